Background: an optimization exercise with open tools, aiming at small area. Do not read the settings as production practice. Function was checked by simulation only, so behaviour that the tests miss may differ from the original. Order is by start time. A run may have started before the one above it ended, and the first run may already hold edits. Not every run is shown, and edits may drop behaviour that the tests do not exercise. Power is estimated from default activity; no workload was simulated.

==> design/flow/design.v <==
`timescale 1ns / 1ns
module mc6809is
#(
    parameter ILLEGAL_INSTRUCTIONS="GHOST"
) 
(
    input   CLK,
    input   fallE_en,
    input   fallQ_en,
    input   [7:0]  D,
    output  [7:0]  DOut,
    output  [15:0] ADDR,
    output  RnW,
    output  BS,
    output  BA,
    input   nIRQ,
    input   nFIRQ,
    input   nNMI,
    output  AVMA,
    output  BUSY,
    output  LIC,
    input   nHALT,
    input   nRESET,
    input   nDMABREQ,
    output  [111:0] RegData
);
reg     [7:0]  DOutput;
assign DOut = DOutput;
reg     RnWOut;          
reg     rLIC;
assign LIC = rLIC;
reg     rAVMA;
assign AVMA = rAVMA;
reg     rBUSY;
assign BUSY = rBUSY;
assign RnW = RnWOut;
reg     [7:0]           a;
reg     [7:0]           b;
reg     [15:0]          x;
reg     [15:0]          y;
reg     [15:0]          u;
reg     [15:0]          s;
reg     [15:0]          pc;
reg     [7:0]           dp;
reg     [7:0]           cc;
reg     [15:0]          tmp;
reg     [15:0]          addr;
reg     [15:0]          ea;
assign  RegData[7:0] = a;
assign  RegData[15:8] = b;
assign  RegData[31:16] = x;
assign  RegData[47:32] = y;
assign  RegData[63:48] = s;
assign  RegData[79:64] = u;
assign  RegData[87:80] = cc;
assign  RegData[95:88] = dp;
assign  RegData[111:96] = pc;
reg     [7:0]           a_nxt;
reg     [7:0]           b_nxt;
reg     [15:0]          x_nxt;
reg     [15:0]          y_nxt;
reg     [15:0]          u_nxt;
reg     [15:0]          s_nxt;
reg     [15:0]          pc_nxt;
reg     [7:0]           dp_nxt;
reg     [7:0]           cc_nxt;
reg     [15:0]          addr_nxt;
reg     [15:0]          ea_nxt;
reg     [15:0]          tmp_nxt;
reg                     BS_nxt;
reg                     BA_nxt;
assign BS = BS_nxt;
assign BA = BA_nxt;
assign ADDR=addr_nxt;
localparam CC_E=  8'H80;
localparam CC_F=  8'H40;
localparam CC_H=  8'H20;
localparam CC_I=  8'H10;
localparam CC_N=  8'H08;
localparam CC_Z=  8'H04;
localparam CC_V=  8'H02;
localparam CC_C=  8'H01;
localparam CC_E_BIT=  3'd7;
localparam CC_F_BIT=  3'd6;
localparam CC_H_BIT=  3'd5;
localparam CC_I_BIT=  3'd4;
localparam CC_N_BIT=  3'd3;
localparam CC_Z_BIT=  3'd2;
localparam CC_V_BIT=  3'd1;
localparam CC_C_BIT=  3'd0;
reg     [15:0] pc_p1;
reg     [15:0] pc_p2;
reg     [15:0] pc_p3;
reg     [15:0] s_p1;
reg     [15:0] s_m1;
reg     [15:0] u_p1;
reg     [15:0] u_m1;
reg     [15:0] addr_p1;
reg     [15:0] ea_p1;
reg     NMIMask;
reg     NMILatched;
reg     rnRESET;  
reg     NMISample;
reg     NMISample2;
reg     NMIClear;
reg     NMIClear_nxt;
wire    wNMIClear = NMIClear;
reg     IRQLatched;
reg     IRQSample;
reg     IRQSample2;
reg     FIRQLatched;
reg     FIRQSample;
reg     FIRQSample2;
reg     HALTLatched;
reg     HALTSample;
reg     HALTSample2;
reg     DMABREQLatched;
reg     DMABREQSample;
reg     DMABREQSample2;
localparam INTTYPE_NMI      = 3'H0 ;
localparam INTTYPE_IRQ      = 3'H1 ;
localparam INTTYPE_FIRQ     = 3'H2 ;
localparam INTTYPE_SWI      = 3'H3 ;
localparam INTTYPE_SWI2     = 3'H4 ;
localparam INTTYPE_SWI3     = 3'H5 ;
reg [2:0] IntType;
reg [2:0] IntType_nxt;
reg     InstPage2;
reg     InstPage3;
reg     InstPage2_nxt;
reg     InstPage3_nxt;
reg     [7:0]        Inst1;
reg     [7:0]        Inst2;
reg     [7:0]        Inst3;
reg     [7:0]        Inst1_nxt;
reg     [7:0]        Inst2_nxt;
reg     [7:0]        Inst3_nxt;
localparam CPUSTATE_RESET      =  7'd0;
localparam CPUSTATE_RESET0     =  7'd1;
localparam CPUSTATE_RESET2     =  7'd3;
localparam CPUSTATE_FETCH_I1   =  7'd4;
localparam CPUSTATE_FETCH_I1V2 =  7'd5;     
localparam CPUSTATE_FETCH_I2   =  7'd8;
localparam CPUSTATE_LBRA_OFFSETLOW =  7'd17;
localparam CPUSTATE_LBRA_DONTCARE  =  7'd18;
localparam CPUSTATE_LBRA_DONTCARE2 =  7'd19;
localparam CPUSTATE_BRA_DONTCARE   =  7'd20;
localparam CPUSTATE_BSR_DONTCARE1  =  7'd21;
localparam CPUSTATE_BSR_DONTCARE2  =  7'd22;
localparam CPUSTATE_BSR_RETURNLOW  =  7'd23;
localparam CPUSTATE_BSR_RETURNHIGH =  7'd24;
localparam CPUSTATE_TFR_DONTCARE1  =  7'd26;
localparam CPUSTATE_TFR_DONTCARE2  =  7'd27;
localparam CPUSTATE_TFR_DONTCARE3  =  7'd28;
localparam CPUSTATE_TFR_DONTCARE4  =  7'd29;
localparam CPUSTATE_EXG_DONTCARE1      =    7'd30;
localparam CPUSTATE_EXG_DONTCARE2      =    7'd31;
localparam CPUSTATE_EXG_DONTCARE3      =    7'd32;
localparam CPUSTATE_EXG_DONTCARE4      =    7'd33;
localparam CPUSTATE_EXG_DONTCARE5      =    7'd34;
localparam CPUSTATE_EXG_DONTCARE6      =    7'd35;
localparam CPUSTATE_ABX_DONTCARE       =    7'd36;
localparam  CPUSTATE_RTS_HI            =    7'd38;
localparam  CPUSTATE_RTS_LO            =    7'd39;     
localparam  CPUSTATE_RTS_DONTCARE2     =    7'd40;          
localparam  CPUSTATE_16IMM_LO          =    7'd41;
localparam CPUSTATE_ALU16_DONTCARE     =    7'd42;
localparam CPUSTATE_DIRECT_DONTCARE    =    7'd43;
localparam CPUSTATE_ALU_EA             =    7'd44;
localparam CPUSTATE_ALU_DONTCARE       =    7'd46;
localparam CPUSTATE_ALU_WRITEBACK      =    7'd47;
localparam CPUSTATE_LD16_LO            =    7'd48;
localparam CPUSTATE_ST16_LO            =    7'd49;
localparam CPUSTATE_ALU16_LO           =    7'd50;
localparam CPUSTATE_JSR_DONTCARE       =    7'd53;
localparam CPUSTATE_JSR_RETLO          =    7'd54;
localparam CPUSTATE_JSR_RETHI          =    7'd55;      
localparam CPUSTATE_EXTENDED_ADDRLO    =    7'd56;
localparam CPUSTATE_EXTENDED_DONTCARE  =    7'd57;      
localparam CPUSTATE_INDEXED_BASE       =    7'd58;                
localparam CPUSTATE_IDX_DONTCARE3      =    7'd60;
localparam CPUSTATE_IDX_OFFSET_LO      =    7'd61;
localparam CPUSTATE_IDX_16OFFSET_LO    =    7'd62;
localparam CPUSTATE_IDX_16OFF_DONTCARE0=    7'd63;
localparam CPUSTATE_IDX_16OFF_DONTCARE1=    7'd64;
localparam CPUSTATE_IDX_16OFF_DONTCARE2=    7'd65;
localparam CPUSTATE_IDX_16OFF_DONTCARE3=    7'd66;
localparam CPUSTATE_IDX_DOFF_DONTCARE1 =    7'd68;
localparam CPUSTATE_IDX_DOFF_DONTCARE2 =    7'd69;
localparam CPUSTATE_IDX_DOFF_DONTCARE3 =    7'd70;
localparam CPUSTATE_IDX_PC16OFF_DONTCARE =  7'd71;
localparam CPUSTATE_IDX_EXTIND_LO =         7'd72;
localparam CPUSTATE_IDX_EXTIND_DONTCARE =   7'd73;
localparam CPUSTATE_INDIRECT_HI         =   7'd74;
localparam CPUSTATE_INDIRECT_LO         =   7'd75;
localparam CPUSTATE_INDIRECT_DONTCARE   =   7'd76;
localparam CPUSTATE_MUL_ACTION          =   7'd77;
localparam CPUSTATE_PSH_DONTCARE1       =   7'd80;
localparam CPUSTATE_PSH_DONTCARE2       =   7'd81;
localparam CPUSTATE_PSH_DONTCARE3       =   7'd82;
localparam CPUSTATE_PSH_ACTION          =   7'd83;
localparam CPUSTATE_PUL_DONTCARE1       =   7'd84;
localparam CPUSTATE_PUL_DONTCARE2       =   7'd85;
localparam CPUSTATE_PUL_ACTION          =   7'd86;
localparam CPUSTATE_NMI_START           =   7'd87;
localparam CPUSTATE_IRQ_DONTCARE        =   7'd88;
localparam CPUSTATE_IRQ_START           =   7'd89;
localparam CPUSTATE_IRQ_DONTCARE2       =   7'd90;
localparam CPUSTATE_IRQ_VECTOR_HI       =   7'd91;
localparam CPUSTATE_IRQ_VECTOR_LO       =   7'd92;
localparam CPUSTATE_FIRQ_START          =   7'd93;
localparam CPUSTATE_CC_DONTCARE         =   7'd94;
localparam CPUSTATE_SWI_START           =   7'd95;
localparam CPUSTATE_TST_DONTCARE1       =   7'd96;
localparam CPUSTATE_TST_DONTCARE2       =   7'd97;
localparam CPUSTATE_DEBUG               =   7'd98;
localparam CPUSTATE_16IMM_DONTCARE      =   7'd99;
localparam CPUSTATE_HALTED              =  7'd100;
localparam CPUSTATE_HALT_EXIT2          =  7'd102;
localparam CPUSTATE_STOP                =  7'd105;
localparam CPUSTATE_STOP2               =  7'd106;
localparam CPUSTATE_STOP3               =  7'd107;
localparam CPUSTATE_CWAI                =  7'd108;
localparam CPUSTATE_CWAI_DONTCARE1      =  7'd109;
localparam CPUSTATE_CWAI_POST           =  7'd110;
localparam CPUSTATE_DMABREQ             =  7'd111;
localparam CPUSTATE_DMABREQ_EXIT        =  7'd112;
localparam CPUSTATE_SYNC                =  7'd113;
localparam CPUSTATE_SYNC_EXIT           =  7'd114;
localparam CPUSTATE_INT_DONTCARE        =  7'd115;
reg     [6:0]    CpuState;
reg     [6:0]    CpuState_nxt;
reg     [6:0]    NextState;
reg     [6:0]    NextState_nxt;
wire    [6:0]    PostIllegalState;
generate
if (ILLEGAL_INSTRUCTIONS=="STOP")
begin : postillegal
    assign PostIllegalState = CPUSTATE_STOP; 
end
else
begin
    assign PostIllegalState = CPUSTATE_FETCH_I1;
end
endgenerate
function [7:0] MapInstruction(input [7:0] i);
reg [3:0] topnyb;
reg [3:0] btmnyb;
reg [7:0] newinst;
begin
    newinst = i;
    topnyb = i[7:4];
    btmnyb = i[3:0];
    if ( (topnyb == 4'H0) || 
         (topnyb == 4'H4) || 
         (topnyb == 4'H5) || 
         (topnyb == 4'H6) ||
         (topnyb == 4'H7) 
        )
    begin
        if (btmnyb == 4'H1)
            newinst = {topnyb, 4'H0};
        if (btmnyb == 4'H2)
            newinst = {topnyb, 4'H3};
        if (btmnyb == 4'H5)
            newinst = {topnyb, 4'H4};
        if (btmnyb == 4'HB)
            newinst = {topnyb, 4'HA};
    end
    MapInstruction = newinst;
end
endfunction
wire [7:0] MappedInstruction;
generate
if (ILLEGAL_INSTRUCTIONS=="GHOST")
begin : ghost
    assign MappedInstruction = MapInstruction(D);  
end
else
begin
    assign MappedInstruction = D;
end
endgenerate
function IllegalInstruction(input [7:0] i);
reg [3:0] hi;
reg [3:0] lo;
reg       illegal;
begin
    illegal = 1'b0;
    hi = i[7:4];
    lo = i[3:0];
    if ( (hi == 4'H0) || (hi == 4'H4) || (hi == 4'H5) || (hi == 4'H6) || (hi == 4'H7) )
    begin
        if ( (lo == 4'H1) || (lo == 4'H2) || (lo == 4'H5) || (lo == 4'HB) )
            illegal = 1'b1;
        if (lo == 4'HE)
            if ( (hi == 4'H4) || (hi == 4'H5) )
                illegal = 1'b1;
    end
    if (hi == 4'H3)
    begin
        if ( (lo == 4'H8) || (lo == 4'HE) )
            illegal = 1'b1;
    end
    if (hi == 4'H1)
    begin
        if ( (lo == 4'H4) || (lo == 4'H5) || (lo == 4'H8) || (lo == 4'HB) )
            illegal = 1'b1;
    end
    if ( (hi == 4'H8) || (hi == 4'HC) )
    begin
        if ( (lo == 4'H7) || (lo == 4'HF) )
            illegal = 1'b1;
        if ( lo == 4'HD )
            if (hi == 4'HC)
                illegal = 1'b1;
    end
    IllegalInstruction = illegal;
end
endfunction
wire IsIllegalInstruction;
generate
if (ILLEGAL_INSTRUCTIONS=="GHOST")
begin : never_illegal
    assign IsIllegalInstruction = 1'b0; 
end
else
begin
    assign IsIllegalInstruction = IllegalInstruction(Inst1);
end
endgenerate
wire [6:0] IllegalInstructionState;
generate
if (ILLEGAL_INSTRUCTIONS=="IGNORE")
begin : illegal_state
    assign IllegalInstructionState = CPUSTATE_FETCH_I1;
end
else if (ILLEGAL_INSTRUCTIONS=="STOP")
begin
    assign IllegalInstructionState = CPUSTATE_STOP;
end
else
begin
    assign IllegalInstructionState = 7'd0;
end
endgenerate
always @(posedge CLK)
begin
	reg old_sample;
	old_sample <= NMISample2;
    if (rnRESET == 0) NMILatched <= 1;
    else if (wNMIClear == 1) NMILatched <= 1;
    else if(old_sample & ~NMISample2) NMILatched <= NMIMask;
end
always @(posedge CLK)
begin
	if(fallQ_en) begin
		NMISample <= nNMI;
		IRQSample <= nIRQ;
		FIRQSample <= nFIRQ;
		HALTSample <= nHALT;
		DMABREQSample <= nDMABREQ;
	end
end
always @(posedge CLK)
begin
	if(fallE_en) begin
		rnRESET <= nRESET;
		NMISample2 <= NMISample;
		IRQSample2 <= IRQSample;
		IRQLatched <= IRQSample2;
		FIRQSample2 <= FIRQSample;
		FIRQLatched <= FIRQSample2;
		HALTSample2 <= HALTSample;
		HALTLatched <= HALTSample2;
		DMABREQSample2 <= DMABREQSample;
		DMABREQLatched <= DMABREQSample2;
		if (rnRESET == 1)
		begin
			CpuState <= CpuState_nxt;
			NextState <= NextState_nxt;
			a <= a_nxt;
			b <= b_nxt;
			x <= x_nxt;
			y <= y_nxt;
			s <= s_nxt;
			u <= u_nxt;
			cc <= cc_nxt;
			dp <= dp_nxt;
			pc <= pc_nxt;
			tmp <= tmp_nxt;
			addr <= addr_nxt;
			ea <= ea_nxt;
			InstPage2 <= InstPage2_nxt;
			InstPage3 <= InstPage3_nxt;
			Inst1 <= Inst1_nxt;
			Inst2 <= Inst2_nxt;
			Inst3 <= Inst3_nxt;
			NMIClear <= NMIClear_nxt;
			IntType <= IntType_nxt;
			if ((s != s_nxt) && (CpuState != CPUSTATE_RESET)) NMIMask <= 1'b0;
		end
		else
		begin
			CpuState <= CPUSTATE_RESET;
			NMIMask <= 1'b1;  
			NMIClear <= 1'b0;  
		end
	end
end
localparam IDX_REG_X   =  3'd0;
localparam IDX_REG_Y   =  3'd1;
localparam IDX_REG_U   =  3'd2;
localparam IDX_REG_S   =  3'd3;
localparam IDX_REG_PC  =  3'd4;
localparam IDX_MODE_POSTINC1   =  4'd0;
localparam IDX_MODE_POSTINC2   =  4'd1;
localparam IDX_MODE_PREDEC1    =  4'd2;
localparam IDX_MODE_PREDEC2    =  4'd3;
localparam IDX_MODE_NOOFFSET   =  4'd4;
localparam IDX_MODE_B_OFFSET   =  4'd5;
localparam IDX_MODE_A_OFFSET   =  4'd6;
localparam IDX_MODE_5BIT_OFFSET=  4'd7;     
localparam IDX_MODE_8BIT_OFFSET=  4'd8;
localparam IDX_MODE_16BIT_OFFSET   =  4'd9;
localparam IDX_MODE_D_OFFSET       =  4'd11;
localparam IDX_MODE_8BIT_OFFSET_PC =  4'd12;
localparam IDX_MODE_16BIT_OFFSET_PC=  4'd13;
localparam IDX_MODE_EXTENDED_INDIRECT  =  4'd15;
function [7:0] IndexDecode(input   [7:0] postbyte);
reg     [2:0]  regnum;
reg     indirect;
reg     [3:0]  mode;
begin
    indirect   =  0;
    mode       =  0;
    if (postbyte[7] == 0)            
    begin
        mode   =  IDX_MODE_5BIT_OFFSET;
    end
    else
    begin
        mode   =  postbyte[3:0];
        indirect   =  postbyte[4];
    end            
    if ((mode != IDX_MODE_8BIT_OFFSET_PC) && (mode != IDX_MODE_16BIT_OFFSET_PC))
        regnum[2:0]    =  postbyte[6:5];
    else
        regnum[2:0]    =  IDX_REG_PC;
    IndexDecode    =  {indirect, mode, regnum};
end
endfunction
wire    [3:0]  IndexedMode;
wire    IndexedIndirect;
wire    [2:0]  IndexedRegister;
assign  {IndexedIndirect, IndexedMode, IndexedRegister}    =  IndexDecode(Inst2);
function IsJMP(input   [7:0] inst);
reg     [3:0] hi;
reg     [3:0] lo;
begin
    hi =  inst[7:4];
    lo =  inst[3:0];
    IsJMP  =  0;
    if ((hi == 4'H0) || (hi == 4'H6) || (hi == 4'H7))
        if (lo == 4'HE)
            IsJMP  =  1;
end
endfunction
localparam ST8_REG_A   =  1'b0;
localparam ST8_REG_B   =  1'b1;
function [1:0] IsST8(input   [7:0] inst);
reg     regnum;
reg     IsStore;
begin
    IsStore        =  1'b0;
    regnum =  1'b1;
    if ( (Inst1 == 8'H97) || (Inst1 == 8'HA7) || (Inst1 == 8'HB7) )
    begin
        IsStore    =  1'b1;
        regnum     =  1'b0;
    end
    else if ( (Inst1 == 8'HD7) || (Inst1 == 8'HE7) || (Inst1 == 8'HF7) )
    begin
        IsStore    =  1'b1;
        regnum     =  1'b1;
    end
    IsST8  =  {IsStore, regnum};
end
endfunction
wire    IsStore8;
wire    Store8RegisterNum;
assign  {IsStore8, Store8RegisterNum}  =  IsST8(Inst1);        
localparam ST16_REG_X  =  3'd0;
localparam ST16_REG_Y  =  3'd1;
localparam ST16_REG_U  =  3'd2;
localparam ST16_REG_S  =  3'd3;
localparam ST16_REG_D  =  3'd4;
function [3:0] IsST16(input   [7:0] inst);
reg     [3:0] hi;
reg     [3:0] lo;
reg     [2:0] regnum;
reg     IsStore;
begin
    hi =  inst[7:4];
    lo =  inst[3:0];
    IsStore    =  1'b0;
    regnum     =  3'b111;
    if ((inst == 8'H9F) || (inst == 8'HAF) || (inst == 8'HBF))
    begin
        IsStore    =  1;
        if (~InstPage2)
            regnum =  ST16_REG_X;
        else
            regnum =  ST16_REG_Y;
    end
    else if ((inst == 8'HDF) || (inst == 8'HEF) || (inst == 8'HFF))
    begin
        IsStore        =  1;
        if (~InstPage2)
            regnum =  ST16_REG_U;
        else
            regnum =  ST16_REG_S;
    end
    else if ((inst == 8'HDD) || (inst == 8'HED) || (inst == 8'HFD))
    begin
        IsStore        =  1;
        regnum =  ST16_REG_D;
    end
    IsST16 =  {IsStore, regnum};
end
endfunction
wire    IsStore16;
wire    [2:0] StoreRegisterNum;
assign  {IsStore16, StoreRegisterNum}  =  IsST16(Inst1);
function IsSpecialImm(input   [7:0] inst);
reg     is;
reg     [3:0] hi;
reg     [3:0] lo;
begin
    hi =  inst[7:4];
    lo =  inst[3:0];
    is =  0;
    if (hi == 4'H1)
    begin
        if ( (lo == 4'HA) || (lo == 4'HC) || (lo == 4'HE) || (lo == 4'HF) )      
            is =  1;
    end
    else if (hi == 4'H3)
    begin
        if ( (lo >= 4'H3) && (lo <= 4'H7) )      
            is =  1;
    end
    else
        is =  0;
    IsSpecialImm   =  is;
end
endfunction
wire    IsSpecialImmediate =  IsSpecialImm(Inst1);
function IsOneByteInstruction(input   [7:0] inst);
reg     is;
reg     [3:0] hi;
reg     [3:0] lo;
begin
    hi =  inst[7:4];
    lo =  inst[3:0];
    is = 1'b0;
    if ( (hi == 4'H4) || (hi == 4'H5) )
        is =  1'b1;
    else if ( hi == 4'H1)
    begin
        if ( (lo == 4'H2) || (lo == 4'H3) || (lo == 4'H9) || (lo == 4'HD) )
            is =  1'b1;
    end
    else if (hi == 4'H3)
    begin
        if ( (lo >= 4'H9) && (lo != 4'HC) )
            is =  1'b1;
    end
    else
        is =  1'b0;
    IsOneByteInstruction   =  is;           
end
endfunction 
localparam ALU16_REG_X =  3'd0;
localparam ALU16_REG_Y =  3'd1;
localparam ALU16_REG_U =  3'd2;
localparam ALU16_REG_S =  3'd3;
localparam ALU16_REG_D =  3'd4;
function [2:0] ALU16RegFromInst(input   Page2, input   Page3, input   [7:0] inst);
reg     [2:0] srcreg;
begin
    srcreg =  3'b111;        
    casex ({Page2, Page3, inst})  
        10'b1010xx0011:          
            srcreg =  ALU16_REG_D;
        10'b1010xx1100:          
            srcreg =  ALU16_REG_Y;
        10'b0110xx0011:          
            srcreg =  ALU16_REG_U;
        10'b0110xx1100:          
            srcreg =  ALU16_REG_S;
        10'b0010xx1100:          
            srcreg =  ALU16_REG_X;
        10'b0011xx0011:          
            srcreg =  ALU16_REG_D;
        10'b0011xx1100:          
            srcreg =  ALU16_REG_D;            
        10'b0010xx1110:          
            srcreg =  ALU16_REG_X;
        10'b0011xx1110:          
            srcreg =  ALU16_REG_U;        
        10'b1010xx1110:          
            srcreg =  ALU16_REG_Y;
        10'b1011xx1110:          
            srcreg =  ALU16_REG_S;               
        10'b0010xx0011:          
            srcreg =  ALU16_REG_D;
        10'H03A:                 
            srcreg =  ALU16_REG_X;
        10'H030:                 
            srcreg =  ALU16_REG_X;
        10'H031:                 
            srcreg =  ALU16_REG_Y;
        10'H032:                 
            srcreg =  ALU16_REG_S;
        10'H033:                 
            srcreg =  ALU16_REG_U;
        default:
            srcreg =  3'b111;
    endcase
    ALU16RegFromInst   =  srcreg;
end
endfunction
wire    [2:0] ALU16Reg     =  ALU16RegFromInst(InstPage2, InstPage3, Inst1);
localparam  ALUOP16_SUB        =  3'H0;
localparam  ALUOP16_ADD        =  3'H1;
localparam  ALUOP16_LD         =  3'H2;
localparam  ALUOP16_CMP        =  3'H3;
localparam  ALUOP16_LEA        =  3'H4;
localparam  ALUOP16_INVALID    =  3'H7;
function [3:0] ALU16OpFromInst(input   Page2, input   Page3, input   [7:0] inst);
reg     [2:0] aluop;
reg     writeback;
begin
    aluop  =  3'b111;
    writeback  =  1'b1;
    casex ({Page2, Page3, inst})
        10'b1010xx0011:          
        begin 
            aluop  =  ALUOP16_CMP;
            writeback  =  1'b0;
        end                
        10'b1010xx1100:          
        begin 
            aluop      =  ALUOP16_CMP;
            writeback  =  1'b0;
        end                
        10'b0110xx0011:          
        begin 
            aluop      =  ALUOP16_CMP;
            writeback  =  1'b0;
        end                
        10'b0110xx1100:          
        begin 
            aluop      =  ALUOP16_CMP;
            writeback  =  1'b0;
        end                
        10'b0010xx1100:          
        begin 
            aluop      =  ALUOP16_CMP;
            writeback  =  1'b0;
        end                
        10'b0011xx0011:          
            aluop  =  ALUOP16_ADD;
        10'b0011xx1100:          
            aluop  =  ALUOP16_LD;                
        10'b001xxx1110:          
            aluop  =  ALUOP16_LD;
        10'b101xxx1110:          
            aluop  =  ALUOP16_LD;
        10'b0010xx0011:          
            aluop  =  ALUOP16_SUB;
        10'H03A:                 
            aluop  =  ALUOP16_ADD;
        10'b00001100xx:          
            aluop  =  ALUOP16_LEA;
        default:
            aluop  =  ALUOP16_INVALID;
    endcase
    ALU16OpFromInst    =  {writeback, aluop};
end
endfunction
wire    ALU16OpWriteback;
wire    [2:0]  ALU16Opcode;
assign  {ALU16OpWriteback, ALU16Opcode}    =  ALU16OpFromInst(InstPage2, InstPage3, Inst1);  
wire    IsALU16Opcode  =  (ALU16Opcode != 3'b111);          
function [23:0] ALU16Inst(input   [2:0] operation16, input   [15:0] a_arg, input   [15:0] b_arg, input   [7:0] cc_arg);
reg     [7:0]    cc_out;
reg     [15:0]   ALUFn;
reg     carry;
reg     borrow;
begin
    cc_out =  cc_arg;
    case (operation16)
        ALUOP16_ADD:
        begin
            {cc_out[CC_C_BIT], ALUFn} =  {1'b0, a_arg} + b_arg;
            cc_out[CC_V_BIT]   =  (a_arg[15] & b_arg[15] & ~ALUFn[15]) | (~a_arg[15] & ~b_arg[15] & ALUFn[15]);
        end
        ALUOP16_SUB:
        begin
            {cc_out[CC_C_BIT], ALUFn} =  {1'b0, a_arg} - {1'b0, b_arg};
            cc_out[CC_V_BIT]   =  (a_arg[15] & ~b_arg[15] & ~ALUFn[15]) | (~a_arg[15] & b_arg[15] & ALUFn[15]);
        end
        ALUOP16_LD:
        begin
            ALUFn  =  b_arg;
            cc_out[CC_V_BIT]   =  1'b0;
        end
        ALUOP16_CMP:
        begin
            {cc_out[CC_C_BIT], ALUFn} =  {1'b0, a_arg} - {1'b0, b_arg};
            cc_out[CC_V_BIT]   =  (a_arg[15] & ~b_arg[15] & ~ALUFn[15]) | (~a_arg[15] & b_arg[15] & ALUFn[15]);
        end
        ALUOP16_LEA:
        begin
            ALUFn  =  a_arg;
        end
        default:
            ALUFn = 16'H0000;
    endcase
    cc_out[CC_Z_BIT]   =  (ALUFn[15:0] == 16'H0000);
    if (operation16 != ALUOP16_LEA)
        cc_out[CC_N_BIT]   =  ALUFn[15];
    ALU16Inst  =  {cc_out, ALUFn};
end
endfunction
reg     [2:0]   ALU16_OP;
reg     [15:0]  ALU16_A;
reg     [15:0]  ALU16_B;
reg     [7:0]   ALU16_CC;     
wire    [23:0] ALU16   =  ALU16Inst(ALU16_OP, ALU16_A, ALU16_B, ALU16_CC);
localparam        ALUOP_NEG  =  5'd0;
localparam        ALUOP_COM  =  5'd3;
localparam        ALUOP_LSR  =  5'd4;
localparam        ALUOP_ROR  =  5'd6;
localparam        ALUOP_ASR  =  5'd7;
localparam        ALUOP_ASL  =  5'd8;
localparam        ALUOP_LSL  =  5'd8;
localparam        ALUOP_ROL  =  5'd9;
localparam        ALUOP_DEC  =  5'd10;
localparam        ALUOP_INC  =  5'd12;
localparam        ALUOP_TST  =  5'd13;
localparam        ALUOP_CLR  =  5'd15;
localparam        ALUOP_SUB  =  5'd16;
localparam        ALUOP_CMP  =  5'd17;
localparam        ALUOP_SBC  =  5'd18;
localparam        ALUOP_AND  =  5'd20;
localparam        ALUOP_BIT  =  5'd21;
localparam        ALUOP_LD   =  5'd22;
localparam        ALUOP_EOR  =  5'd24;
localparam        ALUOP_ADC  =  5'd25;
localparam        ALUOP_OR   =  5'd26;
localparam        ALUOP_ADD  =  5'd27;
function [5:0] ALUOpFromInst(input   [7:0] inst);
reg     [4:0] op;
reg     writeback;
begin
    op =  {inst[7], inst[3:0]};
    case (op)
        ALUOP_CMP:
            writeback  =  0;
        ALUOP_TST:
            writeback  =  0;
        ALUOP_BIT:
            writeback  =  0;
        default:
            writeback  =  1;
    endcase
    ALUOpFromInst  =  {writeback, op};                        
end
endfunction
wire    [4:0] ALU8Op;
wire    ALU8Writeback;
assign  {ALU8Writeback, ALU8Op}    =  ALUOpFromInst(Inst1);
reg     [7:0] ALU_A;
reg     [7:0] ALU_B;
reg     [7:0] ALU_CC;
reg     [4:0] ALU_OP;
function [15:0] ALUInst(input   [4:0] operation, input   [7:0] a_arg, input   [7:0] b_arg, input   [7:0] cc_arg);
reg     [7:0]    cc_out;
reg     [7:0]    ALUFn;
reg     borrow;
begin
    cc_out =  cc_arg;
    case (operation)
        ALUOP_NEG:
        begin
            ALUFn            = ~a_arg + 1'b1;
            cc_out[CC_C_BIT] = (ALUFn != 8'H00);
            cc_out[CC_V_BIT] = (a_arg == 8'H80);
        end
        ALUOP_LSL:
        begin
            {cc_out[CC_C_BIT], ALUFn}  =  {a_arg, 1'b0};
            cc_out[CC_V_BIT] = a_arg[7] ^ a_arg[6];
        end
        ALUOP_LSR:
        begin
            {ALUFn, cc_out[CC_C_BIT]}  =  {1'b0, a_arg}; 
        end
        ALUOP_ASR:
        begin
            {ALUFn, cc_out[CC_C_BIT]}  =  {a_arg[7], a_arg}; 
        end    
        ALUOP_ROL:
        begin
            {cc_out[CC_C_BIT], ALUFn}  =  {a_arg, cc_arg[CC_C_BIT]};
            cc_out[CC_V_BIT] = a_arg[7] ^ a_arg[6];
        end
        ALUOP_ROR:
        begin
            {ALUFn, cc_out[CC_C_BIT]}  =  {cc_arg[CC_C_BIT], a_arg}; 
        end
        ALUOP_OR:
        begin
            ALUFn =  (a_arg | b_arg);
            cc_out[CC_V_BIT] = 0;
        end
        ALUOP_ADD:
        begin
            {cc_out[CC_C_BIT], ALUFn} =  {1'b0, a_arg} + {1'b0, b_arg};
            cc_out[CC_V_BIT] = (a_arg[7] & b_arg[7] & ~ALUFn[7]) | (~a_arg[7] & ~b_arg[7] & ALUFn[7]);
            cc_out[CC_H_BIT] = a_arg[4] ^ b_arg[4] ^ ALUFn[4];
        end
        ALUOP_SUB:
        begin
            {cc_out[CC_C_BIT], ALUFn} = {1'b0, a_arg} - {1'b0, b_arg};
            cc_out[CC_V_BIT] = (a_arg[7] & ~b_arg[7] & ~ALUFn[7]) | (~a_arg[7] & b_arg[7] & ALUFn[7]);
        end
        ALUOP_AND:
        begin
            ALUFn =  (a_arg & b_arg);
            cc_out[CC_V_BIT] = 0;
        end
        ALUOP_BIT:
        begin
            ALUFn =  (a_arg & b_arg);
            cc_out[CC_V_BIT] = 0;
        end
        ALUOP_EOR:
        begin
            ALUFn =  (a_arg ^ b_arg);
            cc_out[CC_V_BIT] = 0;                
        end
        ALUOP_CMP:
        begin
            {cc_out[CC_C_BIT], ALUFn} = {1'b0, a_arg} - {1'b0, b_arg};
            cc_out[CC_V_BIT] =   (a_arg[7] & ~b_arg[7] & ~ALUFn[7]) | (~a_arg[7] & b_arg[7] & ALUFn[7]);
        end
        ALUOP_COM:
        begin
            ALUFn =  ~a_arg;
            cc_out[CC_V_BIT] = 0;
            cc_out[CC_C_BIT] = 1;
        end
        ALUOP_ADC:
        begin
            {cc_out[CC_C_BIT], ALUFn} =  {1'b0, a_arg} + {1'b0, b_arg} + cc_arg[CC_C_BIT];
            cc_out[CC_V_BIT] = (a_arg[7] & b_arg[7] & ~ALUFn[7]) | (~a_arg[7] & ~b_arg[7] & ALUFn[7]);
            cc_out[CC_H_BIT] = a_arg[4] ^ b_arg[4] ^ ALUFn[4];
        end
        ALUOP_LD:
        begin
            ALUFn =  b_arg;
            cc_out[CC_V_BIT] = 0;
        end
        ALUOP_INC:
        begin
            ALUFn            = a_arg + 1'b1;
            cc_out[CC_V_BIT] = (~a_arg[7] & ALUFn[7]);             
        end
        ALUOP_DEC:
        begin
            ALUFn            = a_arg - 1'b1;
            cc_out[CC_V_BIT] = (a_arg[7] & ~ALUFn[7]);
        end
        ALUOP_CLR:
        begin
            ALUFn = 0;
            cc_out[CC_V_BIT] = 0;
            cc_out[CC_C_BIT] = 0;
        end
        ALUOP_TST:
        begin
            ALUFn =  a_arg;
            cc_out[CC_V_BIT] = 0;
        end
        ALUOP_SBC:
        begin
            {cc_out[CC_C_BIT], ALUFn} = {1'b0, a_arg} - {1'b0, b_arg} - cc_arg[CC_C_BIT];
            cc_out[CC_V_BIT] = (a_arg[7] & ~b_arg[7] & ~ALUFn[7]) | (~a_arg[7] & b_arg[7] & ALUFn[7]);
        end
        default:
            ALUFn = 0;
    endcase
    cc_out[CC_N_BIT] = ALUFn[7];
    cc_out[CC_Z_BIT] = !ALUFn;
    ALUInst          = {cc_out[7:0], ALUFn};
end
endfunction
wire    [15:0] ALU =  ALUInst(ALU_OP, ALU_A, ALU_B, ALU_CC);
localparam TYPE_INHERENT   =  3'd0;
localparam TYPE_IMMEDIATE  =  3'd1;
localparam TYPE_DIRECT     =  3'd2;
localparam TYPE_RELATIVE   =  3'd3;
localparam TYPE_INDEXED    =  3'd4;
localparam TYPE_EXTENDED   =  3'd5;
localparam TYPE_INVALID    =  3'd7;
function [2:0] addressing_mode_type(input   [7:0] inst);
begin
    casex (inst)
    8'b0000???? :                 addressing_mode_type   =  TYPE_DIRECT;
    8'b0001???? :
    begin
        casex (inst[3:0])
        4'b0010:
            addressing_mode_type   =  TYPE_INHERENT;
        4'b0011:
            addressing_mode_type   =  TYPE_INHERENT;
        4'b1001:
            addressing_mode_type   =  TYPE_INHERENT;
        4'b1101:
            addressing_mode_type   =  TYPE_INHERENT;
        4'b0110:
            addressing_mode_type   =  TYPE_RELATIVE;
        4'b0111:
            addressing_mode_type   =  TYPE_RELATIVE;
        4'b1010:
            addressing_mode_type   =  TYPE_IMMEDIATE;
        4'b1100:
            addressing_mode_type   =  TYPE_IMMEDIATE;
        4'b1110:
            addressing_mode_type   =  TYPE_IMMEDIATE;
        4'b1111:
            addressing_mode_type   =  TYPE_IMMEDIATE;
        default:
            addressing_mode_type   =  TYPE_INVALID;
        endcase
    end
    8'b0010????:                     addressing_mode_type   =  TYPE_RELATIVE;
    8'b0011????:
    begin
        casex(inst[3:0])
        4'b00??:
            addressing_mode_type   =  TYPE_INDEXED;
        4'b01??:
            addressing_mode_type   =  TYPE_IMMEDIATE;
        4'b1001:
            addressing_mode_type   =  TYPE_INHERENT;
        4'b101?:
            addressing_mode_type   =  TYPE_INHERENT;
        4'b1100:
            addressing_mode_type   =  TYPE_INHERENT;
        4'b1101:
            addressing_mode_type   =  TYPE_INHERENT;
        4'b1111:
            addressing_mode_type   =  TYPE_INHERENT;
        default:
            addressing_mode_type   =  TYPE_INVALID;
        endcase
    end
    8'b010?????:                addressing_mode_type   =  TYPE_INHERENT;
    8'b0110????:                addressing_mode_type   =  TYPE_INDEXED;
    8'b0111????:                addressing_mode_type   =  TYPE_EXTENDED;
    8'b1000????:
    begin
        casex (inst[3:0])
        4'b0111:                addressing_mode_type   =  TYPE_INVALID;
        4'b1111:                addressing_mode_type   =  TYPE_INVALID;
        4'b1101:                addressing_mode_type   =  TYPE_RELATIVE;
        default:                addressing_mode_type   =  TYPE_IMMEDIATE;
        endcase
    end
    8'b1001????:                addressing_mode_type   =  TYPE_DIRECT;
    8'b1010????:                addressing_mode_type   =  TYPE_INDEXED;
    8'b1011????:                addressing_mode_type   =  TYPE_EXTENDED;
    8'b1100????:                addressing_mode_type   =  TYPE_IMMEDIATE;
    8'b1101????:                addressing_mode_type   =  TYPE_DIRECT;
    8'b1110????:                addressing_mode_type   =  TYPE_INDEXED;
    8'b1111????:                addressing_mode_type   =  TYPE_EXTENDED;
    endcase
end
endfunction
wire    [2:0]    AddrModeType   =  addressing_mode_type(Inst1);
localparam OPCODE_INH_ABX           =  8'H3A;
localparam OPCODE_INH_RTS           =  8'H39;
localparam OPCODE_INH_RTI           =  8'H3B;
localparam OPCODE_INH_CWAI          =  8'H3C;
localparam OPCODE_INH_MUL           =  8'H3D;
localparam OPCODE_INH_SWI           =  8'H3F;
localparam OPCODE_INH_SEX           =  8'H1D;
localparam OPCODE_INH_NOP           =  8'H12;
localparam OPCODE_INH_SYNC          =  8'H13;
localparam OPCODE_INH_DAA           =  8'H19;
localparam OPCODE_IMM_ORCC          =  8'H1A;
localparam OPCODE_IMM_ANDCC         =  8'H1C;
localparam OPCODE_IMM_EXG           =  8'H1E;
localparam OPCODE_IMM_TFR           =  8'H1F;
localparam OPCODE_IMM_PSHS          =  8'H34;
localparam OPCODE_IMM_PULS          =  8'H35;
localparam OPCODE_IMM_PSHU          =  8'H36;
localparam OPCODE_IMM_PULU          =  8'H37;
localparam OPCODE_IMM_SUBD          =  8'H83;
localparam OPCODE_IMM_CMPX          =  8'H8C;
localparam OPCODE_IMM_LDX           =  8'H8E;
localparam OPCODE_IMM_ADDD          =  8'HC3;
localparam OPCODE_IMM_LDD           =  8'HCC;
localparam OPCODE_IMM_LDU           =  8'HCE;
localparam OPCODE_IMM_CMPD          =  8'H83;     
localparam OPCODE_IMM_CMPY          =  8'H8C;     
localparam OPCODE_IMM_LDY           =  8'H8E;     
localparam OPCODE_IMM_LDS           =  8'HCE;     
localparam OPCODE_IMM_CMPU          =  8'H83;     
localparam OPCODE_IMM_CMPS          =  8'H8C;     
localparam EXGTFR_REG_D             =  4'H0;
localparam EXGTFR_REG_X             =  4'H1;
localparam EXGTFR_REG_Y             =  4'H2;
localparam EXGTFR_REG_U             =  4'H3;
localparam EXGTFR_REG_S             =  4'H4;
localparam EXGTFR_REG_PC            =  4'H5;
localparam EXGTFR_REG_A             =  4'H8;
localparam EXGTFR_REG_B             =  4'H9;
localparam EXGTFR_REG_CC            =  4'HA;
localparam EXGTFR_REG_DP            =  4'HB;
function IsALU8Set0(input   [7:0] instr);
reg     result;
reg     [3:0] hi;
reg     [3:0] lo;
begin
    hi =  instr[7:4];
    lo =  instr[3:0];
    if ( (hi == 4'H0) || (hi == 4'H4) || (hi == 4'H5) || (hi == 4'H6) || (hi == 4'H7) )
    begin
        if ( (lo != 4'H1) && (lo != 4'H2) && (lo != 4'H5) && (lo != 4'HB) && (lo != 4'HE) )      
            result =  1;
        else
            result =  0;
    end
    else
        result =  0;
    IsALU8Set0     =  result;            
end
endfunction    
function IsALU8Set1(input   [7:0] instr);
reg     result;
reg     [3:0] hi;
reg     [3:0] lo;
begin
    hi =  instr[7:4];
    lo =  instr[3:0];
    if ( (hi >= 4'H8) )
    begin
        if ( (lo <= 4'HB) && (lo != 4'H3) && (lo != 4'H7) )      
            result =  1;
        else
            result =  0;
    end
    else
        result =  0;
    IsALU8Set1     =  result;                
end
endfunction
function ALU8BitOp(input   [7:0] instr);
begin
    ALU8BitOp      =  IsALU8Set0(instr) | IsALU8Set1(instr);
end
endfunction
wire    Is8BitInst     =  ALU8BitOp(Inst1);
function IsRegA(input   [7:0] instr);
reg     result;
reg     [3:0]    hi;
begin
    hi =  instr[7:4];
    if ((hi == 4'H4) || (hi == 4'H8) || (hi == 4'H9) || (hi == 4'HA) || (hi == 4'HB) )
        result =  1;
    else
        result =  0;
    IsRegA =  result;
end
endfunction
wire    IsTargetRegA   =  IsRegA(Inst1);
localparam INST_LBRA   =  8'H16;                 
localparam INST_LBSR   =  8'H17;                
localparam INST_BRA    =  8'H20;            
localparam INST_BRN    =  8'H21;            
localparam INST_BHI    =  8'H22;            
localparam INST_BLS    =  8'H23;            
localparam INST_BCC    =  8'H24;            
localparam INST_BHS    =  8'H24;            
localparam INST_BCS    =  8'H25;            
localparam INST_BLO    =  8'H25;            
localparam INST_BNE    =  8'H26;            
localparam INST_BEQ    =  8'H27;            
localparam INST_BVC    =  8'H28;            
localparam INST_BVS    =  8'H29;            
localparam INST_BPL    =  8'H2A;            
localparam INST_BMI    =  8'H2B;            
localparam INST_BGE    =  8'H2C;            
localparam INST_BLT    =  8'H2D;            
localparam INST_BGT    =  8'H2E;            
localparam INST_BLE    =  8'H2F;            
localparam INST_BSR    =  8'H8D;            
localparam NYB_BRA     =  4'H0;             
localparam NYB_BRN     =  4'H1;             
localparam NYB_BHI     =  4'H2;             
localparam NYB_BLS     =  4'H3;             
localparam NYB_BCC     =  4'H4;             
localparam NYB_BHS     =  4'H4;             
localparam NYB_BCS     =  4'H5;             
localparam NYB_BLO     =  4'H5;             
localparam NYB_BNE     =  4'H6;             
localparam NYB_BEQ     =  4'H7;             
localparam NYB_BVC     =  4'H8;             
localparam NYB_BVS     =  4'H9;             
localparam NYB_BPL     =  4'HA;             
localparam NYB_BMI     =  4'HB;             
localparam NYB_BGE     =  4'HC;             
localparam NYB_BLT     =  4'HD;             
localparam NYB_BGT     =  4'HE;             
localparam NYB_BLE     =  4'HF;             
function take_branch(input   [7:0] Inst1, input   [7:0] cc);
begin
    take_branch    =  0;     
    if ( (Inst1 == INST_BSR) || (Inst1 == INST_LBSR) || (Inst1 == INST_LBRA) )
        take_branch    =  1;
    else
        case (Inst1[3:0])
            NYB_BRA:
                take_branch    =  1;
            NYB_BRN:
                take_branch    =  0;
            NYB_BHI:
                if ( ( cc[CC_Z_BIT] | cc[CC_C_BIT] ) == 0)
                    take_branch    =  1;
            NYB_BLS:
                if ( cc[CC_Z_BIT] | cc[CC_C_BIT] )
                    take_branch    =  1;
            NYB_BCC:
                if ( cc[CC_C_BIT] == 0 )
                    take_branch    =  1;
            NYB_BCS:
                if ( cc[CC_C_BIT] == 1 )
                    take_branch    =  1;
            NYB_BNE:
                if ( cc[CC_Z_BIT] == 0 )
                    take_branch    =  1;
            NYB_BEQ:
                if ( cc[CC_Z_BIT] == 1 )
                    take_branch    =  1;
            NYB_BVC:
                if ( cc[CC_V_BIT] == 0)
                    take_branch    =  1;
            NYB_BVS:
                if ( cc[CC_V_BIT] == 1)
                    take_branch    =  1;
            NYB_BPL:
                if ( cc[CC_N_BIT] == 0 )
                    take_branch    =  1;
            NYB_BMI:
                if (cc[CC_N_BIT] == 1)
                    take_branch    =  1;
            NYB_BGE:
                if ((cc[CC_N_BIT] ^ cc[CC_V_BIT]) == 0)
                    take_branch    =  1;
            NYB_BLT:
                if ((cc[CC_N_BIT] ^ cc[CC_V_BIT]) == 1)
                    take_branch    =  1;
            NYB_BGT:
                if ( ((cc[CC_N_BIT] ^ cc[CC_V_BIT]) == 0) & (cc[CC_Z_BIT] == 0) )
                    take_branch    =  1;
            NYB_BLE:
                if ( ((cc[CC_N_BIT] ^ cc[CC_V_BIT]) == 1) | (cc[CC_Z_BIT] == 1) )
                    take_branch    =  1;
    endcase
end
endfunction
wire    TakeBranch =  take_branch(Inst1, cc);
function [15:0] EXGTFRRegister(input [3:0] regid);
begin
        case (regid)
            EXGTFR_REG_D:
                EXGTFRRegister   =  {a, b};
            EXGTFR_REG_X:
                EXGTFRRegister   =  x;
            EXGTFR_REG_Y:
                EXGTFRRegister   =  y;
            EXGTFR_REG_U:
                EXGTFRRegister   =  u;
            EXGTFR_REG_S:
                EXGTFRRegister   =  s;
            EXGTFR_REG_PC:
                EXGTFRRegister   =  pc_p1;  
            EXGTFR_REG_DP:
                EXGTFRRegister   =  {8'HFF, dp};
            EXGTFR_REG_A:
                EXGTFRRegister   =  {8'HFF, a};
            EXGTFR_REG_B:
                EXGTFRRegister   =  {8'HFF, b};
            EXGTFR_REG_CC:
                EXGTFRRegister   =  {8'HFF, cc};
            default:
                EXGTFRRegister   =  16'H0;                                       
        endcase
end
endfunction
wire [15:0] EXGTFRRegA = EXGTFRRegister(D[7:4]);
wire [15:0] EXGTFRRegB = EXGTFRRegister(D[3:0]);
always @(*)
begin
    rLIC       =  1'b0;
    rAVMA      =  1'b1;
    rBUSY      =  1'b0;
    addr_nxt   =  16'HFFFF;
    pc_p1      =  (pc+16'H1);
    pc_p2      =  (pc+16'H2);
    pc_p3      =  (pc+16'H3);
    s_p1       =  (s+16'H1);
    s_m1       =  (s-16'H1);
    u_p1       =  (u+16'H1);
    u_m1       =  (u-16'H1);
    addr_p1    =  (addr+16'H1);
    ea_p1      =  (ea+16'H1);
    BS_nxt     =  1'b0;
    BA_nxt     =  1'b0;
    IntType_nxt = IntType;
    NMIClear_nxt = NMIClear;
    NextState_nxt = NextState;
    a_nxt      =  a;
    b_nxt      =  b;
    x_nxt      =  x;
    y_nxt      =  y;
    s_nxt      =  s;
    u_nxt      =  u;
    cc_nxt     =  cc;
    dp_nxt     =  dp;
    pc_nxt     =  pc;
    tmp_nxt    =  tmp;
    ea_nxt     =  ea;
    ALU_A      =  8'H00;
    ALU_B      =  8'H00;
    ALU_CC     =  8'H00;
    ALU_OP     =  5'H00;
    ALU16_OP   =  3'H0;
    ALU16_A    =  16'H0000;
    ALU16_B    =  16'H0000;
    ALU16_CC   =  8'H00;
    DOutput       =  8'H00;
    RnWOut     =  1'b1;      
    Inst1_nxt  =  Inst1;
    Inst2_nxt  =  Inst2;
    Inst3_nxt  =  Inst3;
    InstPage2_nxt  =  InstPage2;
    InstPage3_nxt  =  InstPage3;
    CpuState_nxt   =  CpuState;
    case (CpuState)
    CPUSTATE_RESET:
    begin
        addr_nxt   =  16'HFFFF;
        a_nxt      =  0;
        b_nxt      =  0;
        x_nxt      =  0;
        y_nxt      =  0;
        s_nxt      =  16'HFFFD;     
        u_nxt      =  0;
        cc_nxt     =  CC_F | CC_I;  
        dp_nxt     =  0;
        ea_nxt     =  16'HFFFF;
        RnWOut     =  1;         
        rLIC       =  1'b0;      
        NMIClear_nxt= 1'b0;
        IntType_nxt = 3'b111;
        rAVMA = 1'b1;
        CpuState_nxt   =  CPUSTATE_RESET0;
    end
    CPUSTATE_RESET0:
    begin
        addr_nxt       =  16'HFFFE;
        rBUSY          =  1'b1;
        pc_nxt[15:8]   =  D[7:0];
        BS_nxt         =  1'b1;  
        rAVMA = 1'b1;
        rLIC = 1'b1;
        CpuState_nxt   =  CPUSTATE_RESET2;
    end
    CPUSTATE_RESET2:
    begin
        addr_nxt       =  addr_p1;
        BS_nxt         =  1'b1;  
        pc_nxt[7:0]    =  D[7:0];
        rAVMA = 1'b1;
        rLIC = 1'b1;
        CpuState_nxt   =  CPUSTATE_FETCH_I1;
    end
    CPUSTATE_FETCH_I1:
    begin
        if (~DMABREQLatched)
        begin
            addr_nxt      = pc;
            RnWOut        = 1'b1;
            rAVMA         = 1'b0;
            tmp_nxt       = {tmp[15:4], 4'b1111};
            BS_nxt         = 1'b1;
            BA_nxt         = 1'b1;
            rLIC           = 1'b1;
            CpuState_nxt  = CPUSTATE_DMABREQ;
        end
        else if (~HALTLatched)
        begin
            addr_nxt       = pc;
            RnWOut         = 1'b1;
            rAVMA          = 1'b0;
            BS_nxt         = 1'b1;
            BA_nxt         = 1'b1;
            rLIC           = 1'b1;            
            CpuState_nxt = CPUSTATE_HALTED;
        end
        else  
        begin
            addr_nxt       =  pc;    
            pc_nxt =  pc_p1;
            RnWOut =  1;             
            Inst1_nxt  =  MappedInstruction;
            InstPage2_nxt  =  0;
            InstPage3_nxt  =  0;
            if (NMILatched == 0)
            begin
                pc_nxt = pc;        
                rAVMA = 1'b1;
                CpuState_nxt = CPUSTATE_NMI_START;
            end
            else if ((FIRQLatched == 0) && (cc[CC_F_BIT] == 0))
            begin
                pc_nxt = pc;
                rAVMA = 1'b1;
                CpuState_nxt = CPUSTATE_FIRQ_START;
            end
            else if ((IRQLatched == 0) && (cc[CC_I_BIT] == 0))
            begin
                pc_nxt = pc; 
                rAVMA = 1'b1;                
                CpuState_nxt = CPUSTATE_IRQ_START;
            end
            else if (Inst1_nxt == 8'H10)  
            begin
                InstPage2_nxt  =  1;
                rAVMA = 1'b1;
                CpuState_nxt   =  CPUSTATE_FETCH_I1V2;
            end
            else if (Inst1_nxt == 8'H11)     
            begin
                InstPage3_nxt  =  1;
                rAVMA = 1'b1;
                CpuState_nxt   =  CPUSTATE_FETCH_I1V2;
            end
            else
            begin
                rAVMA = 1'b1;
                CpuState_nxt   =  CPUSTATE_FETCH_I2;
            end
        end  
    end
    CPUSTATE_FETCH_I1V2:
    begin
        addr_nxt   =  pc;             
        pc_nxt     =  pc_p1;
        RnWOut     =  1;             
        Inst1_nxt  =  MappedInstruction;
        if (Inst1_nxt == 8'H10)          
        begin
            if (InstPage3 == 0)              
                InstPage2_nxt  =  1;
            rAVMA = 1'b1;
            CpuState_nxt   =  CPUSTATE_FETCH_I1V2;
        end
        else if (Inst1_nxt == 8'H11)     
        begin
            if (InstPage2 == 0)              
                InstPage3_nxt  =  1;
            rAVMA = 1'b1;
            CpuState_nxt   =  CPUSTATE_FETCH_I1V2;
        end
        else
        begin
            rAVMA = 1'b1;
            CpuState_nxt   =  CPUSTATE_FETCH_I2;
        end
    end
    CPUSTATE_FETCH_I2:       
    begin
        addr_nxt   =  addr_p1;     
        pc_nxt     =  pc_p1;
        Inst2_nxt  =  D[7:0];
        rAVMA = 1'b1;
        CpuState_nxt   =  CPUSTATE_FETCH_I1;
        if (IsIllegalInstruction)            
        begin
            rAVMA = 1'b1;
            CpuState_nxt = IllegalInstructionState;
            rLIC = 1'b1;
        end
        else
        begin
            case (AddrModeType)
                TYPE_INDEXED:
                begin
                    rAVMA = 1'b1;
                    CpuState_nxt   =  CPUSTATE_INDEXED_BASE;
                end
                TYPE_EXTENDED:
                begin
                    ea_nxt[15:8]   =  Inst2_nxt;
                    rAVMA = 1'b1;
                    CpuState_nxt   =  CPUSTATE_EXTENDED_ADDRLO;
                end
                TYPE_DIRECT:
                begin
                    ea_nxt =  {dp, Inst2_nxt};
                    rAVMA = 1'b0;
                    CpuState_nxt   =  CPUSTATE_DIRECT_DONTCARE;
                end
                TYPE_INHERENT:
                begin
                    if (Inst1 == OPCODE_INH_NOP)
                    begin
                        rLIC = 1'b1;  
                        rAVMA = 1'b1;
                        CpuState_nxt = CPUSTATE_FETCH_I1;    
                    end
                    else if (Inst1 == OPCODE_INH_DAA)        
                    begin
                        if ( ((cc[CC_C_BIT]) || (a[7:4] > 4'H9)) ||
                             ((a[7:4] > 4'H8) && (a[3:0] > 4'H9)) )
                            tmp_nxt[7:4] = 4'H6;
                        else
                            tmp_nxt[7:4] = 4'H0;
                        if ((cc[CC_H_BIT]) || (a[3:0] > 4'H9))
                            tmp_nxt[3:0] = 4'H6;
                        else
                            tmp_nxt[3:0] = 4'H0;
                        {tmp_nxt[8], a_nxt} = {1'b0, a} + tmp_nxt[7:0];
                        cc_nxt[CC_C_BIT] = cc_nxt[CC_C_BIT] | tmp_nxt[8];
                        cc_nxt[CC_N_BIT] = a_nxt[7];
                        cc_nxt[CC_Z_BIT] = (a_nxt == 8'H00);
                        rLIC = 1'b1;  
                        rAVMA = 1'b1;
                        CpuState_nxt = CPUSTATE_FETCH_I1;    
                    end
                    else if (Inst1 == OPCODE_INH_SYNC)
                    begin
                        CpuState_nxt = CPUSTATE_SYNC;
                        rLIC = 1'b1;
                        rAVMA = 1'b0;
                    end
                    else if (Inst1 == OPCODE_INH_MUL)
                    begin
                        tmp_nxt = 16'H0000;
                        ea_nxt[15:8] = 8'H00;
                        ea_nxt[7:0] = a;
                        a_nxt = 8;
                        rAVMA = 1'b0;
                        CpuState_nxt = CPUSTATE_MUL_ACTION;
                    end
                    else if (Inst1 == OPCODE_INH_RTS)
                    begin
                        rAVMA = 1'b1;
                        CpuState_nxt   =  CPUSTATE_RTS_HI;
                    end
                    else if (Inst1 == OPCODE_INH_RTI)
                    begin
                        rAVMA = 1'b1;
                        tmp_nxt = 16'H1001;  
                        CpuState_nxt = CPUSTATE_PUL_ACTION;
                        NextState_nxt = CPUSTATE_FETCH_I1;
                    end
                    else if (Inst1 == OPCODE_INH_SWI)
                    begin
                        rAVMA = 1'b1;
                        CpuState_nxt = CPUSTATE_SWI_START;
                    end
                    else if (Inst1 == OPCODE_INH_CWAI)
                    begin
                        rAVMA = 1'b1;
                        CpuState_nxt = CPUSTATE_CWAI;
                    end
                    else if (Inst1 == OPCODE_INH_SEX)
                    begin
                        a_nxt = {8{b[7]}};
                        cc_nxt[CC_N_BIT] = b[7];
                        cc_nxt[CC_Z_BIT] = {b == 8'H00};
                        rLIC = 1'b1;  
                        rAVMA = 1'b1;
                        CpuState_nxt = CPUSTATE_FETCH_I1;
                        end
                    else if (Inst1 == OPCODE_INH_ABX)
                    begin
                        x_nxt  =  x + b;
                        rAVMA = 1'b0;
                        CpuState_nxt   =  CPUSTATE_ABX_DONTCARE;
                    end                                                                        
                    else
                    begin
                        ALU_OP =  ALU8Op; 
                        if (IsTargetRegA)
                            ALU_A  =  a;
                        else
                            ALU_A  =  b;
                        ALU_B  =  0;
                        ALU_CC =  cc;
                        cc_nxt =  ALU[15:8];
                        if (ALU8Writeback)
                        begin
                            if (IsTargetRegA)
                                a_nxt  =  ALU[7:0];
                            else
                                b_nxt  =  ALU[7:0];
                        end
                        rLIC = 1'b1;  
                        rAVMA = 1'b1;
                        CpuState_nxt = CPUSTATE_FETCH_I1;  
                    end
                    if (IsOneByteInstruction(Inst1))         
                        pc_nxt =  pc;                        
                 end
                TYPE_IMMEDIATE:
                begin
                    if (IsSpecialImmediate)
                    begin
                        if (Inst1 == OPCODE_IMM_ANDCC)
                        begin
                            pc_nxt = pc_p1;
                            cc_nxt = cc & D;  
                            rAVMA = 1'b1;
                            CpuState_nxt = CPUSTATE_CC_DONTCARE;
                        end
                        else if (Inst1 == OPCODE_IMM_ORCC)
                        begin
                            pc_nxt = pc_p1;
                            cc_nxt = cc | D;  
                            rAVMA = 1'b1;
                            CpuState_nxt = CPUSTATE_CC_DONTCARE;
                        end
                        else if ( (Inst1 == OPCODE_IMM_PSHS) | (Inst1 == OPCODE_IMM_PSHU) )
                        begin
                            pc_nxt = pc_p1;
                            tmp_nxt[15] = 1'b0;
                            tmp_nxt[14] = Inst1[1];  
                            tmp_nxt[13] = 1'b0;  
                            tmp_nxt[13:8] = 6'H00;
                            tmp_nxt[7:0] = Inst2_nxt;
                            rAVMA = 1'b0;
                            CpuState_nxt = CPUSTATE_PSH_DONTCARE1;
                            NextState_nxt = CPUSTATE_FETCH_I1;
                        end
                        else if ( (Inst1 == OPCODE_IMM_PULS) | (Inst1 == OPCODE_IMM_PULU) )
                        begin
                            pc_nxt = pc_p1;
                            tmp_nxt[15] = 1'b0;
                            tmp_nxt[14] = Inst1[1];  
                            tmp_nxt[13:8] = 6'H00;
                            tmp_nxt[7:0] = Inst2_nxt;
                            rAVMA = 1'b0;
                            CpuState_nxt = CPUSTATE_PUL_DONTCARE1;
                            NextState_nxt = CPUSTATE_FETCH_I1;
                        end
                        else if (Inst1 == OPCODE_IMM_TFR)
                        begin
                            case (Inst2_nxt[3:0])
                                EXGTFR_REG_D:
                                    {a_nxt,b_nxt}  =  EXGTFRRegA;
                                EXGTFR_REG_X:
                                    x_nxt  =  EXGTFRRegA;
                                EXGTFR_REG_Y:
                                    y_nxt  =  EXGTFRRegA;
                                EXGTFR_REG_U:
                                    u_nxt  =  EXGTFRRegA;
                                EXGTFR_REG_S:
                                    s_nxt  =  EXGTFRRegA;
                                EXGTFR_REG_PC:
                                    pc_nxt =  EXGTFRRegA;
                                EXGTFR_REG_DP:
                                    dp_nxt =  EXGTFRRegA[7:0];
                                EXGTFR_REG_A:
                                    a_nxt  =  EXGTFRRegA[7:0];
                                EXGTFR_REG_B:
                                    b_nxt  =  EXGTFRRegA[7:0];
                                EXGTFR_REG_CC:
                                    cc_nxt =  EXGTFRRegA[7:0];
                                default:
                                begin
                                end
                            endcase                          
                            rAVMA = 1'b0;
                            CpuState_nxt   =  CPUSTATE_TFR_DONTCARE1;
                        end
                        else if (Inst1 == OPCODE_IMM_EXG)
                        begin
                            case (Inst2_nxt[7:4])
                                EXGTFR_REG_D:
                                    {a_nxt,b_nxt}  =  EXGTFRRegB;
                                EXGTFR_REG_X:
                                    x_nxt  =  EXGTFRRegB;
                                EXGTFR_REG_Y:
                                    y_nxt  =  EXGTFRRegB;
                                EXGTFR_REG_U:
                                    u_nxt  =  EXGTFRRegB;
                                EXGTFR_REG_S:
                                    s_nxt  =  EXGTFRRegB;
                                EXGTFR_REG_PC:
                                    pc_nxt =  EXGTFRRegB;
                                EXGTFR_REG_DP:
                                    dp_nxt =  EXGTFRRegB[7:0];
                                EXGTFR_REG_A:
                                    a_nxt  =  EXGTFRRegB[7:0];
                                EXGTFR_REG_B:
                                    b_nxt  =  EXGTFRRegB[7:0];
                                EXGTFR_REG_CC:
                                    cc_nxt =  EXGTFRRegB[7:0];
                                default:
                                begin
                                end
                            endcase
                            case (Inst2_nxt[3:0])
                                EXGTFR_REG_D:
                                    {a_nxt,b_nxt}  =  EXGTFRRegA;
                                EXGTFR_REG_X:
                                    x_nxt  =  EXGTFRRegA;
                                EXGTFR_REG_Y:
                                    y_nxt  =  EXGTFRRegA;
                                EXGTFR_REG_U:
                                    u_nxt  =  EXGTFRRegA;
                                EXGTFR_REG_S:
                                    s_nxt  =  EXGTFRRegA;
                                EXGTFR_REG_PC:
                                    pc_nxt =  EXGTFRRegA;
                                EXGTFR_REG_DP:
                                    dp_nxt =  EXGTFRRegA[7:0];
                                EXGTFR_REG_A:
                                    a_nxt  =  EXGTFRRegA[7:0];
                                EXGTFR_REG_B:
                                    b_nxt  =  EXGTFRRegA[7:0];
                                EXGTFR_REG_CC:
                                    cc_nxt =  EXGTFRRegA[7:0];
                                default:
                                begin
                                end
                            endcase                               
                            rAVMA = 1'b0;
                            CpuState_nxt   =  CPUSTATE_EXG_DONTCARE1;  
                        end
                    end
                    else if (Is8BitInst)
                    begin
                        ALU_OP =  ALU8Op;     
                        if (IsTargetRegA)
                            ALU_A  =  a;
                        else
                            ALU_A  =  b;
                        ALU_B  =  Inst2_nxt;
                        ALU_CC =  cc;
                        cc_nxt =  ALU[15:8];
                        if (ALU8Writeback)
                        begin
                            if (IsTargetRegA)
                                a_nxt  =  ALU[7:0];
                            else
                                b_nxt  =  ALU[7:0];
                        end
                        rLIC = 1'b1;  
                        rAVMA = 1'b1;
                        CpuState_nxt   =  CPUSTATE_FETCH_I1;
                    end
                    else             
                    begin
                        if (IsALU16Opcode)
                        begin
                            rAVMA = 1'b1;
                            CpuState_nxt   =  CPUSTATE_16IMM_LO;
                        end
                    end
                end
                TYPE_RELATIVE:
                begin
                    if ( (InstPage2) || (Inst1 == INST_LBRA) || (Inst1 == INST_LBSR) )
                    begin
                        rAVMA = 1'b1;
                        CpuState_nxt   =  CPUSTATE_LBRA_OFFSETLOW;
                    end
                    else
                    begin
                        rAVMA = 1'b0;
                        CpuState_nxt   =  CPUSTATE_BRA_DONTCARE;
                    end
                end
                default:
                begin
                    CpuState_nxt = CPUSTATE_FETCH_I1;
                end
            endcase
        end
    end
    CPUSTATE_LBRA_OFFSETLOW:
    begin
        addr_nxt   =  pc;
        pc_nxt     =  pc_p1;
        Inst3_nxt  =  D[7:0];
        rAVMA = 1'b0;
        CpuState_nxt   =  CPUSTATE_LBRA_DONTCARE;
    end
    CPUSTATE_LBRA_DONTCARE:
    begin
        addr_nxt       =  16'HFFFF;
        if ( TakeBranch )
        begin
            rAVMA = 1'b0;
            CpuState_nxt   =  CPUSTATE_LBRA_DONTCARE2;
        end
        else
        begin
            rLIC = 1'b1;  
            rAVMA = 1'b1;            
            CpuState_nxt   =  CPUSTATE_FETCH_I1;
        end            
    end
    CPUSTATE_BRA_DONTCARE:
    begin
        addr_nxt   =  16'HFFFF;
        tmp_nxt    =  pc;
        if (TakeBranch)
        begin
            pc_nxt =  pc + { {8{Inst2[7]}}, Inst2[7:0]};  
            if (Inst1 == INST_BSR)
            begin
                rAVMA = 1'b1;
                CpuState_nxt   =  CPUSTATE_BSR_DONTCARE1;
            end
            else
            begin
                rLIC = 1'b1;  
                rAVMA = 1'b1;                
                CpuState_nxt   =  CPUSTATE_FETCH_I1;
            end
        end
        else
        begin
            rLIC = 1'b1;
            rAVMA = 1'b1;
            CpuState_nxt   =  CPUSTATE_FETCH_I1;
        end
    end
    CPUSTATE_LBRA_DONTCARE2:
    begin
        tmp_nxt=  pc;
        addr_nxt   =  16'HFFFF;
        pc_nxt     =  pc + {Inst2[7:0], Inst3[7:0]};
        if (Inst1 == INST_LBSR)
        begin
            rAVMA = 1'b1;
            CpuState_nxt   =  CPUSTATE_BSR_DONTCARE1;
        end
        else
        begin
            rLIC = 1'b1;  
            rAVMA = 1'b1;
            CpuState_nxt   =  CPUSTATE_FETCH_I1;
        end
    end
    CPUSTATE_BSR_DONTCARE1:
    begin
        addr_nxt   =  pc;
        rAVMA = 1'b0;
        CpuState_nxt   =  CPUSTATE_BSR_DONTCARE2;
    end
    CPUSTATE_BSR_DONTCARE2:
    begin
        addr_nxt       =  16'HFFFF;
        rAVMA = 1'b1;
        CpuState_nxt   =  CPUSTATE_BSR_RETURNLOW;
    end
    CPUSTATE_BSR_RETURNLOW:
    begin
        addr_nxt       =  s_m1;
        s_nxt  =  s_m1;
        DOutput[7:0]  =  tmp[7:0];
        RnWOut     =  0;
        rAVMA = 1'b1;
        CpuState_nxt   =  CPUSTATE_BSR_RETURNHIGH;
    end
    CPUSTATE_BSR_RETURNHIGH:
    begin
        addr_nxt       =  s_m1;
        s_nxt  =  s_m1;
        DOutput[7:0]  =  tmp[15:8];
        RnWOut     =  0;
        rLIC = 1'b1;  
        rAVMA = 1'b1;
        CpuState_nxt   =  CPUSTATE_FETCH_I1;     
    end
    CPUSTATE_TFR_DONTCARE1:
    begin
        addr_nxt       =  16'HFFFF;
        rAVMA = 1'b0;
        CpuState_nxt   =  CPUSTATE_TFR_DONTCARE2;
    end            
    CPUSTATE_TFR_DONTCARE2:
    begin
        addr_nxt       =  16'HFFFF;
        rAVMA = 1'b0;
        CpuState_nxt   =  CPUSTATE_TFR_DONTCARE3;
    end            
    CPUSTATE_TFR_DONTCARE3:
    begin
        addr_nxt       =  16'HFFFF;
        rAVMA = 1'b0;
        CpuState_nxt   =  CPUSTATE_TFR_DONTCARE4;
    end            
    CPUSTATE_TFR_DONTCARE4:
    begin
        addr_nxt       =  16'HFFFF;
        rAVMA = 1'b1;
        rLIC = 1'b1;  
        CpuState_nxt   =  CPUSTATE_FETCH_I1;
    end            
    CPUSTATE_EXG_DONTCARE1:
    begin
        addr_nxt       =  16'HFFFF;
        rAVMA = 1'b0;
        CpuState_nxt   =  CPUSTATE_EXG_DONTCARE2;
    end            
    CPUSTATE_EXG_DONTCARE2:
    begin
        addr_nxt       =  16'HFFFF;
        rAVMA = 1'b0;
        CpuState_nxt   =  CPUSTATE_EXG_DONTCARE3;
    end            
    CPUSTATE_EXG_DONTCARE3:
    begin
        addr_nxt       =  16'HFFFF;
        rAVMA = 1'b0;
        CpuState_nxt   =  CPUSTATE_EXG_DONTCARE4;
    end            
    CPUSTATE_EXG_DONTCARE4:
    begin
        addr_nxt       =  16'HFFFF;
        rAVMA = 1'b0;
        CpuState_nxt   =  CPUSTATE_EXG_DONTCARE5;
    end    
    CPUSTATE_EXG_DONTCARE5:
    begin
        rAVMA = 1'b0;
        addr_nxt       =  16'HFFFF;
        CpuState_nxt   =  CPUSTATE_EXG_DONTCARE6;
    end    
    CPUSTATE_EXG_DONTCARE6:
    begin
        addr_nxt       =  16'HFFFF;
        rAVMA = 1'b1;
        rLIC = 1'b1;  
        CpuState_nxt   =  CPUSTATE_FETCH_I1;
    end            
    CPUSTATE_ABX_DONTCARE:
    begin
        addr_nxt       =  16'HFFFF;
        rAVMA = 1'b1;
        rLIC = 1'b1;  
        CpuState_nxt   =  CPUSTATE_FETCH_I1;
    end            
    CPUSTATE_RTS_HI:
    begin
        addr_nxt       =  s;
        s_nxt  =  s_p1;
        pc_nxt[15:8]   =  D[7:0];
        rAVMA = 1'b1;
        CpuState_nxt   =  CPUSTATE_RTS_LO;
    end
    CPUSTATE_RTS_LO:
    begin
        addr_nxt       =  s;
        s_nxt  =  s_p1;
        pc_nxt[7:0]    =  D[7:0];
        rAVMA = 1'b0;
        CpuState_nxt   =  CPUSTATE_RTS_DONTCARE2;
    end
    CPUSTATE_RTS_DONTCARE2:
    begin
        addr_nxt       =  16'HFFFF;
        rLIC = 1'b1;  
        rAVMA = 1'b1;
        CpuState_nxt   =  CPUSTATE_FETCH_I1;
    end
    CPUSTATE_16IMM_LO:
    begin
        addr_nxt       =  pc;
        pc_nxt =  pc_p1;
        ALU16_OP   =  ALU16Opcode;
        ALU16_CC   =  cc;
        ALU16_B    =  {Inst2, D[7:0]};
        case (ALU16Reg)
            ALU16_REG_X:
                ALU16_A    =  x;
            ALU16_REG_D:
                ALU16_A    =  {a, b};
            ALU16_REG_Y:
                ALU16_A    =  y;
            ALU16_REG_U:
                ALU16_A    =  u;
            ALU16_REG_S:
                ALU16_A    =  s;
            default:
                ALU16_A    =  16'H0;
        endcase
        if (ALU16OpWriteback)
        begin
            case (ALU16Reg)
                ALU16_REG_X:
                    {cc_nxt, x_nxt}        =  ALU16; 
                ALU16_REG_D:
                    {cc_nxt, a_nxt, b_nxt} =  ALU16;
                ALU16_REG_Y:
                    {cc_nxt, y_nxt}        =  ALU16;
                ALU16_REG_U:
                    {cc_nxt, u_nxt}        =  ALU16;
                ALU16_REG_S:
                    {cc_nxt, s_nxt}        =  ALU16;
                default:
                begin
                end
            endcase
        end
        else
            cc_nxt = ALU16[23:16];
        if (ALU16_OP == ALUOP16_LD)
        begin
            rLIC = 1'b1;  
            rAVMA = 1'b1;
            CpuState_nxt   =  CPUSTATE_FETCH_I1;
        end
        else
        begin
            rAVMA = 1'b0;
            CpuState_nxt   =  CPUSTATE_16IMM_DONTCARE;
        end
    end   
    CPUSTATE_DIRECT_DONTCARE:
    begin
        addr_nxt       =  16'HFFFF;
        if (IsJMP(Inst1))
        begin
            pc_nxt =  ea;
            rLIC = 1'b1;  
            rAVMA = 1'b1;
            CpuState_nxt   =  CPUSTATE_FETCH_I1;
        end
        else
        begin
            rAVMA = 1'b1;
            CpuState_nxt   =  CPUSTATE_ALU_EA;
        end
    end
    CPUSTATE_ALU_EA:
    begin
        if (IsALU8Set1(Inst1))
        begin
            addr_nxt   =  ea;
            ALU_OP     =  ALU8Op;
            ALU_B      =  D[7:0];
            ALU_CC     =  cc;
            if (IsTargetRegA)
                ALU_A  =  a;
            else
                ALU_A  =  b;
            cc_nxt =  ALU[15:8];
            if ( (ALU8Writeback) )
            begin
                if (IsTargetRegA)
                    a_nxt  =  ALU[7:0];
                else
                    b_nxt  =  ALU[7:0];
            end
            rLIC = 1'b1;  
            rAVMA = 1'b1;
            CpuState_nxt   =  CPUSTATE_FETCH_I1;
        end
        else if (IsStore8)
        begin
            addr_nxt       =  ea;
            RnWOut =  0;     
            ALU_OP     =  ALUOP_LD;   
            ALU_A      =  8'H00;
            ALU_CC     =  cc;
            case (Store8RegisterNum)
                ST8_REG_A:
                begin
                    DOutput   =  a;
                    ALU_B  =  a;
                end
                ST8_REG_B:
                begin
                    DOutput   =  b;                                                
                    ALU_B  =  b;
                end
            endcase
            cc_nxt =  ALU[15:8];
            rLIC = 1'b1;  
            rAVMA = 1'b1;
            CpuState_nxt   =  CPUSTATE_FETCH_I1;
        end
        else if (IsALU16Opcode & (ALU16Opcode == ALUOP16_LD))
        begin
            addr_nxt   =  ea;
            ea_nxt     =  ea_p1;
            case (ALU16Reg)
                ALU16_REG_X:
                    x_nxt[15:8]    =  D[7:0];
                ALU16_REG_D:
                    a_nxt          =  D[7:0];
                ALU16_REG_Y:
                    y_nxt[15:8]    =  D[7:0];
                ALU16_REG_S:
                    s_nxt[15:8]    =  D[7:0];                                
                ALU16_REG_U:
                    u_nxt[15:8]    =  D[7:0];
                default:
                begin
                end
            endcase
            rAVMA = 1'b1;
            rBUSY = 1'b1;
            CpuState_nxt   =  CPUSTATE_LD16_LO;
        end
        else if (IsStore16)
        begin
            addr_nxt       =  ea;
            ea_nxt         =  ea_p1;
            ALU16_OP       =  ALUOP16_LD;    
            ALU16_CC       =  cc;
            ALU16_A        =  8'H00;
            case (StoreRegisterNum)
                ST16_REG_X:
                begin
                    DOutput[7:0]  =  x[15:8];
                    ALU16_B    =  x;
                end
                ST16_REG_Y:
                begin
                    DOutput[7:0]  =  y[15:8];
                    ALU16_B    =  y;
                end
                ST16_REG_U:
                begin
                    DOutput[7:0]  =  u[15:8];
                    ALU16_B    =  u;                    
                end
                ST16_REG_S:
                begin
                    DOutput[7:0]  =  s[15:8];
                    ALU16_B    =  s;                    
                end
                ST16_REG_D:
                begin
                    DOutput[7:0]  =  a[7:0];
                    ALU16_B    =  {a,b};
                end
                default:
                begin
                end
            endcase
            cc_nxt = ALU16[23:16];
            RnWOut         =  0;         
            rAVMA          =  1'b1;
            rBUSY          =  1'b1;
            CpuState_nxt   =  CPUSTATE_ST16_LO;
        end
        else if (IsALU8Set0(Inst1))
        begin
            addr_nxt       =  ea;
            ALU_OP =  ALU8Op;       
            ALU_A  =  D[7:0];
            ALU_CC =  cc;
            tmp_nxt[15:8] = cc;   
            tmp_nxt[7:0]   =  ALU[7:0];
            cc_nxt =  ALU[15:8];
            if (ALU8Op == ALUOP_TST)
            begin
                rAVMA = 1'b0;
                CpuState_nxt = CPUSTATE_TST_DONTCARE1;
            end
            else
            begin
                rAVMA = 1'b0;
                rBUSY = 1'b1;
                CpuState_nxt   =  CPUSTATE_ALU_DONTCARE;
            end
        end
        else if (IsALU16Opcode && (ALU16Opcode != ALUOP16_LD) && ((Inst1 < 8'H30) || (Inst1 > 8'H33)) )  
        begin
            addr_nxt       =  ea;
            ea_nxt =  ea_p1;
            tmp_nxt[15:8]  =  D[7:0];
            rAVMA = 1'b1;
            rBUSY = 1'b1;
            CpuState_nxt   =  CPUSTATE_ALU16_LO;
        end
        else if ((Inst1 == 8'H9D) || (Inst1 == 8'HAD) || (Inst1 == 8'HBD))       
        begin
            pc_nxt =  ea;
            addr_nxt   =  ea;
            tmp_nxt    =  pc;
            rAVMA = 1'b0;
            CpuState_nxt   =  CPUSTATE_JSR_DONTCARE;
        end
        else if ((Inst1 >= 8'H30) && (Inst1<= 8'H33))
        begin
            addr_nxt = 16'HFFFF;  
            ALU16_OP       =  ALU16Opcode;
            ALU16_CC       =  cc;
            ALU16_A        =  ea;
            case (ALU16Reg)
                ALU16_REG_X:
                    {cc_nxt, x_nxt}    =  ALU16; 
                ALU16_REG_Y:
                    {cc_nxt, y_nxt}    =  ALU16;
                ALU16_REG_U:
                    u_nxt = ALU16[15:0];
                ALU16_REG_S:
                    s_nxt = ALU16[15:0];
                default:
                begin
                end
            endcase
            rLIC = 1'b1;  
            rAVMA = 1'b1;
            CpuState_nxt   =  CPUSTATE_FETCH_I1;
        end
    end         
    CPUSTATE_ALU_DONTCARE:
    begin
        addr_nxt       =  16'HFFFF;
        rAVMA = 1'b1;
        rBUSY = 1'b1;  
        CpuState_nxt   =  CPUSTATE_ALU_WRITEBACK;
    end
    CPUSTATE_ALU_WRITEBACK:
    begin
        addr_nxt       =  ea;
        RnWOut =  0;     
        DOutput   =  tmp[7:0];
        rLIC = 1'b1;  
        rAVMA = 1'b1;
        CpuState_nxt   =  CPUSTATE_FETCH_I1;
    end
    CPUSTATE_LD16_LO:
    begin
        addr_nxt       =  ea;
        case (ALU16Reg)
            ALU16_REG_X:
            begin
                x_nxt[7:0] =  D[7:0];
                ALU16_B[15:8] = x[15:8];
            end
            ALU16_REG_D:
            begin
                b_nxt      =  D[7:0];
                ALU16_B[15:8] = a;
            end
            ALU16_REG_Y:
            begin
                y_nxt[7:0] =  D[7:0];
                ALU16_B[15:8] = y[15:8];                
            end
            ALU16_REG_S:
            begin
                s_nxt[7:0] =  D[7:0];                                
                ALU16_B[15:8] = s[15:8];                
            end
            ALU16_REG_U:
            begin
                u_nxt[7:0] =  D[7:0];                                
                ALU16_B[15:8] = u[15:8];                
            end
            default:
            begin
            end
        endcase
        ALU16_OP       =    ALU16Opcode;
        ALU16_CC       =    cc;
        ALU16_A        =    8'H00;        
        ALU16_B[7:0]   =    D[7:0];
        cc_nxt         =    ALU16[23:16];
        rLIC = 1'b1;  
        rAVMA = 1'b1;
        CpuState_nxt   =  CPUSTATE_FETCH_I1;
    end
    CPUSTATE_ST16_LO:
    begin
        addr_nxt       =  ea;
        ea_nxt =  ea_p1;
        case (StoreRegisterNum)
            ST16_REG_X:
                DOutput[7:0]  =  x[7:0];
            ST16_REG_Y:
                DOutput[7:0]  =  y[7:0];
            ST16_REG_U:
                DOutput[7:0]  =  u[7:0];
            ST16_REG_S:
                DOutput[7:0]  =  s[7:0];
            ST16_REG_D:
                DOutput[7:0]  =  b[7:0];
            default:
            begin
            end
        endcase
        RnWOut     =  0;         
        rLIC = 1'b1;  
        rAVMA = 1'b1;
        CpuState_nxt   =  CPUSTATE_FETCH_I1;                
    end
    CPUSTATE_ALU16_LO:
    begin
        addr_nxt       =  ea;
        ALU16_OP       =  ALU16Opcode;
        ALU16_CC       =  cc;
        ALU16_B        =  {tmp[15:8], D[7:0]};
        case (ALU16Reg)
            ALU16_REG_X:
                ALU16_A        =  x;
            ALU16_REG_D:
                ALU16_A        =  {a, b};
            ALU16_REG_Y:
                ALU16_A        =  y;
            ALU16_REG_S:
                ALU16_A        =  s;                                
            ALU16_REG_U:
                ALU16_A        =  u;      
            default:
                ALU16_A        =  16'H0;
        endcase
        if (ALU16OpWriteback)
        begin
            case (ALU16Reg)
                ALU16_REG_X:
                    {cc_nxt, x_nxt}        =  ALU16; 
                ALU16_REG_D:
                    {cc_nxt, a_nxt, b_nxt} =  ALU16;
                ALU16_REG_Y:
                    {cc_nxt, y_nxt}        =  ALU16;
                ALU16_REG_U:
                    {cc_nxt, u_nxt}        =  ALU16;
                ALU16_REG_S:
                    {cc_nxt, s_nxt}        =  ALU16;
                default:
                begin
                end
            endcase
        end
        else
            cc_nxt = ALU16[23:16];
        rAVMA = 1'b0;
        CpuState_nxt   =  CPUSTATE_ALU16_DONTCARE;
    end
    CPUSTATE_ALU16_DONTCARE:
    begin
        addr_nxt = 16'HFFFF;
        rLIC = 1'b1;  
        rAVMA = 1'b1;
        CpuState_nxt   =  CPUSTATE_FETCH_I1;
    end
    CPUSTATE_JSR_DONTCARE:
    begin
        addr_nxt       =  16'HFFFF;
        rAVMA = 1'b1;
        CpuState_nxt   =  CPUSTATE_JSR_RETLO;
    end
    CPUSTATE_JSR_RETLO:
    begin
        addr_nxt       =  s_m1;
        s_nxt  =  s_m1;
        RnWOut =  0;
        DOutput   =  tmp[7:0];
        rAVMA = 1'b1;
        CpuState_nxt   =  CPUSTATE_JSR_RETHI;
    end
    CPUSTATE_JSR_RETHI:
    begin
        addr_nxt       =  s_m1;
        s_nxt  =  s_m1;
        RnWOut =  0;
        DOutput   =  tmp[15:8];
        rLIC = 1'b1;  
        rAVMA = 1'b1;
        CpuState_nxt   =  CPUSTATE_FETCH_I1;
    end
    CPUSTATE_EXTENDED_ADDRLO:
    begin
        addr_nxt       =  pc;
        pc_nxt =  pc_p1;
        ea_nxt[7:0]    =  D[7:0];
        rAVMA = 1'b0;
        CpuState_nxt   =  CPUSTATE_EXTENDED_DONTCARE;
    end
    CPUSTATE_EXTENDED_DONTCARE:
    begin
        addr_nxt       =  16'HFFFF;
        if (IsJMP(Inst1))
        begin
            pc_nxt =  ea;
            rLIC = 1'b1;  
            rAVMA = 1'b1;
            CpuState_nxt   =  CPUSTATE_FETCH_I1;
        end
        else
        begin
            rAVMA = 1'b1;
            CpuState_nxt   =  CPUSTATE_ALU_EA;
        end
    end
    CPUSTATE_INDEXED_BASE:
    begin
        addr_nxt       =  pc;
        Inst3_nxt      =  D[7:0];
        case (IndexedRegister)
            IDX_REG_X:
                ALU16_A        =  x;
            IDX_REG_Y:
                ALU16_A        =  y;
            IDX_REG_U:
                ALU16_A        =  u;
            IDX_REG_S:
                ALU16_A        =  s;
            IDX_REG_PC:
                ALU16_A        =  pc_p1;
            default:
                ALU16_A        =  16'H0;
        endcase
        ALU16_OP       =  ALUOP16_ADD;                    
        case (IndexedMode)
            IDX_MODE_NOOFFSET:
            begin
                case (IndexedRegister)
                    IDX_REG_X:
                        ea_nxt =  x;
                    IDX_REG_Y:
                        ea_nxt =  y;
                    IDX_REG_U:
                        ea_nxt =  u;
                    IDX_REG_S:
                        ea_nxt =  s;
                    default:
                        ea_nxt =  16'H0;
                endcase
                if (IndexedIndirect)
                begin
                    rAVMA = 1'b1;
                    CpuState_nxt   =  CPUSTATE_INDIRECT_HI;
                end
                else
                begin
                    if (IsJMP(Inst1))
                    begin
                        pc_nxt =  ea_nxt;
                        rLIC = 1'b1;  
                        rAVMA = 1'b1;
                        CpuState_nxt   =  CPUSTATE_FETCH_I1;
                    end
                    else
                    begin
                        rAVMA = 1'b1;
                        CpuState_nxt   =  CPUSTATE_ALU_EA;
                    end
                end
            end
            IDX_MODE_5BIT_OFFSET:
            begin
                ALU16_B    =  { {11{Inst2[4]}}, Inst2[4:0] };
                ea_nxt     =  ALU16[15:0]; 
                rAVMA = 1'b0;
                CpuState_nxt   =  CPUSTATE_IDX_DONTCARE3;
            end
            IDX_MODE_8BIT_OFFSET_PC:
            begin
                ALU16_B        =  { {8{D[7]}}, D[7:0] };
                pc_nxt =  pc_p1;
                ea_nxt =  ALU16[15:0];
                rAVMA = 1'b0;
                CpuState_nxt   =  CPUSTATE_IDX_DONTCARE3;
            end
            IDX_MODE_8BIT_OFFSET:
            begin
                ALU16_B        =  { {8{D[7]}}, D[7:0] };
                pc_nxt =  pc_p1;
                ea_nxt =  ALU16[15:0];
                rAVMA = 1'b0;
                CpuState_nxt   =  CPUSTATE_IDX_DONTCARE3;
            end
            IDX_MODE_A_OFFSET:
            begin
                ALU16_B        =  { {8{a[7]}}, a[7:0] };
                rAVMA = 1'b0;
                CpuState_nxt   =  CPUSTATE_IDX_DONTCARE3;
                ea_nxt =  ALU16[15:0];
            end
            IDX_MODE_B_OFFSET:
            begin
                ALU16_B    =  { {8{b[7]}}, b[7:0] };
                rAVMA = 1'b0;
                CpuState_nxt   =  CPUSTATE_IDX_DONTCARE3;
                ea_nxt =  ALU16[15:0];
            end
            IDX_MODE_D_OFFSET:
            begin
                ALU16_B    =  {a, b};
                ea_nxt     =  ALU16[15:0];
                rAVMA = 1'b1;
                CpuState_nxt = CPUSTATE_IDX_DOFF_DONTCARE1;
            end
            IDX_MODE_POSTINC1:
            begin
                ALU16_B    =  16'H1;
                ea_nxt     =  ALU16_A;
                case (IndexedRegister)
                IDX_REG_X:
                    x_nxt      =  ALU16[15:0];
                IDX_REG_Y:
                    y_nxt      =  ALU16[15:0];
                IDX_REG_U:
                    u_nxt      =  ALU16[15:0];
                IDX_REG_S:
                    s_nxt      =  ALU16[15:0];
                default:
                begin
                end
                endcase
                rAVMA = 1'b0;
                CpuState_nxt   =  CPUSTATE_IDX_16OFF_DONTCARE2;  
            end
            IDX_MODE_POSTINC2:
            begin
                ALU16_B        =  16'H2;
                ea_nxt =  ALU16_A;
                case (IndexedRegister)
                    IDX_REG_X:
                        x_nxt  =  ALU16[15:0];
                    IDX_REG_Y:
                        y_nxt  =  ALU16[15:0];
                    IDX_REG_U:
                        u_nxt  =  ALU16[15:0];
                    IDX_REG_S:
                        s_nxt  =  ALU16[15:0];
                    default:
                    begin
                    end
                endcase
                rAVMA = 1'b0;
                CpuState_nxt   =  CPUSTATE_IDX_16OFF_DONTCARE0;
            end
            IDX_MODE_PREDEC1:
            begin
                ALU16_B        =  16'HFFFF;      
                case (IndexedRegister)
                    IDX_REG_X:
                        x_nxt  =  ALU16[15:0];
                    IDX_REG_Y:
                        y_nxt  =  ALU16[15:0];
                    IDX_REG_U:
                        u_nxt  =  ALU16[15:0];
                    IDX_REG_S:
                        s_nxt  =  ALU16[15:0];
                    default:
                    begin
                    end
                endcase
                ea_nxt =  ALU16[15:0];
                rAVMA = 1'b0;
                CpuState_nxt   =  CPUSTATE_IDX_16OFF_DONTCARE2;                              
            end
            IDX_MODE_PREDEC2:
            begin
                ALU16_B        =  16'HFFFE;      
                case (IndexedRegister)
                    IDX_REG_X:
                        x_nxt  =  ALU16[15:0];
                    IDX_REG_Y:
                        y_nxt  =  ALU16[15:0];
                    IDX_REG_U:
                        u_nxt  =  ALU16[15:0];
                    IDX_REG_S:
                        s_nxt  =  ALU16[15:0];
                    default:
                    begin
                    end
                endcase
                ea_nxt =  ALU16[15:0];
                rAVMA = 1'b1;
                CpuState_nxt   =  CPUSTATE_IDX_16OFF_DONTCARE0;                            
            end
            IDX_MODE_16BIT_OFFSET_PC:            
            begin
                tmp_nxt[15:8]  =  D[7:0];
                pc_nxt =  pc_p1;
                rAVMA = 1'b1;
                CpuState_nxt   =  CPUSTATE_IDX_16OFFSET_LO;
            end
            IDX_MODE_16BIT_OFFSET:
            begin
                tmp_nxt[15:8]  =  D[7:0];
                pc_nxt =  pc_p1;
                rAVMA = 1'b1;
                CpuState_nxt   =  CPUSTATE_IDX_16OFFSET_LO;
            end
            IDX_MODE_EXTENDED_INDIRECT:
            begin
                ea_nxt[15:8] = D[7:0];
                pc_nxt =  pc_p1;
                rAVMA = 1'b1;
                CpuState_nxt   =  CPUSTATE_IDX_EXTIND_LO;
            end
            default:
            begin
                rLIC = 1'b1;
                CpuState_nxt = PostIllegalState;
            end
        endcase
    end
    CPUSTATE_IDX_OFFSET_LO:
    begin
        tmp_nxt[7:0]   =  D[7:0];
        addr_nxt       =  pc;
        pc_nxt =  pc_p1;
        ALU16_B    =  tmp_nxt;
        case (IndexedRegister)
            IDX_REG_X:
                ALU16_A    =  x;
            IDX_REG_Y:
                ALU16_A    =  y;
            IDX_REG_U:
                ALU16_A    =  u;
            IDX_REG_S:
                ALU16_A    =  s;
            IDX_REG_PC:
                ALU16_A    =  pc;
            default:
                ALU16_A    =  16'H0;
        endcase
        ALU16_OP   =  ALUOP16_ADD;                    
        ea_nxt     =  ALU16[15:0];
        rAVMA = 1'b1;
        CpuState_nxt   =  CPUSTATE_IDX_16OFF_DONTCARE1;
    end
    CPUSTATE_IDX_DONTCARE3:
    begin
        addr_nxt   =  16'HFFFF;
        if (IndexedIndirect)
        begin
            rAVMA = 1'b1;
            CpuState_nxt = CPUSTATE_INDIRECT_HI;
        end
        else
        begin
            if (IsJMP(Inst1))
            begin
                pc_nxt =  ea;
                rLIC = 1'b1;  
                rAVMA = 1'b1;
                CpuState_nxt   =  CPUSTATE_FETCH_I1;
            end
            else
            begin
                rAVMA = 1'b1;
                CpuState_nxt   =  CPUSTATE_ALU_EA;
            end
        end
    end                
    CPUSTATE_IDX_16OFFSET_LO:
    begin
        addr_nxt       =  pc;
        pc_nxt =  pc_p1;
        case (IndexedRegister)
            IDX_REG_X:
                ALU16_A    =  x;
            IDX_REG_Y:
                ALU16_A    =  y;
            IDX_REG_U:
                ALU16_A    =  u;
            IDX_REG_S:
                ALU16_A    =  s;
            IDX_REG_PC:
                ALU16_A    =  pc_nxt;   
            default:
                ALU16_A    =  x;  
        endcase
        ALU16_OP   =  ALUOP16_ADD;                    
        ALU16_B    =  {tmp[15:8], D[7:0]};
        ea_nxt     =  ALU16[15:0];
        rAVMA = 1'b1;
        CpuState_nxt   =  CPUSTATE_IDX_16OFF_DONTCARE1;
    end
    CPUSTATE_IDX_16OFF_DONTCARE1:
    begin
        addr_nxt       =  pc;
        rAVMA = 1'b0;
        CpuState_nxt   =  CPUSTATE_IDX_16OFF_DONTCARE2;
    end
    CPUSTATE_IDX_16OFF_DONTCARE0:
    begin
        addr_nxt       =  16'HFFFF;
        rAVMA = 1'b0;
        CpuState_nxt   =  CPUSTATE_IDX_16OFF_DONTCARE2;
    end
    CPUSTATE_IDX_16OFF_DONTCARE2:
    begin
        addr_nxt       =  16'HFFFF;
        if (IndexedRegister == IDX_REG_PC)
        begin
            rAVMA = 1'b0;
            CpuState_nxt = CPUSTATE_IDX_PC16OFF_DONTCARE;
        end
        else        
        begin
            rAVMA = 1'b0;
            CpuState_nxt   =  CPUSTATE_IDX_16OFF_DONTCARE3;
        end
    end
    CPUSTATE_IDX_PC16OFF_DONTCARE:
    begin
        addr_nxt       =  16'HFFFF;
        rAVMA = 1'b0;
        CpuState_nxt   =  CPUSTATE_IDX_16OFF_DONTCARE3;
    end
    CPUSTATE_IDX_16OFF_DONTCARE3:
    begin
        addr_nxt       =  16'HFFFF;
        if (IndexedIndirect)
        begin
            rAVMA = 1'b1;
            CpuState_nxt = CPUSTATE_INDIRECT_HI;
        end
        else
        begin
            if (IsJMP(Inst1))
            begin
                pc_nxt =  ea;
                rLIC = 1'b1;  
                rAVMA = 1'b1;
                CpuState_nxt   =  CPUSTATE_FETCH_I1;
            end
            else
            begin
                rAVMA = 1'b1;
                CpuState_nxt   =  CPUSTATE_ALU_EA;        
            end
        end
    end
    CPUSTATE_IDX_DOFF_DONTCARE1:
    begin
        addr_nxt = pc_p1;
        rAVMA = 1'b1;
        CpuState_nxt = CPUSTATE_IDX_DOFF_DONTCARE2;
    end
    CPUSTATE_IDX_DOFF_DONTCARE2:
    begin
        addr_nxt = pc_p2;
        rAVMA = 1'b0;
        CpuState_nxt = CPUSTATE_IDX_16OFF_DONTCARE2;
    end
    CPUSTATE_IDX_DOFF_DONTCARE3:
    begin
        addr_nxt = pc_p3;
        rAVMA = 1'b1;
        CpuState_nxt = CPUSTATE_IDX_DOFF_DONTCARE2;
    end
    CPUSTATE_IDX_EXTIND_LO:
    begin
        ea_nxt[7:0]   =  D[7:0];
        addr_nxt       =  pc;
        pc_nxt =  pc_p1;
        rAVMA = 1'b1;
        CpuState_nxt = CPUSTATE_IDX_EXTIND_DONTCARE;        
    end
    CPUSTATE_IDX_EXTIND_DONTCARE:
    begin
        addr_nxt = pc;
        if (IndexedIndirect)
        begin
            rAVMA = 1'b1;
            CpuState_nxt = CPUSTATE_INDIRECT_HI;
        end
        else
        begin
            if (IsJMP(Inst1))
            begin
                pc_nxt =  ea;
                rLIC = 1'b1;  
                rAVMA = 1'b1;
                CpuState_nxt   =  CPUSTATE_FETCH_I1;
            end
            else
            begin
                rAVMA = 1'b1;
                CpuState_nxt   =  CPUSTATE_ALU_EA;        
            end
        end
    end
    CPUSTATE_INDIRECT_HI:
    begin
        addr_nxt = ea;
        tmp_nxt[15:8] = D[7:0];
        rAVMA = 1'b1;
        rBUSY = 1'b1;
        CpuState_nxt = CPUSTATE_INDIRECT_LO;
    end                        
    CPUSTATE_INDIRECT_LO:
    begin
        addr_nxt = ea_p1;
        ea_nxt[15:8] = tmp_nxt[15:8];
        ea_nxt[7:0] = D[7:0];
        rAVMA = 1'b0;
        CpuState_nxt = CPUSTATE_INDIRECT_DONTCARE;
    end
    CPUSTATE_INDIRECT_DONTCARE:
    begin
        addr_nxt = 16'HFFFF;
        if (IsJMP(Inst1))
        begin
            pc_nxt =  ea;
            rLIC = 1'b1;  
            rAVMA = 1'b1;
            CpuState_nxt   =  CPUSTATE_FETCH_I1;
        end
        else
        begin
            rAVMA = 1'b1;
            CpuState_nxt   =  CPUSTATE_ALU_EA;
        end
    end
    CPUSTATE_MUL_ACTION:
    begin
        addr_nxt = 16'HFFFF;
        rAVMA = 1'b0;
        if (a != 8'H00)
        begin
            if (b[0])
            begin
                tmp_nxt = tmp + ea;
            end
            ea_nxt = {ea[14:0], 1'b0};
            b_nxt = {1'b0, b[7:1]};
            a_nxt = a - 8'H1;
        end
        else
        begin
            {a_nxt, b_nxt} = tmp;
            cc_nxt[CC_Z_BIT] = (tmp == 0);
            cc_nxt[CC_C_BIT] = tmp[7];
            rLIC = 1'b1;  
            rAVMA = 1'b1;
            CpuState_nxt = CPUSTATE_FETCH_I1;
        end
    end
    CPUSTATE_PSH_DONTCARE1:
    begin
        addr_nxt = 16'HFFFF;
        rAVMA = 1'b0;
        CpuState_nxt = CPUSTATE_PSH_DONTCARE2;
    end
    CPUSTATE_PSH_DONTCARE2:
    begin
        addr_nxt = 16'HFFFF;
        rAVMA = 1'b1;
        CpuState_nxt = CPUSTATE_PSH_DONTCARE3;
    end
    CPUSTATE_PSH_DONTCARE3:
    begin
        addr_nxt = (Inst1[1]) ? u : s;
        CpuState_nxt = CPUSTATE_PSH_ACTION;
    end    
    CPUSTATE_PSH_ACTION:
    begin
        rAVMA = 1'b1;
        if (tmp[7] & ~(tmp[15]))                     
        begin
            addr_nxt = (tmp[14]) ? u_m1 : s_m1;
            if (tmp[14])
                u_nxt = u_m1;
            else
                s_nxt = s_m1;
            DOutput = pc[7:0];
            RnWOut = 1'b0;  
            tmp_nxt[15] = 1'b1;            
        end
        else if (tmp[7] & (tmp[15]))                     
        begin
            addr_nxt = (tmp[14]) ? u_m1 : s_m1;
            if (tmp[14])
                u_nxt = u_m1;
            else
                s_nxt = s_m1;
            DOutput = pc[15:8];
            RnWOut = 1'b0;  
            tmp_nxt[7] = 1'b0;
            tmp_nxt[15] = 1'b0;            
        end
        else if (tmp[6] & ~(tmp[15]))                     
        begin
            addr_nxt = (tmp[14]) ? u_m1 : s_m1;
            if (tmp[14])
                u_nxt = u_m1;
            else
                s_nxt = s_m1;
            DOutput = (tmp[14]) ? s[7:0] : u[7:0]; 
            RnWOut = 1'b0;  
            tmp_nxt[15] = 1'b1;            
        end
        else if (tmp[6] & (tmp[15]))                     
        begin
            addr_nxt = (tmp[14]) ? u_m1 : s_m1;
            if (tmp[14])
                u_nxt = u_m1;
            else
                s_nxt = s_m1;
            DOutput = (tmp[14]) ? s[15:8] : u[15:8]; 
            RnWOut = 1'b0;  
            tmp_nxt[6] = 1'b0;
            tmp_nxt[15] = 1'b0;            
        end
        else if (tmp[5] & ~(tmp[15]))                     
        begin
            addr_nxt = (tmp[14]) ? u_m1 : s_m1;
            if (tmp[14])
                u_nxt = u_m1;
            else
                s_nxt = s_m1;
            DOutput = y[7:0];
            RnWOut = 1'b0;  
            tmp_nxt[15] = 1'b1;            
        end
        else if (tmp[5] & (tmp[15]))                     
        begin
            addr_nxt = (tmp[14]) ? u_m1 : s_m1;
            if (tmp[14])
                u_nxt = u_m1;
            else
                s_nxt = s_m1;
            DOutput = y[15:8];
            RnWOut = 1'b0;  
            tmp_nxt[5] = 1'b0;
            tmp_nxt[15] = 1'b0;            
        end        
        else if (tmp[4] & ~(tmp[15]))                     
        begin
            addr_nxt = (tmp[14]) ? u_m1 : s_m1;
            if (tmp[14])
                u_nxt = u_m1;
            else
                s_nxt = s_m1;
            DOutput = x[7:0];
            RnWOut = 1'b0;  
            tmp_nxt[15] = 1'b1;            
        end
        else if (tmp[4] & (tmp[15]))                     
        begin
            addr_nxt = (tmp[14]) ? u_m1 : s_m1;
            if (tmp[14])
                u_nxt = u_m1;
            else
                s_nxt = s_m1;
            DOutput = x[15:8];
            RnWOut = 1'b0;  
            tmp_nxt[4] = 1'b0;
            tmp_nxt[15] = 1'b0;            
        end
        else if (tmp[3])                     
        begin
            addr_nxt = (tmp[14]) ? u_m1 : s_m1;
            if (tmp[14])
                u_nxt = u_m1;
            else
                s_nxt = s_m1;
            DOutput = dp;
            RnWOut = 1'b0;  
            tmp_nxt[3] = 1'b0;        
        end
        else if (tmp[2])                     
        begin
            addr_nxt = (tmp[14]) ? u_m1 : s_m1;
            if (tmp[14])
                u_nxt = u_m1;
            else
                s_nxt = s_m1;
            DOutput = b;
            RnWOut = 1'b0;  
            tmp_nxt[2] = 1'b0;        
        end
        else if (tmp[1])                     
        begin
            addr_nxt = (tmp[14]) ? u_m1 : s_m1;
            if (tmp[14])
                u_nxt = u_m1;
            else
                s_nxt = s_m1;
            DOutput = a;
            RnWOut = 1'b0;  
            tmp_nxt[1] = 1'b0;        
        end
        else if (tmp[0])                     
        begin
            addr_nxt = (tmp[14]) ? u_m1 : s_m1;
            if (tmp[14])
                u_nxt = u_m1;
            else
                s_nxt = s_m1;
            DOutput = cc;
            RnWOut = 1'b0;  
            tmp_nxt[0] = 1'b0;        
        end
        if (tmp[13])  
            rLIC = 1'b1;
        if (tmp_nxt[7:0] == 8'H00)
        begin
            if (NextState == CPUSTATE_FETCH_I1)
            begin
                rAVMA = 1'b1;
                rLIC = 1'b1;
            end
            else
                rAVMA = 1'b0;
            CpuState_nxt  = NextState;
        end                                           
    end
    CPUSTATE_PUL_DONTCARE1:
    begin
        addr_nxt = 16'HFFFF;
        rAVMA = 1'b0;
        CpuState_nxt = CPUSTATE_PUL_DONTCARE2;
    end
    CPUSTATE_PUL_DONTCARE2:
    begin
        addr_nxt = 16'HFFFF;
        rAVMA = 1'b1;
        CpuState_nxt = CPUSTATE_PUL_ACTION;
    end    
    CPUSTATE_PUL_ACTION:
    begin
        rAVMA = 1'b1;
        if (tmp[0])                     
        begin
            addr_nxt = (tmp[14]) ? u : s;
            if (tmp[14])
                u_nxt = u_p1;
            else
                s_nxt = s_p1;
            cc_nxt = D[7:0];
            if (tmp[12] == 1'b1)  
            begin
                if (D[CC_E_BIT])
                    tmp_nxt[7:0] = 8'HFE;      
                else
                    tmp_nxt[7:0] = 8'H80;      
            end
            else
                tmp_nxt[0] = 1'b0;
        end 
        else if (tmp[1])                     
        begin
            addr_nxt = (tmp[14]) ? u : s;
            if (tmp[14])
                u_nxt = u_p1;
            else
                s_nxt = s_p1;
            a_nxt = D[7:0];
            tmp_nxt[1] = 1'b0;
        end         
        else if (tmp[2])                     
        begin
            addr_nxt = (tmp[14]) ? u : s;
            if (tmp[14])
                u_nxt = u_p1;
            else
                s_nxt = s_p1;
            b_nxt = D[7:0];
            tmp_nxt[2] = 1'b0;
        end 
        else if (tmp[3])                     
        begin
            addr_nxt = (tmp[14]) ? u : s;
            if (tmp[14])
                u_nxt = u_p1;
            else
                s_nxt = s_p1;
            dp_nxt = D[7:0];
            tmp_nxt[3] = 1'b0;
        end        
        else if (tmp[4] & (~tmp[15]))                     
        begin
            addr_nxt = (tmp[14]) ? u : s;
            if (tmp[14])
                u_nxt = u_p1;
            else
                s_nxt = s_p1;
            x_nxt[15:8] = D[7:0];
            tmp_nxt[15] = 1'b1;            
        end
        else if (tmp[4] & tmp[15])                     
        begin
            addr_nxt = (tmp[14]) ? u : s;
            if (tmp[14])
                u_nxt = u_p1;
            else
                s_nxt = s_p1;
            x_nxt[7:0] = D[7:0];
            tmp_nxt[4] = 1'b0;
            tmp_nxt[15] = 1'b0;            
        end
        else if (tmp[5] & (~tmp[15]))                     
        begin
            addr_nxt = (tmp[14]) ? u : s;
            if (tmp[14])
                u_nxt = u_p1;
            else
                s_nxt = s_p1;
            y_nxt[15:8] = D[7:0];
            tmp_nxt[15] = 1'b1;            
        end
        else if (tmp[5] & tmp[15])                     
        begin
            addr_nxt = (tmp[14]) ? u : s;
            if (tmp[14])
                u_nxt = u_p1;
            else
                s_nxt = s_p1;
            y_nxt[7:0] = D[7:0];
            tmp_nxt[5] = 1'b0;
            tmp_nxt[15] = 1'b0;            
        end
        else if (tmp[6] & (~tmp[15]))                     
        begin
            addr_nxt = (tmp[14]) ? u : s;
            if (tmp[14])
                u_nxt = u_p1;
            else
                s_nxt = s_p1;
            if (tmp[14])
                s_nxt[15:8] = D[7:0];
            else
                u_nxt[15:8] = D[7:0];
            tmp_nxt[15] = 1'b1;            
        end
        else if (tmp[6] & tmp[15])                     
        begin
            addr_nxt = (tmp[14]) ? u : s;
            if (tmp[14])
                u_nxt = u_p1;
            else
                s_nxt = s_p1;
            if (tmp[14])
                s_nxt[7:0] = D[7:0];
            else
                u_nxt[7:0] = D[7:0];
            tmp_nxt[6] = 1'b0;
            tmp_nxt[15] = 1'b0;            
        end
        else if (tmp[7] & (~tmp[15]))                     
        begin
            addr_nxt = (tmp[14]) ? u : s;
            if (tmp[14])
                u_nxt = u_p1;
            else
                s_nxt = s_p1;
            pc_nxt[15:8] = D[7:0];
            tmp_nxt[15] = 1'b1;            
        end
        else if (tmp[7] & tmp[15])                     
        begin
            addr_nxt = (tmp[14]) ? u : s;
            if (tmp[14])
                u_nxt = u_p1;
            else
                s_nxt = s_p1;
            pc_nxt[7:0] = D[7:0];
            tmp_nxt[7] = 1'b0;
            tmp_nxt[15] = 1'b0;            
        end
        else
        begin
            addr_nxt = (tmp[14]) ? u : s;
            if (NextState == CPUSTATE_FETCH_I1)
            begin
                rAVMA = 1'b1;
                rLIC = 1'b1;
            end
            else
                rAVMA = 1'b0;
            CpuState_nxt  = NextState;
        end  
    end
    CPUSTATE_NMI_START:
    begin
        NMIClear_nxt = 1'b1;
        addr_nxt = pc;
        tmp_nxt = 16'H20FF;  
        NextState_nxt = CPUSTATE_IRQ_DONTCARE2;
        rAVMA = 1'b0;
        CpuState_nxt = CPUSTATE_IRQ_DONTCARE;
        IntType_nxt = INTTYPE_NMI;
        cc_nxt[CC_E_BIT] = 1'b1;
    end
    CPUSTATE_IRQ_START:
    begin
        addr_nxt = pc;
        tmp_nxt = 16'H20FF;  
        NextState_nxt = CPUSTATE_IRQ_DONTCARE2;
        rAVMA = 1'b1;
        CpuState_nxt = CPUSTATE_IRQ_DONTCARE;
        IntType_nxt = INTTYPE_IRQ;        
        cc_nxt[CC_E_BIT] = 1'b1;
    end
    CPUSTATE_FIRQ_START:
    begin
        addr_nxt = pc;
        tmp_nxt = 16'H2081;  
        NextState_nxt = CPUSTATE_IRQ_DONTCARE2;
        rAVMA = 1'b1;
        CpuState_nxt = CPUSTATE_IRQ_DONTCARE;
        IntType_nxt = INTTYPE_FIRQ;        
        cc_nxt[CC_E_BIT] = 1'b0;
    end
    CPUSTATE_SWI_START:
    begin
        addr_nxt = pc;
        tmp_nxt = 16'H00FF;  
        NextState_nxt = CPUSTATE_IRQ_DONTCARE2;
        rAVMA = 1'b1;
        CpuState_nxt = CPUSTATE_IRQ_DONTCARE;
        if (InstPage3)
            IntType_nxt = INTTYPE_SWI3;
        if (InstPage2)
            IntType_nxt = INTTYPE_SWI2;
        else
            IntType_nxt = INTTYPE_SWI;        
        cc_nxt[CC_E_BIT] = 1'b1;
    end
    CPUSTATE_IRQ_DONTCARE:
    begin
        NMIClear_nxt = 1'b0;    
        addr_nxt = 16'HFFFF;
        rAVMA = 1'b1;
        CpuState_nxt = CPUSTATE_PSH_ACTION;
    end
    CPUSTATE_IRQ_DONTCARE2:
    begin
        addr_nxt = 16'HFFFF;
        rAVMA = 1'b1;
        CpuState_nxt = CPUSTATE_IRQ_VECTOR_HI;
        rLIC = 1'b1;
    end
    CPUSTATE_IRQ_VECTOR_HI:
    begin
        case (IntType)
            INTTYPE_NMI:
            begin
                addr_nxt = 16'HFFFC;
                BS_nxt         =  1'b1;  
            end
            INTTYPE_IRQ:
            begin
                addr_nxt = 16'HFFF8;
                BS_nxt         =  1'b1;  
            end
            INTTYPE_SWI:
            begin
                addr_nxt = 16'HFFFA;
            end
            INTTYPE_FIRQ:
            begin
                addr_nxt = 16'HFFF6;
                BS_nxt         =  1'b1;  
            end
            INTTYPE_SWI2:
            begin
                addr_nxt = 16'HFFF4;
            end
            INTTYPE_SWI3:
            begin
                addr_nxt = 16'HFFF2;
            end
            default:  
            begin
                addr_nxt = 16'HFFF8;
                BS_nxt         =  1'b1;  
            end
        endcase
        pc_nxt[15:8] = D[7:0];
        rAVMA = 1'b1;
        rBUSY = 1'b1;
        rLIC = 1'b1;
        CpuState_nxt = CPUSTATE_IRQ_VECTOR_LO;
    end
    CPUSTATE_IRQ_VECTOR_LO:
    begin
        case (IntType)
            INTTYPE_NMI:
            begin
                addr_nxt = 16'HFFFC+16'H1;
                cc_nxt[CC_I_BIT] = 1'b1;
                cc_nxt[CC_F_BIT] = 1'b1;
                BS_nxt         =  1'b1;  
            end                
            INTTYPE_IRQ:
            begin
                addr_nxt = 16'HFFF8+16'H1;
                cc_nxt[CC_I_BIT] = 1'b1;                
                BS_nxt         =  1'b1;  
            end  
            INTTYPE_SWI:
            begin
                addr_nxt = 16'HFFFA+16'H1;
                cc_nxt[CC_F_BIT] = 1'b1;
                cc_nxt[CC_I_BIT] = 1'b1;
                rLIC = 1'b1;
            end                  
            INTTYPE_FIRQ:
            begin
                addr_nxt = 16'HFFF6+16'H1;
                cc_nxt[CC_F_BIT] = 1'b1;                                
                cc_nxt[CC_I_BIT] = 1'b1;
                BS_nxt         =  1'b1;  
            end                  
            INTTYPE_SWI2:
            begin
                addr_nxt = 16'HFFF4+16'H1;
                rLIC = 1'b1;                
            end                  
            INTTYPE_SWI3:
            begin
                addr_nxt = 16'HFFF2+16'H1;
                rLIC = 1'b1;
            end                
            default:
            begin
            end
        endcase
        pc_nxt[7:0] = D[7:0];
        rAVMA = 1'b1;
        rLIC = 1'b1;
        CpuState_nxt = CPUSTATE_INT_DONTCARE;
    end
    CPUSTATE_INT_DONTCARE:
    begin
        addr_nxt = 16'HFFFF;
        rAVMA = 1'b1;
        rLIC = 1'b1;
        CpuState_nxt = CPUSTATE_FETCH_I1;
    end
    CPUSTATE_CC_DONTCARE:
    begin
        addr_nxt = pc;
        rLIC = 1'b1;
        rAVMA = 1'b1;
        CpuState_nxt = CPUSTATE_FETCH_I1;
    end
    CPUSTATE_TST_DONTCARE1:
    begin
        addr_nxt = 16'HFFFF;
        rAVMA = 1'b0;
        CpuState_nxt = CPUSTATE_TST_DONTCARE2;
    end
    CPUSTATE_TST_DONTCARE2:
    begin
        addr_nxt = 16'HFFFF;
        rLIC = 1'b1;
        rAVMA = 1'b1;
        CpuState_nxt = CPUSTATE_FETCH_I1;
    end
    CPUSTATE_DEBUG:
    begin
        addr_nxt = tmp;
        rLIC = 1'b1;
        rAVMA = 1'b1;
        CpuState_nxt = CPUSTATE_FETCH_I1;
    end
    CPUSTATE_16IMM_DONTCARE:
    begin
        addr_nxt = 16'HFFFF;
        rLIC = 1'b1;
        rAVMA = 1'b1;
        CpuState_nxt = CPUSTATE_FETCH_I1;
    end
    CPUSTATE_SYNC:
    begin
        addr_nxt = 16'HFFFF;
        BA_nxt = 1'b1;
        rLIC   = 1'b1;
        rAVMA  = 1'b0;
        if (~(NMILatched & FIRQLatched & IRQLatched))
        begin
            CpuState_nxt = CPUSTATE_SYNC_EXIT;
        end
    end
    CPUSTATE_SYNC_EXIT:
    begin
        addr_nxt = 16'HFFFF;
        BA_nxt = 1'b1;
        rLIC   = 1'b1;
        rAVMA = 1'b1;
        CpuState_nxt = CPUSTATE_FETCH_I1;
    end
    CPUSTATE_DMABREQ:
    begin
        rAVMA = 1'b0;
        addr_nxt = 16'HFFFF;
        BS_nxt = 1'b1;
        BA_nxt = 1'b1;
        rLIC   = 1'b1;
        tmp_nxt[3:0] = tmp[3:0] - 1'b1;
        if ( (tmp[3:0] == 4'H0) | (DMABREQSample2) )
        begin
            CpuState_nxt = CPUSTATE_DMABREQ_EXIT;
        end
    end
    CPUSTATE_DMABREQ_EXIT:
    begin
        addr_nxt = 16'HFFFF;
        rAVMA = 1'b1;
        CpuState_nxt = CPUSTATE_FETCH_I1;
    end
    CPUSTATE_HALTED:
    begin
        rAVMA = 1'b0;
        addr_nxt = 16'HFFFF;
        BS_nxt = 1'b1;
        BA_nxt = 1'b1;
        rLIC   = 1'b1;
        if (HALTSample2)
        begin
            CpuState_nxt = CPUSTATE_HALT_EXIT2;
        end
    end
    CPUSTATE_HALT_EXIT2:
    begin
        addr_nxt = 16'HFFFF;
        rAVMA = 1'b1;
        CpuState_nxt = CPUSTATE_FETCH_I1;
    end
    CPUSTATE_STOP:
    begin
        addr_nxt = 16'HDEAD;
        rAVMA = 1'b1;
        CpuState_nxt = CPUSTATE_STOP2;
    end
    CPUSTATE_STOP2:
    begin
        addr_nxt = pc;
        rAVMA = 1'b1;
        CpuState_nxt = CPUSTATE_STOP3;
    end
    CPUSTATE_STOP3:
    begin
        addr_nxt = 16'H0000;  
        rAVMA = 1'b1;
        CpuState_nxt = CPUSTATE_STOP;
    end
    CPUSTATE_CWAI:
    begin
        addr_nxt = pc;
        cc_nxt = {1'b1, (cc[6:0] & Inst2[6:0])};  
        tmp_nxt = 16'H00FF;  
        NextState_nxt = CPUSTATE_CWAI_POST;
        rAVMA = 1'b0;
        CpuState_nxt = CPUSTATE_CWAI_DONTCARE1;
    end
    CPUSTATE_CWAI_DONTCARE1:
    begin
        addr_nxt = 16'HFFFF;
        rAVMA = 1'b1;
        CpuState_nxt = CPUSTATE_PSH_ACTION;
    end
    CPUSTATE_CWAI_POST:
    begin
        addr_nxt = 16'HFFFF;
        rAVMA = 1'b0;
        CpuState_nxt = CPUSTATE_CWAI_POST;
        if (NMILatched == 0)
        begin
            rAVMA = 1'b1;
            IntType_nxt = INTTYPE_NMI;
            cc_nxt[CC_F_BIT] = 1'b1;
            cc_nxt[CC_I_BIT] = 1'b1;
            CpuState_nxt = CPUSTATE_IRQ_VECTOR_HI;
        end
        else if ((FIRQLatched == 0) && (cc[CC_F_BIT] == 0))
        begin
            rAVMA = 1'b1;
            cc_nxt[CC_F_BIT] = 1'b1;
            cc_nxt[CC_I_BIT] = 1'b1;
            IntType_nxt = INTTYPE_FIRQ;
            CpuState_nxt = CPUSTATE_IRQ_VECTOR_HI;
        end
        else if ((IRQLatched == 0) && (cc[CC_I_BIT] == 0))
        begin
            rAVMA = 1'b1;
            cc_nxt[CC_I_BIT] = 1'b1;
            IntType_nxt = INTTYPE_IRQ;
            CpuState_nxt = CPUSTATE_IRQ_VECTOR_HI;
        end
    end
    default:  
    begin
        CpuState_nxt = PostIllegalState;
    end
    endcase
end
endmodule
==> design/flow/run.sh <==
#!/bin/bash
# synth_recipe.tcl (not shown) runs the flow's synth.tcl, then flattens the netlist and writes it again
# the make line also repeats each setting of config.mk as NAME=value (left out here)
make -C /OpenROAD-flow-scripts/flow DESIGN_CONFIG=/design/flow/config.mk WORK_HOME=/design/flow/orfs CLKGATE_MAP_FILE= SYNTH_SCRIPT=/design/flow/synth_recipe.tcl finish
==> design/flow/config.mk <==
export PLATFORM = sky130hd
export DESIGN_NAME = mc6809is
export DESIGN_NICKNAME = mc6809is
export VERILOG_FILES = /design/flow/design.v
export SDC_FILE = /design/flow/constraint.sdc
export NUM_CORES = 4
export LEC_CHECK = 0
export CAP_MARGIN = 40
export CORE_MARGIN = 2
export CORE_UTILIZATION = 30
export PLACE_DENSITY = 0.45
export SLEW_MARGIN = 40
==> design/flow/constraint.sdc <==
create_clock -name core_clock -period 10.0 [get_ports {CLK}]
set_input_delay 2.0000 -clock core_clock [delete_from_list [all_inputs] [get_ports {CLK}]]
set_output_delay 2.0000 -clock core_clock [all_outputs]
set_load 0.01 [all_outputs]
==> results of run 1 <==
state kept, by name, summed over array words and instances (netlist names), 3 cells and up, named ones only:
register / cells
addr: 16
ea: 16
pc: 16
s: 16
tmp: 16
u: 16
x: 16
y: 16
Inst1: 8
Inst2: 8
Inst3: 8
a: 8
b: 8
cc: 8
dp: 8
CpuState: 7
NextState: 4
IntType: 3
final cells by class:
class	count	area, um2
Clock buffer	42	933
Sequential cell	222	6620
Tap cell	1876	2350
Antenna cell	75	188
Fill cell	15300	89800
Timing Repair Buffer	657	5330
Clock inverter	24	248
Inverter	145	546
Multi-Input combinational cell	5164	33700
cells in the final DEF (no fill, tap or decap), types with 61 or more instances in the layout:
master / netlist / layout
nand2_1: 657 / 651
nor2_1: 647 / 621
a21oi_1: 536 / 522
o21ai_0: 527 / 513
buf_4: 9 / 474
edfxtp_1: 217 / 217
nand3_1: 200 / 200
nor3_1: 187 / 166
clkdlybuf4s50_1: 0 / 150
ha_1: 142 / 142
inv_1: 138 / 134
xnor2_1: 137 / 132
a221oi_1: 137 / 132
mux2i_1: 129 / 127
o211ai_1: 112 / 112
a22oi_1: 93 / 92
o221ai_1: 91 / 91
a31oi_1: 86 / 85
a211oi_1: 83 / 78
xor2_1: 78 / 77
o22ai_1: 80 / 77
diode_2: 0 / 75
nand4_1: 70 / 70
nor2b_1: 67 / 65
and3_1: 61 / 61
cells in the mapped netlist, drive strengths merged (70+ instances only):
master,count,area [um2]
a211oi,84,636
a21oi,540,2720
a221oi,138,1210
a22oi,94,711
a31oi,87,559
buf,106,488
clkbuf,481,1810
edfxtp,217,6520
ha,142,1780
inv,141,529
mux2i,129,1290
nand2,658,2470
nand3,200,1000
nand4,70,438
nor2,649,2450
nor3,190,966
nor4,70,472
o211ai,115,878
o21ai,544,2730
o221ai,92,812
o22ai,80,500
xnor2,137,1200
xor2,78,683
cells by family after synthesis:
kind of cell	synth area share [%]
AND/OR/NAND/NOR	25.3
flip-flops	15.7
XOR/XNOR	4.46
multiplexers	5.08
AO/OA/AOI/OAI	38.2
buffers and inverters	6.72
adder cells (fa/ha/maj)	4.63
metrics by stage:
stage               power, W  hold WS (ns)
global route         0.00465         0.397
finish               0.00469         0.373
detailed placement   0.00309         0.363
floorplan            0.00203         0.349
global placement     0.00308         0.353
CTS                  0.00446         0.376
worst max-delay path: stages (launching register included):
cell             delay (ns)
edfxtp_1               0.61
buf_4                  0.49
nand2b_1               0.44
nor2_1                 0.70
nand2_1                0.67
nand2_1                0.65
nor4_1                 0.15
o21ai_0                0.38
nor2_1                 0.19
nor2_1                 0.30
o21ai_0                0.25
a2111oi_0              0.50
nand2_1                0.21
clkdlybuf4s50_1        0.56
worst paths after layout:
path              slack (ns)  endpoint
setup / recovery        1.18   ADDR[3]
hold / removal          0.37      flop
setup reg to reg        1.63     cc[2]
hold reg to reg         0.37      flop
power breakdown:
group / switching, W / internal (W) / total [W]
combinational: 0.00158 / 0.000558 / 0.00213
sequential: 0.0000742 / 0.00108 / 0.00116
clock: 0.000646 / 0.000756 / 0.00140
total: 0.00230 / 0.00240 / 0.00469
per-layer routing:
| layer | GRT usage [%] | vias to the layer above | routed length (um) |
|---|---|---|---|
| met1 | 67.3 | 31200 | 154000 |
| li1 | - | 23900 | - |
| met4 | 46.3 | 64 | 44200 |
| met3 | 32.1 | 2049 | 71000 |
| met2 | 74.2 | 7000 | 157000 |
| met5 | 4.43 | - | 1600 |
==> impl_results.md, run 1 <==
- Status: finished clean
- Worst slew margin: ~25%
- Hold Buf Count CTS: 0
- Pre-CTS setup slack: 1.86 ns
- Critical Path RT: ~8 ns
- Pwr/cell area: 94.0 nW/um2
- CTS Buf Count: 36
- # H-tree levels: 2
- CP Max Fanout: 41
- Final Hold Violating Endpoints: 0
- Placed Cells: between 8k and 9k
- Initial core utilization: ~30%
- Core Box Area: between 100000 and 150000 um2
- Post-Synthesis Cells: roughly 6k
- Global-route wire length before repair: 552 mm
- Row cnt: around 140
- Min-Delay Startpoint: NMISample2
- Die W: roughly 380 um
- Post-DP Area: 48300 um2
- Dpl hpwl: 324 mm
- Final Max Tran Viols: 0
- Reg clk slew, reported paths: 0.07 ns
- Global route total overflow: 0
- RSZ-0062 raised after global routing: false
- DIE HEIGHT: 379 um
- Main synth FF type: edfxtp_1
- Via count: 64.2k
- Critical path class: flop to output port
- Post-layout util: about 36%
- Fmax: 0.113 GHz
- # setup viols final: 0
- Reg2Reg Depth: 24
- IO Count: about 160
- Tot GR Track Use: between 50% and 60%
- Post-CTS Resized: 0
- Worst Hold Class: flop to flop
- CTS tree: done
- Maximum vdd drop: between 100 and 150 uV
- LEAKAGE: roughly 18 nW
- Setup ws final: between 1 and 1.5 ns
- Share of cells above drive strength 1: about 14%
- R2r startpoint: Inst1[1]
- Postcts setup bufs: 0
- Placer Congestion: between 1 and 1.5
- Starting DRT DRC Count: around 15k
- Final ANT Viol Nets: 0
- Detailed Routing Iterations Pass 1: 12
- Initial antenna violation count: 86
- Critical Path Source: CpuState[1]
- Clk sink count: around 220
- Yosys cell types: around 120
- Area grow syn2layout: 18.2%
- Async set-reset flop share out of synthesis: 0%
- Design area: 49900 um2
- Measured slew at the worst slew-check pin: around 1.1 ns
- Clock latency on the worst-skew pair: 0.69 ns
- Total Die Area: between 100000 and 150000 um2
- Max cap viols: 0
- Number of port buffers: 158
- Crit path time final: between 8 and 9 ns
- CTS root buf: clkbuf_16
- Mean Syn Cell Area: 6.91 um2
- Wire per inst: 52.2 um
- Nets@finish: approximately 6.4k
- Setup TNS: 0 ns
- Non-filler cells, final: between 8k and 9k
- Final Skew: between 0.03 and 0.04 ns
- Startpoint Class: flop
- Synth Register Bits: 222
- Synth warnings: 1
- Via density: 7.83
- Mapped Area: approximately 42000 um2
- Arrival @ worst endpoint: ~6.8 ns
- EDFF count, synth: around 220
- DR DRC count: 0
- Routed Wire Length: 428 mm
- CP Capture Type: output port
- Min-Delay Path Depth: 0
- Pin count of the biggest net entering global routing: between 60 and 70
- Tcrit/Tclk final: roughly nine tenths
- Vias in the first global route: 56.3k
- Sequential fraction of the synthesis area: between 15 and 20%
- CTS Buffer Depth: 3
==> run 2: changes to the inputs <==
==> design/flow/design.v (replaced) <==
`timescale 1ns / 1ns
module mc6809is
#(
    parameter ILLEGAL_INSTRUCTIONS="GHOST"
) 
(
    input   CLK,
    input   fallE_en,
    input   fallQ_en,
    input   [7:0]  D,
    output  [7:0]  DOut,
    output  [15:0] ADDR,
    output  RnW,
    output  BS,
    output  BA,
    input   nIRQ,
    input   nFIRQ,
    input   nNMI,
    output  AVMA,
    output  BUSY,
    output  LIC,
    input   nHALT,
    input   nRESET,
    input   nDMABREQ,
    output  [111:0] RegData
);
reg     [7:0]  DOutput;
assign DOut = DOutput;
reg     RnWOut;          
reg     rLIC;
assign LIC = rLIC;
reg     rAVMA;
assign AVMA = rAVMA;
reg     rBUSY;
assign BUSY = rBUSY;
assign RnW = RnWOut;
reg     [7:0]           a;
reg     [7:0]           b;
reg     [15:0]          x;
reg     [15:0]          y;
reg     [15:0]          u;
reg     [15:0]          s;
reg     [15:0]          pc;
reg     [7:0]           dp;
reg     [7:0]           cc;
reg     [15:0]          tmp;
reg     [15:0]          ea;
assign  RegData[7:0] = a;
assign  RegData[15:8] = b;
assign  RegData[31:16] = x;
assign  RegData[47:32] = y;
assign  RegData[63:48] = s;
assign  RegData[79:64] = u;
assign  RegData[87:80] = cc;
assign  RegData[95:88] = dp;
assign  RegData[111:96] = pc;
reg     [7:0]           a_nxt;
reg     [7:0]           b_nxt;
reg     [15:0]          x_nxt;
reg     [15:0]          y_nxt;
reg     [15:0]          u_nxt;
reg     [15:0]          s_nxt;
reg     [15:0]          pc_nxt;
reg     [7:0]           dp_nxt;
reg     [7:0]           cc_nxt;
reg     [15:0]          addr_nxt;
reg     [15:0]          ea_nxt;
reg                     s_chg;           
reg     [15:0]          tmp_nxt;
reg                     BS_nxt;
reg                     BA_nxt;
assign BS = BS_nxt;
assign BA = BA_nxt;
assign ADDR=addr_nxt;
localparam CC_E=  8'H80;
localparam CC_F=  8'H40;
localparam CC_H=  8'H20;
localparam CC_I=  8'H10;
localparam CC_N=  8'H08;
localparam CC_Z=  8'H04;
localparam CC_V=  8'H02;
localparam CC_C=  8'H01;
localparam CC_E_BIT=  3'd7;
localparam CC_F_BIT=  3'd6;
localparam CC_H_BIT=  3'd5;
localparam CC_I_BIT=  3'd4;
localparam CC_N_BIT=  3'd3;
localparam CC_Z_BIT=  3'd2;
localparam CC_V_BIT=  3'd1;
localparam CC_C_BIT=  3'd0;
wire    [15:0] pc_p1;
reg     NMIMask;
reg     NMILatched;
reg     rnRESET;  
reg     NMISample;
reg     NMISample2;
reg     NMIClear;
reg     NMIClear_nxt;
wire    wNMIClear = NMIClear;
reg     IRQLatched;
reg     IRQSample;
reg     IRQSample2;
reg     FIRQLatched;
reg     FIRQSample;
reg     FIRQSample2;
reg     HALTLatched;
reg     HALTSample;
reg     HALTSample2;
reg     DMABREQLatched;
reg     DMABREQSample;
reg     DMABREQSample2;
localparam INTTYPE_NMI      = 3'H0 ;
localparam INTTYPE_IRQ      = 3'H1 ;
localparam INTTYPE_FIRQ     = 3'H2 ;
localparam INTTYPE_SWI      = 3'H3 ;
localparam INTTYPE_SWI2     = 3'H4 ;
localparam INTTYPE_SWI3     = 3'H5 ;
reg [2:0] IntType;
reg [2:0] IntType_nxt;
reg     InstPage2;
reg     InstPage3;
reg     InstPage2_nxt;
reg     InstPage3_nxt;
reg     [7:0]        Inst1;
reg     [7:0]        Inst2;
reg     [7:0]        Inst1_nxt;
reg     [7:0]        Inst2_nxt;
localparam CPUSTATE_RESET      =  7'd0;
localparam CPUSTATE_RESET0     =  7'd1;
localparam CPUSTATE_RESET2     =  7'd3;
localparam CPUSTATE_FETCH_I1   =  7'd4;
localparam CPUSTATE_FETCH_I1V2 =  7'd5;     
localparam CPUSTATE_FETCH_I2   =  7'd8;
localparam CPUSTATE_LBRA_OFFSETLOW =  7'd17;
localparam CPUSTATE_LBRA_DONTCARE  =  7'd18;
localparam CPUSTATE_LBRA_DONTCARE2 =  7'd19;
localparam CPUSTATE_BRA_DONTCARE   =  7'd20;
localparam CPUSTATE_BSR_DONTCARE1  =  7'd21;
localparam CPUSTATE_BSR_DONTCARE2  =  7'd22;
localparam CPUSTATE_BSR_RETURNLOW  =  7'd23;
localparam CPUSTATE_BSR_RETURNHIGH =  7'd24;
localparam CPUSTATE_TFR_DONTCARE1  =  7'd26;
localparam CPUSTATE_TFR_DONTCARE2  =  7'd27;
localparam CPUSTATE_TFR_DONTCARE3  =  7'd28;
localparam CPUSTATE_TFR_DONTCARE4  =  7'd29;
localparam CPUSTATE_EXG_DONTCARE1      =    7'd30;
localparam CPUSTATE_EXG_DONTCARE2      =    7'd31;
localparam CPUSTATE_EXG_DONTCARE3      =    7'd32;
localparam CPUSTATE_EXG_DONTCARE4      =    7'd33;
localparam CPUSTATE_EXG_DONTCARE5      =    7'd34;
localparam CPUSTATE_EXG_DONTCARE6      =    7'd35;
localparam CPUSTATE_ABX_DONTCARE       =    7'd36;
localparam  CPUSTATE_RTS_HI            =    7'd38;
localparam  CPUSTATE_RTS_LO            =    7'd39;     
localparam  CPUSTATE_RTS_DONTCARE2     =    7'd40;          
localparam  CPUSTATE_16IMM_LO          =    7'd41;
localparam CPUSTATE_ALU16_DONTCARE     =    7'd42;
localparam CPUSTATE_DIRECT_DONTCARE    =    7'd43;
localparam CPUSTATE_ALU_EA             =    7'd44;
localparam CPUSTATE_ALU_DONTCARE       =    7'd46;
localparam CPUSTATE_ALU_WRITEBACK      =    7'd47;
localparam CPUSTATE_LD16_LO            =    7'd48;
localparam CPUSTATE_ST16_LO            =    7'd49;
localparam CPUSTATE_ALU16_LO           =    7'd50;
localparam CPUSTATE_JSR_DONTCARE       =    7'd53;
localparam CPUSTATE_JSR_RETLO          =    7'd54;
localparam CPUSTATE_JSR_RETHI          =    7'd55;      
localparam CPUSTATE_EXTENDED_ADDRLO    =    7'd56;
localparam CPUSTATE_EXTENDED_DONTCARE  =    7'd57;      
localparam CPUSTATE_INDEXED_BASE       =    7'd58;                
localparam CPUSTATE_IDX_DONTCARE3      =    7'd60;
localparam CPUSTATE_IDX_OFFSET_LO      =    7'd61;
localparam CPUSTATE_IDX_16OFFSET_LO    =    7'd62;
localparam CPUSTATE_IDX_16OFF_DONTCARE0=    7'd63;
localparam CPUSTATE_IDX_16OFF_DONTCARE1=    7'd64;
localparam CPUSTATE_IDX_16OFF_DONTCARE2=    7'd65;
localparam CPUSTATE_IDX_16OFF_DONTCARE3=    7'd66;
localparam CPUSTATE_IDX_DOFF_DONTCARE1 =    7'd68;
localparam CPUSTATE_IDX_DOFF_DONTCARE2 =    7'd69;
localparam CPUSTATE_IDX_DOFF_DONTCARE3 =    7'd70;
localparam CPUSTATE_IDX_PC16OFF_DONTCARE =  7'd71;
localparam CPUSTATE_IDX_EXTIND_LO =         7'd72;
localparam CPUSTATE_IDX_EXTIND_DONTCARE =   7'd73;
localparam CPUSTATE_INDIRECT_HI         =   7'd74;
localparam CPUSTATE_INDIRECT_LO         =   7'd75;
localparam CPUSTATE_INDIRECT_DONTCARE   =   7'd76;
localparam CPUSTATE_MUL_ACTION          =   7'd77;
localparam CPUSTATE_PSH_DONTCARE1       =   7'd80;
localparam CPUSTATE_PSH_DONTCARE2       =   7'd81;
localparam CPUSTATE_PSH_DONTCARE3       =   7'd82;
localparam CPUSTATE_PSH_ACTION          =   7'd83;
localparam CPUSTATE_PUL_DONTCARE1       =   7'd84;
localparam CPUSTATE_PUL_DONTCARE2       =   7'd85;
localparam CPUSTATE_PUL_ACTION          =   7'd86;
localparam CPUSTATE_NMI_START           =   7'd87;
localparam CPUSTATE_IRQ_DONTCARE        =   7'd88;
localparam CPUSTATE_IRQ_START           =   7'd89;
localparam CPUSTATE_IRQ_DONTCARE2       =   7'd90;
localparam CPUSTATE_IRQ_VECTOR_HI       =   7'd91;
localparam CPUSTATE_IRQ_VECTOR_LO       =   7'd92;
localparam CPUSTATE_FIRQ_START          =   7'd93;
localparam CPUSTATE_CC_DONTCARE         =   7'd94;
localparam CPUSTATE_SWI_START           =   7'd95;
localparam CPUSTATE_TST_DONTCARE1       =   7'd96;
localparam CPUSTATE_TST_DONTCARE2       =   7'd97;
localparam CPUSTATE_DEBUG               =   7'd98;
localparam CPUSTATE_16IMM_DONTCARE      =   7'd99;
localparam CPUSTATE_HALTED              =  7'd100;
localparam CPUSTATE_HALT_EXIT2          =  7'd102;
localparam CPUSTATE_STOP                =  7'd105;
localparam CPUSTATE_STOP2               =  7'd106;
localparam CPUSTATE_STOP3               =  7'd107;
localparam CPUSTATE_CWAI                =  7'd108;
localparam CPUSTATE_CWAI_DONTCARE1      =  7'd109;
localparam CPUSTATE_CWAI_POST           =  7'd110;
localparam CPUSTATE_DMABREQ             =  7'd111;
localparam CPUSTATE_DMABREQ_EXIT        =  7'd112;
localparam CPUSTATE_SYNC                =  7'd113;
localparam CPUSTATE_SYNC_EXIT           =  7'd114;
localparam CPUSTATE_INT_DONTCARE        =  7'd115;
reg     [6:0]    CpuState;
reg     [6:0]    CpuState_nxt;
reg     [1:0]    NextState;       
reg     [1:0]    NextState_nxt;
wire    [6:0]    PostIllegalState;
generate
if (ILLEGAL_INSTRUCTIONS=="STOP")
begin : postillegal
    assign PostIllegalState = CPUSTATE_STOP; 
end
else
begin
    assign PostIllegalState = CPUSTATE_FETCH_I1;
end
endgenerate
function [7:0] MapInstruction(input [7:0] i);
reg [3:0] topnyb;
reg [3:0] btmnyb;
reg [7:0] newinst;
begin
    newinst = i;
    topnyb = i[7:4];
    btmnyb = i[3:0];
    if ( (topnyb == 4'H0) || 
         (topnyb == 4'H4) || 
         (topnyb == 4'H5) || 
         (topnyb == 4'H6) ||
         (topnyb == 4'H7) 
        )
    begin
        if (btmnyb == 4'H1)
            newinst = {topnyb, 4'H0};
        if (btmnyb == 4'H2)
            newinst = {topnyb, 4'H3};
        if (btmnyb == 4'H5)
            newinst = {topnyb, 4'H4};
        if (btmnyb == 4'HB)
            newinst = {topnyb, 4'HA};
    end
    MapInstruction = newinst;
end
endfunction
wire [7:0] MappedInstruction = MapInstruction(D);
wire    [15:0]  inc_out = pc + 16'H1;
assign  pc_p1 = inc_out;
always @(posedge CLK)
begin
	reg old_sample;
	old_sample <= NMISample2;
    if (rnRESET == 0) NMILatched <= 1;
    else if (wNMIClear == 1) NMILatched <= 1;
    else if(old_sample & ~NMISample2) NMILatched <= NMIMask;
end
always @(posedge CLK)
begin
	if(fallQ_en) begin
		NMISample <= nNMI;
		IRQSample <= nIRQ;
		FIRQSample <= nFIRQ;
		HALTSample <= nHALT;
		DMABREQSample <= nDMABREQ;
	end
end
always @(posedge CLK)
begin
	if(fallE_en) begin
		rnRESET <= nRESET;
		NMISample2 <= NMISample;
		IRQSample2 <= IRQSample;
		IRQLatched <= IRQSample2;
		FIRQSample2 <= FIRQSample;
		FIRQLatched <= FIRQSample2;
		HALTSample2 <= HALTSample;
		HALTLatched <= HALTSample2;
		DMABREQSample2 <= DMABREQSample;
		DMABREQLatched <= DMABREQSample2;
		if (rnRESET == 1)
		begin
			CpuState <= CpuState_nxt;
			NextState <= NextState_nxt;
			a <= a_nxt;
			b <= b_nxt;
			x <= x_nxt;
			y <= y_nxt;
			s <= s_nxt;
			u <= u_nxt;
			cc <= cc_nxt;
			dp <= dp_nxt;
			pc <= pc_nxt;
			tmp <= tmp_nxt;
			ea <= ea_nxt;
			InstPage2 <= InstPage2_nxt;
			InstPage3 <= InstPage3_nxt;
			Inst1 <= Inst1_nxt;
			Inst2 <= Inst2_nxt;
			NMIClear <= NMIClear_nxt;
			IntType <= IntType_nxt;
			if (s_chg && (CpuState != CPUSTATE_RESET)) NMIMask <= 1'b0;
		end
		else
		begin
			CpuState <= CPUSTATE_RESET;
			NMIMask <= 1'b1;  
			NMIClear <= 1'b0;  
		end
	end
end
localparam IDX_REG_X   =  3'd0;
localparam IDX_REG_Y   =  3'd1;
localparam IDX_REG_U   =  3'd2;
localparam IDX_REG_S   =  3'd3;
localparam IDX_REG_PC  =  3'd4;
localparam IDX_MODE_POSTINC1   =  4'd0;
localparam IDX_MODE_POSTINC2   =  4'd1;
localparam IDX_MODE_PREDEC1    =  4'd2;
localparam IDX_MODE_PREDEC2    =  4'd3;
localparam IDX_MODE_NOOFFSET   =  4'd4;
localparam IDX_MODE_B_OFFSET   =  4'd5;
localparam IDX_MODE_A_OFFSET   =  4'd6;
localparam IDX_MODE_5BIT_OFFSET=  4'd7;     
localparam IDX_MODE_8BIT_OFFSET=  4'd8;
localparam IDX_MODE_16BIT_OFFSET   =  4'd9;
localparam IDX_MODE_D_OFFSET       =  4'd11;
localparam IDX_MODE_8BIT_OFFSET_PC =  4'd12;
localparam IDX_MODE_16BIT_OFFSET_PC=  4'd13;
localparam IDX_MODE_EXTENDED_INDIRECT  =  4'd15;
function [7:0] IndexDecode(input   [7:0] postbyte);
reg     [2:0]  regnum;
reg     indirect;
reg     [3:0]  mode;
begin
    indirect   =  0;
    mode       =  0;
    if (postbyte[7] == 0)            
    begin
        mode   =  IDX_MODE_5BIT_OFFSET;
    end
    else
    begin
        mode   =  postbyte[3:0];
        indirect   =  postbyte[4];
    end            
    if ((mode != IDX_MODE_8BIT_OFFSET_PC) && (mode != IDX_MODE_16BIT_OFFSET_PC))
        regnum[2:0]    =  postbyte[6:5];
    else
        regnum[2:0]    =  IDX_REG_PC;
    IndexDecode    =  {indirect, mode, regnum};
end
endfunction
wire    [3:0]  IndexedMode;
wire    IndexedIndirect;
wire    [2:0]  IndexedRegister;
assign  {IndexedIndirect, IndexedMode, IndexedRegister}    =  IndexDecode(Inst2);
function IsJMP(input   [7:0] inst);
reg     [3:0] hi;
reg     [3:0] lo;
begin
    hi =  inst[7:4];
    lo =  inst[3:0];
    IsJMP  =  0;
    if ((hi == 4'H0) || (hi == 4'H6) || (hi == 4'H7))
        if (lo == 4'HE)
            IsJMP  =  1;
end
endfunction
localparam ST8_REG_A   =  1'b0;
localparam ST8_REG_B   =  1'b1;
function [1:0] IsST8(input   [7:0] inst);
reg     regnum;
reg     IsStore;
begin
    IsStore        =  1'b0;
    regnum =  1'b1;
    if ( (Inst1 == 8'H97) || (Inst1 == 8'HA7) || (Inst1 == 8'HB7) )
    begin
        IsStore    =  1'b1;
        regnum     =  1'b0;
    end
    else if ( (Inst1 == 8'HD7) || (Inst1 == 8'HE7) || (Inst1 == 8'HF7) )
    begin
        IsStore    =  1'b1;
        regnum     =  1'b1;
    end
    IsST8  =  {IsStore, regnum};
end
endfunction
wire    IsStore8;
wire    Store8RegisterNum;
assign  {IsStore8, Store8RegisterNum}  =  IsST8(Inst1);        
localparam ST16_REG_X  =  3'd0;
localparam ST16_REG_Y  =  3'd1;
localparam ST16_REG_U  =  3'd2;
localparam ST16_REG_S  =  3'd3;
localparam ST16_REG_D  =  3'd4;
function [3:0] IsST16(input   [7:0] inst);
reg     [3:0] hi;
reg     [3:0] lo;
reg     [2:0] regnum;
reg     IsStore;
begin
    hi =  inst[7:4];
    lo =  inst[3:0];
    IsStore    =  1'b0;
    regnum     =  3'b111;
    if ((inst == 8'H9F) || (inst == 8'HAF) || (inst == 8'HBF))
    begin
        IsStore    =  1;
        if (~InstPage2)
            regnum =  ST16_REG_X;
        else
            regnum =  ST16_REG_Y;
    end
    else if ((inst == 8'HDF) || (inst == 8'HEF) || (inst == 8'HFF))
    begin
        IsStore        =  1;
        if (~InstPage2)
            regnum =  ST16_REG_U;
        else
            regnum =  ST16_REG_S;
    end
    else if ((inst == 8'HDD) || (inst == 8'HED) || (inst == 8'HFD))
    begin
        IsStore        =  1;
        regnum =  ST16_REG_D;
    end
    IsST16 =  {IsStore, regnum};
end
endfunction
wire    IsStore16;
wire    [2:0] StoreRegisterNum;
assign  {IsStore16, StoreRegisterNum}  =  IsST16(Inst1);
function IsSpecialImm(input   [7:0] inst);
reg     is;
reg     [3:0] hi;
reg     [3:0] lo;
begin
    hi =  inst[7:4];
    lo =  inst[3:0];
    is =  0;
    if (hi == 4'H1)
    begin
        if ( (lo == 4'HA) || (lo == 4'HC) || (lo == 4'HE) || (lo == 4'HF) )      
            is =  1;
    end
    else if (hi == 4'H3)
    begin
        if ( (lo >= 4'H3) && (lo <= 4'H7) )      
            is =  1;
    end
    else
        is =  0;
    IsSpecialImm   =  is;
end
endfunction
wire    IsSpecialImmediate =  IsSpecialImm(Inst1);
function IsOneByteInstruction(input   [7:0] inst);
reg     is;
reg     [3:0] hi;
reg     [3:0] lo;
begin
    hi =  inst[7:4];
    lo =  inst[3:0];
    is = 1'b0;
    if ( (hi == 4'H4) || (hi == 4'H5) )
        is =  1'b1;
    else if ( hi == 4'H1)
    begin
        if ( (lo == 4'H2) || (lo == 4'H3) || (lo == 4'H9) || (lo == 4'HD) )
            is =  1'b1;
    end
    else if (hi == 4'H3)
    begin
        if ( (lo >= 4'H9) && (lo != 4'HC) )
            is =  1'b1;
    end
    else
        is =  1'b0;
    IsOneByteInstruction   =  is;           
end
endfunction 
localparam ALU16_REG_X =  3'd0;
localparam ALU16_REG_Y =  3'd1;
localparam ALU16_REG_U =  3'd2;
localparam ALU16_REG_S =  3'd3;
localparam ALU16_REG_D =  3'd4;
function [2:0] ALU16RegFromInst(input   Page2, input   Page3, input   [7:0] inst);
reg     [2:0] srcreg;
begin
    srcreg =  3'b111;        
    casex ({Page2, Page3, inst})  
        10'b1010xx0011:          
            srcreg =  ALU16_REG_D;
        10'b1010xx1100:          
            srcreg =  ALU16_REG_Y;
        10'b0110xx0011:          
            srcreg =  ALU16_REG_U;
        10'b0110xx1100:          
            srcreg =  ALU16_REG_S;
        10'b0010xx1100:          
            srcreg =  ALU16_REG_X;
        10'b0011xx0011:          
            srcreg =  ALU16_REG_D;
        10'b0011xx1100:          
            srcreg =  ALU16_REG_D;            
        10'b0010xx1110:          
            srcreg =  ALU16_REG_X;
        10'b0011xx1110:          
            srcreg =  ALU16_REG_U;        
        10'b1010xx1110:          
            srcreg =  ALU16_REG_Y;
        10'b1011xx1110:          
            srcreg =  ALU16_REG_S;               
        10'b0010xx0011:          
            srcreg =  ALU16_REG_D;
        10'H03A:                 
            srcreg =  ALU16_REG_X;
        10'H030:                 
            srcreg =  ALU16_REG_X;
        10'H031:                 
            srcreg =  ALU16_REG_Y;
        10'H032:                 
            srcreg =  ALU16_REG_S;
        10'H033:                 
            srcreg =  ALU16_REG_U;
        default:
            srcreg =  3'b111;
    endcase
    ALU16RegFromInst   =  srcreg;
end
endfunction
wire    [2:0] ALU16Reg     =  ALU16RegFromInst(InstPage2, InstPage3, Inst1);
localparam  ALUOP16_SUB        =  3'H0;
localparam  ALUOP16_ADD        =  3'H1;
localparam  ALUOP16_LD         =  3'H2;
localparam  ALUOP16_CMP        =  3'H3;
localparam  ALUOP16_LEA        =  3'H4;
localparam  ALUOP16_INVALID    =  3'H7;
function [3:0] ALU16OpFromInst(input   Page2, input   Page3, input   [7:0] inst);
reg     [2:0] aluop;
reg     writeback;
begin
    aluop  =  3'b111;
    writeback  =  1'b1;
    casex ({Page2, Page3, inst})
        10'b1010xx0011:          
        begin 
            aluop  =  ALUOP16_CMP;
            writeback  =  1'b0;
        end                
        10'b1010xx1100:          
        begin 
            aluop      =  ALUOP16_CMP;
            writeback  =  1'b0;
        end                
        10'b0110xx0011:          
        begin 
            aluop      =  ALUOP16_CMP;
            writeback  =  1'b0;
        end                
        10'b0110xx1100:          
        begin 
            aluop      =  ALUOP16_CMP;
            writeback  =  1'b0;
        end                
        10'b0010xx1100:          
        begin 
            aluop      =  ALUOP16_CMP;
            writeback  =  1'b0;
        end                
        10'b0011xx0011:          
            aluop  =  ALUOP16_ADD;
        10'b0011xx1100:          
            aluop  =  ALUOP16_LD;                
        10'b001xxx1110:          
            aluop  =  ALUOP16_LD;
        10'b101xxx1110:          
            aluop  =  ALUOP16_LD;
        10'b0010xx0011:          
            aluop  =  ALUOP16_SUB;
        10'H03A:                 
            aluop  =  ALUOP16_ADD;
        10'b00001100xx:          
            aluop  =  ALUOP16_LEA;
        default:
            aluop  =  ALUOP16_INVALID;
    endcase
    ALU16OpFromInst    =  {writeback, aluop};
end
endfunction
wire    ALU16OpWriteback;
wire    [2:0]  ALU16Opcode;
assign  {ALU16OpWriteback, ALU16Opcode}    =  ALU16OpFromInst(InstPage2, InstPage3, Inst1);  
wire    IsALU16Opcode  =  (ALU16Opcode != 3'b111);          
reg     [2:0]   a16_op;
reg     [15:0]  add_a;
reg     [15:0]  add_b;
reg             add_pc1;         
wire            add_sub = (a16_op == ALUOP16_SUB) | (a16_op == ALUOP16_CMP);
wire    [15:0]  add_bx = add_b ^ {16{add_sub}};
wire    [16:0]  add_full = {1'b0, add_a} + {1'b0, add_bx} + {16'h0, add_sub | add_pc1};
wire    [15:0]  sum16 = add_full[15:0];
wire            add_v = (add_a[15] & add_bx[15] & ~sum16[15]) | (~add_a[15] & ~add_bx[15] & sum16[15]);
reg     [7:0]   a16_cc;
always @(*)
begin
    a16_cc = cc;
    case (a16_op)
        ALUOP16_ADD:
        begin
            a16_cc[CC_C_BIT] = add_full[16];
            a16_cc[CC_V_BIT] = add_v;
        end
        ALUOP16_SUB, ALUOP16_CMP:
        begin
            a16_cc[CC_C_BIT] = ~add_full[16];
            a16_cc[CC_V_BIT] = add_v;
        end
        ALUOP16_LD:
            a16_cc[CC_V_BIT] = 1'b0;
        default:
        begin
        end
    endcase
    a16_cc[CC_Z_BIT] = (sum16 == 16'H0000);
    if (a16_op != ALUOP16_LEA)
        a16_cc[CC_N_BIT] = sum16[15];
end
localparam        ALUOP_NEG  =  5'd0;
localparam        ALUOP_COM  =  5'd3;
localparam        ALUOP_LSR  =  5'd4;
localparam        ALUOP_ROR  =  5'd6;
localparam        ALUOP_ASR  =  5'd7;
localparam        ALUOP_ASL  =  5'd8;
localparam        ALUOP_LSL  =  5'd8;
localparam        ALUOP_ROL  =  5'd9;
localparam        ALUOP_DEC  =  5'd10;
localparam        ALUOP_INC  =  5'd12;
localparam        ALUOP_TST  =  5'd13;
localparam        ALUOP_CLR  =  5'd15;
localparam        ALUOP_SUB  =  5'd16;
localparam        ALUOP_CMP  =  5'd17;
localparam        ALUOP_SBC  =  5'd18;
localparam        ALUOP_AND  =  5'd20;
localparam        ALUOP_BIT  =  5'd21;
localparam        ALUOP_LD   =  5'd22;
localparam        ALUOP_EOR  =  5'd24;
localparam        ALUOP_ADC  =  5'd25;
localparam        ALUOP_OR   =  5'd26;
localparam        ALUOP_ADD  =  5'd27;
function [5:0] ALUOpFromInst(input   [7:0] inst);
reg     [4:0] op;
reg     writeback;
begin
    op =  {inst[7], inst[3:0]};
    case (op)
        ALUOP_CMP:
            writeback  =  0;
        ALUOP_TST:
            writeback  =  0;
        ALUOP_BIT:
            writeback  =  0;
        default:
            writeback  =  1;
    endcase
    ALUOpFromInst  =  {writeback, op};                        
end
endfunction
wire    [4:0] ALU8Op;
wire    ALU8Writeback;
assign  {ALU8Writeback, ALU8Op}    =  ALUOpFromInst(Inst1);
reg     [4:0]   alu_op;
reg     [7:0]   alu_a;
reg             alu_daa;         
wire    [7:0]   daa_corr;
reg     [7:0]   alu_x;
reg     [7:0]   alu_y;
reg             alu_ci;
wire    [8:0]   alu_sum = {1'b0, alu_x} + {1'b0, alu_y} + {8'h00, alu_ci};
wire            alu_v = (alu_x[7] & alu_y[7] & ~alu_sum[7]) | (~alu_x[7] & ~alu_y[7] & alu_sum[7]);
reg     [7:0]   alu_r;
reg     [7:0]   alu_cc;
always @(*)
begin
    alu_x  = alu_a;
    alu_y  = alu_daa ? daa_corr : D;
    alu_ci = 1'b0;
    case (alu_op)
        ALUOP_NEG:
        begin
            alu_x  = ~alu_a;
            alu_y  = 8'H00;
            alu_ci = 1'b1;
        end
        ALUOP_INC:
        begin
            alu_y  = 8'H00;
            alu_ci = 1'b1;
        end
        ALUOP_DEC:
            alu_y  = 8'HFF;
        ALUOP_SUB, ALUOP_CMP:
        begin
            alu_y  = ~D;
            alu_ci = 1'b1;
        end
        ALUOP_SBC:
        begin
            alu_y  = ~D;
            alu_ci = ~cc[CC_C_BIT];
        end
        ALUOP_ADC:
            alu_ci = cc[CC_C_BIT];
        default:
        begin
        end
    endcase
    alu_cc = cc;
    case (alu_op)
        ALUOP_NEG, ALUOP_SUB, ALUOP_CMP, ALUOP_SBC:
        begin
            alu_r = alu_sum[7:0];
            alu_cc[CC_C_BIT] = ~alu_sum[8];
            alu_cc[CC_V_BIT] = alu_v;
        end
        ALUOP_ADD, ALUOP_ADC:
        begin
            alu_r = alu_sum[7:0];
            alu_cc[CC_C_BIT] = alu_sum[8];
            alu_cc[CC_V_BIT] = alu_v;
            alu_cc[CC_H_BIT] = alu_a[4] ^ D[4] ^ alu_sum[4];
        end
        ALUOP_INC, ALUOP_DEC:
        begin
            alu_r = alu_sum[7:0];
            alu_cc[CC_V_BIT] = alu_v;
        end
        ALUOP_LSL:
        begin
            {alu_cc[CC_C_BIT], alu_r} = {alu_a, 1'b0};
            alu_cc[CC_V_BIT] = alu_a[7] ^ alu_a[6];
        end
        ALUOP_ROL:
        begin
            {alu_cc[CC_C_BIT], alu_r} = {alu_a, cc[CC_C_BIT]};
            alu_cc[CC_V_BIT] = alu_a[7] ^ alu_a[6];
        end
        ALUOP_LSR:
            {alu_r, alu_cc[CC_C_BIT]} = {1'b0, alu_a};
        ALUOP_ASR:
            {alu_r, alu_cc[CC_C_BIT]} = {alu_a[7], alu_a};
        ALUOP_ROR:
            {alu_r, alu_cc[CC_C_BIT]} = {cc[CC_C_BIT], alu_a};
        ALUOP_OR:
        begin
            alu_r = alu_a | D;
            alu_cc[CC_V_BIT] = 1'b0;
        end
        ALUOP_AND, ALUOP_BIT:
        begin
            alu_r = alu_a & D;
            alu_cc[CC_V_BIT] = 1'b0;
        end
        ALUOP_EOR:
        begin
            alu_r = alu_a ^ D;
            alu_cc[CC_V_BIT] = 1'b0;
        end
        ALUOP_COM:
        begin
            alu_r = ~alu_a;
            alu_cc[CC_V_BIT] = 1'b0;
            alu_cc[CC_C_BIT] = 1'b1;
        end
        ALUOP_LD:
        begin
            alu_r = D;
            alu_cc[CC_V_BIT] = 1'b0;
        end
        ALUOP_TST:
        begin
            alu_r = alu_a;
            alu_cc[CC_V_BIT] = 1'b0;
        end
        ALUOP_CLR:
        begin
            alu_r = 8'H00;
            alu_cc[CC_V_BIT] = 1'b0;
            alu_cc[CC_C_BIT] = 1'b0;
        end
        default:
            alu_r = 8'H00;
    endcase
    alu_cc[CC_N_BIT] = alu_r[7];
    alu_cc[CC_Z_BIT] = (alu_r == 8'H00);
end
localparam TYPE_INHERENT   =  3'd0;
localparam TYPE_IMMEDIATE  =  3'd1;
localparam TYPE_DIRECT     =  3'd2;
localparam TYPE_RELATIVE   =  3'd3;
localparam TYPE_INDEXED    =  3'd4;
localparam TYPE_EXTENDED   =  3'd5;
localparam TYPE_INVALID    =  3'd7;
function [2:0] addressing_mode_type(input   [7:0] inst);
begin
    casex (inst)
    8'b0000???? :                 addressing_mode_type   =  TYPE_DIRECT;
    8'b0001???? :
    begin
        casex (inst[3:0])
        4'b0010:
            addressing_mode_type   =  TYPE_INHERENT;
        4'b0011:
            addressing_mode_type   =  TYPE_INHERENT;
        4'b1001:
            addressing_mode_type   =  TYPE_INHERENT;
        4'b1101:
            addressing_mode_type   =  TYPE_INHERENT;
        4'b0110:
            addressing_mode_type   =  TYPE_RELATIVE;
        4'b0111:
            addressing_mode_type   =  TYPE_RELATIVE;
        4'b1010:
            addressing_mode_type   =  TYPE_IMMEDIATE;
        4'b1100:
            addressing_mode_type   =  TYPE_IMMEDIATE;
        4'b1110:
            addressing_mode_type   =  TYPE_IMMEDIATE;
        4'b1111:
            addressing_mode_type   =  TYPE_IMMEDIATE;
        default:
            addressing_mode_type   =  TYPE_INVALID;
        endcase
    end
    8'b0010????:                     addressing_mode_type   =  TYPE_RELATIVE;
    8'b0011????:
    begin
        casex(inst[3:0])
        4'b00??:
            addressing_mode_type   =  TYPE_INDEXED;
        4'b01??:
            addressing_mode_type   =  TYPE_IMMEDIATE;
        4'b1001:
            addressing_mode_type   =  TYPE_INHERENT;
        4'b101?:
            addressing_mode_type   =  TYPE_INHERENT;
        4'b1100:
            addressing_mode_type   =  TYPE_INHERENT;
        4'b1101:
            addressing_mode_type   =  TYPE_INHERENT;
        4'b1111:
            addressing_mode_type   =  TYPE_INHERENT;
        default:
            addressing_mode_type   =  TYPE_INVALID;
        endcase
    end
    8'b010?????:                addressing_mode_type   =  TYPE_INHERENT;
    8'b0110????:                addressing_mode_type   =  TYPE_INDEXED;
    8'b0111????:                addressing_mode_type   =  TYPE_EXTENDED;
    8'b1000????:
    begin
        casex (inst[3:0])
        4'b0111:                addressing_mode_type   =  TYPE_INVALID;
        4'b1111:                addressing_mode_type   =  TYPE_INVALID;
        4'b1101:                addressing_mode_type   =  TYPE_RELATIVE;
        default:                addressing_mode_type   =  TYPE_IMMEDIATE;
        endcase
    end
    8'b1001????:                addressing_mode_type   =  TYPE_DIRECT;
    8'b1010????:                addressing_mode_type   =  TYPE_INDEXED;
    8'b1011????:                addressing_mode_type   =  TYPE_EXTENDED;
    8'b1100????:                addressing_mode_type   =  TYPE_IMMEDIATE;
    8'b1101????:                addressing_mode_type   =  TYPE_DIRECT;
    8'b1110????:                addressing_mode_type   =  TYPE_INDEXED;
    8'b1111????:                addressing_mode_type   =  TYPE_EXTENDED;
    endcase
end
endfunction
wire    [2:0]    AddrModeType   =  addressing_mode_type(Inst1);
localparam OPCODE_INH_ABX           =  8'H3A;
localparam OPCODE_INH_RTS           =  8'H39;
localparam OPCODE_INH_RTI           =  8'H3B;
localparam OPCODE_INH_CWAI          =  8'H3C;
localparam OPCODE_INH_MUL           =  8'H3D;
localparam OPCODE_INH_SWI           =  8'H3F;
localparam OPCODE_INH_SEX           =  8'H1D;
localparam OPCODE_INH_NOP           =  8'H12;
localparam OPCODE_INH_SYNC          =  8'H13;
localparam OPCODE_INH_DAA           =  8'H19;
localparam OPCODE_IMM_ORCC          =  8'H1A;
localparam OPCODE_IMM_ANDCC         =  8'H1C;
localparam OPCODE_IMM_EXG           =  8'H1E;
localparam OPCODE_IMM_TFR           =  8'H1F;
localparam OPCODE_IMM_PSHS          =  8'H34;
localparam OPCODE_IMM_PULS          =  8'H35;
localparam OPCODE_IMM_PSHU          =  8'H36;
localparam OPCODE_IMM_PULU          =  8'H37;
localparam OPCODE_IMM_SUBD          =  8'H83;
localparam OPCODE_IMM_CMPX          =  8'H8C;
localparam OPCODE_IMM_LDX           =  8'H8E;
localparam OPCODE_IMM_ADDD          =  8'HC3;
localparam OPCODE_IMM_LDD           =  8'HCC;
localparam OPCODE_IMM_LDU           =  8'HCE;
localparam OPCODE_IMM_CMPD          =  8'H83;     
localparam OPCODE_IMM_CMPY          =  8'H8C;     
localparam OPCODE_IMM_LDY           =  8'H8E;     
localparam OPCODE_IMM_LDS           =  8'HCE;     
localparam OPCODE_IMM_CMPU          =  8'H83;     
localparam OPCODE_IMM_CMPS          =  8'H8C;     
localparam EXGTFR_REG_D             =  4'H0;
localparam EXGTFR_REG_X             =  4'H1;
localparam EXGTFR_REG_Y             =  4'H2;
localparam EXGTFR_REG_U             =  4'H3;
localparam EXGTFR_REG_S             =  4'H4;
localparam EXGTFR_REG_PC            =  4'H5;
localparam EXGTFR_REG_A             =  4'H8;
localparam EXGTFR_REG_B             =  4'H9;
localparam EXGTFR_REG_CC            =  4'HA;
localparam EXGTFR_REG_DP            =  4'HB;
function IsALU8Set0(input   [7:0] instr);
reg     result;
reg     [3:0] hi;
reg     [3:0] lo;
begin
    hi =  instr[7:4];
    lo =  instr[3:0];
    if ( (hi == 4'H0) || (hi == 4'H4) || (hi == 4'H5) || (hi == 4'H6) || (hi == 4'H7) )
    begin
        if ( (lo != 4'H1) && (lo != 4'H2) && (lo != 4'H5) && (lo != 4'HB) && (lo != 4'HE) )      
            result =  1;
        else
            result =  0;
    end
    else
        result =  0;
    IsALU8Set0     =  result;            
end
endfunction    
function IsALU8Set1(input   [7:0] instr);
reg     result;
reg     [3:0] hi;
reg     [3:0] lo;
begin
    hi =  instr[7:4];
    lo =  instr[3:0];
    if ( (hi >= 4'H8) )
    begin
        if ( (lo <= 4'HB) && (lo != 4'H3) && (lo != 4'H7) )      
            result =  1;
        else
            result =  0;
    end
    else
        result =  0;
    IsALU8Set1     =  result;                
end
endfunction
function ALU8BitOp(input   [7:0] instr);
begin
    ALU8BitOp      =  IsALU8Set0(instr) | IsALU8Set1(instr);
end
endfunction
wire    Is8BitInst     =  ALU8BitOp(Inst1);
function IsRegA(input   [7:0] instr);
reg     result;
reg     [3:0]    hi;
begin
    hi =  instr[7:4];
    if ((hi == 4'H4) || (hi == 4'H8) || (hi == 4'H9) || (hi == 4'HA) || (hi == 4'HB) )
        result =  1;
    else
        result =  0;
    IsRegA =  result;
end
endfunction
wire    IsTargetRegA   =  IsRegA(Inst1);
localparam INST_LBRA   =  8'H16;                 
localparam INST_LBSR   =  8'H17;                
localparam INST_BRA    =  8'H20;            
localparam INST_BRN    =  8'H21;            
localparam INST_BHI    =  8'H22;            
localparam INST_BLS    =  8'H23;            
localparam INST_BCC    =  8'H24;            
localparam INST_BHS    =  8'H24;            
localparam INST_BCS    =  8'H25;            
localparam INST_BLO    =  8'H25;            
localparam INST_BNE    =  8'H26;            
localparam INST_BEQ    =  8'H27;            
localparam INST_BVC    =  8'H28;            
localparam INST_BVS    =  8'H29;            
localparam INST_BPL    =  8'H2A;            
localparam INST_BMI    =  8'H2B;            
localparam INST_BGE    =  8'H2C;            
localparam INST_BLT    =  8'H2D;            
localparam INST_BGT    =  8'H2E;            
localparam INST_BLE    =  8'H2F;            
localparam INST_BSR    =  8'H8D;            
localparam NYB_BRA     =  4'H0;             
localparam NYB_BRN     =  4'H1;             
localparam NYB_BHI     =  4'H2;             
localparam NYB_BLS     =  4'H3;             
localparam NYB_BCC     =  4'H4;             
localparam NYB_BHS     =  4'H4;             
localparam NYB_BCS     =  4'H5;             
localparam NYB_BLO     =  4'H5;             
localparam NYB_BNE     =  4'H6;             
localparam NYB_BEQ     =  4'H7;             
localparam NYB_BVC     =  4'H8;             
localparam NYB_BVS     =  4'H9;             
localparam NYB_BPL     =  4'HA;             
localparam NYB_BMI     =  4'HB;             
localparam NYB_BGE     =  4'HC;             
localparam NYB_BLT     =  4'HD;             
localparam NYB_BGT     =  4'HE;             
localparam NYB_BLE     =  4'HF;             
function take_branch(input   [7:0] Inst1, input   [7:0] cc);
begin
    take_branch    =  0;     
    if ( (Inst1 == INST_BSR) || (Inst1 == INST_LBSR) || (Inst1 == INST_LBRA) )
        take_branch    =  1;
    else
        case (Inst1[3:0])
            NYB_BRA:
                take_branch    =  1;
            NYB_BRN:
                take_branch    =  0;
            NYB_BHI:
                if ( ( cc[CC_Z_BIT] | cc[CC_C_BIT] ) == 0)
                    take_branch    =  1;
            NYB_BLS:
                if ( cc[CC_Z_BIT] | cc[CC_C_BIT] )
                    take_branch    =  1;
            NYB_BCC:
                if ( cc[CC_C_BIT] == 0 )
                    take_branch    =  1;
            NYB_BCS:
                if ( cc[CC_C_BIT] == 1 )
                    take_branch    =  1;
            NYB_BNE:
                if ( cc[CC_Z_BIT] == 0 )
                    take_branch    =  1;
            NYB_BEQ:
                if ( cc[CC_Z_BIT] == 1 )
                    take_branch    =  1;
            NYB_BVC:
                if ( cc[CC_V_BIT] == 0)
                    take_branch    =  1;
            NYB_BVS:
                if ( cc[CC_V_BIT] == 1)
                    take_branch    =  1;
            NYB_BPL:
                if ( cc[CC_N_BIT] == 0 )
                    take_branch    =  1;
            NYB_BMI:
                if (cc[CC_N_BIT] == 1)
                    take_branch    =  1;
            NYB_BGE:
                if ((cc[CC_N_BIT] ^ cc[CC_V_BIT]) == 0)
                    take_branch    =  1;
            NYB_BLT:
                if ((cc[CC_N_BIT] ^ cc[CC_V_BIT]) == 1)
                    take_branch    =  1;
            NYB_BGT:
                if ( ((cc[CC_N_BIT] ^ cc[CC_V_BIT]) == 0) & (cc[CC_Z_BIT] == 0) )
                    take_branch    =  1;
            NYB_BLE:
                if ( ((cc[CC_N_BIT] ^ cc[CC_V_BIT]) == 1) | (cc[CC_Z_BIT] == 1) )
                    take_branch    =  1;
    endcase
end
endfunction
wire    TakeBranch =  take_branch(Inst1, cc);
function [15:0] EXGTFRRegister(input [3:0] regid);
begin
        case (regid)
            EXGTFR_REG_D:
                EXGTFRRegister   =  {a, b};
            EXGTFR_REG_X:
                EXGTFRRegister   =  x;
            EXGTFR_REG_Y:
                EXGTFRRegister   =  y;
            EXGTFR_REG_U:
                EXGTFRRegister   =  u;
            EXGTFR_REG_S:
                EXGTFRRegister   =  s;
            EXGTFR_REG_PC:
                EXGTFRRegister   =  pc_p1;  
            EXGTFR_REG_DP:
                EXGTFRRegister   =  {8'HFF, dp};
            EXGTFR_REG_A:
                EXGTFRRegister   =  {8'HFF, a};
            EXGTFR_REG_B:
                EXGTFRRegister   =  {8'HFF, b};
            EXGTFR_REG_CC:
                EXGTFRRegister   =  {8'HFF, cc};
            default:
                EXGTFRRegister   =  16'H0;                                       
        endcase
end
endfunction
wire [15:0] EXGTFRRegB = EXGTFRRegister(D[3:0]);
reg     [3:0]   rsel_code;
reg     [15:0]  rsel;
function [3:0] RegNum(input [2:0] r);
begin
    case (r)
        3'd0:    RegNum = 4'H1;
        3'd1:    RegNum = 4'H2;
        3'd2:    RegNum = 4'H3;
        3'd3:    RegNum = 4'H4;
        3'd4:    RegNum = 4'H0;
        default: RegNum = 4'H7;
    endcase
end
endfunction
wire    [15:0]  stk = tmp[14] ? u : s;
always @(*)
begin
    case (CpuState)
        CPUSTATE_FETCH_I2:
            rsel_code = (D[7:6] == 2'b11) ? 4'H7 : D[7:4];
        CPUSTATE_INDEXED_BASE, CPUSTATE_IDX_16OFFSET_LO:
            rsel_code = (IndexedRegister == IDX_REG_PC) ? 4'H5 : RegNum({1'b0, IndexedRegister[1:0]});
        CPUSTATE_ALU_EA, CPUSTATE_ST16_LO:
            rsel_code = RegNum(StoreRegisterNum);
        CPUSTATE_RTS_HI, CPUSTATE_RTS_LO, CPUSTATE_BSR_RETURNLOW, CPUSTATE_BSR_RETURNHIGH, CPUSTATE_JSR_RETLO, CPUSTATE_JSR_RETHI:
            rsel_code = 4'H4;
        CPUSTATE_PUL_ACTION, CPUSTATE_PSH_DONTCARE3:
            rsel_code = tmp[14] ? 4'H3 : 4'H4;
        CPUSTATE_PSH_ACTION:
            if (tmp[7])       rsel_code = 4'HC;
            else if (tmp[6])  rsel_code = tmp[14] ? 4'H4 : 4'H3;
            else if (tmp[5])  rsel_code = 4'H2;
            else if (tmp[4])  rsel_code = 4'H1;
            else if (tmp[3])  rsel_code = 4'HB;
            else if (tmp[2])  rsel_code = 4'H9;
            else if (tmp[1])  rsel_code = 4'H8;
            else              rsel_code = 4'HA;
        default:
            rsel_code = RegNum(ALU16Reg);
    endcase
    case (rsel_code)
        4'H0:    rsel = {a, b};
        4'H1:    rsel = x;
        4'H2:    rsel = y;
        4'H3:    rsel = u;
        4'H4:    rsel = s;
        4'H5:    rsel = pc;          
        4'HC:    rsel = pc;
        4'H8:    rsel = {8'HFF, a};
        4'H9:    rsel = {8'HFF, b};
        4'HA:    rsel = {8'HFF, cc};
        4'HB:    rsel = {8'HFF, dp};
        default: rsel = 16'H0000;
    endcase
end
assign          daa_corr = { ( ((cc[CC_C_BIT]) || (a[7:4] > 4'H9)) || ((a[7:4] > 4'H8) && (a[3:0] > 4'H9)) ) ? 4'H6 : 4'H0,
                             ((cc[CC_H_BIT]) || (a[3:0] > 4'H9)) ? 4'H6 : 4'H0 };
localparam NS_FETCH_I1       = 2'd0;
localparam NS_IRQ_DONTCARE2  = 2'd1;
localparam NS_CWAI_POST      = 2'd2;
wire [6:0] NextStateDecoded = (NextState == NS_FETCH_I1)      ? CPUSTATE_FETCH_I1 :
                              (NextState == NS_IRQ_DONTCARE2) ? CPUSTATE_IRQ_DONTCARE2 :
                                                                CPUSTATE_CWAI_POST;
reg [15:0] psh_prog;
always @(*)
begin
    psh_prog = tmp;
    if (tmp[7] & ~(tmp[15]))       psh_prog[15] = 1'b1;
    else if (tmp[7] & (tmp[15]))   begin psh_prog[7] = 1'b0; psh_prog[15] = 1'b0; end
    else if (tmp[6] & ~(tmp[15]))  psh_prog[15] = 1'b1;
    else if (tmp[6] & (tmp[15]))   begin psh_prog[6] = 1'b0; psh_prog[15] = 1'b0; end
    else if (tmp[5] & ~(tmp[15]))  psh_prog[15] = 1'b1;
    else if (tmp[5] & (tmp[15]))   begin psh_prog[5] = 1'b0; psh_prog[15] = 1'b0; end
    else if (tmp[4] & ~(tmp[15]))  psh_prog[15] = 1'b1;
    else if (tmp[4] & (tmp[15]))   begin psh_prog[4] = 1'b0; psh_prog[15] = 1'b0; end
    else if (tmp[3])               psh_prog[3] = 1'b0;
    else if (tmp[2])               psh_prog[2] = 1'b0;
    else if (tmp[1])               psh_prog[1] = 1'b0;
    else if (tmp[0])               psh_prog[0] = 1'b0;
end
reg [15:0] pul_prog;
always @(*)
begin
    pul_prog = tmp;
    if (tmp[0])
    begin
        if (tmp[12] == 1'b1)
            pul_prog[7:0] = D[CC_E_BIT] ? 8'HFE : 8'H80;
        else
            pul_prog[0] = 1'b0;
    end
    else if (tmp[1])               pul_prog[1] = 1'b0;
    else if (tmp[2])               pul_prog[2] = 1'b0;
    else if (tmp[3])               pul_prog[3] = 1'b0;
    else if (tmp[4] & ~(tmp[15]))  pul_prog[15] = 1'b1;
    else if (tmp[4] & (tmp[15]))   begin pul_prog[4] = 1'b0; pul_prog[15] = 1'b0; end
    else if (tmp[5] & ~(tmp[15]))  pul_prog[15] = 1'b1;
    else if (tmp[5] & (tmp[15]))   begin pul_prog[5] = 1'b0; pul_prog[15] = 1'b0; end
    else if (tmp[6] & ~(tmp[15]))  pul_prog[15] = 1'b1;
    else if (tmp[6] & (tmp[15]))   begin pul_prog[6] = 1'b0; pul_prog[15] = 1'b0; end
    else if (tmp[7] & ~(tmp[15]))  pul_prog[15] = 1'b1;
    else if (tmp[7] & (tmp[15]))   begin pul_prog[7] = 1'b0; pul_prog[15] = 1'b0; end
end
wire pul_cc  = tmp[0];
wire pul_a   = ~tmp[0] & tmp[1];
wire pul_b   = ~tmp[0] & ~tmp[1] & tmp[2];
wire pul_dp  = ~tmp[0] & ~tmp[1] & ~tmp[2] & tmp[3];
wire pul_16  = ~tmp[0] & ~tmp[1] & ~tmp[2] & ~tmp[3];
wire pul_x   = pul_16 & tmp[4];
wire pul_y   = pul_16 & ~tmp[4] & tmp[5];
wire pul_us  = pul_16 & ~tmp[4] & ~tmp[5] & tmp[6];
wire pul_pc  = pul_16 & ~tmp[4] & ~tmp[5] & ~tmp[6] & tmp[7];
reg [3:0] vec_lo;
reg       vec_second;    
always @(*)
begin
    if (!vec_second)
        case (IntType)
            INTTYPE_NMI:  vec_lo = 4'HC;
            INTTYPE_SWI:  vec_lo = 4'HA;
            INTTYPE_FIRQ: vec_lo = 4'H6;
            INTTYPE_SWI2: vec_lo = 4'H4;
            INTTYPE_SWI3: vec_lo = 4'H2;
            default:      vec_lo = 4'H8;
        endcase
    else
        case (IntType)
            INTTYPE_NMI:  vec_lo = 4'HD;
            INTTYPE_IRQ:  vec_lo = 4'H9;
            INTTYPE_SWI:  vec_lo = 4'HB;
            INTTYPE_FIRQ: vec_lo = 4'H7;
            INTTYPE_SWI2: vec_lo = 4'H5;
            INTTYPE_SWI3: vec_lo = 4'H3;
            default:      vec_lo = 4'HF;
        endcase
end
localparam A_HOLD=4'd0, A_ZERO=4'd1, A_ALU=4'd2, A_SEX=4'd3, A_EIGHT=4'd4, A_D=4'd5, A_S16H=4'd6, A_S16L=4'd7, A_V2H=4'd8, A_V2L=4'd9;
localparam B_HOLD=3'd0, B_ZERO=3'd1, B_ALU=3'd2, B_D=3'd3, B_S16L=3'd4, B_V2L=3'd5, B_SHR=3'd6;
localparam R_HOLD=3'd0, R_RST=3'd1, R_SUM=3'd2, R_V2=3'd3, R_DHI=3'd4, R_DLO=3'd5, R_INC=3'd6;
localparam DP_HOLD=3'd0, DP_ZERO=3'd1, DP_S16L=3'd2, DP_V2L=3'd3, DP_D=3'd4;
localparam CC_HOLD=4'd0, CC_RST=4'd1, CC_ALU=4'd2, CC_A16=4'd3, CC_D=4'd4, CC_S16L=4'd5, CC_V2L=4'd6, CC_AND=4'd7, CC_OR=4'd8,
           CC_CWAI=4'd9, CC_DAA=4'd10, CC_SEX=4'd11, CC_ST16=4'd12, CC_MUL=4'd13;
localparam EA_HOLD=3'd0, EA_SUM=3'd1, EA_RSEL=3'd2, EA_DIRECT=3'd3, EA_MUL=3'd4, EA_SHL=3'd5, EA_INDIR=3'd6, EA_DHI=3'd7;
localparam T_HOLD=4'd0, T_DMA=4'd1, T_DMADEC=4'd2, T_ZERO=4'd3, T_SUM=4'd4, T_PC=4'd5, T_RTI=4'd6, T_NMI=4'd7, T_FIRQ=4'd8,
           T_SWI=4'd9, T_PSHPUL=4'd10, T_HID=4'd11, T_LOD=4'd12, T_LOALU=4'd13, T_PSH=4'd14, T_PUL=4'd15;
localparam AD_FFFF=3'd0, AD_FFFE=3'd1, AD_PC=3'd2, AD_INC=3'd3, AD_SUM=3'd4, AD_RSEL=3'd5, AD_EA=3'd6, AD_VEC=3'd7;
localparam DO_ZERO=3'd0, DO_TMPL=3'd1, DO_TMPH=3'd2, DO_ALUA=3'd3, DO_RSELH=3'd4, DO_RSELL=3'd5;
reg [3:0] a_sel;
reg [2:0] b_sel;
reg [2:0] x_sel, y_sel, u_sel, s_sel, pc_sel;
reg [2:0] dp_sel;
reg [3:0] cc_sel;
reg       cc_set_e, cc_clr_e, cc_set_i, cc_set_f;
reg [2:0] ea_sel;
reg       ea_dlo;
reg [3:0] tmp_sel;
reg [2:0] addr_sel;
reg [2:0] do_sel;
always @(*)
begin
    rLIC       =  1'b0;
    rAVMA      =  1'b1;
    rBUSY      =  1'b0;
    BS_nxt     =  1'b0;
    BA_nxt     =  1'b0;
    addr_sel   =  AD_FFFF;
    vec_second =  1'b0;
    do_sel     =  DO_ZERO;
    RnWOut     =  1'b1;      
    IntType_nxt = IntType;
    NMIClear_nxt = NMIClear;
    NextState_nxt = NextState;
    a_sel      =  A_HOLD;
    b_sel      =  B_HOLD;
    x_sel      =  R_HOLD;
    y_sel      =  R_HOLD;
    u_sel      =  R_HOLD;
    s_sel      =  R_HOLD;
    pc_sel     =  R_HOLD;
    dp_sel     =  DP_HOLD;
    cc_sel     =  CC_HOLD;
    cc_set_e   =  1'b0;
    cc_clr_e   =  1'b0;
    cc_set_i   =  1'b0;
    cc_set_f   =  1'b0;
    ea_sel     =  EA_HOLD;
    ea_dlo     =  1'b0;
    tmp_sel    =  T_HOLD;
    alu_op     =  ALU8Op;
    alu_a      =  IsTargetRegA ? a : b;
    alu_daa    =  1'b0;
    a16_op     =  ALUOP16_ADD;
    add_a      =  rsel;
    add_b      =  16'H0000;
    add_pc1    =  1'b0;
    Inst1_nxt  =  Inst1;
    Inst2_nxt  =  Inst2;
    InstPage2_nxt  =  InstPage2;
    InstPage3_nxt  =  InstPage3;
    CpuState_nxt   =  CpuState;
    case (CpuState)
    CPUSTATE_RESET:
    begin
        a_sel      =  A_ZERO;
        b_sel      =  B_ZERO;
        x_sel      =  R_RST;
        y_sel      =  R_RST;
        s_sel      =  R_RST;
        u_sel      =  R_RST;
        cc_sel     =  CC_RST;
        dp_sel     =  DP_ZERO;
        NMIClear_nxt= 1'b0;
        IntType_nxt = 3'b111;
        CpuState_nxt   =  CPUSTATE_RESET0;
    end
    CPUSTATE_RESET0:
    begin
        addr_sel       =  AD_FFFE;
        rBUSY          =  1'b1;
        pc_sel         =  R_DHI;
        BS_nxt         =  1'b1;
        rLIC = 1'b1;
        CpuState_nxt   =  CPUSTATE_RESET2;
    end
    CPUSTATE_RESET2:
    begin
        BS_nxt         =  1'b1;
        pc_sel         =  R_DLO;
        rLIC = 1'b1;
        CpuState_nxt   =  CPUSTATE_FETCH_I1;
    end
    CPUSTATE_FETCH_I1:
    begin
        addr_sel = AD_PC;
        if (~DMABREQLatched)
        begin
            rAVMA         = 1'b0;
            tmp_sel       = T_DMA;
            BS_nxt         = 1'b1;
            BA_nxt         = 1'b1;
            rLIC           = 1'b1;
            CpuState_nxt  = CPUSTATE_DMABREQ;
        end
        else if (~HALTLatched)
        begin
            rAVMA          = 1'b0;
            BS_nxt         = 1'b1;
            BA_nxt         = 1'b1;
            rLIC           = 1'b1;            
            CpuState_nxt = CPUSTATE_HALTED;
        end
        else
        begin
            Inst1_nxt  =  MappedInstruction;
            InstPage2_nxt  =  0;
            InstPage3_nxt  =  0;
            if (NMILatched == 0)
                CpuState_nxt = CPUSTATE_NMI_START;
            else if ((FIRQLatched == 0) && (cc[CC_F_BIT] == 0))
                CpuState_nxt = CPUSTATE_FIRQ_START;
            else if ((IRQLatched == 0) && (cc[CC_I_BIT] == 0))
                CpuState_nxt = CPUSTATE_IRQ_START;
            else
            begin
                pc_sel = R_INC;
                if (MappedInstruction == 8'H10)
                begin
                    InstPage2_nxt  =  1;
                    CpuState_nxt   =  CPUSTATE_FETCH_I1V2;
                end
                else if (MappedInstruction == 8'H11)
                begin
                    InstPage3_nxt  =  1;
                    CpuState_nxt   =  CPUSTATE_FETCH_I1V2;
                end
                else
                    CpuState_nxt   =  CPUSTATE_FETCH_I2;
            end
        end
    end
    CPUSTATE_FETCH_I1V2:
    begin
        addr_sel   =  AD_PC;
        pc_sel     =  R_INC;
        Inst1_nxt  =  MappedInstruction;
        if (MappedInstruction == 8'H10)
        begin
            if (InstPage3 == 0)
                InstPage2_nxt  =  1;
            CpuState_nxt   =  CPUSTATE_FETCH_I1V2;
        end
        else if (MappedInstruction == 8'H11)
        begin
            if (InstPage2 == 0)
                InstPage3_nxt  =  1;
            CpuState_nxt   =  CPUSTATE_FETCH_I1V2;
        end
        else
            CpuState_nxt   =  CPUSTATE_FETCH_I2;
    end
    CPUSTATE_FETCH_I2:
    begin
        addr_sel   =  AD_PC;
        pc_sel     =  R_INC;
        Inst2_nxt  =  D[7:0];
        CpuState_nxt   =  CPUSTATE_FETCH_I1;
        case (AddrModeType)
            TYPE_INDEXED:
                CpuState_nxt   =  CPUSTATE_INDEXED_BASE;
            TYPE_EXTENDED:
            begin
                ea_sel         =  EA_DHI;
                CpuState_nxt   =  CPUSTATE_EXTENDED_ADDRLO;
            end
            TYPE_DIRECT:
            begin
                ea_sel         =  EA_DIRECT;
                rAVMA = 1'b0;
                CpuState_nxt   =  CPUSTATE_DIRECT_DONTCARE;
            end
            TYPE_INHERENT:
            begin
                if (Inst1 == OPCODE_INH_NOP)
                begin
                    rLIC = 1'b1;
                end
                else if (Inst1 == OPCODE_INH_DAA)
                begin
                    alu_op  = ALUOP_ADD;
                    alu_a   = a;
                    alu_daa = 1'b1;
                    a_sel   = A_ALU;
                    cc_sel  = CC_DAA;
                    rLIC = 1'b1;
                end
                else if (Inst1 == OPCODE_INH_SYNC)
                begin
                    CpuState_nxt = CPUSTATE_SYNC;
                    rLIC = 1'b1;
                    rAVMA = 1'b0;
                end
                else if (Inst1 == OPCODE_INH_MUL)
                begin
                    tmp_sel = T_ZERO;
                    ea_sel  = EA_MUL;
                    a_sel   = A_EIGHT;
                    rAVMA = 1'b0;
                    CpuState_nxt = CPUSTATE_MUL_ACTION;
                end
                else if (Inst1 == OPCODE_INH_RTS)
                begin
                    CpuState_nxt   =  CPUSTATE_RTS_HI;
                end
                else if (Inst1 == OPCODE_INH_RTI)
                begin
                    tmp_sel = T_RTI;
                    CpuState_nxt = CPUSTATE_PUL_ACTION;
                    NextState_nxt = NS_FETCH_I1;
                end
                else if (Inst1 == OPCODE_INH_SWI)
                begin
                    CpuState_nxt = CPUSTATE_SWI_START;
                end
                else if (Inst1 == OPCODE_INH_CWAI)
                begin
                    CpuState_nxt = CPUSTATE_CWAI;
                end
                else if (Inst1 == OPCODE_INH_SEX)
                begin
                    a_sel  = A_SEX;
                    cc_sel = CC_SEX;
                    rLIC = 1'b1;
                end
                else if (Inst1 == OPCODE_INH_ABX)
                begin
                    add_a  =  x;
                    add_b  =  {8'H00, b};
                    x_sel  =  R_SUM;
                    rAVMA = 1'b0;
                    CpuState_nxt   =  CPUSTATE_ABX_DONTCARE;
                end                                                                        
                else
                begin
                    cc_sel =  CC_ALU;
                    if (ALU8Writeback)
                    begin
                        if (IsTargetRegA)
                            a_sel  =  A_ALU;
                        else
                            b_sel  =  B_ALU;
                    end
                    rLIC = 1'b1;
                end
                if (IsOneByteInstruction(Inst1))
                    pc_sel =  R_HOLD;
            end
            TYPE_IMMEDIATE:
            begin
                if (IsSpecialImmediate)
                begin
                    if (Inst1 == OPCODE_IMM_ANDCC)
                    begin
                        cc_sel = CC_AND;
                        CpuState_nxt = CPUSTATE_CC_DONTCARE;
                    end
                    else if (Inst1 == OPCODE_IMM_ORCC)
                    begin
                        cc_sel = CC_OR;
                        CpuState_nxt = CPUSTATE_CC_DONTCARE;
                    end
                    else if ( (Inst1 == OPCODE_IMM_PSHS) | (Inst1 == OPCODE_IMM_PSHU) )
                    begin
                        tmp_sel = T_PSHPUL;
                        rAVMA = 1'b0;
                        CpuState_nxt = CPUSTATE_PSH_DONTCARE1;
                        NextState_nxt = NS_FETCH_I1;
                    end
                    else if ( (Inst1 == OPCODE_IMM_PULS) | (Inst1 == OPCODE_IMM_PULU) )
                    begin
                        tmp_sel = T_PSHPUL;
                        rAVMA = 1'b0;
                        CpuState_nxt = CPUSTATE_PUL_DONTCARE1;
                        NextState_nxt = NS_FETCH_I1;
                    end
                    else if ((Inst1 == OPCODE_IMM_TFR) || (Inst1 == OPCODE_IMM_EXG))
                    begin
                        add_pc1 = (D[7:4] == EXGTFR_REG_PC);
                        if (Inst1 == OPCODE_IMM_EXG)
                        begin
                            case (D[7:4])
                                EXGTFR_REG_D:  begin a_sel = A_V2H; b_sel = B_V2L; end
                                EXGTFR_REG_X:  x_sel  = R_V2;
                                EXGTFR_REG_Y:  y_sel  = R_V2;
                                EXGTFR_REG_U:  u_sel  = R_V2;
                                EXGTFR_REG_S:  s_sel  = R_V2;
                                EXGTFR_REG_PC: pc_sel = R_V2;
                                EXGTFR_REG_DP: dp_sel = DP_V2L;
                                EXGTFR_REG_A:  a_sel  = A_V2L;
                                EXGTFR_REG_B:  b_sel  = B_V2L;
                                EXGTFR_REG_CC: cc_sel = CC_V2L;
                                default:
                                begin
                                end
                            endcase
                        end
                        case (D[3:0])
                            EXGTFR_REG_D:  begin a_sel = A_S16H; b_sel = B_S16L; end
                            EXGTFR_REG_X:  x_sel  = R_SUM;
                            EXGTFR_REG_Y:  y_sel  = R_SUM;
                            EXGTFR_REG_U:  u_sel  = R_SUM;
                            EXGTFR_REG_S:  s_sel  = R_SUM;
                            EXGTFR_REG_PC: pc_sel = R_SUM;
                            EXGTFR_REG_DP: dp_sel = DP_S16L;
                            EXGTFR_REG_A:  a_sel  = A_S16L;
                            EXGTFR_REG_B:  b_sel  = B_S16L;
                            EXGTFR_REG_CC: cc_sel = CC_S16L;
                            default:
                            begin
                            end
                        endcase
                        rAVMA = 1'b0;
                        CpuState_nxt   =  (Inst1 == OPCODE_IMM_EXG) ? CPUSTATE_EXG_DONTCARE1 : CPUSTATE_TFR_DONTCARE1;
                    end
                end
                else if (Is8BitInst)
                begin
                    cc_sel =  CC_ALU;
                    if (ALU8Writeback)
                    begin
                        if (IsTargetRegA)
                            a_sel  =  A_ALU;
                        else
                            b_sel  =  B_ALU;
                    end
                    rLIC = 1'b1;
                end
                else if (IsALU16Opcode)
                begin
                    CpuState_nxt   =  CPUSTATE_16IMM_LO;
                end
            end
            TYPE_RELATIVE:
            begin
                if ( (InstPage2) || (Inst1 == INST_LBRA) || (Inst1 == INST_LBSR) )
                    CpuState_nxt   =  CPUSTATE_LBRA_OFFSETLOW;
                else
                begin
                    rAVMA = 1'b0;
                    CpuState_nxt   =  CPUSTATE_BRA_DONTCARE;
                end
            end
            default:
            begin
            end
        endcase
    end
    CPUSTATE_LBRA_OFFSETLOW:
    begin
        addr_sel   =  AD_PC;
        pc_sel     =  R_INC;
        tmp_sel    =  T_LOD;      
        rAVMA = 1'b0;
        CpuState_nxt   =  CPUSTATE_LBRA_DONTCARE;
    end
    CPUSTATE_LBRA_DONTCARE:
    begin
        if ( TakeBranch )
        begin
            rAVMA = 1'b0;
            CpuState_nxt   =  CPUSTATE_LBRA_DONTCARE2;
        end
        else
        begin
            rLIC = 1'b1;
            CpuState_nxt   =  CPUSTATE_FETCH_I1;
        end            
    end
    CPUSTATE_BRA_DONTCARE:
    begin
        tmp_sel    =  T_PC;
        add_a      =  pc;
        add_b      =  { {8{Inst2[7]}}, Inst2[7:0]};
        if (TakeBranch)
        begin
            pc_sel =  R_SUM;
            if (Inst1 == INST_BSR)
                CpuState_nxt   =  CPUSTATE_BSR_DONTCARE1;
            else
            begin
                rLIC = 1'b1;
                CpuState_nxt   =  CPUSTATE_FETCH_I1;
            end
        end
        else
        begin
            rLIC = 1'b1;
            CpuState_nxt   =  CPUSTATE_FETCH_I1;
        end
    end
    CPUSTATE_LBRA_DONTCARE2:
    begin
        tmp_sel    =  T_PC;
        add_a      =  pc;
        add_b      =  {Inst2[7:0], tmp[7:0]};
        pc_sel     =  R_SUM;
        if (Inst1 == INST_LBSR)
            CpuState_nxt   =  CPUSTATE_BSR_DONTCARE1;
        else
        begin
            rLIC = 1'b1;
            CpuState_nxt   =  CPUSTATE_FETCH_I1;
        end
    end
    CPUSTATE_BSR_DONTCARE1:
    begin
        addr_sel   =  AD_PC;
        rAVMA = 1'b0;
        CpuState_nxt   =  CPUSTATE_BSR_DONTCARE2;
    end
    CPUSTATE_BSR_DONTCARE2:
    begin
        CpuState_nxt   =  CPUSTATE_BSR_RETURNLOW;
    end
    CPUSTATE_BSR_RETURNLOW, CPUSTATE_JSR_RETLO:
    begin
        add_b          =  16'HFFFF;
        addr_sel       =  AD_SUM;
        s_sel          =  R_SUM;
        do_sel         =  DO_TMPL;
        RnWOut         =  0;
        CpuState_nxt   =  (CpuState == CPUSTATE_JSR_RETLO) ? CPUSTATE_JSR_RETHI : CPUSTATE_BSR_RETURNHIGH;
    end
    CPUSTATE_BSR_RETURNHIGH, CPUSTATE_JSR_RETHI:
    begin
        add_b          =  16'HFFFF;
        addr_sel       =  AD_SUM;
        s_sel          =  R_SUM;
        do_sel         =  DO_TMPH;
        RnWOut         =  0;
        rLIC = 1'b1;
        CpuState_nxt   =  CPUSTATE_FETCH_I1;
    end
    CPUSTATE_TFR_DONTCARE1:
    begin
        rAVMA = 1'b0;
        CpuState_nxt   =  CPUSTATE_TFR_DONTCARE2;
    end            
    CPUSTATE_TFR_DONTCARE2:
    begin
        rAVMA = 1'b0;
        CpuState_nxt   =  CPUSTATE_TFR_DONTCARE3;
    end            
    CPUSTATE_TFR_DONTCARE3:
    begin
        rAVMA = 1'b0;
        CpuState_nxt   =  CPUSTATE_TFR_DONTCARE4;
    end            
    CPUSTATE_EXG_DONTCARE1:
    begin
        rAVMA = 1'b0;
        CpuState_nxt   =  CPUSTATE_EXG_DONTCARE2;
    end            
    CPUSTATE_EXG_DONTCARE2:
    begin
        rAVMA = 1'b0;
        CpuState_nxt   =  CPUSTATE_EXG_DONTCARE3;
    end            
    CPUSTATE_EXG_DONTCARE3:
    begin
        rAVMA = 1'b0;
        CpuState_nxt   =  CPUSTATE_EXG_DONTCARE4;
    end            
    CPUSTATE_EXG_DONTCARE4:
    begin
        rAVMA = 1'b0;
        CpuState_nxt   =  CPUSTATE_EXG_DONTCARE5;
    end    
    CPUSTATE_EXG_DONTCARE5:
    begin
        rAVMA = 1'b0;
        CpuState_nxt   =  CPUSTATE_EXG_DONTCARE6;
    end    
    CPUSTATE_TFR_DONTCARE4, CPUSTATE_EXG_DONTCARE6, CPUSTATE_ABX_DONTCARE, CPUSTATE_RTS_DONTCARE2,
    CPUSTATE_ALU16_DONTCARE, CPUSTATE_16IMM_DONTCARE, CPUSTATE_INT_DONTCARE, CPUSTATE_TST_DONTCARE2:
    begin
        rLIC = 1'b1;
        CpuState_nxt   =  CPUSTATE_FETCH_I1;
    end            
    CPUSTATE_RTS_HI:
    begin
        addr_sel       =  AD_RSEL;
        add_b          =  16'H0001;
        s_sel          =  R_SUM;
        pc_sel         =  R_DHI;
        CpuState_nxt   =  CPUSTATE_RTS_LO;
    end
    CPUSTATE_RTS_LO:
    begin
        addr_sel       =  AD_RSEL;
        add_b          =  16'H0001;
        s_sel          =  R_SUM;
        pc_sel         =  R_DLO;
        rAVMA = 1'b0;
        CpuState_nxt   =  CPUSTATE_RTS_DONTCARE2;
    end
    CPUSTATE_16IMM_LO, CPUSTATE_ALU16_LO:
    begin
        if (CpuState == CPUSTATE_16IMM_LO)
        begin
            addr_sel   =  AD_PC;
            pc_sel     =  R_INC;
            add_b      =  {Inst2, D[7:0]};
        end
        else
        begin
            addr_sel   =  AD_EA;
            add_b      =  {tmp[15:8], D[7:0]};
        end
        a16_op     =  ALU16Opcode;
        if (ALU16Opcode == ALUOP16_LD)
            add_a  =  16'H0000;
        cc_sel     =  CC_A16;
        if (ALU16OpWriteback)
        begin
            case (ALU16Reg)
                ALU16_REG_X:
                    x_sel  =  R_SUM;
                ALU16_REG_D:
                begin
                    a_sel  =  A_S16H;
                    b_sel  =  B_S16L;
                end
                ALU16_REG_Y:
                    y_sel  =  R_SUM;
                ALU16_REG_U:
                    u_sel  =  R_SUM;
                ALU16_REG_S:
                    s_sel  =  R_SUM;
                default:
                    cc_sel =  CC_HOLD;
            endcase
        end
        if ((CpuState == CPUSTATE_16IMM_LO) && (ALU16Opcode == ALUOP16_LD))
        begin
            rLIC = 1'b1;
            CpuState_nxt   =  CPUSTATE_FETCH_I1;
        end
        else
        begin
            rAVMA = 1'b0;
            CpuState_nxt   =  (CpuState == CPUSTATE_16IMM_LO) ? CPUSTATE_16IMM_DONTCARE : CPUSTATE_ALU16_DONTCARE;
        end
    end   
    CPUSTATE_DIRECT_DONTCARE, CPUSTATE_EXTENDED_DONTCARE, CPUSTATE_INDIRECT_DONTCARE,
    CPUSTATE_IDX_DONTCARE3, CPUSTATE_IDX_16OFF_DONTCARE3, CPUSTATE_IDX_EXTIND_DONTCARE:
    begin
        if (CpuState == CPUSTATE_IDX_EXTIND_DONTCARE)
            addr_sel   =  AD_PC;
        add_a          =  ea;
        if (IndexedIndirect && ((CpuState == CPUSTATE_IDX_DONTCARE3) || (CpuState == CPUSTATE_IDX_16OFF_DONTCARE3) ||
                                (CpuState == CPUSTATE_IDX_EXTIND_DONTCARE)))
        begin
            CpuState_nxt = CPUSTATE_INDIRECT_HI;
        end
        else if (IsJMP(Inst1))
        begin
            pc_sel =  R_SUM;
            rLIC = 1'b1;
            CpuState_nxt   =  CPUSTATE_FETCH_I1;
        end
        else
        begin
            CpuState_nxt   =  CPUSTATE_ALU_EA;
        end
    end
    CPUSTATE_ALU_EA:
    begin
        add_a = ea;
        if (IsALU8Set1(Inst1))
        begin
            addr_sel   =  AD_EA;
            cc_sel     =  CC_ALU;
            if ( (ALU8Writeback) )
            begin
                if (IsTargetRegA)
                    a_sel  =  A_ALU;
                else
                    b_sel  =  B_ALU;
            end
            rLIC = 1'b1;
            CpuState_nxt   =  CPUSTATE_FETCH_I1;
        end
        else if (IsStore8)
        begin
            addr_sel   =  AD_EA;
            RnWOut =  0;
            alu_op     =  ALUOP_TST;   
            do_sel     =  DO_ALUA;
            cc_sel     =  CC_ALU;
            rLIC = 1'b1;
            CpuState_nxt   =  CPUSTATE_FETCH_I1;
        end
        else if (IsALU16Opcode & (ALU16Opcode == ALUOP16_LD))
        begin
            addr_sel   =  AD_EA;
            add_b      =  16'H0001;
            ea_sel     =  EA_SUM;
            case (ALU16Reg)
                ALU16_REG_X:
                    x_sel  =  R_DHI;
                ALU16_REG_D:
                    a_sel  =  A_D;
                ALU16_REG_Y:
                    y_sel  =  R_DHI;
                ALU16_REG_S:
                    s_sel  =  R_DHI;
                ALU16_REG_U:
                    u_sel  =  R_DHI;
                default:
                begin
                end
            endcase
            rBUSY = 1'b1;
            CpuState_nxt   =  CPUSTATE_LD16_LO;
        end
        else if (IsStore16)
        begin
            addr_sel       =  AD_EA;
            add_b          =  16'H0001;
            ea_sel         =  EA_SUM;
            do_sel         =  DO_RSELH;
            cc_sel         =  CC_ST16;
            RnWOut         =  0;
            rBUSY          =  1'b1;
            CpuState_nxt   =  CPUSTATE_ST16_LO;
        end
        else if (IsALU8Set0(Inst1))
        begin
            addr_sel       =  AD_EA;
            alu_a          =  D[7:0];
            tmp_sel        =  T_LOALU;
            cc_sel         =  CC_ALU;
            rAVMA = 1'b0;
            if (ALU8Op == ALUOP_TST)
            begin
                CpuState_nxt = CPUSTATE_TST_DONTCARE1;
            end
            else
            begin
                rBUSY = 1'b1;
                CpuState_nxt   =  CPUSTATE_ALU_DONTCARE;
            end
        end
        else if (IsALU16Opcode && (ALU16Opcode != ALUOP16_LD) && ((Inst1 < 8'H30) || (Inst1 > 8'H33)) )
        begin
            addr_sel       =  AD_EA;
            add_b          =  16'H0001;
            ea_sel         =  EA_SUM;
            tmp_sel        =  T_HID;
            rBUSY = 1'b1;
            CpuState_nxt   =  CPUSTATE_ALU16_LO;
        end
        else if ((Inst1 == 8'H9D) || (Inst1 == 8'HAD) || (Inst1 == 8'HBD))       
        begin
            pc_sel     =  R_SUM;
            addr_sel   =  AD_EA;
            tmp_sel    =  T_PC;
            rAVMA = 1'b0;
            CpuState_nxt   =  CPUSTATE_JSR_DONTCARE;
        end
        else if ((Inst1 >= 8'H30) && (Inst1<= 8'H33))
        begin
            a16_op         =  ALUOP16_LEA;
            case (ALU16Reg)
                ALU16_REG_X:
                begin
                    cc_sel = CC_A16;
                    x_sel  = R_SUM;
                end
                ALU16_REG_Y:
                begin
                    cc_sel = CC_A16;
                    y_sel  = R_SUM;
                end
                ALU16_REG_U:
                    u_sel  = R_SUM;
                ALU16_REG_S:
                    s_sel  = R_SUM;
                default:
                begin
                end
            endcase
            rLIC = 1'b1;
            CpuState_nxt   =  CPUSTATE_FETCH_I1;
        end
    end         
    CPUSTATE_ALU_DONTCARE:
    begin
        rBUSY = 1'b1;
        CpuState_nxt   =  CPUSTATE_ALU_WRITEBACK;
    end
    CPUSTATE_ALU_WRITEBACK:
    begin
        addr_sel       =  AD_EA;
        RnWOut =  0;
        do_sel         =  DO_TMPL;
        rLIC = 1'b1;
        CpuState_nxt   =  CPUSTATE_FETCH_I1;
    end
    CPUSTATE_LD16_LO:
    begin
        addr_sel       =  AD_EA;
        case (ALU16Reg)
            ALU16_REG_X:
                x_sel  =  R_DLO;
            ALU16_REG_D:
                b_sel  =  B_D;
            ALU16_REG_Y:
                y_sel  =  R_DLO;
            ALU16_REG_S:
                s_sel  =  R_DLO;
            ALU16_REG_U:
                u_sel  =  R_DLO;
            default:
            begin
            end
        endcase
        a16_op         =    ALUOP16_LD;
        add_a          =    {rsel[15:8], 8'H00};
        add_b          =    {8'H00, D[7:0]};
        cc_sel         =    CC_A16;
        rLIC = 1'b1;
        CpuState_nxt   =  CPUSTATE_FETCH_I1;
    end
    CPUSTATE_ST16_LO:
    begin
        addr_sel       =  AD_EA;
        do_sel         =  DO_RSELL;
        RnWOut     =  0;
        rLIC = 1'b1;
        CpuState_nxt   =  CPUSTATE_FETCH_I1;                
    end
    CPUSTATE_JSR_DONTCARE:
    begin
        CpuState_nxt   =  CPUSTATE_JSR_RETLO;
    end
    CPUSTATE_EXTENDED_ADDRLO:
    begin
        addr_sel       =  AD_PC;
        pc_sel         =  R_INC;
        ea_sel         =  EA_HOLD;
        ea_dlo         =  1'b1;
        rAVMA = 1'b0;
        CpuState_nxt   =  CPUSTATE_EXTENDED_DONTCARE;
    end
    CPUSTATE_INDEXED_BASE:
    begin
        addr_sel       =  AD_PC;
        ea_sel         =  EA_SUM;
        add_pc1        =  (IndexedRegister == IDX_REG_PC);
        case (IndexedMode)
            IDX_MODE_NOOFFSET:
            begin
                if (IndexedIndirect)
                    CpuState_nxt   =  CPUSTATE_INDIRECT_HI;
                else if (IsJMP(Inst1))
                begin
                    pc_sel =  R_SUM;
                    rLIC = 1'b1;
                    CpuState_nxt   =  CPUSTATE_FETCH_I1;
                end
                else
                    CpuState_nxt   =  CPUSTATE_ALU_EA;
            end
            IDX_MODE_5BIT_OFFSET:
            begin
                add_b      =  { {11{Inst2[4]}}, Inst2[4:0] };
                rAVMA = 1'b0;
                CpuState_nxt   =  CPUSTATE_IDX_DONTCARE3;
            end
            IDX_MODE_8BIT_OFFSET_PC, IDX_MODE_8BIT_OFFSET:
            begin
                add_b          =  { {8{D[7]}}, D[7:0] };
                pc_sel         =  R_INC;
                rAVMA = 1'b0;
                CpuState_nxt   =  CPUSTATE_IDX_DONTCARE3;
            end
            IDX_MODE_A_OFFSET:
            begin
                add_b          =  { {8{a[7]}}, a[7:0] };
                rAVMA = 1'b0;
                CpuState_nxt   =  CPUSTATE_IDX_DONTCARE3;
            end
            IDX_MODE_B_OFFSET:
            begin
                add_b          =  { {8{b[7]}}, b[7:0] };
                rAVMA = 1'b0;
                CpuState_nxt   =  CPUSTATE_IDX_DONTCARE3;
            end
            IDX_MODE_D_OFFSET:
            begin
                add_b          =  {a, b};
                CpuState_nxt   =  CPUSTATE_IDX_DOFF_DONTCARE1;
            end
            IDX_MODE_POSTINC1, IDX_MODE_POSTINC2, IDX_MODE_PREDEC1, IDX_MODE_PREDEC2:
            begin
                case (IndexedMode)
                    IDX_MODE_POSTINC1: add_b = 16'H0001;
                    IDX_MODE_POSTINC2: add_b = 16'H0002;
                    IDX_MODE_PREDEC1:  add_b = 16'HFFFF;
                    default:           add_b = 16'HFFFE;
                endcase
                if ((IndexedMode == IDX_MODE_POSTINC1) || (IndexedMode == IDX_MODE_POSTINC2))
                    ea_sel     =  EA_RSEL;
                case (IndexedRegister)
                IDX_REG_X:
                    x_sel      =  R_SUM;
                IDX_REG_Y:
                    y_sel      =  R_SUM;
                IDX_REG_U:
                    u_sel      =  R_SUM;
                IDX_REG_S:
                    s_sel      =  R_SUM;
                default:
                begin
                end
                endcase
                rAVMA = (IndexedMode == IDX_MODE_PREDEC2);
                CpuState_nxt   =  ((IndexedMode == IDX_MODE_POSTINC1) || (IndexedMode == IDX_MODE_PREDEC1)) ?
                                   CPUSTATE_IDX_16OFF_DONTCARE2 : CPUSTATE_IDX_16OFF_DONTCARE0;
            end
            IDX_MODE_16BIT_OFFSET_PC, IDX_MODE_16BIT_OFFSET:
            begin
                tmp_sel        =  T_HID;
                pc_sel         =  R_INC;
                CpuState_nxt   =  CPUSTATE_IDX_16OFFSET_LO;
            end
            IDX_MODE_EXTENDED_INDIRECT:
            begin
                ea_sel         =  EA_DHI;
                pc_sel         =  R_INC;
                CpuState_nxt   =  CPUSTATE_IDX_EXTIND_LO;
            end
            default:
            begin
                rLIC = 1'b1;
                CpuState_nxt = CPUSTATE_FETCH_I1;
            end
        endcase
    end
    CPUSTATE_IDX_16OFFSET_LO:
    begin
        addr_sel       =  AD_PC;
        pc_sel         =  R_INC;
        add_pc1        =  (IndexedRegister == IDX_REG_PC);
        add_b          =  {tmp[15:8], D[7:0]};
        ea_sel         =  EA_SUM;
        CpuState_nxt   =  CPUSTATE_IDX_16OFF_DONTCARE1;
    end
    CPUSTATE_IDX_16OFF_DONTCARE1:
    begin
        addr_sel       =  AD_PC;
        rAVMA = 1'b0;
        CpuState_nxt   =  CPUSTATE_IDX_16OFF_DONTCARE2;
    end
    CPUSTATE_IDX_16OFF_DONTCARE0:
    begin
        rAVMA = 1'b0;
        CpuState_nxt   =  CPUSTATE_IDX_16OFF_DONTCARE2;
    end
    CPUSTATE_IDX_16OFF_DONTCARE2:
    begin
        rAVMA = 1'b0;
        if (IndexedRegister == IDX_REG_PC)
            CpuState_nxt = CPUSTATE_IDX_PC16OFF_DONTCARE;
        else        
            CpuState_nxt   =  CPUSTATE_IDX_16OFF_DONTCARE3;
    end
    CPUSTATE_IDX_PC16OFF_DONTCARE:
    begin
        rAVMA = 1'b0;
        CpuState_nxt   =  CPUSTATE_IDX_16OFF_DONTCARE3;
    end
    CPUSTATE_IDX_DOFF_DONTCARE1:
    begin
        addr_sel = AD_INC;            
        CpuState_nxt = CPUSTATE_IDX_DOFF_DONTCARE2;
    end
    CPUSTATE_IDX_DOFF_DONTCARE2:
    begin
        add_a    = pc;
        add_b    = 16'H0002;
        addr_sel = AD_SUM;            
        rAVMA = 1'b0;
        CpuState_nxt = CPUSTATE_IDX_16OFF_DONTCARE2;
    end
    CPUSTATE_IDX_EXTIND_LO:
    begin
        ea_dlo         =  1'b1;
        addr_sel       =  AD_PC;
        pc_sel         =  R_INC;
        CpuState_nxt = CPUSTATE_IDX_EXTIND_DONTCARE;        
    end
    CPUSTATE_INDIRECT_HI:
    begin
        addr_sel = AD_EA;
        tmp_sel  = T_HID;
        rBUSY = 1'b1;
        CpuState_nxt = CPUSTATE_INDIRECT_LO;
    end                        
    CPUSTATE_INDIRECT_LO:
    begin
        add_a    = ea;
        add_b    = 16'H0001;
        addr_sel = AD_SUM;            
        ea_sel   = EA_INDIR;
        rAVMA = 1'b0;
        CpuState_nxt = CPUSTATE_INDIRECT_DONTCARE;
    end
    CPUSTATE_MUL_ACTION:
    begin
        rAVMA = 1'b0;
        add_a = tmp;
        alu_op = ALUOP_DEC;
        alu_a  = a;
        if (a != 8'H00)
        begin
            add_b = ea;
            if (b[0])
                tmp_sel = T_SUM;
            ea_sel = EA_SHL;
            b_sel  = B_SHR;
            a_sel  = A_ALU;
        end
        else
        begin
            a_sel  = A_S16H;
            b_sel  = B_S16L;
            cc_sel = CC_MUL;
            rLIC = 1'b1;
            rAVMA = 1'b1;
            CpuState_nxt = CPUSTATE_FETCH_I1;
        end
    end
    CPUSTATE_PSH_DONTCARE1:
    begin
        rAVMA = 1'b0;
        CpuState_nxt = CPUSTATE_PSH_DONTCARE2;
    end
    CPUSTATE_PSH_DONTCARE2:
    begin
        CpuState_nxt = CPUSTATE_PSH_DONTCARE3;
    end
    CPUSTATE_PSH_DONTCARE3:
    begin
        addr_sel = AD_RSEL;
        CpuState_nxt = CPUSTATE_PSH_ACTION;
    end    
    CPUSTATE_PSH_ACTION:
    begin
        add_a = stk;
        add_b = 16'HFFFF;
        do_sel = tmp[15] ? DO_RSELH : DO_RSELL;
        tmp_sel = T_PSH;
        if (tmp[7:0] != 8'H00)
        begin
            addr_sel = AD_SUM;
            if (tmp[14])
                u_sel = R_SUM;
            else
                s_sel = R_SUM;
            RnWOut = 1'b0;  
        end
        if (tmp[13])
            rLIC = 1'b1;
        if (psh_prog[7:0] == 8'H00)
        begin
            if (NextState == NS_FETCH_I1)
                rLIC = 1'b1;
            else
                rAVMA = 1'b0;
            CpuState_nxt  = NextStateDecoded;
        end                                           
    end
    CPUSTATE_PUL_DONTCARE1:
    begin
        rAVMA = 1'b0;
        CpuState_nxt = CPUSTATE_PUL_DONTCARE2;
    end
    CPUSTATE_PUL_DONTCARE2:
    begin
        CpuState_nxt = CPUSTATE_PUL_ACTION;
    end    
    CPUSTATE_PUL_ACTION:
    begin
        addr_sel = AD_RSEL;
        add_b = 16'H0001;
        tmp_sel = T_PUL;
        if (tmp[7:0] != 8'H00)
        begin
            if (tmp[14])
                u_sel = R_SUM;
            else
                s_sel = R_SUM;
        end
        if (pul_cc)
            cc_sel = CC_D;
        if (pul_a)
            a_sel = A_D;
        if (pul_b)
            b_sel = B_D;
        if (pul_dp)
            dp_sel = DP_D;
        if (pul_x)
            x_sel = tmp[15] ? R_DLO : R_DHI;
        if (pul_y)
            y_sel = tmp[15] ? R_DLO : R_DHI;
        if (pul_us)
        begin
            if (tmp[14])
                s_sel = tmp[15] ? R_DLO : R_DHI;
            else
                u_sel = tmp[15] ? R_DLO : R_DHI;
        end
        if (pul_pc)
            pc_sel = tmp[15] ? R_DLO : R_DHI;
        if (tmp[7:0] == 8'H00)
        begin
            if (NextState == NS_FETCH_I1)
                rLIC = 1'b1;
            else
                rAVMA = 1'b0;
            CpuState_nxt  = NextStateDecoded;
        end  
    end
    CPUSTATE_NMI_START, CPUSTATE_IRQ_START, CPUSTATE_FIRQ_START, CPUSTATE_SWI_START:
    begin
        addr_sel = AD_PC;
        NextState_nxt = NS_IRQ_DONTCARE2;
        CpuState_nxt = CPUSTATE_IRQ_DONTCARE;
        case (CpuState)
            CPUSTATE_NMI_START:
            begin
                NMIClear_nxt = 1'b1;
                tmp_sel = T_NMI;
                rAVMA = 1'b0;
                IntType_nxt = INTTYPE_NMI;
                cc_set_e = 1'b1;
            end
            CPUSTATE_IRQ_START:
            begin
                tmp_sel = T_NMI;
                IntType_nxt = INTTYPE_IRQ;        
                cc_set_e = 1'b1;
            end
            CPUSTATE_FIRQ_START:
            begin
                tmp_sel = T_FIRQ;
                IntType_nxt = INTTYPE_FIRQ;        
                cc_clr_e = 1'b1;
            end
            default:
            begin
                tmp_sel = T_SWI;
                if (InstPage2)
                    IntType_nxt = INTTYPE_SWI2;
                else
                    IntType_nxt = INTTYPE_SWI;        
                cc_set_e = 1'b1;
            end
        endcase
    end
    CPUSTATE_IRQ_DONTCARE:
    begin
        NMIClear_nxt = 1'b0;    
        CpuState_nxt = CPUSTATE_PSH_ACTION;
    end
    CPUSTATE_IRQ_DONTCARE2:
    begin
        CpuState_nxt = CPUSTATE_IRQ_VECTOR_HI;
        rLIC = 1'b1;
    end
    CPUSTATE_IRQ_VECTOR_HI:
    begin
        addr_sel = AD_VEC;
        BS_nxt   = (IntType != INTTYPE_SWI) && (IntType != INTTYPE_SWI2) && (IntType != INTTYPE_SWI3);
        pc_sel   = R_DHI;
        rBUSY = 1'b1;
        rLIC = 1'b1;
        CpuState_nxt = CPUSTATE_IRQ_VECTOR_LO;
    end
    CPUSTATE_IRQ_VECTOR_LO:
    begin
        addr_sel   = AD_VEC;
        vec_second = 1'b1;
        case (IntType)
            INTTYPE_NMI, INTTYPE_SWI, INTTYPE_FIRQ:
            begin
                cc_set_i = 1'b1;
                cc_set_f = 1'b1;
            end
            INTTYPE_IRQ:
                cc_set_i = 1'b1;                
            default:
            begin
            end
        endcase
        BS_nxt   = (IntType == INTTYPE_NMI) || (IntType == INTTYPE_IRQ) || (IntType == INTTYPE_FIRQ);
        pc_sel   = R_DLO;
        rLIC = 1'b1;
        CpuState_nxt = CPUSTATE_INT_DONTCARE;
    end
    CPUSTATE_CC_DONTCARE:
    begin
        addr_sel = AD_PC;
        rLIC = 1'b1;
        CpuState_nxt = CPUSTATE_FETCH_I1;
    end
    CPUSTATE_TST_DONTCARE1:
    begin
        rAVMA = 1'b0;
        CpuState_nxt = CPUSTATE_TST_DONTCARE2;
    end
    CPUSTATE_SYNC:
    begin
        BA_nxt = 1'b1;
        rLIC   = 1'b1;
        rAVMA  = 1'b0;
        if (~(NMILatched & FIRQLatched & IRQLatched))
            CpuState_nxt = CPUSTATE_SYNC_EXIT;
    end
    CPUSTATE_SYNC_EXIT:
    begin
        BA_nxt = 1'b1;
        rLIC   = 1'b1;
        CpuState_nxt = CPUSTATE_FETCH_I1;
    end
    CPUSTATE_DMABREQ:
    begin
        rAVMA = 1'b0;
        BS_nxt = 1'b1;
        BA_nxt = 1'b1;
        rLIC   = 1'b1;
        tmp_sel = T_DMADEC;
        if ( (tmp[3:0] == 4'H0) | (DMABREQSample2) )
            CpuState_nxt = CPUSTATE_DMABREQ_EXIT;
    end
    CPUSTATE_DMABREQ_EXIT, CPUSTATE_HALT_EXIT2:
    begin
        CpuState_nxt = CPUSTATE_FETCH_I1;
    end
    CPUSTATE_HALTED:
    begin
        rAVMA = 1'b0;
        BS_nxt = 1'b1;
        BA_nxt = 1'b1;
        rLIC   = 1'b1;
        if (HALTSample2)
            CpuState_nxt = CPUSTATE_HALT_EXIT2;
    end
    CPUSTATE_CWAI:
    begin
        addr_sel = AD_PC;
        cc_sel   = CC_CWAI;
        tmp_sel  = T_SWI;
        NextState_nxt = NS_CWAI_POST;
        rAVMA = 1'b0;
        CpuState_nxt = CPUSTATE_CWAI_DONTCARE1;
    end
    CPUSTATE_CWAI_DONTCARE1:
    begin
        CpuState_nxt = CPUSTATE_PSH_ACTION;
    end
    CPUSTATE_CWAI_POST:
    begin
        rAVMA = 1'b0;
        if (NMILatched == 0)
        begin
            rAVMA = 1'b1;
            IntType_nxt = INTTYPE_NMI;
            cc_set_f = 1'b1;
            cc_set_i = 1'b1;
            CpuState_nxt = CPUSTATE_IRQ_VECTOR_HI;
        end
        else if ((FIRQLatched == 0) && (cc[CC_F_BIT] == 0))
        begin
            rAVMA = 1'b1;
            cc_set_f = 1'b1;
            cc_set_i = 1'b1;
            IntType_nxt = INTTYPE_FIRQ;
            CpuState_nxt = CPUSTATE_IRQ_VECTOR_HI;
        end
        else if ((IRQLatched == 0) && (cc[CC_I_BIT] == 0))
        begin
            rAVMA = 1'b1;
            cc_set_i = 1'b1;
            IntType_nxt = INTTYPE_IRQ;
            CpuState_nxt = CPUSTATE_IRQ_VECTOR_HI;
        end
    end
    default:
    begin
        CpuState_nxt = CPUSTATE_FETCH_I1;
    end
    endcase
end
wire [15:0] V2 = (CpuState == CPUSTATE_FETCH_I2) ? EXGTFRRegB : {D, D};
always @(*)
begin
    case (a_sel)
        A_ZERO:  a_nxt = 8'H00;
        A_ALU:   a_nxt = alu_r;
        A_SEX:   a_nxt = {8{b[7]}};
        A_EIGHT: a_nxt = 8'H08;
        A_S16H:  a_nxt = sum16[15:8];
        A_S16L:  a_nxt = sum16[7:0];
        A_V2H:   a_nxt = V2[15:8];
        A_V2L, A_D: a_nxt = V2[7:0];
        default: a_nxt = a;
    endcase
    case (b_sel)
        B_ZERO:  b_nxt = 8'H00;
        B_ALU:   b_nxt = alu_r;
        B_S16L:  b_nxt = sum16[7:0];
        B_V2L, B_D: b_nxt = V2[7:0];
        B_SHR:   b_nxt = {1'b0, b[7:1]};
        default: b_nxt = b;
    endcase
    case (x_sel)
        R_RST:        x_nxt[15:8] = 8'H00;
        R_SUM:        x_nxt[15:8] = sum16[15:8];
        R_V2, R_DHI:  x_nxt[15:8] = V2[15:8];
        default:      x_nxt[15:8] = x[15:8];
    endcase
    case (x_sel)
        R_RST:        x_nxt[7:0] = 8'H00;
        R_SUM:        x_nxt[7:0] = sum16[7:0];
        R_V2, R_DLO:  x_nxt[7:0] = V2[7:0];
        default:      x_nxt[7:0] = x[7:0];
    endcase
    case (y_sel)
        R_RST:        y_nxt[15:8] = 8'H00;
        R_SUM:        y_nxt[15:8] = sum16[15:8];
        R_V2, R_DHI:  y_nxt[15:8] = V2[15:8];
        default:      y_nxt[15:8] = y[15:8];
    endcase
    case (y_sel)
        R_RST:        y_nxt[7:0] = 8'H00;
        R_SUM:        y_nxt[7:0] = sum16[7:0];
        R_V2, R_DLO:  y_nxt[7:0] = V2[7:0];
        default:      y_nxt[7:0] = y[7:0];
    endcase
    case (u_sel)
        R_RST:        u_nxt[15:8] = 8'H00;
        R_SUM:        u_nxt[15:8] = sum16[15:8];
        R_V2, R_DHI:  u_nxt[15:8] = V2[15:8];
        default:      u_nxt[15:8] = u[15:8];
    endcase
    case (u_sel)
        R_RST:        u_nxt[7:0] = 8'H00;
        R_SUM:        u_nxt[7:0] = sum16[7:0];
        R_V2, R_DLO:  u_nxt[7:0] = V2[7:0];
        default:      u_nxt[7:0] = u[7:0];
    endcase
    case (s_sel)
        R_RST:        s_nxt[15:8] = 8'HFF;
        R_SUM:        s_nxt[15:8] = sum16[15:8];
        R_V2, R_DHI:  s_nxt[15:8] = V2[15:8];
        default:      s_nxt[15:8] = s[15:8];
    endcase
    case (s_sel)
        R_RST:        s_nxt[7:0] = 8'HFD;
        R_SUM:        s_nxt[7:0] = sum16[7:0];
        R_V2, R_DLO:  s_nxt[7:0] = V2[7:0];
        default:      s_nxt[7:0] = s[7:0];
    endcase
    case (pc_sel)
        R_INC:        pc_nxt[15:8] = inc_out[15:8];
        R_SUM:        pc_nxt[15:8] = sum16[15:8];
        R_V2, R_DHI:  pc_nxt[15:8] = V2[15:8];
        default:      pc_nxt[15:8] = pc[15:8];
    endcase
    case (pc_sel)
        R_INC:        pc_nxt[7:0] = inc_out[7:0];
        R_SUM:        pc_nxt[7:0] = sum16[7:0];
        R_V2, R_DLO:  pc_nxt[7:0] = V2[7:0];
        default:      pc_nxt[7:0] = pc[7:0];
    endcase
    case (dp_sel)
        DP_ZERO: dp_nxt = 8'H00;
        DP_S16L: dp_nxt = sum16[7:0];
        DP_V2L, DP_D: dp_nxt = V2[7:0];
        default: dp_nxt = dp;
    endcase
    case (cc_sel)
        CC_RST:  cc_nxt = CC_F | CC_I;
        CC_ALU:  cc_nxt = alu_cc;
        CC_A16:  cc_nxt = a16_cc;
        CC_S16L: cc_nxt = sum16[7:0];
        CC_V2L, CC_D: cc_nxt = V2[7:0];
        CC_AND:  cc_nxt = cc & D;
        CC_OR:   cc_nxt = cc | D;
        CC_CWAI: cc_nxt = {1'b1, (cc[6:0] & Inst2[6:0])};
        CC_DAA:  cc_nxt = {cc[7:4], alu_cc[CC_N_BIT], alu_cc[CC_Z_BIT], cc[CC_V_BIT], cc[CC_C_BIT] | alu_sum[8]};
        CC_SEX:  cc_nxt = {cc[7:4], b[7], (b == 8'H00), cc[1:0]};
        CC_ST16: cc_nxt = {cc[7:4], rsel[15], (rsel == 16'H0000), 1'b0, cc[0]};
        CC_MUL:  cc_nxt = {cc[7:3], (tmp == 16'H0000), cc[1], tmp[7]};
        default: cc_nxt = cc;
    endcase
    if (cc_set_e) cc_nxt[CC_E_BIT] = 1'b1;
    if (cc_clr_e) cc_nxt[CC_E_BIT] = 1'b0;
    if (cc_set_i) cc_nxt[CC_I_BIT] = 1'b1;
    if (cc_set_f) cc_nxt[CC_F_BIT] = 1'b1;
    case (ea_sel)
        EA_SUM:    ea_nxt = sum16;
        EA_RSEL:   ea_nxt = rsel;
        EA_DIRECT: ea_nxt = {dp, D};
        EA_MUL:    ea_nxt = {8'H00, a};
        EA_SHL:    ea_nxt = {ea[14:0], 1'b0};
        EA_INDIR:  ea_nxt = {tmp[15:8], D};
        EA_DHI:    ea_nxt = {D, ea[7:0]};
        default:   ea_nxt = ea;
    endcase
    if (ea_dlo) ea_nxt[7:0] = D;
    case (tmp_sel)
        T_DMA:    tmp_nxt = {tmp[15:4], 4'b1111};
        T_DMADEC: tmp_nxt = {tmp[15:4], tmp[3:0] - 4'H1};
        T_ZERO:   tmp_nxt = 16'H0000;
        T_SUM:    tmp_nxt = sum16;
        T_PC:     tmp_nxt = pc;
        T_RTI:    tmp_nxt = 16'H1001;
        T_NMI:    tmp_nxt = 16'H20FF;
        T_FIRQ:   tmp_nxt = 16'H2081;
        T_SWI:    tmp_nxt = 16'H00FF;
        T_PSHPUL: tmp_nxt = {1'b0, Inst1[1], 6'H00, D};
        T_HID:    tmp_nxt = {D, tmp[7:0]};
        T_LOD:    tmp_nxt = {tmp[15:8], D};
        T_LOALU:  tmp_nxt = {tmp[15:8], alu_r};
        T_PSH:    tmp_nxt = psh_prog;
        T_PUL:    tmp_nxt = pul_prog;
        default:  tmp_nxt = tmp;
    endcase
    case (addr_sel)
        AD_FFFE: addr_nxt = 16'HFFFE;
        AD_PC:   addr_nxt = pc;
        AD_INC:  addr_nxt = inc_out;
        AD_SUM:  addr_nxt = sum16;
        AD_RSEL: addr_nxt = rsel;
        AD_EA:   addr_nxt = ea;
        AD_VEC:  addr_nxt = {12'HFFF, vec_lo};
        default: addr_nxt = 16'HFFFF;
    endcase
    case (do_sel)
        DO_TMPL:  DOutput = tmp[7:0];
        DO_TMPH:  DOutput = tmp[15:8];
        DO_ALUA:  DOutput = alu_a;
        DO_RSELH: DOutput = rsel[15:8];
        DO_RSELL: DOutput = rsel[7:0];
        default:  DOutput = 8'H00;
    endcase
end
always @(*)
begin
    case (s_sel)
        R_SUM:
        begin
            if (a16_op == ALUOP16_LD)
                s_chg = (add_b != s);                
            else if (add_b != 16'H0000)
                s_chg = 1'b1;                        
            else if (add_pc1)
                s_chg = (inc_out != s);              
            else
                s_chg = (add_a != s);                
        end
        R_RST:   s_chg = (s != 16'HFFFD);
        R_V2:    s_chg = (V2 != s);
        R_DHI:   s_chg = (V2[15:8] != s[15:8]);
        R_DLO:   s_chg = (V2[7:0] != s[7:0]);
        default: s_chg = 1'b0;
    endcase
end
endmodule
--- a/design/flow/config.mk
+++ b/design/flow/config.mk
@@ -9,4 +9,5 @@
 export CORE_MARGIN = 2
 export CORE_UTILIZATION = 30
 export PLACE_DENSITY = 0.45
+export SETUP_SLACK_MARGIN = 0.3
 export SLEW_MARGIN = 40
==> run 2 against run 1 <==
Net effect:
- area after synthesis decreased by 39%
- register-to-register slack got worse by 0.32 ns
- via count decreased by 45%
- sequential cell count shrank 26
- largest cell class unchanged
- largest power group unchanged
==> impl_results.md, run 2 <==
- Status: finished clean
- # setup viols final: 0 (unchanged)
- Routed Wire Length: 208 mm (-51%)
- Synth Register Bits: 196 (-12%)
- Register-to-Register Setup Slack: 1.31 ns (-0.32 ns)
- Tcrit/Tclk final: 96.0% (+7.8 points)
- Reg clk slew, reported paths: 0.08 ns (about the same)
- DIE HEIGHT: 297 um (-22%)
- Cell count along the critical path: 27 (+14)
- RSZ-0062 raised after global routing: true
- LEAKAGE: 11.4 nW (-35%)
- Via density: 7.18 (-8.3%)
- Mapped Area: 25800 um2 (-39%)
- Die W: 297 um (-22%)
- Most common cell after layout, fill and taps aside: buf_4
- Area grow syn2layout: 22.4%
- Design area: 31600 um2 (-37%)
- Dpl hpwl: 160 mm (-51%)
- Clock latency on the worst-skew pair: 0.58 ns (-0.11 ns)
- Worst Path Buf+Inv: 6 (+4)
- CP Capture Type: output port
- Post-DP Area: 30500 um2 (-37%)
- CTS Buf Count: 17 (-53%)
- CP Max Fanout: 12 (-71%)
- Wire per inst: 42.2 um (-19%)
- Critical Path RT: 8.00 ns (about the same)
- DR DRC count: 0 (unchanged)
- Main synth FF type: edfxtp_1
- Crit path time final: 9.60 ns (+0.782 ns)
- Synth top area share: 22.3% (+6.8 points)
- Mean Syn Cell Area: 7.37 um2 (+6.7%)
- Pwr/cell area: 117 nW/um2 (+24%)
- Startpoint Class: input pin
- Async set-reset flop share out of synthesis: 0% (unchanged)
- Worst slew margin: 32.5% (+7.8 points)
- Maximum vdd drop: 159 uV (+29%)
- Number of port buffers: 158 (unchanged)
- Top post-synthesis cells by area: edfxtp_1 22%, nand2_1 5.4%, a21oi_1 5.2%
- Tot GR Track Use: 45.1% (-12 points)
- # H-tree levels: 4 (+2)
- Fmax: 0.104 GHz (-8.1%)
- Final Hold Violating Endpoints: 0 (unchanged)
- GRT met1 Usage: 58.5% (-8.8 points)
- CTS Buffer Depth: 2 (-1)
- Detailed Routing Iterations Pass 1: 13 (+1)
- Clk sink count: 196 (-12%)
- Starting DRT DRC Count: 7033 (-52%)
- Hold Slack: 0.380 ns (+0.00654 ns)
- Non-filler cells, final: 4929 (-40%)
- IO Count: 159 (unchanged)
- Met2 usage: 61.9% (-12 points)
- Critical path class: input pin to output port
- CP delay by family, top: compound AO/OA/AOI/OAI gates
- Reg2Reg Depth: 27 (+13%)
- Pre-CTS setup slack: -0.561 ns (-2.42 ns)
- Final ANT Viol Nets: 0 (unchanged)
- Core Box Area: 85100 um2 (-39%)
- Final Max Tran Viols: 0 (unchanged)
- Pin count of the biggest net entering global routing: 46 (-25%)
- CTS tree: done
- Final Skew: 0.0332 ns (+0.000105 ns)
- Cell taking the most area after synthesis: edfxtp_1
- Measured slew at the worst slew-check pin: 1.01 ns (-0.0892 ns)
- Arrival @ worst endpoint: 7.60 ns (+0.78 ns)
- Post-Synthesis Cells: 3499 (-43%)
- Placer Congestion: 1.09 (-6.7%)
- Nets@finish: 3824 (-40%)
- Worst Hold Class: flop to flop
- Initial antenna violation count: 29 (-66%)
- Min-Delay Startpoint: NMISample2
- Yosys cell types: 108 (-9.2%)
- Most common library cells after synthesis: 370 x nand2_1, 331 x nor2_1, 270 x a21oi_1, 243 x o21ai_0, 214 x clkbuf_1
- Most frequent cells in the layout: 383 x buf_4, 370 x nand2_1, 313 x nor2_1
- EDFF count, synth: 191 (-12%)
- Initial core utilization: 30.3% (about the same)
- Max cap viols: 0 (unchanged)
- Synth warnings: 1 (unchanged)
- Busiest grt layer: met2
- Top-count cell post-synth: nand2_1
- GR Util met3: 19.2% (-13 points)
- Crit-path max cell delay: 0.55 ns (-0.15 ns)
- Crit path max-delay cell type: or4_4
- Via count: 35.4k (-45%)
- Setup ws final: 0.398 ns (-0.782 ns)
- CTS root buf: clkbuf_16
- Placed Cells: 4862 (-40%)
- R2r startpoint: CpuState[5]
- Vias in the first global route: 32.2k (-43%)
- Worst R2R End: cc[2]
- Row cnt: 107 (-22%)
- Post-layout util: 37.1% (+1.3 points)
- Min-Delay Path Depth: 0 (unchanged)
- Share of cells above drive strength 1: 16.1% (+2.3 points)
- Sequential fraction of the synthesis area: 22.6% (+7.0 points)
- Total Die Area: 88300 um2 (-39%)
- Global-route wire length before repair: 279 mm (-49%)
- Global route total overflow: 0 (unchanged)
## run 2: power by group
part           total [W]  switching, W  internal, W
combinational    0.00188       0.00130     0.000585
clock           0.000818      0.000470     0.000347
sequential      0.000985     0.0000514     0.000934
total            0.00368       0.00182      0.00187
## run 2: how the worst max path moves through the flow
stage,startpoint,end,slack [ns]
after CTS,D[6],ADDR[12],0.31
after detailed placement,D[6],ADDR[14],-0.56
after global routing,D[6],ADDR[14],0.23
after global placement,D[6],ADDR[14],-0.45
after floorplan,D[6],ADDR[13],0.92
final,D[6],ADDR[14],0.40
## run 2: area by class of cell
type | count | area [um2]
diodes | 19 | 47.5
clock buffers | 18 | 429
clock inverters | 14 | 194
fillers | 9218 | 53600
inverters | 103 | 387
multi-input cells | 2890 | 18700
flip-flops and latches | 196 | 5840
well taps | 1144 | 1430
repair buffers | 545 | 4510
## run 2: timing repair
item,CTS,global route
gates resized for setup,26,27
hold buffers,0,0
buffers inserted,3,12
setup endpoints to repair,10,9
pin swaps,3,7
## run 2: cell families (layout without fill, tap and decap cells)
family	Yosys count	count (layout)	share of synthesized area, %
AOI/OAI and AO/OA	1340	1340	35.9
and+or+nand+nor	1300	1300	24.8
buffers and inverters	413	680	6.69
DFF	196	196	22.6
xor gates and xnor gates	100	100	3.40
muxes	96	96	3.91
adders and majority gates	54	54	2.74
other	0	19	0
## run 2: worst register-to-register path, stage by stage, from the launching register on
cell	delay, ns
edfxtp_1	0.61
buf_4	0.30
or3b_1	0.63
buf_4	0.27
nor3_2	0.36
buf_4	0.51
nor2_1	0.11
o21ai_1	0.56
nand2_1	0.55
nor2_1	0.33
nor3_1	0.07
o22ai_1	0.48
a21boi_0	0.26
o22ai_1	0.14
fa_1	0.46
a21o_1	0.18
a21oi_1	0.24
o21bai_1	0.11
a21oi_1	0.24
o21bai_1	0.09
a21oi_1	0.19
xor2_1	0.35
o2111ai_1	0.23
nor4_1	0.28
and4b_1	0.57
a211oi_1	0.15
o41ai_1	0.11
buf_4	0.22
## run 2: per-layer routing
metal  vias up  share of wire, %
met1     17100                39
li1      14100                 -
met3       786                15
met2      3337                39
met5         -             0.081
met4        26               7.0
## run 2: metrics by stage
step | total power (W) | setup TNS (ns)
finish | 0.00368 | 0
global placement | 0.00275 | -2.06
CTS | 0.00354 | 0
floorplan | 0.00181 | 0
detailed placement | 0.00273 | -1.97
global route | 0.00371 | 0
==> run 3: changes to the inputs <==
--- a/design/flow/design.v
+++ b/design/flow/design.v
@@ -142,7 +142,7 @@
 localparam CPUSTATE_TFR_DONTCARE1  =  7'd26;
 localparam CPUSTATE_TFR_DONTCARE2  =  7'd27;
 localparam CPUSTATE_TFR_DONTCARE3  =  7'd28;
-localparam CPUSTATE_TFR_DONTCARE4  =  7'd29;
+localparam CPUSTATE_END            =  7'd29;      
 localparam CPUSTATE_EXG_DONTCARE1      =    7'd30;
 localparam CPUSTATE_EXG_DONTCARE2      =    7'd31;
 localparam CPUSTATE_EXG_DONTCARE3      =    7'd32;
@@ -1132,7 +1132,6 @@
     endcase
 end
 endfunction
-wire    [15:0]  stk = tmp[14] ? u : s;
 always @(*)
 begin
     case (CpuState)
@@ -1142,7 +1141,7 @@
             rsel_code = (IndexedRegister == IDX_REG_PC) ? 4'H5 : RegNum({1'b0, IndexedRegister[1:0]});
         CPUSTATE_ALU_EA, CPUSTATE_ST16_LO:
             rsel_code = RegNum(StoreRegisterNum);
-        CPUSTATE_RTS_HI, CPUSTATE_RTS_LO, CPUSTATE_BSR_RETURNLOW, CPUSTATE_BSR_RETURNHIGH, CPUSTATE_JSR_RETLO, CPUSTATE_JSR_RETHI:
+        CPUSTATE_RTS_HI, CPUSTATE_RTS_LO, CPUSTATE_BSR_DONTCARE2, CPUSTATE_IRQ_DONTCARE:
             rsel_code = 4'H4;
         CPUSTATE_PUL_ACTION, CPUSTATE_PSH_DONTCARE3:
             rsel_code = tmp[14] ? 4'H3 : 4'H4;
@@ -1256,14 +1255,14 @@
 end
 localparam A_HOLD=4'd0, A_ZERO=4'd1, A_ALU=4'd2, A_SEX=4'd3, A_EIGHT=4'd4, A_D=4'd5, A_S16H=4'd6, A_S16L=4'd7, A_V2H=4'd8, A_V2L=4'd9;
 localparam B_HOLD=3'd0, B_ZERO=3'd1, B_ALU=3'd2, B_D=3'd3, B_S16L=3'd4, B_V2L=3'd5, B_SHR=3'd6;
-localparam R_HOLD=3'd0, R_RST=3'd1, R_SUM=3'd2, R_V2=3'd3, R_DHI=3'd4, R_DLO=3'd5, R_INC=3'd6;
+localparam R_HOLD=3'd0, R_RST=3'd1, R_SUM=3'd2, R_V2=3'd3, R_DHI=3'd4, R_DLO=3'd5, R_INC=3'd6, R_EA=3'd7;
 localparam DP_HOLD=3'd0, DP_ZERO=3'd1, DP_S16L=3'd2, DP_V2L=3'd3, DP_D=3'd4;
 localparam CC_HOLD=4'd0, CC_RST=4'd1, CC_ALU=4'd2, CC_A16=4'd3, CC_D=4'd4, CC_S16L=4'd5, CC_V2L=4'd6, CC_AND=4'd7, CC_OR=4'd8,
            CC_CWAI=4'd9, CC_DAA=4'd10, CC_SEX=4'd11, CC_ST16=4'd12, CC_MUL=4'd13;
 localparam EA_HOLD=3'd0, EA_SUM=3'd1, EA_RSEL=3'd2, EA_DIRECT=3'd3, EA_MUL=3'd4, EA_SHL=3'd5, EA_INDIR=3'd6, EA_DHI=3'd7;
 localparam T_HOLD=4'd0, T_DMA=4'd1, T_DMADEC=4'd2, T_ZERO=4'd3, T_SUM=4'd4, T_PC=4'd5, T_RTI=4'd6, T_NMI=4'd7, T_FIRQ=4'd8,
            T_SWI=4'd9, T_PSHPUL=4'd10, T_HID=4'd11, T_LOD=4'd12, T_LOALU=4'd13, T_PSH=4'd14, T_PUL=4'd15;
-localparam AD_FFFF=3'd0, AD_FFFE=3'd1, AD_PC=3'd2, AD_INC=3'd3, AD_SUM=3'd4, AD_RSEL=3'd5, AD_EA=3'd6, AD_VEC=3'd7;
+localparam AD_FFFF=3'd0, AD_FFFE=3'd1, AD_PC=3'd2, AD_INC=3'd3, AD_TMP=3'd4, AD_RSEL=3'd5, AD_EA=3'd6, AD_VEC=3'd7;
 localparam DO_ZERO=3'd0, DO_TMPL=3'd1, DO_TMPH=3'd2, DO_ALUA=3'd3, DO_RSELH=3'd4, DO_RSELL=3'd5;
 reg [3:0] a_sel;
 reg [2:0] b_sel;
@@ -1497,7 +1496,7 @@
                     add_b  =  {8'H00, b};
                     x_sel  =  R_SUM;
                     rAVMA = 1'b0;
-                    CpuState_nxt   =  CPUSTATE_ABX_DONTCARE;
+                    CpuState_nxt   =  CPUSTATE_END;
                 end                                                                        
                 else
                 begin
@@ -1679,22 +1678,25 @@
     end
     CPUSTATE_BSR_DONTCARE2:
     begin
+        add_b          =  16'HFFFF;
+        ea_sel         =  EA_SUM;          
         CpuState_nxt   =  CPUSTATE_BSR_RETURNLOW;
     end
-    CPUSTATE_BSR_RETURNLOW, CPUSTATE_JSR_RETLO:
+    CPUSTATE_BSR_RETURNLOW:
     begin
+        add_a          =  ea;
         add_b          =  16'HFFFF;
-        addr_sel       =  AD_SUM;
-        s_sel          =  R_SUM;
+        ea_sel         =  EA_SUM;
+        addr_sel       =  AD_EA;
+        s_sel          =  R_EA;
         do_sel         =  DO_TMPL;
         RnWOut         =  0;
-        CpuState_nxt   =  (CpuState == CPUSTATE_JSR_RETLO) ? CPUSTATE_JSR_RETHI : CPUSTATE_BSR_RETURNHIGH;
+        CpuState_nxt   =  CPUSTATE_BSR_RETURNHIGH;
     end
-    CPUSTATE_BSR_RETURNHIGH, CPUSTATE_JSR_RETHI:
+    CPUSTATE_BSR_RETURNHIGH:
     begin
-        add_b          =  16'HFFFF;
-        addr_sel       =  AD_SUM;
-        s_sel          =  R_SUM;
+        addr_sel       =  AD_EA;
+        s_sel          =  R_EA;
         do_sel         =  DO_TMPH;
         RnWOut         =  0;
         rLIC = 1'b1;
@@ -1713,7 +1715,7 @@
     CPUSTATE_TFR_DONTCARE3:
     begin
         rAVMA = 1'b0;
-        CpuState_nxt   =  CPUSTATE_TFR_DONTCARE4;
+        CpuState_nxt   =  CPUSTATE_END;
     end            
     CPUSTATE_EXG_DONTCARE1:
     begin
@@ -1723,25 +1725,9 @@
     CPUSTATE_EXG_DONTCARE2:
     begin
         rAVMA = 1'b0;
-        CpuState_nxt   =  CPUSTATE_EXG_DONTCARE3;
-    end            
-    CPUSTATE_EXG_DONTCARE3:
-    begin
-        rAVMA = 1'b0;
-        CpuState_nxt   =  CPUSTATE_EXG_DONTCARE4;
+        CpuState_nxt   =  CPUSTATE_TFR_DONTCARE1;
     end            
-    CPUSTATE_EXG_DONTCARE4:
-    begin
-        rAVMA = 1'b0;
-        CpuState_nxt   =  CPUSTATE_EXG_DONTCARE5;
-    end    
-    CPUSTATE_EXG_DONTCARE5:
-    begin
-        rAVMA = 1'b0;
-        CpuState_nxt   =  CPUSTATE_EXG_DONTCARE6;
-    end    
-    CPUSTATE_TFR_DONTCARE4, CPUSTATE_EXG_DONTCARE6, CPUSTATE_ABX_DONTCARE, CPUSTATE_RTS_DONTCARE2,
-    CPUSTATE_ALU16_DONTCARE, CPUSTATE_16IMM_DONTCARE, CPUSTATE_INT_DONTCARE, CPUSTATE_TST_DONTCARE2:
+    CPUSTATE_END:
     begin
         rLIC = 1'b1;
         CpuState_nxt   =  CPUSTATE_FETCH_I1;
@@ -1761,7 +1747,7 @@
         s_sel          =  R_SUM;
         pc_sel         =  R_DLO;
         rAVMA = 1'b0;
-        CpuState_nxt   =  CPUSTATE_RTS_DONTCARE2;
+        CpuState_nxt   =  CPUSTATE_END;
     end
     CPUSTATE_16IMM_LO, CPUSTATE_ALU16_LO:
     begin
@@ -1808,16 +1794,15 @@
         else
         begin
             rAVMA = 1'b0;
-            CpuState_nxt   =  (CpuState == CPUSTATE_16IMM_LO) ? CPUSTATE_16IMM_DONTCARE : CPUSTATE_ALU16_DONTCARE;
+            CpuState_nxt   =  (CpuState == CPUSTATE_16IMM_LO) ? CPUSTATE_END : CPUSTATE_END;
         end
     end   
-    CPUSTATE_DIRECT_DONTCARE, CPUSTATE_EXTENDED_DONTCARE, CPUSTATE_INDIRECT_DONTCARE,
-    CPUSTATE_IDX_DONTCARE3, CPUSTATE_IDX_16OFF_DONTCARE3, CPUSTATE_IDX_EXTIND_DONTCARE:
+    CPUSTATE_DIRECT_DONTCARE, CPUSTATE_IDX_DONTCARE3, CPUSTATE_IDX_EXTIND_DONTCARE:
     begin
         if (CpuState == CPUSTATE_IDX_EXTIND_DONTCARE)
             addr_sel   =  AD_PC;
         add_a          =  ea;
-        if (IndexedIndirect && ((CpuState == CPUSTATE_IDX_DONTCARE3) || (CpuState == CPUSTATE_IDX_16OFF_DONTCARE3) ||
+        if (IndexedIndirect && ((CpuState == CPUSTATE_IDX_DONTCARE3) || (CpuState == CPUSTATE_IDX_DONTCARE3) ||
                                 (CpuState == CPUSTATE_IDX_EXTIND_DONTCARE)))
         begin
             CpuState_nxt = CPUSTATE_INDIRECT_HI;
@@ -1903,7 +1888,7 @@
             rAVMA = 1'b0;
             if (ALU8Op == ALUOP_TST)
             begin
-                CpuState_nxt = CPUSTATE_TST_DONTCARE1;
+                CpuState_nxt = CPUSTATE_TFR_DONTCARE3;
             end
             else
             begin
@@ -1926,7 +1911,7 @@
             addr_sel   =  AD_EA;
             tmp_sel    =  T_PC;
             rAVMA = 1'b0;
-            CpuState_nxt   =  CPUSTATE_JSR_DONTCARE;
+            CpuState_nxt   =  CPUSTATE_BSR_DONTCARE2;
         end
         else if ((Inst1 >= 8'H30) && (Inst1<= 8'H33))
         begin
@@ -2000,10 +1985,6 @@
         rLIC = 1'b1;
         CpuState_nxt   =  CPUSTATE_FETCH_I1;                
     end
-    CPUSTATE_JSR_DONTCARE:
-    begin
-        CpuState_nxt   =  CPUSTATE_JSR_RETLO;
-    end
     CPUSTATE_EXTENDED_ADDRLO:
     begin
         addr_sel       =  AD_PC;
@@ -2011,7 +1992,7 @@
         ea_sel         =  EA_HOLD;
         ea_dlo         =  1'b1;
         rAVMA = 1'b0;
-        CpuState_nxt   =  CPUSTATE_EXTENDED_DONTCARE;
+        CpuState_nxt   =  CPUSTATE_DIRECT_DONTCARE;
     end
     CPUSTATE_INDEXED_BASE:
     begin
@@ -2134,23 +2115,24 @@
         if (IndexedRegister == IDX_REG_PC)
             CpuState_nxt = CPUSTATE_IDX_PC16OFF_DONTCARE;
         else        
-            CpuState_nxt   =  CPUSTATE_IDX_16OFF_DONTCARE3;
+            CpuState_nxt   =  CPUSTATE_IDX_DONTCARE3;
     end
     CPUSTATE_IDX_PC16OFF_DONTCARE:
     begin
         rAVMA = 1'b0;
-        CpuState_nxt   =  CPUSTATE_IDX_16OFF_DONTCARE3;
+        CpuState_nxt   =  CPUSTATE_IDX_DONTCARE3;
     end
     CPUSTATE_IDX_DOFF_DONTCARE1:
     begin
         addr_sel = AD_INC;            
+        add_a    = pc;
+        add_b    = 16'H0002;
+        tmp_sel  = T_SUM;             
         CpuState_nxt = CPUSTATE_IDX_DOFF_DONTCARE2;
     end
     CPUSTATE_IDX_DOFF_DONTCARE2:
     begin
-        add_a    = pc;
-        add_b    = 16'H0002;
-        addr_sel = AD_SUM;            
+        addr_sel = AD_TMP;            
         rAVMA = 1'b0;
         CpuState_nxt = CPUSTATE_IDX_16OFF_DONTCARE2;
     end
@@ -2164,18 +2146,19 @@
     CPUSTATE_INDIRECT_HI:
     begin
         addr_sel = AD_EA;
+        add_a    = ea;
+        add_b    = 16'H0001;
+        ea_sel   = EA_SUM;            
         tmp_sel  = T_HID;
         rBUSY = 1'b1;
         CpuState_nxt = CPUSTATE_INDIRECT_LO;
     end                        
     CPUSTATE_INDIRECT_LO:
     begin
-        add_a    = ea;
-        add_b    = 16'H0001;
-        addr_sel = AD_SUM;            
+        addr_sel = AD_EA;             
         ea_sel   = EA_INDIR;
         rAVMA = 1'b0;
-        CpuState_nxt = CPUSTATE_INDIRECT_DONTCARE;
+        CpuState_nxt = CPUSTATE_DIRECT_DONTCARE;
     end
     CPUSTATE_MUL_ACTION:
     begin
@@ -2214,21 +2197,24 @@
     CPUSTATE_PSH_DONTCARE3:
     begin
         addr_sel = AD_RSEL;
+        add_b    = 16'HFFFF;
+        ea_sel   = EA_SUM;            
         CpuState_nxt = CPUSTATE_PSH_ACTION;
     end    
     CPUSTATE_PSH_ACTION:
     begin
-        add_a = stk;
+        add_a = ea;
         add_b = 16'HFFFF;
+        ea_sel = EA_SUM;
         do_sel = tmp[15] ? DO_RSELH : DO_RSELL;
         tmp_sel = T_PSH;
         if (tmp[7:0] != 8'H00)
         begin
-            addr_sel = AD_SUM;
+            addr_sel = AD_EA;
             if (tmp[14])
-                u_sel = R_SUM;
+                u_sel = R_EA;
             else
-                s_sel = R_SUM;
+                s_sel = R_EA;
             RnWOut = 1'b0;  
         end
         if (tmp[13])
@@ -2333,6 +2319,8 @@
     CPUSTATE_IRQ_DONTCARE:
     begin
         NMIClear_nxt = 1'b0;    
+        add_b    = 16'HFFFF;
+        ea_sel   = EA_SUM;            
         CpuState_nxt = CPUSTATE_PSH_ACTION;
     end
     CPUSTATE_IRQ_DONTCARE2:
@@ -2368,7 +2356,7 @@
         BS_nxt   = (IntType == INTTYPE_NMI) || (IntType == INTTYPE_IRQ) || (IntType == INTTYPE_FIRQ);
         pc_sel   = R_DLO;
         rLIC = 1'b1;
-        CpuState_nxt = CPUSTATE_INT_DONTCARE;
+        CpuState_nxt = CPUSTATE_END;
     end
     CPUSTATE_CC_DONTCARE:
     begin
@@ -2376,11 +2364,6 @@
         rLIC = 1'b1;
         CpuState_nxt = CPUSTATE_FETCH_I1;
     end
-    CPUSTATE_TST_DONTCARE1:
-    begin
-        rAVMA = 1'b0;
-        CpuState_nxt = CPUSTATE_TST_DONTCARE2;
-    end
     CPUSTATE_SYNC:
     begin
         BA_nxt = 1'b1;
@@ -2405,7 +2388,7 @@
         if ( (tmp[3:0] == 4'H0) | (DMABREQSample2) )
             CpuState_nxt = CPUSTATE_DMABREQ_EXIT;
     end
-    CPUSTATE_DMABREQ_EXIT, CPUSTATE_HALT_EXIT2:
+    CPUSTATE_DMABREQ_EXIT:
     begin
         CpuState_nxt = CPUSTATE_FETCH_I1;
     end
@@ -2416,7 +2399,7 @@
         BA_nxt = 1'b1;
         rLIC   = 1'b1;
         if (HALTSample2)
-            CpuState_nxt = CPUSTATE_HALT_EXIT2;
+            CpuState_nxt = CPUSTATE_DMABREQ_EXIT;
     end
     CPUSTATE_CWAI:
     begin
@@ -2425,11 +2408,7 @@
         tmp_sel  = T_SWI;
         NextState_nxt = NS_CWAI_POST;
         rAVMA = 1'b0;
-        CpuState_nxt = CPUSTATE_CWAI_DONTCARE1;
-    end
-    CPUSTATE_CWAI_DONTCARE1:
-    begin
-        CpuState_nxt = CPUSTATE_PSH_ACTION;
+        CpuState_nxt = CPUSTATE_IRQ_DONTCARE;
     end
     CPUSTATE_CWAI_POST:
     begin
@@ -2513,24 +2492,28 @@
     case (u_sel)
         R_RST:        u_nxt[15:8] = 8'H00;
         R_SUM:        u_nxt[15:8] = sum16[15:8];
+        R_EA:         u_nxt[15:8] = ea[15:8];
         R_V2, R_DHI:  u_nxt[15:8] = V2[15:8];
         default:      u_nxt[15:8] = u[15:8];
     endcase
     case (u_sel)
         R_RST:        u_nxt[7:0] = 8'H00;
         R_SUM:        u_nxt[7:0] = sum16[7:0];
+        R_EA:         u_nxt[7:0] = ea[7:0];
         R_V2, R_DLO:  u_nxt[7:0] = V2[7:0];
         default:      u_nxt[7:0] = u[7:0];
     endcase
     case (s_sel)
         R_RST:        s_nxt[15:8] = 8'HFF;
         R_SUM:        s_nxt[15:8] = sum16[15:8];
+        R_EA:         s_nxt[15:8] = ea[15:8];
         R_V2, R_DHI:  s_nxt[15:8] = V2[15:8];
         default:      s_nxt[15:8] = s[15:8];
     endcase
     case (s_sel)
         R_RST:        s_nxt[7:0] = 8'HFD;
         R_SUM:        s_nxt[7:0] = sum16[7:0];
+        R_EA:         s_nxt[7:0] = ea[7:0];
         R_V2, R_DLO:  s_nxt[7:0] = V2[7:0];
         default:      s_nxt[7:0] = s[7:0];
     endcase
@@ -2604,7 +2587,7 @@
         AD_FFFE: addr_nxt = 16'HFFFE;
         AD_PC:   addr_nxt = pc;
         AD_INC:  addr_nxt = inc_out;
-        AD_SUM:  addr_nxt = sum16;
+        AD_TMP:  addr_nxt = tmp;
         AD_RSEL: addr_nxt = rsel;
         AD_EA:   addr_nxt = ea;
         AD_VEC:  addr_nxt = {12'HFFF, vec_lo};
@@ -2619,25 +2602,17 @@
         default:  DOutput = 8'H00;
     endcase
 end
+reg     [15:0]  s_cmp;
 always @(*)
 begin
-    case (s_sel)
-        R_SUM:
-        begin
-            if (a16_op == ALUOP16_LD)
-                s_chg = (add_b != s);                
-            else if (add_b != 16'H0000)
-                s_chg = 1'b1;                        
-            else if (add_pc1)
-                s_chg = (inc_out != s);              
-            else
-                s_chg = (add_a != s);                
-        end
-        R_RST:   s_chg = (s != 16'HFFFD);
-        R_V2:    s_chg = (V2 != s);
-        R_DHI:   s_chg = (V2[15:8] != s[15:8]);
-        R_DLO:   s_chg = (V2[7:0] != s[7:0]);
-        default: s_chg = 1'b0;
-    endcase
+    if (s_sel == R_SUM)
+        s_cmp = (a16_op == ALUOP16_LD) ? add_b : (add_pc1 ? inc_out : add_a);
+    else if (s_sel == R_EA)
+        s_cmp = ea;
+    else
+        s_cmp = {(s_sel == R_DLO) ? s[15:8] : V2[15:8], (s_sel == R_DHI) ? s[7:0] : V2[7:0]};
+    s_chg = (s_sel == R_SUM) & (a16_op != ALUOP16_LD) & (add_b != 16'H0000);
+    if ((s_sel == R_SUM) || (s_sel == R_V2) || (s_sel == R_DHI) || (s_sel == R_DLO) || (s_sel == R_EA))
+        s_chg = s_chg | (s_cmp != s);
 end
 endmodule
==> design/flow/config.mk (replaced) <==
export PLATFORM = sky130hd
export DESIGN_NAME = mc6809is
export DESIGN_NICKNAME = mc6809is
export VERILOG_FILES = /design/flow/design.v
export SDC_FILE = /design/flow/constraint.sdc
export NUM_CORES = 4
export LEC_CHECK = 0
export CAP_MARGIN = 20
export CORE_MARGIN = 2
export CORE_UTILIZATION = 30
export GPL_TIMING_DRIVEN = 0
export PLACE_DENSITY = 0.45
export SETUP_SLACK_MARGIN = 0.5
export SLEW_MARGIN = 20
==> run 3 against run 2 <==
Net effect:
- clock skew decreased by 0.0027 ns
- final area shrank 2.9%
- sequential cell count is the same
- largest cell class unchanged
- register-to-register slack got worse by 0.93 ns
- wire length grew 11%
- sequential share of layout area up 0.55 points
==> impl_results.md, run 3 <==
- Nets@finish: 3738 (-2.2%)
- CP Max Fanout: 10 (-2)
- Final Max Tran Viols: 0 (unchanged)
- Main synth FF type: edfxtp_1
- Mapped Area: 25600 um2 (-0.52%)
- Tcrit/Tclk final: 96.2% (+0.14 points)
- RSZ-0062 raised after global routing: true
- Pwr/cell area: 111 nW/um2 (-4.5%)
- LEAKAGE: 10.5 nW (-7.9%)
- Cell taking the most area after synthesis: edfxtp_1
- Register-to-Register Setup Slack: 0.38 ns (-0.93 ns)
- Placer Congestion: 1.09 (+0.66%)
- EDFF count, synth: 191 (unchanged)
- Synth Register Bits: 196 (unchanged)
- Most Frequent Cell on Critical Path: a21o_1
- Routed Wire Length: 230 mm (+11%)
- Post-Synthesis Cells: 3425 (-2.1%)
- Number of port buffers: 158 (unchanged)
- Fmax: 0.104 GHz (-0.15%)
- CTS Buffer Depth: 2 (unchanged)
- Post-layout util: 36.1% (-0.96 points)
- Critical path class: flop to flop
- Most common cell after layout, fill and taps aside: nand2_1
- Critical Path RT: 10.30 ns (+2.30 ns)
- Min-Delay Startpoint: NMISample2
- # setup viols final: 0 (unchanged)
- Core Box Area: 84900 um2 (-0.31%)
- DIE HEIGHT: 296 um (-0.26%)
- Global route total overflow: 0 (unchanged)
- Design area: 30600 um2 (-2.9%)
- Status: finished clean
- Tot GR Track Use: 50.7% (+5.6 points)
- Async set-reset flop share out of synthesis: 0% (unchanged)
- Area grow syn2layout: 19.5%
- Maximum vdd drop: 157 uV (-1.5%)
- Yosys cell types: 133 (+23%)
- Initial antenna violation count: 24 (-17%)
- Final ANT Viol Nets: 0 (unchanged)
- Measured slew at the worst slew-check pin: 1.43 ns (+0.419 ns)
- Startpoint Class: flop
- Final Hold Violating Endpoints: 0 (unchanged)
- Most frequent cells in the layout: 374 x nand2_1, 313 x nor2_1, 260 x a21oi_1
- Clock latency on the worst-skew pair: 0.55 ns (-0.03 ns)
- Starting DRT DRC Count: 7479 (+6.3%)
- DR DRC count: 0 (unchanged)
- Post-DP Area: 29600 um2 (-3.0%)
- CTS tree: done
- Sequential fraction of the synthesis area: 22.8% (+0.12 points)
- Synth warnings: 1 (unchanged)
- Crit path time final: 9.62 ns (+0.0143 ns)
- Synth top area share: 22.4% (+0.12 points)
- Mean Syn Cell Area: 7.49 um2 (+1.6%)
- Dpl hpwl: 181 mm (+13%)
- M1 WL: 87.4 mm (+8.7%)
- Most common library cells after synthesis: 375 x nand2_1, 317 x nor2_1, 263 x a21oi_1, 247 x o21ai_0, 191 x edfxtp_1
- Reg2Reg Depth: 26 (-3.7%)
- Crit path max-delay cell type: clkbuf_1
- Row cnt: 107 (unchanged)
- Clk sink count: 196 (unchanged)
- Vias in the first global route: 32.8k (+1.9%)
- Worst Path Buf+Inv: 7 (+1)
- Worst Hold Class: flop to flop
- CP Capture Type: flop
- Top post-synthesis cells by area: edfxtp_1 22%, nand2_1 5.5%, a21oi_1 5.1%
- Final Skew: 0.0305 ns (-0.00270 ns)
- Reg clk slew, reported paths: 0.10 ns (+0.02 ns)
- CTS Buf Count: 17 (unchanged)
- Arrival @ worst endpoint: 9.91 ns (+2.31 ns)
- Share of cells above drive strength 1: 10.7% (-5.4 points)
- Top-count cell post-synth: nand2_1
- # H-tree levels: 4 (unchanged)
- Via count: 36.5k (+3.2%)
- Crit-path max cell delay: 0.89 ns (+0.34 ns)
- Met3 WL post-DR: 37.4 mm (+18%)
- Global-route wire length before repair: 300 mm (+7.5%)
- Via density: 7.54 (+5.1%)
- Die W: 296 um (-0.26%)
- Worst slew margin: 4.21% (-28 points)
- CP delay by family, top: buffers and inverters
- Hold Buf Count CTS: 0 (unchanged)
- CTS root buf: clkbuf_16
- Total Die Area: 87800 um2 (-0.52%)
- Initial core utilization: 30.2% (-0.064 points)
- Setup TNS: 0 ns (unchanged)
- R2r startpoint: CpuState[0]
- Routed wl met2: 87.7 mm (+8.2%)
- IO Count: 159 (unchanged)
- Detailed Routing Iterations Pass 1: 14 (+1)
- Wire per inst: 47.5 um (+13%)
- Max cap viols: 0 (unchanged)
- Hold Slack: 0.411 ns (+0.0308 ns)
- Pin count of the biggest net entering global routing: 26 (-43%)
- Min-Delay Path Depth: 0 (unchanged)
- Worst R2R End: cc[0]
- Max Used Layer: met5
run 3: logic make-up (layout without fill, tap and decap cells):
kind of cell / after synthesis / count (layout) / share of synthesized area, %
compound gates: 1326 / 1326 / 36.3
simple gates: 1306 / 1306 / 25.8
buf+inv: 383 / 638 / 6.35
flops: 196 / 196 / 22.8
xor+xnor: 80 / 80 / 2.76
mux: 79 / 79 / 3.25
fa+ha+maj: 55 / 55 / 2.79
other cells: 0 / 16 / 0
run 3: layout make-up:
class,instances,area (um2)
sequential,196,5840
multi-input combinational,2846,18700
clock inverter,15,241
inverter,99,380
clock buffer,17,425
tap,1144,1430
fill,9228,54200
timing repair buffer,223,2270
buffer,284,1310
antenna,16,40.0
run 3: what timing repair did:
item                                    CTS  global route
gates resized for setup                  24            20
buffers inserted                          5            10
endpoints found under the setup margin  101            16
pin swaps                                 2             4
run 3: worst max-delay path by stage:
stage / end / slack, ns / cells after the start / start
final: cc[0] / 0.38 / 26 / CpuState[0]
after global routing: cc[0] / 0.46 / 26 / D[7]
after CTS: cc[0] / 0.51 / 28 / D[4]
after detailed placement: cc[0] / -1.86 / 27 / D[6]
after global placement: tmp[14] / -2.26 / 27 / D[6]
after floorplan: a[6] / 2.36 / 26 / D[7]
run 3: per-layer routing:
layer  global-route usage, %  vias up
met2                    68.4     3669
met3                    25.1      938
met5                   0.887        -
met4                    30.6       20
li1                        -    13900
met1                    63.9    18000
run 3: power breakdown:
group	internal, W	leakage, nW	total (W)	switching (W)
registers	0.000926	1.76	0.000962	0.0000355
logic	0.000445	8.46	0.00160	0.00115
clock network	0.000361	0.322	0.000857	0.000496
total	0.00173	10.5	0.00341	0.00168
run 3: metrics by stage:
stage | std cells | setup slack [ns] | total power (W)
global route | 4824 | 0.460 | 0.00339
CTS | 4810 | 0.507 | 0.00326
global placement | 4727 | -2.26 | 0.00230
detailed placement | 4773 | -1.86 | 0.00242
finish | 4840 | 0.384 | 0.00341
floorplan | 3425 | 2.36 | 0.00159
==> run 4: changes to the inputs <==
==> design/flow/flow/run.sh (new file) <==
#!/bin/bash
# The standard layout, with two changes: a small buffer (buf_1) on every input and output
# port instead of the default clkdlybuf4s50_1, and the buffers that synthesis (abc) put in
# are taken out at floorplan, so that the resizer buffers the netlist from scratch. All tool
# output goes to standard.log here and to ORFS's own logs under orfs/logs.
set -euo pipefail
export BUFFER_PORTS_ARGS="-buffer_cell sky130_fd_sc_hd__buf_1"
export REMOVE_ABC_BUFFERS=1
bash standard.sh finish > standard.log 2>&1
==> design/flow/standard.sh (new file) <==
#!/bin/bash
# synth_recipe.tcl (not shown) runs the flow's synth.tcl, then flattens the netlist and writes it again
# the make line also repeats each setting of config.mk as NAME=value (left out here)
make -C /OpenROAD-flow-scripts/flow DESIGN_CONFIG=/design/flow/config.mk WORK_HOME=/design/flow/orfs CLKGATE_MAP_FILE= SYNTH_SCRIPT=/design/flow/synth_recipe.tcl "${@:-finish}"
--- a/design/flow/config.mk
+++ b/design/flow/config.mk
@@ -5,10 +5,11 @@
 export SDC_FILE = /design/flow/constraint.sdc
 export NUM_CORES = 4
 export LEC_CHECK = 0
+export ABC_AREA = 1
 export CAP_MARGIN = 20
 export CORE_MARGIN = 2
 export CORE_UTILIZATION = 30
 export GPL_TIMING_DRIVEN = 0
 export PLACE_DENSITY = 0.45
-export SETUP_SLACK_MARGIN = 0.5
+export SETUP_SLACK_MARGIN = 0.8
 export SLEW_MARGIN = 20
removed: design/flow/run.sh
==> run 4 against run 3 <==
Net effect:
- still clean on timing, DRC and antenna
- highest routed layer unchanged
- sequential cell count unchanged
- via count decreased by 9.9%
- clock skew increased by 0.0015 ns
- final cell count increased by 3.0%
==> impl_results.md, run 4 <==
- Main synth FF type: edfxtp_1
- CTS Buffer Depth: 2 (unchanged)
- Sequential Area: 5840 um2 (unchanged)
- Sequential fraction of the synthesis area: 24.2% (+1.4 points)
- CP delay by family, top: simple AND/OR/NAND/NOR gates
- Detailed Routing Iterations Pass 1: 7 (-7)
- Pin count of the biggest net entering global routing: 51 (+96%)
- Maximum vdd drop: 156 uV (-0.63%)
- Crit path max-delay cell type: nor2_4
- Via density: 6.60 (-12%)
- LEAKAGE: 11.5 nW (+9.2%)
- Crit-path max cell delay: 0.84 ns (-0.05 ns)
- Dpl hpwl: 156 mm (-14%)
- Startpoint Class: flop
- Fmax: 0.109 GHz (+5.0%)
- Worst Path Buf+Inv: 4 (-3)
- Routed Wire Length: 195 mm (-15%)
- Clk sink count: 196 (unchanged)
- Tcrit/Tclk final: 91.6% (-4.6 points)
- Non-filler cells, final: 4983 (+3.0%)
- CTS root buf: clkbuf_16
- Mean Syn Cell Area: 6.33 um2 (-15%)
- Tot GR Track Use: 45.8% (-4.9 points)
- Initial antenna violation count: 17 (-29%)
- Row cnt: 103 (-3.7%)
- Global route total overflow: 0 (unchanged)
- # setup viols final: 0 (unchanged)
- CTS tree: done
- Most Frequent Cell on Critical Path: nand3_1
- Post-layout util: 33.9% (-2.2 points)
- IO Count: 159 (unchanged)
- Clock latency on the worst-skew pair: 0.56 ns (about the same)
- Post-Synthesis Cells: 3812 (+11%)
- # H-tree levels: 4 (unchanged)
- RSZ-0062 raised after global routing: false
- Final ANT Viol Nets: 0 (unchanged)
- Vias in the first global route: 29.8k (-8.9%)
- Worst slew margin: 14.3% (+10 points)
- Global-route wire length before repair: 259 mm (-14%)
- Area grow syn2layout: 11.4%
- Critical path class: flop to flop
- Max cap viols: 0 (unchanged)
- Most frequent cells in the layout: 795 x nand2_1, 514 x nor2_1, 507 x inv_1
- CTS Buf Count: 17 (unchanged)
- Placed Cells: 4931 (+3.3%)
- Placer Congestion: 1.07 (-2.0%)
- Cell taking the most area after synthesis: edfxtp_1
- Async set-reset flop share out of synthesis: 0% (unchanged)
- Fillers: 9113 (-1.2%)
- Synth top area share: 23.8% (+1.4 points)
- CP Capture Type: flop
- Core Box Area: 79300 um2 (-6.6%)
- Most common cell after layout, fill and taps aside: nand2_1
- Reg clk slew, reported paths: 0.10 ns (about the same)
- EDFF count, synth: 191 (unchanged)
- Yosys cell types: 72 (-46%)
- Synth Register Bits: 196 (unchanged)
- Die W: 288 um (-3.0%)
- Critical Path RT: 10.41 ns (+0.11 ns)
- Top post-synthesis cells by area: edfxtp_1 24%, nand2_1 12%, nor2_1 8.2%
- Status: finished clean
- Hold Buf Count CTS: 0 (unchanged)
- Setup TNS: 0 ns (unchanged)
- Total Die Area: 82700 um2 (-5.8%)
- Final Hold Violating Endpoints: 0 (unchanged)
- Top-count cell post-synth: nand2_1
- Number of port buffers: 158 (unchanged)
- Most common library cells after synthesis: 800 x nand2_1, 528 x nor2_1, 508 x inv_1, 231 x nand3_1, 209 x o21ai_0
- Mapped Area: 24100 um2 (-5.9%)
- Nets@finish: 3975 (+6.3%)
- Final Max Tran Viols: 0 (unchanged)
- DR DRC count: 0 (unchanged)
- Wire per inst: 39.1 um (-18%)
- Arrival @ worst endpoint: 9.57 ns (-0.34 ns)
- CP Max Fanout: 20 (+10)
- Final Skew: 0.0320 ns (+0.00150 ns)
- Measured slew at the worst slew-check pin: 1.27 ns (-0.163 ns)
- Initial core utilization: 30.4% (+0.23 points)
- DIE HEIGHT: 288 um (-3.0%)
- Multi-input gate area: 15800 um2 (-15%)
- Starting DRT DRC Count: 5854 (-22%)
- Synth warnings: 1 (unchanged)
- Crit path time final: 9.16 ns (-0.455 ns)
- Via count: 32.9k (-9.9%)
- Share of cells above drive strength 1: 7.17% (-3.5 points)
- Pwr/cell area: 138 nW/um2 (+24%)
- Worst Hold Class: flop to flop
==> run 4: cell types whose count changed in the layout (fill, tap and decap cells not counted), sizes merged, moves of 38 or more <==
cell	delta
a21oi	-83
o22ai	+38
nand2b	-38
nand3	+126
o2111ai	+41
nand2	+457
inv	+456
nor2	+240
clkdlybuf4s50	-156
a222oi	-67
mux2i	-65
clkbuf	-186
==> run 4: through the flow <==
stage / power [W] / worst slack (ns) / instance area [um2] / hold slack (ns)
floorplan: 0.00181 / 3.24 / 23600 / 0.348
global placement: 0.00268 / -2.78 / 25500 / 0.403
detailed placement: 0.00273 / -0.666 / 26100 / 0.413
CTS: 0.00357 / 0.821 / 26800 / 0.434
global route: 0.00375 / 0.800 / 26800 / 0.444
finish: 0.00372 / 0.839 / 26900 / 0.428
==> run 4: kinds of logic after synthesis <==
group | count (synthesis) | synth area share, %
XOR/XNOR | 57 | 2.07
flip-flops | 196 | 24.2
AO/OA/AOI/OAI | 950 | 25.7
multiplexers | 1 | 0.0467
adder cells (fa/ha/maj) | 54 | 2.93
AND/OR/NAND/NOR | 1865 | 33.8
buffers and inverters | 689 | 11.3
==> run 4: layout make-up <==
class / count / share of cell area, %
antenna: 16 / 0.149
clock buffer: 17 / 1.58
clock inverter: 15 / 0.773
inverter: 570 / 8.03
multi-input combinational: 2927 / 59.0
sequential: 196 / 21.7
tap: 1050 / 4.89
timing repair buffer: 192 / 3.89
==> run 4: final timing paths <==
path	start	endpoint	slack (ns)	cells after the start
max	CpuState[5]	cc[2]	0.84	25
min	NMISample2	flop	0.43	0
max reg2reg	CpuState[5]	cc[2]	0.84	25
min reg2reg	NMISample2	flop	0.43	0
==> run 4: per-layer routing <==
| layer | up-vias | wire, um | track usage (%) | part of all wire [%] |
|---|---|---|---|---|
| li1 | 13500 | - | - | - |
| met1 | 16100 | 79100 | 61.6 | 41 |
| met2 | 2734 | 77200 | 63.5 | 40 |
| met3 | 536 | 26900 | 16.7 | 14 |
| met4 | 6 | 11600 | 23.6 | 6.0 |
| met5 | - | 34 | 0 | 0.017 |
==> run 4: worst register-to-register path, delay by kind of cell (launching register included) <==
| family | cells | cell delay (ns) |
|---|---|---|
| and+or+nand+nor | 12 | 3.88 |
| AOI/OAI and AO/OA | 6 | 1.53 |
| buffers and inverters | 4 | 1.48 |
| adders and majority gates | 2 | 0.99 |
| xor gates and xnor gates | 1 | 0.63 |
| DFF | 1 | 0.52 |
==> run 4: report_power, final <==
group          switching [W]  internal, W  leakage (nW)
clock network       0.000438     0.000406         0.305
registers          0.0000473     0.000950          1.81
logic                0.00147     0.000405          9.39
==> run 4: timing repair <==
action / CTS / global route
setup buffers: 1 / 3
setup endpoints to repair: 15 / 10
pin swaps: 2 / 1
gates resized for setup: 7 / 14
==> run 5: changes to the inputs <==
--- a/design/flow/config.mk
+++ b/design/flow/config.mk
@@ -6,10 +6,10 @@
 export NUM_CORES = 4
 export LEC_CHECK = 0
 export ABC_AREA = 1
-export CAP_MARGIN = 20
+export CAP_MARGIN = 5
 export CORE_MARGIN = 2
 export CORE_UTILIZATION = 30
 export GPL_TIMING_DRIVEN = 0
 export PLACE_DENSITY = 0.45
-export SETUP_SLACK_MARGIN = 0.8
-export SLEW_MARGIN = 20
+export SETUP_SLACK_MARGIN = 0.6
+export SLEW_MARGIN = 5
==> run 5 against run 4 <==
Net effect:
- the layout now fails its checks (capacitance limit, slew limit)
- synthesized cell count is the same
- highest routed layer unchanged
- count of clock-buffer cells in the layout is the same
- fmax down 1.7%
- critical endpoint unchanged
- final cell count decreased by 0.14%
- utilization is 0.12 points lower
- final area down 0.34%
- setup slack worse by 0.16 ns
- hold slack is essentially flat
- via count up 0.35%
==> impl_results.md, run 5 <==
- Status: failed layout checks
- Layout check fault list: capacitance limit, slew limit
- Wire per inst: 39.4 um (+0.74%)
- IO Count: 159 (unchanged)
- CP Capture Type: flop
- Nets@finish: 3972 (-0.075%)
- Synth Register Bits: 196 (unchanged)
- CTS Buf Count: 17 (unchanged)
- Top post-synthesis cells by area: edfxtp_1 24%, nand2_1 12%, nor2_1 8.2%
- Number of port buffers: 158 (unchanged)
- Mean Syn Cell Area: 6.33 um2 (unchanged)
- Fmax: 0.107 GHz (-1.7%)
- Critical Path Source: D[0]
- Reg clk slew, reported paths: 0.08 ns (-0.02 ns)
- Adder-cell area share of the yosys netlist: 2.93% (unchanged)
- Yosys cell types: 72 (unchanged)
- Main synth FF type: edfxtp_1
- Final Skew: 0.0349 ns (+0.00294 ns)
- CP Max Fanout: 13 (-35%)
- Cell taking the most area after synthesis: edfxtp_1
- Synth warnings: 1 (unchanged)
- R2r startpoint: CpuState[5]
- Worst slew margin: -4.61% (-19 points)
- Row cnt: 103 (unchanged)
- Mux share of post-synthesis cell area: 0.0467% (unchanged)
- Placer Congestion: 1.07 (unchanged)
- Measured slew at the worst slew-check pin: 1.56 ns (+0.290 ns)
- CTS Buffer Depth: 2 (unchanged)
- Hold Slack: 0.428 ns (+0.000208 ns)
- Share of cells above drive strength 1: 6.85% (-0.33 points)
- Post-Synthesis Cells: 3812 (unchanged)
- Global-route wire length before repair: 260 mm (+0.72%)
- Maximum vdd drop: 158 uV (+1.8%)
- Crit path time final: 9.32 ns (+0.156 ns)
- Final ANT Viol Nets: 0 (unchanged)
- Routed Wire Length: 196 mm (+0.60%)
- Synthesized-area fraction occupied by xor and xnor cells: 2.07% (unchanged)
- CTS root buf: clkbuf_16
- Max cap viols: 4 (+4)
- Sequential fraction of the synthesis area: 24.2% (unchanged)
- Area grow syn2layout: 11.0%
- Core Box Area: 79300 um2 (unchanged)
- Most common cell after layout, fill and taps aside: nand2_1
- DR DRC count: 0 (unchanged)
- RSZ-0062 raised after global routing: true
- Synth Area in Simple Gates: 33.8% (unchanged)
- # setup viols final: 0 (unchanged)
- Total chip power: 0.00369 W (-0.84%)
- Critical Path RT: 10.42 ns (about the same)
- DIE HEIGHT: 288 um (unchanged)
- Top-count cell post-synth: nand2_1
- Dpl hpwl: 156 mm (-0.18%)
- Synth top area share: 23.8% (unchanged)
- Tot GR Track Use: 46.2% (+0.39 points)
- Detailed Routing Iterations Pass 1: 7 (unchanged)
- Reg2Reg Depth: 28 (+12%)
- Min-Delay Startpoint: NMISample
- Vias in the first global route: 29.8k (-0.050%)
- Starting DRT DRC Count: 6178 (+5.5%)
- Clk sink count: 196 (unchanged)
- Clock latency on the worst-skew pair: 0.58 ns (+0.02 ns)
- Min-Delay Path Depth: 0 (unchanged)
- Global route total overflow: 0 (unchanged)
- Initial core utilization: 30.4% (unchanged)
- Largest family of logic cells by synthesized area: simple AND/OR/NAND/NOR gates
- Pin count of the biggest net entering global routing: 51 (unchanged)
- EDFF count, synth: 191 (unchanged)
- Worst Hold Class: flop to flop
- Initial antenna violation count: 19 (+2)
- Final Max Tran Viols: 13 (+13)
- Mapped Area: 24100 um2 (unchanged)
- # H-tree levels: 4 (unchanged)
- Via density: 6.63 (+0.49%)
- Total Die Area: 82700 um2 (unchanged)
- Most frequent cells in the layout: 796 x nand2_1, 515 x nor2_1, 506 x inv_1
- Synth Area in Compound Gates: 25.7% (unchanged)
- Via count: 33.0k (+0.35%)
- Non-filler cells, final: 4976 (-0.14%)
- Final Hold Violating Endpoints: 0 (unchanged)
- Pwr/cell area: 138 nW/um2 (-0.50%)
- Placed Cells: 4925 (-0.12%)
- Fillers: 9071 (-0.46%)
- LEAKAGE: 11.4 nW (-0.57%)
- Critical path class: input pin to flop
- Tcrit/Tclk final: 93.2% (+1.6 points)
- Startpoint Class: input pin
- Async set-reset flop share out of synthesis: 0% (unchanged)
- CTS tree: done
- Most common library cells after synthesis: 800 x nand2_1, 528 x nor2_1, 508 x inv_1, 231 x nand3_1, 209 x o21ai_0
- Arrival @ worst endpoint: 9.74 ns (+0.17 ns)
- Die W: 288 um (unchanged)
[run 5: cell counts after synthesis]
No cell type changed its count.
[run 5: final timing paths]
check             slack, ns          to
setup reg to reg       0.71       cc[2]
hold reg to reg        0.43  NMISample2
hold / removal         0.43  NMISample2
setup / recovery       0.68       cc[2]
[run 5: through the flow]
| stage | setup TNS (ns) | util, % | cell area (um2) | worst slack [ns] |
|---|---|---|---|---|
| floorplan | 0 | - | 23600 | 3.24 |
| global placement | -60.84 | 32.1 | 25500 | -2.78 |
| detailed placement | -6.63 | 32.8 | 26000 | -1.23 |
| CTS | 0 | 33.6 | 26700 | 0.644 |
| global route | 0 | 33.8 | 26800 | 0.491 |
| finish | 0 | 33.8 | 26800 | 0.683 |
[run 5: cell families (layout without fill, tap and decap cells)]
| family | Yosys count | after routing |
|---|---|---|
| buffers and inverters | 689 | 790 |
| multiplexers | 1 | 1 |
| adder cells (fa/ha/maj) | 54 | 54 |
| AND/OR/NAND/NOR | 1865 | 1866 |
| flip-flops | 196 | 196 |
| other | 0 | 12 |
| XOR/XNOR | 57 | 57 |
| AO/OA/AOI/OAI | 950 | 950 |
[run 5: critical path, cell delays in order]
cell and delay, ns:
buf_1 1.05, clkinv_2 0.77, o221ai_1 0.40, a21oi_1 0.09, o2111ai_1 0.68, xnor2_1 0.18
fa_1 0.49, fa_1 0.44, o21ai_0 0.34, a21oi_1 0.16, o21bai_1 0.29, nand3_1 0.12
nand2_1 0.20, nand3_1 0.11, nand2_1 0.19, a21oi_1 0.12, o21bai_1 0.23, xor2_1 0.13
inv_1 0.64, nand3_1 0.25, nor3_4 0.57, nand3_1 0.14, nand3_1 0.11
[run 5: final cells by class]
| cell class | instances | area (um2) | area share, % |
|---|---|---|---|
| Clock buffer | 17 | 425 | 1.59 |
| Clock inverter | 15 | 186 | 0.696 |
| Multi-Input combinational cell | 2928 | 15800 | 59.0 |
| Timing Repair Buffer | 188 | 1030 | 3.84 |
| Sequential cell | 196 | 5840 | 21.8 |
| Tap cell | 1050 | 1310 | 4.91 |
| Antenna cell | 12 | 30.0 | 0.112 |
| Inverter | 570 | 2160 | 8.07 |
[run 5: report_power, final]
group	switching (W)	internal (W)	total (W)
clock network	0.000461	0.000341	0.000803
logic	0.00148	0.000405	0.00189
registers	0.0000470	0.000950	0.000997
total	0.00199	0.00170	0.00369
[run 5: timing repair]
item                       4_1_cts  5_1_grt
cloned                           1        0
hold buffers                     0        0
pin swaps                        3        1
gates resized for setup         10       10
setup endpoints to repair       62       13
buffers inserted                 3        3
[run 5: layer usage]
layer  share of wire, %  wire (um)  GRT usage, %
met5              0.057        112             0
met3                 14      28300          17.2
met1                 40      78600          62.3
met4                5.7      11200          23.1
met2                 40      77700          63.8
==> run 6: changes to the inputs <==
--- a/design/flow/design.v
+++ b/design/flow/design.v
@@ -263,9 +263,9 @@
 wire [7:0] MappedInstruction = MapInstruction(D);
 wire    [15:0]  inc_out = pc + 16'H1;
 assign  pc_p1 = inc_out;
+reg     old_sample;      
 always @(posedge CLK)
 begin
-	reg old_sample;
 	old_sample <= NMISample2;
     if (rnRESET == 0) NMILatched <= 1;
     else if (wNMIClear == 1) NMILatched <= 1;
@@ -826,30 +826,13 @@
     8'b0000???? :                 addressing_mode_type   =  TYPE_DIRECT;
     8'b0001???? :
     begin
-        casex (inst[3:0])
-        4'b0010:
+        addressing_mode_type   =  TYPE_INVALID;
+        if ((inst[3:0] == 4'b0010) || (inst[3:0] == 4'b0011) || (inst[3:0] == 4'b1001) || (inst[3:0] == 4'b1101))
             addressing_mode_type   =  TYPE_INHERENT;
-        4'b0011:
-            addressing_mode_type   =  TYPE_INHERENT;
-        4'b1001:
-            addressing_mode_type   =  TYPE_INHERENT;
-        4'b1101:
-            addressing_mode_type   =  TYPE_INHERENT;
-        4'b0110:
-            addressing_mode_type   =  TYPE_RELATIVE;
-        4'b0111:
+        if ((inst[3:0] == 4'b0110) || (inst[3:0] == 4'b0111))
             addressing_mode_type   =  TYPE_RELATIVE;
-        4'b1010:
+        if ((inst[3:0] == 4'b1010) || (inst[3:0] == 4'b1100) || (inst[3:0] == 4'b1110) || (inst[3:0] == 4'b1111))
             addressing_mode_type   =  TYPE_IMMEDIATE;
-        4'b1100:
-            addressing_mode_type   =  TYPE_IMMEDIATE;
-        4'b1110:
-            addressing_mode_type   =  TYPE_IMMEDIATE;
-        4'b1111:
-            addressing_mode_type   =  TYPE_IMMEDIATE;
-        default:
-            addressing_mode_type   =  TYPE_INVALID;
-        endcase
     end
     8'b0010????:                     addressing_mode_type   =  TYPE_RELATIVE;
     8'b0011????:
==> design/flow/flow/run.sh (replaced) <==
#!/bin/bash
# The standard layout (standard.sh) with three changes:
#  - synthesis maps the logic with flow/abc_area3.script (see flow/synth.tcl); the rest of the
#    synthesis is the standard flow's own (synth_recipe.tcl), so registers keep their names and cells;
#  - the buffers abc put in are removed at floorplan (REMOVE_ABC_BUFFERS), so the resizer
#    buffers the netlist itself;
#  - every input and output port gets a buf_1 instead of the default clkdlybuf4s50_1.
# All tool output goes to standard.log here and to ORFS's own logs under orfs/logs.
set -euo pipefail
export FLOW_WORK="$PWD"
export FLOW_ABC_SCRIPT="$PWD/flow/abc_area3.script"
export BUFFER_PORTS_ARGS="-buffer_cell sky130_fd_sc_hd__buf_1"
export REMOVE_ABC_BUFFERS=1
bash standard.sh "SYNTH_SCRIPT=$PWD/flow/synth.tcl" finish > standard.log 2>&1
==> design/flow/flow/abc_area3.script (new file) <==
strash
ifraig
dc2
dch -f
amap
strash
dc2
dch -f
amap
strash
dch -f
amap
topo
stime -c
buffer -c
dnsize -c
==> design/flow/flow/synth.tcl (new file) <==
# The standard flow's synthesis script (synth_recipe.tcl, in the work folder), with one change: abc maps the
# logic with flow/abc_area3.script, three rounds of AIG optimisation and area-oriented
# standard-cell mapping (amap), instead of ORFS's abc_area.script. Registers are mapped before
# abc and are untouched by it.
proc abc {args} {
  set i [lsearch -exact $args -script]
  if {$i >= 0} { lset args [expr {$i + 1}] $::env(FLOW_ABC_SCRIPT) }
  yosys abc {*}$args
}
source $::env(FLOW_WORK)/synth_recipe.tcl
--- a/design/flow/config.mk
+++ b/design/flow/config.mk
@@ -6,10 +6,10 @@
 export NUM_CORES = 4
 export LEC_CHECK = 0
 export ABC_AREA = 1
-export CAP_MARGIN = 5
+export CAP_MARGIN = 20
 export CORE_MARGIN = 2
 export CORE_UTILIZATION = 30
 export GPL_TIMING_DRIVEN = 0
 export PLACE_DENSITY = 0.45
-export SETUP_SLACK_MARGIN = 0.6
-export SLEW_MARGIN = 5
+export SETUP_SLACK_MARGIN = 0.8
+export SLEW_MARGIN = 20
==> run 6 against run 5 <==
Net effect:
- now clean on timing, DRC and antenna
- critical endpoint is now NMIMask
- sequential share of layout area rose by 0.88 points
- global-route usage rose by 2.0 points
- wire length fell by 8.3%
==> impl_results.md, run 6 <==
- Hold Path Sink: old_sample
- EDFF count, synth: 191 (unchanged)
- Area grow syn2layout: 21.9%
- Initial antenna violation count: 13 (-6)
- Via density: 7.30 (+10%)
- Critical Path RT: 10.31 ns (-0.11 ns)
- Pin count of the biggest net entering global routing: 41 (-20%)
- IO Count: 159 (unchanged)
- Measured slew at the worst slew-check pin: 1.39 ns (-0.166 ns)
- Die W: 268 um (-6.8%)
- Most common library cells after synthesis: 571 x nor2_1, 367 x inv_1, 197 x o21ai_0, 197 x o22ai_1, 191 x edfxtp_1
- Status: finished clean
- Gate power share: 50.3% (-0.9 points)
- Arrival @ worst endpoint: 9.84 ns (+0.10 ns)
- Synth warnings: 1 (unchanged)
- Sequential Area: 5780 um2 (-1.0%)
- Mean Syn Cell Area: 6.96 um2 (+9.9%)
- CTS Buf Count: 17 (unchanged)
- Wire per inst: 43.0 um (+9.2%)
- Mapped Area: 20900 um2 (-13%)
- # H-tree levels: 4 (unchanged)
- Initial core utilization: 30.4% (-0.072 points)
- Crit path max-delay cell type: clkdlybuf4s15_1
- Vias in the first global route: 26.8k (-10%)
- Global-route wire length before repair: 235 mm (-9.8%)
- Pwr/cell area: 139 nW/um2 (+0.93%)
- Reg2Reg Depth: 40 (+43%)
- Nets@finish: 3299 (-17%)
- Register-to-Register Setup Slack: 0.63 ns (-0.08 ns)
- Most frequent cells in the layout: 527 x nor2_1, 340 x inv_1, 192 x o22ai_1
- Main synth FF type: edfxtp_1
- Routed Wire Length: 180 mm (-8.3%)
- Final Skew: 0.0316 ns (-0.00327 ns)
- Maximum vdd drop: 86.2 uV (-46%)
- Sequential fraction of the synthesis area: 27.6% (+3.4 points)
- CP Max Fanout: 17 (+4)
- Total Die Area: 71800 um2 (-13%)
- CP delay by family, top: simple AND/OR/NAND/NOR gates
- Multi-input gate area: 14300 um2 (-9.5%)
- Max cap viols: 0 (-4)
- Min-Delay Path Depth: 0 (unchanged)
- Synthesized-area fraction occupied by xor and xnor cells: 0.0419% (-2.0 points)
- Synth Register Bits: 193 (-1.5%)
- Fillers: 7444 (-18%)
- Post-layout util: 37.0% (+3.2 points)
- Crit path time final: 9.52 ns (+0.205 ns)
- Reg power frac: 27.6% (+0.6 points)
- DIE HEIGHT: 268 um (-6.8%)
- Core Box Area: 68800 um2 (-13%)
- Reg clk slew, reported paths: 0.09 ns (about the same)
- CP Capture Type: flop
- Detailed Routing Iterations Pass 1: 10 (+3)
- Startpoint Class: input pin
- Dpl hpwl: 140 mm (-11%)
- Mux share of post-synthesis cell area: 0% (-0.047 points)
- CTS tree: done
- Top post-synthesis cells by area: edfxtp_1 27%, nor2_1 10%, inv_1 6.6%
- Post-Synthesis Cells: 3004 (-21%)
- # setup viols final: 0 (unchanged)
- Adder-cell area share of the yosys netlist: 3.32% (+0.39 points)
- Top-count cell post-synth: nor2_1
- Synth Area in Compound Gates: 34.3% (+8.5 points)
- Clk sink count: 193 (-1.5%)
- Worst Hold Class: flop to flop
- Number of port buffers: 158 (unchanged)
- Critical path class: input pin to flop
- Clock latency on the worst-skew pair: 0.55 ns (-0.03 ns)
- RSZ-0062 raised after global routing: true
- Yosys cell types: 67 (-6.9%)
- Tcrit/Tclk final: 95.2% (+2.1 points)
- Most Frequent Cell on Critical Path: nor2_1
- Sw Pwr: 0.00181 W (-9.3%)
- M1 WL: 69.4 mm (-12%)
- Async set-reset flop share out of synthesis: 0% (unchanged)
- Row cnt: 96 (-6.8%)
- CTS Buffer Depth: 2 (unchanged)
- Sw Ratio: 51.1% (-3.0 points)
- Routed wl met2: 67.8 mm (-13%)
- Share of cells above drive strength 1: 13.8% (+6.9 points)
- Setup TNS: 0 ns (unchanged)
- Worst Path Buf+Inv: 7 (+4)
- LEAKAGE: 9.32 nW (-19%)
- CTS root buf: clkbuf_16
- Final ANT Viol Nets: 0 (unchanged)
- Worst slew margin: 6.32% (+11 points)
- Max Used Layer: met5
- Min-Delay Startpoint: NMISample2
- Tot GR Track Use: 48.2% (+2.0 points)
- Cell taking the most area after synthesis: edfxtp_1
- Synth top area share: 27.4% (+3.7 points)
- Global route total overflow: 0 (unchanged)
- Most common cell after layout, fill and taps aside: nor2_1
- Cell Int Power: 0.00173 W (+2.2%)
- Clock power frac: 22.1% (+0.3 points)
- DR DRC count: 0 (unchanged)
- Fmax: 0.105 GHz (-2.2%)
- Synth Area in Simple Gates: 25.7% (-8.1 points)
- Largest family of logic cells by synthesized area: compound AO/OA/AOI/OAI gates
- Starting DRT DRC Count: 6755 (+9.3%)
- Hold Buf Count CTS: 0 (unchanged)
- Worst R2R End: cc[0]
- Hold Slack: 0.384 ns (-0.0442 ns)
- Placed Cells: 4030 (-18%)
- Final Max Tran Viols: 0 (-13)
- Met3 WL post-DR: 28.9 mm (+2.1%)
- Non-filler cells, final: 4181 (-16%)
- Crit-path max cell delay: 0.91 ns (-0.14 ns)
- Placer Congestion: 1.13 (+5.2%)
- R2r startpoint: CpuState[6]
- Via count: 30.5k (-7.5%)
- Final Hold Violating Endpoints: 0 (unchanged)
==> run 6: cell types whose count changed after synthesis, moves of 32 or more <==
cell       delta
o21a_1       +36
nand3_1     -159
inv_2        -39
inv_1       -141
a2111oi_0    +32
clkbuf_1     +35
nor2_1       +43
o221ai_1     +68
o211ai_1     -52
o22ai_1      +72
o2111ai_1    -49
nand2_1     -612
nor3_1       +51
xor2_1       -45
==> run 6: cell families after synthesis <==
| logic type | count (synthesis) |
|---|---|
| buf+inv | 504 |
| fa+ha+maj | 53 |
| xor+xnor | 1 |
| simple gates | 1200 |
| flops | 193 |
| compound gates | 1053 |
==> run 6: repair_timing <==
item,CTS,global route
setup endpoints to repair,129,35
buffers inserted,46,61
gates cloned,1,2
pin swaps,17,19
gates resized for setup,79,110
==> run 6: final cells by class <==
class	instances	share of cell area, %
inverter	384	6.02
timing repair buffer	323	8.15
antenna	8	0.0786
multi-input combinational	2308	56.1
clock buffer	18	1.68
tap	931	4.57
sequential	193	22.7
timing repair inverter	2	0.0393
clock inverter	14	0.653
==> run 6: worst max-delay path by stage <==
stage | slack, ns | cells past startpoint | startpoint | endpoint
floorplan | 1.61 | 39 | D[7] | cc[1]
global placement | -9.18 | 25 | CpuState[2] | cc[2]
detailed placement | -2.86 | 40 | D[6] | cc[1]
CTS | 0.69 | 44 | CpuState[2] | cc[1]
global route | 0.57 | 42 | CpuState[6] | cc[1]
finish | 0.48 | 25 | D[2] | NMIMask
==> run 6: through the flow <==
stage          total power (W)  instance area, um2  setup slack, ns
4_1_cts                0.00332               24500            0.692
2_1_floorplan          0.00163               20400             1.61
3_3_place_gp           0.00239               22200            -9.18
5_1_grt                0.00352               25500            0.566
3_5_place_dp           0.00250               23200            -2.86
6_report               0.00354               25500            0.478
==> run 6: power groups by stage <==
| stage | logic, W | registers, W | clock network [W] |
|---|---|---|---|
| finish | 0.00178 | 0.000976 | 0.000783 |
| global route | 0.00175 | 0.000975 | 0.000798 |
| CTS | 0.00157 | 0.000975 | 0.000777 |
| detailed placement | 0.00151 | 0.000993 | 0 |
| global placement | 0.00139 | 0.000994 | 0 |
| floorplan | 0.000659 | 0.000974 | 0 |
==> run 6: per-layer routing <==
layer	GRT usage, %	up-vias
met2	64.8	3129
met4	27.4	12
met3	20.3	687
met1	63.9	14800
li1	-	11900
met5	0	-
==> run 6: worst reg2reg max path: cells and delay by family (launching register included) <==
kind,cells,cell delay [ns]
compound gates,13,2.98
fa+ha+maj,2,0.55
buf+inv,8,1.31
flops,1,0.55
simple gates,17,3.70
==> run 7: changes to the inputs <==
--- a/design/flow/config.mk
+++ b/design/flow/config.mk
@@ -8,8 +8,9 @@
 export ABC_AREA = 1
 export CAP_MARGIN = 20
 export CORE_MARGIN = 2
-export CORE_UTILIZATION = 30
+export CORE_UTILIZATION = 35
+export CTS_BUF_LIST = sky130_fd_sc_hd__clkbuf_8 sky130_fd_sc_hd__clkbuf_16
 export GPL_TIMING_DRIVEN = 0
-export PLACE_DENSITY = 0.45
+export PLACE_DENSITY = 0.5
 export SETUP_SLACK_MARGIN = 0.8
 export SLEW_MARGIN = 20
==> run 7 against run 6 <==
Net effect:
- combinational power decreased by 3%
- synthesized cell count unchanged
- area after synthesis did not move
- final area decreased by 0.88%
==> impl_results.md, run 7 <==
- Status: finished clean
- Hold Buf Count CTS: 0 (unchanged)
- Share of cells above drive strength 1: 13.5% (-0.29 points)
- Fillers: 6179 (-17%)
- Multi-input gate area: 14300 um2 (-0.23%)
- CP Max Fanout: 15 (-2)
- Reg power frac: 28.5% (+0.9 points)
- Worst slew margin: 8.54% (+2.2 points)
- Clock latency on the worst-skew pair: 0.53 ns (-0.02 ns)
- Dpl hpwl: 135 mm (-3.3%)
- Critical Path RT: 10.29 ns (-0.02 ns)
- Nets@finish: 3303 (+0.12%)
- Cell Int Power: 0.00169 W (-2.7%)
- Post-layout util: 42.8% (+5.8 points)
- Non-filler cells, final: 4046 (-3.2%)
- CTS Buf Count: 17 (unchanged)
- CP delay by family, top: compound AO/OA/AOI/OAI gates
- Detailed Routing Iterations Pass 1: 13 (+3)
- CTS tree: done
- Via density: 7.92 (+8.5%)
- Placer Congestion: 1.13 (about the same)
- Placed Cells: 3867 (-4.0%)
- Global-route wire length before repair: 235 mm (about the same)
- Yosys cell types: 67 (unchanged)
- Number of port buffers: 158 (unchanged)
- Sw Ratio: 50.6% (-0.46 points)
- Critical path class: input pin to flop
- Top-count cell post-synth: nor2_1
- CTS Buffer Depth: 2 (unchanged)
- Register-to-Register Setup Slack: 0.57 ns (-0.06 ns)
- Sw Pwr: 0.00173 W (-4.4%)
- CTS root buf: clkbuf_16
- LEAKAGE: 9.30 nW (-0.23%)
- Measured slew at the worst slew-check pin: 1.37 ns (-0.0205 ns)
- Area grow syn2layout: 20.8%
- Gate power share: 50.2% (about the same)
- Cell taking the most area after synthesis: edfxtp_1
- Pwr/cell area: 135 nW/um2 (-2.7%)
- Wire per inst: 44.0 um (+2.4%)
- Final Max Tran Viols: 0 (unchanged)
- Final ANT Viol Nets: 0 (unchanged)
- Maximum vdd drop: 164 uV (+90%)
- Crit path time final: 9.50 ns (-0.0246 ns)
- # setup viols final: 0 (unchanged)
- IO Count: 159 (unchanged)
- Row cnt: 89 (-7.3%)
- Worst Hold Class: flop to flop
- EDFF count, synth: 191 (unchanged)
- Sequential Area: 5780 um2 (unchanged)
- Synth warnings: 1 (unchanged)
- DR DRC count: 0 (unchanged)
- Synth Register Bits: 193 (unchanged)
- Fmax: 0.105 GHz (+0.26%)
- RSZ-0062 raised after global routing: false
- CP Capture Type: flop
- Total Die Area: 61700 um2 (-14%)
- Core Box Area: 59000 um2 (-14%)
- Tot GR Track Use: 55.8% (+7.6 points)
- Most common cell after layout, fill and taps aside: nor2_1
- Worst Path Buf+Inv: 6 (-1)
- Startpoint Class: input pin
- Starting DRT DRC Count: 7126 (+5.5%)
- Crit-path max cell delay: 0.69 ns (-0.22 ns)
- Total chip power: 0.00342 W (-3.6%)
- Synth top area share: 27.4% (unchanged)
- Main synth FF type: edfxtp_1
- Global route total overflow: 0 (unchanged)
- Routed Wire Length: 178 mm (-0.95%)
- Final Skew: 0.0212 ns (-0.0105 ns)
- Sequential fraction of the synthesis area: 27.6% (unchanged)
- Post-Synthesis Cells: 3004 (unchanged)
- Pin count of the biggest net entering global routing: 28 (-32%)
- Most common library cells after synthesis: 571 x nor2_1, 367 x inv_1, 197 x o21ai_0, 197 x o22ai_1, 191 x edfxtp_1
- # H-tree levels: 4 (unchanged)
- Reg clk slew, reported paths: 0.08 ns (about the same)
- Mean Syn Cell Area: 6.96 um2 (unchanged)
- Mapped Area: 20900 um2 (unchanged)
- Die W: 248 um (-7.3%)
- Max cap viols: 0 (unchanged)
- Via count: 32.0k (+5.0%)
- Vias in the first global route: 27.9k (+3.9%)
- Tcrit/Tclk final: 95.0% (-0.25 points)
- Final Hold Violating Endpoints: 0 (unchanged)
- Most frequent cells in the layout: 529 x nor2_1, 345 x inv_1, 191 x edfxtp_1, 191 x o22ai_1, 189 x o21ai_0
- Async set-reset flop share out of synthesis: 0% (unchanged)
- Clock power frac: 21.3% (-0.8 points)
- Crit path max-delay cell type: inv_1
- Arrival @ worst endpoint: 9.79 ns (-0.05 ns)
- DIE HEIGHT: 248 um (-7.3%)
- Clk sink count: 193 (unchanged)
- Initial core utilization: 35.4% (+5.0 points)
- Top post-synthesis cells by area: edfxtp_1 27%, nor2_1 10%, inv_1 6.6%
- Initial antenna violation count: 34 (+21)
- Crit-path cells: buf_2 > inv_1 > nor2_1 > inv_1 > o21ai_1 > inv_1 > o221ai_1 > a22oi_2 > buf_6 > inv_1 > o221ai_1 > a32oi_1 > nor2_1 > a2111oi_1 > o21ai_0 > nor4_1 > a21boi_0 > and4_1 > nand2_1 > nand3b_1 > a21boi_1 > nor2_1 > nor2_1
run 7: cell families after synthesis:
family                     Yosys count  share of synthesized area, %
adders and majority gates           53                          3.32
buffers and inverters              504                          9.08
and+or+nand+nor                   1200                          25.7
AOI/OAI and AO/OA                 1053                          34.3
DFF                                193                          27.6
xor gates and xnor gates             1                        0.0419
run 7: worst paths after layout:
check             startpoint    endpoint  depth (start not counted)
setup / recovery        D[3]     NMIMask                         23
hold / removal    NMISample2  old_sample                          0
setup reg to reg      tmp[1]     NMIMask                         32
hold reg to reg   NMISample2  old_sample                          0
run 7: per-stage QoR:
stage | TNS (ns) | hold WS [ns] | instance area, um2 | worst slack (ns)
after CTS | 0 | 0.419 | 24200 | 0.808
after detailed placement | -136.72 | 0.406 | 22900 | -3.22
after global placement | -998.95 | 0.403 | 22000 | -9.01
after floorplan | 0 | 0.349 | 20400 | 1.61
final | 0 | 0.410 | 25200 | 0.503
after global routing | 0 | 0.429 | 25200 | 0.764
run 7: timing repair:
| action | 4_1_cts | 5_1_grt |
|---|---|---|
| setup endpoints to repair | 138 | 44 |
| resized for setup | 85 | 102 |
| gates cloned | 2 | 0 |
| pin swaps | 12 | 17 |
| setup buffers | 46 | 72 |
run 7: final cells by class:
cell class / count / share of cell area [%]
tap: 773 / 3.83
antenna: 28 / 0.278
multi-input combinational: 2307 / 56.5
timing repair buffer: 328 / 8.24
clock inverter: 14 / 0.496
timing repair inverter: 2 / 0.0396
clock buffer: 17 / 1.68
inverter: 384 / 6.06
sequential: 193 / 22.9
run 7: power by group through the flow:
stage / combinational (W) / clock (W) / sequential [W]
floorplan: 0.000659 / 0 / 0.000974
global placement: 0.00133 / 0 / 0.000989
detailed placement: 0.00142 / 0 / 0.000990
CTS: 0.00147 / 0.000714 / 0.000971
global route: 0.00166 / 0.000732 / 0.000971
finish: 0.00172 / 0.000728 / 0.000972
run 7: layer usage:
metal,global-route usage [%],up-vias,wire [um]
li1,-,11900,-
met1,67.3,15100,61900
met2,72.5,3909,64200
met3,35.5,1142,35300
met4,34.9,34,16300
met5,1.27,-,400
run 7: worst reg2reg max path: cells and delay by family, from the launching register on:
kind	cells	cell delay (ns)
flip-flops	1	0.64
AO/OA/AOI/OAI	8	2.43
adder cells (fa/ha/maj)	1	0.21
AND/OR/NAND/NOR	15	3.86
buffers and inverters	8	2.07
==> run 8: changes to the inputs <==
==> design/flow/flow/abc_area3.script (replaced) <==
strash
ifraig
dc2
dch -f
amap
strash
dc2
dch -f
amap
strash
dch -f
amap
topo
stime -c
buffer -c
upsize -c
dnsize -c
--- a/design/flow/config.mk
+++ b/design/flow/config.mk
@@ -8,9 +8,8 @@
 export ABC_AREA = 1
 export CAP_MARGIN = 20
 export CORE_MARGIN = 2
-export CORE_UTILIZATION = 35
-export CTS_BUF_LIST = sky130_fd_sc_hd__clkbuf_8 sky130_fd_sc_hd__clkbuf_16
+export CORE_UTILIZATION = 30
 export GPL_TIMING_DRIVEN = 0
-export PLACE_DENSITY = 0.5
+export PLACE_DENSITY = 0.45
 export SETUP_SLACK_MARGIN = 0.8
 export SLEW_MARGIN = 20
==> run 8 against run 7 <==
Net effect:
- power is 4.0% higher
- sequential cell count stayed put
- combinational power is 3% higher
- critical path depth is 16 higher
- via count is 4.9% lower
- fmax is 3.1% higher
- die area is 18% higher
- non-clock buffer count is 10 lower
- critical path type is now flop to flop
==> impl_results.md, run 8 <==
- Pin count of the biggest net entering global routing: 41 (+46%)
- DIE HEIGHT: 270 um (+8.6%)
- Core Box Area: 70000 um2 (+19%)
- Post-Synthesis Cells: 3004 (unchanged)
- Global route total overflow: 0 (unchanged)
- Tot GR Track Use: 47.7% (-8.1 points)
- Worst R2R End: cc[1]
- CTS root buf: clkbuf_16
- Via density: 7.28 (-8.0%)
- Worst slew margin: 8.11% (-0.43 points)
- Global-route wire length before repair: 239 mm (+1.7%)
- Sequential fraction of the synthesis area: 27.2% (-0.39 points)
- Synth warnings: 1 (unchanged)
- Row cnt: 97 (+9.0%)
- Measured slew at the worst slew-check pin: 1.38 ns (+0.00642 ns)
- Wire per inst: 43.4 um (-1.4%)
- Arrival @ worst endpoint: 9.48 ns (-0.31 ns)
- CP Max Fanout: 18 (+3)
- Placer Congestion: 1.11 (-1.6%)
- Critical path class: flop to flop
- Total Die Area: 72800 um2 (+18%)
- Share of cells above drive strength 1: 14.4% (+0.93 points)
- Final Hold Violating Endpoints: 0 (unchanged)
- Number of port buffers: 158 (unchanged)
- Maximum vdd drop: 100 uV (-39%)
- Reg clk slew, reported paths: 0.11 ns (+0.03 ns)
- CTS Buf Count: 17 (unchanged)
- Tcrit/Tclk final: 92.1% (-2.9 points)
- Pre-CTS setup slack: -2.74 ns (+0.477 ns)
- Setup ws final: 0.790 ns (+0.287 ns)
- LEAKAGE: 9.38 nW (+0.82%)
- DR DRC count: 0 (unchanged)
- Initial core utilization: 30.3% (-5.1 points)
- Clk sink count: 193 (unchanged)
- Synth Register Bits: 193 (unchanged)
- EDFF count, synth: 191 (unchanged)
- CP Capture Type: flop
- Status: finished clean
- Clock latency on the worst-skew pair: 0.55 ns (+0.02 ns)
- Crit path time final: 9.21 ns (-0.287 ns)
- RSZ-0062 raised after global routing: false
- Via count: 30.5k (-4.9%)
- Fillers: 7641 (+24%)
- Initial antenna violation count: 21 (-38%)
- Async set-reset flop share out of synthesis: 0% (unchanged)
- Final Max Tran Viols: 0 (unchanged)
- Most common library cells after synthesis: 559 x nor2_1, 355 x inv_1, 197 x o22ai_1, 191 x edfxtp_1, 189 x o21ai_0
- Detailed Routing Iterations Pass 1: 10 (-3)
- Top post-synthesis cells by area: edfxtp_1 27%, nor2_1 9.9%, inv_1 6.3%
- Dpl hpwl: 141 mm (+4.4%)
- Pwr/cell area: 139 nW/um2 (+2.5%)
- Min-Delay Startpoint: NMISample
- Startpoint Class: flop
- Mapped Area: 21200 um2 (+1.4%)
- Worst Hold Class: flop to flop
- Min-Delay Path Depth: 0 (unchanged)
- Most common cell after layout, fill and taps aside: nor2_1
- Cell taking the most area after synthesis: edfxtp_1
- Routed Wire Length: 181 mm (+1.9%)
- R2r startpoint: CpuState[3]
- Hold Buf Count CTS: 0 (unchanged)
- Post-layout util: 36.6% (-6.2 points)
- Register-to-Register Setup Slack: 0.79 ns (+0.22 ns)
- Vias in the first global route: 27.1k (-2.8%)
- Most Frequent Cell on Critical Path: nor2_1
- Area grow syn2layout: 20.9% (about the same)
- Final ANT Viol Nets: 0 (unchanged)
- Top-count cell post-synth: nor2_1
- Fmax: 0.109 GHz (+3.1%)
- Most frequent cells in the layout: 519 x nor2_1, 331 x inv_1, 192 x o22ai_1
- IO Count: 159 (unchanged)
- Mean Syn Cell Area: 7.06 um2 (+1.4%)
- CTS Buffer Depth: 2 (unchanged)
- Crit path max-delay cell type: a32oi_4
- Crit-path max cell delay: 0.64 ns (-0.05 ns)
- # H-tree levels: 4 (unchanged)
- Die W: 270 um (+8.6%)
- Synth top area share: 27.1% (-0.39 points)
- Hold Path Sink: NMISample2
- Yosys cell types: 87 (+30%)
- Starting DRT DRC Count: 6661 (-6.5%)
- CTS tree: done
- Critical Path RT: 10.27 ns (-0.02 ns)
- Nets@finish: 3293 (-0.30%)
- Final Skew: 0.0429 ns (+0.0217 ns)
- Main synth FF type: edfxtp_1
- # setup viols final: 0 (unchanged)
- Max cap viols: 0 (unchanged)
- Reg2Reg Depth: 39 (+22%)
run 8: cell types whose count changed after synthesis, moves of 5 or more:
cell,previous run,this run
o21ai_0,197,189
buf_2,1,13
clkbuf_1,110,96
a2111oi_0,50,43
inv_1,367,355
o21ai_1,12,20
nor2_4,0,5
inv_2,0,15
nor2_2,0,7
nor2_1,571,559
run 8: final cells by class:
type                       instances  area [um2]  area share [%]
antenna                            7        17.5          0.0683
clock buffer                      17         425            1.66
clock inverter                    15         178           0.693
inverter                         384        1520            5.94
multi-input combinational       2308       14500            56.5
sequential                       193        5780            22.5
tap                              940        1180            4.59
timing repair buffer             318        2050            8.00
timing repair inverter             1        5.00          0.0195
run 8: routing by layer:
layer,GRT usage (%),routed length [um]
met5,0,123
met4,25.5,13200
met3,19.7,29200
met2,65.1,69200
met1,63.2,69700
run 8: stage by stage:
step | hold slack [ns] | power (W) | cell area (um2) | TNS, ns | instances
after detailed placement | 0.404 | 0.00251 | 23400 | -82.42 | 4031
after floorplan | 0.349 | 0.00165 | 20700 | 0 | 2884
after global placement | 0.403 | 0.00241 | 22500 | -753.26 | 3982
after global routing | 0.423 | 0.00354 | 25600 | 0 | 4176
after CTS | 0.422 | 0.00334 | 24500 | 0 | 4099
final | 0.413 | 0.00355 | 25600 | 0 | 4183
run 8: repair_timing:
action,in CTS,in global routing
gates resized for setup,59,109
cloned,1,1
setup endpoints to repair,110,32
pin swaps,11,18
buffers inserted,35,74
run 8: how the worst max path moves through the flow:
stage | slack (ns) | end | from
floorplan | 1.85 | cc[1] | CpuState[2]
global placement | -8.27 | cc[2] | CpuState[2]
detailed placement | -2.74 | cc[1] | D[6]
CTS | 0.67 | cc[1] | Inst2[7]
global route | 0.73 | cc[1] | CpuState[2]
finish | 0.79 | cc[1] | CpuState[3]
run 8: cells by family after synthesis:
group / after synthesis / synth area share [%]
and+or+nand+nor: 1200 / 26.1
AOI/OAI and AO/OA: 1053 / 34.3
buffers and inverters: 504 / 9.04
DFF: 193 / 27.2
adders and majority gates: 53 / 3.27
xor gates and xnor gates: 1 / 0.0413
run 8: power by group:
part           switching [W]  total (W)  internal, W
clock network       0.000466   0.000808     0.000342
registers          0.0000460   0.000979     0.000933
logic                0.00131    0.00177     0.000454
total                0.00182    0.00355      0.00173
run 8: worst max-delay path, delay by kind of cell (launching register included):
family	cells	cell delay, ns
adder cells (fa/ha/maj)	1	0.38
AND/OR/NAND/NOR	21	3.78
AO/OA/AOI/OAI	11	2.86
buffers and inverters	6	1.40
flip-flops	1	0.48
==> run 9: changes to the inputs <==
==> design/flow/flow/abc_area3.script (replaced) <==
strash
ifraig
dc2
dch -f
amap
strash
dc2
dch -f
amap
strash
dch -f
amap
topo
stime -c
buffer -c
dnsize -c
==> design/flow/config.mk (replaced) <==
export PLATFORM = sky130hd
export DESIGN_NAME = mc6809is
export DESIGN_NICKNAME = mc6809is
export VERILOG_FILES = /design/flow/design.v
export SDC_FILE = /design/flow/constraint.sdc
export NUM_CORES = 4
export LEC_CHECK = 0
export ABC_AREA = 1
export CAP_MARGIN = 15
export CORE_MARGIN = 2
export CORE_UTILIZATION = 35
export CTS_BUF_LIST = sky130_fd_sc_hd__clkbuf_8 sky130_fd_sc_hd__clkbuf_16
export GPL_TIMING_DRIVEN = 0
export PLACE_DENSITY = 0.5
export SETUP_SLACK_MARGIN = 0.8
export SLEW_MARGIN = 15
==> run 9 against run 8 <==
Net effect:
- critical endpoint is now NMIMask
- hold slack worse by 0.0036 ns
- still clean on timing, DRC and antenna
- clock skew fell by 0.027 ns
- sequential cell count did not move
- sequential power is 0.7% lower
- via count is 4.9% higher
- synthesized cell count did not move
- largest cell class unchanged
- power down 3.1%
- final area fell by 2.4%
- first-iteration DRC count rose by 12%
- highest routed layer unchanged
- area after synthesis shrank 1.4%
- non-clock buffer count shrank 9
- setup slack worse by 0.43 ns
- critical path type is now input pin to flop
==> impl_results.md, run 9 <==
- Status: finished clean
- Gate power share: 49.5% (-0.2 points)
- CTS Buf Count: 17 (unchanged)
- Number of port buffers: 158 (unchanged)
- Top-count cell post-synth: nor2_1
- Crit-path cells: buf_1 > clkinvlp_4 > nand2_1 > nor2_1 > nand2_1 > o21ai_0 > inv_1 > o221ai_1 > a22oi_2 > buf_6 > inv_1 > o221ai_1 > a32oi_1 > nor2_1 > a2111oi_2 > o21ai_0 > nor4_1 > a21boi_0 > and4_1 > nand2_1 > nand3b_1 > a21boi_2 > nor2_1 > nor2_1
- Clock latency on the worst-skew pair: 0.55 ns (about the same)
- Reg clk slew, reported paths: 0.08 ns (-0.03 ns)
- Startpoint Class: input pin
- Crit-path max cell delay: 0.97 ns (+0.33 ns)
- Nets@finish: 3285 (-0.24%)
- Worst Hold Class: flop to flop
- Final Hold Violating Endpoints: 0 (unchanged)
- Sw Pwr: 0.00174 W (-4.7%)
- Top post-synthesis cells by area: edfxtp_1 27%, nor2_1 10%, inv_1 6.6%
- Crit path max-delay cell type: clkinvlp_4
- Max cap viols: 0 (unchanged)
- Crit path time final: 9.64 ns (+0.431 ns)
- Global-route wire length before repair: 234 mm (-2.1%)
- Clock power frac: 22.3% (-0.4 points)
- Arrival @ worst endpoint: 9.89 ns (+0.41 ns)
- CTS root buf: clkbuf_16
- # H-tree levels: 4 (unchanged)
- Tot GR Track Use: 55.6% (+8.0 points)
- Sequential Area: 5780 um2 (unchanged)
- Critical Path RT: 10.25 ns (-0.02 ns)
- Multi-input gate area: 14200 um2 (-2.0%)
- Synth Register Bits: 193 (unchanged)
- CP Capture Type: flop
- Via count: 32.0k (+4.9%)
- Synth top area share: 27.4% (+0.39 points)
- Main synth FF type: edfxtp_1
- Maximum vdd drop: 158 uV (+58%)
- Fmax: 0.104 GHz (-4.5%)
- Initial core utilization: 35.4% (+5.1 points)
- Tcrit/Tclk final: 96.4% (+4.3 points)
- Core Box Area: 59000 um2 (-16%)
- LEAKAGE: 9.20 nW (-1.9%)
- Post-layout util: 42.4% (+5.8 points)
- Measured slew at the worst slew-check pin: 1.40 ns (+0.0217 ns)
- Sequential fraction of the synthesis area: 27.6% (+0.39 points)
- Pre-CTS setup slack: -3.23 ns (-0.493 ns)
- Hold Buf Count CTS: 0 (unchanged)
- Reg power frac: 28.2% (+0.6 points)
- Row cnt: 89 (-8.2%)
- Most frequent cells in the layout: 534 x nor2_1, 343 x inv_1, 192 x o21ai_0, 192 x o22ai_1, 191 x edfxtp_1
- Async set-reset flop share out of synthesis: 0% (unchanged)
- Via density: 7.95 (+9.1%)
- DIE HEIGHT: 248 um (-8.0%)
- Non-filler cells, final: 4024 (-3.8%)
- Final Skew: 0.0157 ns (-0.0272 ns)
- CTS tree: done
- Fillers: 6218 (-19%)
- Pin count of the biggest net entering global routing: 28 (-32%)
- RSZ-0062 raised after global routing: true
- IO Count: 159 (unchanged)
- Placer Congestion: 1.13 (+1.6%)
- Most common cell after layout, fill and taps aside: nor2_1
- Placed Cells: 3861 (-4.2%)
- Synth warnings: 1 (unchanged)
- Initial antenna violation count: 38 (+81%)
- Final Max Tran Viols: 0 (unchanged)
- CP Max Fanout: 13 (-5)
- DR DRC count: 0 (unchanged)
- Setup ws final: 0.358 ns (-0.431 ns)
- Setup TNS: 0 ns (unchanged)
- Total Die Area: 61700 um2 (-15%)
- Share of cells above drive strength 1: 12.6% (-1.8 points)
- Die W: 248 um (-8.0%)
- Yosys cell types: 67 (-23%)
- Sw Ratio: 50.5% (-0.87 points)
- Pwr/cell area: 138 nW/um2 (-0.67%)
- Mean Syn Cell Area: 6.96 um2 (-1.4%)
- Area grow syn2layout: 19.7%
- # setup viols final: 0 (unchanged)
- Clk sink count: 193 (unchanged)
- Routed Wire Length: 177 mm (-2.2%)
- Most common library cells after synthesis: 571 x nor2_1, 367 x inv_1, 197 x o21ai_0, 197 x o22ai_1, 191 x edfxtp_1
- Detailed Routing Iterations Pass 1: 14 (+4)
- Starting DRT DRC Count: 7469 (+12%)
- Cell taking the most area after synthesis: edfxtp_1
- Wire per inst: 44.1 um (+1.6%)
- Vias in the first global route: 27.9k (+2.9%)
- Global route total overflow: 0 (unchanged)
- EDFF count, synth: 191 (unchanged)
- Dpl hpwl: 135 mm (-4.4%)
- Worst slew margin: 6.66% (-1.4 points)
- CTS Buffer Depth: 2 (unchanged)
- Critical path class: input pin to flop
- Mapped Area: 20900 um2 (-1.4%)
- Post-Synthesis Cells: 3004 (unchanged)
- Cell Int Power: 0.00171 W (-1.3%)
- Final ANT Viol Nets: 0 (unchanged)
- Most Frequent Cell on Critical Path: nor2_1
## run 9: power groups by stage
stage	combinational [W]	sequential [W]	clock [W]
floorplan	0.000659	0.000974	0
global placement	0.00133	0.000989	0
detailed placement	0.00141	0.000990	0
CTS	0.00147	0.000971	0.000757
global route	0.00165	0.000970	0.000780
finish	0.00170	0.000972	0.000768
## run 9: stage by stage
stage	power (W)	area, um2	hold slack, ns
global placement	0.00232	22000	0.403
global route	0.00340	25000	0.432
CTS	0.00319	24000	0.425
finish	0.00344	25000	0.410
detailed placement	0.00240	22800	0.407
floorplan	0.00163	20400	0.349
## run 9: critical path: cells and delay by family
kind / cells / cell delay (ns)
AOI/OAI and AO/OA: 9 / 2.79
buffers and inverters: 5 / 2.58
and+or+nand+nor: 10 / 2.48
## run 9: what timing repair did
action	4_1_cts	5_1_grt
setup buffers	40	64
resized for setup	82	89
gates cloned	2	1
pin swaps	8	15
setup endpoints to repair	143	42
## run 9: cell families (layout without fill, tap and decap cells)
logic type / count (synthesis) / count (layout) / share of synthesized area, %
AOI/OAI and AO/OA: 1053 / 1053 / 34.3
other: 0 / 23 / 0
buffers and inverters: 504 / 727 / 9.08
xor gates and xnor gates: 1 / 1 / 0.0419
DFF: 193 / 193 / 27.6
adders and majority gates: 53 / 53 / 3.32
and+or+nand+nor: 1200 / 1201 / 25.7
## run 9: path summary, 6_finish.rpt
check             slack [ns]  startpoint  depth (start not counted)         end
setup / recovery        0.36        D[0]                         24     NMIMask
hold / removal          0.41  NMISample2                          0  old_sample
setup reg to reg        0.50      tmp[1]                         31     NMIMask
hold reg to reg         0.41  NMISample2                          0  old_sample
## run 9: layout make-up
cell class,count,share of cell area [%]
clock buffer,17,1.70
timing repair buffer,309,7.54
tap,773,3.87
timing repair inverter,2,0.0400
antenna,23,0.230
sequential,193,23.1
clock inverter,15,0.685
multi-input combinational,2308,56.8
inverter,384,6.09
## run 9: per-layer routing
layer | track usage (%) | part of all wire (%)
met1 | 67.3 | 35
met2 | 71.9 | 36
met4 | 35.8 | 9.3
met3 | 34.7 | 20
met5 | 2.46 | 0.22
==> run 10: changes to the inputs <==
==> design/flow/flow/abc_area3.script (replaced) <==
strash
ifraig
dc2
dch -f
amap
strash
dc2
dch -f
amap
strash
dch -f
amap
topo
stime -c
buffer -c
upsize -c
dnsize -c
==> design/flow/config.mk (replaced) <==
export PLATFORM = sky130hd
export DESIGN_NAME = mc6809is
export DESIGN_NICKNAME = mc6809is
export VERILOG_FILES = /design/flow/design.v
export SDC_FILE = /design/flow/constraint.sdc
export NUM_CORES = 4
export LEC_CHECK = 0
export ABC_AREA = 1
export CAP_MARGIN = 20
export CORE_MARGIN = 2
export CORE_UTILIZATION = 30
export GPL_TIMING_DRIVEN = 0
export PLACE_DENSITY = 0.45
export SETUP_SLACK_MARGIN = 0.5
export SLEW_MARGIN = 20
==> run 10 against run 9 <==
Net effect:
- still clean
- sequential power grew 0.7%
- final area is essentially flat
- global-route usage shrank 8.0 points
- sequential share of layout area is essentially flat
- combinational power is essentially flat
- die area grew 18%
- utilization shrank 6.7 points
- critical path type unchanged
- highest routed layer unchanged
==> impl_results.md, run 10 <==
- Setup ws final: 0.504 ns (+0.146 ns)
- Clk sink count: 193 (unchanged)
- Crit path time final: 9.50 ns (-0.146 ns)
- Multi-input gate area: 14200 um2 (+0.19%)
- Most common library cells after synthesis: 559 x nor2_1, 355 x inv_1, 197 x o22ai_1, 191 x edfxtp_1, 189 x o21ai_0
- Crit-path cells: buf_1 > clkinvlp_4 > nand2_1 > nor3_4 > nor2_1 > o21ai_0 > a211oi_1 > nor2_2 > buf_8 > inv_1 > nor3_1 > a31oi_1 > a21oi_1 > a2111oi_2 > o21ai_1 > nor4_1 > a21boi_1 > and4_1 > nand2_1 > nand3b_1 > a21boi_1 > nor2_1 > nor2_1
- Most common cell after layout, fill and taps aside: nor2_1
- Most frequent cells in the layout: 531 x nor2_1, 339 x inv_1, 192 x o22ai_1
- Top post-synthesis cells by area: edfxtp_1 27%, nor2_1 9.9%, inv_1 6.3%
- Total chip power: 0.00351 W (+2.0%)
- Row cnt: 97 (+9.0%)
- Final ANT Viol Nets: 0 (unchanged)
- # setup viols final: 0 (unchanged)
- Global route total overflow: 0 (unchanged)
- Reg2Reg Depth: 44 (+42%)
- Synthesized-area fraction occupied by xor and xnor cells: 0.0413% (-0.00059 points)
- Placer Congestion: 1.11 (-1.6%)
- Register-to-Register Setup Slack: 0.57 ns (+0.07 ns)
- Arrival @ worst endpoint: 9.78 ns (-0.11 ns)
- Tot GR Track Use: 47.6% (-8.0 points)
- Tcrit/Tclk final: 95.0% (-1.5 points)
- Pre-CTS setup slack: -2.74 ns (+0.493 ns)
- EDFF count, synth: 191 (unchanged)
- Fmax: 0.105 GHz (+1.5%)
- Critical path class: input pin to flop
- Pin count of the biggest net entering global routing: 41 (+46%)
- CTS Buf Count: 17 (unchanged)
- CP Max Fanout: 29 (+16)
- Synth top area share: 27.1% (-0.39 points)
- Mapped Area: 21200 um2 (+1.4%)
- CP Capture Type: flop
- DIE HEIGHT: 270 um (+8.6%)
- Sequential fraction of the synthesis area: 27.2% (-0.39 points)
- Via density: 7.34 (-7.6%)
- Number of port buffers: 158 (unchanged)
- Synth Area in Simple Gates: 26.1% (+0.42 points)
- RSZ-0062 raised after global routing: true
- Min-Delay Path Depth: 0 (unchanged)
- Worst slew margin: 4.25% (-2.4 points)
- CP delay by family, top: buffers and inverters
- Startpoint Class: input pin
- Final Max Tran Viols: 0 (unchanged)
- Routed Wire Length: 181 mm (+2.0%)
- Async set-reset flop share out of synthesis: 0% (unchanged)
- Worst Hold Class: flop to flop
- IO Count: 159 (unchanged)
- Largest family of logic cells by synthesized area: compound AO/OA/AOI/OAI gates
- Setup crit end: NMIMask
- CTS tree: done
- Wire per inst: 43.7 um (-0.83%)
- Measured slew at the worst slew-check pin: 1.43 ns (+0.0275 ns)
- R2r startpoint: Inst2[7]
- Clock latency on the worst-skew pair: 0.55 ns (about the same)
- Crit path max-delay cell type: a211oi_1
- Vias in the first global route: 27.0k (-3.4%)
- Post-Synthesis Cells: 3004 (unchanged)
- Yosys cell types: 87 (+30%)
- Initial core utilization: 30.3% (-5.1 points)
- Starting DRT DRC Count: 6406 (-14%)
- Synth warnings: 1 (unchanged)
- Synth Register Bits: 193 (unchanged)
- Fillers: 7686 (+24%)
- Final Hold Violating Endpoints: 0 (unchanged)
- Pwr/cell area: 140 nW/um2 (+2.0%)
- Max cap viols: 0 (unchanged)
- Die W: 270 um (+8.6%)
- Synth Area in Compound Gates: 34.3% (+0.050 points)
- Detailed Routing Iterations Pass 1: 9 (-5)
- CTS Buffer Depth: 2 (unchanged)
- Worst Path Buf+Inv: 4 (-1)
- Mux share of post-synthesis cell area: 0% (unchanged)
- Nets@finish: 3245 (-1.2%)
- CTS root buf: clkbuf_16
- Crit-path max cell delay: 0.96 ns (about the same)
- Cell count along the critical path: 23 (-4.2%)
- Top-count cell post-synth: nor2_1
- Reg clk slew, reported paths: 0.11 ns (+0.03 ns)
- Adder-cell area share of the yosys netlist: 3.27% (-0.047 points)
- Initial antenna violation count: 26 (-32%)
- Worst R2R End: cc[1]
- Sequential Area: 5780 um2 (unchanged)
- Final Skew: 0.0424 ns (+0.0266 ns)
- Via count: 30.4k (-4.9%)
- Area grow syn2layout: 17.9%
- Dpl hpwl: 141 mm (+4.6%)
- Maximum vdd drop: 97.6 uV (-38%)
- Critical Path RT: 10.28 ns (+0.03 ns)
- Cell taking the most area after synthesis: edfxtp_1
- Core Box Area: 70000 um2 (+19%)
- Share of cells above drive strength 1: 11.9% (-0.75 points)
- # H-tree levels: 4 (unchanged)
- Total Die Area: 72800 um2 (+18%)
- Main synth FF type: edfxtp_1
- LEAKAGE: 9.09 nW (-1.1%)
- Critical Path Source: D[1]
- DR DRC count: 0 (unchanged)
- Global-route wire length before repair: 239 mm (+2.0%)
- Mean Syn Cell Area: 7.06 um2 (+1.4%)
- Status: finished clean
- Most Frequent Cell on Critical Path: nor2_1
-- run 10: cell count changes after synthesis, sizes merged --
cell and change:
inv +3, clkbuf -14, buf +14, clkinv -3
-- run 10: cells by family (layout without fill, tap and decap cells) --
group | Yosys count | count (layout)
AND/OR/NAND/NOR | 1200 | 1200
AO/OA/AOI/OAI | 1053 | 1053
buffers and inverters | 504 | 688
flip-flops | 193 | 193
adder cells (fa/ha/maj) | 53 | 53
XOR/XNOR | 1 | 1
other | 0 | 11
-- run 10: area by class of cell --
| cell class | count | share of cell area (%) |
|---|---|---|
| Multi-Input combinational cell | 2307 | 56.9 |
| Sequential cell | 193 | 23.1 |
| Timing Repair inverter | 1 | 0.0200 |
| Inverter | 384 | 6.03 |
| Antenna cell | 11 | 0.110 |
| Clock inverter | 15 | 0.711 |
| Tap cell | 940 | 4.71 |
| Timing Repair Buffer | 271 | 6.72 |
| Clock buffer | 17 | 1.70 |
-- run 10: worst reg2reg max path, delay by kind of cell, from the launching register on --
| kind | cells | cell delay, ns |
|---|---|---|
| compound gates | 14 | 3.62 |
| simple gates | 18 | 2.84 |
| buf+inv | 10 | 1.63 |
| fa+ha+maj | 2 | 0.62 |
| flops | 1 | 0.47 |
-- run 10: report_power, final --
group	switching [W]	leakage (nW)	total (W)	internal, W
registers	0.0000452	1.77	0.000979	0.000933
logic	0.00129	7.03	0.00173	0.000433
clock network	0.000465	0.294	0.000806	0.000342
-- run 10: how the worst min path moves through the flow --
| stage | slack, ns | end | start |
|---|---|---|---|
| after floorplan | 0.35 | old_sample | NMISample2 |
| after global placement | 0.40 | FIRQSample2 | FIRQSample |
| after detailed placement | 0.40 | old_sample | NMISample2 |
| after CTS | 0.42 | NMISample2 | NMISample |
| after global routing | 0.42 | NMISample2 | NMISample |
| final | 0.41 | NMISample2 | NMISample |
-- run 10: repair_timing --
action	4_1_cts	5_1_grt
gates cloned	1	0
setup endpoints to repair	89	32
hold endpoints to repair	0	0
hold buffers	0	0
pin swaps	8	12
buffers inserted	21	41
resized for setup	42	62
-- run 10: through the flow --
step	setup TNS [ns]	hold slack (ns)	utilization [%]	std cells	cell area, um2
2_1_floorplan	0	0.349	-	2884	20700
3_3_place_gp	-753.26	0.403	32.1	3982	22500
3_5_place_dp	-82.42	0.404	33.4	4031	23400
4_1_cts	0	0.422	34.8	4085	24300
5_1_grt	0	0.422	35.7	4131	25000
6_report	0	0.410	35.7	4139	25000
-- run 10: routing by layer --
metal	vias up	GRT usage, %	wire length, um
met5	-	0.395	127
met3	678	20.2	29400
li1	11800	-	-
met4	16	24.2	12400
met1	14800	63.0	69800
met2	3131	65.3	69300
==> run 11: changes to the inputs <==
==> design/flow/config.mk (replaced) <==
export PLATFORM = sky130hd
export DESIGN_NAME = mc6809is
export DESIGN_NICKNAME = mc6809is
export VERILOG_FILES = /design/flow/design.v
export SDC_FILE = /design/flow/constraint.sdc
export NUM_CORES = 4
export LEC_CHECK = 0
export ABC_AREA = 1
export CAP_MARGIN = 15
export CORE_MARGIN = 2
export CORE_UTILIZATION = 35
export CTS_BUF_LIST = sky130_fd_sc_hd__clkbuf_8 sky130_fd_sc_hd__clkbuf_16
export GPL_TIMING_DRIVEN = 0
export PLACE_DENSITY = 0.5
export SETUP_SLACK_MARGIN = 0.5
export SLEW_MARGIN = 15
==> run 11 against run 10 <==
Net effect:
- still clean on timing, DRC and antenna
- first-iteration DRC count rose by 2.9%
- die area fell by 14%
- utilization rose by 5.4 points
- fmax fell by 0.94%
- via count rose by 1.6%
- clock skew fell by 0.023 ns
- hold slack got worse by 0.012 ns
- area after synthesis did not move
- non-clock buffer count fell by 1
- critical path depth fell by 4
- critical path type unchanged
==> impl_results.md, run 11 <==
- Dpl hpwl: 134 mm (-5.0%)
- Post-Synthesis Cells: 3004 (unchanged)
- Critical path class: input pin to flop
- Area grow syn2layout: 16.5%
- Yosys cell types: 87 (unchanged)
- Crit-path cells: buf_1 > inv_1 > nand2_1 > nor3_1 > inv_1 > nor2_1 > a2111oi_0 > nand3_1 > o21ai_2 > or2_2 > a31oi_1 > a221oi_1 > o221a_2 > and4_1 > nand2_1 > nand3b_1 > a21boi_1 > nor2_1 > nor2_1
- Sequential fraction of the synthesis area: 27.2% (unchanged)
- Max cap viols: 0 (unchanged)
- Final Max Tran Viols: 0 (unchanged)
- CP delay by family, top: simple AND/OR/NAND/NOR gates
- Hold Slack: 0.398 ns (-0.0117 ns)
- Hold Buf Count CTS: 0 (unchanged)
- Initial antenna violation count: 20 (-23%)
- # setup viols final: 0 (unchanged)
- Pwr/cell area: 139 nW/um2 (-0.93%)
- Starting DRT DRC Count: 6591 (+2.9%)
- Via count: 30.9k (+1.6%)
- Initial core utilization: 35.2% (+5.0 points)
- Share of cells above drive strength 1: 11.3% (-0.56 points)
- Crit-path max cell delay: 1.05 ns (+0.09 ns)
- Most common library cells after synthesis: 559 x nor2_1, 355 x inv_1, 197 x o22ai_1, 191 x edfxtp_1, 189 x o21ai_0
- Global-route wire length before repair: 229 mm (-4.1%)
- LEAKAGE: 9.07 nW (-0.31%)
- Clk sink count: 193 (unchanged)
- DIE HEIGHT: 250 um (-7.3%)
- CTS Buffer Depth: 2 (unchanged)
- Crit path max-delay cell type: inv_1
- Startpoint Class: input pin
- Placer Congestion: 1.14 (+3.1%)
- EDFF count, synth: 191 (unchanged)
- Sequential Area: 5780 um2 (unchanged)
- Cell taking the most area after synthesis: edfxtp_1
- Detailed Routing Iterations Pass 1: 11 (+2)
- Final Hold Violating Endpoints: 0 (unchanged)
- Worst Path Buf+Inv: 3 (-1)
- Top-count cell post-synth: nor2_1
- Pin count of the biggest net entering global routing: 30 (-27%)
- Most common cell after layout, fill and taps aside: nor2_1
- # H-tree levels: 4 (unchanged)
- Synth top area share: 27.1% (unchanged)
- Row cnt: 90 (-7.2%)
- Main synth FF type: edfxtp_1
- Most Frequent Cell on Critical Path: nor2_1
- Synth Register Bits: 193 (unchanged)
- Tot GR Track Use: 53.0% (+5.4 points)
- Vias in the first global route: 27.3k (+1.1%)
- Reg clk slew, reported paths: 0.09 ns (-0.02 ns)
- Wire per inst: 43.4 um (-0.72%)
- Total chip power: 0.00344 W (-2.2%)
- Routed Wire Length: 173 mm (-4.4%)
- Maximum vdd drop: 145 uV (+48%)
- Critical Path RT: 10.25 ns (-0.03 ns)
- Non-filler cells, final: 3984 (-3.7%)
- Fmax: 0.104 GHz (-0.94%)
- Top post-synthesis cells by area: edfxtp_1 27%, nor2_1 9.9%, inv_1 6.3%
- CTS Buf Count: 17 (unchanged)
- DR DRC count: 0 (unchanged)
- CTS root buf: clkbuf_16
- Mapped Area: 21200 um2 (unchanged)
- IO Count: 159 (unchanged)
- Die W: 250 um (-7.3%)
- Worst slew margin: 2.26% (-2.0 points)
- Worst Hold Class: flop to flop
- Synth warnings: 1 (unchanged)
- Nets@finish: 3244 (-0.031%)
- Fillers: 6424 (-16%)
- Global route total overflow: 0 (unchanged)
- Async set-reset flop share out of synthesis: 0% (unchanged)
- Most frequent cells in the layout: 532 x nor2_1, 342 x inv_1, 193 x o22ai_1
- Status: finished clean
- Mean Syn Cell Area: 7.06 um2 (unchanged)
- Placed Cells: 3868 (-4.0%)
- Multi-input gate area: 14100 um2 (-0.68%)
- Clock latency on the worst-skew pair: 0.54 ns (about the same)
- Crit path time final: 9.59 ns (+0.0901 ns)
- Setup TNS: 0 ns (unchanged)
- Measured slew at the worst slew-check pin: 1.47 ns (+0.0385 ns)
- Register-to-Register Setup Slack: 0.61 ns (+0.04 ns)
- Total Die Area: 62500 um2 (-14%)
- Final Skew: 0.0198 ns (-0.0226 ns)
- CTS tree: done
- CP Max Fanout: 15 (-48%)
- Arrival @ worst endpoint: 9.84 ns (+0.06 ns)
- Number of port buffers: 158 (unchanged)
- RSZ-0062 raised after global routing: false
- Final ANT Viol Nets: 0 (unchanged)
- Tcrit/Tclk final: 95.9% (+0.90 points)
- CP Capture Type: flop
- Core Box Area: 60100 um2 (-14%)
- Via density: 7.75 (+5.6%)
run 11: cell counts after synthesis:
No cell type changed its count.
run 11: cell type report:
cell class	count	area share, %
timing repair inverter	1	0.0203
clock inverter	15	0.765
sequential	193	23.4
antenna	15	0.152
inverter	384	6.07
timing repair buffer	270	6.69
tap	782	3.96
multi-input combinational	2307	57.2
clock buffer	17	1.72
run 11: final timing paths:
check | start | endpoint | cells after the start
min reg2reg | NMISample2 | old_sample | 0
max reg2reg | Inst2[7] | cc[3] | 48
max | D[1] | NMIMask | 19
min | NMISample2 | old_sample | 0
run 11: cell families (layout without fill, tap and decap cells):
logic type      count (synthesis)  count (layout)  synth area share (%)
fa+ha+maj                      53              53                  3.27
other cells                     0              15                     0
xor+xnor                        1               1                0.0413
buf+inv                       504             687                  9.04
compound gates               1053            1053                  34.3
flops                         193             193                  27.2
simple gates                 1200            1200                  26.1
run 11: layer usage:
metal | share of wire, % | global-route usage (%) | vias to the layer above
li1 | - | - | 11700
met1 | 36 | 67.1 | 14800
met2 | 37 | 69.2 | 3411
met3 | 19 | 29.1 | 887
met4 | 8.3 | 31.3 | 18
met5 | 0.14 | 2.39 | -
run 11: repair_timing:
action,in CTS,in global routing
cloned,1,0
setup endpoints to repair,88,23
buffers inserted,22,43
pin swaps,9,12
hold endpoints to repair,0,0
gates resized for setup,44,59
run 11: through the flow:
step	utilization, %	area [um2]	setup WS (ns)
global placement	37.1	22300	-7.17
CTS	40.0	24000	0.591
finish	41.1	24700	0.414
floorplan	-	20700	1.85
global route	41.0	24700	0.416
detailed placement	38.4	23100	-2.40
run 11: where the power goes:
part | internal, W | switching (W) | total (W)
combinational | 0.000413 | 0.00127 | 0.00168
sequential | 0.000933 | 0.0000453 | 0.000979
clock | 0.000340 | 0.000436 | 0.000776
total | 0.00169 | 0.00175 | 0.00344
==> run 12: changes to the inputs <==
--- a/design/flow/config.mk
+++ b/design/flow/config.mk
@@ -8,9 +8,9 @@
 export ABC_AREA = 1
 export CAP_MARGIN = 15
 export CORE_MARGIN = 2
-export CORE_UTILIZATION = 35
+export CORE_UTILIZATION = 30
 export CTS_BUF_LIST = sky130_fd_sc_hd__clkbuf_8 sky130_fd_sc_hd__clkbuf_16
 export GPL_TIMING_DRIVEN = 0
-export PLACE_DENSITY = 0.5
+export PLACE_DENSITY = 0.45
 export SETUP_SLACK_MARGIN = 0.5
 export SLEW_MARGIN = 15
==> run 12 against run 11 <==
Net effect:
- first-iteration DRC count down 4.2%
- setup slack worse by 0.057 ns
- sequential power is essentially flat
- global-route usage shrank 5.5 points
- die area is 16% higher
- fmax decreased by 0.59%
- critical endpoint unchanged
==> impl_results.md, run 12 <==
- Clock power frac: 22.7% (about the same)
- Placed Cells: 4032 (+4.2%)
- Pin count of the biggest net entering global routing: 30 (unchanged)
- Clock latency on the worst-skew pair: 0.56 ns (+0.02 ns)
- EDFF count, synth: 191 (unchanged)
- Gate power share: 49.7% (+0.8 points)
- Most Frequent Cell on Critical Path: nor2_1
- Fmax: 0.104 GHz (-0.59%)
- Top post-synthesis cells by area: edfxtp_1 27%, nor2_1 9.9%, inv_1 6.3%
- Crit-path cells: clkdlybuf4s15_2 > inv_1 > nor3_4 > clkinv_1 > and3_1 > or3_1 > nor2_2 > buf_8 > inv_1 > nor3_1 > a31oi_1 > nor2_1 > a21oi_1 > a2111oi_2 > o21ai_1 > nor4_1 > a21boi_1 > and4_1 > nand2_1 > nand3b_1 > a21boi_1 > nor2_1 > nor2_1
- Clk sink count: 193 (unchanged)
- Status: finished clean
- Detailed Routing Iterations Pass 1: 10 (-1)
- Core Box Area: 70000 um2 (+16%)
- Hold Buf Count CTS: 0 (unchanged)
- # H-tree levels: 4 (unchanged)
- Vias in the first global route: 27.2k (-0.14%)
- Global route total overflow: 0 (unchanged)
- Reg power frac: 27.6% (-0.9 points)
- Global-route wire length before repair: 238 mm (+4.1%)
- Startpoint Class: input pin
- Final ANT Viol Nets: 0 (unchanged)
- Fillers: 7678 (+20%)
- CTS Buf Count: 17 (unchanged)
- Tcrit/Tclk final: 96.4% (+0.57 points)
- Total Die Area: 72800 um2 (+16%)
- Final Max Tran Viols: 0 (unchanged)
- Most common cell after layout, fill and taps aside: nor2_1
- CTS Buffer Depth: 2 (unchanged)
- R2r startpoint: tmp[7]
- Starting DRT DRC Count: 6316 (-4.2%)
- Total chip power: 0.00354 W (+2.9%)
- Routed Wire Length: 181 mm (+4.5%)
- Critical Path Source: D[2]
- DIE HEIGHT: 270 um (+7.9%)
- Design area: 25400 um2 (+2.8%)
- Cell Int Power: 0.00172 W (+2.1%)
- Arrival @ worst endpoint: 9.93 ns (+0.09 ns)
- Crit-path max cell delay: 0.78 ns (-0.27 ns)
- Multi-input gate area: 14400 um2 (+1.7%)
- Post-DP Area: 23400 um2 (+1.3%)
- Critical path class: input pin to flop
- Reg clk slew, reported paths: 0.09 ns (about the same)
- CTS root buf: clkbuf_16
- Post-Synthesis Cells: 3004 (unchanged)
- LEAKAGE: 9.28 nW (+2.3%)
- Most common library cells after synthesis: 559 x nor2_1, 355 x inv_1, 197 x o22ai_1, 191 x edfxtp_1, 189 x o21ai_0
- Number of port buffers: 158 (unchanged)
- Top-count cell post-synth: nor2_1
- DR DRC count: 0 (unchanged)
- Min-Delay Startpoint: NMISample2
- Crit path time final: 9.64 ns (+0.0569 ns)
- CP Max Fanout: 29 (+14)
- Crit path max-delay cell type: inv_1
- Sw Pwr: 0.00182 W (+3.7%)
- Sw Ratio: 51.3% (+0.40 points)
- Initial antenna violation count: 14 (-30%)
- Critical Path RT: 10.28 ns (+0.03 ns)
- Register-to-Register Setup Slack: 0.60 ns (about the same)
- Synth Register Bits: 193 (unchanged)
- CTS tree: done
- Maximum vdd drop: 98.4 uV (-32%)
- Wire per inst: 43.4 um (-0.12%)
- Cell taking the most area after synthesis: edfxtp_1
- Most frequent cells in the layout: 525 x nor2_1, 334 x inv_1, 193 x o22ai_1
- Main synth FF type: edfxtp_1
- Synth top area share: 27.1% (unchanged)
- RSZ-0062 raised after global routing: true
- Worst Hold Class: flop to flop
- Setup TNS: 0 ns (unchanged)
- Sequential fraction of the synthesis area: 27.2% (unchanged)
- Nets@finish: 3277 (+1.0%)
- Sequential Area: 5780 um2 (unchanged)
- Row cnt: 97 (+7.8%)
- Via count: 30.3k (-1.7%)
- Measured slew at the worst slew-check pin: 1.39 ns (-0.0760 ns)
- Non-filler cells, final: 4169 (+4.6%)
- Yosys cell types: 87 (unchanged)
- Initial core utilization: 30.3% (-5.0 points)
- Mean Syn Cell Area: 7.06 um2 (unchanged)
- Synth warnings: 1 (unchanged)
- Placer Congestion: 1.11 (-3.0%)
- IO Count: 159 (unchanged)
- Final Skew: 0.0452 ns (+0.0254 ns)
- Async set-reset flop share out of synthesis: 0% (unchanged)
- Hold Slack: 0.396 ns (-0.00219 ns)
- Area grow syn2layout: 19.8%
- Pwr/cell area: 139 nW/um2 (about the same)
- Share of cells above drive strength 1: 13.2% (+1.9 points)
- Tot GR Track Use: 47.5% (-5.5 points)
- Final Hold Violating Endpoints: 0 (unchanged)
- Via density: 7.28 (-6.1%)
- Dpl hpwl: 141 mm (+5.5%)
- CP Capture Type: flop
- Worst slew margin: 6.77% (+4.5 points)
- # setup viols final: 0 (unchanged)
- Die W: 270 um (+7.9%)
- Max cap viols: 0 (unchanged)
- Mapped Area: 21200 um2 (unchanged)
[run 12: timing repair]
action | in CTS | in global routing
gates resized for setup | 43 | 108
pin swaps | 10 | 19
setup buffers | 23 | 70
setup endpoints to repair | 100 | 29
gates cloned | 1 | 1
hold endpoints to repair | 0 | 0
[run 12: final cells by class]
type / instances / share of cell area, %
Multi-Input combinational cell: 2308 / 56.6
Sequential cell: 193 / 22.7
Timing Repair Buffer: 302 / 7.59
Inverter: 384 / 5.96
Tap cell: 940 / 4.63
Clock buffer: 17 / 1.68
Clock inverter: 15 / 0.719
Antenna cell: 9 / 0.0887
Timing Repair inverter: 1 / 0.0197
[run 12: worst max-delay path: cells and delay by family]
kind,cells,cell delay (ns)
buf+inv,5,2.71
compound gates,6,1.41
simple gates,12,3.74
[run 12: kinds of logic after synthesis]
logic type	Yosys count	synth area share, %
adder cells (fa/ha/maj)	53	3.27
XOR/XNOR	1	0.0413
AO/OA/AOI/OAI	1053	34.3
buffers and inverters	504	9.04
AND/OR/NAND/NOR	1200	26.1
flip-flops	193	27.2
[run 12: power by group through the flow]
stage	logic [W]	registers, W	clock network (W)
floorplan	0.000677	0.000974	0
global placement	0.00142	0.000996	0
detailed placement	0.00151	0.000995	0
CTS	0.00155	0.000977	0.000792
global route	0.00173	0.000976	0.000818
finish	0.00176	0.000977	0.000801
[run 12: final timing paths]
kind / endpoint / cells after the start
hold reg to reg: old_sample / 0
setup / recovery: NMIMask / 23
setup reg to reg: cc[1] / 43
hold / removal: old_sample / 0
[run 12: routing by layer]
layer	global-route usage (%)	vias up	part of all wire, %
li1	-	11800	-
met1	62.1	14900	38
met2	63.4	2982	38
met3	21.3	672	16
met4	27.6	14	7.4
met5	1.71	-	0.13
[run 12: through the flow]
stage	utilization (%)	setup slack [ns]
5_1_grt	36.2	0.446
3_5_place_dp	33.4	-2.67
6_report	36.3	0.357
4_1_cts	34.8	0.495
3_3_place_gp	32.1	-8.27
2_1_floorplan	-	1.85

separate check: timing with driven ports:
The results above use ideal ports. As a check the final layouts listed here were re-extracted and re-timed, cells and wires unchanged.
Step 1 sets driving cells, clkbuf_16 on the clock port and buf_2 on the other inputs (assumed; they add their load-dependent delay and slew).
Step 2 moves the port delays by t, midway between the first and last clock arrival at a register: inputs arrive t later, outputs are due t later. That takes back most of the time a late clock gives input paths.
Slacks: ideal ports / drivers / drivers and shift; pairs: ideal ports / drivers.
run	t, ns	slack for setup (ns)	cell pins on the clock port's net
run 1	0.756	1.181 / 1.094 / 1.625	1
run 2	0.625	0.398 / 0.381 / 0.381	1
run 3	0.615	0.384 / 0.384 / -0.084	1
run 4	0.611	0.839 / 0.839 / 0.354	1
run 5	0.624	0.683 / 0.704 / 0.080	1
run 6	0.612	0.478 / 0.525 / -0.087	1
run 7	0.583	0.503 / 0.537 / -0.046	1
run 8	0.605	0.790 / 0.790 / 0.294	1
run 9	0.597	0.358 / 0.389 / -0.208	1
run 10	0.605	0.504 / 0.548 / -0.058	1
run 11	0.585	0.414 / 0.454 / -0.131	1
run 12	0.593	0.357 / 0.393 / -0.200	1
Met with ideal ports but missed after step 2: setup timing in 7 of these runs. The setup slack of run 5, which loses most, moves by +0.021 ns with the drivers and by -0.603 ns with both steps.
